From an optimization exercise on the open Yosys and OpenROAD flow, aimed at small area and a short achievable clock period; shortcuts taken in it are not production practice.
At most, simulation tests tie the RTL to the original design; equivalence was not proved.
Runs are listed by start time; runs that overlapped did not see each other's results, and the first one shown may already differ from the original design.
Some runs may be left out. An edit can pass the tests and still lose a function that they never use.
No functional check of the RTL was part of runs 2 to 6, 9 to 12, 18, 19, 30, 31 and 33.
Power and IR drop assume default switching activity.

## flow/run.sh

```bash
#!/bin/bash
# synth_recipe.tcl (not shown) runs the flow's synth.tcl, then flattens the netlist and writes it again
# the make line also repeats each setting of config.mk as NAME=value (left out here)
make -C /OpenROAD-flow-scripts/flow DESIGN_CONFIG=/design/flow/config.mk WORK_HOME=/design/flow/orfs CLKGATE_MAP_FILE= SYNTH_SCRIPT=/design/flow/synth_recipe.tcl finish
```

## flow/constraint.sdc

```tcl
create_clock -name core_clock -period 22.0 [get_ports {aclk}]
set_input_delay 4.4000 -clock core_clock [delete_from_list [all_inputs] [get_ports {aclk}]]
set_output_delay 4.4000 -clock core_clock [all_outputs]
set_load 0.01 [all_outputs]
```

## flow/design.v

```verilog
module X_multiply_theta#(parameter m=20, n=3)
(
    input[16*m*n-1:0]X,
    input[16*n-1:0] theta,
    output reg [32*m-1:0] X_theta
    );
 reg signed [15:0] X_tmp;
 reg signed [15:0] theta_tmp;
 reg signed [31:0] tmp;
 integer i,j;
 always@(*)begin
 for (i=0;i<m;i=i+1)begin
    tmp=0;
    for(j=0;j<n;j=j+1)begin
    X_tmp=X[16*(m-i)*n-1-16*j -:16];
    theta_tmp=theta[16*n-1-16*j -:16];
    tmp= tmp+X_tmp*theta_tmp;
    end
    X_theta[32*m-1-32*i -:32] = tmp;
end
end
endmodule
`timescale 1ns / 1ps
module X_to_XT#(parameter m=20, n=3)
(
    input [16*m*n-1:0] X,
    output reg [16*n*m-1:0] XT
    );
integer i,j;   
always@(*)begin
for (i=0;i<m;i=i+1)begin
    for(j=0; j<n; j=j+1)begin
        XT[16*(n-j)*m-1-16*i -:16] =X[16*(m-i)*n-1-16*j -:16];
    end
end
end
endmodule
`timescale 1ns / 1ps
module Xtheta_minus_Y#(parameter m=20)
(
    input[32*m-1:0] X_theta,
    input[32*m-1:0] Y,
    output reg [32*m-1:0] Xtheta_Y
    );
reg signed [31:0]theta_tmp;
reg signed [31:0]Y_tmp;
reg signed [31:0]tmp;
integer i;
always@(*)begin
for(i=0;i<m;i=i+1)begin
    tmp=0;
    theta_tmp=X_theta[32*m-1-32*i -:32];
    Y_tmp=Y[32*m-1-32*i -:32];
    tmp=theta_tmp- Y_tmp;
    Xtheta_Y[32*m-1-32*i -:32] = tmp;
end
end
endmodule
`timescale 1ns / 1ps
module XT_multiply_Xtheta_Y#(parameter m=20, n=3)
(
    input [16*n*m-1:0] XT,
    input [32*m-1:0] Xtheta_Y,
    output reg [32*n-1:0] gradient_vector
    );
reg signed [15:0]XT_tmp;
reg signed [31:0]Xtheta_Y_tmp;
reg signed [31:0]tmp;
integer i,j;
always@(*)begin
for(j=0;j<n;j=j+1)begin
    tmp=0;
    for(i=0;i<m;i=i+1)begin
        XT_tmp=XT[16*(n-j)*m-1-16*i -:16];
        Xtheta_Y_tmp=Xtheta_Y[32*m-1-32*i -:32];
        tmp=tmp + XT_tmp * Xtheta_Y_tmp;
    end
    gradient_vector[32*n-1-32*j -:32]=tmp;
end
end     
endmodule
`timescale 1ns / 1ps
module gradient_calc #(parameter m=20, n=3)
    (
        input [16*m*n-1:0] X,
        input [32*m-1:0] Y,
        input [16*n-1:0] theta,
        output [32*n-1:0] gradient_vector
    );
    wire [32*m-1:0] X_theta;
    wire [16*n*m-1:0] XT;
    wire [32*m-1:0] Xtheta_Y;
    X_multiply_theta #(m,n) m1(X,theta,X_theta);
    X_to_XT #(m,n) m2(X,XT);
    Xtheta_minus_Y #(m) m3(X_theta,Y,Xtheta_Y);
    XT_multiply_Xtheta_Y #(m,n) m4(XT,Xtheta_Y,gradient_vector);
endmodule
`timescale 1 ns / 1 ps
	module AXIS_linear_regression_v1_0 #
		(
        parameter M = 8,     
        parameter N = 3,     
		parameter integer C_S00_AXIS_TDATA_WIDTH	= 32,
		parameter integer C_M00_AXIS_TDATA_WIDTH	= 32,
		parameter integer C_M00_AXIS_START_COUNT	= 32
	)
	(
		input wire  aclk,
		input wire  aresetn,
		output wire  s00_axis_tready,
		input wire [C_S00_AXIS_TDATA_WIDTH-1 : 0] s00_axis_tdata,
		input wire  s00_axis_tlast,
		input wire  s00_axis_tvalid,
		output wire  m00_axis_tvalid,
		output wire [C_M00_AXIS_TDATA_WIDTH-1 : 0] m00_axis_tdata,
		output wire  m00_axis_tlast,
		input wire  m00_axis_tready
	);
	integer i;  
    integer j;  
    integer t;  
    integer w;  
    integer count;  
    reg s00_axis_tready_reg;
	reg m00_axis_tvalid_reg;
	reg m00_axis_tlast_reg;
	reg [C_M00_AXIS_TDATA_WIDTH-1 : 0] m00_axis_tdata_reg;
	wire [C_M00_AXIS_TDATA_WIDTH-1 : 0] data_out;
    wire [32*N-1:0] gradient_vector;
    reg [16*M*N-1:0] X;
    reg [32*M-1:0] Y;
    reg [16*N-1:0] theta;
    reg temp1_tlast;
	reg temp2_tlast;
	reg temp3_tlast;
	reg temp1_valid;
	reg temp2_valid;
	reg temp3_valid;
	reg prepare_data_done;
    assign m00_axis_tvalid = m00_axis_tvalid_reg;
    assign m00_axis_tlast = m00_axis_tlast_reg;
    assign m00_axis_tdata = m00_axis_tdata_reg;
    assign s00_axis_tready = s00_axis_tready_reg;
    gradient_calc #(M,N) gradient (X,Y,theta,gradient_vector);
   always @(posedge aclk)begin
        if(aresetn==0)begin
            i<=0;
            j<=0;
            t<=0;
            count<=0;
            s00_axis_tready_reg <= 0;
            prepare_data_done <= 0;
        end
        else begin
            s00_axis_tready_reg <= m00_axis_tready;
            if (w == 2 && m00_axis_tready)begin
               prepare_data_done <= 0;
               i <= 0;
               j <= 0;
               t <= 0;
               count <= 0;
            end
            else if(s00_axis_tvalid & s00_axis_tready_reg) begin
                if(count==(M+1)*(N+1)-1)begin
                       prepare_data_done <= 1;
                end
                t <= t+1;
                if (j == M && t < N)begin
                       theta[16*N-1-(16*t) -:16] <= s00_axis_tdata[15:0];
                end
                if(j < M) begin  
                       if(t < N)begin    
                            X[16*M*N-1-16*t-16*N*j -:16] <= s00_axis_tdata[15:0];
                       end
                       if(t == N) begin
                       Y[32*M-1-(32*j) -:32] <= s00_axis_tdata;
                       t <= 0;
                       j <= j+1;
                       end
                end
                count <= count+1;
            end
     end
end
	always @(posedge aclk)begin
	    if (aresetn==0)begin
	        m00_axis_tvalid_reg <= 0;
            m00_axis_tlast_reg <= 0;
            m00_axis_tdata_reg <= 0;
            w <= 0;
            temp1_valid <= 0;
            temp2_valid <= 0;
            temp3_valid <= 0;
            temp1_tlast <= 0;
            temp2_tlast <= 0;
            temp3_tlast <= 0;
        end
        else begin
            temp1_valid <= s00_axis_tvalid;
            temp2_valid <= temp1_valid;
            temp3_valid <= temp2_valid;
            m00_axis_tvalid_reg <= temp3_valid;
            temp1_tlast <= s00_axis_tlast;
            temp2_tlast <= temp1_tlast;
            temp3_tlast <= temp2_tlast;
            m00_axis_tlast_reg <= temp3_tlast;
            if (m00_axis_tready & prepare_data_done== 1) begin
                m00_axis_tdata_reg <= gradient_vector[32*N-1-32*w -:32];
                w <= w+1;
                if(w == 2) begin
                   w <= 0;
                end
            end
      end
end
endmodule
```

## flow/config.mk

```make
export PLATFORM = sky130hd
export DESIGN_NAME = AXIS_linear_regression_v1_0
export DESIGN_NICKNAME = AXIS_linear_regression_v1_0
export VERILOG_FILES = /design/flow/design.v
export SDC_FILE = /design/flow/constraint.sdc
export NUM_CORES = 8
export LEC_CHECK = 0
export CAP_MARGIN = 20
export CORE_MARGIN = 2
export CORE_UTILIZATION = 40
export SLEW_MARGIN = 20
```

==> results of run 1 <==
-- worst min-delay path by stage --
stage	end	slack [ns]	depth (start not counted)
5_1_grt	temp2_tlast	0.44	1
6_report	m00_axis_tlast_reg	0.43	1
3_3_place_gp	temp2_tlast	0.41	1
2_1_floorplan	m00_axis_tlast_reg	0.41	1
3_5_place_dp	temp2_tlast	0.42	1
4_1_cts	temp2_tlast	0.44	1
-- area by class of cell --
| type | count | area share, % |
|---|---|---|
| antenna | 163 | 0.06842 |
| clock buffer | 174 | 0.6622 |
| clock inverter | 84 | 0.1671 |
| inverter | 15810 | 9.958 |
| multi-input combinational | 39120 | 79.11 |
| sequential | 858 | 4.037 |
| tap | 18880 | 3.962 |
| timing repair buffer | 1438 | 2.041 |
-- synth_stat cells, drive strengths merged, types with 18 or more instances --
cell type	count	area share, %
fa	15840	56
inv	15810	10
nand2	7828	5.2
and2	6938	7.7
clkbuf	3318	2.2
ha	3052	6.7
xnor2	1183	1.8
edfxtp	688	3.7
mux2	675	1.4
nand2b	660	0.73
nor2	589	0.39
nor2b	355	0.39
xor2	265	0.41
a21oi	243	0.22
o21ai	240	0.21
dfxtp	170	0.60
nor3	137	0.13
nand3	127	0.11
buf	119	0.10
o21a	79	0.10
and3	70	0.077
a21o	62	0.082
nand4	58	0.072
nor4	57	0.10
xnor3	55	0.22
or3	53	0.061
or2	43	0.048
a211oi	42	0.057
a31oi	42	0.046
o21bai	38	0.050
a21boi	35	0.046
o31ai	32	0.042
or4	24	0.033
o22ai	23	0.025
a22oi	18	0.024
o211ai	18	0.024
-- timing repair --
item                                    CTS  global route
endpoints found under the setup margin    0             1
resized for setup                         0             3
buffers inserted                          0             3
-- cell families (layout without fill, tap and decap cells) --
group / Yosys count / in the layout
AND/OR/NAND/NOR: 16990 / 16990
buffers and inverters: 19250 / 17510
XOR/XNOR: 1506 / 1506
flip-flops: 858 / 858
AO/OA/AOI/OAI: 1041 / 1041
other: 0 / 163
multiplexers: 692 / 692
adder cells (fa/ha/maj): 18900 / 18900
-- layer usage --
layer | track usage (%) | part of all wire [%]
met1 | 38.51 | 37
met2 | 48.73 | 45
met3 | 8.087 | 11
met4 | 16.54 | 6.7
met5 | 0 | 0.026
-- cell usage in the layout, fill, tap and decap left out, types with 30 or more instances in the layout --
master           count
a211oi_1            40
a21boi_0            31
a21o_1              62
a21oi_1            226
a31oi_1             39
and2_1            6937
and3_1              70
buf_12             105
buf_4             1277
clkbuf_16          153
clkdlybuf4s50_1     38
dfxtp_1            169
diode_2            163
edfxtp_1           688
fa_1             15830
ha_1              3022
ha_2                30
inv_1            15810
mux2_1              33
mux2_2             622
nand2_1           7826
nand2b_1           660
nand3_1            126
nand4_1             55
nor2_1             570
nor2b_1            354
nor3_1             131
nor4_1              38
o21a_1              79
o21ai_0            235
o21bai_1            38
o31ai_1             30
or2_2               43
or3_1               48
xnor2_1           1058
xnor2_2            123
xnor3_1             54
xor2_1             225
xor2_4              31
-- metrics by stage --
step                setup slack, ns  util, %  area, um^2  hold WS, ns  cells
finish                       0.5486    42.19      596200       0.4334  76530
CTS                          0.5384    42.16      595600       0.4357  76360
global placement             0.6292    41.81      590700       0.4140  76100
global route                 0.1163    42.17      595800       0.4406  76390
floorplan                     3.950        -      565900       0.4119  59230
detailed placement           0.6612    41.81      590700       0.4229  76110
==> out/metrics.yaml, run 1 <==
rrSetupSlack_ns: 0.55
synth_compound_area_share_pct: 1.219
dpl.hpwl_mm: 1837
fmax_mhz: 46.62
cpMaxStageDelayCell: "fa_1"
dr.pass1.iters: 8
cp.depth: 61
synth_adder_area_share_pct: 62.80
multiInputGateArea_um2: 471600
register_area_um2: 24060
slew_violations: 0
syn_avg_cell_area_um2: 9.554
tns_ns: 0
r2r_cells: 61
insertion_delay_ns: 1.12
r2r-start: "X[6]"
timing.rr.end: "m00_axis_tdata_reg[31]"
wl_mm: 2167
cts-htree-levels: 4
grt-ovfl-total: 0
crit_buf_inv: 9
grt_max_degree: 112
relSlewSlack_pct: 6.529
port_buffers: 71
io-pin-count: 72
start_kind: "flop"
period_share_pct: 97.51
grt_pass1_vias: 439600
ys.flop_type: "edfxtp_1"
slowest_delay_ns: 0.87
initial_core_util_pct: 40.05
synth_xor_area_share_pct: 2.473
die_y_mm: 1.193
cts.sinks: 858
end_kind: "flop"
synthMuxAreaShare_pct: 1.387
vias: 406500
drt_iter0_markers: 38570
reg_top3: "X x384, Y x256, theta x48"
crit_start: "X[6]"
path_delay_family: "adder cells"
outcome: "complete, no violations"
crit_type: "flop to flop"
post-route-min-period_ns: 21.45
crit_end: "m00_axis_tdata_reg[31]"
synthSimpleGateAreaFrac_pct: 15.08
synth_top_family_by_area: "adder cells"
ys_ff_latch: 858
synth_area_um2: 565900
worst_ep_required_time_ns: 22.93
drive_above_1_share_pct: 4.587
largest_reg_flops: 384
yosys_warnings: 5
finalHoldViolCount: 0
max-clock-path-buffers: 5
setup_viol: 0
crit_arrival_ns: 22.38
min_path_type: "flop to flop"
grt_pass1_wl_mm: 3124
synth_edf_count: 688
ys_async_sr_fraction_pct: 0
grt_usage_pct: 30.72
drc: 0
avgRoutedWirePerCell_um: 28.31
yosysSeqAreaShare_pct: 4.252
rsz0062_at_grt: "no"
n_fill_cell: 139800
dieArea_um2: 1424000
fp.dieW_mm: 1.193
largest_register: "X"
crit_fanout: 28
vias_per_cell: 5.312
tightest_slew_ns: 1.392
cap_violations: 0
ctsHoldBuffers: 0
tritoncts: "built"
nets: 76320
synth_cell_types: 102
gp_congestion: 1.028
row_count: 437
worst_path_most_repeated_cell: "fa_1"
final_antenna_net_count: 0
antenna_found_initial: 221
min_from: "temp3_tlast"
clockRootBuffer: "clkbuf_16"
clk_pin_slew_ns: 0.06
synthCells: 59230
finalClockSkew_ns: 0.1644
syn2layout_area_growth_pct: 5.352
cts_inserted_buffers: 151
core_area_um2: 1413000
Power of run 1 is left out: the tool's default activity adds up to more than one toggle a clock period on the data nets, which glitch-free logic cannot reach.
==> run 2: too many edits to list; what changed since run 1 <==
flow/design.v: 216 -> 952 lines; modules unchanged: 0
  AXIS_linear_regression_v1_0: edited, 118 -> 108 lines, not shown
  mac: new, 832 lines, shown in part
  fa: new, 4 lines
  ha: new, 4 lines
  bpp: new, 3 lines
  removed: X_multiply_theta, X_to_XT, Xtheta_minus_Y, XT_multiply_Xtheta_Y, gradient_calc
  code outside the modules changed too, not shown
==> module mac as of run 2, first 19 of 832 lines <==
module mac(input [15:0] a, input [31:0] b, input [31:0] c, input ci, output [31:0] r);
wire one0 = a[0] ^ 1'b0;
wire two0 = (a[1] & ~a[0] & ~1'b0) | (~a[1] & a[0] & 1'b0);
wire neg0 = a[1];
wire p0_0 = (one0 & b[0]) ^ neg0;
wire p0_1; bpp u_p0_1(one0, two0, neg0, b[1], b[0], p0_1);
wire p0_2; bpp u_p0_2(one0, two0, neg0, b[2], b[1], p0_2);
wire p0_3; bpp u_p0_3(one0, two0, neg0, b[3], b[2], p0_3);
wire p0_4; bpp u_p0_4(one0, two0, neg0, b[4], b[3], p0_4);
wire p0_5; bpp u_p0_5(one0, two0, neg0, b[5], b[4], p0_5);
wire p0_6; bpp u_p0_6(one0, two0, neg0, b[6], b[5], p0_6);
wire p0_7; bpp u_p0_7(one0, two0, neg0, b[7], b[6], p0_7);
wire p0_8; bpp u_p0_8(one0, two0, neg0, b[8], b[7], p0_8);
wire p0_9; bpp u_p0_9(one0, two0, neg0, b[9], b[8], p0_9);
wire p0_10; bpp u_p0_10(one0, two0, neg0, b[10], b[9], p0_10);
wire p0_11; bpp u_p0_11(one0, two0, neg0, b[11], b[10], p0_11);
wire p0_12; bpp u_p0_12(one0, two0, neg0, b[12], b[11], p0_12);
wire p0_13; bpp u_p0_13(one0, two0, neg0, b[13], b[12], p0_13);
wire p0_14; bpp u_p0_14(one0, two0, neg0, b[14], b[13], p0_14);
==> module fa as of run 2 <==
module fa(input a, input b, input c, output s, output co);
assign s = a ^ b ^ c;
assign co = (a & b) | (a & c) | (b & c);
endmodule
==> module ha as of run 2 <==
module ha(input a, input b, output s, output co);
assign s = a ^ b;
assign co = a & b;
endmodule
==> module bpp as of run 2 <==
module bpp(input one, input two, input neg, input bj, input bj1, output p);
assign p = ((one & bj) | (two & bj1)) ^ neg;
endmodule
--- a/flow/config.mk
+++ b/flow/config.mk
@@ -10,2 +10,4 @@
 export CORE_UTILIZATION = 40
 export SLEW_MARGIN = 20
+export SYNTH_HIERARCHICAL = 1
+export SYNTH_MINIMUM_KEEP_SIZE = 0
==> run 2 against run 1 <==
Synthesized area down 91%; non-clock buffer count down 1184; setup slack better by 13 ns; utilization up 3.3 points; largest cell class unchanged; global-route usage down 3.2 points; final cell count down 92%; critical path type unchanged; synthesized cell count down 93%.
==> out/metrics.yaml, run 2 <==
ir_worst_vdd_mv: 0.2285
final_antenna_net_count: 0  # unchanged
layout_setup_ws_ns: 13.39  # +12.84 ns
die_y_um: 352.8  # -70%
grt_usage_pct: 27.49  # -3.2 points
crit_start: "st1"
max-clock-path-buffers: 3  # -2
rsz0062_at_grt: "no"
syn_avg_cell_area_um2: 11.76  # +23%
cts_inserted_buffers: 46  # -70%
synth_most_common_cell: "xnor2_1"
n_fill_cell: 11110  # -92%
crit_buf_inv: 3  # -6
cts-htree-levels: 2  # -2
gp_congestion: 0.9435  # -8.2%
grt_pass1_wl_mm: 258.7  # -92%
initial_core_util_pct: 40.45  # +0.40 points
row_count: 127  # -71%
r2r_cells: 23  # -62%
leakagePower_uw: 0.01779
met1_length_mm: 71.53  # -91%
r2r-start: "st1"
yosysSeqAreaShare_pct: 24.46  # +20 points
end_kind: "flop"
crit_type: "flop to flop"
ys.flop_type: "edfxtp_1"
ys_async_sr_fraction_pct: 0  # unchanged
tns_ns: 0  # unchanged
synthMuxAreaShare_pct: 1.831  # +0.44 points
crit_end: "A22[26]"
insertion_delay_ns: 0.63  # -0.49 ns
synth_top_family_by_area: "adder cells"
cap_violations: 0  # unchanged
slowest_delay_ns: 0.68  # -0.19 ns
cts_setup_buffers: 0  # unchanged
slew_violations: 0  # unchanged
yosys_warnings: 7  # +2
power_uw: 7057
synth_cell_types: 73  # -28%
period_share_pct: 39.15  # -58 points
finalClockSkew_ns: 0.05822  # -0.1061 ns
cts.sinks: 426  # -50%
yosys.area.top_type: "fa_1"
path_delay_family: "adder cells"
synth_area_um2: 48650  # -91%
drive_above_1_share_pct: 23.54  # +19 points
fp.dieW_um: 352.8  # -70%
dpl.hpwl_mm: 129.3  # -93%
drt_iter0_markers: 3826  # -90%
min_path_type: "flop to flop"
ys_ff_latch: 426  # -50%
clockRootBuffer: "clkbuf_16"
cp.depth: 23  # -62%
syn2layout_area_growth_pct: 12.36
timing.rr.end: "A22[26]"
fmax_mhz: 116.1  # +150%
finalNonFillerCells: 5926  # -92%
synth_compound_area_share_pct: 25.60  # +24 points
final_cell_mix: "xnor2_1 (720), a22oi_2 (576), fa_1 (510), edfxtp_1 (337), nand2_1 (301)"
relSlewSlack_pct: 18.84  # +12 points
dr.pass1.iters: 5  # -3
synth_edf_count: 337  # -51%
post-route-min-period_ns: 8.614  # -12.84 ns
place_inst: 5834  # -92%
core_area_um2: 120300  # -91%
setup_viol: 0  # unchanged
worst_ep_required_time_ns: 22.33  # -0.60 ns
worst_path_most_repeated_cell: "fa_1"
vias_per_cell: 6.241  # +17%
grt-ovfl-total: 0  # unchanged
post_cts_resized: 0  # unchanged
clk_pin_slew_ns: 0.07  # about the same
p_per_area_nw_per_um2: 129.1
tightest_slew_ns: 1.215  # -0.1772 ns
finalHoldViolCount: 0  # unchanged
outcome: "complete, no violations"
dr_wl_met3_mm: 13.84  # -94%
highest_layer: "met5"
antenna_found_initial: 11  # -95%
synth_adder_area_share_pct: 26.00  # -37 points
vias: 36990  # -91%
cpMaxStageDelayCell: "or3_1"
dp_worst_setup_slack_ns: 13.54  # +12.88 ns
nets: 5012  # -93%
synth_area_leaders: "fa_1 (21%), edfxtp_1 (21%), a22oi_2 (15%), xnor2_1 (13%), ha_1 (5.0%)"
met2WireLength_mm: 80.06  # -92%
yosys.area.top_type_share_pct: 20.98  # -35 points
grt_max_degree: 80  # -29%
synthSimpleGateAreaFrac_pct: 5.709  # -9.4 points
crit_arrival_ns: 8.94  # -13.44 ns
rrSetupSlack_ns: 13.39  # +12.84 ns
tritoncts: "built"
avgRoutedWirePerCell_um: 29.29  # +3.5%
start_kind: "flop"
crit_fanout: 53  # +89%
drc: 0  # unchanged
yosys-top-cells-count: "xnor2_1 (720), a22oi_2 (576), fa_1 (510)"
wl_mm: 173.6  # -92%
dieArea_um2: 124400  # -91%
io-pin-count: 72  # unchanged
ctsHoldBuffers: 0  # unchanged
crit_path_cell_trace: "buf_4 -> or3_1 -> nor2_8 -> mux2_2 -> buf_4 -> nand2_1 -> o21ai_4 -> buf_4 -> a22oi_2 -> xnor2_1 -> ha_1 -> fa_1 -> fa_1 -> fa_1 -> fa_1 -> ha_1 -> nand4_1 -> nor2_1 -> a221o_1 -> a311oi_2 -> nor3_1 -> a31oi_1 -> a311oi_1"
grt_pass1_vias: 37500  # -91%
mostFrequentLayoutCell: "xnor2_1"
synth_xor_area_share_pct: 14.56  # +12 points
port_buffers: 71  # unchanged
synthCells: 4138  # -93%
## run 2: cell types whose count changed after synthesis, sizes merged, moves of 590 or more
| cell | before | now |
|---|---|---|
| inv | 15811 | 29 |
| fa | 15843 | 510 |
| nand2 | 7828 | 301 |
| and2 | 6938 | 23 |
| clkbuf | 3318 | 110 |
| ha | 3052 | 195 |
| nand2b | 660 | 4 |
| mux2 | 675 | 48 |
| a22oi | 18 | 608 |
## run 2: worst min path at each step
stage               cells after the start     from  endpoint
CTS                                     1  ldly[1]   ldly[2]
floorplan                               1  vdly[0]   vdly[1]
global placement                        1  vdly[0]   vdly[1]
detailed placement                      1  vdly[0]   vdly[1]
global route                            1  ldly[1]   ldly[2]
finish                                  1  ldly[1]   ldly[2]
## run 2: layout make-up
type | count | area [um^2] | share of cell area (%)
multi-input cells | 3512 | 37030 | 67.73
inverters | 30 | 112.6 | 0.2060
flip-flops and latches | 426 | 11920 | 21.80
diodes | 7 | 17.52 | 0.03204
clock inverters | 18 | 163.9 | 0.2998
well taps | 1612 | 2017 | 3.689
clock buffers | 67 | 1311 | 2.399
repair buffers | 254 | 2100 | 3.840
## run 2: kinds of logic after synthesis
group                    Yosys count
AO/OA/AOI/OAI                   1290
XOR/XNOR                         809
adder cells (fa/ha/maj)          705
AND/OR/NAND/NOR                  625
flip-flops                       426
buffers and inverters            200
multiplexers                      83
## run 2: metal layers
layer / global-route usage (%) / vias up
met4: 11.42 / 18
met1: 37.24 / 19180
met5: 0 / -
met2: 43.11 / 1712
li1: - / 15770
met3: 5.240 / 315
## run 2: Yosys stat by module, one instance, submodules excluded
module	copies in the design	flops+latches
AXIS_linear_regression_v1_0	1	426
bpp	576	0
fa	507	0
ha	96	0
mac	3	0
## run 2: report_power, final
part           leakage [uW]  switching, uW  internal, uW  total, uW
logic                0.0133           2980          1670       4650
clock network      0.000727            357           431        788
registers           0.00376           23.4          1600       1620
total                0.0178           3360          3700       7060
## run 2: stage by stage
step	hold WS [ns]	instance area, um^2	utilization (%)
6_report	0.4373	54670	45.45
5_1_grt	0.4482	54650	45.43
4_1_cts	0.4413	54650	45.43
3_5_place_dp	0.4220	53180	44.21
3_3_place_gp	0.4084	53160	44.19
2_1_floorplan	0.4057	48650	-
==> run 3, diff against run 2 <==
--- a/flow/design.v
+++ b/flow/design.v
@@ -34,13 +34,29 @@
     wire take = s00_axis_tvalid & tready_r & ~pending;
     wire xrow = ~row[3];
-    reg [31:0] d;                       
+    wire [15:0] bus16 = s00_axis_tdata[15:0];
+    wire [23:0] enc;
+    genvar g;
+    generate for (g = 0; g < 8; g = g + 1) begin : be
+        wire am1 = (g == 0) ? 1'b0 : bus16[2*g-1];
+        wire a0 = bus16[2*g], a1 = bus16[2*g+1];
+        assign enc[3*g]   = a0 ^ am1;
+        assign enc[3*g+1] = (a1 & ~a0 & ~am1) | (~a1 & a0 & am1);
+        assign enc[3*g+2] = a1;
+    end endgenerate
+    reg [23:0] E0, E1, E2;
+    wire [31:0] busx = (col == 2'd3) ? s00_axis_tdata : {{16{s00_axis_tdata[15]}}, bus16};
+    reg [31:0] Q0, Q1, Q2;
     reg sx0, sx1, sx2, sx3;             
     reg st0, st1, st2;                  
     reg first;                          
-    reg [15:0] X0, X1, X2;              
     reg [31:0] A00, A01, A02, A11, A12, A22;
     reg [31:0] B0, B1, B2;              
     always @(posedge aclk) begin
-        d <= s00_axis_tdata;
+        if (~xrow | col == 2'd0) E0 <= enc;
+        if (~xrow | col == 2'd1) E1 <= enc;
+        if (~xrow | col == 2'd2) E2 <= enc;
+        Q0 <= xrow ? busx : (col == 2'd0) ? A00 : (col == 2'd1) ? A01 : A02;
+        Q1 <= xrow ? busx : (col == 2'd0) ? A01 : (col == 2'd1) ? A11 : A12;
+        Q2 <= xrow ? busx : (col == 2'd0) ? A02 : (col == 2'd1) ? A12 : A22;
         if (!aresetn) begin
             tready_r <= 1'b0;
@@ -81,35 +97,27 @@
         if (take) first <= (row == 4'd0);
     end
-    wire st = st0 | st1 | st2;
     wire sx = sx0 | sx1 | sx2 | sx3;
-    wire [15:0] d16 = d[15:0];
-    wire [31:0] dx = sx3 ? d : {{16{d[15]}}, d16};
+    wire st = st0 | st1 | st2;
     wire clr = first & sx;
-    wire [15:0] a0 = (sx0 | st) ? d16 : X0;
-    wire [31:0] b0 = st0 ? A00 : st1 ? A01 : st2 ? A02 : dx;
     wire [31:0] c0 = clr ? 32'd0 : sx0 ? A00 : sx1 ? A01 : sx2 ? A02 : st0 ? ~B0 : B0;
     wire [31:0] r0;
-    mac u0 (a0, b0, c0, st0, r0);
-    wire [15:0] a1 = (sx1 | st) ? d16 : X1;
-    wire [31:0] b1 = st0 ? A01 : st1 ? A11 : st2 ? A12 : dx;
+    mac u0 (E0, Q0, c0, st0, r0);
     wire [31:0] c1 = clr ? 32'd0 : sx1 ? A11 : sx2 ? A12 : st0 ? ~B1 : B1;
     wire [31:0] r1;
-    mac u1 (a1, b1, c1, st0, r1);
-    wire [15:0] a2 = (sx2 | st) ? d16 : X2;
-    wire [31:0] b2 = st0 ? A02 : st1 ? A12 : st2 ? A22 : dx;
+    mac u1 (E1, Q1, c1, st0, r1);
     wire [31:0] c2 = clr ? 32'd0 : sx2 ? A22 : st0 ? ~B2 : B2;
     wire [31:0] r2;
-    mac u2 (a2, b2, c2, st0, r2);
+    mac u2 (E2, Q2, c2, st0, r2);
     always @(posedge aclk) begin
-        if (sx0) begin X0 <= d16; A00 <= r0; end
-        if (sx1) begin X1 <= d16; A01 <= r0; A11 <= r1; end
-        if (sx2) begin X2 <= d16; A02 <= r0; A12 <= r1; A22 <= r2; end
+        if (sx0) A00 <= r0;
+        if (sx1) begin A01 <= r0; A11 <= r1; end
+        if (sx2) begin A02 <= r0; A12 <= r1; A22 <= r2; end
         if (sx3 | st) begin B0 <= r0; B1 <= r1; B2 <= r2; end
     end
 endmodule
-module mac(input [15:0] a, input [31:0] b, input [31:0] c, input ci, output [31:0] r);
-wire one0 = a[0] ^ 1'b0;
-wire two0 = (a[1] & ~a[0] & ~1'b0) | (~a[1] & a[0] & 1'b0);
-wire neg0 = a[1];
+module mac(input [23:0] e, input [31:0] b, input [31:0] c, input ci, output [31:0] r);
+wire one0 = e[0];
+wire two0 = e[1];
+wire neg0 = e[2];
 wire p0_0 = (one0 & b[0]) ^ neg0;
 wire p0_1; bpp u_p0_1(one0, two0, neg0, b[1], b[0], p0_1);
@@ -144,7 +152,7 @@
 wire p0_30; bpp u_p0_30(one0, two0, neg0, b[30], b[29], p0_30);
 wire p0_31; bpp u_p0_31(one0, two0, neg0, b[31], b[30], p0_31);
-wire one1 = a[2] ^ a[1];
-wire two1 = (a[3] & ~a[2] & ~a[1]) | (~a[3] & a[2] & a[1]);
-wire neg1 = a[3];
+wire one1 = e[3];
+wire two1 = e[4];
+wire neg1 = e[5];
 wire p1_0 = (one1 & b[0]) ^ neg1;
 wire p1_1; bpp u_p1_1(one1, two1, neg1, b[1], b[0], p1_1);
@@ -177,7 +185,7 @@
 wire p1_28; bpp u_p1_28(one1, two1, neg1, b[28], b[27], p1_28);
 wire p1_29; bpp u_p1_29(one1, two1, neg1, b[29], b[28], p1_29);
-wire one2 = a[4] ^ a[3];
-wire two2 = (a[5] & ~a[4] & ~a[3]) | (~a[5] & a[4] & a[3]);
-wire neg2 = a[5];
+wire one2 = e[6];
+wire two2 = e[7];
+wire neg2 = e[8];
 wire p2_0 = (one2 & b[0]) ^ neg2;
 wire p2_1; bpp u_p2_1(one2, two2, neg2, b[1], b[0], p2_1);
@@ -208,7 +216,7 @@
 wire p2_26; bpp u_p2_26(one2, two2, neg2, b[26], b[25], p2_26);
 wire p2_27; bpp u_p2_27(one2, two2, neg2, b[27], b[26], p2_27);
-wire one3 = a[6] ^ a[5];
-wire two3 = (a[7] & ~a[6] & ~a[5]) | (~a[7] & a[6] & a[5]);
-wire neg3 = a[7];
+wire one3 = e[9];
+wire two3 = e[10];
+wire neg3 = e[11];
 wire p3_0 = (one3 & b[0]) ^ neg3;
 wire p3_1; bpp u_p3_1(one3, two3, neg3, b[1], b[0], p3_1);
@@ -237,7 +245,7 @@
 wire p3_24; bpp u_p3_24(one3, two3, neg3, b[24], b[23], p3_24);
 wire p3_25; bpp u_p3_25(one3, two3, neg3, b[25], b[24], p3_25);
-wire one4 = a[8] ^ a[7];
-wire two4 = (a[9] & ~a[8] & ~a[7]) | (~a[9] & a[8] & a[7]);
-wire neg4 = a[9];
+wire one4 = e[12];
+wire two4 = e[13];
+wire neg4 = e[14];
 wire p4_0 = (one4 & b[0]) ^ neg4;
 wire p4_1; bpp u_p4_1(one4, two4, neg4, b[1], b[0], p4_1);
@@ -264,7 +272,7 @@
 wire p4_22; bpp u_p4_22(one4, two4, neg4, b[22], b[21], p4_22);
 wire p4_23; bpp u_p4_23(one4, two4, neg4, b[23], b[22], p4_23);
-wire one5 = a[10] ^ a[9];
-wire two5 = (a[11] & ~a[10] & ~a[9]) | (~a[11] & a[10] & a[9]);
-wire neg5 = a[11];
+wire one5 = e[15];
+wire two5 = e[16];
+wire neg5 = e[17];
 wire p5_0 = (one5 & b[0]) ^ neg5;
 wire p5_1; bpp u_p5_1(one5, two5, neg5, b[1], b[0], p5_1);
@@ -289,7 +297,7 @@
 wire p5_20; bpp u_p5_20(one5, two5, neg5, b[20], b[19], p5_20);
 wire p5_21; bpp u_p5_21(one5, two5, neg5, b[21], b[20], p5_21);
-wire one6 = a[12] ^ a[11];
-wire two6 = (a[13] & ~a[12] & ~a[11]) | (~a[13] & a[12] & a[11]);
-wire neg6 = a[13];
+wire one6 = e[18];
+wire two6 = e[19];
+wire neg6 = e[20];
 wire p6_0 = (one6 & b[0]) ^ neg6;
 wire p6_1; bpp u_p6_1(one6, two6, neg6, b[1], b[0], p6_1);
@@ -312,7 +320,7 @@
 wire p6_18; bpp u_p6_18(one6, two6, neg6, b[18], b[17], p6_18);
 wire p6_19; bpp u_p6_19(one6, two6, neg6, b[19], b[18], p6_19);
-wire one7 = a[14] ^ a[13];
-wire two7 = (a[15] & ~a[14] & ~a[13]) | (~a[15] & a[14] & a[13]);
-wire neg7 = a[15];
+wire one7 = e[21];
+wire two7 = e[22];
+wire neg7 = e[23];
 wire p7_0 = (one7 & b[0]) ^ neg7;
 wire p7_1; bpp u_p7_1(one7, two7, neg7, b[1], b[0], p7_1);
==> run 3 against run 2 <==
Still clean on timing, DRC and antenna; synthesized cell count up 1.6%; final cell count up 1.7%; hold slack worse by 0.0088 ns; critical path depth down 7; final area up 1.6%; clock skew down 0.0084 ns; largest cell class unchanged.
==> out/metrics.yaml, run 3 <==
crit_path_cell_trace: "buf_4 -> buf_4 -> xor2_1 -> mux2i_1 -> nor2_1 -> fa_1 -> fa_1 -> fa_1 -> fa_1 -> ha_1 -> nand4_1 -> nor4_2 -> nand2_1 -> o21bai_1 -> or2_1 -> xor2_1"
n_fill_cell: 11700  # +5.3%
final_antenna_net_count: 0  # unchanged
multiInputGateArea_um2: 35730  # -3.5%
antenna_found_initial: 7  # -4
drt_iter0_markers: 3980  # +4.0%
synth_area_um2: 50390  # +3.6%
grt_max_degree: 104  # +30%
dr.pass1.iters: 6  # +1
rsz0062_at_grt: "no"
start_kind: "flop"
tritoncts: "built"
syn2layout_area_growth_pct: 10.17
insertion_delay_ns: 0.69  # +0.06 ns
grt_usage_pct: 26.72  # -0.77 points
cpMaxStageDelayCell: "buf_4"
clk_pin_slew_ns: 0.06  # about the same
synth_cell_types: 66  # -9.6%
cts.sinks: 514  # +21%
cts_inserted_buffers: 59  # +28%
mostFrequentLayoutCell: "xnor2_1"
cts-htree-levels: 2  # unchanged
max-clock-path-buffers: 3  # unchanged
yosys.area.top_type: "edfxtp_1"
crit_fanout: 43  # -19%
yosys-top-cells-count: "xnor2_1 (711), a22oi_2 (576), fa_1 (510)"
finalClockSkew_ns: 0.04983  # -0.008391 ns
tns_ns: 0  # unchanged
crit_type: "flop to flop"
synthCells: 4206  # +1.6%
ys_ff_latch: 514  # +21%
drive_above_1_share_pct: 19.87  # -3.7 points
drc: 0  # unchanged
post-route-cell-area_um2: 55520  # +1.6%
yosys.area.top_type_share_pct: 21.51  # +0.53 points
vias_per_cell: 6.179  # -0.99%
outcome: "complete, no violations"
worst_path_most_repeated_cell: "fa_1"
dpl-instance-area_um2: 53590  # +0.77%
syn_avg_cell_area_um2: 11.98  # +1.9%
yosys_warnings: 7  # unchanged
final_cell_mix: "xnor2_1 (711), a22oi_2 (576), fa_1 (510), edfxtp_1 (361), nand2_1 (240)"
die_y_um: 358.9  # +1.8%
cts_setup_buffers: 0  # unchanged
cap_violations: 0  # unchanged
gp_congestion: 0.9863  # +4.5%
dpl.hpwl_mm: 127.4  # -1.4%
avgRoutedWirePerCell_um: 28.99  # -1.0%
fmax_mhz: 138.8  # +20%
port_buffers: 71  # unchanged
grt_pass1_vias: 37980  # +1.3%
hold_depth: 1  # unchanged
grt-ovfl-total: 0  # unchanged
initial_core_util_pct: 40.24  # -0.21 points
clockRootBuffer: "clkbuf_16"
row_count: 130  # +2.4%
grt_pass1_wl_mm: 260.3  # +0.63%
dieArea_um2: 128800  # +3.5%
min_path_type: "flop to flop"
core_area_um2: 125200  # +4.1%
vias: 37230  # +0.64%
post-route-min-period_ns: 7.204  # -1.410 ns
slew_violations: 0  # unchanged
ys.flop_type: "edfxtp_1"
r2r_cells: 16  # -30%
fp.dieW_um: 358.9  # +1.8%
setup_viol: 0  # unchanged
worst_ep_required_time_ns: 22.44  # +0.11 ns
register_area_um2: 13920  # +17%
period_share_pct: 32.74  # -6.4 points
synth_edf_count: 361  # +7.1%
yosysSeqAreaShare_pct: 27.59  # +3.1 points
io-pin-count: 72  # unchanged
finalHoldViolCount: 0  # unchanged
ys_async_sr_fraction_pct: 0  # unchanged
nets: 5065  # +1.1%
synth_area_leaders: "edfxtp_1 (22%), fa_1 (20%), a22oi_2 (14%), xnor2_1 (12%), dfxtp_1 (6.1%)"
crit_arrival_ns: 7.65  # -1.29 ns
relSlewSlack_pct: 21.84  # +3.0 points
wl_mm: 174.6  # +0.61%
tightest_slew_ns: 1.171  # -0.04412 ns
end_kind: "flop"
slowest_delay_ns: 0.80  # +0.12 ns
ctsHoldBuffers: 0  # unchanged
post_cts_resized: 0  # unchanged
synth_most_common_cell: "xnor2_1"
## run 3: metal layers
layer  up-vias  global-route usage [%]  part of all wire, %
met3       244                   5.250                  8.8
met1     19320                   38.41                   44
li1      15870                       -                    -
met4         6                   7.396                  2.7
met2      1788                   40.88                   44
met5         -                       0                0.023
## run 3: critical path, delay by kind of cell, from the launching register on
kind | cells | cell delay, ns
adders and majority gates | 5 | 2.28
and+or+nand+nor | 5 | 1.50
buffers and inverters | 2 | 1.38
AOI/OAI and AO/OA | 1 | 0.55
xor gates and xnor gates | 2 | 0.48
DFF | 1 | 0.33
muxes | 1 | 0.33
## run 3: worst paths after layout
kind / slack [ns] / to / startpoint
max: 14.80 / A22[27] / st0
min: 0.43 / tlast_r / ldly[2]
max reg2reg: 14.80 / A22[27] / st0
min reg2reg: 0.43 / tlast_r / ldly[2]
## run 3: modules after synthesis, one instance, submodules excluded
module | cell area [um^2] | times used | flops+latches
ha | 12.51 | 96 | 0
fa | 20.02 | 507 | 0
AXIS_linear_regression_v1_0 | 21240 | 1 | 514
mac | 1849 | 3 | 0
bpp | 21.27 | 576 | 0
## run 3: layout make-up
type / instances / area share, %
tap: 1650 / 3.719
clock inverter: 27 / 0.4598
multi-input combinational: 3512 / 64.36
inverter: 25 / 0.1690
antenna: 1 / 0.004507
clock buffer: 84 / 3.011
sequential: 514 / 25.08
timing repair buffer: 211 / 3.196
## run 3: kinds of logic after synthesis
family / count (synthesis) / share of synthesized area [%]
AOI/OAI and AO/OA: 1310 / 24.15
xor gates and xnor gates: 789 / 13.71
adders and majority gates: 705 / 25.10
buffers and inverters: 180 / 1.601
DFF: 514 / 27.59
muxes: 115 / 2.284
and+or+nand+nor: 593 / 5.559
## run 3: metrics by stage
step	hold slack [ns]	std cells	setup slack [ns]	utilization (%)
detailed placement	0.4231	5912	14.89	42.78
floorplan	0.4057	4206	14.97	-
finish	0.4285	6024	14.80	44.33
CTS	0.4366	6023	14.84	44.32
global placement	0.4136	5912	14.87	42.78
global route	0.4413	6024	14.58	44.33
Power of run 3 is not shown: the default activity estimate is doubtful for this run.
--- run 4: outline of the changes from run 3 ---
flow/design.v: 960 -> 861 lines; modules unchanged: 3
  mac: edited, 832 -> 732 lines, shown in part
  bpp2: new, 4 lines
  removed: bpp
==> module mac as of run 4, first 37 of 732 lines <==
module mac(input [23:0] e, input [31:0] b, input [31:0] c, input ci, output [31:0] r);
wire one0 = e[0];
wire two0 = e[1];
wire neg0 = e[2];
wire one1 = e[3];
wire two1 = e[4];
wire neg1 = e[5];
wire one2 = e[6];
wire two2 = e[7];
wire neg2 = e[8];
wire one3 = e[9];
wire two3 = e[10];
wire neg3 = e[11];
wire one4 = e[12];
wire two4 = e[13];
wire neg4 = e[14];
wire one5 = e[15];
wire two5 = e[16];
wire neg5 = e[17];
wire one6 = e[18];
wire two6 = e[19];
wire neg6 = e[20];
wire one7 = e[21];
wire two7 = e[22];
wire neg7 = e[23];
wire p0_0, p0_1; bpp2 u_p0_0(one0, two0, neg0, 1'b0, b[0], b[1], p0_0, p0_1);
wire p0_2, p0_3; bpp2 u_p0_2(one0, two0, neg0, b[1], b[2], b[3], p0_2, p0_3);
wire p0_4, p0_5; bpp2 u_p0_4(one0, two0, neg0, b[3], b[4], b[5], p0_4, p0_5);
wire p0_6, p0_7; bpp2 u_p0_6(one0, two0, neg0, b[5], b[6], b[7], p0_6, p0_7);
wire p0_8, p0_9; bpp2 u_p0_8(one0, two0, neg0, b[7], b[8], b[9], p0_8, p0_9);
wire p0_10, p0_11; bpp2 u_p0_10(one0, two0, neg0, b[9], b[10], b[11], p0_10, p0_11);
wire p0_12, p0_13; bpp2 u_p0_12(one0, two0, neg0, b[11], b[12], b[13], p0_12, p0_13);
wire p0_14, p0_15; bpp2 u_p0_14(one0, two0, neg0, b[13], b[14], b[15], p0_14, p0_15);
wire p0_16, p0_17; bpp2 u_p0_16(one0, two0, neg0, b[15], b[16], b[17], p0_16, p0_17);
wire p0_18, p0_19; bpp2 u_p0_18(one0, two0, neg0, b[17], b[18], b[19], p0_18, p0_19);
wire p0_20, p0_21; bpp2 u_p0_20(one0, two0, neg0, b[19], b[20], b[21], p0_20, p0_21);
wire p0_22, p0_23; bpp2 u_p0_22(one0, two0, neg0, b[21], b[22], b[23], p0_22, p0_23);
==> module bpp2 as of run 4 <==
module bpp2(input one, input two, input neg, input bm1, input b0, input b1, output p0, output p1);
assign p0 = ((one & b0) | (two & bm1)) ^ neg;
assign p1 = ((one & b1) | (two & b0)) ^ neg;
endmodule
==> run 4 against run 3 <==
Global-route usage down 0.74 points; synthesized cell count unchanged; routed wire length down 8.2%; synthesized area down 5.5%; final area down 5.7%; hold slack better by 0.0018 ns; critical endpoint unchanged; first-iteration DRC count up 9.0%; critical path depth unchanged; die area down 5.5%; still clean on timing, DRC and antenna; register-to-register slack worse by 0.80 ns.
==> out/metrics.yaml, run 4 <==
core_area_um2: 118100  # -5.7%
yosys.area.top_type_share_pct: 22.77  # +1.3 points
yosys-top-cells-count: "xnor2_1 (711), a22oi_1 (600), fa_1 (510)"
cts_setup_buffers: 0  # unchanged
synth_area_um2: 47600  # -5.5%
ctsHoldBuffers: 0  # unchanged
cts_inserted_buffers: 59  # unchanged
gp_congestion: 0.9832  # -0.31%
grt_usage_pct: 25.98  # -0.74 points
min_path_type: "flop to flop"
drc: 0  # unchanged
rsz0062_at_grt: "no"
nets: 5031  # -0.67%
finalHoldViolCount: 0  # unchanged
antenna_found_initial: 11  # +4
worst_ep_required_time_ns: 22.47  # +0.03 ns
post-route-min-period_ns: 8.000  # +0.7968 ns
drive_above_1_share_pct: 5.580  # -14 points
synth_area_leaders: "edfxtp_1 (23%), fa_1 (21%), xnor2_1 (13%), a22oi_1 (9.5%), dfxtp_1 (6.4%)"
vias: 36270  # -2.6%
ys_async_sr_fraction_pct: 0  # unchanged
ys_ff_latch: 514  # unchanged
synth_edf_count: 361  # unchanged
dr.pass1.iters: 6  # unchanged
cap_violations: 0  # unchanged
end_kind: "flop"
tritoncts: "built"
drt_iter0_markers: 4339  # +9.0%
grt-ovfl-total: 0  # unchanged
tightest_slew_ns: 1.092  # -0.07869 ns
avgRoutedWirePerCell_um: 27.28  # -5.9%
crit_type: "flop to flop"
start_kind: "flop"
clk_pin_slew_ns: 0.06  # about the same
fp.dieW_um: 349.0  # -2.8%
tns_ns: 0  # unchanged
grt_pass1_vias: 36290  # -4.5%
yosys.area.top_type: "edfxtp_1"
initial_core_util_pct: 40.31  # +0.076 points
fmax_mhz: 125.0  # -10%
insertion_delay_ns: 0.69  # about the same
n_fill_cell: 10980  # -6.1%
synth_cell_types: 67  # +1.5%
crit_fanout: 41  # -4.7%
post_cts_resized: 0  # unchanged
dieArea_um2: 121800  # -5.5%
cts.sinks: 514  # unchanged
final_cell_mix: "xnor2_1 (711), a22oi_1 (600), fa_1 (510), edfxtp_1 (361), nand2_1 (216)"
setup_viol: 0  # unchanged
io-pin-count: 72  # unchanged
cts-htree-levels: 2  # unchanged
grt_pass1_wl_mm: 240.7  # -7.5%
yosysSeqAreaShare_pct: 29.21  # +1.6 points
mostFrequentLayoutCell: "xnor2_1"
synthCells: 4206  # unchanged
syn_avg_cell_area_um2: 11.32  # -5.5%
synth_most_common_cell: "xnor2_1"
yosys_warnings: 7  # unchanged
grt_max_degree: 102  # -1.9%
outcome: "complete, no violations"
slew_violations: 0  # unchanged
clockRootBuffer: "clkbuf_16"
layout_setup_ws_ns: 14.00  # -0.7968 ns
hold_slack_ns: 0.4302  # +0.001765 ns
syn2layout_area_growth_pct: 9.944
dp_worst_setup_slack_ns: 14.23  # -0.6590 ns
period_share_pct: 36.36  # +3.6 points
finalClockSkew_ns: 0.04302  # -0.006812 ns
die_y_um: 349.0  # -2.8%
relSlewSlack_pct: 27.20  # +5.4 points
dpl.hpwl_mm: 121.9  # -4.3%
port_buffers: 71  # unchanged
row_count: 126  # -3.1%
max-clock-path-buffers: 3  # unchanged
final_antenna_net_count: 0  # unchanged
wl_mm: 160.3  # -8.2%
crit_arrival_ns: 8.47  # +0.82 ns
vias_per_cell: 6.174  # about the same
ys.flop_type: "edfxtp_1"
## run 4: cell types whose count changed in the layout (fill, tap and decap cells not counted), moves of 3 or more
cell and delta:
conb_1 +24, a22oi_2 -576, clkinv_2 +3, clkinv_1 -5, nand2_1 -24, clkbuf_8 +3, buf_4 -59, clkbuf_1 -6
bufinv_16 +3, a22oi_1 +600
## run 4: critical path, cell delays in order (launching register included)
cell and delay [ns]:
dfxtp_4 0.70, buf_4 0.61, o41a_2 0.61, buf_4 0.59
buf_4 0.55, nor2_1 0.20, fa_1 0.42, fa_1 0.41
fa_1 0.47, fa_1 0.46, ha_1 0.42, nand4_1 0.25
nor4_2 0.74, nand2_1 0.10, o21bai_1 0.59, or2_1 0.21
xor2_1 0.25
## run 4: logic make-up (layout without fill, tap and decap cells)
logic type | after synthesis | in the layout | share of synthesized area [%]
flip-flops | 514 | 514 | 29.21
other | 3 | 26 | 0.02366
adder cells (fa/ha/maj) | 705 | 705 | 26.57
AND/OR/NAND/NOR | 569 | 569 | 5.696
multiplexers | 115 | 115 | 2.418
AO/OA/AOI/OAI | 1334 | 1334 | 19.89
XOR/XNOR | 789 | 789 | 14.52
buffers and inverters | 177 | 287 | 1.672
## run 4: area by class of cell
cell class	instances	area, um^2	area share (%)
sequential	514	13920	26.60
tap	1536	1922	3.672
inverter	25	93.84	0.1793
clock buffer	81	1690	3.230
antenna	2	5.005	0.009563
multi-input combinational	3536	33030	63.11
clock inverter	28	331.6	0.6336
timing repair buffer	153	1341	2.563
## run 4: path summary, 6_finish.rpt
| kind | from | to | slack [ns] | depth (start not counted) |
|---|---|---|---|---|
| max | sx1 | A22[27] | 14.00 | 16 |
| max reg2reg | sx1 | A22[27] | 14.00 | 16 |
| min | vdly[1] | vdly[2] | 0.43 | 1 |
| min reg2reg | vdly[1] | vdly[2] | 0.43 | 1 |
## run 4: modules after synthesis (local to each module, per instance)
| module | times used | area [um^2] |
|---|---|---|
| AXIS_linear_regression_v1_0 | 1 | 21240 |
| bpp2 | 300 | 32.53 |
| fa | 507 | 20.02 |
| ha | 96 | 12.51 |
| mac | 3 | 1749 |
## run 4: metrics by stage
stage | utilization, % | std cells | cell area (um^2)
2_1_floorplan | - | 4227 | 47680
3_3_place_gp | 42.58 | 5762 | 50280
3_5_place_dp | 42.58 | 5762 | 50280
4_1_cts | 44.29 | 5871 | 52300
5_1_grt | 44.32 | 5873 | 52330
6_report | 44.32 | 5875 | 52330
## run 4: routing by layer
metal	track usage (%)	part of all wire (%)	wire length [um]	vias up
met5	0	0.034	55	-
met4	5.120	1.9	3121	8
met3	4.865	8.6	13790	209
met2	41.18	45	72620	1738
met1	37.13	44	70710	18490
li1	-	-	-	15830
Power of run 4 is not shown: default switching activity piles up to over one toggle a cycle in this logic, so the estimate is an artifact.
--- run 5: outline of the changes from run 4 ---
flow/design.v: 861 -> 1149 lines; modules unchanged: 3
  AXIS_linear_regression_v1_0: edited, 116 -> 123 lines, not shown
  mac: edited, 732 -> 729 lines, shown in part
  add32: new, 270 lines, not shown
  pgc: new, 4 lines
  dot: new, 4 lines
  gray: new, 3 lines
  xr: new, 3 lines
==> module mac, changes in run 5, first 44 of 296 lines <==
@@ -1,27 +1,27 @@
-module mac(input [23:0] e, input [31:0] b, input [31:0] c, input ci, output [31:0] r);
+module mac(input [23:0] e, input [31:0] b, input [31:0] c, input sub, output [31:0] r);
 wire one0 = e[0];
 wire two0 = e[1];
-wire neg0 = e[2];
+wire neg0 = e[2] ^ sub;
 wire one1 = e[3];
 wire two1 = e[4];
-wire neg1 = e[5];
+wire neg1 = e[5] ^ sub;
 wire one2 = e[6];
 wire two2 = e[7];
-wire neg2 = e[8];
+wire neg2 = e[8] ^ sub;
 wire one3 = e[9];
 wire two3 = e[10];
-wire neg3 = e[11];
+wire neg3 = e[11] ^ sub;
 wire one4 = e[12];
 wire two4 = e[13];
-wire neg4 = e[14];
+wire neg4 = e[14] ^ sub;
 wire one5 = e[15];
 wire two5 = e[16];
-wire neg5 = e[17];
+wire neg5 = e[17] ^ sub;
 wire one6 = e[18];
 wire two6 = e[19];
-wire neg6 = e[20];
+wire neg6 = e[20] ^ sub;
 wire one7 = e[21];
 wire two7 = e[22];
-wire neg7 = e[23];
+wire neg7 = e[23] ^ sub;
 wire p0_0, p0_1; bpp2 u_p0_0(one0, two0, neg0, 1'b0, b[0], b[1], p0_0, p0_1);
 wire p0_2, p0_3; bpp2 u_p0_2(one0, two0, neg0, b[1], b[2], b[3], p0_2, p0_3);
@@ -540,193 +540,190 @@
 wire n277;
 wire n278;
-ha un278 (p0_0, neg0, n277, n278);
+ha un278 (p0_2, p1_0, n277, n278);
 wire n279;
 wire n280;
==> module pgc as of run 5 <==
module pgc(input a, input b, output g, output p);
assign g = a & b;
assign p = a ^ b;
endmodule
==> module dot as of run 5 <==
module dot(input g1, input p1, input g0, input p0, output g, output p);
assign g = g1 | (p1 & g0);
assign p = p1 & p0;
endmodule
==> module gray as of run 5 <==
module gray(input g1, input p1, input g0, output g);
assign g = g1 | (p1 & g0);
endmodule
==> module xr as of run 5 <==
module xr(input a, input b, output y);
assign y = a ^ b;
endmodule
==> run 5 against run 4 <==
Sequential cell count increased by 3; final cell count decreased by 8.5%; first-iteration DRC count decreased by 9.5%; non-clock buffer count decreased by 5; still clean; clock skew decreased by 0.027 ns; count of clock-buffer cells in the layout decreased by 11; setup slack improved by 1.1 ns; via count decreased by 9.7%; global-route usage decreased by 0.69 points.
==> out/metrics.yaml, run 5 <==
outcome: "complete, no violations"
antenna_found_initial: 2  # -9
place_inst: 5273  # -8.5%
slew_violations: 0  # unchanged
dpl.hpwl_mm: 107.4  # -12%
mostFrequentLayoutCell: "a22oi_1"
max-clock-path-buffers: 3  # unchanged
cts.sinks: 517  # +0.58%
yosys.area.top_type: "edfxtp_1"
syn_avg_cell_area_um2: 11.98  # +5.8%
wl_mm: 147.3  # -8.1%
grt_max_degree: 81  # -21%
cts_inserted_buffers: 52  # -12%
cts-htree-levels: 2  # unchanged
tightest_slew_ns: 1.206  # +0.1135 ns
setup_viol: 0  # unchanged
dr.pass1.iters: 6  # unchanged
yosys.area.top_type_share_pct: 24.14  # +1.4 points
relSlewSlack_pct: 19.63  # -7.6 points
grt_usage_pct: 25.30  # -0.69 points
end_kind: "flop"
cts_setup_buffers: 0  # unchanged
cap_violations: 0  # unchanged
period_share_pct: 31.59  # -4.8 points
fmax_mhz: 143.9  # +15%
ctsHoldBuffers: 0  # unchanged
clk_pin_slew_ns: 0.07  # about the same
yosys-top-cells-count: "a22oi_1 (696), xnor2_1 (602), fa_1 (504)"
clockRootBuffer: "clkbuf_16"
synth_area_leaders: "edfxtp_1 (24%), fa_1 (23%), xnor2_1 (12%), a22oi_1 (12%), dfxtp_1 (7.0%)"
finalHoldViolCount: 0  # unchanged
yosys_warnings: 7  # unchanged
insertion_delay_ns: 0.64  # -0.05 ns
crit_fanout: 33  # -20%
tns_ns: 0  # unchanged
io-pin-count: 72  # unchanged
drc: 0  # unchanged
fp.dieW_um: 338.6  # -3.0%
ys_async_sr_fraction_pct: 0  # unchanged
yosysSeqAreaShare_pct: 31.16  # +1.9 points
ys_ff_latch: 517  # +0.58%
port_buffers: 71  # unchanged
synth_edf_count: 360  # -0.28%
crit_arrival_ns: 7.32  # -1.15 ns
hold_slack_ns: 0.4299  # -0.0003650 ns
crit_type: "flop to flop"
nets: 4579  # -9.0%
die_y_um: 338.6  # -3.0%
synthCells: 3739  # -11%
final_antenna_net_count: 0  # unchanged
grt-ovfl-total: 0  # unchanged
syn2layout_area_growth_pct: 10.94
synth_cell_types: 43  # -36%
drt_iter0_markers: 3927  # -9.5%
grt_pass1_wl_mm: 221.1  # -8.1%
grt_pass1_vias: 32550  # -10%
drive_above_1_share_pct: 5.458  # -0.12 points
dieArea_um2: 114700  # -5.8%
final_cell_mix: "a22oi_1 (696), xnor2_1 (602), fa_1 (504), edfxtp_1 (360), ha_1 (196)"
synth_area_um2: 44790  # -5.9%
finalNonFillerCells: 5373  # -8.5%
rsz0062_at_grt: "no"
tritoncts: "built"
worst_ep_required_time_ns: 22.37  # -0.10 ns
gp_congestion: 0.9325  # -5.2%
ys.flop_type: "edfxtp_1"
avgRoutedWirePerCell_um: 27.41  # +0.48%
finalClockSkew_ns: 0.01595  # -0.02707 ns
start_kind: "flop"
min_path_type: "flop to flop"
post-route-min-period_ns: 6.950  # -1.051 ns
vias: 32740  # -9.7%
post_cts_resized: 0  # unchanged
synth_most_common_cell: "a22oi_1"
row_count: 122  # -3.2%
initial_core_util_pct: 40.41  # +0.10 points
vias_per_cell: 6.093  # -1.3%
final_util_pct: 44.83  # +0.51 points
core_area_um2: 110800  # -6.1%
## run 5: changes by cell type after synthesis, sizes merged, moves of 46 or more
cell   previous run  this run
mux2i           115         4
a21o             81       156
xnor2           711       602
a21oi           124        18
nand2           217        96
and2             14        83
a22oi           600       696
nor2            104        18
xor2             78       124
nand3            48         1
## run 5: cell type report
class                   instances  area (um^2)
inverters                      39        147.6
multi-input cells            3082        30570
diodes                          1        2.502
clock inverters                28        325.3
repair buffers                148         1304
clock buffers                  70         1495
flip-flops and latches        517        13980
fillers                     10300        61130
well taps                    1488         1862
## run 5: worst max-delay path: stages (launching register included)
cell	delay, ns
dfxtp_4	0.62
buf_4	0.72
xor2_4	0.18
buf_4	0.56
xnor2_1	0.16
ha_1	0.34
fa_1	0.46
fa_1	0.57
fa_1	0.44
fa_1	0.47
ha_1	0.32
and2_1	0.18
and2_1	0.16
and2_1	0.15
a21o_1	0.26
a21o_1	0.29
a21o_1	0.24
a21o_1	0.20
a21o_1	0.17
xor2_1	0.18
## run 5: Yosys stat by module, one instance, submodules excluded, a selection
module                       cells inside  cell area [um^2]  flops+latches  times used
dot                                     2             13.76              0          66
fa                                      1             20.02              0         504
mac                                    10             85.08              0           3
ha                                      1             12.51              0          96
AXIS_linear_regression_v1_0          1495             19860            517           1
add32                                   1             7.507              0           3
pgc                                     1             12.51              0          96
xr                                      1             8.758              0          93
gray                                    1             7.507              0          90
## run 5: worst paths after layout
path                            cells past startpoint  slack (ns)     from      end
worst max-delay path                               19       15.05      sx3   B1[31]
worst min register to register                      1        0.43  vdly[0]  vdly[1]
worst min-delay path                                1        0.43  vdly[0]  vdly[1]
worst max register to register                     19       15.05      sx3   B1[31]
## run 5: metal layers
layer  vias to the layer above  global-route usage, %  share of wire, %
li1                      14120                      -                 -
met1                     16790                  36.74                44
met2                      1652                  37.94                44
met3                       172                  6.561                11
met4                         2                  5.287               1.9
met5                         -                      0            0.0068
## run 5: logic make-up after synthesis
| kind of cell | count (synthesis) | synth area share (%) |
|---|---|---|
| adder cells (fa/ha/maj) | 702 | 28.06 |
| other | 3 | 0.02514 |
| multiplexers | 4 | 0.08940 |
| buffers and inverters | 161 | 1.682 |
| XOR/XNOR | 726 | 14.20 |
| flip-flops | 517 | 31.16 |
| AO/OA/AOI/OAI | 1297 | 20.79 |
| AND/OR/NAND/NOR | 329 | 4.001 |
## run 5: metrics by stage
step	worst slack, ns	cell area [um^2]
after floorplan	14.65	44860
after global routing	14.78	49680
final	15.05	49690
after CTS	15.03	49660
after detailed placement	15.05	47840
after global placement	15.10	47840
Power of run 5 is not shown: the default activity estimate is doubtful for this run.
==> run 6, diff against run 5 <==
--- a/flow/design.v
+++ b/flow/design.v
@@ -35,14 +35,20 @@
     wire xrow = ~row[3];
     wire [15:0] bus16 = s00_axis_tdata[15:0];
-    wire [23:0] enc;
+    wire [15:0] enc;
+    wire [7:0] encn;
     genvar g;
     generate for (g = 0; g < 8; g = g + 1) begin : be
         wire am1 = (g == 0) ? 1'b0 : bus16[2*g-1];
         wire a0 = bus16[2*g], a1 = bus16[2*g+1];
-        assign enc[3*g]   = a0 ^ am1;
-        assign enc[3*g+1] = (a1 & ~a0 & ~am1) | (~a1 & a0 & am1);
-        assign enc[3*g+2] = a1;
+        assign enc[2*g]   = a0 ^ am1;
+        assign enc[2*g+1] = (a1 & ~a0 & ~am1) | (~a1 & a0 & am1);
+        assign encn[g]    = a1;
     end endgenerate
-    reg [23:0] E0, E1, E2;
+    reg [15:0] E0, E1, E2;
+    reg [7:0] N0, N1, N2;
+    wire ld0 = ~xrow | (col == 2'd0);
+    wire ld1 = ~xrow | (col == 2'd1);
+    wire ld2 = ~xrow | (col == 2'd2);
+    wire flip = take & xrow & (col == 2'd3);
     wire [31:0] busx = (col == 2'd3) ? s00_axis_tdata : {{16{s00_axis_tdata[15]}}, bus16};
     reg [31:0] Q0, Q1, Q2;
@@ -53,7 +59,10 @@
     reg [31:0] B0, B1, B2;              
     always @(posedge aclk) begin
-        if (~xrow | col == 2'd0) E0 <= enc;
-        if (~xrow | col == 2'd1) E1 <= enc;
-        if (~xrow | col == 2'd2) E2 <= enc;
+        if (ld0) E0 <= enc;
+        if (ld1) E1 <= enc;
+        if (ld2) E2 <= enc;
+        if (ld0 | flip) N0 <= ld0 ? encn : ~N0;
+        if (ld1 | flip) N1 <= ld1 ? encn : ~N1;
+        if (ld2 | flip) N2 <= ld2 ? encn : ~N2;
         Q0 <= xrow ? busx : (col == 2'd0) ? A00 : (col == 2'd1) ? A01 : A02;
         Q1 <= xrow ? busx : (col == 2'd0) ? A01 : (col == 2'd1) ? A11 : A12;
@@ -65,5 +74,4 @@
             col <= 2'd0; row <= 4'd0;
             pending <= 1'b0; w <= 2'd0;
-            tdata_r <= 32'd0;
             {sx0, sx1, sx2, sx3, st0, st1, st2} <= 7'b0;
             {cA00, cA01, cA02, cB0, cA11, cA12, cB1, cA22, cB2} <= 9'b0;
@@ -96,5 +104,4 @@
             end
             if (pending & m00_axis_tready) begin
-                tdata_r <= (w == 2'd0) ? B0 : (w == 2'd1) ? B1 : B2;
                 w <= (w == 2'd2) ? 2'd0 : w + 2'd1;
                 if (w == 2'd2) begin
@@ -109,11 +116,15 @@
     wire [31:0] c0 = ({32{cA00}} & A00) | ({32{cA01}} & A01) | ({32{cA02}} & A02) | ({32{cB0}} & B0);
     wire [31:0] r0;
-    mac u0 (E0, Q0, c0, sx3, r0);
+    mac u0 (E0, N0, Q0, c0, r0);
     wire [31:0] c1 = ({32{cA11}} & A11) | ({32{cA12}} & A12) | ({32{cB1}} & B1);
     wire [31:0] r1;
-    mac u1 (E1, Q1, c1, sx3, r1);
+    mac u1 (E1, N1, Q1, c1, r1);
     wire [31:0] c2 = ({32{cA22}} & A22) | ({32{cB2}} & B2);
     wire [31:0] r2;
-    mac u2 (E2, Q2, c2, sx3, r2);
+    mac u2 (E2, N2, Q2, c2, r2);
+    wire tload = ~aresetn | (pending & m00_axis_tready);
+    wire [31:0] gw = (w == 2'd0) ? B0 : (w == 2'd1) ? B1 : B2;
+    always @(posedge aclk)
+        if (tload) tdata_r <= gw & {32{aresetn}};
     always @(posedge aclk) begin
         if (sx0) A00 <= r0;
@@ -123,29 +134,29 @@
     end
 endmodule
-module mac(input [23:0] e, input [31:0] b, input [31:0] c, input sub, output [31:0] r);
+module mac(input [15:0] e, input [7:0] n, input [31:0] b, input [31:0] c, output [31:0] r);
 wire one0 = e[0];
 wire two0 = e[1];
-wire neg0 = e[2] ^ sub;
-wire one1 = e[3];
-wire two1 = e[4];
-wire neg1 = e[5] ^ sub;
-wire one2 = e[6];
-wire two2 = e[7];
-wire neg2 = e[8] ^ sub;
-wire one3 = e[9];
-wire two3 = e[10];
-wire neg3 = e[11] ^ sub;
-wire one4 = e[12];
-wire two4 = e[13];
-wire neg4 = e[14] ^ sub;
-wire one5 = e[15];
-wire two5 = e[16];
-wire neg5 = e[17] ^ sub;
-wire one6 = e[18];
-wire two6 = e[19];
-wire neg6 = e[20] ^ sub;
-wire one7 = e[21];
-wire two7 = e[22];
-wire neg7 = e[23] ^ sub;
+wire neg0 = n[0];
+wire one1 = e[2];
+wire two1 = e[3];
+wire neg1 = n[1];
+wire one2 = e[4];
+wire two2 = e[5];
+wire neg2 = n[2];
+wire one3 = e[6];
+wire two3 = e[7];
+wire neg3 = n[3];
+wire one4 = e[8];
+wire two4 = e[9];
+wire neg4 = n[4];
+wire one5 = e[10];
+wire two5 = e[11];
+wire neg5 = n[5];
+wire one6 = e[12];
+wire two6 = e[13];
+wire neg6 = n[6];
+wire one7 = e[14];
+wire two7 = e[15];
+wire neg7 = n[7];
 wire p0_0, p0_1; bpp2 u_p0_0(one0, two0, neg0, 1'b0, b[0], b[1], p0_0, p0_1);
 wire p0_2, p0_3; bpp2 u_p0_2(one0, two0, neg0, b[1], b[2], b[3], p0_2, p0_3);
==> run 6 against run 5 <==
Die area rose by 1.8%; synthesized area rose by 1.8%; non-clock buffer count did not move; still clean on timing, DRC and antenna; critical path depth fell by 1.
==> out/metrics.yaml, run 6 <==
fp.dieW_um: 341.6  # +0.88%
tns_ns: 0  # unchanged
final_antenna_net_count: 0  # unchanged
insertion_delay_ns: 0.66  # +0.02 ns
min_from: "ldly[1]"
synth_area_leaders: "edfxtp_1 (26%), fa_1 (22%), xnor2_1 (12%), a22oi_1 (11%), dfxtp_1 (5.5%)"
yosys-top-cells-count: "a22oi_1 (664), xnor2_1 (602), fa_1 (504)"
clockRootBuffer: "clkbuf_16"
cts_inserted_buffers: 56  # +7.7%
wl_mm: 144.3  # -2.0%
grt_max_degree: 78  # -3.7%
multiInputGateArea_um2: 30600  # about the same
ys_ff_latch: 517  # unchanged
initial_core_util_pct: 40.41  # about the same
grt_pass1_wl_mm: 216.9  # -1.9%
cpMaxStageDelayCell: "buf_4"
final_cell_mix: "a22oi_1 (664), xnor2_1 (602), fa_1 (504), edfxtp_1 (392), ha_1 (196)"
n_fill_cell: 10410  # +1.1%
yosys_warnings: 7  # unchanged
drc: 0  # unchanged
grt-ovfl-total: 0  # unchanged
register_area_um2: 14300  # +2.3%
crit_fanout: 44  # +33%
ys_async_sr_fraction_pct: 0  # unchanged
synth_most_common_cell: "a22oi_1"
crit_path_cell_trace: "buf_4 -> buf_4 -> a222oi_1 -> inv_1 -> fa_1 -> fa_1 -> fa_1 -> fa_1 -> ha_1 -> and2_1 -> and2_1 -> and2_1 -> a21o_1 -> a21o_1 -> a21o_1 -> a21o_1 -> a21o_1 -> xor2_1"
grt_usage_pct: 24.38  # -0.91 points
syn2layout_area_growth_pct: 10.26
finalHoldViolCount: 0  # unchanged
tritoncts: "built"
syn_avg_cell_area_um2: 12.21  # +1.9%
synth_area_um2: 45580  # +1.8%
outcome: "complete, no violations"
cts.sinks: 517  # unchanged
crit_type: "flop to flop"
max-clock-path-buffers: 3  # unchanged
die_y_um: 341.6  # +0.88%
vias_per_cell: 6.059  # -0.56%
worst_ep_required_time_ns: 22.45  # +0.08 ns
antenna_found_initial: 7  # +5
ys.flop_type: "edfxtp_1"
avgRoutedWirePerCell_um: 26.79  # -2.3%
rrSetupSlack_ns: 15.62  # +0.57 ns
io-pin-count: 72  # unchanged
port_buffers: 71  # unchanged
dpl.hpwl_mm: 105.8  # -1.5%
cts_setup_buffers: 0  # unchanged
min_path_type: "flop to flop"
crit_buf_inv: 3  # +1
yosys.area.top_type: "edfxtp_1"
r2r_cells: 18  # -1
highest_layer: "met5"
worst_path_most_repeated_cell: "a21o_1"
dr.pass1.iters: 6  # unchanged
dpl-instance-area_um2: 48190  # +0.74%
final_util_pct: 44.55  # -0.28 points
relSlewSlack_pct: 22.03  # +2.4 points
fmax_mhz: 156.6  # +8.9%
synth_edf_count: 392  # +8.9%
start_kind: "flop"
drt_iter0_markers: 3755  # -4.4%
mostFrequentLayoutCell: "a22oi_1"
post-route-min-period_ns: 6.384  # -0.5654 ns
end_kind: "flop"
yosysSeqAreaShare_pct: 31.31  # +0.16 points
synthCells: 3734  # -0.13%
clk_pin_slew_ns: 0.06  # about the same
cts-htree-levels: 2  # unchanged
finalClockSkew_ns: 0.03271  # +0.01676 ns
ctsHoldBuffers: 0  # unchanged
cp.depth: 18  # -1
grt_pass1_vias: 32880  # +1.0%
synth_cell_types: 48  # +12%
core_area_um2: 112800  # +1.8%
dieArea_um2: 116700  # +1.8%
holdPathEnd: "ldly[2]"
slew_violations: 0  # unchanged
drive_above_1_share_pct: 7.306  # +1.8 points
hold_depth: 1  # unchanged
path_delay_family: "adder cells"
post-route-cell-area_um2: 50260  # +1.2%
cap_violations: 0  # unchanged
slowest_delay_ns: 0.65  # -0.07 ns
row_count: 123  # +0.82%
timing.rr.end: "A11[31]"
met1_length_mm: 65.98  # +2.4%
gp_congestion: 0.9345  # +0.21%
rsz0062_at_grt: "no"
dr_wl_met3_mm: 13.02  # -17%
r2r-start: "cB0"
period_share_pct: 29.02  # -2.6 points
met2WireLength_mm: 62.49  # -2.9%
nets: 4579  # unchanged
yosys.area.top_type_share_pct: 25.82  # +1.7 points
tightest_slew_ns: 1.170  # -0.03600 ns
crit_arrival_ns: 6.83  # -0.49 ns
post_cts_resized: 0  # unchanged
vias: 32650  # -0.27%
setup_viol: 0  # unchanged
[run 6: routing by layer]
layer / track usage [%] / up-vias
met1: 36.64 / 16810
met5: 0 / -
met2: 36.35 / 1574
met4: 5.672 / 6
met3: 4.422 / 167
li1: - / 14100
[run 6: modules after synthesis (local to each module, per instance)]
module	cells inside	flops+latches	times used
dot	2	0	66
add32	1	0	3
gray	1	0	90
fa	1	0	504
pgc	1	0	96
AXIS_linear_regression_v1_0	1517	517	1
ha	1	0	96
mac	1	0	3
bpp2	4	0	300
xr	1	0	93
[run 6: cells by family (layout without fill, tap and decap cells)]
kind of cell | after synthesis | after routing | share of synthesized area (%)
xor+xnor | 702 | 702 | 13.49
compound gates | 1227 | 1227 | 20.05
flops | 517 | 517 | 31.31
buf+inv | 160 | 292 | 1.792
fa+ha+maj | 702 | 702 | 27.57
mux | 67 | 67 | 1.559
other cells | 3 | 26 | 0.02470
simple gates | 356 | 356 | 4.202
[run 6: final cells by class]
| cell class | count | area share [%] |
|---|---|---|
| multi-input cells | 3078 | 60.89 |
| clock inverters | 35 | 0.8763 |
| inverters | 39 | 0.2913 |
| flip-flops and latches | 517 | 28.44 |
| diodes | 2 | 0.009958 |
| repair buffers | 148 | 2.659 |
| well taps | 1500 | 3.734 |
| clock buffers | 70 | 3.097 |
[run 6: worst max-delay path by stage]
| stage | slack, ns | endpoint | from |
|---|---|---|---|
| after floorplan | 16.18 | A00[31] | N0[0] |
| after CTS | 15.58 | s00_axis_tready | tready_r |
| final | 15.62 | A11[31] | cB0 |
| after detailed placement | 15.63 | tdata_r[2] | aresetn |
| after global routing | 15.42 | A11[31] | cB0 |
| after global placement | 15.63 | tdata_r[2] | aresetn |
[run 6: stage by stage]
step / instances / hold WS, ns / worst slack (ns)
after global placement: 5279 / 0.4178 / 15.63
after global routing: 5387 / 0.4581 / 15.42
final: 5389 / 0.4317 / 15.62
after detailed placement: 5279 / 0.4169 / 15.63
after floorplan: 3755 / 0.4119 / 16.18
after CTS: 5384 / 0.4316 / 15.58
Power of run 6 is not shown: the default activity estimate is doubtful for this run.
==> run 7, diff against run 6 <==
--- a/flow/design.v
+++ b/flow/design.v
@@ -1023,125 +1023,194 @@
 wire q97;
 wire q98;
-dot u_d98(q70, q71, q68, q69, q97, q98);
+dot u_d98(q68, q69, q66, q67, q97, q98);
 wire q99;
 wire q100;
-dot u_d100(q74, q75, q72, q73, q99, q100);
+dot u_d100(q70, q71, q68, q69, q99, q100);
 wire q101;
 wire q102;
-dot u_d102(q78, q79, q76, q77, q101, q102);
+dot u_d102(q72, q73, q70, q71, q101, q102);
 wire q103;
 wire q104;
-dot u_d104(q82, q83, q80, q81, q103, q104);
+dot u_d104(q74, q75, q72, q73, q103, q104);
 wire q105;
 wire q106;
-dot u_d106(q86, q87, q84, q85, q105, q106);
+dot u_d106(q76, q77, q74, q75, q105, q106);
 wire q107;
 wire q108;
-dot u_d108(q90, q91, q88, q89, q107, q108);
+dot u_d108(q78, q79, q76, q77, q107, q108);
 wire q109;
 wire q110;
-dot u_d110(q94, q95, q92, q93, q109, q110);
+dot u_d110(q80, q81, q78, q79, q109, q110);
 wire q111;
-gray u_g111(q97, q98, q96, q111);
 wire q112;
+dot u_d112(q82, q83, q80, q81, q111, q112);
 wire q113;
-dot u_d113(q101, q102, q99, q100, q112, q113);
 wire q114;
+dot u_d114(q84, q85, q82, q83, q113, q114);
 wire q115;
-dot u_d115(q105, q106, q103, q104, q114, q115);
 wire q116;
+dot u_d116(q86, q87, q84, q85, q115, q116);
 wire q117;
-dot u_d117(q109, q110, q107, q108, q116, q117);
 wire q118;
-gray u_g118(q112, q113, q111, q118);
+dot u_d118(q88, q89, q86, q87, q117, q118);
 wire q119;
 wire q120;
-dot u_d120(q116, q117, q114, q115, q119, q120);
+dot u_d120(q90, q91, q88, q89, q119, q120);
 wire q121;
-gray u_g121(q119, q120, q118, q121);
 wire q122;
-gray u_g122(q114, q115, q118, q122);
+dot u_d122(q92, q93, q90, q91, q121, q122);
 wire q123;
-gray u_g123(q99, q100, q111, q123);
 wire q124;
-gray u_g124(q103, q104, q118, q124);
+dot u_d124(q94, q95, q92, q93, q123, q124);
 wire q125;
-gray u_g125(q107, q108, q122, q125);
+gray u_g125(q97, q98, q65, q125);
 wire q126;
-gray u_g126(q68, q69, q96, q126);
+gray u_g126(q99, q100, q96, q126);
 wire q127;
-gray u_g127(q72, q73, q111, q127);
 wire q128;
-gray u_g128(q76, q77, q123, q128);
+dot u_d128(q101, q102, q97, q98, q127, q128);
 wire q129;
-gray u_g129(q80, q81, q118, q129);
 wire q130;
-gray u_g130(q84, q85, q124, q130);
+dot u_d130(q103, q104, q99, q100, q129, q130);
 wire q131;
-gray u_g131(q88, q89, q122, q131);
 wire q132;
-gray u_g132(q92, q93, q125, q132);
+dot u_d132(q105, q106, q101, q102, q131, q132);
 wire q133;
-gray u_g133(q5, q6, q65, q133);
 wire q134;
-gray u_g134(q9, q10, q96, q134);
+dot u_d134(q107, q108, q103, q104, q133, q134);
 wire q135;
-gray u_g135(q13, q14, q126, q135);
 wire q136;
-gray u_g136(q17, q18, q111, q136);
+dot u_d136(q109, q110, q105, q106, q135, q136);
 wire q137;
-gray u_g137(q21, q22, q127, q137);
 wire q138;
-gray u_g138(q25, q26, q123, q138);
+dot u_d138(q111, q112, q107, q108, q137, q138);
 wire q139;
-gray u_g139(q29, q30, q128, q139);
 wire q140;
-gray u_g140(q33, q34, q118, q140);
+dot u_d140(q113, q114, q109, q110, q139, q140);
 wire q141;
-gray u_g141(q37, q38, q129, q141);
 wire q142;
-gray u_g142(q41, q42, q124, q142);
+dot u_d142(q115, q116, q111, q112, q141, q142);
 wire q143;
-gray u_g143(q45, q46, q130, q143);
 wire q144;
-gray u_g144(q49, q50, q122, q144);
+dot u_d144(q117, q118, q113, q114, q143, q144);
 wire q145;
-gray u_g145(q53, q54, q131, q145);
 wire q146;
-gray u_g146(q57, q58, q125, q146);
+dot u_d146(q119, q120, q115, q116, q145, q146);
 wire q147;
-gray u_g147(q61, q62, q132, q147);
+wire q148;
+dot u_d148(q121, q122, q117, q118, q147, q148);
+wire q149;
+wire q150;
+dot u_d150(q123, q124, q119, q120, q149, q150);
+wire q151;
+gray u_g151(q127, q128, q65, q151);
+wire q152;
+gray u_g152(q129, q130, q96, q152);
+wire q153;
+gray u_g153(q131, q132, q125, q153);
+wire q154;
+gray u_g154(q133, q134, q126, q154);
+wire q155;
+wire q156;
+dot u_d156(q135, q136, q127, q128, q155, q156);
+wire q157;
+wire q158;
+dot u_d158(q137, q138, q129, q130, q157, q158);
+wire q159;
+wire q160;
+dot u_d160(q139, q140, q131, q132, q159, q160);
+wire q161;
+wire q162;
+dot u_d162(q141, q142, q133, q134, q161, q162);
+wire q163;
+wire q164;
+dot u_d164(q143, q144, q135, q136, q163, q164);
+wire q165;
+wire q166;
+dot u_d166(q145, q146, q137, q138, q165, q166);
+wire q167;
+wire q168;
+dot u_d168(q147, q148, q139, q140, q167, q168);
+wire q169;
+wire q170;
+dot u_d170(q149, q150, q141, q142, q169, q170);
+wire q171;
+gray u_g171(q155, q156, q65, q171);
+wire q172;
+gray u_g172(q157, q158, q96, q172);
+wire q173;
+gray u_g173(q159, q160, q125, q173);
+wire q174;
+gray u_g174(q161, q162, q126, q174);
+wire q175;
+gray u_g175(q163, q164, q151, q175);
+wire q176;
+gray u_g176(q165, q166, q152, q176);
+wire q177;
+gray u_g177(q167, q168, q153, q177);
+wire q178;
+gray u_g178(q169, q170, q154, q178);
+wire q179;
+gray u_g179(q5, q6, q65, q179);
+wire q180;
+gray u_g180(q9, q10, q96, q180);
+wire q181;
+gray u_g181(q13, q14, q125, q181);
+wire q182;
+gray u_g182(q17, q18, q126, q182);
+wire q183;
+gray u_g183(q21, q22, q151, q183);
+wire q184;
+gray u_g184(q25, q26, q152, q184);
+wire q185;
+gray u_g185(q29, q30, q153, q185);
+wire q186;
+gray u_g186(q33, q34, q154, q186);
+wire q187;
+gray u_g187(q37, q38, q171, q187);
+wire q188;
+gray u_g188(q41, q42, q172, q188);
+wire q189;
+gray u_g189(q45, q46, q173, q189);
+wire q190;
+gray u_g190(q49, q50, q174, q190);
+wire q191;
+gray u_g191(q53, q54, q175, q191);
+wire q192;
+gray u_g192(q57, q58, q176, q192);
+wire q193;
+gray u_g193(q61, q62, q177, q193);
 assign s[0] = q2;
 xr u_x1(q4, q1, s[1]);
 xr u_x2(q6, q65, s[2]);
-xr u_x3(q8, q133, s[3]);
+xr u_x3(q8, q179, s[3]);
 xr u_x4(q10, q96, s[4]);
-xr u_x5(q12, q134, s[5]);
-xr u_x6(q14, q126, s[6]);
-xr u_x7(q16, q135, s[7]);
-xr u_x8(q18, q111, s[8]);
-xr u_x9(q20, q136, s[9]);
-xr u_x10(q22, q127, s[10]);
-xr u_x11(q24, q137, s[11]);
-xr u_x12(q26, q123, s[12]);
-xr u_x13(q28, q138, s[13]);
-xr u_x14(q30, q128, s[14]);
-xr u_x15(q32, q139, s[15]);
-xr u_x16(q34, q118, s[16]);
-xr u_x17(q36, q140, s[17]);
-xr u_x18(q38, q129, s[18]);
-xr u_x19(q40, q141, s[19]);
-xr u_x20(q42, q124, s[20]);
-xr u_x21(q44, q142, s[21]);
-xr u_x22(q46, q130, s[22]);
-xr u_x23(q48, q143, s[23]);
-xr u_x24(q50, q122, s[24]);
-xr u_x25(q52, q144, s[25]);
-xr u_x26(q54, q131, s[26]);
-xr u_x27(q56, q145, s[27]);
-xr u_x28(q58, q125, s[28]);
-xr u_x29(q60, q146, s[29]);
-xr u_x30(q62, q132, s[30]);
-xr u_x31(q64, q147, s[31]);
+xr u_x5(q12, q180, s[5]);
+xr u_x6(q14, q125, s[6]);
+xr u_x7(q16, q181, s[7]);
+xr u_x8(q18, q126, s[8]);
+xr u_x9(q20, q182, s[9]);
+xr u_x10(q22, q151, s[10]);
+xr u_x11(q24, q183, s[11]);
+xr u_x12(q26, q152, s[12]);
+xr u_x13(q28, q184, s[13]);
+xr u_x14(q30, q153, s[14]);
+xr u_x15(q32, q185, s[15]);
+xr u_x16(q34, q154, s[16]);
+xr u_x17(q36, q186, s[17]);
+xr u_x18(q38, q171, s[18]);
+xr u_x19(q40, q187, s[19]);
+xr u_x20(q42, q172, s[20]);
+xr u_x21(q44, q188, s[21]);
+xr u_x22(q46, q173, s[22]);
+xr u_x23(q48, q189, s[23]);
+xr u_x24(q50, q174, s[24]);
+xr u_x25(q52, q190, s[25]);
+xr u_x26(q54, q175, s[26]);
+xr u_x27(q56, q191, s[27]);
+xr u_x28(q58, q176, s[28]);
+xr u_x29(q60, q192, s[29]);
+xr u_x30(q62, q177, s[30]);
+xr u_x31(q64, q193, s[31]);
 endmodule
 module pgc(input a, input b, output g, output p);
==> run 7 against run 6 <==
Largest cell class unchanged; utilization decreased by 0.44 points; synthesized area increased by 2.1%; count of clock-buffer cells in the layout unchanged; sequential cell count unchanged; clock skew increased by 0.027 ns; non-clock buffer count decreased by 2; final area increased by 1.6%; maximum frequency increased by 3.6%.
==> out/metrics.yaml, run 7 <==
grt_pass1_wl_mm: 232.2  # +7.1%
grt_usage_pct: 25.70  # +1.3 points
relSlewSlack_pct: 15.71  # -6.3 points
hold_slack_ns: 0.4364  # +0.004691 ns
n_fill_cell: 10770  # +3.5%
max-clock-path-buffers: 3  # unchanged
outcome: "complete, no violations"
yosys_warnings: 7  # unchanged
wl_mm: 156.9  # +8.7%
tns_ns: 0  # unchanged
core_area_um2: 115700  # +2.6%
tritoncts: "built"
finalNonFillerCells: 5550  # +3.0%
drc: 0  # unchanged
synth_edf_count: 392  # unchanged
drive_above_1_share_pct: 6.809  # -0.50 points
start_kind: "flop"
grt_max_degree: 144  # +85%
yosysSeqAreaShare_pct: 30.67  # -0.64 points
setup_viol: 0  # unchanged
cap_violations: 0  # unchanged
insertion_delay_ns: 0.67  # about the same
post_cts_resized: 0  # unchanged
fmax_mhz: 162.2  # +3.6%
antenna_found_initial: 8  # +1
cts.sinks: 517  # unchanged
crit_type: "flop to primary output"
syn2layout_area_growth_pct: 9.720
synth_xor_area_share_pct: 13.21  # -0.28 points
row_count: 125  # +1.6%
grt-ovfl-total: 0  # unchanged
crit_buf_inv: 1  # -2
path_delay_family: "buffers and inverters"
synth_compound_area_share_pct: 20.75  # +0.70 points
crit_arrival_ns: 1.76  # -5.07 ns
cpMaxStageDelayCell: "clkdlybuf4s50_1"
drt_iter0_markers: 4104  # +9.3%
end_kind: "primary output"
place_inst: 5441  # +3.1%
final_cell_mix: "a22oi_1 (664), xnor2_1 (602), fa_1 (504), edfxtp_1 (392), a21o_1 (225)"
synthSimpleGateAreaFrac_pct: 5.044  # +0.84 points
nets: 4715  # +3.0%
vias_per_cell: 6.159  # +1.6%
dr.pass1.iters: 6  # unchanged
cts_setup_buffers: 0  # unchanged
yosys.area.top_type: "edfxtp_1"
synth_cell_types: 48  # unchanged
synthCells: 3872  # +3.7%
dpl.hpwl_mm: 114.7  # +8.5%
port_buffers: 71  # unchanged
crit_fanout: 4  # -91%
register_area_um2: 14300  # about the same
synth_area_um2: 46530  # +2.1%
finalHoldViolCount: 0  # unchanged
fp.dieW_um: 345.1  # +1.0%
finalClockSkew_ns: 0.05994  # +0.02723 ns
mostFrequentLayoutCell: "a22oi_1"
initial_core_util_pct: 40.21  # -0.20 points
io-pin-count: 72  # unchanged
avgRoutedWirePerCell_um: 28.26  # +5.5%
post-route-min-period_ns: 6.165  # -0.2198 ns
gp_congestion: 0.9611  # +2.8%
yosys.area.top_type_share_pct: 25.30  # -0.53 points
ys_ff_latch: 517  # unchanged
tightest_slew_ns: 1.264  # +0.09480 ns
synthMuxAreaShare_pct: 1.527  # -0.032 points
synth_top_family_by_area: "adder cells"
period_share_pct: 28.02  # -1.0 points
multiInputGateArea_um2: 31560  # +3.1%
ys.flop_type: "edfxtp_1"
clk_pin_slew_ns: 0.06  # about the same
slowest_delay_ns: 0.61  # -0.04 ns
ctsHoldBuffers: 0  # unchanged
vias: 34180  # +4.7%
dieArea_um2: 119100  # +2.1%
synth_most_common_cell: "a22oi_1"
yosys-top-cells-count: "a22oi_1 (664), xnor2_1 (602), fa_1 (504)"
worst_ep_required_time_ns: 17.60  # -4.85 ns
die_y_um: 345.1  # +1.0%
rsz0062_at_grt: "no"
min_path_type: "flop to flop"
cts_inserted_buffers: 56  # unchanged
synth_adder_area_share_pct: 27.01  # -0.56 points
cts-htree-levels: 2  # unchanged
grt_pass1_vias: 34340  # +4.4%
synth_area_leaders: "edfxtp_1 (25%), fa_1 (22%), xnor2_1 (11%), a22oi_1 (11%), dfxtp_1 (5.4%)"
ys_async_sr_fraction_pct: 0  # unchanged
final_antenna_net_count: 0  # unchanged
slew_violations: 0  # unchanged
syn_avg_cell_area_um2: 12.02  # -1.6%
clockRootBuffer: "clkbuf_16"
crit_path_cell_trace: "clkdlybuf4s50_1"
[run 7: routing by layer]
metal  up-vias  routed length, um  global-route usage, %  part of all wire [%]
li1      14590                  -                      -                     -
met1     17560              67810                  36.71                    43
met2      1798              68690                  39.20                    44
met3       218              16910                  6.360                    11
met4        10               3292                  5.908                   2.1
met5         -                157                 0.6403                  0.10
[run 7: cell families after synthesis]
| logic type | count (synthesis) |
|---|---|
| adders and majority gates | 702 |
| buffers and inverters | 160 |
| muxes | 67 |
| AOI/OAI and AO/OA | 1296 |
| xor gates and xnor gates | 702 |
| and+or+nand+nor | 425 |
| DFF | 517 |
| other | 3 |
[run 7: cell type report]
class / count / share of cell area [%]
antenna: 2 / 0.009803
clock buffer: 70 / 2.985
clock inverter: 36 / 0.6372
inverter: 39 / 0.2867
multi-input combinational: 3216 / 61.81
sequential: 517 / 28.00
tap: 1524 / 3.735
timing repair buffer: 146 / 2.534
[run 7: modules after synthesis (local to each module, per instance)]
module / cell area (um^2) / cells inside / copies in the design / flops+latches
bpp2: 32.53 / 4 / 300 / 0
ha: 12.51 / 1 / 96 / 0
xr: 8.758 / 1 / 93 / 0
gray: 7.507 / 1 / 90 / 0
AXIS_linear_regression_v1_0: 20900 / 1517 / 1 / 517
fa: 20.02 / 1 / 504 / 0
pgc: 12.51 / 1 / 96 / 0
dot: 13.76 / 2 / 135 / 0
mac: 3.754 / 1 / 3 / 0
add32: 7.507 / 1 / 3 / 0
[run 7: per-stage QoR]
step / area (um^2) / setup WS [ns] / utilization, %
3_3_place_gp: 49180 / 15.45 / 42.49
5_1_grt: 51050 / 15.77 / 44.11
4_1_cts: 51030 / 15.82 / 44.09
6_report: 51060 / 15.84 / 44.11
3_5_place_dp: 49180 / 15.41 / 42.49
2_1_floorplan: 46610 / 16.36 / -
[run 7: path summary, 6_finish.rpt]
check / start / endpoint / slack [ns] / cells past startpoint
max: tready_r / s00_axis_tready / 15.84 / 1
min: vdly[0] / vdly[1] / 0.44 / 1
max reg2reg: Q2[13] / B2[27] / 16.02 / 15
min reg2reg: vdly[0] / vdly[1] / 0.44 / 1
Power of run 7 is left out: the tool's default activity adds up to more than one toggle a clock period on the data nets, which glitch-free logic cannot reach.
==> run 8, diff against run 7 <==
==> flow/flow/run.sh (new file) <==
#!/bin/bash
# The standard layout, with the port buffers made from buf_4 instead of the default cell
set -euo pipefail
bash standard.sh finish 'BUFFER_PORTS_ARGS=-buffer_cell sky130_fd_sc_hd__buf_4' > standard.log 2>&1
==> flow/standard.sh (new file) <==
#!/bin/bash
# synth_recipe.tcl (not shown) runs the flow's synth.tcl, then flattens the netlist and writes it again
# the make line also repeats each setting of config.mk as NAME=value (left out here)
make -C /OpenROAD-flow-scripts/flow DESIGN_CONFIG=/design/flow/config.mk WORK_HOME=/design/flow/orfs CLKGATE_MAP_FILE= SYNTH_SCRIPT=/design/flow/synth_recipe.tcl "${@:-finish}"
removed: flow/run.sh
==> run 8 against run 7 <==
Still clean; sequential cell count is the same; via count is essentially flat; setup slack gained 0.34 ns; sequential share of layout area is essentially flat; register-to-register slack gained 0.16 ns; first-iteration DRC count shrank 3.0%; non-clock buffer count grew 3; global-route usage shrank 0.24 points; routed wire length shrank 1.1%; clock skew shrank 0.013 ns; critical path type is now flop to flop; largest cell class unchanged.
==> out/metrics.yaml, run 8 <==
outcome: "complete, no violations"
ys.flop_type: "edfxtp_1"
relSlewSlack_pct: 22.05  # +6.3 points
core_area_um2: 115700  # unchanged
port_buffers: 71  # unchanged
ys_async_sr_fraction_pct: 0  # unchanged
cap_violations: 0  # unchanged
crit_arrival_ns: 6.21  # +4.45 ns
dieArea_um2: 119100  # unchanged
syn_avg_cell_area_um2: 12.02  # unchanged
synth_area_um2: 46530  # unchanged
antenna_found_initial: 6  # -2
grtUsageMet3_pct: 5.671  # -0.69 points
row_count: 125  # unchanged
finalHoldViolCount: 0  # unchanged
yosysSeqAreaShare_pct: 30.67  # unchanged
vias: 34150  # -0.082%
dp_worst_setup_slack_ns: 16.08  # +0.6723 ns
end_kind: "flop"
final_util_pct: 44.09  # about the same
cts_inserted_buffers: 59  # +5.4%
place_inst: 5442  # +0.018%
cts-htree-levels: 2  # unchanged
worst_ep_required_time_ns: 22.39  # +4.79 ns
grt_usage_pct: 25.47  # -0.24 points
tritoncts: "built"
dr.pass1.iters: 9  # +3
synth_most_common_cell: "a22oi_1"
vias_per_cell: 6.146  # -0.21%
setup_viol: 0  # unchanged
ctsHoldBuffers: 0  # unchanged
crit_fanout: 60  # +56
grt-ovfl-total: 0  # unchanged
synth_edf_count: 392  # unchanged
cts_setup_buffers: 0  # unchanged
tightest_slew_ns: 1.169  # -0.09511 ns
wl_mm: 155.1  # -1.1%
synthCells: 3872  # unchanged
post_cts_resized: 0  # unchanged
grt_max_degree: 99  # -31%
die_y_um: 345.1  # unchanged
initial_core_util_pct: 40.21  # unchanged
n_antenna_cell: 0  # -2
yosys-top-cells-count: "a22oi_1 (664), xnor2_1 (602), fa_1 (504)"
crit_type: "flop to flop"
dpl.hpwl_mm: 115.5  # +0.72%
final_antenna_net_count: 0  # unchanged
met1_usage_pct: 36.87  # +0.16 points
syn2layout_area_growth_pct: 9.653  # about the same
synth_area_leaders: "edfxtp_1 (25%), fa_1 (22%), xnor2_1 (11%), a22oi_1 (11%), dfxtp_1 (5.4%)"
clockRootBuffer: "clkbuf_16"
max-clock-path-buffers: 3  # unchanged
layout_setup_ws_ns: 16.18  # +0.3422 ns
fp.dieW_um: 345.1  # unchanged
cts.sinks: 517  # unchanged
period_share_pct: 26.46  # -1.6 points
slew_violations: 0  # unchanged
start_kind: "flop"
finalNonFillerCells: 5557  # +0.13%
io-pin-count: 72  # unchanged
drt_iter0_markers: 3981  # -3.0%
drc: 0  # unchanged
grt_util_met2_pct: 38.67  # -0.53 points
grt_pass1_wl_mm: 230.5  # -0.72%
yosys.area.top_type: "edfxtp_1"
min_path_type: "flop to flop"
rsz0062_at_grt: "no"
fmax_mhz: 171.8  # +5.9%
clk_pin_slew_ns: 0.07  # about the same
nets: 4721  # +0.13%
grt_pass1_vias: 33960  # -1.1%
busiest_layer: "met2"
drive_above_1_share_pct: 8.926  # +2.1 points
finalClockSkew_ns: 0.04690  # -0.01304 ns
final_cell_mix: "a22oi_1 (664), xnor2_1 (602), fa_1 (504), edfxtp_1 (392), a21o_1 (225)"
yosys_warnings: 7  # unchanged
insertion_delay_ns: 0.69  # +0.02 ns
tns_ns: 0  # unchanged
synth_cell_types: 48  # unchanged
avgRoutedWirePerCell_um: 27.91  # -1.3%
yosys.area.top_type_share_pct: 25.30  # unchanged
ys_ff_latch: 517  # unchanged
mostFrequentLayoutCell: "a22oi_1"
post-route-min-period_ns: 5.822  # -0.3422 ns
gp_congestion: 0.9377  # -2.4%
run 8: cell types whose count changed in the layout (fill, tap and decap cells not counted), moves of 3 or more:
| cell | delta |
|---|---|
| buf_4 | +73 |
| clkbuf_16 | +3 |
| clkdlybuf4s50_1 | -71 |
| clkinv_1 | -8 |
| clkinv_2 | +6 |
run 8: critical path, cell delays in order, from the launching register on:
cell	delay, ns
dfxtp_4	0.69
buf_4	0.76
a222oi_1	0.26
inv_1	0.18
fa_1	0.45
fa_1	0.41
fa_1	0.54
fa_1	0.44
ha_1	0.33
and2_1	0.21
and2_1	0.19
and2_1	0.18
and2_1	0.15
a21o_1	0.26
a21o_1	0.19
xor2_1	0.17
run 8: cell families (layout without fill, tap and decap cells):
group,after synthesis,count (layout),share of synthesized area [%]
AO/OA/AOI/OAI,1296,1296,20.75
buffers and inverters,160,300,1.756
AND/OR/NAND/NOR,425,425,5.044
flip-flops,517,517,30.67
adder cells (fa/ha/maj),702,702,27.01
XOR/XNOR,702,702,13.21
other,3,24,0.02420
multiplexers,67,67,1.527
run 8: modules after synthesis (local to each module, per instance):
module	times used	flip-flops and latches	cells	cell area (um^2)
xr	93	0	1	8.758
add32	3	0	1	7.507
dot	135	0	2	13.76
gray	90	0	1	7.507
fa	504	0	1	20.02
pgc	96	0	1	12.51
AXIS_linear_regression_v1_0	1	517	1517	20900
mac	3	0	1	3.754
ha	96	0	1	12.51
bpp2	300	0	4	32.53
run 8: final timing paths:
path	startpoint	endpoint	slack (ns)	depth (start not counted)
worst max-delay path	cB0	A11[29]	16.18	15
worst min-delay path	vdly[1]	vdly[2]	0.44	1
worst max register to register	cB0	A11[29]	16.18	15
worst min register to register	vdly[1]	vdly[2]	0.44	1
run 8: per-layer routing:
layer	wire [um]	up-vias
met5	36	-
met4	3750	6
met3	15270	200
met2	67850	1839
met1	68180	17520
li1	-	14590
run 8: metrics by stage:
stage          area, um^2  hold slack (ns)
2_1_floorplan       46610           0.4119
3_3_place_gp        49000           0.4163
3_5_place_dp        49000           0.4233
4_1_cts             50970           0.4391
5_1_grt             51020           0.4472
6_report            51020           0.4387
run 8: area by class of cell:
cell class,count,area (um^2)
clock buffer,77,1634
sequential,517,14300
timing repair buffer,149,1141
tap,1524,1907
multi-input combinational,3216,31560
fill,10860,64710
inverter,39,146.4
clock inverter,35,341.6
Power of run 8 is left out for the same reason.
==> run 9, diff against run 8 <==
--- a/flow/design.v
+++ b/flow/design.v
@@ -34,4 +34,5 @@
     wire take = s00_axis_tvalid & tready_r & ~pending;
     wire xrow = ~row[3];
+    wire nz = row != 4'd0;              
     wire [15:0] bus16 = s00_axis_tdata[15:0];
     wire [15:0] enc;
@@ -51,11 +52,15 @@
     wire ld2 = ~xrow | (col == 2'd2);
     wire flip = take & xrow & (col == 2'd3);
+    reg [31:0] R0a, R0b, R0c;           
+    reg [31:0] R1a, R1b;                
+    reg [31:0] A22;
+    reg [31:0] B0, B1, B2;              
     wire [31:0] busx = (col == 2'd3) ? s00_axis_tdata : {{16{s00_axis_tdata[15]}}, bus16};
     reg [31:0] Q0, Q1, Q2;
     reg sx0, sx1, sx2, sx3;             
-    reg st0, st1, st2;                  
-    reg cA00, cA01, cA02, cB0, cA11, cA12, cB1, cA22, cB2;
-    reg [31:0] A00, A01, A02, A11, A12, A22;
-    reg [31:0] B0, B1, B2;              
+    reg st;                             
+    reg cR0, cB0, cR1, cB1, cR2, cB2;
+    wire rot0 = take & ~xrow & (col != 2'd3);
+    wire rot1 = take & ~xrow & (col == 2'd1 || col == 2'd2);
     always @(posedge aclk) begin
         if (ld0) E0 <= enc;
@@ -65,7 +70,7 @@
         if (ld1 | flip) N1 <= ld1 ? encn : ~N1;
         if (ld2 | flip) N2 <= ld2 ? encn : ~N2;
-        Q0 <= xrow ? busx : (col == 2'd0) ? A00 : (col == 2'd1) ? A01 : A02;
-        Q1 <= xrow ? busx : (col == 2'd0) ? A01 : (col == 2'd1) ? A11 : A12;
-        Q2 <= xrow ? busx : (col == 2'd0) ? A02 : (col == 2'd1) ? A12 : A22;
+        Q0 <= xrow ? busx : R0a;
+        Q1 <= xrow ? busx : (col == 2'd0) ? R0b : R1a;
+        Q2 <= xrow ? busx : (col == 2'd0) ? R0c : (col == 2'd1) ? R1b : A22;
         if (!aresetn) begin
             tready_r <= 1'b0;
@@ -74,6 +79,6 @@
             col <= 2'd0; row <= 4'd0;
             pending <= 1'b0; w <= 2'd0;
-            {sx0, sx1, sx2, sx3, st0, st1, st2} <= 7'b0;
-            {cA00, cA01, cA02, cB0, cA11, cA12, cB1, cA22, cB2} <= 9'b0;
+            {sx0, sx1, sx2, sx3, st} <= 5'b0;
+            {cR0, cB0, cR1, cB1, cR2, cB2} <= 6'b0;
         end else begin
             tready_r <= m00_axis_tready;
@@ -86,16 +91,11 @@
             sx2 <= take & xrow & (col == 2'd2);
             sx3 <= take & xrow & (col == 2'd3);
-            st0 <= take & ~xrow & (col == 2'd0);
-            st1 <= take & ~xrow & (col == 2'd1);
-            st2 <= take & ~xrow & (col == 2'd2);
-            cA00 <= take & xrow & (row != 4'd0) & (col == 2'd0);
-            cA01 <= take & xrow & (row != 4'd0) & (col == 2'd1);
-            cA02 <= take & xrow & (row != 4'd0) & (col == 2'd2);
-            cA11 <= take & xrow & (row != 4'd0) & (col == 2'd1);
-            cA12 <= take & xrow & (row != 4'd0) & (col == 2'd2);
-            cA22 <= take & xrow & (row != 4'd0) & (col == 2'd2);
-            cB0  <= take & (xrow ? (row != 4'd0) & (col == 2'd3) : (col != 2'd3));
-            cB1  <= take & (xrow ? (row != 4'd0) & (col == 2'd3) : (col != 2'd3));
-            cB2  <= take & (xrow ? (row != 4'd0) & (col == 2'd3) : (col != 2'd3));
+            st  <= rot0;
+            cR0 <= take & xrow & nz & (col != 2'd3);
+            cB0 <= take & (xrow ? nz & (col == 2'd3) : (col != 2'd3));
+            cR1 <= take & xrow & nz & (col == 2'd1 || col == 2'd2);
+            cB1 <= take & (xrow ? nz & (col == 2'd3) : 1'b1);
+            cR2 <= take & xrow & nz & (col == 2'd2);
+            cB2 <= take & (xrow ? nz & col[0] : 1'b1);
             if (take) begin
                 col <= col + 2'd1;
@@ -113,22 +113,30 @@
         end
     end
-    wire st = st0 | st1 | st2;
-    wire [31:0] c0 = ({32{cA00}} & A00) | ({32{cA01}} & A01) | ({32{cA02}} & A02) | ({32{cB0}} & B0);
+    wire tload = ~aresetn | (pending & m00_axis_tready);
+    wire [31:0] gw = (w == 2'd0) ? B0 : (w == 2'd1) ? B1 : B2;
+    always @(posedge aclk)
+        if (tload) tdata_r <= gw & {32{aresetn}};
+    wire [31:0] c0 = ({32{cR0}} & R0a) | ({32{cB0}} & B0);
     wire [31:0] r0;
     mac u0 (E0, N0, Q0, c0, r0);
-    wire [31:0] c1 = ({32{cA11}} & A11) | ({32{cA12}} & A12) | ({32{cB1}} & B1);
+    wire [31:0] c1 = ({32{cR1}} & R1a) | ({32{cB1}} & B1);
     wire [31:0] r1;
     mac u1 (E1, N1, Q1, c1, r1);
-    wire [31:0] c2 = ({32{cA22}} & A22) | ({32{cB2}} & B2);
+    wire [31:0] c2 = ({32{cR2}} & A22) | ({32{cB2}} & B2);
     wire [31:0] r2;
     mac u2 (E2, N2, Q2, c2, r2);
-    wire tload = ~aresetn | (pending & m00_axis_tready);
-    wire [31:0] gw = (w == 2'd0) ? B0 : (w == 2'd1) ? B1 : B2;
-    always @(posedge aclk)
-        if (tload) tdata_r <= gw & {32{aresetn}};
+    wire wa0 = sx0 | sx1 | sx2;
+    wire wa1 = sx1 | sx2;
     always @(posedge aclk) begin
-        if (sx0) A00 <= r0;
-        if (sx1) begin A01 <= r0; A11 <= r1; end
-        if (sx2) begin A02 <= r0; A12 <= r1; A22 <= r2; end
+        if (wa0 | rot0) begin
+            R0a <= R0b;
+            R0b <= R0c;
+            R0c <= wa0 ? r0 : R0a;
+        end
+        if (wa1 | rot1) begin
+            R1a <= R1b;
+            R1b <= wa1 ? r1 : R1a;
+        end
+        if (sx2) A22 <= r2;
         if (sx3 | st) begin B0 <= r0; B1 <= r1; B2 <= r2; end
     end
==> flow/run.sh (new file) <==
#!/bin/bash
# synth_recipe.tcl (not shown) runs the flow's synth.tcl, then flattens the netlist and writes it again
# the make line also repeats each setting of config.mk as NAME=value (left out here)
make -C /OpenROAD-flow-scripts/flow DESIGN_CONFIG=/design/flow/config.mk WORK_HOME=/design/flow/orfs CLKGATE_MAP_FILE= SYNTH_SCRIPT=/design/flow/synth_recipe.tcl finish
removed: flow/flow/run.sh
removed: flow/standard.sh
==> run 9 against run 8 <==
Still clean on timing, DRC and antenna; sequential share of layout area is 0.35 points higher; global-route usage is 1.6 points higher; critical path depth is 11 lower; setup slack worse by 1.1 ns; synthesized cell count is 3.8% lower; via count is 1.9% lower; non-clock buffer count is 16 higher; die area is 2.3% lower; final cell count is 2.3% lower; routed wire length is 2.1% higher; count of clock-buffer cells in the layout stayed put; largest cell class unchanged.
==> out/metrics.yaml, run 9 <==
crit_type: "input port to flop"
slew_violations: 0  # unchanged
register_area_um2: 14280  # about the same
synth_cell_types: 42  # -13%
grt_max_degree: 72  # -27%
synth_edf_count: 392  # unchanged
avgRoutedWirePerCell_um: 29.18  # +4.5%
insertion_delay_ns: 0.65  # -0.04 ns
drc: 0  # unchanged
yosys.area.top_type_share_pct: 25.91  # +0.61 points
grt-ovfl-total: 0  # unchanged
dr.pass1.iters: 6  # -3
synthCells: 3726  # -3.8%
final_antenna_net_count: 0  # unchanged
synth_area_leaders: "edfxtp_1 (26%), fa_1 (22%), xnor2_1 (12%), a22oi_1 (9.9%), dfxtp_1 (5.5%)"
clockRootBuffer: "clkbuf_16"
wl_mm: 158.4  # +2.1%
ctsHoldBuffers: 0  # unchanged
tns_ns: 0  # unchanged
crit_fanout: 71  # +18%
relSlewSlack_pct: 23.41  # +1.4 points
rsz0062_at_grt: "no"
dieArea_um2: 116300  # -2.3%
ys_async_sr_fraction_pct: 0  # unchanged
grt_pass1_wl_mm: 234.5  # +1.7%
gp_congestion: 0.9457  # +0.85%
crit_path_cell_trace: "clkdlybuf4s50_1 -> nand3b_1 -> o21ai_4 -> buf_4"
path_delay_family: "buffers and inverters"
vias_per_cell: 6.173  # +0.43%
max-clock-path-buffers: 3  # unchanged
synth_most_common_cell: "xnor2_1"
multiInputGateArea_um2: 30730  # -2.6%
drive_above_1_share_pct: 7.037  # -1.9 points
outcome: "complete, no violations"
cts_setup_buffers: 0  # unchanged
grt_usage_pct: 27.11  # +1.6 points
drt_iter0_markers: 3988  # +0.18%
die_y_um: 341.0  # -1.2%
r2r_cells: 15  # unchanged
yosys-top-cells-count: "xnor2_1 (602), a22oi_1 (600), fa_1 (504)"
initial_core_util_pct: 40.33  # +0.13 points
post-route-min-period_ns: 6.891  # +1.069 ns
period_share_pct: 31.32  # +4.9 points
cpMaxStageDelayCell: "buf_4"
finalClockSkew_ns: 0.03804  # -0.008863 ns
vias: 33510  # -1.9%
io-pin-count: 72  # unchanged
post_cts_resized: 0  # unchanged
ys.flop_type: "edfxtp_1"
cap_violations: 0  # unchanged
clk_pin_slew_ns: 0.06  # about the same
cts.sinks: 517  # unchanged
finalHoldViolCount: 0  # unchanged
syn2layout_area_growth_pct: 10.79
mostFrequentLayoutCell: "xnor2_1"
hold_depth: 1  # unchanged
tritoncts: "built"
final_cell_mix: "xnor2_1 (602), a22oi_1 (600), fa_1 (504), edfxtp_1 (392), a21o_1 (225)"
cp.depth: 4  # -11
slowest_delay_ns: 0.81  # +0.05 ns
fmax_mhz: 145.1  # -16%
tightest_slew_ns: 1.149  # -0.02029 ns
min_path_type: "flop to flop"
yosys.area.top_type: "edfxtp_1"
port_buffers: 71  # unchanged
yosysSeqAreaShare_pct: 31.41  # +0.74 points
cts_inserted_buffers: 57  # -3.4%
syn_avg_cell_area_um2: 12.20  # +1.5%
worst_ep_required_time_ns: 22.25  # -0.14 ns
start_kind: "input port"
cts-htree-levels: 2  # unchanged
grt_pass1_vias: 33550  # -1.2%
antenna_found_initial: 12  # +6
setup_viol: 0  # unchanged
crit_arrival_ns: 7.14  # +0.93 ns
nets: 4612  # -2.3%
fp.dieW_um: 341.0  # -1.2%
dpl.hpwl_mm: 116.8  # +1.1%
synth_area_um2: 45440  # -2.4%
yosys_warnings: 7  # unchanged
end_kind: "flop"
core_area_um2: 112700  # -2.7%
ys_ff_latch: 517  # unchanged
row_count: 123  # -1.6%
n_fill_cell: 10550  # -2.9%
crit_buf_inv: 2  # unchanged
==> run 9: changes by cell type after synthesis, sizes merged, moves of 34 or more <==
cell | before | now
nor2b | 98 | 35
a21oi | 19 | 53
o21bai | 48 | 0
o21ai | 178 | 132
a22o | 32 | 96
a22oi | 664 | 600
a211oi | 97 | 48
==> run 9: layout make-up <==
class                      count  share of cell area (%)
multi-input combinational   3109                   61.04
sequential                   517                   28.37
tap                         1500                   3.728
clock buffer                  77                   3.363
timing repair buffer         165                   2.873
clock inverter                31                  0.4151
inverter                      23                  0.1715
antenna                        6                 0.02983
==> run 9: cell families (layout without fill, tap and decap cells) <==
logic type	after synthesis	in the layout	synth area share (%)
buffers and inverters	121	296	1.242
and+or+nand+nor	378	378	4.502
AOI/OAI and AO/OA	1172	1172	18.57
adders and majority gates	702	702	27.66
muxes	131	131	3.062
DFF	517	517	31.41
xor gates and xnor gates	702	702	13.53
other	3	30	0.02478
==> run 9: worst reg2reg max path: cells and delay by family, from the launching register on <==
kind                       cells  cell delay, ns
xor gates and xnor gates       2            0.65
and+or+nand+nor                4            0.73
adders and majority gates      6            2.65
buffers and inverters          1            0.47
AOI/OAI and AO/OA              2            0.43
DFF                            1            0.87
==> run 9: through the flow <==
stage | cells | area [um^2] | utilization (%) | hold slack, ns | setup slack (ns)
3_3_place_gp | 5311 | 48370 | 42.93 | 0.4138 | 14.53
4_1_cts | 5422 | 50320 | 44.67 | 0.4390 | 15.14
6_report | 5428 | 50340 | 44.69 | 0.4379 | 15.11
3_5_place_dp | 5314 | 48420 | 42.98 | 0.4211 | 14.46
5_1_grt | 5423 | 50330 | 44.67 | 0.4529 | 14.90
2_1_floorplan | 3747 | 45520 | - | 0.4119 | 9.941
==> run 9: layer usage <==
layer  global-route usage [%]  up-vias  routed length (um)
li1                         -    14090                   -
met1                    37.86    17140               66010
met2                    39.41     1936               67910
met3                    7.854      325               17290
met4                    10.97       12                7102
met5                        0        -                  76
==> run 9: worst paths after layout <==
kind	startpoint	endpoint	slack, ns
setup reg to reg	N2[0]	A22[25]	15.88
hold / removal	ldly[0]	ldly[1]	0.44
hold reg to reg	ldly[0]	ldly[1]	0.44
setup / recovery	s00_axis_tvalid	R0a[29]	15.11
==> run 9: per-module statistics from Yosys (local to each module, per instance), excerpt <==
module | cells | area (um^2)
AXIS_linear_regression_v1_0 | 1371 | 19810
bpp2 | 4 | 32.53
dot | 2 | 13.76
gray | 1 | 7.507
ha | 1 | 12.51
mac | 1 | 3.754
pgc | 1 | 12.51
xr | 1 | 8.758
Power of run 9 is not shown: the default activity estimate is doubtful for this run.
==> run 10, diff against run 9 <==
==> flow/flow/run.sh (new file) <==
#!/bin/bash
# The standard layout, with the port buffers made from buf_4 instead of the default cell,
# and the resizer's timing repair aiming at 16.5 ns of setup slack
set -euo pipefail
bash standard.sh finish 'BUFFER_PORTS_ARGS=-buffer_cell sky130_fd_sc_hd__buf_4' SETUP_SLACK_MARGIN=16.5 > standard.log 2>&1
==> flow/standard.sh (new file) <==
#!/bin/bash
# synth_recipe.tcl (not shown) runs the flow's synth.tcl, then flattens the netlist and writes it again
# the make line also repeats each setting of config.mk as NAME=value (left out here)
make -C /OpenROAD-flow-scripts/flow DESIGN_CONFIG=/design/flow/config.mk WORK_HOME=/design/flow/orfs CLKGATE_MAP_FILE= SYNTH_SCRIPT=/design/flow/synth_recipe.tcl "${@:-finish}"
removed: flow/run.sh
==> run 10 against run 9 <==
Still clean; via count rose by 3.1%; global-route usage rose by 1.5 points; die area unchanged; sequential cell count unchanged; critical path type is now flop to primary output; critical endpoint is now m00_axis_tdata[15]; highest routed layer unchanged.
==> out/metrics.yaml, run 10 <==
final_cell_mix: "xnor2_1 (602), a22oi_1 (549), fa_1 (419), edfxtp_1 (392), a21o_1 (223)"
cts_inserted_buffers: 51  # -11%
avgRoutedWirePerCell_um: 30.90  # +5.9%
crit_type: "flop to primary output"
grtUsageMet3_pct: 6.367  # -1.5 points
synthMuxAreaShare_pct: 3.062  # unchanged
rrSetupSlack_ns: 16.45  # +0.57 ns
max-clock-path-buffers: 3  # unchanged
yosys.area.top_type_share_pct: 25.91  # unchanged
gp_congestion: 0.9561  # +1.1%
crit_fanout: 1  # -99%
crit_arrival_ns: 1.19  # -5.95 ns
dpl.hpwl_mm: 118.4  # +1.3%
cpMaxStageDelayCell: "edfxtp_1"
dr.pass1.iters: 6  # unchanged
ctsHoldBuffers: 0  # unchanged
end_kind: "primary output"
grt_max_degree: 69  # -4.2%
crit_path_cell_trace: "buf_6"
insertion_delay_ns: 0.64  # about the same
yosys.area.top_type: "edfxtp_1"
synth_xor_area_share_pct: 13.53  # unchanged
syn_avg_cell_area_um2: 12.20  # unchanged
grt_pass1_wl_mm: 246.5  # +5.1%
syn2layout_area_growth_pct: 15.49
tns_ns: 0  # unchanged
r2r_cells: 15  # unchanged
initial_core_util_pct: 40.33  # unchanged
dieArea_um2: 116300  # unchanged
cp.depth: 1  # -3
drive_above_1_share_pct: 16.29  # +9.3 points
yosysSeqAreaShare_pct: 31.41  # unchanged
synthCells: 3726  # unchanged
grt_usage_pct: 28.65  # +1.5 points
synth_adder_area_share_pct: 27.66  # unchanged
clockRootBuffer: "clkbuf_16"
met1_usage_pct: 38.87  # +1.0 points
r2r-start: "cB1"
setup_viol: 0  # unchanged
finalHoldViolCount: 0  # unchanged
synth_cell_types: 42  # unchanged
clk_pin_slew_ns: 0.06  # about the same
synth_edf_count: 392  # unchanged
drt_iter0_markers: 4208  # +5.5%
final_util_pct: 46.58  # +1.9 points
tightest_slew_ns: 1.076  # -0.07303 ns
yosys_warnings: 7  # unchanged
cap_violations: 0  # unchanged
start_kind: "flop"
ys_async_sr_fraction_pct: 0  # unchanged
synth_area_leaders: "edfxtp_1 (26%), fa_1 (22%), xnor2_1 (12%), a22oi_1 (9.9%), dfxtp_1 (5.5%)"
period_share_pct: 25.41  # -5.9 points
crit_buf_inv: 1  # -1
synthSimpleGateAreaFrac_pct: 4.502  # unchanged
crit_start: "tdata_r[15]"
synth_most_common_cell: "xnor2_1"
path_delay_family: "flip-flops"
grt_util_met2_pct: 44.48  # +5.1 points
nets: 4679  # +1.5%
synth_area_um2: 45440  # unchanged
worst_ep_required_time_ns: 17.60  # -4.65 ns
outcome: "complete, no violations"
port_buffers: 71  # unchanged
final_antenna_net_count: 0  # unchanged
yosys-top-cells-count: "xnor2_1 (602), a22oi_1 (600), fa_1 (504)"
mostFrequentLayoutCell: "xnor2_1"
cts-htree-levels: 2  # unchanged
min_path_type: "flop to flop"
busiest_layer: "met2"
hold_slack_ns: 0.4313  # -0.006574 ns
post-route-min-period_ns: 5.590  # -1.301 ns
core_area_um2: 112700  # unchanged
slowest_delay_ns: 0.42  # -0.39 ns
place_inst: 5317  # +0.056%
tritoncts: "built"
timing.rr.end: "R1b[31]"
fmax_mhz: 178.9  # +23%
grt_pass1_vias: 35020  # +4.4%
finalNonFillerCells: 5487  # +1.1%
row_count: 123  # unchanged
crit_end: "m00_axis_tdata[15]"
vias: 34530  # +3.1%
ys.flop_type: "edfxtp_1"
wl_mm: 169.5  # +7.0%
relSlewSlack_pct: 27.52  # +4.1 points
rsz0062_at_grt: "yes"
slew_violations: 0  # unchanged
io-pin-count: 72  # unchanged
cts.sinks: 517  # unchanged
vias_per_cell: 6.293  # +2.0%
synth_top_family_by_area: "adder cells"
grt-ovfl-total: 0  # unchanged
finalClockSkew_ns: 0.03103  # -0.007011 ns
drc: 0  # unchanged
antenna_found_initial: 10  # -2
fp.dieW_um: 341.0  # unchanged
ys_ff_latch: 517  # unchanged
die_y_um: 341.0  # unchanged
synth_compound_area_share_pct: 18.57  # unchanged
-- run 10: cell counts after synthesis --
No cell type changed its count.
-- run 10: worst reg2reg max path, delay by kind of cell (launching register included) --
kind            cells  cell delay [ns]
compound gates      6             1.68
xor+xnor            1             0.20
fa+ha+maj           5             2.18
buf+inv             1             0.47
flops               1             0.30
mux                 1             0.28
simple gates        1             0.18
-- run 10: how the worst min path moves through the flow --
stage / start / end / slack [ns] / cells past startpoint
6_report: ldly[0] / ldly[1] / 0.43 / 1
5_1_grt: R0c[27] / R0b[27] / 0.44 / 0
4_1_cts: vdly[1] / vdly[2] / 0.44 / 1
3_5_place_dp: ldly[0] / ldly[1] / 0.42 / 1
3_3_place_gp: ldly[0] / ldly[1] / 0.41 / 1
2_1_floorplan: ldly[0] / ldly[1] / 0.41 / 1
-- run 10: kinds of logic (layout without fill, tap and decap cells) --
logic type	after synthesis	count (layout)
AND/OR/NAND/NOR	378	378
XOR/XNOR	702	702
multiplexers	131	131
other	3	28
AO/OA/AOI/OAI	1172	1172
buffers and inverters	121	357
adder cells (fa/ha/maj)	702	702
flip-flops	517	517
-- run 10: modules after synthesis (local to each module, per instance) --
module / flip-flops and latches / cell area (um^2) / cells / copies in the design
dot: 0 / 13.76 / 2 / 135
fa: 0 / 20.02 / 1 / 504
mac: 0 / 3.754 / 1 / 3
add32: 0 / 7.507 / 1 / 3
bpp2: 0 / 32.53 / 4 / 300
xr: 0 / 8.758 / 1 / 93
pgc: 0 / 12.51 / 1 / 96
AXIS_linear_regression_v1_0: 517 / 19810 / 1371 / 1
ha: 0 / 12.51 / 1 / 96
gray: 0 / 7.507 / 1 / 90
-- run 10: routing by layer --
layer | up-vias | share of wire (%) | wire, um
met5 | - | 0.021 | 36
met4 | 6 | 4.7 | 7995
met3 | 362 | 10 | 17630
met2 | 2092 | 45 | 76210
met1 | 17860 | 40 | 67670
li1 | 14210 | - | -
-- run 10: layout make-up --
cell class,count,area (um^2)
fillers,10290,60180
multi-input cells,3109,31910
flip-flops and latches,517,14350
repair buffers,238,2506
well taps,1500,1877
clock buffers,65,1441
clock inverters,31,292.8
inverters,23,86.33
diodes,4,10.01
-- run 10: repair_timing --
action / 4_1_cts / 5_1_grt
pin swaps: 1 / 101
gates cloned: 1 / 4
endpoints found under the setup margin: 256 / 99
resized for setup: 93 / 167
buffers inserted: 20 / 45
-- run 10: stage by stage --
step	setup slack, ns	area [um^2]
3_5_place_dp	15.21	48710
6_report	16.41	52480
4_1_cts	16.37	50990
3_3_place_gp	15.22	48710
2_1_floorplan	15.25	46010
5_1_grt	16.37	52470
Power of run 10 is not shown: default switching activity piles up to over one toggle a cycle in this logic, so the estimate is an artifact.
==> run 11, diff against run 10 <==
--- a/flow/design.v
+++ b/flow/design.v
@@ -59,8 +59,7 @@
     reg [31:0] Q0, Q1, Q2;
     reg sx0, sx1, sx2, sx3;             
-    reg st;                             
+    reg st0, st1, st2;                  
     reg cR0, cB0, cR1, cB1, cR2, cB2;
-    wire rot0 = take & ~xrow & (col != 2'd3);
-    wire rot1 = take & ~xrow & (col == 2'd1 || col == 2'd2);
+    wire st = st0 | st1 | st2;
     always @(posedge aclk) begin
         if (ld0) E0 <= enc;
@@ -70,6 +69,6 @@
         if (ld1 | flip) N1 <= ld1 ? encn : ~N1;
         if (ld2 | flip) N2 <= ld2 ? encn : ~N2;
-        Q0 <= xrow ? busx : R0a;
-        Q1 <= xrow ? busx : (col == 2'd0) ? R0b : R1a;
+        Q0 <= xrow ? busx : st ? R0b : R0a;
+        Q1 <= xrow ? busx : (col == 2'd0) ? R0b : st1 ? R1b : R1a;
         Q2 <= xrow ? busx : (col == 2'd0) ? R0c : (col == 2'd1) ? R1b : A22;
         if (!aresetn) begin
@@ -79,5 +78,5 @@
             col <= 2'd0; row <= 4'd0;
             pending <= 1'b0; w <= 2'd0;
-            {sx0, sx1, sx2, sx3, st} <= 5'b0;
+            {sx0, sx1, sx2, sx3, st0, st1, st2} <= 7'b0;
             {cR0, cB0, cR1, cB1, cR2, cB2} <= 6'b0;
         end else begin
@@ -91,5 +90,7 @@
             sx2 <= take & xrow & (col == 2'd2);
             sx3 <= take & xrow & (col == 2'd3);
-            st  <= rot0;
+            st0 <= take & ~xrow & (col == 2'd0);
+            st1 <= take & ~xrow & (col == 2'd1);
+            st2 <= take & ~xrow & (col == 2'd2);
             cR0 <= take & xrow & nz & (col != 2'd3);
             cB0 <= take & (xrow ? nz & (col == 2'd3) : (col != 2'd3));
@@ -128,4 +129,6 @@
     wire wa0 = sx0 | sx1 | sx2;
     wire wa1 = sx1 | sx2;
+    wire rot0 = st;
+    wire rot1 = st1 | st2;
     always @(posedge aclk) begin
         if (wa0 | rot0) begin
==> flow/run.sh (new file) <==
#!/bin/bash
# synth_recipe.tcl (not shown) runs the flow's synth.tcl, then flattens the netlist and writes it again
# the make line also repeats each setting of config.mk as NAME=value (left out here)
make -C /OpenROAD-flow-scripts/flow DESIGN_CONFIG=/design/flow/config.mk WORK_HOME=/design/flow/orfs CLKGATE_MAP_FILE= SYNTH_SCRIPT=/design/flow/synth_recipe.tcl finish
removed: flow/flow/run.sh
removed: flow/standard.sh
==> run 11 against run 10 <==
Maximum frequency decreased by 12%; via count decreased by 0.45%; setup slack got worse by 0.77 ns; sequential cell count increased by 2; critical endpoint is now R1b[21]; synthesized area increased by 1.4%; still clean; highest routed layer unchanged; clock skew increased by 0.0024 ns; utilization decreased by 2.0 points.
==> out/metrics.yaml, run 11 <==
yosys.area.top_type: "edfxtp_1"
synth_area_um2: 46080  # +1.4%
min_path_type: "flop to flop"
grt_pass1_vias: 34900  # -0.33%
grt-ovfl-total: 0  # unchanged
synthCells: 3809  # +2.2%
worst_ep_required_time_ns: 22.51  # +4.91 ns
fmax_mhz: 157.2  # -12%
die_y_um: 343.4  # +0.69%
period_share_pct: 28.91  # +3.5 points
clk_pin_slew_ns: 0.06  # about the same
grt_usage_pct: 27.46  # -1.2 points
outcome: "complete, no violations"
io-pin-count: 72  # unchanged
insertion_delay_ns: 0.65  # about the same
setup_viol: 0  # unchanged
yosys-top-cells-count: "xnor2_1 (602), a22oi_1 (600), fa_1 (504)"
tightest_slew_ns: 1.190  # +0.1144 ns
synth_area_leaders: "edfxtp_1 (26%), fa_1 (22%), xnor2_1 (11%), a22oi_1 (9.8%), dfxtp_1 (5.5%)"
slew_violations: 0  # unchanged
crit_fanout: 19  # +18
r2r_cells: 16  # +1
syn2layout_area_growth_pct: 10.65
cts_setup_buffers: 0  # -100%
cts_inserted_buffers: 56  # +9.8%
tns_ns: 0  # unchanged
synth_edf_count: 392  # unchanged
crit_start: "E1[1]"
grt_max_degree: 159  # +130%
layout_setup_ws_ns: 15.64  # -0.7691 ns
ctsHoldBuffers: 0  # unchanged
crit_type: "flop to flop"
drt_iter0_markers: 3766  # -11%
final_util_pct: 44.59  # -2.0 points
core_area_um2: 114300  # +1.5%
syn_avg_cell_area_um2: 12.10  # -0.80%
fp.dieW_um: 343.4  # +0.69%
port_buffers: 71  # unchanged
gp_congestion: 0.9500  # -0.64%
antenna_found_initial: 2  # -8
synth_cell_types: 42  # unchanged
cts-htree-levels: 2  # unchanged
hold_depth: 1  # unchanged
r2r-start: "E1[1]"
final_antenna_net_count: 0  # unchanged
min_from: "ldly[1]"
rsz0062_at_grt: "no"
cap_violations: 0  # unchanged
ys.flop_type: "edfxtp_1"
yosys_warnings: 7  # unchanged
relSlewSlack_pct: 20.64  # -6.9 points
yosysSeqAreaShare_pct: 31.06  # -0.35 points
vias: 34380  # -0.45%
ys_async_sr_fraction_pct: 0  # unchanged
initial_core_util_pct: 40.30  # about the same
post-route-min-period_ns: 6.359  # +0.7691 ns
vias_per_cell: 6.250  # -0.68%
nets: 4678  # -0.021%
crit_end: "R1b[21]"
crit_arrival_ns: 6.87  # +5.68 ns
yosys.area.top_type_share_pct: 25.55  # -0.36 points
grt_pass1_wl_mm: 239.1  # -3.0%
cts.sinks: 519  # +0.39%
finalHoldViolCount: 0  # unchanged
start_kind: "flop"
timing.rr.end: "R1b[21]"
wl_mm: 162.5  # -4.2%
drive_above_1_share_pct: 7.577  # -8.7 points
row_count: 124  # +0.81%
post_cts_resized: 0  # -100%
rrSetupSlack_ns: 15.64  # -0.81 ns
finalClockSkew_ns: 0.03346  # +0.002430 ns
dpl.hpwl_mm: 117.9  # -0.36%
mostFrequentLayoutCell: "xnor2_1"
dp_worst_setup_slack_ns: 15.56  # +0.3485 ns
end_kind: "flop"
dieArea_um2: 117900  # +1.4%
tritoncts: "built"
ys_ff_latch: 519  # +0.39%
final_cell_mix: "xnor2_1 (602), a22oi_1 (600), fa_1 (504), edfxtp_1 (392), a21o_1 (256)"
synth_most_common_cell: "xnor2_1"
dr.pass1.iters: 6  # unchanged
clockRootBuffer: "clkbuf_16"
max-clock-path-buffers: 3  # unchanged
avgRoutedWirePerCell_um: 29.54  # -4.4%
drc: 0  # unchanged
[run 11: changes by cell type in the layout (fill, tap and decap cells not counted), sizes merged, moves of 14 or more]
cell           delta
and3             +18
a211oi           -14
a31oi            +16
o22ai            +16
buf             -142
a311o            +15
and2             -31
o21ai            -32
mux2             +32
nor2             +49
clkdlybuf4s50    +71
a21o             +31
a21oi            -32
[run 11: final cells by class]
| class | instances | area, um^2 |
|---|---|---|
| fillers | 10480 | 63360 |
| multi-input cells | 3178 | 31340 |
| flip-flops and latches | 519 | 14330 |
| well taps | 1512 | 1892 |
| clock buffers | 76 | 1577 |
| repair buffers | 161 | 1406 |
| clock inverters | 29 | 351.6 |
| inverters | 23 | 86.33 |
| diodes | 2 | 5.005 |
[run 11: worst min-delay path by stage]
stage | end | slack (ns)
3_3_place_gp | ldly[2] | 0.41
5_1_grt | R0b[3] | 0.45
3_5_place_dp | ldly[2] | 0.43
6_report | ldly[2] | 0.44
4_1_cts | ldly[2] | 0.45
2_1_floorplan | ldly[1] | 0.41
[run 11: modules after synthesis (local to each module, per instance), a selection]
module                       times used  area (um^2)  flip-flops and latches
fa                                  504        20.02                       0
bpp2                                300        32.53                       0
add32                                 3        7.507                       0
ha                                   96        12.51                       0
mac                                   3        3.754                       0
AXIS_linear_regression_v1_0           1        20440                     519
xr                                   93        8.758                       0
[run 11: per-stage QoR]
step / hold WS, ns / instances / cell area [um^2]
floorplan: 0.4119 / 3830 / 46160
global placement: 0.4148 / 5392 / 49040
detailed placement: 0.4308 / 5392 / 49040
CTS: 0.4470 / 5497 / 50970
global route: 0.4534 / 5499 / 50980
finish: 0.4428 / 5500 / 50990
[run 11: layer usage]
layer	up-vias	wire (um)	global-route usage, %
li1	14400	-	-
met1	17850	65580	37.42
met2	1824	74910	43.11
met3	293	14170	4.636
met4	2	7810	12.06
met5	-	11	0
[run 11: cell families after synthesis]
| family | synth area share [%] |
|---|---|
| AO/OA/AOI/OAI | 18.64 |
| XOR/XNOR | 13.34 |
| adder cells (fa/ha/maj) | 27.27 |
| buffers and inverters | 1.211 |
| flip-flops | 31.06 |
| multiplexers | 3.758 |
| other | 0.02444 |
| AND/OR/NAND/NOR | 4.689 |
[run 11: critical path, stage by stage (launching register included)]
cell,delay (ns)
edfxtp_1,1.03
a22oi_1,0.24
xnor2_1,0.18
ha_1,0.35
fa_1,0.52
fa_1,0.46
fa_1,0.57
fa_1,0.45
ha_1,0.33
and2_1,0.19
and2_1,0.18
and2_1,0.17
and2_1,0.16
a21o_1,0.21
a21o_1,0.17
xor2_1,0.68
mux2_2,0.29
Power of run 11 is left out for the same reason.
==> run 12, diff against run 11 <==
==> flow/flow/run.sh (new file) <==
#!/bin/bash
# The standard layout, with the port buffers made from buf_4 instead of the default cell,
# and the resizer's timing repair aiming at 16.5 ns of setup slack
set -euo pipefail
bash standard.sh finish 'BUFFER_PORTS_ARGS=-buffer_cell sky130_fd_sc_hd__buf_4' SETUP_SLACK_MARGIN=16.5 > standard.log 2>&1
==> flow/standard.sh (new file) <==
#!/bin/bash
# synth_recipe.tcl (not shown) runs the flow's synth.tcl, then flattens the netlist and writes it again
# the make line also repeats each setting of config.mk as NAME=value (left out here)
make -C /OpenROAD-flow-scripts/flow DESIGN_CONFIG=/design/flow/config.mk WORK_HOME=/design/flow/orfs CLKGATE_MAP_FILE= SYNTH_SCRIPT=/design/flow/synth_recipe.tcl "${@:-finish}"
removed: flow/run.sh
==> run 12 against run 11 <==
First-iteration DRC count rose by 12%; critical path depth fell by 15; routed wire length rose by 5.4%; non-clock buffer count rose by 68; count of clock-buffer cells in the layout rose by 4; maximum frequency rose by 13%; critical endpoint is now m00_axis_tdata[27].
==> out/metrics.yaml, run 12 <==
grt_max_degree: 81  # -49%
slowest_delay_ns: 0.46  # -0.57 ns
ys_async_sr_fraction_pct: 0  # unchanged
synth_most_common_cell: "xnor2_1"
synth_compound_area_share_pct: 18.64  # unchanged
final_util_pct: 46.38  # +1.8 points
tightest_slew_ns: 1.020  # -0.1708 ns
yosys.area.top_type_share_pct: 25.55  # unchanged
syn2layout_area_growth_pct: 15.10
crit_buf_inv: 1  # +1
syn_avg_cell_area_um2: 12.10  # unchanged
drt_iter0_markers: 4225  # +12%
io-pin-count: 72  # unchanged
clockRootBuffer: "clkbuf_16"
yosys-top-cells-count: "xnor2_1 (602), a22oi_1 (600), fa_1 (504)"
dpl.hpwl_mm: 122.1  # +3.5%
antenna_found_initial: 2  # unchanged
ys_ff_latch: 519  # unchanged
rsz0062_at_grt: "yes"
yosys_warnings: 7  # unchanged
port_buffers: 71  # unchanged
cap_violations: 0  # unchanged
cts-htree-levels: 2  # unchanged
multiInputGateArea_um2: 32350  # +3.2%
grt-ovfl-total: 0  # unchanged
synth_top_family_by_area: "adder cells"
vias_per_cell: 6.267  # +0.27%
drc: 0  # unchanged
fmax_mhz: 177.3  # +13%
ctsHoldBuffers: 0  # unchanged
vias: 34900  # +1.5%
nets: 4746  # +1.5%
initial_core_util_pct: 40.30  # unchanged
cts.sinks: 519  # unchanged
ys.flop_type: "edfxtp_1"
relSlewSlack_pct: 31.31  # +11 points
gp_congestion: 1.011  # +6.4%
crit_type: "flop to primary output"
register_area_um2: 14400  # +0.48%
post-route-min-period_ns: 5.639  # -0.7201 ns
end_kind: "primary output"
die_y_um: 343.4  # unchanged
finalHoldViolCount: 0  # unchanged
grt_pass1_vias: 35210  # +0.90%
period_share_pct: 25.63  # -3.3 points
path_delay_family: "flip-flops"
fp.dieW_um: 343.4  # unchanged
setup_viol: 0  # unchanged
dr.pass1.iters: 6  # unchanged
crit_fanout: 1  # -18
cpMaxStageDelayCell: "edfxtp_1"
tns_ns: 0  # unchanged
busiest_layer: "met2"
grt_util_met2_pct: 43.55  # +0.45 points
grt_usage_pct: 28.42  # +0.96 points
synth_edf_count: 392  # unchanged
crit_path_cell_trace: "buf_6"
wl_mm: 171.3  # +5.4%
cts_inserted_buffers: 56  # unchanged
tritoncts: "built"
dpl-instance-area_um2: 49280  # +0.51%
insertion_delay_ns: 0.65  # about the same
post-route-cell-area_um2: 53040  # +4.0%
crit_arrival_ns: 1.24  # -5.63 ns
slew_violations: 0  # unchanged
mostFrequentLayoutCell: "xnor2_1"
synth_xor_area_share_pct: 13.34  # unchanged
met1_usage_pct: 38.93  # +1.5 points
synth_cell_types: 42  # unchanged
final_antenna_net_count: 0  # unchanged
synth_area_um2: 46080  # unchanged
synth_adder_area_share_pct: 27.27  # unchanged
dieArea_um2: 117900  # unchanged
clk_pin_slew_ns: 0.06  # about the same
outcome: "complete, no violations"
yosysSeqAreaShare_pct: 31.06  # unchanged
max-clock-path-buffers: 3  # unchanged
grtUsageMet3_pct: 5.714  # +1.1 points
grt_pass1_wl_mm: 247.2  # +3.4%
synthSimpleGateAreaFrac_pct: 4.689  # unchanged
drive_above_1_share_pct: 16.93  # +9.3 points
finalClockSkew_ns: 0.04455  # +0.01110 ns
n_fill_cell: 10360  # -1.2%
avgRoutedWirePerCell_um: 30.77  # +4.2%
final_cell_mix: "xnor2_1 (596), a22oi_1 (548), fa_1 (423), edfxtp_1 (392), a21o_1 (255)"
worst_ep_required_time_ns: 17.60  # -4.91 ns
yosys.area.top_type: "edfxtp_1"
min_path_type: "flop to flop"
start_kind: "flop"
synthMuxAreaShare_pct: 3.758  # unchanged
row_count: 124  # unchanged
synth_area_leaders: "edfxtp_1 (26%), fa_1 (22%), xnor2_1 (11%), a22oi_1 (9.8%), dfxtp_1 (5.5%)"
synthCells: 3809  # unchanged
core_area_um2: 114300  # unchanged
## run 12: cell count changes in the layout (fill, tap and decap cells not counted), moves of 51 or more
cell | previous run | this run
a22oi_1 | 600 | 548
a22oi_2 | 0 | 52
buf_6 | 0 | 56
clkdlybuf4s50_1 | 71 | 0
dfxtp_1 | 116 | 65
fa_1 | 504 | 423
fa_2 | 0 | 81
## run 12: final cells by class
cell class / count / share of cell area [%]
multi-input cells: 3178 / 61.00
flip-flops and latches: 519 / 27.15
repair buffers: 229 / 4.586
well taps: 1512 / 3.567
clock buffers: 80 / 3.161
clock inverters: 24 / 0.3586
inverters: 23 / 0.1628
diodes: 3 / 0.01415
## run 12: stage by stage
stage	setup slack [ns]	hold WS, ns	cells
2_1_floorplan	16.43	0.4119	3830
3_3_place_gp	15.96	0.4140	5389
3_5_place_dp	15.95	0.4181	5390
4_1_cts	16.32	0.4351	5521
5_1_grt	16.33	0.4440	5566
6_report	16.36	0.4329	5568
## run 12: logic make-up (layout without fill, tap and decap cells)
| group | count (synthesis) | count (layout) |
|---|---|---|
| adders and majority gates | 702 | 702 |
| and+or+nand+nor | 418 | 418 |
| other | 3 | 27 |
| DFF | 519 | 519 |
| muxes | 161 | 161 |
| buffers and inverters | 133 | 356 |
| xor gates and xnor gates | 702 | 702 |
| AOI/OAI and AO/OA | 1171 | 1171 |
## run 12: repair_timing
| item | in CTS | in global routing |
|---|---|---|
| gates resized for setup | 69 | 171 |
| pin swaps | 0 | 76 |
| cloned | 0 | 7 |
| endpoints found under the setup margin | 118 | 94 |
| buffers inserted | 27 | 36 |
## run 12: metal layers
metal	vias to the layer above	wire, um
met3	373	16710
met4	0	9548
li1	14500	-
met1	18010	68710
met5	-	0
met2	2015	76340
## run 12: worst paths after layout
kind                                           end        start  slack (ns)  depth (start not counted)
worst min-delay path                       vdly[2]      vdly[1]        0.43                          1
worst max register to register             R0c[29]        E0[1]       16.45                         19
worst max-delay path            m00_axis_tdata[27]  tdata_r[27]       16.36                          1
worst min register to register             vdly[2]      vdly[1]        0.43                          1
## run 12: modules after synthesis (local to each module, per instance), excerpt
module	cells	cell area, um^2	times used	flops+latches
ha	1	12.51	96	0
gray	1	7.507	90	0
bpp2	4	32.53	300	0
mac	1	3.754	3	0
fa	1	20.02	504	0
dot	2	13.76	135	0
add32	1	7.507	3	0
xr	1	8.758	93	0
AXIS_linear_regression_v1_0	1454	20440	1	519
Power of run 12 is not shown: the default activity estimate is doubtful for this run.
==> run 13, diff against run 12 <==
==> flow/design.v: back to that of run 7 <==
==> run 13 against run 12 <==
Critical path type unchanged; sequential share of layout area up 0.39 points; setup slack better by 0.019 ns; maximum frequency up 0.34%; synthesized area up 0.99%; final area down 1.8%; utilization down 1.4 points; first-iteration DRC count up 11%; count of clock-buffer cells in the layout unchanged; synthesized cell count up 1.7%; non-clock buffer count down 39; register-to-register slack better by 0.11 ns; via count up 0.23%.
==> out/metrics.yaml, run 13 <==
finalClockSkew_ns: 0.06879  # +0.02423 ns
port_buffers: 71  # unchanged
grt-ovfl-total: 0  # unchanged
core_area_um2: 115700  # +1.2%
clockRootBuffer: "clkbuf_16"
fp.dieW_um: 345.1  # +0.48%
dieArea_um2: 119100  # +0.97%
synth_adder_area_share_pct: 27.01  # -0.27 points
nets: 4761  # +0.32%
grt_max_degree: 104  # +28%
grt_pass1_vias: 35330  # +0.34%
row_count: 125  # +0.81%
synthSimpleGateAreaFrac_pct: 5.044  # +0.35 points
rsz0062_at_grt: "yes"
layout_setup_ws_ns: 16.38  # +0.01920 ns
dr.pass1.iters: 9  # +3
crit_buf_inv: 1  # unchanged
ctsHoldBuffers: 0  # unchanged
synth_compound_area_share_pct: 20.75  # +2.1 points
ys.flop_type: "edfxtp_1"
cts.sinks: 517  # -0.39%
yosys_warnings: 7  # unchanged
dpl.hpwl_mm: 119.0  # -2.5%
synth_top_family_by_area: "adder cells"
tns_ns: 0  # unchanged
n_fill_cell: 10730  # +3.6%
syn_avg_cell_area_um2: 12.02  # -0.66%
vias_per_cell: 6.249  # -0.29%
final_util_pct: 45.02  # -1.4 points
slowest_delay_ns: 0.44  # -0.02 ns
crit_type: "flop to primary output"
post-route-min-period_ns: 5.620  # -0.01920 ns
crit_fanout: 1  # unchanged
synth_area_leaders: "edfxtp_1 (25%), fa_1 (22%), xnor2_1 (11%), a22oi_1 (11%), dfxtp_1 (5.4%)"
synthMuxAreaShare_pct: 1.527  # -2.2 points
synthCells: 3872  # +1.7%
relSlewSlack_pct: 27.21  # -4.1 points
dp_worst_setup_slack_ns: 16.11  # +0.1609 ns
outcome: "complete, no violations"
min_path_type: "flop to flop"
io-pin-count: 72  # unchanged
yosys-top-cells-count: "a22oi_1 (664), xnor2_1 (602), fa_1 (504)"
cap_violations: 0  # unchanged
tritoncts: "built"
grt_pass1_wl_mm: 243.9  # -1.3%
drt_iter0_markers: 4698  # +11%
antenna_found_initial: 7  # +5
mostFrequentLayoutCell: "a22oi_1"
insertion_delay_ns: 0.70  # +0.05 ns
cpMaxStageDelayCell: "edfxtp_1"
slew_violations: 0  # unchanged
period_share_pct: 25.55  # -0.087 points
crit_arrival_ns: 1.22  # -0.02 ns
cts-htree-levels: 2  # unchanged
avgRoutedWirePerCell_um: 30.04  # -2.4%
synth_cell_types: 48  # +14%
vias: 34980  # +0.23%
finalHoldViolCount: 0  # unchanged
clk_pin_slew_ns: 0.07  # about the same
gp_congestion: 0.9751  # -3.5%
yosys.area.top_type: "edfxtp_1"
setup_viol: 0  # unchanged
final_cell_mix: "a22oi_1 (650), xnor2_1 (602), fa_1 (503), edfxtp_1 (392), a21o_1 (222)"
drive_above_1_share_pct: 11.59  # -5.3 points
final_antenna_net_count: 0  # unchanged
wl_mm: 168.1  # -1.9%
crit_path_cell_trace: "buf_6"
path_delay_family: "flip-flops"
fmax_mhz: 177.9  # +0.34%
grt_usage_pct: 27.33  # -1.1 points
tightest_slew_ns: 1.092  # +0.07229 ns
end_kind: "primary output"
hold_slack_ns: 0.4294  # -0.003536 ns
yosys.area.top_type_share_pct: 25.30  # -0.25 points
synth_edf_count: 392  # unchanged
synth_area_um2: 46530  # +0.99%
synth_most_common_cell: "a22oi_1"
start_kind: "flop"
initial_core_util_pct: 40.21  # -0.092 points
worst_ep_required_time_ns: 17.60  # about the same
max-clock-path-buffers: 3  # unchanged
die_y_um: 345.1  # +0.48%
synth_xor_area_share_pct: 13.21  # -0.13 points
cts_inserted_buffers: 58  # +3.6%
syn2layout_area_growth_pct: 11.98
ys_async_sr_fraction_pct: 0  # unchanged
ys_ff_latch: 517  # -0.39%
drc: 0  # unchanged
yosysSeqAreaShare_pct: 30.67  # -0.39 points
==> run 13: path summary, 6_finish.rpt <==
kind | startpoint | end | slack (ns) | cells past startpoint
worst min-delay path | vdly[1] | vdly[2] | 0.43 | 1
worst min register to register | vdly[1] | vdly[2] | 0.43 | 1
worst max-delay path | tdata_r[5] | m00_axis_tdata[5] | 16.38 | 1
worst max register to register | Q0[20] | A00[23] | 16.56 | 15
==> run 13: per-module statistics from Yosys, one instance, submodules excluded, a selection <==
module                       copies in the design  cells  flops+latches
dot                                           135      2              0
xr                                             93      1              0
mac                                             3      1              0
gray                                           90      1              0
AXIS_linear_regression_v1_0                     1   1517            517
add32                                           3      1              0
bpp2                                          300      4              0
==> run 13: final cells by class <==
cell class	instances	area, um^2	area share [%]
multi-input combinational	3216	31780	60.99
sequential	517	14350	27.54
timing repair buffer	190	1921	3.686
tap	1524	1907	3.659
clock buffer	80	1625	3.119
clock inverter	30	377.9	0.7251
inverter	39	146.4	0.2809
antenna	1	2.502	0.004802
==> run 13: repair_timing <==
action / 4_1_cts / 5_1_grt
cloned: 1 / 0
gates resized for setup: 49 / 104
setup endpoints to repair: 164 / 134
pin swaps: 1 / 3
buffers inserted: 11 / 24
==> run 13: stage by stage <==
stage,instance area [um^2],cells
4_1_cts,51370,5572
2_1_floorplan,46610,3893
6_report,52110,5597
5_1_grt,52110,5596
3_5_place_dp,49060,5450
3_3_place_gp,49060,5450
==> run 13: metal layers <==
layer  GRT usage [%]  share of wire (%)  wire [um]  vias up
met1           38.65                 42      70090    17880
met2           41.26                 44      73540     2105
li1                -                  -          -    14670
met5          0.8003               0.11        187        -
met4           8.494                3.2       5430       10
met3           6.576                 11      18870      313
==> run 13: logic make-up (layout without fill, tap and decap cells) <==
group,Yosys count,in the layout
muxes,67,67
other,3,25
and+or+nand+nor,425,425
xor gates and xnor gates,702,702
adders and majority gates,702,702
DFF,517,517
AOI/OAI and AO/OA,1296,1296
buffers and inverters,160,339
Power of run 13 is not shown: default switching activity piles up to over one toggle a cycle in this logic, so the estimate is an artifact.
==> run 14, diff against run 13 <==
--- a/flow/config.mk
+++ b/flow/config.mk
@@ -8,5 +8,6 @@
 export CAP_MARGIN = 20
 export CORE_MARGIN = 2
-export CORE_UTILIZATION = 40
+export CORE_UTILIZATION = 65
+export PLACE_DENSITY = 0.75
 export SLEW_MARGIN = 20
 export SYNTH_HIERARCHICAL = 1
==> run 14 against run 13 <==
Maximum frequency increased by 0.33%; die area decreased by 38%; register-to-register slack got worse by 0.04 ns; via count decreased by 0.46%; utilization increased by 26 points; routed wire length decreased by 11%; sequential cell count unchanged; still clean on timing, DRC and antenna; non-clock buffer count decreased by 27; synthesized area unchanged; critical path type unchanged; clock skew decreased by 0.038 ns; final cell count decreased by 11%; synthesized cell count unchanged.
==> out/metrics.yaml, run 14 <==
rsz0062_at_grt: "yes"
cts-htree-levels: 2  # unchanged
crit_type: "flop to primary output"
drt_iter0_markers: 4451  # -5.3%
tns_ns: 0  # unchanged
initial_core_util_pct: 65.32  # +25 points
vias_per_cell: 6.966  # +11%
grt_pass1_vias: 34450  # -2.5%
rrSetupSlack_ns: 16.52  # -0.04 ns
insertion_delay_ns: 0.65  # -0.05 ns
synth_edf_count: 392  # unchanged
r2r_cells: 14  # -1
synth_area_um2: 46530  # unchanged
mostFrequentLayoutCell: "a22oi_1"
timing.rr.end: "A11[31]"
finalClockSkew_ns: 0.03029  # -0.03849 ns
dieArea_um2: 73740  # -38%
io-pin-count: 72  # unchanged
dr.pass1.iters: 6  # -3
hold_depth: 1  # unchanged
ctsHoldBuffers: 0  # unchanged
crit_path_cell_trace: "buf_6"
drive_above_1_share_pct: 10.24  # -1.3 points
min_path_type: "flop to flop"
antenna_found_initial: 7  # unchanged
port_buffers: 71  # unchanged
cpMaxStageDelayCell: "edfxtp_1"
slowest_delay_ns: 0.42  # -0.02 ns
path_delay_family: "flip-flops"
r2r-start: "Q1[5]"
grt_pass1_wl_mm: 221.3  # -9.3%
yosys_warnings: 7  # unchanged
wl_mm: 149.8  # -11%
clk_pin_slew_ns: 0.06  # about the same
cts.sinks: 517  # unchanged
n_fill_cell: 5188  # -52%
synth_cell_types: 48  # unchanged
period_share_pct: 25.46  # -0.084 points
dpl.hpwl_mm: 108.6  # -8.8%
crit_arrival_ns: 1.20  # -0.02 ns
holdPathEnd: "ldly[1]"
drc: 0  # unchanged
gp_congestion: 0.9734  # -0.17%
fmax_mhz: 178.5  # +0.33%
yosys.area.top_type: "edfxtp_1"
start_kind: "flop"
finalNonFillerCells: 4998  # -11%
cts_inserted_buffers: 56  # -3.4%
syn2layout_area_growth_pct: 9.153
min_from: "ldly[0]"
synthCells: 3872  # unchanged
vias: 34820  # -0.46%
ys.flop_type: "edfxtp_1"
outcome: "complete, no violations"
crit_buf_inv: 1  # unchanged
fp.dieW_um: 271.6  # -21%
tritoncts: "built"
final_cell_mix: "a22oi_1 (663), xnor2_1 (602), fa_1 (504), edfxtp_1 (392), a21o_1 (225)"
tightest_slew_ns: 1.159  # +0.06722 ns
ys_ff_latch: 517  # unchanged
yosys.area.top_type_share_pct: 25.30  # unchanged
nets: 4732  # -0.61%
grt-ovfl-total: 0  # unchanged
avgRoutedWirePerCell_um: 29.98  # -0.18%
place_inst: 4860  # -11%
end_kind: "primary output"
clockRootBuffer: "clkbuf_16"
syn_avg_cell_area_um2: 12.02  # unchanged
ys_async_sr_fraction_pct: 0  # unchanged
cap_violations: 0  # unchanged
max-clock-path-buffers: 3  # unchanged
worst_ep_required_time_ns: 17.60  # about the same
grt_max_degree: 89  # -14%
final_antenna_net_count: 0  # unchanged
finalHoldViolCount: 0  # unchanged
slew_violations: 0  # unchanged
relSlewSlack_pct: 22.73  # -4.5 points
yosys-top-cells-count: "a22oi_1 (664), xnor2_1 (602), fa_1 (504)"
post-route-min-period_ns: 5.602  # -0.01840 ns
yosysSeqAreaShare_pct: 30.67  # unchanged
core_area_um2: 71240  # -38%
die_y_um: 271.6  # -21%
synth_most_common_cell: "a22oi_1"
grt_usage_pct: 39.73  # +12 points
synth_area_leaders: "edfxtp_1 (25%), fa_1 (22%), xnor2_1 (11%), a22oi_1 (11%), dfxtp_1 (5.4%)"
crit_fanout: 1  # unchanged
row_count: 98  # -22%
setup_viol: 0  # unchanged
[run 14: cell counts after synthesis]
Identical to the previous run, type by type.
[run 14: final cells by class]
class	count	area [um^2]	area share (%)
sequential	517	14360	28.27
antenna	7	17.52	0.03449
inverter	39	146.4	0.2882
tap	950	1189	2.340
clock buffer	69	1470	2.895
clock inverter	37	474.2	0.9336
timing repair buffer	163	1559	3.069
multi-input combinational	3216	31580	62.17
[run 14: cell families (layout without fill, tap and decap cells)]
| group | count (synthesis) | after routing | share of synthesized area (%) |
|---|---|---|---|
| compound gates | 1296 | 1296 | 20.75 |
| fa+ha+maj | 702 | 702 | 27.01 |
| xor+xnor | 702 | 702 | 13.21 |
| flops | 517 | 517 | 30.67 |
| simple gates | 425 | 425 | 5.044 |
| buf+inv | 160 | 308 | 1.756 |
| mux | 67 | 67 | 1.527 |
| other cells | 3 | 31 | 0.02420 |
[run 14: worst max-delay path by stage]
stage                               start            endpoint  slack (ns)  cells past startpoint
after global routing          tdata_r[25]  m00_axis_tdata[25]       16.38                      1
after floorplan                     N0[0]             A00[31]       16.57                     14
after detailed placement  s00_axis_tvalid               N1[2]       16.30                      3
final                         tdata_r[25]  m00_axis_tdata[25]       16.40                      1
after CTS                     tdata_r[22]  m00_axis_tdata[22]       16.37                      1
after global placement    m00_axis_tready          tdata_r[4]       16.33                      3
[run 14: per-module statistics from Yosys, one instance, submodules excluded]
module	flip-flops and latches	cells	copies in the design
AXIS_linear_regression_v1_0	517	1517	1
add32	0	1	3
bpp2	0	4	300
dot	0	2	135
fa	0	1	504
gray	0	1	90
ha	0	1	96
mac	0	1	3
pgc	0	1	96
xr	0	1	93
[run 14: metrics by stage]
step / hold WS [ns] / cell area (um^2) / setup slack [ns] / utilization (%)
after global placement: 0.4139 / 48220 / 16.33 / 67.69
after detailed placement: 0.4212 / 48220 / 16.30 / 67.69
after floorplan: 0.4119 / 46610 / 16.57 / -
after CTS: 0.4352 / 50300 / 16.37 / 70.61
final: 0.4323 / 50790 / 16.40 / 71.30
after global routing: 0.4504 / 50780 / 16.38 / 71.28
[run 14: routing by layer]
metal	part of all wire, %	GRT usage [%]
met1	39	54.34
met2	44	60.92
met3	13	12.60
met4	4.1	12.09
met5	0.016	0
[run 14: timing repair]
action | in CTS | in global routing
setup buffers | 3 | 22
cloned | 0 | 0
setup endpoints to repair | 99 | 146
gates resized for setup | 30 | 71
Power of run 14 is not shown: the default activity estimate is doubtful for this run.
==> run 15, diff against run 14 <==
--- a/flow/design.v
+++ b/flow/design.v
@@ -34,4 +34,5 @@
     wire take = s00_axis_tvalid & tready_r & ~pending;
     wire xrow = ~row[3];
+    wire nz = row != 4'd0;              
     wire [15:0] bus16 = s00_axis_tdata[15:0];
     wire [15:0] enc;
@@ -51,11 +52,13 @@
     wire ld2 = ~xrow | (col == 2'd2);
     wire flip = take & xrow & (col == 2'd3);
+    reg [31:0] R0a, R0b, R0c;           
+    reg [31:0] R1a, R1b;                
+    reg [31:0] A22;
+    reg [31:0] B0, B1, B2;              
     wire [31:0] busx = (col == 2'd3) ? s00_axis_tdata : {{16{s00_axis_tdata[15]}}, bus16};
     reg [31:0] Q0, Q1, Q2;
     reg sx0, sx1, sx2, sx3;             
-    reg st0, st1, st2;                  
-    reg cA00, cA01, cA02, cB0, cA11, cA12, cB1, cA22, cB2;
-    reg [31:0] A00, A01, A02, A11, A12, A22;
-    reg [31:0] B0, B1, B2;              
+    reg st;                             
+    reg cR0, cB0, cR1, cB1, cR2, cB2;
     always @(posedge aclk) begin
         if (ld0) E0 <= enc;
@@ -65,7 +68,7 @@
         if (ld1 | flip) N1 <= ld1 ? encn : ~N1;
         if (ld2 | flip) N2 <= ld2 ? encn : ~N2;
-        Q0 <= xrow ? busx : (col == 2'd0) ? A00 : (col == 2'd1) ? A01 : A02;
-        Q1 <= xrow ? busx : (col == 2'd0) ? A01 : (col == 2'd1) ? A11 : A12;
-        Q2 <= xrow ? busx : (col == 2'd0) ? A02 : (col == 2'd1) ? A12 : A22;
+        Q0 <= xrow ? busx : (col == 2'd0) ? R0a : (col == 2'd1) ? R0b : R0c;
+        Q1 <= xrow ? busx : (col == 2'd0) ? R0b : (col == 2'd1) ? R1a : R1b;
+        Q2 <= xrow ? busx : (col == 2'd0) ? R0c : (col == 2'd1) ? R1b : A22;
         if (!aresetn) begin
             tready_r <= 1'b0;
@@ -74,6 +77,6 @@
             col <= 2'd0; row <= 4'd0;
             pending <= 1'b0; w <= 2'd0;
-            {sx0, sx1, sx2, sx3, st0, st1, st2} <= 7'b0;
-            {cA00, cA01, cA02, cB0, cA11, cA12, cB1, cA22, cB2} <= 9'b0;
+            {sx0, sx1, sx2, sx3, st} <= 5'b0;
+            {cR0, cB0, cR1, cB1, cR2, cB2} <= 6'b0;
         end else begin
             tready_r <= m00_axis_tready;
@@ -86,16 +89,11 @@
             sx2 <= take & xrow & (col == 2'd2);
             sx3 <= take & xrow & (col == 2'd3);
-            st0 <= take & ~xrow & (col == 2'd0);
-            st1 <= take & ~xrow & (col == 2'd1);
-            st2 <= take & ~xrow & (col == 2'd2);
-            cA00 <= take & xrow & (row != 4'd0) & (col == 2'd0);
-            cA01 <= take & xrow & (row != 4'd0) & (col == 2'd1);
-            cA02 <= take & xrow & (row != 4'd0) & (col == 2'd2);
-            cA11 <= take & xrow & (row != 4'd0) & (col == 2'd1);
-            cA12 <= take & xrow & (row != 4'd0) & (col == 2'd2);
-            cA22 <= take & xrow & (row != 4'd0) & (col == 2'd2);
-            cB0  <= take & (xrow ? (row != 4'd0) & (col == 2'd3) : (col != 2'd3));
-            cB1  <= take & (xrow ? (row != 4'd0) & (col == 2'd3) : (col != 2'd3));
-            cB2  <= take & (xrow ? (row != 4'd0) & (col == 2'd3) : (col != 2'd3));
+            st  <= take & ~xrow & (col != 2'd3);
+            cR0 <= take & xrow & nz & (col != 2'd3);
+            cB0 <= take & (xrow ? nz & (col == 2'd3) : (col != 2'd3));
+            cR1 <= take & xrow & nz & (col == 2'd1 || col == 2'd2);
+            cB1 <= take & (xrow ? nz & (col == 2'd3) : 1'b1);
+            cR2 <= take & xrow & nz & (col == 2'd2);
+            cB2 <= take & (xrow ? nz & col[0] : 1'b1);
             if (take) begin
                 col <= col + 2'd1;
@@ -113,22 +111,30 @@
         end
     end
-    wire st = st0 | st1 | st2;
-    wire [31:0] c0 = ({32{cA00}} & A00) | ({32{cA01}} & A01) | ({32{cA02}} & A02) | ({32{cB0}} & B0);
+    wire tload = pending & m00_axis_tready;
+    wire [31:0] gw = (w == 2'd0) ? B0 : (w == 2'd1) ? B1 : B2;
+    always @(posedge aclk)
+        tdata_r <= ({32{tload & aresetn}} & gw) | ({32{~tload & aresetn}} & tdata_r);
+    wire [31:0] c0 = ({32{cR0}} & R0a) | ({32{cB0}} & B0);
     wire [31:0] r0;
     mac u0 (E0, N0, Q0, c0, r0);
-    wire [31:0] c1 = ({32{cA11}} & A11) | ({32{cA12}} & A12) | ({32{cB1}} & B1);
+    wire [31:0] c1 = ({32{cR1}} & R1a) | ({32{cB1}} & B1);
     wire [31:0] r1;
     mac u1 (E1, N1, Q1, c1, r1);
-    wire [31:0] c2 = ({32{cA22}} & A22) | ({32{cB2}} & B2);
+    wire [31:0] c2 = ({32{cR2}} & A22) | ({32{cB2}} & B2);
     wire [31:0] r2;
     mac u2 (E2, N2, Q2, c2, r2);
-    wire tload = ~aresetn | (pending & m00_axis_tready);
-    wire [31:0] gw = (w == 2'd0) ? B0 : (w == 2'd1) ? B1 : B2;
-    always @(posedge aclk)
-        if (tload) tdata_r <= gw & {32{aresetn}};
+    wire wa0 = sx0 | sx1 | sx2;
+    wire wa1 = sx1 | sx2;
     always @(posedge aclk) begin
-        if (sx0) A00 <= r0;
-        if (sx1) begin A01 <= r0; A11 <= r1; end
-        if (sx2) begin A02 <= r0; A12 <= r1; A22 <= r2; end
+        if (wa0) begin
+            R0a <= R0b;
+            R0b <= R0c;
+            R0c <= r0;
+        end
+        if (wa1) begin
+            R1a <= R1b;
+            R1b <= r1;
+        end
+        if (sx2) A22 <= r2;
         if (sx3 | st) begin B0 <= r0; B1 <= r1; B2 <= r2; end
     end
==> flow/flow/run.sh (replaced) <==
#!/bin/bash
# The standard layout, with the port buffers made from buf_2 instead of the default cell,
# and the resizer's timing repair aiming at 16.5 ns of setup slack
set -euo pipefail
bash standard.sh finish 'BUFFER_PORTS_ARGS=-buffer_cell sky130_fd_sc_hd__buf_2' SETUP_SLACK_MARGIN=16.5 > standard.log 2>&1
==> run 15 against run 14 <==
Register-to-register slack got worse by 0.03 ns; via count increased by 6.0%; die area decreased by 2.4%; synthesized cell count decreased by 2.6%; highest routed layer unchanged.
==> out/metrics.yaml, run 15 <==
grt_max_degree: 107  # +20%
insertion_delay_ns: 0.62  # -0.03 ns
ys.flop_type: "edfxtp_1"
grt-ovfl-total: 0  # unchanged
synth_most_common_cell: "xnor2_1"
crit_type: "input port to flop"
drt_iter0_markers: 6052  # +36%
synth_area_leaders: "edfxtp_1 (24%), fa_1 (22%), xnor2_1 (12%), a22oi_1 (9.9%), dfxtp_1 (6.9%)"
cts.sinks: 517  # unchanged
vias: 36920  # +6.0%
gp_congestion: 1.025  # +5.3%
grt_pass1_wl_mm: 245.9  # +11%
grt_usage_pct: 47.17  # +7.4 points
ctsHoldBuffers: 0  # unchanged
cts-htree-levels: 2  # unchanged
yosys_warnings: 7  # unchanged
rsz0062_at_grt: "yes"
crit_buf_inv: 1  # unchanged
cap_violations: 0  # unchanged
wl_mm: 171.2  # +14%
yosys.area.top_type: "edfxtp_1"
clk_pin_slew_ns: 0.06  # about the same
crit_arrival_ns: 6.10  # +4.90 ns
syn2layout_area_growth_pct: 11.33
dieArea_um2: 71940  # -2.4%
dpl.hpwl_mm: 119.4  # +9.9%
clockRootBuffer: "clkbuf_16"
fp.dieW_um: 268.2  # -1.2%
worst_ep_required_time_ns: 22.46  # +4.86 ns
busiest_layer: "met2"
finalHoldViolCount: 0  # unchanged
drc: 0  # unchanged
met1_usage_pct: 63.71  # +9.4 points
final_cell_mix: "xnor2_1 (600), a22oi_1 (590), fa_1 (488), edfxtp_1 (360), a21o_1 (263)"
row_count: 96  # -2.0%
ys_ff_latch: 517  # unchanged
slew_violations: 0  # unchanged
cpMaxStageDelayCell: "a221oi_1"
yosys-top-cells-count: "xnor2_1 (602), a22oi_1 (600), fa_1 (504)"
io-pin-count: 72  # unchanged
crit_fanout: 36  # +35
tritoncts: "built"
avgRoutedWirePerCell_um: 34.77  # +16%
synth_edf_count: 360  # -8.2%
min_path_type: "flop to flop"
vias_per_cell: 7.498  # +7.6%
ys_async_sr_fraction_pct: 0  # unchanged
final_antenna_net_count: 0  # unchanged
relSlewSlack_pct: 23.47  # +0.74 points
max-clock-path-buffers: 3  # unchanged
path_delay_family: "compound AO/OA/AOI/OAI gates"
outcome: "complete, no violations"
synth_area_um2: 45380  # -2.5%
yosysSeqAreaShare_pct: 30.75  # +0.074 points
synthCells: 3771  # -2.6%
antenna_found_initial: 8  # +1
post-route-min-period_ns: 5.636  # +0.03440 ns
grt_pass1_vias: 36580  # +6.2%
tightest_slew_ns: 1.148  # -0.01106 ns
port_buffers: 71  # unchanged
grt_util_met2_pct: 65.20  # +4.3 points
syn_avg_cell_area_um2: 12.03  # +0.13%
die_y_um: 268.2  # -1.2%
core_area_um2: 68830  # -3.4%
synth_cell_types: 50  # +4.2%
initial_core_util_pct: 65.93  # +0.62 points
setup_viol: 0  # unchanged
start_kind: "input port"
fmax_mhz: 177.4  # -0.61%
grtUsageMet3_pct: 19.19  # +6.6 points
crit_path_cell_trace: "buf_2 -> nand2_2 -> a221oi_1 -> o2bb2ai_1"
dr.pass1.iters: 10  # +4
mostFrequentLayoutCell: "xnor2_1"
cts_inserted_buffers: 53  # -5.4%
end_kind: "flop"
nets: 4683  # -1.0%
period_share_pct: 25.62  # +0.16 points
slowest_delay_ns: 0.86  # +0.44 ns
finalClockSkew_ns: 0.02132  # -0.008975 ns
yosys.area.top_type_share_pct: 23.82  # -1.5 points
tns_ns: 0  # unchanged
drive_above_1_share_pct: 11.46  # +1.2 points
## run 15: cell types whose count changed after synthesis, sizes merged, moves of 48 or more
| cell | previous run | this run |
|---|---|---|
| a22o | 32 | 96 |
| a22oi | 664 | 600 |
| a211oi | 97 | 48 |
| nor2b | 98 | 49 |
| a21o | 225 | 273 |
| o21bai | 48 | 0 |
## run 15: logic make-up (layout without fill, tap and decap cells)
family	Yosys count	count (layout)	share of synthesized area [%]
compound gates	1313	1313	21.14
xor+xnor	702	702	13.55
mux	51	51	1.125
flops	517	517	30.75
other cells	3	28	0.02481
fa+ha+maj	702	702	27.69
buf+inv	119	316	1.304
simple gates	364	364	4.412
## run 15: area by class of cell
cell class	count	area (um^2)
diodes	4	10.01
clock inverters	29	385.4
multi-input cells	3156	31320
well taps	931	1165
flip-flops and latches	517	14110
repair buffers	209	1992
fillers	4680	18310
clock buffers	71	1516
inverters	7	26.28
## run 15: per-layer routing
layer,part of all wire [%],wire (um),vias up
li1,-,-,14380
met1,35,60690,18280
met2,41,70460,3566
met3,17,28750,696
met4,6.6,11310,4
met5,0.016,28,-
## run 15: path summary, 6_finish.rpt
| check | startpoint | to | slack (ns) | depth (start not counted) |
|---|---|---|---|---|
| max | m00_axis_tready | tdata_r[28] | 16.36 | 4 |
| min | ldly[0] | ldly[1] | 0.43 | 1 |
| max reg2reg | E2[12] | B2[29] | 16.49 | 15 |
| min reg2reg | ldly[0] | ldly[1] | 0.43 | 1 |
## run 15: Yosys stat by module (local to each module, per instance)
module                       times used  cells inside  flops+latches  cell area [um^2]
AXIS_linear_regression_v1_0           1          1416            517             19750
bpp2                                300             4              0             32.53
fa                                  504             1              0             20.02
dot                                 135             2              0             13.76
ha                                   96             1              0             12.51
pgc                                  96             1              0             12.51
xr                                   93             1              0             8.758
add32                                 3             1              0             7.507
gray                                 90             1              0             7.507
mac                                   3             1              0             3.754
## run 15: what timing repair did
item / 4_1_cts / 5_1_grt
setup buffers: 20 / 36
pin swaps: 1 / 24
cloned: 0 / 1
resized for setup: 113 / 114
endpoints found under the setup margin: 97 / 127
## run 15: per-stage QoR
stage	setup slack (ns)	hold slack, ns	util (%)	instances	instance area [um^2]
floorplan	16.59	0.4119	-	3792	45460
global placement	15.98	0.4243	68.35	4761	47040
detailed placement	15.89	0.4200	68.37	4762	47060
CTS	16.47	0.4361	71.94	4882	49510
global route	16.40	0.4684	73.40	4923	50520
finish	16.36	0.4323	73.40	4924	50520
Power of run 15 is left out: the tool's default activity adds up to more than one toggle a clock period on the data nets, which glitch-free logic cannot reach.
==> run 16, diff against run 15 <==
==> flow/flow/run.sh (replaced) <==
#!/bin/bash
# The standard layout, with the port buffers made from buf_4 instead of the default cell,
# and the resizer's timing repair aiming at 16.5 ns of setup slack
set -euo pipefail
bash standard.sh finish 'BUFFER_PORTS_ARGS=-buffer_cell sky130_fd_sc_hd__buf_4' SETUP_SLACK_MARGIN=16.5 > standard.log 2>&1
--- a/flow/config.mk
+++ b/flow/config.mk
@@ -8,6 +8,5 @@
 export CAP_MARGIN = 20
 export CORE_MARGIN = 2
-export CORE_UTILIZATION = 65
-export PLACE_DENSITY = 0.75
+export CORE_UTILIZATION = 40
 export SLEW_MARGIN = 20
 export SYNTH_HIERARCHICAL = 1
==> run 16 against run 15 <==
Still clean; utilization fell by 29 points; synthesized cell count unchanged; final cell count is 11% higher; synthesized area unchanged; maximum frequency up 1.5%; non-clock buffer count down 27; critical path type is now flop to primary output; critical endpoint is now m00_axis_tdata[5].
==> out/metrics.yaml, run 16 <==
die_y_um: 340.8  # +27%
final_cell_mix: "xnor2_1 (602), a22oi_1 (592), fa_1 (504), edfxtp_1 (360), a21o_1 (273)"
ctsHoldBuffers: 0  # unchanged
finalHoldViolCount: 0  # unchanged
grt_usage_pct: 28.03  # -19 points
core_area_um2: 112500  # +63%
cpMaxStageDelayCell: "dfxtp_4"
cap_violations: 0  # unchanged
highest_layer: "met5"
crit_buf_inv: 1  # unchanged
cts-htree-levels: 2  # unchanged
synth_area_um2: 45380  # unchanged
insertion_delay_ns: 0.64  # +0.02 ns
period_share_pct: 25.25  # -0.37 points
crit_arrival_ns: 1.16  # -4.94 ns
synth_most_common_cell: "xnor2_1"
tightest_slew_ns: 1.160  # +0.01198 ns
grt_pass1_wl_mm: 241.1  # -2.0%
yosys-top-cells-count: "xnor2_1 (602), a22oi_1 (600), fa_1 (504)"
end_kind: "primary output"
max-clock-path-buffers: 3  # unchanged
io-pin-count: 72  # unchanged
ys_ff_latch: 517  # unchanged
initial_core_util_pct: 40.34  # -26 points
syn2layout_area_growth_pct: 11.27  # about the same
rsz0062_at_grt: "yes"
tritoncts: "built"
yosys_warnings: 7  # unchanged
antenna_found_initial: 7  # -1
mostFrequentLayoutCell: "xnor2_1"
dieArea_um2: 116200  # +61%
clk_pin_slew_ns: 0.06  # about the same
n_fill_cell: 10410  # +120%
synth_edf_count: 360  # unchanged
outcome: "complete, no violations"
drt_iter0_markers: 4109  # -32%
fp.dieW_um: 340.8  # +27%
relSlewSlack_pct: 21.85  # -1.6 points
dr.pass1.iters: 6  # -4
yosysSeqAreaShare_pct: 30.75  # unchanged
nets: 4657  # -0.56%
post-route-min-period_ns: 5.555  # -0.08090 ns
yosys.area.top_type: "edfxtp_1"
vias_per_cell: 6.259  # -17%
min_path_type: "flop to flop"
hold_slack_ns: 0.4334  # +0.001112 ns
ys.flop_type: "edfxtp_1"
dr_wl_met3_mm: 16.56  # -42%
worst_ep_required_time_ns: 17.60  # -4.86 ns
synthCells: 3771  # unchanged
grt_max_degree: 110  # +2.8%
crit_fanout: 2  # -94%
cts_inserted_buffers: 54  # +1.9%
setup_viol: 0  # unchanged
clockRootBuffer: "clkbuf_16"
vias: 34210  # -7.3%
finalClockSkew_ns: 0.04029  # +0.01897 ns
dpl-instance-area_um2: 48090  # +2.2%
grt-ovfl-total: 0  # unchanged
synth_cell_types: 50  # unchanged
crit_type: "flop to primary output"
syn_avg_cell_area_um2: 12.03  # unchanged
synth_area_leaders: "edfxtp_1 (24%), fa_1 (22%), xnor2_1 (12%), a22oi_1 (9.9%), dfxtp_1 (6.9%)"
yosys.area.top_type_share_pct: 23.82  # unchanged
crit_path_cell_trace: "buf_6"
dpl.hpwl_mm: 122.1  # +2.2%
port_buffers: 71  # unchanged
ys_async_sr_fraction_pct: 0  # unchanged
cts.sinks: 517  # unchanged
slowest_delay_ns: 0.39  # -0.47 ns
final_antenna_net_count: 0  # unchanged
avgRoutedWirePerCell_um: 30.13  # -13%
post-route-cell-area_um2: 50490  # about the same
gp_congestion: 0.9697  # -5.4%
wl_mm: 164.7  # -3.8%
path_delay_family: "flip-flops"
met1_length_mm: 67.83  # +12%
tns_ns: 0  # unchanged
fmax_mhz: 180.0  # +1.5%
met2WireLength_mm: 72.06  # +2.3%
start_kind: "flop"
grt_pass1_vias: 34240  # -6.4%
slew_violations: 0  # unchanged
drive_above_1_share_pct: 9.286  # -2.2 points
row_count: 123  # +28%
drc: 0  # unchanged
## run 16: cell types whose count changed in the layout (fill, tap and decap cells not counted), moves of 10 or more
cell	change
ha_1	+10
buf_12	-14
dfxtp_1	+16
dfxtp_2	-24
buf_4	+32
fa_2	-16
ha_4	-11
fa_1	+16
a21o_1	+10
buf_2	-37
## run 16: what timing repair did
| item | 4_1_cts | 5_1_grt |
|---|---|---|
| buffers inserted | 6 | 6 |
| endpoints found under the setup margin | 97 | 112 |
| resized for setup | 104 | 61 |
## run 16: area by class of cell
| class | instances | area [um^2] | area share (%) |
|---|---|---|---|
| tap | 1500 | 1877 | 3.717 |
| clock buffer | 76 | 1516 | 3.003 |
| clock inverter | 25 | 267.8 | 0.5303 |
| timing repair buffer | 182 | 1637 | 3.241 |
| multi-input combinational | 3156 | 31060 | 61.51 |
| sequential | 517 | 14110 | 27.94 |
| antenna | 2 | 5.005 | 0.009912 |
| inverter | 7 | 26.28 | 0.05204 |
## run 16: cell families (layout without fill, tap and decap cells)
family	Yosys count	after routing	synth area share [%]
simple gates	364	364	4.412
fa+ha+maj	702	702	27.69
compound gates	1313	1313	21.14
other cells	3	26	0.02481
flops	517	517	30.75
mux	51	51	1.125
xor+xnor	702	702	13.55
buf+inv	119	290	1.304
## run 16: worst paths after layout
| kind | to | cells after the start | slack, ns | startpoint |
|---|---|---|---|---|
| worst min-delay path | ldly[1] | 1 | 0.43 | ldly[0] |
| worst max-delay path | m00_axis_tdata[5] | 1 | 16.44 | tdata_r[5] |
| worst min register to register | ldly[1] | 1 | 0.43 | ldly[0] |
| worst max register to register | R0c[18] | 15 | 16.58 | E0[1] |
## run 16: layer usage
layer,vias up,track usage [%]
met3,306,5.565
met5,-,0
met4,2,12.66
li1,14320,-
met2,1880,41.68
met1,17700,39.51
## run 16: Yosys stat by module, one instance, submodules excluded, a selection
| module | flip-flops and latches | cells | copies in the design |
|---|---|---|---|
| fa | 0 | 1 | 504 |
| gray | 0 | 1 | 90 |
| bpp2 | 0 | 4 | 300 |
| mac | 0 | 1 | 3 |
| AXIS_linear_regression_v1_0 | 517 | 1416 | 1 |
| ha | 0 | 1 | 96 |
| add32 | 0 | 1 | 3 |
| xr | 0 | 1 | 93 |
| dot | 0 | 2 | 135 |
## run 16: through the flow
step	setup slack, ns	instances	util (%)
finish	16.44	5465	44.88
global route	16.43	5463	44.88
CTS	16.42	5457	44.63
detailed placement	16.00	5350	42.75
global placement	15.72	5349	42.73
floorplan	16.59	3792	-
Power of run 16 is left out for the same reason.
==> run 17, diff against run 16 <==
==> flow/flow/run.sh (replaced) <==
#!/bin/bash
# The standard layout, with the port buffers made from buf_4 instead of the default cell,
# and the resizer's timing repair aiming at 17 ns of setup slack
set -euo pipefail
bash standard.sh finish 'BUFFER_PORTS_ARGS=-buffer_cell sky130_fd_sc_hd__buf_4' SETUP_SLACK_MARGIN=17 > standard.log 2>&1
==> run 17 against run 16 <==
Still clean on timing, DRC and antenna; register-to-register slack better by 0.14 ns; via count up 2.2%; maximum frequency down 0.33%; global-route usage up 0.63 points; sequential share of layout area down 1.8 points; sequential cell count unchanged; final area up 7.4%; final cell count up 1.7%; utilization up 3.3 points; critical path type unchanged; critical endpoint is now m00_axis_tdata[1]; largest cell class unchanged.
==> out/metrics.yaml, run 17 <==
outcome: "complete, no violations"
busiest_layer: "met2"
drc: 0  # unchanged
grtUsageMet3_pct: 7.047  # +1.5 points
synth_area_um2: 45380  # unchanged
n_fill_cell: 9941  # -4.5%
core_area_um2: 112500  # unchanged
yosys-top-cells-count: "xnor2_1 (602), a22oi_1 (600), fa_1 (504)"
yosys.area.top_type_share_pct: 23.82  # unchanged
grt_util_met2_pct: 42.91  # +1.2 points
clk_pin_slew_ns: 0.06  # about the same
yosysSeqAreaShare_pct: 30.75  # unchanged
end_kind: "primary output"
crit_arrival_ns: 1.17  # about the same
cts-htree-levels: 2  # unchanged
met1_usage_pct: 40.59  # +1.1 points
tritoncts: "built"
vias: 34970  # +2.2%
grt-ovfl-total: 0  # unchanged
dr.pass1.iters: 8  # +2
cpMaxStageDelayCell: "dfxtp_4"
crit_path_cell_trace: "buf_6"
grt_pass1_wl_mm: 247.1  # +2.5%
avgRoutedWirePerCell_um: 30.25  # +0.37%
port_buffers: 71  # unchanged
ys.flop_type: "edfxtp_1"
crit_buf_inv: 1  # unchanged
grt_pass1_vias: 35040  # +2.3%
period_share_pct: 25.33  # +0.083 points
vias_per_cell: 6.291  # +0.51%
syn_avg_cell_area_um2: 12.03  # unchanged
tns_ns: 0  # unchanged
ys_async_sr_fraction_pct: 0  # unchanged
relSlewSlack_pct: 28.38  # +6.5 points
synth_area_leaders: "edfxtp_1 (24%), fa_1 (22%), xnor2_1 (12%), a22oi_1 (9.9%), dfxtp_1 (6.9%)"
fmax_mhz: 179.4  # -0.33%
final_antenna_net_count: 0  # unchanged
finalClockSkew_ns: 0.06754  # +0.02725 ns
clockRootBuffer: "clkbuf_16"
multiInputGateArea_um2: 33160  # +6.8%
insertion_delay_ns: 0.67  # +0.03 ns
synth_edf_count: 360  # unchanged
cts.sinks: 517  # unchanged
wl_mm: 168.1  # +2.1%
finalHoldViolCount: 0  # unchanged
gp_congestion: 0.9277  # -4.3%
yosys_warnings: 7  # unchanged
crit_type: "flop to primary output"
grt_max_degree: 100  # -9.1%
cts_inserted_buffers: 53  # -1.9%
dpl.hpwl_mm: 118.5  # -2.9%
start_kind: "flop"
io-pin-count: 72  # unchanged
max-clock-path-buffers: 3  # unchanged
path_delay_family: "flip-flops"
grt_usage_pct: 28.67  # +0.63 points
tightest_slew_ns: 1.074  # -0.08558 ns
drt_iter0_markers: 4700  # +14%
layout_setup_ws_ns: 16.43  # -0.01830 ns
synth_most_common_cell: "xnor2_1"
slowest_delay_ns: 0.38  # about the same
post-route-min-period_ns: 5.573  # +0.01830 ns
ys_ff_latch: 517  # unchanged
row_count: 123  # unchanged
synth_cell_types: 50  # unchanged
nets: 4754  # +2.1%
initial_core_util_pct: 40.34  # unchanged
yosys.area.top_type: "edfxtp_1"
syn2layout_area_growth_pct: 19.53
worst_ep_required_time_ns: 17.60  # about the same
crit_fanout: 2  # unchanged
drive_above_1_share_pct: 21.56  # +12 points
cap_violations: 0  # unchanged
rsz0062_at_grt: "yes"
dieArea_um2: 116200  # unchanged
die_y_um: 340.8  # unchanged
antenna_found_initial: 3  # -4
fp.dieW_um: 340.8  # unchanged
dp_worst_setup_slack_ns: 15.92  # -0.08420 ns
n_antenna_cell: 0  # -2
slew_violations: 0  # unchanged
final_cell_mix: "xnor2_1 (599), a22oi_1 (513), edfxtp_1 (360), fa_1 (349), a21o_1 (268)"
register_area_um2: 14160  # +0.41%
setup_viol: 0  # unchanged
synthCells: 3771  # unchanged
min_path_type: "flop to flop"
mostFrequentLayoutCell: "xnor2_1"
-- run 17: Yosys stat by module (local to each module, per instance) --
module | cells | times used | flip-flops and latches
AXIS_linear_regression_v1_0 | 1416 | 1 | 517
add32 | 1 | 3 | 0
bpp2 | 4 | 300 | 0
dot | 2 | 135 | 0
fa | 1 | 504 | 0
gray | 1 | 90 | 0
ha | 1 | 96 | 0
mac | 1 | 3 | 0
pgc | 1 | 96 | 0
xr | 1 | 93 | 0
-- run 17: cells by family after synthesis --
family / share of synthesized area [%]
AOI/OAI and AO/OA: 21.14
xor gates and xnor gates: 13.55
adders and majority gates: 27.69
buffers and inverters: 1.304
DFF: 30.75
muxes: 1.125
other: 0.02481
and+or+nand+nor: 4.412
-- run 17: final timing paths --
check / end / startpoint / cells after the start / slack [ns]
setup / recovery: m00_axis_tdata[1] / tdata_r[1] / 1 / 16.43
hold reg to reg: ldly[1] / ldly[0] / 1 / 0.44
setup reg to reg: B1[21] / E1[2] / 17 / 16.72
hold / removal: ldly[1] / ldly[0] / 1 / 0.44
-- run 17: cell type report --
cell class	instances	share of cell area (%)
multi-input cells	3157	61.13
flip-flops and latches	517	26.11
repair buffers	279	5.908
well taps	1500	3.460
clock buffers	74	2.777
clock inverters	25	0.5652
inverters	7	0.04844
-- run 17: routing by layer --
| metal | vias to the layer above | wire length, um |
|---|---|---|
| met4 | 6 | 6611 |
| met5 | - | 41 |
| met3 | 289 | 19270 |
| li1 | 14500 | - |
| met1 | 18040 | 68800 |
| met2 | 2132 | 73420 |
-- run 17: through the flow --
| stage | instances | util (%) | area [um^2] | hold slack (ns) |
|---|---|---|---|---|
| 6_report | 5559 | 48.21 | 54240 | 0.4385 |
| 3_3_place_gp | 5336 | 43.46 | 48890 | 0.4226 |
| 4_1_cts | 5533 | 47.54 | 53490 | 0.4455 |
| 2_1_floorplan | 3792 | - | 46450 | 0.4119 |
| 3_5_place_dp | 5337 | 43.47 | 48900 | 0.4283 |
| 5_1_grt | 5559 | 48.21 | 54240 | 0.4565 |
-- run 17: repair_timing --
action	CTS	global route
pin swaps	217	171
setup endpoints to repair	186	171
hold endpoints to repair	0	0
gates cloned	14	0
hold buffers	0	0
setup buffers	83	26
resized for setup	396	107
-- run 17: worst register-to-register path, stage by stage, from the launching register on --
cell,delay (ns)
edfxtp_1,0.40
buf_8,0.17
buf_12,0.16
a22oi_2,0.22
xnor2_1,0.10
ha_1,0.36
fa_2,0.38
fa_2,0.60
fa_2,0.45
fa_2,0.59
ha_4,0.23
and2_4,0.16
and2_1,0.18
and2_1,0.18
and2_1,0.16
a21o_4,0.22
a21o_1,0.19
xor2_2,0.27
Power of run 17 is left out for the same reason.
==> run 18, diff against run 17 <==
--- a/flow/design.v
+++ b/flow/design.v
@@ -165,5 +165,5 @@
 wire two7 = e[15];
 wire neg7 = n[7];
-wire p0_0, p0_1; bpp2 u_p0_0(one0, two0, neg0, 1'b0, b[0], b[1], p0_0, p0_1);
+wire p0_0, p0_1; bpp2z u_p0_0(one0, two0, neg0, b[0], b[1], p0_0, p0_1);
 wire p0_2, p0_3; bpp2 u_p0_2(one0, two0, neg0, b[1], b[2], b[3], p0_2, p0_3);
 wire p0_4, p0_5; bpp2 u_p0_4(one0, two0, neg0, b[3], b[4], b[5], p0_4, p0_5);
@@ -181,5 +181,5 @@
 wire p0_28, p0_29; bpp2 u_p0_28(one0, two0, neg0, b[27], b[28], b[29], p0_28, p0_29);
 wire p0_30, p0_31; bpp2 u_p0_30(one0, two0, neg0, b[29], b[30], b[31], p0_30, p0_31);
-wire p1_0, p1_1; bpp2 u_p1_0(one1, two1, neg1, 1'b0, b[0], b[1], p1_0, p1_1);
+wire p1_0, p1_1; bpp2z u_p1_0(one1, two1, neg1, b[0], b[1], p1_0, p1_1);
 wire p1_2, p1_3; bpp2 u_p1_2(one1, two1, neg1, b[1], b[2], b[3], p1_2, p1_3);
 wire p1_4, p1_5; bpp2 u_p1_4(one1, two1, neg1, b[3], b[4], b[5], p1_4, p1_5);
@@ -196,5 +196,5 @@
 wire p1_26, p1_27; bpp2 u_p1_26(one1, two1, neg1, b[25], b[26], b[27], p1_26, p1_27);
 wire p1_28, p1_29; bpp2 u_p1_28(one1, two1, neg1, b[27], b[28], b[29], p1_28, p1_29);
-wire p2_0, p2_1; bpp2 u_p2_0(one2, two2, neg2, 1'b0, b[0], b[1], p2_0, p2_1);
+wire p2_0, p2_1; bpp2z u_p2_0(one2, two2, neg2, b[0], b[1], p2_0, p2_1);
 wire p2_2, p2_3; bpp2 u_p2_2(one2, two2, neg2, b[1], b[2], b[3], p2_2, p2_3);
 wire p2_4, p2_5; bpp2 u_p2_4(one2, two2, neg2, b[3], b[4], b[5], p2_4, p2_5);
@@ -210,5 +210,5 @@
 wire p2_24, p2_25; bpp2 u_p2_24(one2, two2, neg2, b[23], b[24], b[25], p2_24, p2_25);
 wire p2_26, p2_27; bpp2 u_p2_26(one2, two2, neg2, b[25], b[26], b[27], p2_26, p2_27);
-wire p3_0, p3_1; bpp2 u_p3_0(one3, two3, neg3, 1'b0, b[0], b[1], p3_0, p3_1);
+wire p3_0, p3_1; bpp2z u_p3_0(one3, two3, neg3, b[0], b[1], p3_0, p3_1);
 wire p3_2, p3_3; bpp2 u_p3_2(one3, two3, neg3, b[1], b[2], b[3], p3_2, p3_3);
 wire p3_4, p3_5; bpp2 u_p3_4(one3, two3, neg3, b[3], b[4], b[5], p3_4, p3_5);
@@ -223,5 +223,5 @@
 wire p3_22, p3_23; bpp2 u_p3_22(one3, two3, neg3, b[21], b[22], b[23], p3_22, p3_23);
 wire p3_24, p3_25; bpp2 u_p3_24(one3, two3, neg3, b[23], b[24], b[25], p3_24, p3_25);
-wire p4_0, p4_1; bpp2 u_p4_0(one4, two4, neg4, 1'b0, b[0], b[1], p4_0, p4_1);
+wire p4_0, p4_1; bpp2z u_p4_0(one4, two4, neg4, b[0], b[1], p4_0, p4_1);
 wire p4_2, p4_3; bpp2 u_p4_2(one4, two4, neg4, b[1], b[2], b[3], p4_2, p4_3);
 wire p4_4, p4_5; bpp2 u_p4_4(one4, two4, neg4, b[3], b[4], b[5], p4_4, p4_5);
@@ -235,5 +235,5 @@
 wire p4_20, p4_21; bpp2 u_p4_20(one4, two4, neg4, b[19], b[20], b[21], p4_20, p4_21);
 wire p4_22, p4_23; bpp2 u_p4_22(one4, two4, neg4, b[21], b[22], b[23], p4_22, p4_23);
-wire p5_0, p5_1; bpp2 u_p5_0(one5, two5, neg5, 1'b0, b[0], b[1], p5_0, p5_1);
+wire p5_0, p5_1; bpp2z u_p5_0(one5, two5, neg5, b[0], b[1], p5_0, p5_1);
 wire p5_2, p5_3; bpp2 u_p5_2(one5, two5, neg5, b[1], b[2], b[3], p5_2, p5_3);
 wire p5_4, p5_5; bpp2 u_p5_4(one5, two5, neg5, b[3], b[4], b[5], p5_4, p5_5);
@@ -246,5 +246,5 @@
 wire p5_18, p5_19; bpp2 u_p5_18(one5, two5, neg5, b[17], b[18], b[19], p5_18, p5_19);
 wire p5_20, p5_21; bpp2 u_p5_20(one5, two5, neg5, b[19], b[20], b[21], p5_20, p5_21);
-wire p6_0, p6_1; bpp2 u_p6_0(one6, two6, neg6, 1'b0, b[0], b[1], p6_0, p6_1);
+wire p6_0, p6_1; bpp2z u_p6_0(one6, two6, neg6, b[0], b[1], p6_0, p6_1);
 wire p6_2, p6_3; bpp2 u_p6_2(one6, two6, neg6, b[1], b[2], b[3], p6_2, p6_3);
 wire p6_4, p6_5; bpp2 u_p6_4(one6, two6, neg6, b[3], b[4], b[5], p6_4, p6_5);
@@ -256,5 +256,5 @@
 wire p6_16, p6_17; bpp2 u_p6_16(one6, two6, neg6, b[15], b[16], b[17], p6_16, p6_17);
 wire p6_18, p6_19; bpp2 u_p6_18(one6, two6, neg6, b[17], b[18], b[19], p6_18, p6_19);
-wire p7_0, p7_1; bpp2 u_p7_0(one7, two7, neg7, 1'b0, b[0], b[1], p7_0, p7_1);
+wire p7_0, p7_1; bpp2z u_p7_0(one7, two7, neg7, b[0], b[1], p7_0, p7_1);
 wire p7_2, p7_3; bpp2 u_p7_2(one7, two7, neg7, b[1], b[2], b[3], p7_2, p7_3);
 wire p7_4, p7_5; bpp2 u_p7_4(one7, two7, neg7, b[3], b[4], b[5], p7_4, p7_5);
@@ -881,4 +881,8 @@
 assign p1 = ((one & b1) | (two & b0)) ^ neg;
 endmodule
+module bpp2z(input one, input two, input neg, input b0, input b1, output p0, output p1);
+assign p0 = (one & b0) ^ neg;
+assign p1 = ((one & b1) | (two & b0)) ^ neg;
+endmodule
 module add32(input [31:0] a, input [31:0] b, output [31:0] s);
 wire q1;
==> flow/flow/run.sh (replaced) <==
#!/bin/bash
# The standard layout, with the port buffers made from buf_4 instead of the default cell,
# and the resizer's timing repair aiming at 16.5 ns of setup slack
set -euo pipefail
bash standard.sh finish 'BUFFER_PORTS_ARGS=-buffer_cell sky130_fd_sc_hd__buf_4' SETUP_SLACK_MARGIN=16.5 > standard.log 2>&1
==> run 18 against run 17 <==
Via count decreased by 1.9%; register-to-register slack got worse by 0.09 ns; global-route usage decreased by 0.62 points; first-iteration DRC count barely moved; setup slack gained 0.0017 ns; routed wire length decreased by 1.3%; final area is 6.8% lower; maximum frequency about the same; hold slack got worse by 0.0050 ns; synthesized cell count about the same; critical path type unchanged; critical endpoint is now m00_axis_tdata[2].
==> out/metrics.yaml, run 18 <==
insertion_delay_ns: 0.66  # about the same
yosys-top-cells-count: "xnor2_1 (602), a22oi_1 (552), fa_1 (504)"
avgRoutedWirePerCell_um: 30.41  # +0.53%
r2r_cells: 14  # -3
max-clock-path-buffers: 3  # unchanged
synth_edf_count: 360  # unchanged
grt_usage_pct: 28.05  # -0.62 points
min_from: "ldly[0]"
cp.depth: 1  # unchanged
layout_setup_ws_ns: 16.43  # +0.001700 ns
cap_violations: 0  # unchanged
end_kind: "primary output"
dieArea_um2: 116200  # about the same
synth_area_um2: 45400  # about the same
dpl.hpwl_mm: 119.9  # +1.2%
crit_path_cell_trace: "buf_6"
vias: 34310  # -1.9%
synth_area_leaders: "edfxtp_1 (24%), fa_1 (22%), xnor2_1 (12%), a22oi_1 (9.1%), dfxtp_1 (6.9%)"
timing.rr.end: "R1b[31]"
crit_arrival_ns: 1.17  # about the same
final_cell_mix: "xnor2_1 (602), a22oi_1 (552), fa_1 (504), edfxtp_1 (360), a21o_1 (273)"
fmax_mhz: 179.5  # about the same
row_count: 123  # unchanged
outcome: "complete, no violations"
tns_ns: 0  # unchanged
crit_buf_inv: 1  # unchanged
nets: 4648  # -2.2%
antenna_found_initial: 5  # +2
grt_max_degree: 89  # -11%
tritoncts: "built"
cts-htree-levels: 2  # unchanged
final_antenna_net_count: 0  # unchanged
crit_type: "flop to primary output"
crit_start: "tdata_r[2]"
crit_fanout: 2  # unchanged
grt_pass1_vias: 34340  # -2.0%
yosys.area.top_type: "edfxtp_1"
rsz0062_at_grt: "yes"
relSlewSlack_pct: 28.85  # +0.47 points
synth_top_family_by_area: "adder cells"
clk_pin_slew_ns: 0.07  # about the same
r2r-start: "Q1[7]"
worst_ep_required_time_ns: 17.60  # about the same
rrSetupSlack_ns: 16.63  # -0.09 ns
mostFrequentLayoutCell: "xnor2_1"
setup_viol: 0  # unchanged
synth_most_common_cell: "xnor2_1"
yosys_warnings: 7  # unchanged
finalClockSkew_ns: 0.05021  # -0.01732 ns
period_share_pct: 25.33  # about the same
ys_ff_latch: 517  # unchanged
wl_mm: 165.9  # -1.3%
vias_per_cell: 6.289  # about the same
cts.sinks: 517  # unchanged
synthMuxAreaShare_pct: 1.124  # about the same
start_kind: "flop"
post-route-min-period_ns: 5.572  # -0.001700 ns
syn2layout_area_growth_pct: 11.36
synthSimpleGateAreaFrac_pct: 4.608  # +0.20 points
grt_pass1_wl_mm: 242.2  # -2.0%
clockRootBuffer: "clkbuf_16"
synth_adder_area_share_pct: 27.68  # about the same
initial_core_util_pct: 40.35  # about the same
synthCells: 3768  # -0.080%
cts_inserted_buffers: 54  # +1.9%
ys_async_sr_fraction_pct: 0  # unchanged
dp_worst_setup_slack_ns: 16.11  # +0.1925 ns
grt-ovfl-total: 0  # unchanged
core_area_um2: 112500  # unchanged
yosys.area.top_type_share_pct: 23.81  # about the same
io-pin-count: 72  # unchanged
cpMaxStageDelayCell: "dfxtp_4"
crit_end: "m00_axis_tdata[2]"
path_delay_family: "flip-flops"
syn_avg_cell_area_um2: 12.05  # +0.12%
yosysSeqAreaShare_pct: 30.74  # about the same
drt_iter0_markers: 4696  # -0.085%
slowest_delay_ns: 0.40  # +0.02 ns
finalHoldViolCount: 0  # unchanged
tightest_slew_ns: 1.067  # -0.007079 ns
min_path_type: "flop to flop"
drc: 0  # unchanged
die_y_um: 340.9  # about the same
drive_above_1_share_pct: 9.861  # -12 points
synth_xor_area_share_pct: 13.54  # about the same
synth_cell_types: 50  # unchanged
slew_violations: 0  # unchanged
ys.flop_type: "edfxtp_1"
fp.dieW_um: 340.9  # about the same
dr.pass1.iters: 6  # -2
synth_compound_area_share_pct: 21.00  # -0.14 points
port_buffers: 71  # unchanged
gp_congestion: 0.9677  # +4.3%
-- run 18: kinds of logic after synthesis --
family / after synthesis
flip-flops: 517
AO/OA/AOI/OAI: 1289
adder cells (fa/ha/maj): 702
XOR/XNOR: 702
buffers and inverters: 119
AND/OR/NAND/NOR: 388
multiplexers: 51
-- run 18: timing repair --
action / 4_1_cts / 5_1_grt
resized for setup: 98 / 32
hold buffers: 0 / 0
setup endpoints to repair: 71 / 101
buffers inserted: 4 / 12
-- run 18: stage by stage --
step | cells | hold WS, ns | util (%) | instance area (um^2)
after global placement | 5335 | 0.4155 | 42.75 | 48090
after floorplan | 3768 | 0.4119 | - | 45400
final | 5456 | 0.4335 | 44.94 | 50560
after detailed placement | 5337 | 0.4241 | 42.77 | 48120
after global routing | 5455 | 0.4510 | 44.94 | 50550
after CTS | 5443 | 0.4382 | 44.72 | 50310
-- run 18: layout make-up --
class / instances / area [um^2]
Antenna cell: 1 / 2.502
Clock buffer: 78 / 1574
Clock inverter: 24 / 336.6
Fill cell: 10310 / 61940
Inverter: 7 / 26.28
Multi-Input combinational cell: 3132 / 30890
Sequential cell: 517 / 14100
Tap cell: 1500 / 1877
Timing Repair Buffer: 197 / 1750
-- run 18: how the worst min path moves through the flow --
stage / endpoint / cells after the start / slack, ns
2_1_floorplan: ldly[1] / 1 / 0.41
3_3_place_gp: ldly[1] / 1 / 0.42
3_5_place_dp: ldly[1] / 1 / 0.42
4_1_cts: ldly[1] / 1 / 0.44
5_1_grt: ldly[1] / 1 / 0.45
6_report: ldly[1] / 1 / 0.43
-- run 18: modules after synthesis (local to each module, per instance), excerpt --
module,cell area [um^2],flip-flops and latches,times used,cells inside
ha,12.51,0,96,1
xr,8.758,0,93,1
add32,7.507,0,3,1
pgc,12.51,0,96,1
bpp2,32.53,0,276,4
dot,13.76,0,135,2
fa,20.02,0,504,1
gray,7.507,0,90,1
bpp2z,33.78,0,24,4
AXIS_linear_regression_v1_0,19750,517,1,1416
-- run 18: worst reg2reg max path, cell delays in order (launching register included) --
cell	delay, ns
dfxtp_1	0.83
a22oi_1	0.24
xnor2_1	0.26
fa_1	0.49
fa_1	0.42
fa_1	0.58
fa_1	0.45
ha_1	0.34
and2_1	0.24
and2_1	0.21
and2_1	0.19
a21o_1	0.25
a21o_1	0.24
a21o_1	0.18
xor2_1	0.18
-- run 18: per-layer routing --
metal | track usage (%) | vias up | share of wire [%]
met5 | 0 | - | 0.040
met4 | 10.85 | 8 | 4.5
met3 | 6.785 | 286 | 11
met2 | 41.88 | 2092 | 44
met1 | 39.30 | 17650 | 41
li1 | - | 14270 | -
Power of run 18 is not shown: the default activity estimate is doubtful for this run.
==> run 19, diff against run 18 <==
==> flow/flow/run.sh (replaced) <==
#!/bin/bash
# The standard layout, with the port buffers made from buf_4 instead of the default cell,
# and the resizer's timing repair aiming at 16.3 ns of setup slack
set -euo pipefail
bash standard.sh finish 'BUFFER_PORTS_ARGS=-buffer_cell sky130_fd_sc_hd__buf_4' SETUP_SLACK_MARGIN=16.3 > standard.log 2>&1
==> run 19 against run 18 <==
Maximum frequency decreased by 2.1%; synthesized area unchanged; utilization is 0.37 points lower; via count down 0.43%; non-clock buffer count is 8 lower; clock skew down 0.0013 ns; critical endpoint is now m00_axis_tdata[22]; highest routed layer unchanged.
==> out/metrics.yaml, run 19 <==
slowest_delay_ns: 0.48  # +0.08 ns
vias: 34160  # -0.43%
gp_congestion: 0.9677  # unchanged
slew_violations: 0  # unchanged
fp.dieW_um: 340.9  # unchanged
syn2layout_area_growth_pct: 10.44
fmax_mhz: 175.7  # -2.1%
synth_area_um2: 45400  # unchanged
r2r-start: "Q0[12]"
yosysSeqAreaShare_pct: 30.74  # unchanged
period_share_pct: 25.87  # +0.55 points
finalClockSkew_ns: 0.04894  # -0.001279 ns
mostFrequentLayoutCell: "xnor2_1"
crit_path_cell_trace: "buf_4"
clk_pin_slew_ns: 0.06  # about the same
synth_area_leaders: "edfxtp_1 (24%), fa_1 (22%), xnor2_1 (12%), a22oi_1 (9.1%), dfxtp_1 (6.9%)"
port_buffers: 71  # unchanged
initial_core_util_pct: 40.35  # unchanged
ys.flop_type: "edfxtp_1"
tritoncts: "built"
yosys_warnings: 7  # unchanged
path_delay_family: "flip-flops"
finalHoldViolCount: 0  # unchanged
cpMaxStageDelayCell: "dfxtp_1"
synthCells: 3768  # unchanged
wl_mm: 164.7  # -0.75%
final_antenna_net_count: 0  # unchanged
cts.sinks: 517  # unchanged
ctsHoldBuffers: 0  # unchanged
synth_most_common_cell: "xnor2_1"
outcome: "complete, no violations"
synth_cell_types: 50  # unchanged
crit_type: "flop to primary output"
drc: 0  # unchanged
grt-ovfl-total: 0  # unchanged
antenna_found_initial: 3  # -2
grt_max_degree: 89  # unchanged
vias_per_cell: 6.271  # -0.29%
crit_start: "tdata_r[22]"
tightest_slew_ns: 1.168  # +0.1004 ns
drt_iter0_markers: 5130  # +9.2%
crit_arrival_ns: 1.29  # +0.12 ns
dr.pass1.iters: 8  # +2
clockRootBuffer: "clkbuf_16"
end_kind: "primary output"
cap_violations: 0  # unchanged
setup_viol: 0  # unchanged
yosys-top-cells-count: "xnor2_1 (602), a22oi_1 (552), fa_1 (504)"
grt_pass1_vias: 34220  # -0.34%
die_y_um: 340.9  # unchanged
dpl.hpwl_mm: 119.9  # unchanged
nets: 4640  # -0.17%
cp.depth: 1  # unchanged
post-route-min-period_ns: 5.692  # +0.1206 ns
tns_ns: 0  # unchanged
crit_fanout: 2  # unchanged
rrSetupSlack_ns: 16.43  # -0.20 ns
hold_slack_ns: 0.4336  # +0.00001100 ns
cts-htree-levels: 2  # unchanged
cts_inserted_buffers: 54  # unchanged
row_count: 123  # unchanged
crit_end: "m00_axis_tdata[22]"
ys_async_sr_fraction_pct: 0  # unchanged
core_area_um2: 112500  # unchanged
io-pin-count: 72  # unchanged
start_kind: "flop"
crit_buf_inv: 1  # unchanged
drive_above_1_share_pct: 8.563  # -1.3 points
final_cell_mix: "xnor2_1 (602), a22oi_1 (552), fa_1 (504), edfxtp_1 (360), a21o_1 (273)"
yosys.area.top_type_share_pct: 23.81  # unchanged
relSlewSlack_pct: 22.15  # -6.7 points
avgRoutedWirePerCell_um: 30.22  # -0.60%
ys_ff_latch: 517  # unchanged
syn_avg_cell_area_um2: 12.05  # unchanged
timing.rr.end: "B0[25]"
r2r_cells: 15  # +1
insertion_delay_ns: 0.66  # about the same
worst_ep_required_time_ns: 17.60  # about the same
yosys.area.top_type: "edfxtp_1"
synth_edf_count: 360  # unchanged
max-clock-path-buffers: 3  # unchanged
dieArea_um2: 116200  # unchanged
rsz0062_at_grt: "no"
grt_usage_pct: 27.95  # -0.10 points
grt_pass1_wl_mm: 241.4  # -0.33%
min_path_type: "flop to flop"
run 19: cell counts after synthesis:
Identical to the previous run, type by type.
run 19: area by class of cell:
type	count	area, um^2
Fill cell	10360	62360
Multi-Input combinational cell	3132	30880
Tap cell	1500	1877
Antenna cell	1	2.502
Timing Repair Buffer	189	1460
Inverter	7	26.28
Clock inverter	24	336.6
Sequential cell	517	13980
Clock buffer	78	1574
run 19: worst register-to-register path: cells and delay by family, from the launching register on:
family	cells	cell delay, ns
and+or+nand+nor	2	0.38
xor gates and xnor gates	2	0.54
adders and majority gates	6	2.61
AOI/OAI and AO/OA	5	0.90
DFF	1	0.88
run 19: Yosys stat by module (local to each module, per instance), excerpt:
module                       cell area (um^2)  flops+latches  cells  times used
AXIS_linear_regression_v1_0             19750            517   1416           1
bpp2z                                   33.78              0      4          24
bpp2                                    32.53              0      4         276
fa                                      20.02              0      1         504
dot                                     13.76              0      2         135
ha                                      12.51              0      1          96
pgc                                     12.51              0      1          96
xr                                      8.758              0      1          93
add32                                   7.507              0      1           3
gray                                    7.507              0      1          90
run 19: how the worst min path moves through the flow:
stage	from	to	slack (ns)	cells after the start
after floorplan	ldly[0]	ldly[1]	0.41	1
after global placement	ldly[0]	ldly[1]	0.42	1
after detailed placement	ldly[0]	ldly[1]	0.42	1
after CTS	ldly[0]	ldly[1]	0.44	1
after global routing	ldly[0]	ldly[1]	0.45	1
final	ldly[0]	ldly[1]	0.43	1
run 19: kinds of logic (layout without fill, tap and decap cells):
kind of cell	count (synthesis)	in the layout	share of synthesized area (%)
other	0	1	0
xor gates and xnor gates	702	702	13.54
and+or+nand+nor	388	388	4.608
AOI/OAI and AO/OA	1289	1289	21.00
muxes	51	51	1.124
buffers and inverters	119	298	1.304
DFF	517	517	30.74
adders and majority gates	702	702	27.68
run 19: routing by layer:
metal | track usage (%) | vias to the layer above | routed length, um
li1 | - | 14260 | -
met3 | 6.662 | 296 | 18320
met4 | 10.91 | 4 | 7522
met1 | 39.28 | 17510 | 67390
met5 | 0 | - | 29
met2 | 41.62 | 2093 | 71390
run 19: stage by stage:
stage / utilization [%] / std cells / area (um^2) / setup slack (ns)
floorplan: - / 3768 / 45400 / 16.59
global placement: 42.75 / 5335 / 48090 / 16.11
detailed placement: 42.77 / 5337 / 48120 / 16.11
CTS: 44.48 / 5439 / 50040 / 16.30
global route: 44.56 / 5447 / 50130 / 16.30
finish: 44.57 / 5448 / 50140 / 16.31
run 19: repair_timing:
| action | 4_1_cts | 5_1_grt |
|---|---|---|
| gates resized for setup | 7 | 9 |
| setup buffers | 0 | 7 |
| endpoints found under the setup margin | 7 | 36 |
Power of run 19 is not shown: the default activity estimate is doubtful for this run.
==> run 20, diff against run 19 <==
==> flow/design.v: back to that of run 15 <==
==> flow/flow/run.sh (replaced) <==
#!/bin/bash
# The standard layout, with the port buffers made from buf_4 instead of the default cell,
# and the resizer's timing repair aiming at 16.5 ns of setup slack
set -euo pipefail
bash standard.sh finish 'BUFFER_PORTS_ARGS=-buffer_cell sky130_fd_sc_hd__buf_4' SETUP_SLACK_MARGIN=16.5 > standard.log 2>&1
--- a/flow/config.mk
+++ b/flow/config.mk
@@ -9,4 +9,6 @@
 export CORE_MARGIN = 2
 export CORE_UTILIZATION = 40
+export CTS_CLUSTER_DIAMETER = 60
+export CTS_CLUSTER_SIZE = 30
 export SLEW_MARGIN = 20
 export SYNTH_HIERARCHICAL = 1
==> run 20 against run 19 <==
Still clean; final cell count is 0.33% lower; critical path depth stayed put; sequential cell count stayed put; die area about the same; clock skew fell by 0.00066 ns; routed wire length is 0.70% lower; final area down 0.20%; hold slack better by 0.0051 ns; global-route usage is 0.066 points lower.
==> out/metrics.yaml, run 20 <==
clockRootBuffer: "clkbuf_16"
dpl-instance-area_um2: 48090  # about the same
yosys.area.top_type: "edfxtp_1"
drive_above_1_share_pct: 8.605  # +0.041 points
ys.flop_type: "edfxtp_1"
n_fill_cell: 10440  # +0.76%
crit_fanout: 2  # unchanged
grt_max_degree: 110  # +24%
drc: 0  # unchanged
rrSetupSlack_ns: 16.54  # +0.11 ns
r2r_cells: 15  # unchanged
dr.pass1.iters: 6  # -2
cts.sinks: 517  # unchanged
cap_violations: 0  # unchanged
path_delay_family: "flip-flops"
hold_depth: 1  # unchanged
insertion_delay_ns: 0.62  # -0.04 ns
fp.dieW_um: 340.8  # about the same
antenna_found_initial: 10  # +7
post-route-min-period_ns: 5.543  # -0.1491 ns
fmax_mhz: 180.4  # +2.7%
synth_cell_types: 50  # unchanged
clk_pin_slew_ns: 0.11  # +0.05 ns
nets: 4638  # -0.043%
slew_violations: 0  # unchanged
cpMaxStageDelayCell: "dfxtp_4"
finalClockSkew_ns: 0.04827  # -0.0006621 ns
grt_pass1_wl_mm: 239.9  # -0.62%
cts_inserted_buffers: 37  # -31%
crit_buf_inv: 1  # unchanged
setup_viol: 0  # unchanged
rsz0062_at_grt: "yes"
die_y_um: 340.8  # about the same
synthCells: 3771  # +0.080%
syn_avg_cell_area_um2: 12.03  # -0.12%
yosys-top-cells-count: "xnor2_1 (602), a22oi_1 (600), fa_1 (504)"
io-pin-count: 72  # unchanged
ys_async_sr_fraction_pct: 0  # unchanged
yosys.area.top_type_share_pct: 23.82  # about the same
max-clock-path-buffers: 3  # unchanged
synth_most_common_cell: "xnor2_1"
yosysSeqAreaShare_pct: 30.75  # about the same
vias_per_cell: 6.292  # +0.33%
grt_usage_pct: 27.89  # -0.066 points
mostFrequentLayoutCell: "xnor2_1"
core_area_um2: 112500  # unchanged
worst_ep_required_time_ns: 17.60  # about the same
r2r-start: "Q0[18]"
crit_type: "flop to primary output"
grt_pass1_vias: 34030  # -0.58%
synth_area_leaders: "edfxtp_1 (24%), fa_1 (22%), xnor2_1 (12%), a22oi_1 (9.9%), dfxtp_1 (6.9%)"
grt-ovfl-total: 0  # unchanged
final_cell_mix: "xnor2_1 (602), a22oi_1 (600), fa_1 (504), edfxtp_1 (360), a21o_1 (273)"
post-route-cell-area_um2: 50040  # -0.20%
vias: 34160  # -0.0029%
finalHoldViolCount: 0  # unchanged
syn2layout_area_growth_pct: 10.27
synth_area_um2: 45380  # about the same
outcome: "complete, no violations"
end_kind: "primary output"
yosys_warnings: 7  # unchanged
min_path_type: "flop to flop"
dpl.hpwl_mm: 122.1  # +1.8%
tritoncts: "built"
ctsHoldBuffers: 0  # unchanged
relSlewSlack_pct: 21.37  # -0.78 points
holdPathEnd: "ldly[1]"
tightest_slew_ns: 1.167  # -0.0005608 ns
gp_congestion: 0.9697  # +0.21%
slowest_delay_ns: 0.42  # -0.06 ns
dieArea_um2: 116200  # about the same
cp.depth: 1  # unchanged
start_kind: "flop"
cts-htree-levels: 2  # unchanged
crit_path_cell_trace: "buf_6"
ys_ff_latch: 517  # unchanged
synth_edf_count: 360  # unchanged
final_antenna_net_count: 0  # unchanged
period_share_pct: 25.20  # -0.68 points
tns_ns: 0  # unchanged
crit_arrival_ns: 1.14  # -0.15 ns
port_buffers: 71  # unchanged
row_count: 123  # unchanged
min_from: "ldly[0]"
wl_mm: 163.5  # -0.70%
avgRoutedWirePerCell_um: 30.11  # -0.37%
timing.rr.end: "R0c[30]"
initial_core_util_pct: 40.34  # about the same
drt_iter0_markers: 4149  # -19%
run 20: cell count changes after synthesis:
cell / previous run / this run
a22oi_2: 24 / 0
a22oi_1: 552 / 600
nand2_1: 129 / 105
conb_1: 0 / 3
run 20: worst max path at each step:
stage,startpoint,end
5_1_grt,tdata_r[12],m00_axis_tdata[12]
6_report,tdata_r[12],m00_axis_tdata[12]
4_1_cts,tdata_r[4],m00_axis_tdata[4]
3_3_place_gp,s00_axis_tdata[15],Q2[31]
3_5_place_dp,m00_axis_tready,col[1]
2_1_floorplan,N0[0],B0[31]
run 20: modules after synthesis (local to each module, per instance):
module / times used / area (um^2) / cells inside / flops+latches
dot: 135 / 13.76 / 2 / 0
xr: 93 / 8.758 / 1 / 0
bpp2: 300 / 32.53 / 4 / 0
add32: 3 / 7.507 / 1 / 0
AXIS_linear_regression_v1_0: 1 / 19750 / 1416 / 517
fa: 504 / 20.02 / 1 / 0
gray: 90 / 7.507 / 1 / 0
pgc: 96 / 12.51 / 1 / 0
mac: 3 / 3.754 / 1 / 0
ha: 96 / 12.51 / 1 / 0
run 20: metrics by stage:
| step | utilization (%) | setup slack (ns) | hold WS (ns) | cells |
|---|---|---|---|---|
| 3_3_place_gp | 42.73 | 15.72 | 0.4138 | 5349 |
| 4_1_cts | 44.32 | 16.44 | 0.4442 | 5424 |
| 3_5_place_dp | 42.75 | 16.00 | 0.4188 | 5350 |
| 5_1_grt | 44.47 | 16.43 | 0.4512 | 5428 |
| 2_1_floorplan | - | 16.59 | 0.4119 | 3792 |
| 6_report | 44.48 | 16.46 | 0.4387 | 5430 |
run 20: kinds of logic after synthesis:
family,Yosys count,share of synthesized area [%]
adders and majority gates,702,27.69
DFF,517,30.75
AOI/OAI and AO/OA,1313,21.14
other,3,0.02481
muxes,51,1.125
and+or+nand+nor,364,4.412
buffers and inverters,119,1.304
xor gates and xnor gates,702,13.55
run 20: repair_timing:
item / CTS / global route
endpoints found under the setup margin: 95 / 105
pin swaps: 0 / 2
setup buffers: 6 / 4
gates resized for setup: 109 / 39
run 20: final cells by class:
cell class | count | area [um^2] | share of cell area (%)
clock inverter | 30 | 474.2 | 0.9477
inverter | 7 | 26.28 | 0.05251
multi-input combinational | 3156 | 31040 | 62.04
tap | 1500 | 1877 | 3.751
sequential | 517 | 14100 | 28.18
timing repair buffer | 180 | 1578 | 3.153
clock buffer | 38 | 929.6 | 1.858
antenna | 2 | 5.005 | 0.01000
run 20: layer usage:
metal	vias to the layer above	GRT usage [%]	wire length [um]
li1	14260	-	-
met1	17690	39.34	67670
met2	1923	42.03	71990
met3	288	5.264	16130
met4	6	11.72	7679
met5	-	0	37
Power of run 20 is left out: the tool's default activity adds up to more than one toggle a clock period on the data nets, which glitch-free logic cannot reach.
==> run 21, diff against run 20 <==
--- a/flow/config.mk
+++ b/flow/config.mk
@@ -9,6 +9,6 @@
 export CORE_MARGIN = 2
 export CORE_UTILIZATION = 40
-export CTS_CLUSTER_DIAMETER = 60
-export CTS_CLUSTER_SIZE = 30
+export CTS_CLUSTER_DIAMETER = 50
+export CTS_CLUSTER_SIZE = 24
 export SLEW_MARGIN = 20
 export SYNTH_HIERARCHICAL = 1
==> run 21 against run 20 <==
Final area grew 0.49%; sequential cell count is the same; die area is the same; global-route usage about the same; critical path depth stayed put; still clean on timing, DRC and antenna; register-to-register slack better by 0.03 ns; setup slack worse by 0.014 ns; maximum frequency is 0.24% lower; routed wire length is essentially flat; synthesized area unchanged; synthesized cell count is the same.
==> out/metrics.yaml, run 21 <==
initial_core_util_pct: 40.34  # unchanged
crit_path_cell_trace: "buf_6"
start_kind: "flop"
yosys_warnings: 7  # unchanged
grt-ovfl-total: 0  # unchanged
drc: 0  # unchanged
ys.flop_type: "edfxtp_1"
grt_pass1_vias: 34090  # +0.18%
syn_avg_cell_area_um2: 12.03  # unchanged
max-clock-path-buffers: 3  # unchanged
nets: 4650  # +0.26%
rrSetupSlack_ns: 16.57  # +0.03 ns
fmax_mhz: 180.0  # -0.24%
crit_arrival_ns: 1.16  # +0.02 ns
yosysSeqAreaShare_pct: 30.75  # unchanged
min_from: "ldly[0]"
synth_cell_types: 50  # unchanged
yosys-top-cells-count: "xnor2_1 (602), a22oi_1 (600), fa_1 (504)"
n_fill_cell: 10410  # -0.26%
post-route-min-period_ns: 5.557  # +0.01350 ns
io-pin-count: 72  # unchanged
cts_inserted_buffers: 48  # +30%
clk_pin_slew_ns: 0.08  # -0.03 ns
outcome: "complete, no violations"
grt_max_degree: 110  # unchanged
ys_async_sr_fraction_pct: 0  # unchanged
synthCells: 3771  # unchanged
die_y_um: 340.8  # unchanged
synth_edf_count: 360  # unchanged
finalHoldViolCount: 0  # unchanged
syn2layout_area_growth_pct: 10.80
mostFrequentLayoutCell: "xnor2_1"
final_cell_mix: "xnor2_1 (602), a22oi_1 (600), fa_1 (504), edfxtp_1 (360), a21o_1 (273)"
setup_viol: 0  # unchanged
gp_congestion: 0.9697  # unchanged
min_path_type: "flop to flop"
crit_buf_inv: 1  # unchanged
synth_area_leaders: "edfxtp_1 (24%), fa_1 (22%), xnor2_1 (12%), a22oi_1 (9.9%), dfxtp_1 (6.9%)"
wl_mm: 163.5  # about the same
holdPathEnd: "ldly[1]"
tns_ns: 0  # unchanged
layout_setup_ws_ns: 16.44  # -0.01350 ns
dpl.hpwl_mm: 122.1  # unchanged
r2r_cells: 16  # +1
avgRoutedWirePerCell_um: 30.00  # -0.38%
tightest_slew_ns: 1.150  # -0.01684 ns
crit_fanout: 2  # unchanged
row_count: 123  # unchanged
rsz0062_at_grt: "yes"
vias_per_cell: 6.258  # -0.54%
vias: 34120  # -0.14%
synth_most_common_cell: "xnor2_1"
r2r-start: "E0[1]"
place_inst: 5350  # unchanged
finalNonFillerCells: 5452  # +0.41%
dieArea_um2: 116200  # unchanged
grt_usage_pct: 27.93  # +0.044 points
cts.sinks: 517  # unchanged
dp_worst_setup_slack_ns: 16.00  # unchanged
fp.dieW_um: 340.8  # unchanged
ys_ff_latch: 517  # unchanged
tritoncts: "built"
drt_iter0_markers: 4141  # -0.19%
ctsHoldBuffers: 0  # unchanged
worst_ep_required_time_ns: 17.60  # about the same
clockRootBuffer: "clkbuf_16"
drive_above_1_share_pct: 8.911  # +0.31 points
end_kind: "primary output"
dr.pass1.iters: 6  # unchanged
antenna_found_initial: 5  # -5
period_share_pct: 25.26  # +0.061 points
cpMaxStageDelayCell: "dfxtp_4"
insertion_delay_ns: 0.64  # +0.02 ns
cap_violations: 0  # unchanged
grt_pass1_wl_mm: 240.4  # +0.19%
path_delay_family: "flip-flops"
cts-htree-levels: 2  # unchanged
crit_type: "flop to primary output"
final_antenna_net_count: 0  # unchanged
core_area_um2: 112500  # unchanged
slew_violations: 0  # unchanged
finalClockSkew_ns: 0.04779  # -0.0004800 ns
synth_area_um2: 45380  # unchanged
yosys.area.top_type_share_pct: 23.82  # unchanged
hold_depth: 1  # unchanged
relSlewSlack_pct: 22.50  # +1.1 points
slowest_delay_ns: 0.41  # about the same
port_buffers: 71  # unchanged
timing.rr.end: "B0[21]"
yosys.area.top_type: "edfxtp_1"
[run 21: cell counts after synthesis]
No cell type changed its count.
[run 21: worst max-delay path by stage]
stage / startpoint / to / depth (start not counted)
final: tdata_r[31] / m00_axis_tdata[31] / 1
after floorplan: N0[0] / B0[31] / 14
after global routing: tdata_r[12] / m00_axis_tdata[12] / 1
after detailed placement: m00_axis_tready / col[1] / 4
after CTS: tdata_r[4] / m00_axis_tdata[4] / 1
after global placement: s00_axis_tdata[15] / Q2[31] / 5
[run 21: cell type report]
class                      count  area (um^2)  area share, %
clock buffer                  52         1216          2.419
tap                         1500         1877          3.733
inverter                       7        26.28        0.05226
timing repair buffer         181         1592          3.165
sequential                   517        14100          28.04
clock inverter                37        429.2         0.8536
antenna                        2        5.005       0.009954
multi-input combinational   3156        31040          61.73
[run 21: per-stage QoR]
step	hold WS [ns]	util (%)	cell area, um^2
after global placement	0.4138	42.73	48070
final	0.4356	44.69	50280
after global routing	0.4464	44.69	50270
after CTS	0.4406	44.54	50110
after detailed placement	0.4188	42.75	48090
after floorplan	0.4119	-	45460
[run 21: worst reg2reg max path, cell delays in order (launching register included)]
cell      delay [ns]
edfxtp_1        0.39
clkbuf_8        0.24
a22oi_1         0.33
xnor2_1         0.10
ha_1            0.34
fa_1            0.54
fa_1            0.47
fa_1            0.55
fa_1            0.43
ha_1            0.33
and2_1          0.19
a21o_1          0.18
a21o_1          0.21
a21o_1          0.15
a21o_1          0.20
a21o_1          0.21
xor2_2          0.36
[run 21: timing repair]
action / 4_1_cts / 5_1_grt
gates resized for setup: 110 / 36
pin swaps: 0 / 2
cloned: 0 / 0
endpoints found under the setup margin: 97 / 103
buffers inserted: 6 / 5
[run 21: per-module statistics from Yosys, one instance, submodules excluded, a selection]
module	cells inside	area [um^2]	times used	flops+latches
AXIS_linear_regression_v1_0	1416	19750	1	517
bpp2	4	32.53	300	0
dot	2	13.76	135	0
fa	1	20.02	504	0
mac	1	3.754	3	0
pgc	1	12.51	96	0
xr	1	8.758	93	0
[run 21: logic make-up (layout without fill, tap and decap cells)]
kind of cell	after synthesis	count (layout)	share of synthesized area [%]
compound gates	1313	1313	21.14
fa+ha+maj	702	702	27.69
simple gates	364	364	4.412
flops	517	517	30.75
mux	51	51	1.125
other cells	3	26	0.02481
xor+xnor	702	702	13.55
buf+inv	119	277	1.304
[run 21: per-layer routing]
| metal | vias to the layer above | GRT usage [%] | routed length, um |
|---|---|---|---|
| li1 | 14310 | - | - |
| met1 | 17620 | 39.29 | 67560 |
| met4 | 2 | 11.67 | 7788 |
| met5 | - | 0 | 9 |
| met2 | 1889 | 42.17 | 72100 |
| met3 | 304 | 5.381 | 16090 |
Power of run 21 is left out for the same reason.
==> run 22, diff against run 21 <==
--- a/flow/design.v
+++ b/flow/design.v
@@ -68,6 +68,6 @@
         if (ld1 | flip) N1 <= ld1 ? encn : ~N1;
         if (ld2 | flip) N2 <= ld2 ? encn : ~N2;
-        Q0 <= xrow ? busx : (col == 2'd0) ? R0a : (col == 2'd1) ? R0b : R0c;
-        Q1 <= xrow ? busx : (col == 2'd0) ? R0b : (col == 2'd1) ? R1a : R1b;
+        Q0 <= xrow ? busx : R0a;
+        Q1 <= xrow ? busx : (col == 2'd0) ? R0b : R1a;
         Q2 <= xrow ? busx : (col == 2'd0) ? R0c : (col == 2'd1) ? R1b : A22;
         if (!aresetn) begin
@@ -124,6 +124,6 @@
     wire [31:0] r2;
     mac u2 (E2, N2, Q2, c2, r2);
-    wire wa0 = sx0 | sx1 | sx2;
-    wire wa1 = sx1 | sx2;
+    wire wa0 = sx0 | sx1 | sx2 | (take & ~xrow & (col != 2'd3));
+    wire wa1 = sx1 | sx2 | (take & ~xrow & (col == 2'd1));
     always @(posedge aclk) begin
         if (wa0) begin
@@ -165,5 +165,5 @@
 wire two7 = e[15];
 wire neg7 = n[7];
-wire p0_0, p0_1; bpp2 u_p0_0(one0, two0, neg0, 1'b0, b[0], b[1], p0_0, p0_1);
+wire p0_0, p0_1; bpp2z u_p0_0(one0, two0, neg0, b[0], b[1], p0_0, p0_1);
 wire p0_2, p0_3; bpp2 u_p0_2(one0, two0, neg0, b[1], b[2], b[3], p0_2, p0_3);
 wire p0_4, p0_5; bpp2 u_p0_4(one0, two0, neg0, b[3], b[4], b[5], p0_4, p0_5);
@@ -181,5 +181,5 @@
 wire p0_28, p0_29; bpp2 u_p0_28(one0, two0, neg0, b[27], b[28], b[29], p0_28, p0_29);
 wire p0_30, p0_31; bpp2 u_p0_30(one0, two0, neg0, b[29], b[30], b[31], p0_30, p0_31);
-wire p1_0, p1_1; bpp2 u_p1_0(one1, two1, neg1, 1'b0, b[0], b[1], p1_0, p1_1);
+wire p1_0, p1_1; bpp2z u_p1_0(one1, two1, neg1, b[0], b[1], p1_0, p1_1);
 wire p1_2, p1_3; bpp2 u_p1_2(one1, two1, neg1, b[1], b[2], b[3], p1_2, p1_3);
 wire p1_4, p1_5; bpp2 u_p1_4(one1, two1, neg1, b[3], b[4], b[5], p1_4, p1_5);
@@ -196,5 +196,5 @@
 wire p1_26, p1_27; bpp2 u_p1_26(one1, two1, neg1, b[25], b[26], b[27], p1_26, p1_27);
 wire p1_28, p1_29; bpp2 u_p1_28(one1, two1, neg1, b[27], b[28], b[29], p1_28, p1_29);
-wire p2_0, p2_1; bpp2 u_p2_0(one2, two2, neg2, 1'b0, b[0], b[1], p2_0, p2_1);
+wire p2_0, p2_1; bpp2z u_p2_0(one2, two2, neg2, b[0], b[1], p2_0, p2_1);
 wire p2_2, p2_3; bpp2 u_p2_2(one2, two2, neg2, b[1], b[2], b[3], p2_2, p2_3);
 wire p2_4, p2_5; bpp2 u_p2_4(one2, two2, neg2, b[3], b[4], b[5], p2_4, p2_5);
@@ -210,5 +210,5 @@
 wire p2_24, p2_25; bpp2 u_p2_24(one2, two2, neg2, b[23], b[24], b[25], p2_24, p2_25);
 wire p2_26, p2_27; bpp2 u_p2_26(one2, two2, neg2, b[25], b[26], b[27], p2_26, p2_27);
-wire p3_0, p3_1; bpp2 u_p3_0(one3, two3, neg3, 1'b0, b[0], b[1], p3_0, p3_1);
+wire p3_0, p3_1; bpp2z u_p3_0(one3, two3, neg3, b[0], b[1], p3_0, p3_1);
 wire p3_2, p3_3; bpp2 u_p3_2(one3, two3, neg3, b[1], b[2], b[3], p3_2, p3_3);
 wire p3_4, p3_5; bpp2 u_p3_4(one3, two3, neg3, b[3], b[4], b[5], p3_4, p3_5);
@@ -223,5 +223,5 @@
 wire p3_22, p3_23; bpp2 u_p3_22(one3, two3, neg3, b[21], b[22], b[23], p3_22, p3_23);
 wire p3_24, p3_25; bpp2 u_p3_24(one3, two3, neg3, b[23], b[24], b[25], p3_24, p3_25);
-wire p4_0, p4_1; bpp2 u_p4_0(one4, two4, neg4, 1'b0, b[0], b[1], p4_0, p4_1);
+wire p4_0, p4_1; bpp2z u_p4_0(one4, two4, neg4, b[0], b[1], p4_0, p4_1);
 wire p4_2, p4_3; bpp2 u_p4_2(one4, two4, neg4, b[1], b[2], b[3], p4_2, p4_3);
 wire p4_4, p4_5; bpp2 u_p4_4(one4, two4, neg4, b[3], b[4], b[5], p4_4, p4_5);
@@ -235,5 +235,5 @@
 wire p4_20, p4_21; bpp2 u_p4_20(one4, two4, neg4, b[19], b[20], b[21], p4_20, p4_21);
 wire p4_22, p4_23; bpp2 u_p4_22(one4, two4, neg4, b[21], b[22], b[23], p4_22, p4_23);
-wire p5_0, p5_1; bpp2 u_p5_0(one5, two5, neg5, 1'b0, b[0], b[1], p5_0, p5_1);
+wire p5_0, p5_1; bpp2z u_p5_0(one5, two5, neg5, b[0], b[1], p5_0, p5_1);
 wire p5_2, p5_3; bpp2 u_p5_2(one5, two5, neg5, b[1], b[2], b[3], p5_2, p5_3);
 wire p5_4, p5_5; bpp2 u_p5_4(one5, two5, neg5, b[3], b[4], b[5], p5_4, p5_5);
@@ -246,5 +246,5 @@
 wire p5_18, p5_19; bpp2 u_p5_18(one5, two5, neg5, b[17], b[18], b[19], p5_18, p5_19);
 wire p5_20, p5_21; bpp2 u_p5_20(one5, two5, neg5, b[19], b[20], b[21], p5_20, p5_21);
-wire p6_0, p6_1; bpp2 u_p6_0(one6, two6, neg6, 1'b0, b[0], b[1], p6_0, p6_1);
+wire p6_0, p6_1; bpp2z u_p6_0(one6, two6, neg6, b[0], b[1], p6_0, p6_1);
 wire p6_2, p6_3; bpp2 u_p6_2(one6, two6, neg6, b[1], b[2], b[3], p6_2, p6_3);
 wire p6_4, p6_5; bpp2 u_p6_4(one6, two6, neg6, b[3], b[4], b[5], p6_4, p6_5);
@@ -256,5 +256,5 @@
 wire p6_16, p6_17; bpp2 u_p6_16(one6, two6, neg6, b[15], b[16], b[17], p6_16, p6_17);
 wire p6_18, p6_19; bpp2 u_p6_18(one6, two6, neg6, b[17], b[18], b[19], p6_18, p6_19);
-wire p7_0, p7_1; bpp2 u_p7_0(one7, two7, neg7, 1'b0, b[0], b[1], p7_0, p7_1);
+wire p7_0, p7_1; bpp2z u_p7_0(one7, two7, neg7, b[0], b[1], p7_0, p7_1);
 wire p7_2, p7_3; bpp2 u_p7_2(one7, two7, neg7, b[1], b[2], b[3], p7_2, p7_3);
 wire p7_4, p7_5; bpp2 u_p7_4(one7, two7, neg7, b[3], b[4], b[5], p7_4, p7_5);
@@ -881,4 +881,8 @@
 assign p1 = ((one & b1) | (two & b0)) ^ neg;
 endmodule
+module bpp2z(input one, input two, input neg, input b0, input b1, output p0, output p1);
+assign p0 = (one & b0) ^ neg;
+assign p1 = ((one & b1) | (two & b0)) ^ neg;
+endmodule
 module add32(input [31:0] a, input [31:0] b, output [31:0] s);
 wire q1;
--- a/flow/config.mk
+++ b/flow/config.mk
@@ -9,6 +9,4 @@
 export CORE_MARGIN = 2
 export CORE_UTILIZATION = 40
-export CTS_CLUSTER_DIAMETER = 50
-export CTS_CLUSTER_SIZE = 24
 export SLEW_MARGIN = 20
 export SYNTH_HIERARCHICAL = 1
==> run 22 against run 21 <==
Final cell count fell by 3.7%; synthesized cell count is 5.2% lower; first-iteration DRC count increased by 6.0%; final area fell by 1.1%; routed wire length fell by 3.5%; maximum frequency fell by 0.48%; sequential cell count is the same; register-to-register slack gained 0.03 ns; critical path type unchanged; critical endpoint is now m00_axis_tdata[1]; largest cell class unchanged.
==> out/metrics.yaml, run 22 <==
outcome: "complete, no violations"
synth_edf_count: 360  # unchanged
mostFrequentLayoutCell: "xnor2_1"
dpl-instance-area_um2: 47160  # -1.9%
tns_ns: 0  # unchanged
row_count: 122  # -0.81%
drc: 0  # unchanged
slowest_delay_ns: 0.40  # about the same
final_util_pct: 44.99  # +0.30 points
drt_iter0_markers: 4389  # +6.0%
worst_ep_required_time_ns: 17.60  # about the same
n_antenna_cell: 0  # -2
grt-ovfl-total: 0  # unchanged
crit_path_cell_trace: "buf_6"
yosys.area.top_type_share_pct: 24.26  # +0.43 points
rsz0062_at_grt: "yes"
final_cell_mix: "xnor2_1 (602), a22oi_1 (546), fa_1 (504), edfxtp_1 (360), a21o_1 (225)"
syn2layout_area_growth_pct: 11.57
dpl.hpwl_mm: 113.4  # -7.1%
ctsHoldBuffers: 0  # unchanged
dr.pass1.iters: 8  # +2
port_buffers: 71  # unchanged
cts.sinks: 517  # unchanged
clk_pin_slew_ns: 0.07  # about the same
dieArea_um2: 114100  # -1.8%
yosys_warnings: 7  # unchanged
synth_area_leaders: "edfxtp_1 (24%), fa_1 (23%), xnor2_1 (12%), a22oi_1 (9.3%), dfxtp_1 (7.1%)"
gp_congestion: 0.9540  # -1.6%
wl_mm: 157.9  # -3.5%
path_delay_family: "flip-flops"
io-pin-count: 72  # unchanged
core_area_um2: 110500  # -1.8%
synth_most_common_cell: "xnor2_1"
grt_max_degree: 66  # -40%
crit_arrival_ns: 1.18  # +0.02 ns
synth_area_um2: 44570  # -1.8%
min_path_type: "flop to flop"
grt_pass1_vias: 32400  # -5.0%
finalHoldViolCount: 0  # unchanged
setup_viol: 0  # unchanged
end_kind: "primary output"
grt_pass1_wl_mm: 229.2  # -4.6%
period_share_pct: 25.38  # +0.12 points
crit_fanout: 2  # unchanged
vias_per_cell: 6.225  # -0.52%
antenna_found_initial: 2  # -3
clockRootBuffer: "clkbuf_16"
hold_slack_ns: 0.4353  # -0.0003030 ns
fmax_mhz: 179.1  # -0.48%
post-route-min-period_ns: 5.583  # +0.02650 ns
crit_type: "flop to primary output"
finalClockSkew_ns: 0.08725  # +0.03946 ns
crit_buf_inv: 1  # unchanged
yosysSeqAreaShare_pct: 31.31  # +0.56 points
nets: 4457  # -4.2%
relSlewSlack_pct: 25.55  # +3.0 points
tritoncts: "built"
yosys.area.top_type: "edfxtp_1"
ys_async_sr_fraction_pct: 0  # unchanged
slew_violations: 0  # unchanged
cpMaxStageDelayCell: "dfxtp_4"
initial_core_util_pct: 40.33  # about the same
ys_ff_latch: 517  # unchanged
ys.flop_type: "edfxtp_1"
cts-htree-levels: 2  # unchanged
synthCells: 3576  # -5.2%
insertion_delay_ns: 0.66  # +0.02 ns
fp.dieW_um: 337.8  # -0.89%
synth_cell_types: 53  # +6.0%
grt_usage_pct: 27.28  # -0.65 points
yosys-top-cells-count: "xnor2_1 (602), a22oi_1 (552), fa_1 (504)"
post-route-cell-area_um2: 49730  # -1.1%
cts_inserted_buffers: 54  # +13%
drive_above_1_share_pct: 11.61  # +2.7 points
start_kind: "flop"
cap_violations: 0  # unchanged
tightest_slew_ns: 1.117  # -0.03356 ns
avgRoutedWirePerCell_um: 30.06  # +0.20%
final_antenna_net_count: 0  # unchanged
max-clock-path-buffers: 3  # unchanged
vias: 32690  # -4.2%
syn_avg_cell_area_um2: 12.46  # +3.6%
die_y_um: 337.8  # -0.89%
==> run 22: cell count changes after synthesis, sizes merged, moves of 15 or more <==
cell / previous run / this run
a211oi: 48 / 31
a21o: 273 / 225
a21oi: 22 / 56
a22oi: 600 / 576
clkbuf: 57 / 41
inv: 7 / 22
mux2: 0 / 32
nand2: 106 / 87
nor2: 18 / 48
nor2b: 49 / 4
o21ai: 209 / 82
==> run 22: per-layer routing <==
metal / wire length, um / GRT usage, %
met1: 67640 / 40.05
met2: 67770 / 39.88
met3: 16530 / 5.995
met4: 5908 / 8.709
met5: 13 / 0
==> run 22: cells by family after synthesis <==
group | Yosys count | share of synthesized area, %
fa+ha+maj | 702 | 28.20
buf+inv | 112 | 1.235
flops | 517 | 31.31
mux | 97 | 2.268
compound gates | 1133 | 19.48
xor+xnor | 702 | 13.80
simple gates | 313 | 3.717
==> run 22: per-stage QoR <==
step                setup slack, ns  instances
global route                  16.40       5252
global placement              15.21       5128
floorplan                     15.43       3576
detailed placement            15.19       5128
finish                        16.42       5252
CTS                           16.40       5236
==> run 22: area by class of cell <==
class | instances | area (um^2)
Sequential cell | 517 | 14120
Timing Repair Buffer | 175 | 1634
Clock inverter | 24 | 276.5
Multi-Input combinational cell | 2948 | 30210
Inverter | 22 | 82.58
Clock buffer | 78 | 1543
Fill cell | 10250 | 60790
Tap cell | 1488 | 1862
==> run 22: final timing paths <==
kind	startpoint	endpoint	slack, ns	cells past startpoint
max	tdata_r[1]	m00_axis_tdata[1]	16.42	1
min	ldly[1]	ldly[2]	0.44	1
max reg2reg	Q2[10]	B2[28]	16.60	13
min reg2reg	ldly[1]	ldly[2]	0.44	1
==> run 22: worst register-to-register path: stages, from the launching register on <==
cell and delay, ns:
dfxtp_1 0.90, a22oi_1 0.21, xnor2_1 0.20, fa_1 0.59
fa_1 0.45, fa_1 0.54, fa_1 0.43, ha_1 0.32
and2_1 0.18, and2_1 0.18, a21o_1 0.18, a21o_1 0.22
a21o_1 0.24, xor2_2 0.46
==> run 22: per-module statistics from Yosys (local to each module, per instance), a selection <==
module                       flops+latches  cells  cell area (um^2)
AXIS_linear_regression_v1_0            517   1224             18920
add32                                    0      1             7.507
bpp2                                     0      4             32.53
fa                                       0      1             20.02
gray                                     0      1             7.507
pgc                                      0      1             12.51
xr                                       0      1             8.758
==> run 22: timing repair <==
item | 4_1_cts | 5_1_grt
buffers inserted | 5 | 15
cloned | 1 | 0
setup endpoints to repair | 149 | 101
gates resized for setup | 116 | 50
pin swaps | 1 | 0
Power of run 22 is not shown: the default activity estimate is doubtful for this run.
==> run 23, diff against run 22 <==
--- a/flow/config.mk
+++ b/flow/config.mk
@@ -9,4 +9,6 @@
 export CORE_MARGIN = 2
 export CORE_UTILIZATION = 40
+export CTS_CLUSTER_DIAMETER = 50
+export CTS_CLUSTER_SIZE = 24
 export SLEW_MARGIN = 20
 export SYNTH_HIERARCHICAL = 1
==> run 23 against run 22 <==
Global-route usage decreased by 0.079 points; die area unchanged; routed wire length down 0.42%; register-to-register slack lost 0.02 ns; still clean; synthesized cell count did not move; largest cell class unchanged.
==> out/metrics.yaml, run 23 <==
tritoncts: "built"
core_area_um2: 110500  # unchanged
post-route-cell-area_um2: 49630  # -0.20%
r2r_cells: 16  # +3
vias_per_cell: 6.216  # -0.14%
fp.dieW_um: 337.8  # unchanged
hold_slack_ns: 0.4405  # +0.005235 ns
grt_pass1_wl_mm: 228.6  # -0.25%
mostFrequentLayoutCell: "xnor2_1"
avgRoutedWirePerCell_um: 30.03  # -0.10%
max-clock-path-buffers: 3  # unchanged
finalHoldViolCount: 0  # unchanged
final_cell_mix: "xnor2_1 (602), a22oi_1 (544), fa_1 (504), edfxtp_1 (360), a21o_1 (223)"
outcome: "complete, no violations"
holdPathEnd: "ldly[2]"
antenna_found_initial: 2  # unchanged
slowest_delay_ns: 0.41  # about the same
clk_pin_slew_ns: 0.09  # +0.02 ns
cts_inserted_buffers: 46  # -15%
tns_ns: 0  # unchanged
dpl-instance-area_um2: 47160  # unchanged
dpl.hpwl_mm: 113.4  # unchanged
rrSetupSlack_ns: 16.58  # -0.02 ns
end_kind: "primary output"
finalClockSkew_ns: 0.04367  # -0.04358 ns
dieArea_um2: 114100  # unchanged
yosysSeqAreaShare_pct: 31.31  # unchanged
finalNonFillerCells: 5235  # -0.32%
cp.depth: 1  # unchanged
synth_area_leaders: "edfxtp_1 (24%), fa_1 (23%), xnor2_1 (12%), a22oi_1 (9.3%), dfxtp_1 (7.1%)"
fmax_mhz: 180.4  # +0.70%
relSlewSlack_pct: 25.46  # -0.089 points
insertion_delay_ns: 0.61  # -0.05 ns
drc: 0  # unchanged
synth_cell_types: 53  # unchanged
synthCells: 3576  # unchanged
nets: 4449  # -0.18%
crit_fanout: 2  # unchanged
r2r-start: "E1[3]"
worst_ep_required_time_ns: 17.60  # about the same
register_area_um2: 14120  # about the same
drive_above_1_share_pct: 11.88  # +0.27 points
path_delay_family: "flip-flops"
crit_buf_inv: 1  # unchanged
initial_core_util_pct: 40.33  # unchanged
clockRootBuffer: "clkbuf_16"
multiInputGateArea_um2: 30270  # +0.19%
slew_violations: 0  # unchanged
final_util_pct: 44.90  # -0.092 points
period_share_pct: 25.20  # -0.18 points
ys_async_sr_fraction_pct: 0  # unchanged
rsz0062_at_grt: "yes"
gp_congestion: 0.9540  # unchanged
row_count: 122  # unchanged
syn2layout_area_growth_pct: 11.35
grt_max_degree: 66  # unchanged
cts-htree-levels: 2  # unchanged
crit_path_cell_trace: "buf_6"
io-pin-count: 72  # unchanged
grt_pass1_vias: 32270  # -0.41%
synth_edf_count: 360  # unchanged
crit_type: "flop to primary output"
vias: 32540  # -0.46%
tightest_slew_ns: 1.118  # +0.001334 ns
dr.pass1.iters: 7  # -1
hold_depth: 1  # unchanged
port_buffers: 71  # unchanged
synth_most_common_cell: "xnor2_1"
ctsHoldBuffers: 0  # unchanged
dp_worst_setup_slack_ns: 15.19  # unchanged
die_y_um: 337.8  # unchanged
yosys.area.top_type_share_pct: 24.26  # unchanged
place_inst: 5128  # unchanged
cpMaxStageDelayCell: "dfxtp_4"
yosys-top-cells-count: "xnor2_1 (602), a22oi_1 (552), fa_1 (504)"
yosys.area.top_type: "edfxtp_1"
syn_avg_cell_area_um2: 12.46  # unchanged
layout_setup_ws_ns: 16.46  # +0.03890 ns
synth_area_um2: 44570  # unchanged
cap_violations: 0  # unchanged
wl_mm: 157.2  # -0.42%
final_antenna_net_count: 0  # unchanged
ys.flop_type: "edfxtp_1"
grt-ovfl-total: 0  # unchanged
cts.sinks: 517  # unchanged
start_kind: "flop"
timing.rr.end: "R1b[21]"
post-route-min-period_ns: 5.544  # -0.03890 ns
yosys_warnings: 7  # unchanged
n_fill_cell: 10240  # -0.088%
grt_usage_pct: 27.20  # -0.079 points
min_from: "ldly[1]"
min_path_type: "flop to flop"
ys_ff_latch: 517  # unchanged
setup_viol: 0  # unchanged
drt_iter0_markers: 4127  # -6.0%
crit_arrival_ns: 1.14  # -0.04 ns
==> run 23: cell counts after synthesis <==
Identical to the previous run, type by type.
==> run 23: cell families (layout without fill, tap and decap cells) <==
logic type	Yosys count	count (layout)	synth area share, %
AO/OA/AOI/OAI	1133	1134	19.48
other	0	1	0
buffers and inverters	112	281	1.235
adder cells (fa/ha/maj)	702	702	28.20
XOR/XNOR	702	702	13.80
flip-flops	517	517	31.31
multiplexers	97	97	2.268
AND/OR/NAND/NOR	313	313	3.717
==> run 23: worst max-delay path by stage <==
stage | slack, ns | from | endpoint
detailed placement | 15.19 | s00_axis_tvalid | R0b[2]
global placement | 15.21 | s00_axis_tvalid | R0b[5]
CTS | 16.44 | tdata_r[22] | m00_axis_tdata[22]
floorplan | 15.43 | s00_axis_tvalid | R0a[0]
finish | 16.46 | tdata_r[21] | m00_axis_tdata[21]
global route | 16.42 | tdata_r[31] | m00_axis_tdata[31]
==> run 23: routing by layer <==
| metal | vias to the layer above | track usage (%) | part of all wire, % |
|---|---|---|---|
| met4 | 2 | 9.532 | 4.1 |
| met2 | 1852 | 39.56 | 43 |
| met5 | - | 0 | 0.040 |
| met1 | 16880 | 39.97 | 43 |
| met3 | 235 | 5.669 | 10 |
| li1 | 13580 | - | - |
==> run 23: cell type report <==
type | instances | share of cell area [%]
Antenna cell | 1 | 0.005043
Clock buffer | 47 | 2.327
Clock inverter | 37 | 0.9757
Inverter | 22 | 0.1664
Multi-Input combinational cell | 2948 | 60.99
Sequential cell | 517 | 28.45
Tap cell | 1488 | 3.752
Timing Repair Buffer | 175 | 3.331
==> run 23: modules after synthesis, one instance, submodules excluded, excerpt <==
module / cell area, um^2 / times used
AXIS_linear_regression_v1_0: 18920 / 1
bpp2: 32.53 / 276
bpp2z: 33.78 / 24
fa: 20.02 / 504
gray: 7.507 / 90
ha: 12.51 / 96
pgc: 12.51 / 96
xr: 8.758 / 93
==> run 23: what timing repair did <==
item                       4_1_cts  5_1_grt
setup buffers                    5       15
resized for setup              116       65
setup endpoints to repair      179       97
gates cloned                     1        0
pin swaps                        1        0
==> run 23: worst register-to-register path: stages, from the launching register on <==
cell      delay (ns)
edfxtp_1        0.49
buf_12          0.22
a22oi_1         0.29
xnor2_1         0.15
ha_1            0.28
fa_1            0.50
fa_1            0.46
fa_1            0.56
fa_1            0.44
ha_1            0.33
and2_1          0.22
and2_1          0.18
and2_1          0.19
and2_1          0.16
a21o_1          0.22
a21o_1          0.20
xor2_2          0.34
Power of run 23 is not shown: the default activity estimate is doubtful for this run.
==> run 24, diff against run 23 <==
==> flow/flow/run.sh (replaced) <==
#!/bin/bash
# The standard layout, with the port buffers made from buf_4 instead of the default cell,
# the resizer's timing repair aiming at 16.5 ns of setup slack, and the clock tree built
# with one level of sink clustering
set -euo pipefail
bash standard.sh finish 'BUFFER_PORTS_ARGS=-buffer_cell sky130_fd_sc_hd__buf_4' SETUP_SLACK_MARGIN=16.5 \
  'CTS_ARGS=-sink_clustering_enable -repair_clock_nets -sink_clustering_size 24 -sink_clustering_max_diameter 50 -sink_clustering_levels 1' > standard.log 2>&1
==> run 24 against run 23 <==
Synthesized area stayed put; critical path type unchanged; die area is the same; final cell count did not move; first-iteration DRC count unchanged; critical endpoint unchanged; sequential share of layout area stayed put; maximum frequency unchanged; final area is the same; setup slack unchanged; via count stayed put.
==> out/metrics.yaml, run 24 <==
outcome: "complete, no violations"
vias: 32540  # unchanged
fmax_mhz: 180.4  # unchanged
slowest_delay_ns: 0.41  # about the same
period_share_pct: 25.20  # unchanged
die_y_um: 337.8  # unchanged
dieArea_um2: 114100  # unchanged
cts.sinks: 517  # unchanged
fp.dieW_um: 337.8  # unchanged
grt_pass1_vias: 32270  # unchanged
max-clock-path-buffers: 3  # unchanged
end_kind: "primary output"
row_count: 122  # unchanged
avgRoutedWirePerCell_um: 30.03  # unchanged
synth_most_common_cell: "xnor2_1"
nets: 4449  # unchanged
relSlewSlack_pct: 25.46  # unchanged
met2WireLength_mm: 67.43  # unchanged
crit_type: "flop to primary output"
min_path_type: "flop to flop"
tns_ns: 0  # unchanged
mostFrequentLayoutCell: "xnor2_1"
finalHoldViolCount: 0  # unchanged
grt_pass1_wl_mm: 228.6  # unchanged
antenna_found_initial: 2  # unchanged
cap_violations: 0  # unchanged
grt_max_degree: 66  # unchanged
tritoncts: "built"
ys.flop_type: "edfxtp_1"
cts-htree-levels: 2  # unchanged
crit_arrival_ns: 1.14  # about the same
grt-ovfl-total: 0  # unchanged
finalClockSkew_ns: 0.04367  # unchanged
wl_mm: 157.2  # unchanged
path_delay_family: "flip-flops"
gp_congestion: 0.9540  # unchanged
setup_viol: 0  # unchanged
dr_wl_met3_mm: 16.27  # unchanged
syn_avg_cell_area_um2: 12.46  # unchanged
crit_buf_inv: 1  # unchanged
final_antenna_net_count: 0  # unchanged
vias_per_cell: 6.216  # unchanged
met1_length_mm: 67.06  # unchanged
synthCells: 3576  # unchanged
worst_ep_required_time_ns: 17.60  # about the same
tightest_slew_ns: 1.118  # unchanged
ys_ff_latch: 517  # unchanged
drive_above_1_share_pct: 11.88  # unchanged
drt_iter0_markers: 4127  # unchanged
syn2layout_area_growth_pct: 11.35  # unchanged
final_util_pct: 44.90  # unchanged
cp.depth: 1  # unchanged
dpl.hpwl_mm: 113.4  # unchanged
insertion_delay_ns: 0.61  # about the same
clk_pin_slew_ns: 0.09  # about the same
crit_path_cell_trace: "buf_6"
crit_fanout: 2  # unchanged
yosys.area.top_type: "edfxtp_1"
yosys-top-cells-count: "xnor2_1 (602), a22oi_1 (552), fa_1 (504)"
post-route-min-period_ns: 5.544  # unchanged
rsz0062_at_grt: "yes"
synth_area_um2: 44570  # unchanged
yosys.area.top_type_share_pct: 24.26  # unchanged
cpMaxStageDelayCell: "dfxtp_4"
synth_edf_count: 360  # unchanged
n_fill_cell: 10240  # unchanged
start_kind: "flop"
slew_violations: 0  # unchanged
dr.pass1.iters: 7  # unchanged
port_buffers: 71  # unchanged
clockRootBuffer: "clkbuf_16"
hold_depth: 1  # unchanged
io-pin-count: 72  # unchanged
initial_core_util_pct: 40.33  # unchanged
final_cell_mix: "xnor2_1 (602), a22oi_1 (544), fa_1 (504), edfxtp_1 (360), a21o_1 (223)"
drc: 0  # unchanged
r2r_cells: 16  # unchanged
ys_async_sr_fraction_pct: 0  # unchanged
core_area_um2: 110500  # unchanged
synth_cell_types: 53  # unchanged
yosys_warnings: 7  # unchanged
highest_layer: "met5"
cts_inserted_buffers: 46  # unchanged
yosysSeqAreaShare_pct: 31.31  # unchanged
grt_usage_pct: 27.20  # unchanged
synth_area_leaders: "edfxtp_1 (24%), fa_1 (23%), xnor2_1 (12%), a22oi_1 (9.3%), dfxtp_1 (7.1%)"
-- run 24: cell counts after synthesis --
Identical to the previous run, type by type.
-- run 24: logic make-up after synthesis --
kind of cell / after synthesis / synth area share, %
fa+ha+maj: 702 / 28.20
xor+xnor: 702 / 13.80
flops: 517 / 31.31
buf+inv: 112 / 1.235
simple gates: 313 / 3.717
mux: 97 / 2.268
compound gates: 1133 / 19.48
-- run 24: Yosys stat by module, one instance, submodules excluded, a selection --
module	copies in the design	area, um^2	cells inside
pgc	96	12.51	1
fa	504	20.02	1
bpp2z	24	33.78	4
bpp2	276	32.53	4
ha	96	12.51	1
AXIS_linear_regression_v1_0	1	18920	1224
-- run 24: worst paths after layout --
kind | start | to | slack [ns]
min reg2reg | ldly[1] | ldly[2] | 0.44
max | tdata_r[21] | m00_axis_tdata[21] | 16.46
max reg2reg | E1[3] | R1b[21] | 16.58
min | ldly[1] | ldly[2] | 0.44
-- run 24: cell type report --
type                       count  area (um^2)  share of cell area [%]
sequential                   517        14120                   28.45
multi-input combinational   2948        30270                   60.99
clock inverter                37        484.2                  0.9757
inverter                      22        82.58                  0.1664
tap                         1488         1862                   3.752
timing repair buffer         175         1653                   3.331
antenna                        1        2.502                0.005043
clock buffer                  47         1155                   2.327
-- run 24: routing by layer --
layer	up-vias	track usage [%]
met5	-	0
met3	235	5.669
met4	2	9.532
li1	13580	-
met1	16880	39.97
met2	1852	39.56
-- run 24: stage by stage --
| step | hold WS [ns] | instance area, um^2 | worst slack [ns] | instances |
|---|---|---|---|---|
| after CTS | 0.4423 | 49160 | 16.44 | 5218 |
| after floorplan | 0.4119 | 44590 | 15.43 | 3576 |
| after global routing | 0.4657 | 49620 | 16.42 | 5234 |
| after global placement | 0.4150 | 47160 | 15.21 | 5128 |
| final | 0.4405 | 49630 | 16.46 | 5235 |
| after detailed placement | 0.4210 | 47160 | 15.19 | 5128 |
-- run 24: timing repair --
| action | in CTS | in global routing |
|---|---|---|
| setup endpoints to repair | 179 | 97 |
| buffers inserted | 5 | 15 |
| gates resized for setup | 116 | 65 |
| pin swaps | 1 | 0 |
| gates cloned | 1 | 0 |
| hold buffers | 0 | 0 |
Power of run 24 is not shown: the default activity estimate is doubtful for this run.
==> run 25, diff against run 24 <==
==> flow/flow/run.sh (replaced) <==
#!/bin/bash
# The standard layout, with the port buffers made from buf_4 instead of the default cell,
# the resizer's timing repair aiming at 16.5 ns of setup slack, and the clock tree built
# with two levels of sink clustering
set -euo pipefail
bash standard.sh finish 'BUFFER_PORTS_ARGS=-buffer_cell sky130_fd_sc_hd__buf_4' SETUP_SLACK_MARGIN=16.5 \
  'CTS_ARGS=-sink_clustering_enable -repair_clock_nets -sink_clustering_size 24 -sink_clustering_max_diameter 50 -sink_clustering_levels 2' > standard.log 2>&1
==> run 25 against run 24 <==
Synthesized cell count unchanged; final area unchanged; sequential cell count unchanged; first-iteration DRC count unchanged; final cell count unchanged; maximum frequency unchanged; routed wire length unchanged; utilization unchanged; register-to-register slack about the same; critical path type unchanged; critical endpoint unchanged; highest routed layer unchanged.
==> out/metrics.yaml, run 25 <==
slowest_delay_ns: 0.41  # about the same
syn2layout_area_growth_pct: 11.35  # unchanged
fp.dieW_um: 337.8  # unchanged
outcome: "complete, no violations"
cts-htree-levels: 2  # unchanged
cpMaxStageDelayCell: "dfxtp_4"
yosys_warnings: 7  # unchanged
grt_pass1_wl_mm: 228.6  # unchanged
ys.flop_type: "edfxtp_1"
crit_path_cell_trace: "buf_6"
crit_buf_inv: 1  # unchanged
tightest_slew_ns: 1.118  # unchanged
dpl.hpwl_mm: 113.4  # unchanged
row_count: 122  # unchanged
syn_avg_cell_area_um2: 12.46  # unchanged
io-pin-count: 72  # unchanged
grt_pass1_vias: 32270  # unchanged
cap_violations: 0  # unchanged
cts.sinks: 517  # unchanged
end_kind: "primary output"
max-clock-path-buffers: 3  # unchanged
slew_violations: 0  # unchanged
crit_fanout: 2  # unchanged
yosysSeqAreaShare_pct: 31.31  # unchanged
tritoncts: "built"
min_path_type: "flop to flop"
grt_usage_pct: 27.20  # unchanged
post-route-min-period_ns: 5.544  # unchanged
final_cell_mix: "xnor2_1 (602), a22oi_1 (544), fa_1 (504), edfxtp_1 (360), a21o_1 (223)"
fmax_mhz: 180.4  # unchanged
synthCells: 3576  # unchanged
dr.pass1.iters: 7  # unchanged
period_share_pct: 25.20  # unchanged
nets: 4449  # unchanged
drive_above_1_share_pct: 11.88  # unchanged
crit_arrival_ns: 1.14  # about the same
path_delay_family: "flip-flops"
grt_max_degree: 66  # unchanged
synth_cell_types: 53  # unchanged
start_kind: "flop"
yosys-top-cells-count: "xnor2_1 (602), a22oi_1 (552), fa_1 (504)"
rsz0062_at_grt: "yes"
ys_ff_latch: 517  # unchanged
ys_async_sr_fraction_pct: 0  # unchanged
final_antenna_net_count: 0  # unchanged
relSlewSlack_pct: 25.46  # unchanged
synth_area_um2: 44570  # unchanged
clockRootBuffer: "clkbuf_16"
core_area_um2: 110500  # unchanged
drc: 0  # unchanged
worst_ep_required_time_ns: 17.60  # about the same
avgRoutedWirePerCell_um: 30.03  # unchanged
tns_ns: 0  # unchanged
crit_type: "flop to primary output"
gp_congestion: 0.9540  # unchanged
vias_per_cell: 6.216  # unchanged
synth_edf_count: 360  # unchanged
port_buffers: 71  # unchanged
clk_pin_slew_ns: 0.09  # about the same
antenna_found_initial: 2  # unchanged
wl_mm: 157.2  # unchanged
yosys.area.top_type: "edfxtp_1"
mostFrequentLayoutCell: "xnor2_1"
n_fill_cell: 10240  # unchanged
finalHoldViolCount: 0  # unchanged
drt_iter0_markers: 4127  # unchanged
yosys.area.top_type_share_pct: 24.26  # unchanged
setup_viol: 0  # unchanged
finalClockSkew_ns: 0.04367  # unchanged
ctsHoldBuffers: 0  # unchanged
vias: 32540  # unchanged
cts_inserted_buffers: 46  # unchanged
initial_core_util_pct: 40.33  # unchanged
die_y_um: 337.8  # unchanged
synth_most_common_cell: "xnor2_1"
dieArea_um2: 114100  # unchanged
insertion_delay_ns: 0.61  # about the same
synth_area_leaders: "edfxtp_1 (24%), fa_1 (23%), xnor2_1 (12%), a22oi_1 (9.3%), dfxtp_1 (7.1%)"
grt-ovfl-total: 0  # unchanged
## run 25: worst paths after layout
check / start / endpoint / slack, ns / cells after the start
worst min register to register: ldly[1] / ldly[2] / 0.44 / 1
worst max-delay path: tdata_r[21] / m00_axis_tdata[21] / 16.46 / 1
worst max register to register: E1[3] / R1b[21] / 16.58 / 16
worst min-delay path: ldly[1] / ldly[2] / 0.44 / 1
## run 25: metal layers
layer / vias to the layer above / share of wire (%) / track usage, %
met1: 16880 / 43 / 39.97
li1: 13580 / - / -
met2: 1852 / 43 / 39.56
met4: 2 / 4.1 / 9.532
met5: - / 0.040 / 0
met3: 235 / 10 / 5.669
## run 25: layout make-up
class	instances	area, um^2	share of cell area (%)
Clock buffer	47	1155	2.327
Antenna cell	1	2.502	0.005043
Sequential cell	517	14120	28.45
Timing Repair Buffer	175	1653	3.331
Tap cell	1488	1862	3.752
Clock inverter	37	484.2	0.9757
Multi-Input combinational cell	2948	30270	60.99
Inverter	22	82.58	0.1664
## run 25: kinds of logic after synthesis
logic type | Yosys count | synth area share (%)
AOI/OAI and AO/OA | 1133 | 19.48
xor gates and xnor gates | 702 | 13.80
adders and majority gates | 702 | 28.20
DFF | 517 | 31.31
and+or+nand+nor | 313 | 3.717
buffers and inverters | 112 | 1.235
muxes | 97 | 2.268
## run 25: through the flow
step | area (um^2) | setup slack [ns] | cells | util, % | hold slack (ns)
CTS | 49160 | 16.44 | 5218 | 44.49 | 0.4423
floorplan | 44590 | 15.43 | 3576 | - | 0.4119
global placement | 47160 | 15.21 | 5128 | 42.68 | 0.4150
detailed placement | 47160 | 15.19 | 5128 | 42.68 | 0.4210
global route | 49620 | 16.42 | 5234 | 44.90 | 0.4657
finish | 49630 | 16.46 | 5235 | 44.90 | 0.4405
## run 25: per-module statistics from Yosys, one instance, submodules excluded, a selection
module / times used / cells / cell area [um^2]
gray: 90 / 1 / 7.507
pgc: 96 / 1 / 12.51
fa: 504 / 1 / 20.02
xr: 93 / 1 / 8.758
dot: 135 / 2 / 13.76
AXIS_linear_regression_v1_0: 1 / 1224 / 18920
ha: 96 / 1 / 12.51
add32: 3 / 1 / 7.507
bpp2: 276 / 4 / 32.53
bpp2z: 24 / 4 / 33.78
## run 25: timing repair
item	in CTS	in global routing
endpoints found under the setup margin	179	97
buffers inserted	5	15
cloned	1	0
gates resized for setup	116	65
pin swaps	1	0
Power of run 25 is not shown: the default activity estimate is doubtful for this run.
==> run 26, diff against run 25 <==
==> flow/flow/run.sh (replaced) <==
#!/bin/bash
# The standard layout, with the port buffers made from buf_4 instead of the default cell,
# and the resizer's timing repair aiming at 16.5 ns of setup slack
set -euo pipefail
bash standard.sh finish 'BUFFER_PORTS_ARGS=-buffer_cell sky130_fd_sc_hd__buf_4' SETUP_SLACK_MARGIN=16.5 > standard.log 2>&1
--- a/flow/config.mk
+++ b/flow/config.mk
@@ -11,4 +11,5 @@
 export CTS_CLUSTER_DIAMETER = 50
 export CTS_CLUSTER_SIZE = 24
+export PLACE_DENSITY = 0.7
 export SLEW_MARGIN = 20
 export SYNTH_HIERARCHICAL = 1
==> run 26 against run 25 <==
Critical endpoint is now m00_axis_tdata[10]; hold slack got worse by 0.0026 ns; sequential share of layout area about the same; global-route usage shrank 0.98 points; count of clock-buffer cells in the layout grew 1; sequential cell count unchanged; die area unchanged.
==> out/metrics.yaml, run 26 <==
drc: 0  # unchanged
synth_cell_types: 53  # unchanged
syn2layout_area_growth_pct: 11.36  # about the same
grt_pass1_wl_mm: 223.5  # -2.2%
clk_pin_slew_ns: 0.08  # about the same
synth_area_um2: 44570  # unchanged
crit_type: "flop to primary output"
synthCells: 3576  # unchanged
cts_inserted_buffers: 46  # unchanged
end_kind: "primary output"
mostFrequentLayoutCell: "xnor2_1"
drive_above_1_share_pct: 11.18  # -0.70 points
tns_ns: 0  # unchanged
hold_slack_ns: 0.4379  # -0.002605 ns
drt_iter0_markers: 4504  # +9.1%
min_from: "R1b[13]"
finalClockSkew_ns: 0.04517  # +0.001498 ns
rrSetupSlack_ns: 16.64  # +0.06 ns
crit_arrival_ns: 1.17  # +0.03 ns
grt-ovfl-total: 0  # unchanged
syn_avg_cell_area_um2: 12.46  # unchanged
r2r_cells: 15  # -1
grt_pass1_vias: 32950  # +2.1%
core_area_um2: 110500  # unchanged
ys_async_sr_fraction_pct: 0  # unchanged
yosys.area.top_type_share_pct: 24.26  # unchanged
row_count: 122  # unchanged
timing.rr.end: "R1b[31]"
rsz0062_at_grt: "yes"
crit_path_cell_trace: "buf_6"
crit_buf_inv: 1  # unchanged
holdPathEnd: "R1a[13]"
die_y_um: 337.8  # unchanged
final_cell_mix: "xnor2_1 (602), a22oi_1 (552), fa_1 (504), edfxtp_1 (360), a21o_1 (225)"
cpMaxStageDelayCell: "dfxtp_4"
max-clock-path-buffers: 3  # unchanged
clockRootBuffer: "clkbuf_16"
dpl.hpwl_mm: 111.5  # -1.7%
final_antenna_net_count: 0  # unchanged
period_share_pct: 25.33  # +0.12 points
yosys.area.top_type: "edfxtp_1"
tritoncts: "built"
r2r-start: "E1[9]"
synth_edf_count: 360  # unchanged
io-pin-count: 72  # unchanged
n_fill_cell: 9962  # -2.8%
path_delay_family: "flip-flops"
cts.sinks: 517  # unchanged
slowest_delay_ns: 0.42  # about the same
vias_per_cell: 6.290  # +1.2%
yosys-top-cells-count: "xnor2_1 (602), a22oi_1 (552), fa_1 (504)"
gp_congestion: 1.001  # +4.9%
ys.flop_type: "edfxtp_1"
initial_core_util_pct: 40.33  # unchanged
port_buffers: 71  # unchanged
min_path_type: "flop to flop"
grt_usage_pct: 26.22  # -0.98 points
finalHoldViolCount: 0  # unchanged
crit_fanout: 2  # unchanged
fmax_mhz: 179.5  # -0.49%
post-route-min-period_ns: 5.572  # +0.02740 ns
worst_ep_required_time_ns: 17.60  # about the same
cts-htree-levels: 2  # unchanged
nets: 4459  # +0.22%
start_kind: "flop"
setup_viol: 0  # unchanged
hold_depth: 0  # -1
relSlewSlack_pct: 26.52  # +1.1 points
synth_most_common_cell: "xnor2_1"
grt_max_degree: 76  # +15%
tightest_slew_ns: 1.102  # -0.01594 ns
insertion_delay_ns: 0.63  # +0.02 ns
dr.pass1.iters: 8  # +1
outcome: "complete, no violations"
yosysSeqAreaShare_pct: 31.31  # unchanged
synth_area_leaders: "edfxtp_1 (24%), fa_1 (23%), xnor2_1 (12%), a22oi_1 (9.3%), dfxtp_1 (7.1%)"
fp.dieW_um: 337.8  # unchanged
ys_ff_latch: 517  # unchanged
vias: 33010  # +1.4%
wl_mm: 152.5  # -3.0%
cap_violations: 0  # unchanged
yosys_warnings: 7  # unchanged
slew_violations: 0  # unchanged
dieArea_um2: 114100  # unchanged
ctsHoldBuffers: 0  # unchanged
antenna_found_initial: 5  # +3
avgRoutedWirePerCell_um: 29.06  # -3.2%
==> run 26: how the worst max path moves through the flow <==
stage                                from            endpoint  slack (ns)  depth (start not counted)
after global routing           tdata_r[9]   m00_axis_tdata[9]       16.42                          1
after floorplan           s00_axis_tvalid              R0a[0]       15.43                          2
after CTS                      tdata_r[9]   m00_axis_tdata[9]       16.42                          1
final                         tdata_r[10]  m00_axis_tdata[10]       16.43                          1
after detailed placement  s00_axis_tvalid             R0b[25]       15.43                          4
after global placement    s00_axis_tvalid             R0a[25]       15.48                          4
==> run 26: modules after synthesis (local to each module, per instance), a selection <==
module	flip-flops and latches	cells inside
gray	0	1
AXIS_linear_regression_v1_0	517	1224
ha	0	1
pgc	0	1
fa	0	1
bpp2	0	4
add32	0	1
xr	0	1
dot	0	2
bpp2z	0	4
==> run 26: cell families after synthesis <==
| family | share of synthesized area (%) |
|---|---|
| AOI/OAI and AO/OA | 19.48 |
| xor gates and xnor gates | 13.80 |
| adders and majority gates | 28.20 |
| DFF | 31.31 |
| and+or+nand+nor | 3.717 |
| buffers and inverters | 1.235 |
| muxes | 2.268 |
==> run 26: through the flow <==
| stage | cell area, um^2 | utilization, % | setup slack (ns) | std cells |
|---|---|---|---|---|
| after global routing | 49630 | 44.91 | 16.42 | 5246 |
| after global placement | 47200 | 42.71 | 15.48 | 5134 |
| after detailed placement | 47220 | 42.72 | 15.43 | 5135 |
| after CTS | 49230 | 44.55 | 16.42 | 5226 |
| after floorplan | 44590 | - | 15.43 | 3576 |
| final | 49630 | 44.91 | 16.43 | 5247 |
==> run 26: what timing repair did <==
action | in CTS | in global routing
pin swaps | 1 | 0
buffers inserted | 4 | 19
gates resized for setup | 112 | 28
endpoints found under the setup margin | 177 | 167
cloned | 1 | 0
==> run 26: routing by layer <==
metal	wire (um)	part of all wire [%]	track usage [%]
met1	61620	40	37.39
met2	66560	44	39.17
met3	17510	11	5.177
met4	6775	4.4	10.35
met5	9	0.0059	0
==> run 26: final cells by class <==
cell class / instances / area [um^2] / area share, %
multi-input combinational: 2948 / 30130 / 60.70
sequential: 517 / 14100 / 28.42
tap: 1488 / 1862 / 3.751
timing repair buffer: 185 / 1769 / 3.565
clock buffer: 48 / 1159 / 2.334
clock inverter: 38 / 525.5 / 1.059
inverter: 22 / 82.58 / 0.1664
antenna: 1 / 2.502 / 0.005042
Power of run 26 is not shown: the default activity estimate is doubtful for this run.
==> run 27, diff against run 26 <==
--- a/flow/config.mk
+++ b/flow/config.mk
@@ -8,8 +8,7 @@
 export CAP_MARGIN = 20
 export CORE_MARGIN = 2
-export CORE_UTILIZATION = 40
+export CORE_UTILIZATION = 50
 export CTS_CLUSTER_DIAMETER = 50
 export CTS_CLUSTER_SIZE = 24
-export PLACE_DENSITY = 0.7
 export SLEW_MARGIN = 20
 export SYNTH_HIERARCHICAL = 1
==> run 27 against run 26 <==
Still clean on timing, DRC and antenna; count of clock-buffer cells in the layout grew 17; critical path depth unchanged; utilization grew 12 points; final cell count down 5.1%; sequential share of layout area down 0.34 points; synthesized cell count unchanged; die area decreased by 20%; non-clock buffer count up 28; largest cell class unchanged.
==> out/metrics.yaml, run 27 <==
yosysSeqAreaShare_pct: 31.31  # unchanged
crit_fanout: 2  # unchanged
drt_iter0_markers: 4610  # +2.4%
yosys.area.top_type: "edfxtp_1"
core_area_um2: 88370  # -20%
drive_above_1_share_pct: 13.67  # +2.5 points
syn2layout_area_growth_pct: 12.63
final_cell_mix: "xnor2_1 (602), a22oi_1 (541), fa_1 (501), edfxtp_1 (360), a21o_1 (225)"
nets: 4500  # +0.92%
post-route-cell-area_um2: 50200  # +1.1%
crit_type: "flop to primary output"
yosys.area.top_type_share_pct: 24.26  # unchanged
setup_viol: 0  # unchanged
synthCells: 3576  # unchanged
dieArea_um2: 91540  # -20%
synth_area_um2: 44570  # unchanged
crit_buf_inv: 1  # unchanged
tns_ns: 0  # unchanged
outcome: "complete, no violations"
drc: 0  # unchanged
fmax_mhz: 180.5  # +0.59%
period_share_pct: 25.18  # -0.15 points
n_fill_cell: 7350  # -26%
grt_pass1_wl_mm: 237.3  # +6.2%
slew_violations: 0  # unchanged
dpl-instance-area_um2: 46850  # -0.78%
avgRoutedWirePerCell_um: 32.74  # +13%
die_y_um: 302.6  # -10%
clockRootBuffer: "clkbuf_16"
row_count: 109  # -11%
path_delay_family: "flip-flops"
min_path_type: "flop to flop"
mostFrequentLayoutCell: "xnor2_1"
rrSetupSlack_ns: 16.53  # -0.11 ns
synth_area_leaders: "edfxtp_1 (24%), fa_1 (23%), xnor2_1 (12%), a22oi_1 (9.3%), dfxtp_1 (7.1%)"
cts_inserted_buffers: 60  # +30%
synth_most_common_cell: "xnor2_1"
cap_violations: 0  # unchanged
antenna_found_initial: 2  # -3
cts-htree-levels: 2  # unchanged
start_kind: "flop"
ctsHoldBuffers: 0  # unchanged
cts.sinks: 517  # unchanged
grt_usage_pct: 35.44  # +9.2 points
grt-ovfl-total: 0  # unchanged
final_antenna_net_count: 0  # unchanged
vias: 33550  # +1.7%
relSlewSlack_pct: 31.78  # +5.3 points
clk_pin_slew_ns: 0.07  # about the same
synth_cell_types: 53  # unchanged
worst_ep_required_time_ns: 17.60  # about the same
syn_avg_cell_area_um2: 12.46  # unchanged
finalClockSkew_ns: 0.02520  # -0.01997 ns
ys_async_sr_fraction_pct: 0  # unchanged
synth_edf_count: 360  # unchanged
rsz0062_at_grt: "yes"
initial_core_util_pct: 50.43  # +10 points
end_kind: "primary output"
grt_pass1_vias: 33750  # +2.4%
dr.pass1.iters: 7  # -1
cpMaxStageDelayCell: "dfxtp_4"
port_buffers: 71  # unchanged
crit_arrival_ns: 1.14  # -0.03 ns
yosys-top-cells-count: "xnor2_1 (602), a22oi_1 (552), fa_1 (504)"
ys.flop_type: "edfxtp_1"
insertion_delay_ns: 0.63  # about the same
crit_path_cell_trace: "buf_6"
gp_congestion: 0.9645  # -3.7%
io-pin-count: 72  # unchanged
grt_max_degree: 82  # +7.9%
max-clock-path-buffers: 3  # unchanged
dpl.hpwl_mm: 116.6  # +4.6%
finalHoldViolCount: 0  # unchanged
yosys_warnings: 7  # unchanged
tightest_slew_ns: 1.021  # -0.08122 ns
wl_mm: 163.0  # +6.9%
ys_ff_latch: 517  # unchanged
tritoncts: "built"
vias_per_cell: 6.741  # +7.2%
post-route-min-period_ns: 5.539  # -0.03250 ns
fp.dieW_um: 302.6  # -10%
slowest_delay_ns: 0.40  # -0.02 ns
[run 27: cell counts after synthesis]
Identical to the previous run, type by type.
[run 27: stage by stage]
step	hold WS [ns]	setup WS (ns)	instances	utilization (%)
floorplan	0.4119	15.43	3576	-
finish	0.4359	16.46	4977	56.80
detailed placement	0.4246	15.41	4811	53.01
global route	0.4569	16.44	4976	56.80
CTS	0.4353	16.45	4935	55.89
global placement	0.4198	15.50	4806	52.91
[run 27: cell type report]
| class | instances | area, um^2 | share of cell area (%) |
|---|---|---|---|
| Antenna cell | 1 | 2.502 | 0.004985 |
| Clock buffer | 65 | 1551 | 3.091 |
| Multi-Input combinational cell | 2947 | 30300 | 60.37 |
| Tap cell | 1165 | 1458 | 2.904 |
| Sequential cell | 517 | 14100 | 28.08 |
| Inverter | 22 | 82.58 | 0.1645 |
| Timing Repair Buffer | 213 | 2162 | 4.307 |
| Clock inverter | 47 | 543.0 | 1.082 |
[run 27: worst paths after layout]
path | startpoint | endpoint | depth (start not counted)
worst max-delay path | tdata_r[21] | m00_axis_tdata[21] | 1
worst min-delay path | vdly[2] | tvalid_r | 1
worst max register to register | E1[0] | B1[19] | 16
worst min register to register | vdly[2] | tvalid_r | 1
[run 27: cells by family (layout without fill, tap and decap cells)]
family                   Yosys count  after routing  synth area share (%)
AO/OA/AOI/OAI                   1133           1133                 19.48
adder cells (fa/ha/maj)          702            702                 28.20
XOR/XNOR                         702            702                 13.80
flip-flops                       517            517                 31.31
AND/OR/NAND/NOR                  313            313                 3.717
buffers and inverters            112            347                 1.235
multiplexers                      97             97                 2.268
other                              0              1                     0
[run 27: repair_timing]
item | in CTS | in global routing
pin swaps | 0 | 4
hold endpoints to repair | 0 | 0
resized for setup | 112 | 76
setup endpoints to repair | 225 | 179
setup buffers | 12 | 39
cloned | 0 | 1
[run 27: per-layer routing]
layer | GRT usage [%] | routed length (um)
met1 | 51.64 | 66760
met2 | 53.25 | 71800
met3 | 6.932 | 18060
met4 | 11.62 | 6346
met5 | 0 | 0
[run 27: per-module statistics from Yosys (local to each module, per instance), a selection]
| module | cells | copies in the design | area [um^2] |
|---|---|---|---|
| dot | 2 | 135 | 13.76 |
| fa | 1 | 504 | 20.02 |
| gray | 1 | 90 | 7.507 |
| xr | 1 | 93 | 8.758 |
| pgc | 1 | 96 | 12.51 |
| AXIS_linear_regression_v1_0 | 1224 | 1 | 18920 |
| ha | 1 | 96 | 12.51 |
| bpp2 | 4 | 276 | 32.53 |
| add32 | 1 | 3 | 7.507 |
| bpp2z | 4 | 24 | 33.78 |
Power of run 27 is not shown: the default activity estimate is doubtful for this run.
==> run 28, diff against run 27 <==
==> flow/flow/run.sh (replaced) <==
#!/bin/bash
# The standard layout, with the port buffers made from buf_4 instead of the default cell,
# and the resizer's timing repair aiming at 16.45 ns of setup slack
set -euo pipefail
bash standard.sh finish 'BUFFER_PORTS_ARGS=-buffer_cell sky130_fd_sc_hd__buf_4' SETUP_SLACK_MARGIN=16.45 > standard.log 2>&1
--- a/flow/config.mk
+++ b/flow/config.mk
@@ -8,5 +8,5 @@
 export CAP_MARGIN = 20
 export CORE_MARGIN = 2
-export CORE_UTILIZATION = 50
+export CORE_UTILIZATION = 40
 export CTS_CLUSTER_DIAMETER = 50
 export CTS_CLUSTER_SIZE = 24
==> run 28 against run 27 <==
Final cell count rose by 5.1%; routed wire length fell by 3.8%; synthesized area did not move; final area fell by 1.6%; hold slack improved by 0.0041 ns; still clean on timing, DRC and antenna.
==> out/metrics.yaml, run 28 <==
clk_pin_slew_ns: 0.09  # +0.02 ns
worst_ep_required_time_ns: 17.60  # about the same
crit_type: "flop to primary output"
min_from: "ldly[1]"
grt_max_degree: 66  # -20%
avgRoutedWirePerCell_um: 29.95  # -8.5%
setup_viol: 0  # unchanged
holdPathEnd: "ldly[2]"
relSlewSlack_pct: 25.86  # -5.9 points
yosys.area.top_type_share_pct: 24.26  # unchanged
synth_edf_count: 360  # unchanged
tritoncts: "built"
ys_async_sr_fraction_pct: 0  # unchanged
dpl.hpwl_mm: 113.4  # -2.8%
synth_compound_area_share_pct: 19.48  # unchanged
hold_depth: 1  # unchanged
syn2layout_area_growth_pct: 10.86
cpMaxStageDelayCell: "dfxtp_4"
mostFrequentLayoutCell: "xnor2_1"
max-clock-path-buffers: 3  # unchanged
dr.pass1.iters: 6  # -1
cts.sinks: 517  # unchanged
rsz0062_at_grt: "yes"
min_path_type: "flop to flop"
yosys_warnings: 7  # unchanged
synth_cell_types: 53  # unchanged
yosys.area.top_type: "edfxtp_1"
grt_pass1_wl_mm: 228.0  # -3.9%
slew_violations: 0  # unchanged
synthMuxAreaShare_pct: 2.268  # unchanged
clockRootBuffer: "clkbuf_16"
die_y_um: 337.8  # +12%
synthSimpleGateAreaFrac_pct: 3.717  # unchanged
start_kind: "flop"
drc: 0  # unchanged
tns_ns: 0  # unchanged
timing.rr.end: "R1b[29]"
fmax_mhz: 180.0  # -0.27%
crit_buf_inv: 1  # unchanged
synthCells: 3576  # unchanged
cts_inserted_buffers: 46  # -23%
tightest_slew_ns: 1.112  # +0.09120 ns
cap_violations: 0  # unchanged
n_antenna_cell: 0  # -1
yosysSeqAreaShare_pct: 31.31  # unchanged
ctsHoldBuffers: 0  # unchanged
synth_area_leaders: "edfxtp_1 (24%), fa_1 (23%), xnor2_1 (12%), a22oi_1 (9.3%), dfxtp_1 (7.1%)"
syn_avg_cell_area_um2: 12.46  # unchanged
crit_path_cell_trace: "buf_6"
ys.flop_type: "edfxtp_1"
dieArea_um2: 114100  # +25%
vias: 32560  # -3.0%
post-route-min-period_ns: 5.554  # +0.01500 ns
ys_ff_latch: 517  # unchanged
antenna_found_initial: 2  # unchanged
grt_usage_pct: 27.11  # -8.3 points
finalClockSkew_ns: 0.04742  # +0.02222 ns
finalHoldViolCount: 0  # unchanged
path_delay_family: "flip-flops"
insertion_delay_ns: 0.62  # about the same
grt-ovfl-total: 0  # unchanged
n_fill_cell: 10260  # +40%
cts-htree-levels: 2  # unchanged
cp.depth: 1  # unchanged
nets: 4447  # -1.2%
crit_fanout: 2  # unchanged
wl_mm: 156.7  # -3.8%
fp.dieW_um: 337.8  # +12%
gp_congestion: 0.9540  # -1.1%
crit_arrival_ns: 1.15  # about the same
synth_area_um2: 44570  # unchanged
row_count: 122  # +12%
synth_most_common_cell: "xnor2_1"
core_area_um2: 110500  # +25%
initial_core_util_pct: 40.33  # -10 points
slowest_delay_ns: 0.41  # about the same
synth_top_family_by_area: "adder cells"
r2r-start: "Q1[9]"
period_share_pct: 25.25  # +0.068 points
rrSetupSlack_ns: 16.57  # +0.04 ns
drt_iter0_markers: 4351  # -5.6%
drive_above_1_share_pct: 11.22  # -2.5 points
r2r_cells: 14  # -2
grt_pass1_vias: 32180  # -4.7%
yosys-top-cells-count: "xnor2_1 (602), a22oi_1 (552), fa_1 (504)"
synth_xor_area_share_pct: 13.80  # unchanged
outcome: "complete, no violations"
final_antenna_net_count: 0  # unchanged
end_kind: "primary output"
port_buffers: 71  # unchanged
io-pin-count: 72  # unchanged
synth_adder_area_share_pct: 28.20  # unchanged
vias_per_cell: 6.223  # -7.7%
final_cell_mix: "xnor2_1 (602), a22oi_1 (552), fa_1 (504), edfxtp_1 (360), a21o_1 (224)"
==> run 28: cell type report <==
class	count	area [um^2]	area share, %
clock buffer	47	1155	2.337
clock inverter	37	484.2	0.9800
inverter	22	82.58	0.1671
multi-input combinational	2948	30190	61.10
sequential	517	14090	28.52
tap	1488	1862	3.768
timing repair buffer	173	1548	3.133
==> run 28: logic make-up (layout without fill, tap and decap cells) <==
kind of cell,Yosys count,count (layout)
buf+inv,112,279
mux,97,97
compound gates,1133,1134
simple gates,313,313
xor+xnor,702,702
fa+ha+maj,702,702
flops,517,517
==> run 28: worst reg2reg max path, cell delays in order (launching register included) <==
cell	delay, ns
dfxtp_1	0.90
a22oi_1	0.25
xnor2_1	0.27
fa_1	0.49
fa_1	0.54
fa_1	0.44
fa_1	0.49
ha_1	0.32
and2_1	0.20
and2_1	0.19
and2_1	0.17
a21o_1	0.24
a21o_1	0.27
a21o_1	0.23
xor2_2	0.20
==> run 28: worst max path at each step <==
stage / startpoint / to
after global routing: tdata_r[31] / m00_axis_tdata[31]
after floorplan: s00_axis_tvalid / R0a[0]
after global placement: s00_axis_tvalid / R0b[5]
after detailed placement: s00_axis_tvalid / R0b[2]
after CTS: tdata_r[22] / m00_axis_tdata[22]
final: tdata_r[21] / m00_axis_tdata[21]
==> run 28: per-layer routing <==
metal / vias to the layer above / GRT usage [%] / part of all wire [%]
met5: - / 0 / 0
met4: 0 / 9.645 / 4.1
met3: 228 / 5.549 / 11
met2: 1905 / 39.29 / 43
met1: 16860 / 39.97 / 43
li1: 13570 / - / -
==> run 28: modules after synthesis (local to each module, per instance), excerpt <==
module	times used	cells	cell area (um^2)
AXIS_linear_regression_v1_0	1	1224	18920
bpp2z	24	4	33.78
bpp2	276	4	32.53
fa	504	1	20.02
dot	135	2	13.76
ha	96	1	12.51
pgc	96	1	12.51
xr	93	1	8.758
add32	3	1	7.507
gray	90	1	7.507
==> run 28: repair_timing <==
item | in CTS | in global routing
endpoints found under the setup margin | 121 | 152
pin swaps | 1 | 0
gates resized for setup | 88 | 39
gates cloned | 1 | 0
endpoints found under the hold margin | 0 | 0
buffers inserted | 3 | 15
==> run 28: through the flow <==
stage | utilization (%) | setup slack [ns] | std cells | hold WS [ns] | area (um^2)
final | 44.71 | 16.45 | 5232 | 0.4399 | 49410
after global routing | 44.71 | 16.42 | 5232 | 0.4657 | 49410
after CTS | 44.38 | 16.44 | 5216 | 0.4423 | 49050
after detailed placement | 42.68 | 15.19 | 5128 | 0.4210 | 47160
after global placement | 42.68 | 15.21 | 5128 | 0.4150 | 47160
after floorplan | - | 15.43 | 3576 | 0.4119 | 44590
Power of run 28 is not shown: the default activity estimate is doubtful for this run.
==> run 29, diff against run 28 <==
==> flow/flow/run.sh (replaced) <==
#!/bin/bash
# The standard layout, with the port buffers made from buf_4 instead of the default cell,
# and the resizer's timing repair aiming at 16.5 ns of setup slack
set -euo pipefail
bash standard.sh finish 'BUFFER_PORTS_ARGS=-buffer_cell sky130_fd_sc_hd__buf_4' SETUP_SLACK_MARGIN=16.5 > standard.log 2>&1
--- a/flow/config.mk
+++ b/flow/config.mk
@@ -11,4 +11,5 @@
 export CTS_CLUSTER_DIAMETER = 50
 export CTS_CLUSTER_SIZE = 24
+export GPL_TIMING_DRIVEN = 1
 export SLEW_MARGIN = 20
 export SYNTH_HIERARCHICAL = 1
==> run 29 against run 28 <==
Sequential cell count stayed put; critical path type unchanged; register-to-register slack hardly changed; highest routed layer is now met5; first-iteration DRC count is 5.1% lower; still clean; hold slack better by 0.00059 ns; final area is 0.44% higher; critical endpoint unchanged; via count hardly changed; sequential share of layout area is 0.066 points lower; die area stayed put.
==> out/metrics.yaml, run 29 <==
outcome: "complete, no violations"
port_buffers: 71  # unchanged
crit_type: "flop to primary output"
yosys-top-cells-count: "xnor2_1 (602), a22oi_1 (552), fa_1 (504)"
crit_fanout: 2  # unchanged
tritoncts: "built"
grt_pass1_wl_mm: 228.6  # +0.29%
core_area_um2: 110500  # unchanged
drc: 0  # unchanged
slowest_delay_ns: 0.41  # about the same
clk_pin_slew_ns: 0.09  # about the same
drt_iter0_markers: 4127  # -5.1%
ys_ff_latch: 517  # unchanged
crit_arrival_ns: 1.14  # about the same
period_share_pct: 25.20  # -0.045 points
initial_core_util_pct: 40.33  # unchanged
min_path_type: "flop to flop"
yosys.area.top_type: "edfxtp_1"
grt_usage_pct: 27.20  # +0.087 points
wl_mm: 157.2  # +0.30%
row_count: 122  # unchanged
die_y_um: 337.8  # unchanged
avgRoutedWirePerCell_um: 30.03  # +0.24%
synthCells: 3576  # unchanged
synth_cell_types: 53  # unchanged
synth_area_um2: 44570  # unchanged
vias_per_cell: 6.216  # -0.11%
gp_congestion: 0.9540  # unchanged
setup_viol: 0  # unchanged
io-pin-count: 72  # unchanged
cap_violations: 0  # unchanged
mostFrequentLayoutCell: "xnor2_1"
max-clock-path-buffers: 3  # unchanged
grt_max_degree: 66  # unchanged
yosys_warnings: 7  # unchanged
vias: 32540  # -0.049%
fmax_mhz: 180.4  # +0.18%
tns_ns: 0  # unchanged
yosys.area.top_type_share_pct: 24.26  # unchanged
dpl.hpwl_mm: 113.4  # unchanged
finalHoldViolCount: 0  # unchanged
ctsHoldBuffers: 0  # unchanged
cts-htree-levels: 2  # unchanged
post-route-min-period_ns: 5.544  # -0.009900 ns
nets: 4449  # +0.045%
insertion_delay_ns: 0.61  # about the same
dieArea_um2: 114100  # unchanged
hold_depth: 1  # unchanged
syn2layout_area_growth_pct: 11.35
holdPathEnd: "ldly[2]"
rsz0062_at_grt: "yes"
synth_edf_count: 360  # unchanged
ys_async_sr_fraction_pct: 0  # unchanged
min_from: "ldly[1]"
cts.sinks: 517  # unchanged
syn_avg_cell_area_um2: 12.46  # unchanged
crit_buf_inv: 1  # unchanged
path_delay_family: "flip-flops"
drive_above_1_share_pct: 11.88  # +0.66 points
synth_area_leaders: "edfxtp_1 (24%), fa_1 (23%), xnor2_1 (12%), a22oi_1 (9.3%), dfxtp_1 (7.1%)"
ys.flop_type: "edfxtp_1"
r2r_cells: 16  # +2
grt-ovfl-total: 0  # unchanged
dr.pass1.iters: 7  # +1
grt_pass1_vias: 32270  # +0.27%
relSlewSlack_pct: 25.46  # -0.40 points
tightest_slew_ns: 1.118  # +0.005958 ns
timing.rr.end: "R1b[21]"
synth_most_common_cell: "xnor2_1"
r2r-start: "E1[3]"
yosysSeqAreaShare_pct: 31.31  # unchanged
end_kind: "primary output"
slew_violations: 0  # unchanged
crit_path_cell_trace: "buf_6"
final_cell_mix: "xnor2_1 (602), a22oi_1 (544), fa_1 (504), edfxtp_1 (360), a21o_1 (223)"
cts_inserted_buffers: 46  # unchanged
cpMaxStageDelayCell: "dfxtp_4"
rrSetupSlack_ns: 16.58  # about the same
antenna_found_initial: 2  # unchanged
fp.dieW_um: 337.8  # unchanged
start_kind: "flop"
finalClockSkew_ns: 0.04367  # -0.003750 ns
worst_ep_required_time_ns: 17.60  # about the same
final_antenna_net_count: 0  # unchanged
clockRootBuffer: "clkbuf_16"
## run 29: cell counts after synthesis
No cell type changed its count.
## run 29: per-stage QoR
stage	setup slack [ns]	cell area (um^2)	hold slack [ns]	util [%]	instances
2_1_floorplan	15.43	44590	0.4119	-	3576
3_3_place_gp	15.21	47160	0.4150	42.68	5128
3_5_place_dp	15.19	47160	0.4210	42.68	5128
4_1_cts	16.44	49160	0.4423	44.49	5218
5_1_grt	16.42	49620	0.4657	44.90	5234
6_report	16.46	49630	0.4405	44.90	5235
## run 29: layout make-up
class | count | area, um^2
Multi-Input combinational cell | 2948 | 30270
Tap cell | 1488 | 1862
Fill cell | 10240 | 60890
Clock inverter | 37 | 484.2
Sequential cell | 517 | 14120
Inverter | 22 | 82.58
Clock buffer | 47 | 1155
Timing Repair Buffer | 175 | 1653
Antenna cell | 1 | 2.502
## run 29: cells by family after synthesis
kind of cell | synth area share, %
adders and majority gates | 28.20
buffers and inverters | 1.235
AOI/OAI and AO/OA | 19.48
and+or+nand+nor | 3.717
DFF | 31.31
muxes | 2.268
xor gates and xnor gates | 13.80
## run 29: routing by layer
layer  up-vias  part of all wire (%)  GRT usage [%]
li1      13580                     -              -
met1     16880                    43          39.97
met2      1852                    43          39.56
met3       235                    10          5.669
met4         2                   4.1          9.532
met5         -                 0.040              0
## run 29: what timing repair did
| item | 4_1_cts | 5_1_grt |
|---|---|---|
| cloned | 1 | 0 |
| endpoints found under the setup margin | 179 | 97 |
| pin swaps | 1 | 0 |
| resized for setup | 116 | 65 |
| setup buffers | 5 | 15 |
## run 29: how the worst max path moves through the flow
stage	start	endpoint	slack, ns	cells after the start
2_1_floorplan	s00_axis_tvalid	R0a[0]	15.43	2
3_3_place_gp	s00_axis_tvalid	R0b[5]	15.21	4
3_5_place_dp	s00_axis_tvalid	R0b[2]	15.19	4
4_1_cts	tdata_r[22]	m00_axis_tdata[22]	16.44	1
5_1_grt	tdata_r[31]	m00_axis_tdata[31]	16.42	1
6_report	tdata_r[21]	m00_axis_tdata[21]	16.46	1
## run 29: modules after synthesis (local to each module, per instance), a selection
module / times used / flops+latches / cell area (um^2)
AXIS_linear_regression_v1_0: 1 / 517 / 18920
add32: 3 / 0 / 7.507
bpp2: 276 / 0 / 32.53
bpp2z: 24 / 0 / 33.78
dot: 135 / 0 / 13.76
fa: 504 / 0 / 20.02
gray: 90 / 0 / 7.507
pgc: 96 / 0 / 12.51
xr: 93 / 0 / 8.758
Power of run 29 is not shown: the default activity estimate is doubtful for this run.
--- run 30: outline of the changes from run 29 ---
flow/design.v: 1239 -> 1170 lines; modules unchanged: 10
  add32: edited, 339 -> 270 lines, shown in part
==> module add32, changes in run 30, first 54 of 262 lines <==
@@ -147,193 +147,124 @@
 wire q97;
 wire q98;
-dot u_d98(q68, q69, q66, q67, q97, q98);
+dot u_d98(q70, q71, q68, q69, q97, q98);
 wire q99;
 wire q100;
-dot u_d100(q70, q71, q68, q69, q99, q100);
+dot u_d100(q74, q75, q72, q73, q99, q100);
 wire q101;
 wire q102;
-dot u_d102(q72, q73, q70, q71, q101, q102);
+dot u_d102(q78, q79, q76, q77, q101, q102);
 wire q103;
 wire q104;
-dot u_d104(q74, q75, q72, q73, q103, q104);
+dot u_d104(q82, q83, q80, q81, q103, q104);
 wire q105;
 wire q106;
-dot u_d106(q76, q77, q74, q75, q105, q106);
+dot u_d106(q86, q87, q84, q85, q105, q106);
 wire q107;
 wire q108;
-dot u_d108(q78, q79, q76, q77, q107, q108);
+dot u_d108(q90, q91, q88, q89, q107, q108);
 wire q109;
 wire q110;
-dot u_d110(q80, q81, q78, q79, q109, q110);
+dot u_d110(q94, q95, q92, q93, q109, q110);
 wire q111;
+gray u_g111(q97, q98, q96, q111);
 wire q112;
-dot u_d112(q82, q83, q80, q81, q111, q112);
 wire q113;
+dot u_d113(q101, q102, q99, q100, q112, q113);
 wire q114;
-dot u_d114(q84, q85, q82, q83, q113, q114);
 wire q115;
+dot u_d115(q105, q106, q103, q104, q114, q115);
 wire q116;
-dot u_d116(q86, q87, q84, q85, q115, q116);
 wire q117;
+dot u_d117(q109, q110, q107, q108, q116, q117);
 wire q118;
-dot u_d118(q88, q89, q86, q87, q117, q118);
+gray u_g118(q112, q113, q111, q118);
 wire q119;
 wire q120;
-dot u_d120(q90, q91, q88, q89, q119, q120);
+dot u_d120(q116, q117, q114, q115, q119, q120);
 wire q121;
+gray u_g121(q119, q120, q118, q121);
 wire q122;
-dot u_d122(q92, q93, q90, q91, q121, q122);
--- a/flow/config.mk
+++ b/flow/config.mk
@@ -11,5 +11,4 @@
 export CTS_CLUSTER_DIAMETER = 50
 export CTS_CLUSTER_SIZE = 24
-export GPL_TIMING_DRIVEN = 1
 export SLEW_MARGIN = 20
 export SYNTH_HIERARCHICAL = 1
==> run 30 against run 29 <==
Final area grew 0.97%; maximum frequency down 1.0%; sequential cell count unchanged; synthesized cell count decreased by 3.9%; count of clock-buffer cells in the layout up 12; routed wire length shrank 8.1%; final cell count decreased by 2.5%; utilization up 1.3 points; via count shrank 4.4%; hold slack lost 0.034 ns; register-to-register slack got worse by 0.09 ns; die area decreased by 2.1%.
==> out/metrics.yaml, run 30 <==
outcome: "complete, no violations"
ys_async_sr_fraction_pct: 0  # unchanged
period_share_pct: 25.46  # +0.25 points
tightest_slew_ns: 1.115  # -0.003351 ns
setup_viol: 0  # unchanged
crit_path_cell_trace: "buf_6"
grt_max_degree: 85  # +29%
slew_violations: 0  # unchanged
worst_ep_required_time_ns: 17.60  # about the same
die_y_um: 334.2  # -1.1%
port_buffers: 71  # unchanged
grt_usage_pct: 25.57  # -1.6 points
mostFrequentLayoutCell: "xnor2_1"
cap_violations: 0  # unchanged
yosys_warnings: 7  # unchanged
drive_above_1_share_pct: 17.58  # +5.7 points
synth_most_common_cell: "xnor2_1"
synth_edf_count: 360  # unchanged
core_area_um2: 108600  # -1.8%
yosys.area.top_type: "edfxtp_1"
final_cell_mix: "xnor2_1 (602), a22oi_1 (497), fa_1 (461), edfxtp_1 (360), ha_1 (185)"
cts-htree-levels: 2  # unchanged
synth_area_um2: 43620  # -2.1%
hold_depth: 1  # unchanged
crit_buf_inv: 1  # unchanged
gp_congestion: 0.8962  # -6.1%
wl_mm: 144.4  # -8.1%
max-clock-path-buffers: 3  # unchanged
tritoncts: "built"
multiInputGateArea_um2: 29740  # -1.7%
min_path_type: "flop to flop"
yosys.area.top_type_share_pct: 24.78  # +0.53 points
clk_pin_slew_ns: 0.08  # about the same
post-route-min-period_ns: 5.600  # +0.05600 ns
io-pin-count: 72  # unchanged
n_fill_cell: 9737  # -4.9%
row_count: 121  # -0.82%
grt-ovfl-total: 0  # unchanged
timing.rr.end: "R1b[31]"
vias: 31110  # -4.4%
clockRootBuffer: "clkbuf_16"
initial_core_util_pct: 40.18  # -0.14 points
crit_type: "flop to primary output"
avgRoutedWirePerCell_um: 28.30  # -5.8%
drt_iter0_markers: 3154  # -24%
nets: 4378  # -1.6%
rrSetupSlack_ns: 16.49  # -0.09 ns
yosys-top-cells-count: "xnor2_1 (602), a22oi_1 (552), fa_1 (504)"
synth_area_leaders: "edfxtp_1 (25%), fa_1 (23%), xnor2_1 (12%), a22oi_1 (9.5%), dfxtp_1 (7.2%)"
insertion_delay_ns: 0.69  # +0.08 ns
synthCells: 3438  # -3.9%
tns_ns: 0  # unchanged
slowest_delay_ns: 0.38  # -0.03 ns
rsz0062_at_grt: "yes"
dpl.hpwl_mm: 101.8  # -10%
end_kind: "primary output"
yosysSeqAreaShare_pct: 31.99  # +0.68 points
crit_fanout: 2  # unchanged
dr.pass1.iters: 7  # unchanged
vias_per_cell: 6.096  # -1.9%
register_area_um2: 14150  # +0.19%
dieArea_um2: 111700  # -2.1%
synth_cell_types: 53  # unchanged
finalClockSkew_ns: 0.08144  # +0.03777 ns
cts.sinks: 517  # unchanged
grt_pass1_vias: 31380  # -2.7%
start_kind: "flop"
grt_pass1_wl_mm: 215.1  # -5.9%
path_delay_family: "flip-flops"
fp.dieW_um: 334.2  # -1.1%
cts_inserted_buffers: 54  # +17%
syn2layout_area_growth_pct: 14.87
r2r-start: "E1[3]"
ys_ff_latch: 517  # unchanged
finalHoldViolCount: 0  # unchanged
r2r_cells: 19  # +3
fmax_mhz: 178.6  # -1.0%
antenna_found_initial: 5  # +3
ys.flop_type: "edfxtp_1"
syn_avg_cell_area_um2: 12.69  # +1.8%
cpMaxStageDelayCell: "dfxtp_4"
crit_arrival_ns: 1.20  # +0.06 ns
holdPathEnd: "tdata_r[16]"
min_from: "B1[16]"
relSlewSlack_pct: 25.69  # +0.22 points
final_antenna_net_count: 0  # unchanged
drc: 0  # unchanged
run 30: changes by cell type in the layout (fill, tap and decap cells not counted), moves of 33 or more:
cell | before | now
a21o_1 | 223 | 148
and2_1 | 147 | 72
a22oi_1 | 544 | 497
a22oi_2 | 32 | 79
fa_1 | 504 | 461
fa_2 | 0 | 43
buf_4 | 106 | 139
run 30: logic make-up after synthesis:
group                      Yosys count  synth area share, %
xor gates and xnor gates           702                14.10
DFF                                517                31.99
and+or+nand+nor                    244                2.808
buffers and inverters              112                1.262
AOI/OAI and AO/OA                 1064                18.71
muxes                               97                2.318
adders and majority gates          702                28.81
run 30: what timing repair did:
action / 4_1_cts / 5_1_grt
setup endpoints to repair: 133 / 49
cloned: 1 / 5
hold buffers: 0 / 0
buffers inserted: 46 / 30
endpoints found under the hold margin: 0 / 0
pin swaps: 2 / 50
resized for setup: 172 / 154
run 30: per-module statistics from Yosys, one instance, submodules excluded, excerpt:
module	flip-flops and latches	cell area, um^2	cells	copies in the design
add32	0	7.507	1	3
ha	0	12.51	1	96
gray	0	7.507	1	90
bpp2z	0	33.78	4	24
dot	0	13.76	2	66
xr	0	8.758	1	93
fa	0	20.02	1	504
pgc	0	12.51	1	96
bpp2	0	32.53	4	276
AXIS_linear_regression_v1_0	517	18920	1224	1
run 30: how the worst max path moves through the flow:
stage	slack (ns)	end	from	cells past startpoint
6_report	16.40	m00_axis_tdata[2]	tdata_r[2]	1
5_1_grt	16.37	m00_axis_tdata[0]	tdata_r[0]	1
4_1_cts	16.37	m00_axis_tdata[0]	tdata_r[0]	1
3_5_place_dp	15.68	R1a[30]	s00_axis_tvalid	4
3_3_place_gp	15.73	R1a[0]	s00_axis_tvalid	4
2_1_floorplan	15.43	R0a[0]	s00_axis_tvalid	2
run 30: metal layers:
metal | GRT usage [%] | wire [um] | part of all wire [%]
met4 | 4.572 | 2893 | 2.0
met2 | 38.67 | 63680 | 44
met1 | 36.86 | 63110 | 44
met5 | 0 | 28 | 0.019
met3 | 7.161 | 14720 | 10
run 30: area by class of cell:
class                   instances  area share (%)
multi-input cells            2809           59.36
flip-flops and latches        517           28.24
clock buffers                  59           2.754
repair buffers                235           4.840
inverters                      22          0.1648
well taps                    1414           3.531
diodes                          5         0.02497
clock inverters                43           1.091
run 30: per-stage QoR:
step / instances / setup WS, ns / util (%) / hold slack (ns) / instance area, um^2
after floorplan: 3438 / 15.43 / - / 0.4119 / 43690
after global placement: 4915 / 15.73 / 42.54 / 0.4138 / 46180
after detailed placement: 4915 / 15.68 / 42.54 / 0.4196 / 46180
after CTS: 5064 / 16.37 / 45.18 / 0.4136 / 49050
after global routing: 5101 / 16.37 / 46.15 / 0.4319 / 50100
final: 5104 / 16.40 / 46.16 / 0.4061 / 50100
Power of run 30 is not shown: the default activity estimate is doubtful for this run.
--- run 31: outline of the changes from run 30 ---
flow/design.v: 1170 -> 1239 lines; modules unchanged: 9
  AXIS_linear_regression_v1_0: edited, 140 -> 140 lines
  add32: edited, 270 -> 339 lines, shown in part
==> module AXIS_linear_regression_v1_0, changes in run 31 <==
@@ -61,10 +61,10 @@
     reg cR0, cB0, cR1, cB1, cR2, cB2;
     always @(posedge aclk) begin
-        if (ld0) E0 <= enc;
-        if (ld1) E1 <= enc;
-        if (ld2) E2 <= enc;
-        if (ld0 | flip) N0 <= ld0 ? encn : ~N0;
-        if (ld1 | flip) N1 <= ld1 ? encn : ~N1;
-        if (ld2 | flip) N2 <= ld2 ? encn : ~N2;
+        E0 <= ({16{ld0}} & enc) | ({16{~ld0}} & E0);
+        E1 <= ({16{ld1}} & enc) | ({16{~ld1}} & E1);
+        E2 <= ({16{ld2}} & enc) | ({16{~ld2}} & E2);
+        N0 <= ({8{ld0}} & encn) | ({8{~ld0}} & (N0 ^ {8{flip}}));
+        N1 <= ({8{ld1}} & encn) | ({8{~ld1}} & (N1 ^ {8{flip}}));
+        N2 <= ({8{ld2}} & encn) | ({8{~ld2}} & (N2 ^ {8{flip}}));
         Q0 <= xrow ? busx : R0a;
         Q1 <= xrow ? busx : (col == 2'd0) ? R0b : R1a;
==> module add32, changes in run 31, first 33 of 262 lines <==
@@ -147,124 +147,193 @@
 wire q97;
 wire q98;
-dot u_d98(q70, q71, q68, q69, q97, q98);
+dot u_d98(q68, q69, q66, q67, q97, q98);
 wire q99;
 wire q100;
-dot u_d100(q74, q75, q72, q73, q99, q100);
+dot u_d100(q70, q71, q68, q69, q99, q100);
 wire q101;
 wire q102;
-dot u_d102(q78, q79, q76, q77, q101, q102);
+dot u_d102(q72, q73, q70, q71, q101, q102);
 wire q103;
 wire q104;
-dot u_d104(q82, q83, q80, q81, q103, q104);
+dot u_d104(q74, q75, q72, q73, q103, q104);
 wire q105;
 wire q106;
-dot u_d106(q86, q87, q84, q85, q105, q106);
+dot u_d106(q76, q77, q74, q75, q105, q106);
 wire q107;
 wire q108;
-dot u_d108(q90, q91, q88, q89, q107, q108);
+dot u_d108(q78, q79, q76, q77, q107, q108);
 wire q109;
 wire q110;
-dot u_d110(q94, q95, q92, q93, q109, q110);
+dot u_d110(q80, q81, q78, q79, q109, q110);
 wire q111;
-gray u_g111(q97, q98, q96, q111);
 wire q112;
+dot u_d112(q82, q83, q80, q81, q111, q112);
==> run 31 against run 30 <==
Non-clock buffer count down 48; final area down 1.1%; still clean on timing, DRC and antenna; via count up 5.8%; synthesized area up 1.7%; hold slack better by 0.029 ns; sequential cell count unchanged; count of clock-buffer cells in the layout down 3; maximum frequency up 0.56%; register-to-register slack better by 0.15 ns; sequential share of layout area down 0.28 points; final cell count up 4.8%.
==> out/metrics.yaml, run 31 <==
yosys.area.top_type: "fa_1"
yosysSeqAreaShare_pct: 30.91  # -1.1 points
cts.sinks: 517  # unchanged
yosys_warnings: 7  # unchanged
ys_async_sr_fraction_pct: 0  # unchanged
relSlewSlack_pct: 24.18  # -1.5 points
start_kind: "flop"
slowest_delay_ns: 0.42  # +0.04 ns
nets: 4560  # +4.2%
synth_edf_count: 336  # -6.7%
avgRoutedWirePerCell_um: 28.99  # +2.4%
min_path_type: "flop to flop"
dieArea_um2: 113600  # +1.7%
rsz0062_at_grt: "yes"
finalClockSkew_ns: 0.04176  # -0.03968 ns
max-clock-path-buffers: 3  # unchanged
clockRootBuffer: "clkbuf_16"
synth_area_um2: 44360  # +1.7%
cpMaxStageDelayCell: "dfxtp_4"
antenna_found_initial: 5  # unchanged
vias_per_cell: 6.152  # +0.93%
crit_path_cell_trace: "buf_6"
fp.dieW_um: 337.0  # +0.84%
mostFrequentLayoutCell: "xnor2_1"
drt_iter0_markers: 3911  # +24%
fmax_mhz: 179.6  # +0.56%
period_share_pct: 25.31  # -0.14 points
finalHoldViolCount: 0  # unchanged
io-pin-count: 72  # unchanged
dr.pass1.iters: 6  # -1
grt_pass1_vias: 32940  # +5.0%
worst_ep_required_time_ns: 17.60  # about the same
wl_mm: 155.0  # +7.4%
crit_start: "tdata_r[0]"
grt_usage_pct: 26.97  # +1.4 points
min_from: "ldly[2]"
gp_congestion: 0.9646  # +7.6%
end_kind: "primary output"
finalNonFillerCells: 5349  # +4.8%
row_count: 122  # +0.83%
synth_area_leaders: "fa_1 (23%), edfxtp_1 (23%), xnor2_1 (12%), a22oi_1 (9.3%), dfxtp_1 (8.2%)"
die_y_um: 337.0  # +0.84%
dpl.hpwl_mm: 114.7  # +13%
vias: 32910  # +5.8%
drive_above_1_share_pct: 9.790  # -7.8 points
ys.flop_type: "edfxtp_1"
crit_type: "flop to primary output"
syn_avg_cell_area_um2: 12.03  # -5.2%
tritoncts: "built"
drc: 0  # unchanged
yosys-top-cells-count: "xnor2_1 (602), a22oi_1 (552), fa_1 (504)"
crit_fanout: 2  # unchanged
post-route-min-period_ns: 5.569  # -0.03140 ns
initial_core_util_pct: 40.20  # about the same
outcome: "complete, no violations"
synthCells: 3687  # +7.2%
core_area_um2: 110400  # +1.7%
place_inst: 5243  # +6.7%
final_antenna_net_count: 0  # unchanged
synth_cell_types: 45  # -15%
path_delay_family: "flip-flops"
synth_most_common_cell: "xnor2_1"
r2r_cells: 15  # -4
cts-htree-levels: 2  # unchanged
setup_viol: 0  # unchanged
grt-ovfl-total: 0  # unchanged
holdPathEnd: "tlast_r"
n_antenna_cell: 0  # -5
yosys.area.top_type_share_pct: 22.74  # -2.0 points
tns_ns: 0  # unchanged
crit_arrival_ns: 1.17  # -0.03 ns
crit_buf_inv: 1  # unchanged
hold_depth: 1  # unchanged
cts_inserted_buffers: 48  # -11%
port_buffers: 71  # unchanged
grt_pass1_wl_mm: 227.8  # +5.9%
clk_pin_slew_ns: 0.08  # about the same
insertion_delay_ns: 0.63  # -0.06 ns
timing.rr.end: "R0c[19]"
slew_violations: 0  # unchanged
grt_max_degree: 68  # -20%
syn2layout_area_growth_pct: 11.72
rrSetupSlack_ns: 16.64  # +0.15 ns
ys_ff_latch: 517  # unchanged
final_cell_mix: "xnor2_1 (602), a22oi_1 (546), fa_1 (503), edfxtp_1 (336), a21o_1 (225)"
cap_violations: 0  # unchanged
tightest_slew_ns: 1.137  # +0.02258 ns
run 31: changes by cell type after synthesis, moves of 31 or more:
cell	previous run	this run
nor3b_1	0	31
a21oi_1	50	109
o21ai_0	57	104
nor2b_1	3	34
a221oi_1	32	0
o2bb2ai_1	31	0
a32oi_1	0	31
mux2_2	32	1
and2_1	78	146
mux2i_1	65	34
a21o_1	156	225
a211oi_1	11	48
run 31: cell type report:
cell class                      instances  area (um^2)
Clock buffer                           56         1284
Inverter                               26        97.59
Fill cell                           10210        60800
Sequential cell                       517        13850
Tap cell                             1488         1862
Clock inverter                         34        524.3
Multi-Input combinational cell       3041        30240
Timing Repair Buffer                  187         1699
run 31: worst max path at each step:
stage                     cells past startpoint  slack, ns                 to
after floorplan                               2      15.38             R0a[0]
after global placement                        5      15.40            R0c[24]
after detailed placement                      5      15.36            R0c[24]
after CTS                                     1      16.43  m00_axis_tdata[0]
after global routing                          1      16.42  m00_axis_tdata[0]
final                                         1      16.43  m00_axis_tdata[0]
run 31: what timing repair did:
| item | CTS | global route |
|---|---|---|
| gates cloned | 0 | 0 |
| gates resized for setup | 92 | 44 |
| hold buffers | 0 | 0 |
| setup endpoints to repair | 131 | 183 |
| setup buffers | 8 | 8 |
run 31: cell families after synthesis:
logic type | after synthesis | share of synthesized area (%)
adders and majority gates | 702 | 28.33
DFF | 517 | 30.91
AOI/OAI and AO/OA | 1212 | 19.89
xor gates and xnor gates | 726 | 14.33
muxes | 35 | 0.7925
and+or+nand+nor | 366 | 4.535
buffers and inverters | 129 | 1.216
run 31: per-layer routing:
metal / routed length [um] / track usage (%) / up-vias
met5: 35 / 0 / -
li1: - / - / 13920
met2: 72630 / 43.77 / 1697
met1: 62520 / 36.51 / 17040
met4: 5172 / 8.007 / 6
met3: 14690 / 5.217 / 244
run 31: through the flow:
| stage | instance area (um^2) | setup slack, ns | hold slack (ns) | utilization (%) |
|---|---|---|---|---|
| 4_1_cts | 49270 | 16.43 | 0.4382 | 44.64 |
| 2_1_floorplan | 44380 | 15.38 | 0.4119 | - |
| 6_report | 49560 | 16.43 | 0.4347 | 44.91 |
| 5_1_grt | 49560 | 16.42 | 0.4458 | 44.91 |
| 3_5_place_dp | 47150 | 15.36 | 0.4209 | 42.72 |
| 3_3_place_gp | 47120 | 15.40 | 0.4145 | 42.70 |
run 31: modules after synthesis (local to each module, per instance), a selection:
module	area (um^2)	copies in the design	cells	flip-flops and latches
AXIS_linear_regression_v1_0	18710	1	1335	517
add32	7.507	3	1	0
bpp2	32.53	276	4	0
dot	13.76	135	2	0
fa	20.02	504	1	0
ha	12.51	96	1	0
pgc	12.51	96	1	0
xr	8.758	93	1	0
Power of run 31 is not shown: default switching activity piles up to over one toggle a cycle in this logic, so the estimate is an artifact.
==> run 32, diff against run 31 <==
--- a/flow/design.v
+++ b/flow/design.v
@@ -62,10 +62,10 @@
     reg cR0, cB0, cR1, cB1, cR2, cB2;
     always @(posedge aclk) begin
-        E0 <= ({16{ld0}} & enc) | ({16{~ld0}} & E0);
-        E1 <= ({16{ld1}} & enc) | ({16{~ld1}} & E1);
-        E2 <= ({16{ld2}} & enc) | ({16{~ld2}} & E2);
-        N0 <= ({8{ld0}} & encn) | ({8{~ld0}} & (N0 ^ {8{flip}}));
-        N1 <= ({8{ld1}} & encn) | ({8{~ld1}} & (N1 ^ {8{flip}}));
-        N2 <= ({8{ld2}} & encn) | ({8{~ld2}} & (N2 ^ {8{flip}}));
+        if (ld0) E0 <= enc;
+        if (ld1) E1 <= enc;
+        if (ld2) E2 <= enc;
+        if (ld0 | flip) N0 <= ld0 ? encn : ~N0;
+        if (ld1 | flip) N1 <= ld1 ? encn : ~N1;
+        if (ld2 | flip) N2 <= ld2 ? encn : ~N2;
         Q0 <= xrow ? busx : R0a;
         Q1 <= xrow ? busx : (col == 2'd0) ? R0b : R1a;
==> flow/flow/run.sh (replaced) <==
#!/bin/bash
# The standard layout, with the port buffers made from buf_4 instead of the default cell,
# and the resizer's timing repair aiming at 16.45 ns of setup slack
set -euo pipefail
bash standard.sh finish 'BUFFER_PORTS_ARGS=-buffer_cell sky130_fd_sc_hd__buf_4' SETUP_SLACK_MARGIN=16.45 > standard.log 2>&1
--- a/flow/config.mk
+++ b/flow/config.mk
@@ -9,6 +9,6 @@
 export CORE_MARGIN = 2
 export CORE_UTILIZATION = 40
-export CTS_CLUSTER_DIAMETER = 50
-export CTS_CLUSTER_SIZE = 24
+export CTS_CLUSTER_DIAMETER = 40
+export CTS_CLUSTER_SIZE = 20
 export SLEW_MARGIN = 20
 export SYNTH_HIERARCHICAL = 1
==> run 32 against run 31 <==
Largest cell class unchanged; global-route usage grew 0.30 points; critical endpoint is now m00_axis_tdata[22]; setup slack better by 0.020 ns; via count is 0.57% lower; clock skew fell by 0.0058 ns; synthesized cell count shrank 3.0%; die area is 0.45% higher; sequential cell count did not move; final area rose by 1.0%; routed wire length up 1.7%; utilization up 0.40 points; sequential share of layout area rose by 0.19 points; hold slack about the same.
==> out/metrics.yaml, run 32 <==
wl_mm: 157.7  # +1.7%
synth_edf_count: 360  # +7.1%
fp.dieW_um: 337.8  # +0.23%
finalClockSkew_ns: 0.03596  # -0.005799 ns
cts_inserted_buffers: 69  # +44%
crit_path_cell_trace: "buf_6"
gp_congestion: 0.9540  # -1.1%
path_delay_family: "flip-flops"
antenna_found_initial: 2  # -3
initial_core_util_pct: 40.33  # +0.13 points
tns_ns: 0  # unchanged
vias: 32720  # -0.57%
multiInputGateArea_um2: 30190  # -0.17%
max-clock-path-buffers: 3  # unchanged
crit_fanout: 2  # unchanged
grt_pass1_wl_mm: 229.1  # +0.54%
worst_ep_required_time_ns: 17.60  # about the same
cts.sinks: 517  # unchanged
synth_top_family_by_area: "adder cells"
synth_area_um2: 44570  # +0.46%
mostFrequentLayoutCell: "xnor2_1"
finalHoldViolCount: 0  # unchanged
synthMuxAreaShare_pct: 2.268  # +1.5 points
outcome: "complete, no violations"
synth_cell_types: 53  # +18%
drive_above_1_share_pct: 12.08  # +2.3 points
core_area_um2: 110500  # +0.14%
post-route-min-period_ns: 5.549  # -0.01990 ns
ys_async_sr_fraction_pct: 0  # unchanged
grt_pass1_vias: 32300  # -1.9%
synthSimpleGateAreaFrac_pct: 3.717  # -0.82 points
dr.pass1.iters: 6  # unchanged
fmax_mhz: 180.2  # +0.36%
dieArea_um2: 114100  # +0.45%
grt-ovfl-total: 0  # unchanged
cap_violations: 0  # unchanged
register_area_um2: 14090  # +1.7%
synth_area_leaders: "edfxtp_1 (24%), fa_1 (23%), xnor2_1 (12%), a22oi_1 (9.3%), dfxtp_1 (7.1%)"
yosys_warnings: 7  # unchanged
nets: 4468  # -2.0%
clockRootBuffer: "clkbuf_16"
ys.flop_type: "edfxtp_1"
final_cell_mix: "xnor2_1 (602), a22oi_1 (551), fa_1 (504), edfxtp_1 (360), a21o_1 (224)"
start_kind: "flop"
dpl.hpwl_mm: 113.4  # -1.1%
final_antenna_net_count: 0  # unchanged
crit_buf_inv: 1  # unchanged
relSlewSlack_pct: 26.74  # +2.6 points
grt_usage_pct: 27.27  # +0.30 points
tightest_slew_ns: 1.099  # -0.03836 ns
die_y_um: 337.8  # +0.23%
rsz0062_at_grt: "yes"
row_count: 122  # unchanged
port_buffers: 71  # unchanged
ctsHoldBuffers: 0  # unchanged
yosys.area.top_type: "edfxtp_1"
synth_adder_area_share_pct: 28.20  # -0.13 points
yosysSeqAreaShare_pct: 31.31  # +0.40 points
crit_arrival_ns: 1.15  # -0.02 ns
ys_ff_latch: 517  # unchanged
setup_viol: 0  # unchanged
syn2layout_area_growth_pct: 12.35
synth_xor_area_share_pct: 13.80  # -0.54 points
synthCells: 3576  # -3.0%
vias_per_cell: 6.205  # +0.86%
min_path_type: "flop to flop"
end_kind: "primary output"
clk_pin_slew_ns: 0.06  # -0.02 ns
cts-htree-levels: 3  # +1
tritoncts: "built"
yosys-top-cells-count: "xnor2_1 (602), a22oi_1 (552), fa_1 (504)"
io-pin-count: 72  # unchanged
insertion_delay_ns: 0.63  # about the same
avgRoutedWirePerCell_um: 29.90  # +3.2%
drc: 0  # unchanged
slowest_delay_ns: 0.41  # about the same
drt_iter0_markers: 4206  # +7.5%
crit_type: "flop to primary output"
cpMaxStageDelayCell: "dfxtp_4"
synth_compound_area_share_pct: 19.48  # -0.41 points
synth_most_common_cell: "xnor2_1"
syn_avg_cell_area_um2: 12.46  # +3.6%
grt_max_degree: 66  # -2.9%
slew_violations: 0  # unchanged
period_share_pct: 25.22  # -0.090 points
n_fill_cell: 10220  # +0.020%
yosys.area.top_type_share_pct: 24.26  # +1.5 points
[run 32: cell types whose count changed after synthesis, sizes merged, moves of 24 or more]
cell,previous run,this run
a21oi,109,56
a221oi,0,32
a32oi,31,0
dfxtp,181,157
edfxtp,336,360
mux2,1,32
mux2i,34,65
nor2b,34,4
nor3b,31,0
o21ai,106,82
o2bb2ai,0,31
xor2,124,100
[run 32: per-layer routing]
metal / vias up / GRT usage (%) / part of all wire [%]
met5: - / 0 / 0
met1: 16960 / 40.23 / 43
li1: 13630 / - / -
met2: 1899 / 39.60 / 43
met3: 225 / 5.566 / 10
met4: 0 / 9.466 / 4.0
[run 32: final timing paths]
path	from	to	slack (ns)	cells after the start
max	tdata_r[22]	m00_axis_tdata[22]	16.45	1
min	ldly[1]	ldly[2]	0.44	1
max reg2reg	E2[11]	B2[28]	16.52	14
min reg2reg	ldly[1]	ldly[2]	0.44	1
[run 32: cell families (layout without fill, tap and decap cells)]
family                   count (synthesis)  in the layout
AND/OR/NAND/NOR                        313            313
multiplexers                            97             97
flip-flops                             517            517
XOR/XNOR                               702            702
buffers and inverters                  112            319
adder cells (fa/ha/maj)                702            702
other                                    0              1
AO/OA/AOI/OAI                         1133           1134
[run 32: area by class of cell]
class                   instances  area share [%]
well taps                    1488           3.718
repair buffers                171           3.004
clock inverters                47           1.007
clock buffers                  79           3.668
inverters                      22          0.1649
multi-input cells            2948           60.30
flip-flops and latches        517           28.14
diodes                          1        0.004998
[run 32: repair_timing]
item,in CTS,in global routing
pin swaps,1,0
gates cloned,1,0
setup endpoints to repair,125,154
resized for setup,83,40
setup buffers,3,13
hold endpoints to repair,0,0
[run 32: through the flow]
stage	area, um^2	setup WS (ns)	cells	util (%)	hold slack [ns]
2_1_floorplan	44590	15.43	3576	-	0.4119
3_3_place_gp	47160	15.21	5128	42.68	0.4150
3_5_place_dp	47160	15.19	5128	42.68	0.4210
4_1_cts	49730	16.44	5258	45.00	0.4352
5_1_grt	50070	16.42	5272	45.31	0.4546
6_report	50070	16.45	5273	45.31	0.4351
[run 32: Yosys stat by module (local to each module, per instance), excerpt]
module	copies in the design	cells inside	flip-flops and latches	cell area, um^2
AXIS_linear_regression_v1_0	1	1224	517	18920
bpp2z	24	4	0	33.78
bpp2	276	4	0	32.53
dot	135	2	0	13.76
ha	96	1	0	12.51
gray	90	1	0	7.507
add32	3	1	0	7.507
Power of run 32 is not shown: the default activity estimate is doubtful for this run.
==> run 33, diff against run 32 <==
--- a/flow/design.v
+++ b/flow/design.v
@@ -57,7 +57,7 @@
     reg [31:0] B0, B1, B2;              
     wire [31:0] busx = (col == 2'd3) ? s00_axis_tdata : {{16{s00_axis_tdata[15]}}, bus16};
-    reg [31:0] Q0, Q1, Q2;
+    reg [31:0] D;
     reg sx0, sx1, sx2, sx3;             
-    reg st;                             
+    reg st0, st1, st2;                  
     reg cR0, cB0, cR1, cB1, cR2, cB2;
     always @(posedge aclk) begin
@@ -68,7 +68,5 @@
         if (ld1 | flip) N1 <= ld1 ? encn : ~N1;
         if (ld2 | flip) N2 <= ld2 ? encn : ~N2;
-        Q0 <= xrow ? busx : R0a;
-        Q1 <= xrow ? busx : (col == 2'd0) ? R0b : R1a;
-        Q2 <= xrow ? busx : (col == 2'd0) ? R0c : (col == 2'd1) ? R1b : A22;
+        D <= busx;
         if (!aresetn) begin
             tready_r <= 1'b0;
@@ -77,5 +75,5 @@
             col <= 2'd0; row <= 4'd0;
             pending <= 1'b0; w <= 2'd0;
-            {sx0, sx1, sx2, sx3, st} <= 5'b0;
+            {sx0, sx1, sx2, sx3, st0, st1, st2} <= 7'b0;
             {cR0, cB0, cR1, cB1, cR2, cB2} <= 6'b0;
         end else begin
@@ -89,5 +87,7 @@
             sx2 <= take & xrow & (col == 2'd2);
             sx3 <= take & xrow & (col == 2'd3);
-            st  <= take & ~xrow & (col != 2'd3);
+            st0 <= take & ~xrow & (col == 2'd0);
+            st1 <= take & ~xrow & (col == 2'd1);
+            st2 <= take & ~xrow & (col == 2'd2);
             cR0 <= take & xrow & nz & (col != 2'd3);
             cB0 <= take & (xrow ? nz & (col == 2'd3) : (col != 2'd3));
@@ -115,4 +115,8 @@
     always @(posedge aclk)
         tdata_r <= ({32{tload & aresetn}} & gw) | ({32{~tload & aresetn}} & tdata_r);
+    wire st = st0 | st1 | st2;
+    wire [31:0] Q0 = st ? R0a : D;
+    wire [31:0] Q1 = st0 ? R0b : (st1 | st2) ? R1a : D;
+    wire [31:0] Q2 = st0 ? R0c : st1 ? R1b : st2 ? A22 : D;
     wire [31:0] c0 = ({32{cR0}} & R0a) | ({32{cB0}} & B0);
     wire [31:0] r0;
@@ -124,6 +128,6 @@
     wire [31:0] r2;
     mac u2 (E2, N2, Q2, c2, r2);
-    wire wa0 = sx0 | sx1 | sx2 | (take & ~xrow & (col != 2'd3));
-    wire wa1 = sx1 | sx2 | (take & ~xrow & (col == 2'd1));
+    wire wa0 = sx0 | sx1 | sx2 | st0 | st1;
+    wire wa1 = sx1 | sx2 | st1;
     always @(posedge aclk) begin
         if (wa0) begin
--- a/flow/config.mk
+++ b/flow/config.mk
@@ -9,6 +9,6 @@
 export CORE_MARGIN = 2
 export CORE_UTILIZATION = 40
-export CTS_CLUSTER_DIAMETER = 40
-export CTS_CLUSTER_SIZE = 20
+export CTS_CLUSTER_DIAMETER = 50
+export CTS_CLUSTER_SIZE = 24
 export SLEW_MARGIN = 20
 export SYNTH_HIERARCHICAL = 1
==> run 33 against run 32 <==
Maximum frequency shrank 7.2%; clock skew rose by 0.0025 ns; global-route usage is 2.8 points higher; die area is 2.7% lower; setup slack worse by 0.43 ns.
==> out/metrics.yaml, run 33 <==
r2r_cells: 22  # +8
row_count: 120  # -1.6%
synth_area_leaders: "edfxtp_1 (25%), fa_1 (23%), xnor2_1 (12%), a22oi_1 (9.6%), ha_1 (5.7%)"
tns_ns: 0  # unchanged
final_cell_mix: "xnor2_1 (578), a22oi_1 (387), edfxtp_1 (360), fa_1 (307), buf_4 (278)"
end_kind: "flop"
min_from: "ldly[0]"
cts.sinks: 455  # -12%
fp.dieW_um: 333.1  # -1.4%
synth_most_common_cell: "xnor2_1"
fmax_mhz: 167.2  # -7.2%
min_path_type: "flop to flop"
rrSetupSlack_ns: 16.02  # -0.50 ns
syn_avg_cell_area_um2: 12.02  # -3.5%
rsz0062_at_grt: "yes"
ys.flop_type: "edfxtp_1"
holdPathEnd: "ldly[1]"
cts-htree-levels: 2  # -1
mostFrequentLayoutCell: "xnor2_1"
post-route-min-period_ns: 5.982  # +0.4329 ns
initial_core_util_pct: 40.42  # +0.096 points
crit_type: "flop to flop"
synth_area_um2: 43330  # -2.8%
ys_ff_latch: 455  # -12%
io-pin-count: 72  # unchanged
vias: 34630  # +5.8%
synth_edf_count: 360  # unchanged
drive_above_1_share_pct: 32.87  # +21 points
tritoncts: "built"
crit_fanout: 8  # +6
vias_per_cell: 6.366  # +2.6%
avgRoutedWirePerCell_um: 31.38  # +4.9%
yosys-top-cells-count: "xnor2_1 (602), a22oi_1 (552), fa_1 (504)"
dr.pass1.iters: 6  # unchanged
yosys_warnings: 7  # unchanged
grt_max_degree: 65  # -1.5%
cpMaxStageDelayCell: "fa_2"
grt_pass1_vias: 34350  # +6.3%
worst_ep_required_time_ns: 22.36  # +4.76 ns
nets: 4735  # +6.0%
core_area_um2: 107200  # -3.0%
dieArea_um2: 111000  # -2.7%
path_delay_family: "adder cells"
period_share_pct: 27.19  # +2.0 points
yosys.area.top_type_share_pct: 24.95  # +0.69 points
n_fill_cell: 9163  # -10%
cts_inserted_buffers: 46  # -33%
yosys.area.top_type: "edfxtp_1"
finalClockSkew_ns: 0.03846  # +0.002498 ns
slew_violations: 0  # unchanged
antenna_found_initial: 5  # +3
dpl-instance-area_um2: 46180  # -2.1%
r2r-start: "st2"
outcome: "complete, no violations"
grt_pass1_wl_mm: 247.1  # +7.9%
grt_usage_pct: 30.06  # +2.8 points
timing.rr.end: "B2[23]"
final_antenna_net_count: 0  # unchanged
max-clock-path-buffers: 3  # unchanged
hold_depth: 1  # unchanged
yosysSeqAreaShare_pct: 29.34  # -2.0 points
clockRootBuffer: "clkbuf_16"
ctsHoldBuffers: 0  # unchanged
dpl.hpwl_mm: 115.9  # +2.2%
drc: 0  # unchanged
drt_iter0_markers: 4808  # +14%
gp_congestion: 0.9757  # +2.3%
tightest_slew_ns: 1.267  # +0.1681 ns
insertion_delay_ns: 0.63  # about the same
syn2layout_area_growth_pct: 27.78
cts_setup_buffers: 189  # +186
crit_arrival_ns: 6.34  # +5.19 ns
grt-ovfl-total: 0  # unchanged
crit_path_cell_trace: "buf_4 -> buf_6 -> buf_16 -> buf_12 -> mux2_4 -> mux2i_4 -> o21ai_4 -> buf_12 -> a22oi_2 -> xnor2_2 -> fa_2 -> fa_2 -> fa_2 -> fa_2 -> ha_4 -> a21o_1 -> a21o_1 -> a21o_1 -> a21o_1 -> a21o_1 -> a21o_1 -> xor2_2"
wl_mm: 170.7  # +8.2%
synthCells: 3604  # +0.78%
slowest_delay_ns: 0.61  # +0.20 ns
relSlewSlack_pct: 14.64  # -12 points
synth_cell_types: 43  # -19%
worst_path_most_repeated_cell: "a21o_1"
setup_viol: 0  # unchanged
post-route-cell-area_um2: 55370  # +11%
post_cts_resized: 779  # +840%
crit_buf_inv: 5  # +4
clk_pin_slew_ns: 0.08  # +0.02 ns
port_buffers: 71  # unchanged
ys_async_sr_fraction_pct: 0  # unchanged
die_y_um: 333.1  # -1.4%
start_kind: "flop"
cap_violations: 0  # unchanged
finalHoldViolCount: 0  # unchanged
run 33: how the worst max path moves through the flow:
stage | to | cells after the start | startpoint | slack, ns
after floorplan | B1[31] | 20 | st2 | 16.45
after global placement | B1[25] | 19 | st0 | 15.07
after detailed placement | B1[25] | 19 | st2 | 14.98
after CTS | B1[25] | 22 | st2 | 16.06
after global routing | B1[25] | 24 | st2 | 15.92
final | B2[23] | 22 | st2 | 16.02
run 33: final cells by class:
type | instances | area [um^2] | area share, %
multi-input cells | 3056 | 34590 | 62.47
flip-flops and latches | 455 | 12800 | 23.12
repair buffers | 431 | 4563 | 8.241
well taps | 1403 | 1755 | 3.170
clock buffers | 49 | 1182 | 2.135
clock inverters | 37 | 454.2 | 0.8202
inverters | 6 | 22.52 | 0.04067
diodes | 2 | 5.005 | 0.009039
run 33: kinds of logic (layout without fill, tap and decap cells):
kind of cell / after synthesis / in the layout / share of synthesized area (%)
AND/OR/NAND/NOR: 455 / 460 / 5.154
buffers and inverters: 98 / 523 / 1.112
adder cells (fa/ha/maj): 702 / 702 / 29.00
multiplexers: 88 / 88 / 2.111
flip-flops: 455 / 455 / 29.34
AO/OA/AOI/OAI: 1104 / 1104 / 19.10
other: 0 / 2 / 0
XOR/XNOR: 702 / 702 / 14.19
run 33: metal layers:
| metal | global-route usage, % | routed length (um) |
|---|---|---|
| met1 | 42.48 | 68660 |
| met2 | 43.84 | 73800 |
| met3 | 7.657 | 19940 |
| met4 | 12.21 | 8260 |
| met5 | 0 | 11 |
run 33: per-stage QoR:
stage	setup WS [ns]	util [%]	cells	hold slack, ns
floorplan	16.45	-	3604	0.4119
global placement	15.07	43.08	5092	0.4135
detailed placement	14.98	43.08	5092	0.4185
CTS	16.06	50.12	5386	0.4271
global route	15.92	51.65	5438	0.4421
finish	16.02	51.65	5439	0.4223
run 33: Yosys stat by module (local to each module, per instance), a selection:
module	flops+latches	area, um^2
AXIS_linear_regression_v1_0	455	17680
add32	0	7.507
bpp2	0	32.53
bpp2z	0	33.78
dot	0	13.76
fa	0	20.02
gray	0	7.507
ha	0	12.51
pgc	0	12.51
xr	0	8.758
run 33: worst register-to-register path, stage by stage (launching register included):
cell and delay (ns):
dfxtp_4 0.36, buf_4 0.14, buf_6 0.12, buf_16 0.14, buf_12 0.13, mux2_4 0.30, mux2i_4 0.24, o21ai_4 0.15
buf_12 0.18, a22oi_2 0.21, xnor2_2 0.11, fa_2 0.61, fa_2 0.44, fa_2 0.55, fa_2 0.46, ha_4 0.17
a21o_1 0.19, a21o_1 0.20, a21o_1 0.18, a21o_1 0.18, a21o_1 0.21, a21o_1 0.21, xor2_2 0.20
Power of run 33 is not shown: default switching activity piles up to over one toggle a cycle in this logic, so the estimate is an artifact.
==> run 34, diff against run 33 <==
--- a/flow/design.v
+++ b/flow/design.v
@@ -57,7 +57,7 @@
     reg [31:0] B0, B1, B2;              
     wire [31:0] busx = (col == 2'd3) ? s00_axis_tdata : {{16{s00_axis_tdata[15]}}, bus16};
-    reg [31:0] D;
+    reg [31:0] Q0, Q1, Q2;
     reg sx0, sx1, sx2, sx3;             
-    reg st0, st1, st2;                  
+    reg st;                             
     reg cR0, cB0, cR1, cB1, cR2, cB2;
     always @(posedge aclk) begin
@@ -68,5 +68,7 @@
         if (ld1 | flip) N1 <= ld1 ? encn : ~N1;
         if (ld2 | flip) N2 <= ld2 ? encn : ~N2;
-        D <= busx;
+        Q0 <= xrow ? busx : R0a;
+        Q1 <= xrow ? busx : (col == 2'd0) ? R0b : R1a;
+        Q2 <= xrow ? busx : (col == 2'd0) ? R0c : (col == 2'd1) ? R1b : A22;
         if (!aresetn) begin
             tready_r <= 1'b0;
@@ -75,5 +77,5 @@
             col <= 2'd0; row <= 4'd0;
             pending <= 1'b0; w <= 2'd0;
-            {sx0, sx1, sx2, sx3, st0, st1, st2} <= 7'b0;
+            {sx0, sx1, sx2, sx3, st} <= 5'b0;
             {cR0, cB0, cR1, cB1, cR2, cB2} <= 6'b0;
         end else begin
@@ -87,7 +89,5 @@
             sx2 <= take & xrow & (col == 2'd2);
             sx3 <= take & xrow & (col == 2'd3);
-            st0 <= take & ~xrow & (col == 2'd0);
-            st1 <= take & ~xrow & (col == 2'd1);
-            st2 <= take & ~xrow & (col == 2'd2);
+            st  <= take & ~xrow & (col != 2'd3);
             cR0 <= take & xrow & nz & (col != 2'd3);
             cB0 <= take & (xrow ? nz & (col == 2'd3) : (col != 2'd3));
@@ -115,8 +115,4 @@
     always @(posedge aclk)
         tdata_r <= ({32{tload & aresetn}} & gw) | ({32{~tload & aresetn}} & tdata_r);
-    wire st = st0 | st1 | st2;
-    wire [31:0] Q0 = st ? R0a : D;
-    wire [31:0] Q1 = st0 ? R0b : (st1 | st2) ? R1a : D;
-    wire [31:0] Q2 = st0 ? R0c : st1 ? R1b : st2 ? A22 : D;
     wire [31:0] c0 = ({32{cR0}} & R0a) | ({32{cB0}} & B0);
     wire [31:0] r0;
@@ -128,6 +124,6 @@
     wire [31:0] r2;
     mac u2 (E2, N2, Q2, c2, r2);
-    wire wa0 = sx0 | sx1 | sx2 | st0 | st1;
-    wire wa1 = sx1 | sx2 | st1;
+    wire wa0 = sx0 | sx1 | sx2 | (take & ~xrow & (col != 2'd3));
+    wire wa1 = sx1 | sx2 | (take & ~xrow & (col == 2'd1));
     always @(posedge aclk) begin
         if (wa0) begin
--- a/flow/config.mk
+++ b/flow/config.mk
@@ -9,6 +9,6 @@
 export CORE_MARGIN = 2
 export CORE_UTILIZATION = 40
-export CTS_CLUSTER_DIAMETER = 50
-export CTS_CLUSTER_SIZE = 24
+export CTS_CLUSTER_DIAMETER = 55
+export CTS_CLUSTER_SIZE = 28
 export SLEW_MARGIN = 20
 export SYNTH_HIERARCHICAL = 1
==> run 34 against run 33 <==
Non-clock buffer count is 258 lower; synthesized area increased by 2.8%; clock skew rose by 0.0064 ns; first-iteration DRC count decreased by 10%; global-route usage down 3.0 points; critical path type is now flop to primary output; critical endpoint is now m00_axis_tdata[18].
==> out/metrics.yaml, run 34 <==
crit_arrival_ns: 1.15  # -5.19 ns
cp.depth: 1  # -95%
fp.dieW_um: 337.8  # +1.4%
slew_violations: 0  # unchanged
drt_iter0_markers: 4313  # -10%
clockRootBuffer: "clkbuf_16"
synth_edf_count: 360  # unchanged
finalClockSkew_ns: 0.04484  # +0.006379 ns
port_buffers: 71  # unchanged
yosys.area.top_type_share_pct: 24.26  # -0.69 points
tightest_slew_ns: 1.099  # -0.1680 ns
io-pin-count: 72  # unchanged
end_kind: "primary output"
final_antenna_net_count: 0  # unchanged
finalHoldViolCount: 0  # unchanged
synth_area_leaders: "edfxtp_1 (24%), fa_1 (23%), xnor2_1 (12%), a22oi_1 (9.3%), dfxtp_1 (7.1%)"
cts.sinks: 517  # +14%
initial_core_util_pct: 40.33  # -0.096 points
synth_area_um2: 44570  # +2.8%
ys.flop_type: "edfxtp_1"
grt_max_degree: 66  # +1.5%
gp_congestion: 0.9540  # -2.2%
slowest_delay_ns: 0.42  # -0.19 ns
crit_buf_inv: 1  # -4
ctsHoldBuffers: 0  # unchanged
crit_fanout: 2  # -6
tns_ns: 0  # unchanged
drive_above_1_share_pct: 11.02  # -22 points
rrSetupSlack_ns: 16.53  # +0.51 ns
cap_violations: 0  # unchanged
syn2layout_area_growth_pct: 10.49
fmax_mhz: 180.2  # +7.8%
antenna_found_initial: 2  # -3
tritoncts: "built"
crit_type: "flop to primary output"
vias_per_cell: 6.208  # -2.5%
post-route-min-period_ns: 5.550  # -0.4315 ns
vias: 32440  # -6.3%
path_delay_family: "flip-flops"
worst_ep_required_time_ns: 17.60  # -4.76 ns
drc: 0  # unchanged
yosysSeqAreaShare_pct: 31.31  # +2.0 points
place_inst: 5128  # +0.71%
yosys.area.top_type: "edfxtp_1"
r2r_cells: 16  # -27%
grt_usage_pct: 27.09  # -3.0 points
dieArea_um2: 114100  # +2.8%
synth_most_common_cell: "xnor2_1"
grt-ovfl-total: 0  # unchanged
dpl.hpwl_mm: 113.4  # -2.1%
outcome: "complete, no violations"
grt_pass1_vias: 32220  # -6.2%
yosys_warnings: 7  # unchanged
insertion_delay_ns: 0.61  # -0.02 ns
rsz0062_at_grt: "yes"
max-clock-path-buffers: 3  # unchanged
cpMaxStageDelayCell: "dfxtp_4"
period_share_pct: 25.23  # -2.0 points
syn_avg_cell_area_um2: 12.46  # +3.7%
min_path_type: "flop to flop"
n_antenna_cell: 0  # -2
die_y_um: 337.8  # +1.4%
ys_async_sr_fraction_pct: 0  # unchanged
hold_depth: 1  # unchanged
yosys-top-cells-count: "xnor2_1 (602), a22oi_1 (552), fa_1 (504)"
finalNonFillerCells: 5225  # -3.9%
clk_pin_slew_ns: 0.09  # about the same
start_kind: "flop"
final_cell_mix: "xnor2_1 (602), a22oi_1 (550), fa_1 (504), edfxtp_1 (360), a21o_1 (225)"
avgRoutedWirePerCell_um: 29.98  # -4.5%
relSlewSlack_pct: 26.73  # +12 points
cts_inserted_buffers: 42  # -8.7%
synthCells: 3576  # -0.78%
n_fill_cell: 10290  # +12%
synth_cell_types: 53  # +23%
grt_pass1_wl_mm: 227.7  # -7.8%
core_area_um2: 110500  # +3.1%
nets: 4443  # -6.2%
dr.pass1.iters: 5  # -1
wl_mm: 156.6  # -8.2%
setup_viol: 0  # unchanged
cts-htree-levels: 2  # unchanged
row_count: 122  # +1.7%
ys_ff_latch: 517  # +14%
crit_path_cell_trace: "buf_6"
mostFrequentLayoutCell: "xnor2_1"
[run 34: worst paths after layout]
path | start | end
max | tdata_r[18] | m00_axis_tdata[18]
min reg2reg | ldly[0] | ldly[1]
max reg2reg | E1[3] | R1b[31]
min | ldly[0] | ldly[1]
[run 34: per-module statistics from Yosys, one instance, submodules excluded, a selection]
module  area, um^2  flops+latches  copies in the design
add32        7.507              0                     3
bpp2         32.53              0                   276
dot          13.76              0                   135
gray         7.507              0                    90
ha           12.51              0                    96
pgc          12.51              0                    96
xr           8.758              0                    93
[run 34: area by class of cell]
cell class                 instances  area [um^2]  share of cell area [%]
tap                             1488         1862                   3.781
sequential                       517        14080                   28.60
clock inverter                    31        402.9                  0.8182
multi-input combinational       2948        30190                   61.30
timing repair buffer             173         1526                   3.100
clock buffer                      46         1097                   2.228
inverter                          22        82.58                  0.1677
[run 34: cell families after synthesis]
kind of cell	synth area share, %
AOI/OAI and AO/OA	19.48
xor gates and xnor gates	13.80
adders and majority gates	28.20
DFF	31.31
and+or+nand+nor	3.717
buffers and inverters	1.235
muxes	2.268
[run 34: layer usage]
layer  vias up  global-route usage (%)  share of wire [%]
li1      13540                       -                  -
met1     16830                   39.82                 43
met2      1848                   39.33                 43
met3       213                   5.720                 10
met4         2                   9.494                4.0
met5         -                       0             0.0083
[run 34: metrics by stage]
| step | util (%) | setup WS [ns] | area [um^2] | hold WS (ns) |
|---|---|---|---|---|
| 3_3_place_gp | 42.68 | 15.21 | 47160 | 0.4150 |
| 5_1_grt | 44.56 | 16.41 | 49240 | 0.4552 |
| 4_1_cts | 44.25 | 16.44 | 48900 | 0.4360 |
| 6_report | 44.56 | 16.45 | 49240 | 0.4296 |
| 3_5_place_dp | 42.68 | 15.19 | 47160 | 0.4210 |
| 2_1_floorplan | - | 15.43 | 44590 | 0.4119 |
[run 34: what timing repair did]
action / in CTS / in global routing
hold endpoints to repair: 0 / 0
setup buffers: 3 / 15
gates cloned: 1 / 0
resized for setup: 84 / 34
pin swaps: 1 / 0
setup endpoints to repair: 141 / 91
Power of run 34 is not shown: the default activity estimate is doubtful for this run.
==> run 35, diff against run 34 <==
==> flow/flow/run.sh (replaced) <==
#!/bin/bash
# The standard layout, with the port buffers made from buf_4 instead of the default cell,
# the resizer's timing repair aiming at 16.45 ns of setup slack, and no dummy loads in the
# clock tree
set -euo pipefail
bash standard.sh finish 'BUFFER_PORTS_ARGS=-buffer_cell sky130_fd_sc_hd__buf_4' SETUP_SLACK_MARGIN=16.45 \
  'CTS_ARGS=-sink_clustering_enable -repair_clock_nets -sink_clustering_size 28 -sink_clustering_max_diameter 55 -dont_use_dummy_load' > standard.log 2>&1
==> run 35 against run 34 <==
Final area is 0.94% lower; sequential cell count stayed put; die area stayed put; synthesized area stayed put; critical endpoint is now m00_axis_tdata[31]; global-route usage hardly changed; largest cell class unchanged; non-clock buffer count is 1 higher; utilization is 0.42 points lower; register-to-register slack hardly changed; clock skew is 0.059 ns higher; via count hardly changed; count of clock-buffer cells in the layout is 4 lower.
==> out/metrics.yaml, run 35 <==
outcome: "complete, no violations"
cts.sinks: 517  # unchanged
finalClockSkew_ns: 0.1038  # +0.05895 ns
place_inst: 5128  # unchanged
clk_pin_slew_ns: 0.09  # about the same
insertion_delay_ns: 0.62  # about the same
wl_mm: 157.0  # +0.21%
slowest_delay_ns: 0.42  # about the same
met2WireLength_mm: 67.64  # +0.94%
port_buffers: 71  # unchanged
avgRoutedWirePerCell_um: 30.23  # +0.84%
ys_ff_latch: 517  # unchanged
cap_violations: 0  # unchanged
yosys_warnings: 7  # unchanged
crit_path_cell_trace: "buf_6"
slew_violations: 0  # unchanged
gp_congestion: 0.9540  # unchanged
synthCells: 3576  # unchanged
synth_cell_types: 53  # unchanged
yosys.area.top_type_share_pct: 24.26  # unchanged
highest_layer: "met5"
antenna_found_initial: 2  # unchanged
tightest_slew_ns: 1.117  # +0.01816 ns
io-pin-count: 72  # unchanged
dieArea_um2: 114100  # unchanged
crit_buf_inv: 1  # unchanged
grt_usage_pct: 27.07  # about the same
clockRootBuffer: "clkbuf_16"
dpl.hpwl_mm: 113.4  # unchanged
tns_ns: 0  # unchanged
crit_fanout: 2  # unchanged
syn_avg_cell_area_um2: 12.46  # unchanged
syn2layout_area_growth_pct: 9.455
vias_per_cell: 6.242  # +0.54%
grt_pass1_wl_mm: 227.5  # about the same
finalNonFillerCells: 5192  # -0.63%
ys_async_sr_fraction_pct: 0  # unchanged
relSlewSlack_pct: 25.52  # -1.2 points
final_antenna_net_count: 0  # unchanged
cts_inserted_buffers: 42  # unchanged
row_count: 122  # unchanged
drive_above_1_share_pct: 10.18  # -0.84 points
synth_area_um2: 44570  # unchanged
crit_arrival_ns: 1.15  # about the same
ys.flop_type: "edfxtp_1"
core_area_um2: 110500  # unchanged
cpMaxStageDelayCell: "dfxtp_4"
yosys.area.top_type: "edfxtp_1"
worst_ep_required_time_ns: 17.60  # about the same
fmax_mhz: 180.3  # about the same
mostFrequentLayoutCell: "xnor2_1"
max-clock-path-buffers: 3  # unchanged
dr_wl_met3_mm: 15.99  # -1.4%
met1_length_mm: 67.49  # +0.45%
grt-ovfl-total: 0  # unchanged
path_delay_family: "flip-flops"
fp.dieW_um: 337.8  # unchanged
initial_core_util_pct: 40.33  # unchanged
dr.pass1.iters: 5  # unchanged
grt_pass1_vias: 32150  # -0.22%
crit_type: "flop to primary output"
finalHoldViolCount: 0  # unchanged
min_path_type: "flop to flop"
ctsHoldBuffers: 0  # unchanged
post-route-min-period_ns: 5.546  # -0.004100 ns
start_kind: "flop"
synth_most_common_cell: "xnor2_1"
drc: 0  # unchanged
drt_iter0_markers: 4137  # -4.1%
nets: 4444  # +0.023%
yosysSeqAreaShare_pct: 31.31  # unchanged
synth_area_leaders: "edfxtp_1 (24%), fa_1 (23%), xnor2_1 (12%), a22oi_1 (9.3%), dfxtp_1 (7.1%)"
rsz0062_at_grt: "yes"
vias: 32410  # -0.096%
tritoncts: "built"
period_share_pct: 25.21  # about the same
cts-htree-levels: 2  # unchanged
grt_max_degree: 66  # unchanged
end_kind: "primary output"
n_fill_cell: 10310  # +0.17%
yosys-top-cells-count: "xnor2_1 (602), a22oi_1 (552), fa_1 (504)"
die_y_um: 337.8  # unchanged
synth_edf_count: 360  # unchanged
final_cell_mix: "xnor2_1 (602), a22oi_1 (551), fa_1 (504), edfxtp_1 (360), a21o_1 (224)"
setup_viol: 0  # unchanged
-- run 35: cell counts after synthesis --
No cell type changed its count.
-- run 35: final timing paths --
check	from	endpoint	slack, ns	cells after the start
worst max register to register	Q2[10]	B2[28]	16.54	13
worst max-delay path	tdata_r[31]	m00_axis_tdata[31]	16.45	1
worst min-delay path	ldly[0]	ldly[1]	0.43	1
worst min register to register	ldly[0]	ldly[1]	0.43	1
-- run 35: cell families after synthesis --
logic type / count (synthesis) / synth area share (%)
compound gates: 1133 / 19.48
xor+xnor: 702 / 13.80
fa+ha+maj: 702 / 28.20
buf+inv: 112 / 1.235
flops: 517 / 31.31
mux: 97 / 2.268
simple gates: 313 / 3.717
-- run 35: repair_timing --
| item | CTS | global route |
|---|---|---|
| cloned | 1 | 0 |
| endpoints found under the setup margin | 145 | 82 |
| endpoints found under the hold margin | 0 | 0 |
| gates resized for setup | 75 | 39 |
| setup buffers | 3 | 16 |
| pin swaps | 1 | 0 |
-- run 35: worst reg2reg max path, delay by kind of cell, from the launching register on --
| kind | cells | cell delay, ns |
|---|---|---|
| adders and majority gates | 5 | 2.33 |
| DFF | 1 | 0.91 |
| xor gates and xnor gates | 2 | 0.68 |
| AOI/OAI and AO/OA | 3 | 0.67 |
| and+or+nand+nor | 3 | 0.55 |
-- run 35: through the flow --
stage | hold slack [ns] | area (um^2) | setup WS [ns] | util [%]
4_1_cts | 0.4205 | 48420 | 16.44 | 43.81
5_1_grt | 0.4398 | 48780 | 16.42 | 44.14
3_3_place_gp | 0.4150 | 47160 | 15.21 | 42.68
2_1_floorplan | 0.4119 | 44590 | 15.43 | -
3_5_place_dp | 0.4210 | 47160 | 15.19 | 42.68
6_report | 0.4279 | 48780 | 16.45 | 44.14
-- run 35: cell type report --
| type | instances | area (um^2) | share of cell area [%] |
|---|---|---|---|
| multi-input combinational | 2948 | 30170 | 61.84 |
| inverter | 22 | 82.58 | 0.1693 |
| sequential | 517 | 14080 | 28.86 |
| tap | 1488 | 1862 | 3.817 |
| clock buffer | 42 | 1051 | 2.155 |
| antenna | 1 | 2.502 | 0.005130 |
| timing repair buffer | 174 | 1539 | 3.155 |
-- run 35: routing by layer --
layer	vias to the layer above	GRT usage [%]
met3	209	5.806
met4	2	8.965
met1	16940	39.71
met5	-	0
met2	1753	39.58
li1	13500	-
-- run 35: modules after synthesis, one instance, submodules excluded, a selection --
module / copies in the design / cells / flops+latches
bpp2z: 24 / 4 / 0
bpp2: 276 / 4 / 0
ha: 96 / 1 / 0
fa: 504 / 1 / 0
dot: 135 / 2 / 0
add32: 3 / 1 / 0
xr: 93 / 1 / 0
AXIS_linear_regression_v1_0: 1 / 1224 / 517
gray: 90 / 1 / 0
pgc: 96 / 1 / 0
Power of run 35 is not shown: the default activity estimate is doubtful for this run.
==> run 36, diff against run 35 <==
==> flow/flow/run.sh (replaced) <==
#!/bin/bash
# The standard layout, with the port buffers made from buf_2 instead of the default cell,
# the resizer's timing repair aiming at 16.45 ns of setup slack, and no dummy loads in the
# clock tree
set -euo pipefail
bash standard.sh finish 'BUFFER_PORTS_ARGS=-buffer_cell sky130_fd_sc_hd__buf_2' SETUP_SLACK_MARGIN=16.45 \
  'CTS_ARGS=-sink_clustering_enable -repair_clock_nets -sink_clustering_size 28 -sink_clustering_max_diameter 55 -dont_use_dummy_load' > standard.log 2>&1
==> run 36 against run 35 <==
Maximum frequency fell by 0.20%; sequential cell count did not move; setup slack got worse by 0.011 ns; global-route usage rose by 0.52 points; synthesized cell count did not move.
==> out/metrics.yaml, run 36 <==
syn_avg_cell_area_um2: 12.46  # unchanged
port_buffers: 71  # unchanged
cp.depth: 1  # unchanged
grt_usage_pct: 27.59  # +0.52 points
crit_buf_inv: 1  # unchanged
cts-htree-levels: 2  # unchanged
period_share_pct: 25.26  # +0.049 points
synth_area_um2: 44570  # unchanged
slowest_delay_ns: 0.40  # -0.02 ns
crit_start: "tdata_r[12]"
insertion_delay_ns: 0.65  # +0.03 ns
ys.flop_type: "edfxtp_1"
grt-ovfl-total: 0  # unchanged
final_cell_mix: "xnor2_1 (602), a22oi_1 (543), fa_1 (504), edfxtp_1 (360), a21o_1 (224)"
final_util_pct: 44.48  # +0.34 points
crit_path_cell_trace: "buf_6"
initial_core_util_pct: 40.33  # unchanged
dr.pass1.iters: 6  # +1
worst_ep_required_time_ns: 17.60  # about the same
synth_area_leaders: "edfxtp_1 (24%), fa_1 (23%), xnor2_1 (12%), a22oi_1 (9.3%), dfxtp_1 (7.1%)"
yosys-top-cells-count: "xnor2_1 (602), a22oi_1 (552), fa_1 (504)"
r2r_cells: 15  # +2
cts.sinks: 517  # unchanged
rrSetupSlack_ns: 16.49  # -0.05 ns
hold_slack_ns: 0.4080  # -0.01988 ns
crit_fanout: 2  # unchanged
yosys_warnings: 7  # unchanged
min_path_type: "flop to flop"
antenna_found_initial: 9  # +7
crit_arrival_ns: 1.16  # about the same
fp.dieW_um: 337.8  # unchanged
synth_most_common_cell: "xnor2_1"
setup_viol: 0  # unchanged
max-clock-path-buffers: 3  # unchanged
finalHoldViolCount: 0  # unchanged
clockRootBuffer: "clkbuf_16"
tightest_slew_ns: 0.9747  # -0.1425 ns
grt_pass1_wl_mm: 231.6  # +1.8%
ys_ff_latch: 517  # unchanged
row_count: 122  # unchanged
start_kind: "flop"
gp_congestion: 0.9476  # -0.67%
tns_ns: 0  # unchanged
finalClockSkew_ns: 0.1148  # +0.01098 ns
r2r-start: "E2[2]"
synth_edf_count: 360  # unchanged
syn2layout_area_growth_pct: 10.29
io-pin-count: 72  # unchanged
timing.rr.end: "A22[30]"
grt_max_degree: 68  # +3.0%
nets: 4474  # +0.68%
dpl.hpwl_mm: 113.8  # +0.37%
synth_cell_types: 53  # unchanged
end_kind: "primary output"
vias_per_cell: 6.214  # -0.44%
ys_async_sr_fraction_pct: 0  # unchanged
slew_violations: 0  # unchanged
fmax_mhz: 179.9  # -0.20%
cts_inserted_buffers: 47  # +12%
drt_iter0_markers: 4193  # +1.4%
crit_type: "flop to primary output"
core_area_um2: 110500  # unchanged
n_fill_cell: 10170  # -1.3%
synthCells: 3576  # unchanged
post-route-min-period_ns: 5.557  # +0.01080 ns
crit_end: "m00_axis_tdata[12]"
yosys.area.top_type_share_pct: 24.26  # unchanged
wl_mm: 157.6  # +0.43%
outcome: "complete, no violations"
dieArea_um2: 114100  # unchanged
cpMaxStageDelayCell: "dfxtp_4"
rsz0062_at_grt: "yes"
final_antenna_net_count: 0  # unchanged
grt_pass1_vias: 32700  # +1.7%
yosys.area.top_type: "edfxtp_1"
drive_above_1_share_pct: 11.33  # +1.2 points
tritoncts: "built"
yosysSeqAreaShare_pct: 31.31  # unchanged
drc: 0  # unchanged
die_y_um: 337.8  # unchanged
mostFrequentLayoutCell: "xnor2_1"
vias: 32460  # +0.15%
path_delay_family: "flip-flops"
avgRoutedWirePerCell_um: 30.18  # -0.16%
clk_pin_slew_ns: 0.08  # about the same
cap_violations: 0  # unchanged
relSlewSlack_pct: 35.02  # +9.5 points
run 36: cell types whose count changed in the layout (fill, tap and decap cells not counted), moves of 4 or more:
cell / delta
a22oi_2: +8
dfxtp_2: +5
dfxtp_1: -6
a22oi_1: -8
buf_6: +4
buf_12: +9
buf_2: +51
buf_4: -39
clkbuf_16: +5
run 36: logic make-up after synthesis:
kind of cell | Yosys count | synth area share (%)
DFF | 517 | 31.31
adders and majority gates | 702 | 28.20
and+or+nand+nor | 313 | 3.717
muxes | 97 | 2.268
xor gates and xnor gates | 702 | 13.80
AOI/OAI and AO/OA | 1133 | 19.48
buffers and inverters | 112 | 1.235
run 36: metal layers:
metal	global-route usage (%)	part of all wire (%)
met4	8.965	3.7
met3	6.802	11
met5	0	0.0089
met2	40.50	43
met1	39.81	42
run 36: modules after synthesis, one instance, submodules excluded, a selection:
module	cells	flip-flops and latches
add32	1	0
bpp2	4	0
pgc	1	0
fa	1	0
AXIS_linear_regression_v1_0	1224	517
bpp2z	4	0
ha	1	0
xr	1	0
gray	1	0
dot	2	0
run 36: metrics by stage:
step	setup WS, ns	instances	cell area (um^2)
after global routing	16.41	5221	49150
after detailed placement	15.13	5136	47040
after CTS	16.42	5195	48540
final	16.44	5223	49150
after floorplan	15.43	3576	44590
after global placement	15.19	5136	47040
run 36: worst min path at each step:
stage,start,cells past startpoint,endpoint,slack (ns)
3_5_place_dp,ldly[1],1,ldly[2],0.42
3_3_place_gp,ldly[1],1,ldly[2],0.42
6_report,R0c[9],0,R0b[9],0.41
2_1_floorplan,ldly[0],1,ldly[1],0.41
5_1_grt,R0c[9],0,R0b[9],0.42
4_1_cts,R0c[9],0,R0b[9],0.41
run 36: area by class of cell:
class | count | area [um^2] | area share (%)
multi-input combinational | 2948 | 30220 | 61.47
sequential | 517 | 14090 | 28.66
tap | 1488 | 1862 | 3.788
timing repair buffer | 199 | 1728 | 3.515
clock buffer | 47 | 1176 | 2.393
inverter | 22 | 82.58 | 0.1680
antenna | 2 | 5.005 | 0.01018
run 36: what timing repair did:
action | CTS | global route
buffers inserted | 11 | 24
gates resized for setup | 75 | 67
gates cloned | 1 | 0
hold buffers | 0 | 0
pin swaps | 1 | 0
endpoints found under the setup margin | 170 | 76
Power of run 36 is not shown: the default activity estimate is doubtful for this run.
==> run 37, diff against run 36 <==
==> flow/flow/run.sh (replaced) <==
#!/bin/bash
# The standard layout, with the port buffers made from buf_4 instead of the default cell,
# the resizer's timing repair aiming at 16.45 ns of setup slack, and no dummy loads in the
# clock tree
set -euo pipefail
bash standard.sh finish 'BUFFER_PORTS_ARGS=-buffer_cell sky130_fd_sc_hd__buf_4' SETUP_SLACK_MARGIN=16.45 \
  'CTS_ARGS=-sink_clustering_enable -repair_clock_nets -sink_clustering_size 24 -sink_clustering_max_diameter 50 -dont_use_dummy_load' > standard.log 2>&1
==> run 37 against run 36 <==
Still clean; register-to-register slack gained 0.07 ns; sequential cell count is the same; synthesized cell count is the same; critical path type unchanged; largest cell class unchanged; highest routed layer is now met4.
==> out/metrics.yaml, run 37 <==
yosys.area.top_type_share_pct: 24.26  # unchanged
crit_path_cell_trace: "buf_6"
cts_inserted_buffers: 46  # -2.1%
dr.pass1.iters: 6  # unchanged
crit_arrival_ns: 1.15  # about the same
worst_ep_required_time_ns: 17.60  # about the same
drive_above_1_share_pct: 10.31  # -1.0 points
synthSimpleGateAreaFrac_pct: 3.717  # unchanged
synth_adder_area_share_pct: 28.20  # unchanged
r2r-start: "Q1[9]"
die_y_um: 337.8  # unchanged
clk_pin_slew_ns: 0.08  # about the same
dpl.hpwl_mm: 113.4  # -0.36%
outcome: "complete, no violations"
port_buffers: 71  # unchanged
final_antenna_net_count: 0  # unchanged
mostFrequentLayoutCell: "xnor2_1"
cts-htree-levels: 2  # unchanged
avgRoutedWirePerCell_um: 30.09  # -0.32%
ys.flop_type: "edfxtp_1"
synth_most_common_cell: "xnor2_1"
crit_fanout: 2  # unchanged
insertion_delay_ns: 0.61  # -0.04 ns
slowest_delay_ns: 0.41  # about the same
synthCells: 3576  # unchanged
cp.depth: 1  # unchanged
syn2layout_area_growth_pct: 9.613
crit_type: "flop to primary output"
synth_compound_area_share_pct: 19.48  # unchanged
end_kind: "primary output"
tritoncts: "built"
synth_area_um2: 44570  # unchanged
synthMuxAreaShare_pct: 2.268  # unchanged
initial_core_util_pct: 40.33  # unchanged
antenna_found_initial: 2  # -7
yosys.area.top_type: "edfxtp_1"
setup_viol: 0  # unchanged
clockRootBuffer: "clkbuf_16"
ys_async_sr_fraction_pct: 0  # unchanged
post-route-min-period_ns: 5.551  # -0.006600 ns
max-clock-path-buffers: 3  # unchanged
drc: 0  # unchanged
grt-ovfl-total: 0  # unchanged
row_count: 122  # unchanged
synth_top_family_by_area: "adder cells"
fmax_mhz: 180.2  # +0.12%
grt_pass1_wl_mm: 227.6  # -1.7%
synth_edf_count: 360  # unchanged
grt_max_degree: 66  # -2.9%
nets: 4445  # -0.65%
vias_per_cell: 6.219  # about the same
core_area_um2: 110500  # unchanged
n_antenna_cell: 0  # -2
crit_end: "m00_axis_tdata[14]"
synth_area_leaders: "edfxtp_1 (24%), fa_1 (23%), xnor2_1 (12%), a22oi_1 (9.3%), dfxtp_1 (7.1%)"
syn_avg_cell_area_um2: 12.46  # unchanged
min_path_type: "flop to flop"
dieArea_um2: 114100  # unchanged
finalHoldViolCount: 0  # unchanged
vias: 32290  # -0.51%
path_delay_family: "flip-flops"
yosys_warnings: 7  # unchanged
yosysSeqAreaShare_pct: 31.31  # unchanged
rsz0062_at_grt: "yes"
start_kind: "flop"
period_share_pct: 25.23  # -0.030 points
gp_congestion: 0.9540  # +0.68%
crit_start: "tdata_r[14]"
ys_ff_latch: 517  # unchanged
crit_buf_inv: 1  # unchanged
grt_usage_pct: 27.09  # -0.50 points
synth_cell_types: 53  # unchanged
relSlewSlack_pct: 25.82  # -9.2 points
slew_violations: 0  # unchanged
finalClockSkew_ns: 0.08733  # -0.02743 ns
cap_violations: 0  # unchanged
ctsHoldBuffers: 0  # unchanged
cts.sinks: 517  # unchanged
r2r_cells: 14  # -1
cpMaxStageDelayCell: "dfxtp_4"
synth_xor_area_share_pct: 13.80  # unchanged
fp.dieW_um: 337.8  # unchanged
wl_mm: 156.2  # -0.91%
final_cell_mix: "xnor2_1 (602), a22oi_1 (551), fa_1 (504), edfxtp_1 (360), a21o_1 (224)"
yosys-top-cells-count: "xnor2_1 (602), a22oi_1 (552), fa_1 (504)"
timing.rr.end: "R1b[29]"
drt_iter0_markers: 4141  # -1.2%
rrSetupSlack_ns: 16.56  # +0.07 ns
io-pin-count: 72  # unchanged
tightest_slew_ns: 1.113  # +0.1380 ns
tns_ns: 0  # unchanged
grt_pass1_vias: 32140  # -1.7%
-- run 37: changes by cell type in the layout (fill, tap and decap cells not counted), moves of 3 or more --
cell / before / now
buf_2: 51 / 0
buf_6: 37 / 30
buf_4: 90 / 129
dfxtp_1: 95 / 98
a22oi_2: 33 / 25
a22oi_1: 543 / 551
buf_12: 13 / 3
-- run 37: area by class of cell --
type,instances,area [um^2]
clock buffers,46,1151
fillers,10310,61660
inverters,22,82.58
multi-input cells,2948,30180
flip-flops and latches,517,14080
well taps,1488,1862
repair buffers,171,1500
-- run 37: worst min-delay path by stage --
stage,from,cells past startpoint,to,slack (ns)
floorplan,ldly[0],1,ldly[1],0.41
global placement,ldly[1],1,ldly[2],0.42
detailed placement,ldly[1],1,ldly[2],0.42
CTS,R1b[16],0,R1a[16],0.44
global route,R1b[18],0,R1a[18],0.45
finish,R1b[16],0,R1a[16],0.44
-- run 37: repair_timing --
item / CTS / global route
gates resized for setup: 77 / 39
pin swaps: 1 / 0
gates cloned: 1 / 0
setup endpoints to repair: 131 / 86
hold endpoints to repair: 0 / 0
setup buffers: 3 / 13
-- run 37: through the flow --
step	hold slack, ns	worst slack [ns]	cell area [um^2]	cells	utilization [%]
floorplan	0.4119	15.43	44590	3576	-
global placement	0.4150	15.21	47160	5128	42.68
detailed placement	0.4210	15.19	47160	5128	42.68
CTS	0.4357	16.45	48520	5178	43.91
global route	0.4517	16.44	48850	5192	44.20
finish	0.4372	16.45	48850	5192	44.20
-- run 37: cells by family (layout without fill, tap and decap cells) --
family | Yosys count | after routing
compound gates | 1133 | 1134
mux | 97 | 97
flops | 517 | 517
simple gates | 313 | 313
fa+ha+maj | 702 | 702
xor+xnor | 702 | 702
buf+inv | 112 | 239
-- run 37: Yosys stat by module (local to each module, per instance), excerpt --
module                       flops+latches  copies in the design  cell area (um^2)
AXIS_linear_regression_v1_0            517                     1             18920
add32                                    0                     3             7.507
bpp2                                     0                   276             32.53
bpp2z                                    0                    24             33.78
dot                                      0                   135             13.76
fa                                       0                   504             20.02
gray                                     0                    90             7.507
ha                                       0                    96             12.51
pgc                                      0                    96             12.51
xr                                       0                    93             8.758
-- run 37: metal layers --
metal / track usage, % / wire length [um] / vias to the layer above
met5: 0 / 0 / -
met4: 9.381 / 6167 / 0
met3: 5.669 / 15940 / 220
met2: 39.52 / 67190 / 1818
met1: 39.75 / 66920 / 16740
li1: - / - / 13510
Power of run 37 is not shown: the default activity estimate is doubtful for this run.
==> run 38, diff against run 37 <==
==> flow/flow/run.sh (replaced) <==
#!/bin/bash
# The standard layout, with the port buffers made from buf_4 instead of the default cell,
# the resizer's timing repair aiming at 16.45 ns of setup slack, and no dummy loads in the
# clock tree
set -euo pipefail
bash standard.sh finish 'BUFFER_PORTS_ARGS=-buffer_cell sky130_fd_sc_hd__buf_4' SETUP_SLACK_MARGIN=16.45 RECOVER_POWER=50 \
  'CTS_ARGS=-sink_clustering_enable -repair_clock_nets -sink_clustering_size 28 -sink_clustering_max_diameter 55 -dont_use_dummy_load' > standard.log 2>&1
==> run 38 against run 37 <==
The layout now fails its checks (capacitance limit, slew limit); die area unchanged; first-iteration DRC count increased by 0.56%; utilization decreased by 0.18 points; final cell count about the same; critical path type is now flop to flop; highest routed layer is now met5.
==> out/metrics.yaml, run 38 <==
outcome: "complete, but fails checks"
violations: "capacitance limit, slew limit"
crit_path_cell_trace: "clkbuf_1 -> clkbuf_1 -> or2_1 -> clkbuf_1 -> nand2b_1"
synth_edf_count: 360  # unchanged
drt_iter0_markers: 4164  # +0.56%
grt_usage_pct: 27.07  # about the same
synth_area_um2: 44570  # unchanged
worst_ep_required_time_ns: 22.19  # +4.59 ns
fp.dieW_um: 337.8  # unchanged
final_cell_mix: "xnor2_1 (602), a22oi_1 (552), fa_1 (504), edfxtp_1 (360), a21o_1 (224)"
dpl.hpwl_mm: 113.4  # unchanged
fmax_mhz: 118.5  # -34%
yosys_warnings: 7  # unchanged
row_count: 122  # unchanged
r2r-start: "row[3]"
multiInputGateArea_um2: 30150  # about the same
synth_cell_types: 53  # unchanged
tns_ns: 0  # unchanged
yosys-top-cells-count: "xnor2_1 (602), a22oi_1 (552), fa_1 (504)"
ys_async_sr_fraction_pct: 0  # unchanged
tritoncts: "built"
cts_inserted_buffers: 42  # -8.7%
finalHoldViolCount: 0  # unchanged
n_antenna_cell: 0  # unchanged
gp_congestion: 0.9540  # unchanged
core_area_um2: 110500  # unchanged
grt-ovfl-total: 0  # unchanged
ys.flop_type: "edfxtp_1"
syn2layout_area_growth_pct: 9.155
cap_violations: 12  # +12
max-clock-path-buffers: 3  # unchanged
final_util_pct: 44.02  # -0.18 points
synth_most_common_cell: "xnor2_1"
rsz0062_at_grt: "yes"
yosys.area.top_type: "edfxtp_1"
cts-htree-levels: 2  # unchanged
vias_per_cell: 6.247  # +0.44%
yosys.area.top_type_share_pct: 24.26  # unchanged
crit_arrival_ns: 8.63  # +7.48 ns
port_buffers: 71  # unchanged
finalNonFillerCells: 5191  # -0.019%
antenna_found_initial: 2  # unchanged
yosysSeqAreaShare_pct: 31.31  # unchanged
register_area_um2: 14070  # about the same
ys_ff_latch: 517  # unchanged
synthCells: 3576  # unchanged
insertion_delay_ns: 0.62  # about the same
post-route-min-period_ns: 8.437  # +2.886 ns
cpMaxStageDelayCell: "clkbuf_1"
clockRootBuffer: "clkbuf_16"
initial_core_util_pct: 40.33  # unchanged
min_from: "ldly[0]"
clk_pin_slew_ns: 0.09  # about the same
finalClockSkew_ns: 0.1040  # +0.01665 ns
dieArea_um2: 114100  # unchanged
relSlewSlack_pct: -216.4  # -240 points
mostFrequentLayoutCell: "xnor2_1"
slowest_delay_ns: 2.78  # +2.37 ns
place_inst: 5128  # unchanged
period_share_pct: 38.35  # +13 points
hold_slack_ns: 0.4358  # -0.001375 ns
vias: 32430  # +0.42%
min_path_type: "flop to flop"
start_kind: "flop"
tightest_slew_ns: 4.746  # +3.633 ns
drive_above_1_share_pct: 9.290  # -1.0 points
grt_pass1_vias: 32150  # +0.016%
final_antenna_net_count: 0  # unchanged
crit_type: "flop to flop"
setup_viol: 0  # unchanged
io-pin-count: 72  # unchanged
nets: 4444  # -0.022%
synth_area_leaders: "edfxtp_1 (24%), fa_1 (23%), xnor2_1 (12%), a22oi_1 (9.3%), dfxtp_1 (7.1%)"
ctsHoldBuffers: 0  # unchanged
die_y_um: 337.8  # unchanged
n_fill_cell: 10330  # +0.26%
grt_pass1_wl_mm: 227.5  # about the same
dr.pass1.iters: 6  # unchanged
slew_violations: 534  # +534
crit_start: "row[3]"
grt_max_degree: 66  # unchanged
syn_avg_cell_area_um2: 12.46  # unchanged
cts.sinks: 517  # unchanged
wl_mm: 157.0  # +0.48%
crit_fanout: 62  # +60
drc: 0  # unchanged
avgRoutedWirePerCell_um: 30.24  # +0.50%
end_kind: "flop"
worst_path_most_repeated_cell: "clkbuf_1"
run 38: cell counts after synthesis:
No cell type changed its count.
run 38: cells by family after synthesis:
group           count (synthesis)  share of synthesized area (%)
mux                            97                          2.268
buf+inv                       112                          1.235
flops                         517                          31.31
fa+ha+maj                     702                          28.20
compound gates               1133                          19.48
simple gates                  313                          3.717
xor+xnor                      702                          13.80
run 38: worst paths after layout:
| kind | to | slack (ns) | depth (start not counted) |
|---|---|---|---|
| min | ldly[1] | 0.44 | 1 |
| max reg2reg | N2[7] | 13.56 | 5 |
| max | N2[7] | 13.56 | 5 |
| min reg2reg | ldly[1] | 0.44 | 1 |
run 38: per-stage QoR:
step	setup WS, ns	instance area, um^2
floorplan	15.43	44590
global placement	15.21	47160
detailed placement	15.19	47160
CTS	16.44	48420
finish	13.56	48650
global route	13.28	48650
run 38: modules after synthesis, one instance, submodules excluded, a selection:
module | area [um^2] | copies in the design | cells | flops+latches
AXIS_linear_regression_v1_0 | 18920 | 1 | 1224 | 517
add32 | 7.507 | 3 | 1 | 0
bpp2z | 33.78 | 24 | 4 | 0
dot | 13.76 | 135 | 2 | 0
fa | 20.02 | 504 | 1 | 0
gray | 7.507 | 90 | 1 | 0
ha | 12.51 | 96 | 1 | 0
pgc | 12.51 | 96 | 1 | 0
xr | 8.758 | 93 | 1 | 0
run 38: area by class of cell:
cell class / instances / share of cell area, %
tap: 1488 / 3.827
clock buffer: 42 / 2.160
inverter: 22 / 0.1697
multi-input combinational: 2948 / 61.97
sequential: 517 / 28.93
timing repair buffer: 174 / 2.947
run 38: timing repair:
item                                    4_1_cts  5_1_grt
pin swaps                                     1        0
endpoints found under the setup margin      145       82
resized for setup                            75       39
endpoints found under the hold margin         0        0
buffers inserted                              3       16
cloned                                        1        0
run 38: layer usage:
metal / up-vias / routed length [um] / global-route usage [%]
met5: - / 12 / 0
met2: 1812 / 67650 / 39.58
met4: 2 / 5791 / 8.965
li1: 13510 / - / -
met1: 16890 / 67120 / 39.71
met3: 205 / 16390 / 5.806
run 38: worst max-delay path: cells and delay by family, from the launching register on:
family	cells	cell delay (ns)
simple gates	2	0.99
buf+inv	3	6.51
flops	1	0.46
Power of run 38 is not shown: the default activity estimate is doubtful for this run.
==> run 39, diff against run 38 <==
==> flow/flow/run.sh (replaced) <==
#!/bin/bash
# The standard layout, with the port buffers made from buf_4 instead of the default cell,
# the resizer's timing repair aiming at 16.55 ns of setup slack, and no dummy loads in the
# clock tree
set -euo pipefail
bash standard.sh finish 'BUFFER_PORTS_ARGS=-buffer_cell sky130_fd_sc_hd__buf_4' SETUP_SLACK_MARGIN=16.55 \
  'CTS_ARGS=-sink_clustering_enable -repair_clock_nets -sink_clustering_size 28 -sink_clustering_max_diameter 55 -dont_use_dummy_load' > standard.log 2>&1
==> run 39 against run 38 <==
The run now finishes clean; final area grew 1.8%; routed wire length grew 0.76%; largest cell class unchanged; global-route usage up 0.16 points; register-to-register slack improved by 3.1 ns; setup slack improved by 2.9 ns; critical endpoint is now m00_axis_tdata[22]; via count rose by 0.64%; synthesized cell count stayed put; sequential cell count is the same; utilization is 0.77 points higher; critical path depth is 4 lower; synthesized area stayed put.
==> out/metrics.yaml, run 39 <==
dpl.hpwl_mm: 113.4  # unchanged
grt_usage_pct: 27.23  # +0.16 points
max-clock-path-buffers: 3  # unchanged
yosys_warnings: 7  # unchanged
min_path_type: "flop to flop"
cap_violations: 0  # -12
outcome: "complete, no violations"
slowest_delay_ns: 0.41  # -2.37 ns
gp_congestion: 0.9540  # unchanged
nets: 4469  # +0.56%
dieArea_um2: 114100  # unchanged
finalHoldViolCount: 0  # unchanged
clockRootBuffer: "clkbuf_16"
grt-ovfl-total: 0  # unchanged
crit_path_cell_trace: "buf_6"
cts_inserted_buffers: 42  # unchanged
grt_max_degree: 66  # unchanged
n_fill_cell: 10240  # -0.87%
final_antenna_net_count: 0  # unchanged
place_inst: 5128  # unchanged
synth_most_common_cell: "xnor2_1"
io-pin-count: 72  # unchanged
synth_cell_types: 53  # unchanged
vias_per_cell: 6.257  # +0.16%
tns_ns: 0  # unchanged
slew_violations: 0  # -100%
ys.flop_type: "edfxtp_1"
start_kind: "flop"
synth_edf_count: 360  # unchanged
die_y_um: 337.8  # unchanged
fmax_mhz: 180.3  # +52%
ys_ff_latch: 517  # unchanged
layout_setup_ws_ns: 16.45  # +2.891 ns
syn2layout_area_growth_pct: 11.08
antenna_found_initial: 3  # +1
wl_mm: 158.2  # +0.76%
dr.pass1.iters: 6  # unchanged
relSlewSlack_pct: 26.89  # +240 points
yosysSeqAreaShare_pct: 31.31  # unchanged
core_area_um2: 110500  # unchanged
synth_area_um2: 44570  # unchanged
grt_pass1_vias: 32330  # +0.59%
yosys.area.top_type: "edfxtp_1"
mostFrequentLayoutCell: "xnor2_1"
worst_ep_required_time_ns: 17.60  # -4.59 ns
tritoncts: "built"
crit_type: "flop to primary output"
drc: 0  # unchanged
cts.sinks: 517  # unchanged
finalNonFillerCells: 5216  # +0.48%
finalClockSkew_ns: 0.1047  # +0.0007070 ns
clk_pin_slew_ns: 0.09  # about the same
ys_async_sr_fraction_pct: 0  # unchanged
drt_iter0_markers: 4215  # +1.2%
crit_buf_inv: 1  # -2
synth_area_leaders: "edfxtp_1 (24%), fa_1 (23%), xnor2_1 (12%), a22oi_1 (9.3%), dfxtp_1 (7.1%)"
yosys.area.top_type_share_pct: 24.26  # unchanged
fp.dieW_um: 337.8  # unchanged
avgRoutedWirePerCell_um: 30.32  # +0.28%
crit_fanout: 2  # -97%
path_delay_family: "flip-flops"
period_share_pct: 25.21  # -13 points
cts-htree-levels: 2  # unchanged
setup_viol: 0  # unchanged
rsz0062_at_grt: "yes"
synthCells: 3576  # unchanged
initial_core_util_pct: 40.33  # unchanged
insertion_delay_ns: 0.62  # about the same
drive_above_1_share_pct: 12.12  # +2.8 points
vias: 32630  # +0.64%
syn_avg_cell_area_um2: 12.46  # unchanged
n_antenna_cell: 0  # unchanged
post-route-min-period_ns: 5.546  # -2.891 ns
row_count: 122  # unchanged
cpMaxStageDelayCell: "dfxtp_4"
dp_worst_setup_slack_ns: 15.19  # unchanged
final_cell_mix: "xnor2_1 (602), a22oi_1 (534), fa_1 (504), edfxtp_1 (360), a21o_1 (222)"
tightest_slew_ns: 1.097  # -3.650 ns
end_kind: "primary output"
yosys-top-cells-count: "xnor2_1 (602), a22oi_1 (552), fa_1 (504)"
grt_pass1_wl_mm: 228.5  # +0.44%
crit_arrival_ns: 1.15  # -7.48 ns
port_buffers: 71  # unchanged
==> run 39: cell counts after synthesis <==
No cell type changed its count.
==> run 39: path summary, 6_finish.rpt <==
| kind | startpoint | to | slack (ns) | cells past startpoint |
|---|---|---|---|---|
| worst max-delay path | tdata_r[22] | m00_axis_tdata[22] | 16.45 | 1 |
| worst min-delay path | ldly[0] | ldly[1] | 0.43 | 1 |
| worst max register to register | E1[3] | B1[19] | 16.63 | 16 |
| worst min register to register | ldly[0] | ldly[1] | 0.43 | 1 |
==> run 39: Yosys stat by module, one instance, submodules excluded, a selection <==
module	times used	flops+latches	cell area, um^2
AXIS_linear_regression_v1_0	1	517	18920
bpp2z	24	0	33.78
bpp2	276	0	32.53
fa	504	0	20.02
dot	135	0	13.76
ha	96	0	12.51
pgc	96	0	12.51
xr	93	0	8.758
add32	3	0	7.507
gray	90	0	7.507
==> run 39: final cells by class <==
cell class / count / area (um^2) / share of cell area (%)
clock buffers: 42 / 1051 / 2.123
inverters: 22 / 82.58 / 0.1668
multi-input cells: 2948 / 30360 / 61.32
flip-flops and latches: 517 / 14140 / 28.56
well taps: 1488 / 1862 / 3.761
repair buffers: 199 / 2012 / 4.064
==> run 39: cell families (layout without fill, tap and decap cells) <==
family	after synthesis	in the layout	synth area share (%)
AOI/OAI and AO/OA	1133	1134	19.48
adders and majority gates	702	702	28.20
xor gates and xnor gates	702	702	13.80
DFF	517	517	31.31
and+or+nand+nor	313	313	3.717
buffers and inverters	112	263	1.235
muxes	97	97	2.268
==> run 39: routing by layer <==
metal	vias up	track usage, %	part of all wire [%]
li1	13550	-	-
met1	16980	39.77	42
met2	1871	39.48	43
met3	235	6.132	11
met4	2	9.721	4.1
met5	-	0	0.0076
==> run 39: through the flow <==
| stage | instance area, um^2 | util [%] | hold slack [ns] |
|---|---|---|---|
| floorplan | 44590 | - | 0.4119 |
| global placement | 47160 | 42.68 | 0.4150 |
| detailed placement | 47160 | 42.68 | 0.4210 |
| CTS | 48610 | 43.98 | 0.4205 |
| global route | 49500 | 44.79 | 0.4399 |
| finish | 49500 | 44.79 | 0.4271 |
==> run 39: worst reg2reg max path: stages, from the launching register on <==
cell and delay [ns]:
edfxtp_1 0.51, buf_12 0.23, a22oi_1 0.23, xnor2_1 0.15
ha_1 0.28, fa_1 0.50, fa_1 0.46, fa_1 0.56
fa_1 0.44, ha_1 0.33, and2_1 0.22, and2_1 0.19
and2_1 0.18, and2_1 0.16, a21o_1 0.22, a21o_1 0.18
xor2_1 0.34
==> run 39: timing repair <==
action                                  4_1_cts  5_1_grt
buffers inserted                              6       37
gates cloned                                  1        1
endpoints found under the setup margin      224      143
pin swaps                                     1        2
hold buffers                                  0        0
resized for setup                           120       98
Power of run 39 is not shown: the default activity estimate is doubtful for this run.
==> run 40, diff against run 39 <==
==> flow/flow/run.sh (replaced) <==
#!/bin/bash
# The standard layout, with the port buffers made from buf_4 instead of the default cell,
# the resizer's timing repair aiming at 16.45 ns of setup slack, and no dummy loads in the
# clock tree
set -euo pipefail
bash standard.sh finish 'BUFFER_PORTS_ARGS=-buffer_cell sky130_fd_sc_hd__buf_4' SETUP_SLACK_MARGIN=16.45 \
  'CTS_ARGS=-sink_clustering_enable -repair_clock_nets -sink_clustering_size 32 -sink_clustering_max_diameter 60 -dont_use_dummy_load' > standard.log 2>&1
==> run 40 against run 39 <==
Still clean; utilization fell by 0.77 points; sequential cell count did not move; maximum frequency rose by 0.12%; global-route usage fell by 0.19 points; first-iteration DRC count fell by 6.2%; routed wire length fell by 0.66%; non-clock buffer count fell by 26; synthesized area did not move; critical path type unchanged.
==> out/metrics.yaml, run 40 <==
outcome: "complete, no violations"
r2r-start: "Q2[10]"
drive_above_1_share_pct: 10.34  # -1.8 points
period_share_pct: 25.18  # -0.029 points
n_fill_cell: 10350  # +1.0%
port_buffers: 71  # unchanged
avgRoutedWirePerCell_um: 30.31  # about the same
cap_violations: 0  # unchanged
tritoncts: "built"
yosys_warnings: 7  # unchanged
ys.flop_type: "edfxtp_1"
relSlewSlack_pct: 26.64  # -0.25 points
ctsHoldBuffers: 0  # unchanged
multiInputGateArea_um2: 30210  # -0.50%
final_cell_mix: "xnor2_1 (602), a22oi_1 (544), fa_1 (504), edfxtp_1 (360), a21o_1 (223)"
crit_buf_inv: 1  # unchanged
start_kind: "flop"
min_path_type: "flop to flop"
hold_slack_ns: 0.4139  # -0.01318 ns
holdPathEnd: "R1a[16]"
mostFrequentLayoutCell: "xnor2_1"
synth_edf_count: 360  # unchanged
die_y_um: 337.8  # unchanged
ys_ff_latch: 517  # unchanged
grt_pass1_vias: 32110  # -0.70%
synth_area_leaders: "edfxtp_1 (24%), fa_1 (23%), xnor2_1 (12%), a22oi_1 (9.3%), dfxtp_1 (7.1%)"
yosys.area.top_type: "edfxtp_1"
crit_arrival_ns: 1.14  # about the same
finalNonFillerCells: 5184  # -0.61%
r2r_cells: 13  # -3
cpMaxStageDelayCell: "dfxtp_4"
insertion_delay_ns: 0.61  # about the same
wl_mm: 157.1  # -0.66%
dieArea_um2: 114100  # unchanged
grt-ovfl-total: 0  # unchanged
tightest_slew_ns: 1.100  # +0.003781 ns
path_delay_family: "flip-flops"
rsz0062_at_grt: "yes"
worst_ep_required_time_ns: 17.60  # about the same
vias: 32420  # -0.66%
place_inst: 5128  # unchanged
slowest_delay_ns: 0.41  # about the same
dr.pass1.iters: 6  # unchanged
drc: 0  # unchanged
row_count: 122  # unchanged
final_antenna_net_count: 0  # unchanged
nets: 4437  # -0.72%
clk_pin_slew_ns: 0.11  # +0.02 ns
min_from: "R1b[16]"
synth_area_um2: 44570  # unchanged
synth_most_common_cell: "xnor2_1"
end_kind: "primary output"
drt_iter0_markers: 3952  # -6.2%
cts-htree-levels: 2  # unchanged
dpl.hpwl_mm: 113.4  # unchanged
yosysSeqAreaShare_pct: 31.31  # unchanged
fmax_mhz: 180.5  # +0.12%
yosys-top-cells-count: "xnor2_1 (602), a22oi_1 (552), fa_1 (504)"
timing.rr.end: "B2[28]"
clockRootBuffer: "clkbuf_16"
grt_usage_pct: 27.04  # -0.19 points
gp_congestion: 0.9540  # unchanged
synthCells: 3576  # unchanged
antenna_found_initial: 2  # -1
crit_type: "flop to primary output"
register_area_um2: 14080  # -0.41%
finalHoldViolCount: 0  # unchanged
grt_pass1_wl_mm: 227.0  # -0.63%
crit_fanout: 2  # unchanged
cts_inserted_buffers: 36  # -14%
fp.dieW_um: 337.8  # unchanged
ys_async_sr_fraction_pct: 0  # unchanged
tns_ns: 0  # unchanged
finalClockSkew_ns: 0.09322  # -0.01147 ns
vias_per_cell: 6.254  # about the same
io-pin-count: 72  # unchanged
rrSetupSlack_ns: 16.53  # -0.10 ns
core_area_um2: 110500  # unchanged
n_antenna_cell: 0  # unchanged
hold_depth: 0  # -1
syn2layout_area_growth_pct: 9.177
slew_violations: 0  # unchanged
synth_cell_types: 53  # unchanged
grt_max_degree: 66  # unchanged
initial_core_util_pct: 40.33  # unchanged
yosys.area.top_type_share_pct: 24.26  # unchanged
setup_viol: 0  # unchanged
crit_path_cell_trace: "buf_6"
cts.sinks: 517  # unchanged
post-route-min-period_ns: 5.540  # -0.006300 ns
max-clock-path-buffers: 3  # unchanged
syn_avg_cell_area_um2: 12.46  # unchanged
[run 40: cell counts after synthesis]
No cell type changed its count.
[run 40: cell families after synthesis]
family	after synthesis	share of synthesized area, %
flip-flops	517	31.31
AO/OA/AOI/OAI	1133	19.48
buffers and inverters	112	1.235
XOR/XNOR	702	13.80
multiplexers	97	2.268
adder cells (fa/ha/maj)	702	28.20
AND/OR/NAND/NOR	313	3.717
[run 40: per-layer routing]
layer  track usage, %  vias to the layer above  share of wire (%)
met5                0                        -                  0
met4            9.485                        0                4.1
met3            5.818                      227                 11
met2            39.43                     1910                 43
met1            39.54                    16790                 42
li1                 -                    13490                  -
[run 40: area by class of cell]
type	count	area share (%)
Multi-Input combinational cell	2948	62.08
Sequential cell	517	28.94
Tap cell	1488	3.826
Timing Repair Buffer	173	3.137
Clock buffer	36	1.851
Inverter	22	0.1697
[run 40: worst max path at each step]
stage	startpoint	endpoint	slack, ns	cells after the start
4_1_cts	tdata_r[10]	m00_axis_tdata[10]	16.43	1
2_1_floorplan	s00_axis_tvalid	R0a[0]	15.43	2
6_report	tdata_r[10]	m00_axis_tdata[10]	16.46	1
5_1_grt	E1[3]	R1b[29]	16.41	16
3_5_place_dp	s00_axis_tvalid	R0b[2]	15.19	4
3_3_place_gp	s00_axis_tvalid	R0b[5]	15.21	4
[run 40: per-stage QoR]
| stage | setup slack [ns] | utilization [%] | area (um^2) |
|---|---|---|---|
| 6_report | 16.46 | 44.03 | 48660 |
| 5_1_grt | 16.41 | 44.03 | 48660 |
| 4_1_cts | 16.43 | 43.68 | 48270 |
| 3_5_place_dp | 15.19 | 42.68 | 47160 |
| 3_3_place_gp | 15.21 | 42.68 | 47160 |
| 2_1_floorplan | 15.43 | - | 44590 |
[run 40: Yosys stat by module (local to each module, per instance), excerpt]
module	flops+latches	times used	cells	area, um^2
AXIS_linear_regression_v1_0	517	1	1224	18920
add32	0	3	1	7.507
bpp2	0	276	4	32.53
bpp2z	0	24	4	33.78
dot	0	135	2	13.76
fa	0	504	1	20.02
gray	0	90	1	7.507
ha	0	96	1	12.51
pgc	0	96	1	12.51
xr	0	93	1	8.758
[run 40: what timing repair did]
action	CTS	global route
endpoints found under the hold margin	0	0
endpoints found under the setup margin	141	70
setup buffers	3	14
pin swaps	1	0
cloned	1	1
gates resized for setup	74	53
Power of run 40 is not shown: the default activity estimate is doubtful for this run.
==> run 41, diff against run 40 <==
==> flow/flow/run.sh (replaced) <==
#!/bin/bash
# The standard layout, with the port buffers made from buf_4 instead of the default cell,
# the resizer's timing repair aiming at 16.45 ns of setup slack, and no dummy loads in the
# clock tree
set -euo pipefail
bash standard.sh finish 'BUFFER_PORTS_ARGS=-buffer_cell sky130_fd_sc_hd__buf_4' SETUP_SLACK_MARGIN=16.45 SKIP_GATE_CLONING=1 \
  'CTS_ARGS=-sink_clustering_enable -repair_clock_nets -sink_clustering_size 28 -sink_clustering_max_diameter 55 -dont_use_dummy_load' > standard.log 2>&1
==> run 41 against run 40 <==
Utilization up 0.13 points; setup slack worse by 0.016 ns; final area up 0.30%; routed wire length down 0.11%; critical path depth unchanged; critical path type unchanged; first-iteration DRC count up 5.9%; still clean on timing, DRC and antenna; clock skew up 0.012 ns; non-clock buffer count up 3; sequential share of layout area down 0.098 points; hold slack better by 0.011 ns; die area unchanged; sequential cell count unchanged.
==> out/metrics.yaml, run 41 <==
ys_async_sr_fraction_pct: 0  # unchanged
dp_worst_setup_slack_ns: 15.19  # unchanged
tightest_slew_ns: 1.115  # +0.01430 ns
period_share_pct: 25.25  # +0.071 points
die_y_um: 337.8  # unchanged
layout_setup_ws_ns: 16.44  # -0.01560 ns
mostFrequentLayoutCell: "xnor2_1"
synth_adder_area_share_pct: 28.20  # unchanged
core_area_um2: 110500  # unchanged
finalNonFillerCells: 5192  # +0.15%
port_buffers: 71  # unchanged
syn_avg_cell_area_um2: 12.46  # unchanged
drc: 0  # unchanged
yosys-top-cells-count: "xnor2_1 (602), a22oi_1 (552), fa_1 (504)"
slew_violations: 0  # unchanged
io-pin-count: 72  # unchanged
max-clock-path-buffers: 3  # unchanged
drt_iter0_markers: 4184  # +5.9%
grt_usage_pct: 27.07  # about the same
fp.dieW_um: 337.8  # unchanged
synthSimpleGateAreaFrac_pct: 3.717  # unchanged
final_cell_mix: "xnor2_1 (602), a22oi_1 (551), fa_1 (504), edfxtp_1 (360), a21o_1 (224)"
crit_buf_inv: 1  # unchanged
cts_inserted_buffers: 42  # +17%
crit_type: "flop to primary output"
cts.sinks: 517  # unchanged
cts-htree-levels: 2  # unchanged
n_antenna_cell: 0  # unchanged
initial_core_util_pct: 40.33  # unchanged
place_inst: 5128  # unchanged
synth_area_um2: 44570  # unchanged
cap_violations: 0  # unchanged
synth_area_leaders: "edfxtp_1 (24%), fa_1 (23%), xnor2_1 (12%), a22oi_1 (9.3%), dfxtp_1 (7.1%)"
yosys_warnings: 7  # unchanged
dieArea_um2: 114100  # unchanged
clk_pin_slew_ns: 0.09  # -0.02 ns
min_path_type: "flop to flop"
vias: 32380  # -0.14%
drive_above_1_share_pct: 10.21  # -0.13 points
grt_util_met2_pct: 39.46  # about the same
crit_path_cell_trace: "buf_6"
avgRoutedWirePerCell_um: 30.23  # -0.26%
clockRootBuffer: "clkbuf_16"
yosys.area.top_type: "edfxtp_1"
met1_usage_pct: 39.73  # +0.19 points
busiest_layer: "met1"
synth_most_common_cell: "xnor2_1"
finalClockSkew_ns: 0.1057  # +0.01243 ns
end_kind: "primary output"
multiInputGateArea_um2: 30160  # -0.15%
crit_arrival_ns: 1.16  # +0.02 ns
tns_ns: 0  # unchanged
wl_mm: 156.9  # -0.11%
synthMuxAreaShare_pct: 2.268  # unchanged
outcome: "complete, no violations"
syn2layout_area_growth_pct: 9.509
start_kind: "flop"
ys_ff_latch: 517  # unchanged
crit_fanout: 2  # unchanged
dpl-instance-area_um2: 47160  # unchanged
post-route-min-period_ns: 5.555  # +0.01560 ns
post-route-cell-area_um2: 48810  # +0.30%
n_fill_cell: 10300  # -0.41%
synthCells: 3576  # unchanged
finalHoldViolCount: 0  # unchanged
yosysSeqAreaShare_pct: 31.31  # unchanged
synth_edf_count: 360  # unchanged
rsz0062_at_grt: "yes"
dr.pass1.iters: 6  # unchanged
grt_pass1_wl_mm: 227.4  # +0.16%
gp_congestion: 0.9540  # unchanged
fmax_mhz: 180.0  # -0.28%
grt-ovfl-total: 0  # unchanged
grt_max_degree: 66  # unchanged
final_antenna_net_count: 0  # unchanged
grt_pass1_vias: 32150  # +0.12%
setup_viol: 0  # unchanged
slowest_delay_ns: 0.42  # about the same
row_count: 122  # unchanged
synth_compound_area_share_pct: 19.48  # unchanged
worst_ep_required_time_ns: 17.60  # about the same
grtUsageMet3_pct: 5.835  # +0.017 points
register_area_um2: 14080  # about the same
cpMaxStageDelayCell: "dfxtp_4"
vias_per_cell: 6.236  # -0.29%
synth_xor_area_share_pct: 13.80  # unchanged
ys.flop_type: "edfxtp_1"
dpl.hpwl_mm: 113.4  # unchanged
relSlewSlack_pct: 25.69  # -0.95 points
tritoncts: "built"
antenna_found_initial: 2  # unchanged
synth_cell_types: 53  # unchanged
yosys.area.top_type_share_pct: 24.26  # unchanged
nets: 4445  # +0.18%
synth_top_family_by_area: "adder cells"
insertion_delay_ns: 0.63  # +0.02 ns
path_delay_family: "flip-flops"
## run 41: changes by cell type in the layout (fill, tap and decap cells not counted), moves of 2 or more
| cell | delta |
|---|---|
| a22oi_2 | -7 |
| buf_4 | -3 |
| dfxtp_2 | -4 |
| buf_12 | +2 |
| clkbuf_16 | +5 |
| a22oi_1 | +7 |
| dfxtp_1 | +4 |
| buf_6 | +5 |
## run 41: kinds of logic after synthesis
| group | after synthesis |
|---|---|
| fa+ha+maj | 702 |
| buf+inv | 112 |
| compound gates | 1133 |
| flops | 517 |
| xor+xnor | 702 |
| simple gates | 313 |
| mux | 97 |
## run 41: through the flow
stage / hold slack [ns] / utilization [%]
2_1_floorplan: 0.4119 / -
3_3_place_gp: 0.4150 / 42.68
3_5_place_dp: 0.4210 / 42.68
4_1_cts: 0.4205 / 43.83
5_1_grt: 0.4398 / 44.16
6_report: 0.4252 / 44.16
## run 41: per-module statistics from Yosys (local to each module, per instance), a selection
module                       flops+latches  cells
AXIS_linear_regression_v1_0            517   1224
add32                                    0      1
bpp2                                     0      4
bpp2z                                    0      4
dot                                      0      2
fa                                       0      1
gray                                     0      1
ha                                       0      1
pgc                                      0      1
xr                                       0      1
## run 41: final timing paths
kind                from                  to  slack, ns  cells after the start
min reg2reg      ldly[0]             ldly[1]       0.43                      1
min              ldly[0]             ldly[1]       0.43                      1
max reg2reg       E1[11]              B1[19]      16.53                     15
max          tdata_r[31]  m00_axis_tdata[31]      16.44                      1
## run 41: what timing repair did
item	in CTS	in global routing
setup endpoints to repair	145	82
pin swaps	1	0
resized for setup	75	39
buffers inserted	5	16
hold buffers	0	0
## run 41: layer usage
metal / part of all wire, % / vias up
met1: 43 / 16830
li1: - / 13510
met2: 43 / 1822
met4: 3.8 / 2
met3: 10 / 213
met5: 0.0083 / -
## run 41: worst register-to-register path, cell delays in order, from the launching register on
cell and delay [ns]:
edfxtp_1 0.86, buf_8 0.28, a22oi_1 0.10, xnor2_1 0.23
fa_1 0.47, fa_1 0.45, fa_1 0.55, fa_1 0.45
ha_1 0.34, and2_1 0.20, and2_1 0.19, and2_1 0.19
and2_1 0.16, a21o_1 0.22, a21o_1 0.18, xor2_1 0.36
## run 41: final cells by class
class	count	share of cell area, %
well taps	1488	3.815
flip-flops and latches	517	28.84
inverters	22	0.1692
clock buffers	42	2.153
repair buffers	176	3.225
multi-input cells	2947	61.80
Power of run 41 is not shown: the default activity estimate is doubtful for this run.
==> run 42, diff against run 41 <==
==> flow/flow/run.sh (replaced) <==
#!/bin/bash
# The standard layout, with the port buffers made from buf_4 instead of the default cell,
# the resizer's timing repair aiming at 16.45 ns of setup slack, and no dummy loads in the
# clock tree
set -euo pipefail
bash standard.sh finish 'BUFFER_PORTS_ARGS=-buffer_cell sky130_fd_sc_hd__buf_4' SETUP_SLACK_MARGIN=16.45 \
  'CTS_ARGS=-sink_clustering_enable -repair_clock_nets -sink_clustering_size 28 -sink_clustering_max_diameter 55 -dont_use_dummy_load' > standard.log 2>&1
--- a/flow/config.mk
+++ b/flow/config.mk
@@ -11,4 +11,5 @@
 export CTS_CLUSTER_DIAMETER = 55
 export CTS_CLUSTER_SIZE = 28
+export PLACE_DENSITY = 0.5
 export SLEW_MARGIN = 20
 export SYNTH_HIERARCHICAL = 1
==> run 42 against run 41 <==
Sequential share of layout area is 0.30 points lower; first-iteration DRC count is 17% lower; final area is 1.3% higher; setup slack worse by 0.023 ns; still clean on timing, DRC and antenna.
==> out/metrics.yaml, run 42 <==
synth_most_common_cell: "xnor2_1"
period_share_pct: 25.35  # +0.10 points
cts.sinks: 517  # unchanged
crit_fanout: 2  # unchanged
r2r_cells: 15  # unchanged
yosys.area.top_type: "edfxtp_1"
crit_start: "tdata_r[20]"
synth_area_leaders: "edfxtp_1 (24%), fa_1 (23%), xnor2_1 (12%), a22oi_1 (9.3%), dfxtp_1 (7.1%)"
nets: 4479  # +0.76%
drc: 0  # unchanged
dpl.hpwl_mm: 120.9  # +6.6%
syn2layout_area_growth_pct: 10.90
insertion_delay_ns: 0.66  # +0.03 ns
vias_per_cell: 6.151  # -1.4%
drive_above_1_share_pct: 11.69  # +1.5 points
final_util_pct: 44.72  # +0.56 points
r2r-start: "E1[3]"
vias: 32140  # -0.72%
n_antenna_cell: 0  # unchanged
rrSetupSlack_ns: 16.51  # -0.02 ns
final_antenna_net_count: 0  # unchanged
core_area_um2: 110500  # unchanged
tns_ns: 0  # unchanged
start_kind: "flop"
path_delay_family: "flip-flops"
crit_type: "flop to primary output"
worst_ep_required_time_ns: 17.60  # about the same
avgRoutedWirePerCell_um: 32.01  # +5.9%
cap_violations: 0  # unchanged
gp_congestion: 0.9276  # -2.8%
crit_path_cell_trace: "buf_6"
tightest_slew_ns: 1.107  # -0.007532 ns
mostFrequentLayoutCell: "xnor2_1"
dr.pass1.iters: 6  # unchanged
finalClockSkew_ns: 0.1043  # -0.001346 ns
finalHoldViolCount: 0  # unchanged
synthCells: 3576  # unchanged
cpMaxStageDelayCell: "dfxtp_4"
grt_pass1_wl_mm: 240.6  # +5.8%
io-pin-count: 72  # unchanged
dieArea_um2: 114100  # unchanged
clockRootBuffer: "clkbuf_16"
ys_ff_latch: 517  # unchanged
antenna_found_initial: 4  # +2
clk_pin_slew_ns: 0.09  # about the same
end_kind: "primary output"
post-route-min-period_ns: 5.578  # +0.02290 ns
max-clock-path-buffers: 3  # unchanged
grt_max_degree: 65  # -1.5%
yosys-top-cells-count: "xnor2_1 (602), a22oi_1 (552), fa_1 (504)"
cp.depth: 1  # unchanged
grt_usage_pct: 29.14  # +2.1 points
cts-htree-levels: 2  # unchanged
timing.rr.end: "B1[20]"
outcome: "complete, no violations"
relSlewSlack_pct: 25.41  # -0.28 points
crit_end: "m00_axis_tdata[20]"
syn_avg_cell_area_um2: 12.46  # unchanged
yosysSeqAreaShare_pct: 31.31  # unchanged
fmax_mhz: 179.3  # -0.41%
yosys_warnings: 7  # unchanged
ctsHoldBuffers: 0  # unchanged
crit_arrival_ns: 1.18  # +0.02 ns
ys.flop_type: "edfxtp_1"
fp.dieW_um: 337.8  # unchanged
final_cell_mix: "xnor2_1 (602), a22oi_1 (549), fa_1 (504), edfxtp_1 (360), a21o_1 (225)"
cts_inserted_buffers: 54  # +29%
initial_core_util_pct: 40.33  # unchanged
slowest_delay_ns: 0.41  # about the same
synth_edf_count: 360  # unchanged
synth_cell_types: 53  # unchanged
setup_viol: 0  # unchanged
ys_async_sr_fraction_pct: 0  # unchanged
wl_mm: 167.3  # +6.6%
grt-ovfl-total: 0  # unchanged
grt_pass1_vias: 32010  # -0.41%
crit_buf_inv: 1  # unchanged
die_y_um: 337.8  # unchanged
tritoncts: "built"
rsz0062_at_grt: "yes"
slew_violations: 0  # unchanged
synth_area_um2: 44570  # unchanged
min_path_type: "flop to flop"
row_count: 122  # unchanged
drt_iter0_markers: 3490  # -17%
port_buffers: 71  # unchanged
yosys.area.top_type_share_pct: 24.26  # unchanged
run 42: cell counts after synthesis:
Identical to the previous run, type by type.
run 42: how the worst min path moves through the flow:
| stage | startpoint | slack (ns) | to | cells after the start |
|---|---|---|---|---|
| 6_report | R0c[9] | 0.40 | R0b[9] | 0 |
| 5_1_grt | R0c[9] | 0.43 | R0b[9] | 0 |
| 4_1_cts | R0c[9] | 0.41 | R0b[9] | 0 |
| 3_5_place_dp | ldly[0] | 0.42 | ldly[1] | 1 |
| 3_3_place_gp | ldly[0] | 0.42 | ldly[1] | 1 |
| 2_1_floorplan | ldly[0] | 0.41 | ldly[1] | 1 |
run 42: routing by layer:
layer	share of wire [%]	global-route usage [%]
met3	8.1	4.862
met1	46	44.27
met2	44	42.98
met5	0	0
met4	2.6	7.206
run 42: modules after synthesis (local to each module, per instance), excerpt:
module  flip-flops and latches  times used  area, um^2
xr                           0          93       8.758
gray                         0          90       7.507
pgc                          0          96       12.51
bpp2z                        0          24       33.78
ha                           0          96       12.51
add32                        0           3       7.507
fa                           0         504       20.02
dot                          0         135       13.76
bpp2                         0         276       32.53
run 42: metrics by stage:
step / worst slack (ns) / area [um^2] / cells / hold slack, ns
floorplan: 15.43 / 44590 / 3576 / 0.4119
global placement: 15.15 / 47270 / 5142 / 0.4156
detailed placement: 15.13 / 47270 / 5142 / 0.4185
CTS: 16.40 / 48960 / 5203 / 0.4136
global route: 16.39 / 49420 / 5226 / 0.4321
finish: 16.42 / 49420 / 5226 / 0.4044
run 42: timing repair:
item / CTS / global route
hold endpoints to repair: 0 / 0
gates resized for setup: 103 / 51
pin swaps: 1 / 0
setup endpoints to repair: 152 / 72
gates cloned: 1 / 0
setup buffers: 6 / 23
run 42: final cells by class:
type	count	area, um^2
clock buffers	54	1351
fillers	10410	61090
inverters	22	82.58
multi-input cells	2948	30220
flip-flops and latches	517	14100
well taps	1488	1862
repair buffers	197	1807
run 42: cell families (layout without fill, tap and decap cells):
| logic type | count (synthesis) | count (layout) | share of synthesized area, % |
|---|---|---|---|
| flip-flops | 517 | 517 | 31.31 |
| AO/OA/AOI/OAI | 1133 | 1134 | 19.48 |
| buffers and inverters | 112 | 273 | 1.235 |
| multiplexers | 97 | 97 | 2.268 |
| XOR/XNOR | 702 | 702 | 13.80 |
| adder cells (fa/ha/maj) | 702 | 702 | 28.20 |
| AND/OR/NAND/NOR | 313 | 313 | 3.717 |
Power of run 42 is not shown: the default activity estimate is doubtful for this run.
==> run 43, diff against run 42 <==
==> flow/flow/run.sh (replaced) <==
#!/bin/bash
# The standard layout, with the port buffers made from buf_4 instead of the default cell,
# the resizer's timing repair aiming at 16.45 ns of setup slack, and no dummy loads in the
# clock tree
set -euo pipefail
bash standard.sh finish 'BUFFER_PORTS_ARGS=-buffer_cell sky130_fd_sc_hd__buf_4' SETUP_SLACK_MARGIN=16.45 \
  'CTS_ARGS=-sink_clustering_enable -repair_clock_nets -sink_clustering_size 28 -sink_clustering_max_diameter 55 -buf_list {sky130_fd_sc_hd__clkbuf_8 sky130_fd_sc_hd__clkbuf_16} -dont_use_dummy_load' > standard.log 2>&1
--- a/flow/config.mk
+++ b/flow/config.mk
@@ -11,5 +11,4 @@
 export CTS_CLUSTER_DIAMETER = 55
 export CTS_CLUSTER_SIZE = 28
-export PLACE_DENSITY = 0.5
 export SLEW_MARGIN = 20
 export SYNTH_HIERARCHICAL = 1
==> run 43 against run 42 <==
Via count increased by 0.82%; die area unchanged; clock skew is 0.00052 ns lower; critical path depth stayed put; routed wire length down 6.2%; register-to-register slack improved by 0.03 ns; maximum frequency grew 0.57%; final cell count down 0.65%; synthesized area did not move; non-clock buffer count down 23.
==> out/metrics.yaml, run 43 <==
outcome: "complete, no violations"
layout_setup_ws_ns: 16.45  # +0.03160 ns
synthCells: 3576  # unchanged
n_fill_cell: 10310  # -1.0%
fmax_mhz: 180.3  # +0.57%
syn2layout_area_growth_pct: 9.455
clk_pin_slew_ns: 0.09  # about the same
yosys-top-cells-count: "xnor2_1 (602), a22oi_1 (552), fa_1 (504)"
crit_path_cell_trace: "buf_6"
yosys_warnings: 7  # unchanged
path_delay_family: "flip-flops"
grt_pass1_wl_mm: 227.5  # -5.4%
end_kind: "primary output"
tritoncts: "built"
dieArea_um2: 114100  # unchanged
cap_violations: 0  # unchanged
mostFrequentLayoutCell: "xnor2_1"
worst_ep_required_time_ns: 17.60  # about the same
ys_async_sr_fraction_pct: 0  # unchanged
crit_buf_inv: 1  # unchanged
slew_violations: 0  # unchanged
grt_usage_pct: 27.07  # -2.1 points
core_area_um2: 110500  # unchanged
ys_ff_latch: 517  # unchanged
drt_iter0_markers: 4137  # +19%
vias_per_cell: 6.242  # +1.5%
final_util_pct: 44.14  # -0.58 points
io-pin-count: 72  # unchanged
grt_pass1_vias: 32150  # +0.41%
yosysSeqAreaShare_pct: 31.31  # unchanged
tightest_slew_ns: 1.117  # +0.01011 ns
cpMaxStageDelayCell: "dfxtp_4"
synth_area_um2: 44570  # unchanged
crit_type: "flop to primary output"
dpl.hpwl_mm: 113.4  # -6.2%
cts-htree-levels: 2  # unchanged
tns_ns: 0  # unchanged
nets: 4444  # -0.78%
setup_viol: 0  # unchanged
grt-ovfl-total: 0  # unchanged
fp.dieW_um: 337.8  # unchanged
vias: 32410  # +0.82%
max-clock-path-buffers: 3  # unchanged
rsz0062_at_grt: "yes"
initial_core_util_pct: 40.33  # unchanged
yosys.area.top_type: "edfxtp_1"
hold_slack_ns: 0.4279  # +0.02355 ns
synth_area_leaders: "edfxtp_1 (24%), fa_1 (23%), xnor2_1 (12%), a22oi_1 (9.3%), dfxtp_1 (7.1%)"
port_buffers: 71  # unchanged
drc: 0  # unchanged
start_kind: "flop"
met2WireLength_mm: 67.64  # -7.1%
finalClockSkew_ns: 0.1038  # -0.0005190 ns
yosys.area.top_type_share_pct: 24.26  # unchanged
finalHoldViolCount: 0  # unchanged
synth_cell_types: 53  # unchanged
ys.flop_type: "edfxtp_1"
dr.pass1.iters: 5  # -1
crit_fanout: 2  # unchanged
period_share_pct: 25.21  # -0.14 points
dr_wl_met3_mm: 15.99  # +18%
synth_most_common_cell: "xnor2_1"
min_path_type: "flop to flop"
post-route-min-period_ns: 5.546  # -0.03160 ns
dp_worst_setup_slack_ns: 15.19  # +0.06890 ns
final_cell_mix: "xnor2_1 (602), a22oi_1 (551), fa_1 (504), edfxtp_1 (360), a21o_1 (224)"
gp_congestion: 0.9540  # +2.8%
die_y_um: 337.8  # unchanged
relSlewSlack_pct: 25.52  # +0.11 points
slowest_delay_ns: 0.42  # about the same
wl_mm: 157.0  # -6.2%
final_antenna_net_count: 0  # unchanged
insertion_delay_ns: 0.62  # -0.04 ns
grt_max_degree: 66  # +1.5%
ctsHoldBuffers: 0  # unchanged
highest_layer: "met5"
synth_edf_count: 360  # unchanged
clockRootBuffer: "clkbuf_16"
antenna_found_initial: 2  # -2
crit_arrival_ns: 1.15  # -0.03 ns
row_count: 122  # unchanged
met1_length_mm: 67.49  # -12%
cts.sinks: 517  # unchanged
avgRoutedWirePerCell_um: 30.23  # -5.6%
drive_above_1_share_pct: 10.18  # -1.5 points
syn_avg_cell_area_um2: 12.46  # unchanged
cts_inserted_buffers: 42  # -22%
[run 43: path summary, 6_finish.rpt]
path              depth (start not counted)  slack (ns)                  to        start
setup / recovery                          1       16.45  m00_axis_tdata[31]  tdata_r[31]
hold / removal                            1        0.43             ldly[1]      ldly[0]
setup reg to reg                         13       16.54              B2[28]       Q2[10]
hold reg to reg                           1        0.43             ldly[1]      ldly[0]
[run 43: layer usage]
metal  up-vias  GRT usage (%)
met5         -              0
met1     16940          39.71
met4         2          8.965
met3       209          5.806
li1      13500              -
met2      1753          39.58
[run 43: kinds of logic (layout without fill, tap and decap cells)]
kind of cell,count (synthesis),after routing,synth area share (%)
buf+inv,112,238,1.235
compound gates,1133,1134,19.48
other cells,0,1,0
simple gates,313,313,3.717
fa+ha+maj,702,702,28.20
flops,517,517,31.31
mux,97,97,2.268
xor+xnor,702,702,13.80
[run 43: what timing repair did]
item | 4_1_cts | 5_1_grt
gates resized for setup | 75 | 39
hold endpoints to repair | 0 | 0
setup endpoints to repair | 145 | 82
gates cloned | 1 | 0
pin swaps | 1 | 0
setup buffers | 3 | 16
[run 43: cell type report]
| cell class | count | area (um^2) | area share, % |
|---|---|---|---|
| Timing Repair Buffer | 174 | 1539 | 3.155 |
| Clock buffer | 42 | 1051 | 2.155 |
| Inverter | 22 | 82.58 | 0.1693 |
| Antenna cell | 1 | 2.502 | 0.005130 |
| Tap cell | 1488 | 1862 | 3.817 |
| Multi-Input combinational cell | 2948 | 30170 | 61.84 |
| Sequential cell | 517 | 14080 | 28.86 |
[run 43: stage by stage]
step	cell area [um^2]	cells
final	48780	5192
after global routing	48780	5191
after CTS	48420	5174
after detailed placement	47160	5128
after global placement	47160	5128
after floorplan	44590	3576
[run 43: per-module statistics from Yosys, one instance, submodules excluded, excerpt]
module                       cell area, um^2  flip-flops and latches  times used
xr                                     8.758                       0          93
gray                                   7.507                       0          90
bpp2z                                  33.78                       0          24
add32                                  7.507                       0           3
ha                                     12.51                       0          96
bpp2                                   32.53                       0         276
fa                                     20.02                       0         504
dot                                    13.76                       0         135
AXIS_linear_regression_v1_0            18920                     517           1
pgc                                    12.51                       0          96
Power of run 43 is not shown: the default activity estimate is doubtful for this run.
==> run 44, diff against run 43 <==
==> flow/flow/run.sh (replaced) <==
#!/bin/bash
# The standard layout, with the port buffers made from buf_4 instead of the default cell,
# the resizer's timing repair aiming at 16.45 ns of setup slack, and no dummy loads in the
# clock tree
set -euo pipefail
bash standard.sh finish 'BUFFER_PORTS_ARGS=-buffer_cell sky130_fd_sc_hd__buf_4' SETUP_SLACK_MARGIN=16.45 \
  'CTS_ARGS=-sink_clustering_enable -repair_clock_nets -sink_clustering_size 26 -sink_clustering_max_diameter 52 -dont_use_dummy_load' > standard.log 2>&1
==> run 44 against run 43 <==
Synthesized cell count is the same; sequential cell count is the same; sequential share of layout area is essentially flat; utilization grew 0.051 points; critical endpoint is now m00_axis_tdata[13].
==> out/metrics.yaml, run 44 <==
outcome: "complete, no violations"
yosys.area.top_type_share_pct: 24.26  # unchanged
ctsHoldBuffers: 0  # unchanged
drc: 0  # unchanged
ys.flop_type: "edfxtp_1"
drive_above_1_share_pct: 10.42  # +0.24 points
avgRoutedWirePerCell_um: 30.06  # -0.58%
cts_inserted_buffers: 46  # +9.5%
syn2layout_area_growth_pct: 9.582
hold_slack_ns: 0.4200  # -0.007879 ns
core_area_um2: 110500  # unchanged
slew_violations: 0  # unchanged
max-clock-path-buffers: 3  # unchanged
tightest_slew_ns: 1.110  # -0.007452 ns
port_buffers: 71  # unchanged
die_y_um: 337.8  # unchanged
grt_max_degree: 66  # unchanged
dpl.hpwl_mm: 113.4  # unchanged
final_antenna_net_count: 0  # unchanged
nets: 4444  # unchanged
cts-htree-levels: 2  # unchanged
tritoncts: "built"
synth_edf_count: 360  # unchanged
gp_congestion: 0.9540  # unchanged
relSlewSlack_pct: 26.01  # +0.50 points
vias: 32390  # -0.046%
synth_area_leaders: "edfxtp_1 (24%), fa_1 (23%), xnor2_1 (12%), a22oi_1 (9.3%), dfxtp_1 (7.1%)"
io-pin-count: 72  # unchanged
cpMaxStageDelayCell: "dfxtp_2"
end_kind: "primary output"
clockRootBuffer: "clkbuf_16"
path_delay_family: "flip-flops"
min_path_type: "flop to flop"
clk_pin_slew_ns: 0.08  # about the same
vias_per_cell: 6.240  # about the same
fp.dieW_um: 337.8  # unchanged
yosysSeqAreaShare_pct: 31.31  # unchanged
finalNonFillerCells: 5191  # -0.019%
rsz0062_at_grt: "yes"
wl_mm: 156.0  # -0.60%
yosys.area.top_type: "edfxtp_1"
slowest_delay_ns: 0.40  # -0.02 ns
synth_area_um2: 44570  # unchanged
crit_fanout: 2  # unchanged
mostFrequentLayoutCell: "xnor2_1"
tns_ns: 0  # unchanged
final_cell_mix: "xnor2_1 (602), a22oi_1 (546), fa_1 (504), edfxtp_1 (360), a21o_1 (223)"
finalClockSkew_ns: 0.09381  # -0.009979 ns
syn_avg_cell_area_um2: 12.46  # unchanged
grt-ovfl-total: 0  # unchanged
grt_usage_pct: 27.05  # about the same
initial_core_util_pct: 40.33  # unchanged
insertion_delay_ns: 0.63  # about the same
row_count: 122  # unchanged
synth_most_common_cell: "xnor2_1"
ys_async_sr_fraction_pct: 0  # unchanged
yosys_warnings: 7  # unchanged
place_inst: 5128  # unchanged
dieArea_um2: 114100  # unchanged
crit_arrival_ns: 1.14  # about the same
grt_pass1_wl_mm: 227.4  # about the same
crit_path_cell_trace: "buf_4"
dr.pass1.iters: 8  # +3
n_antenna_cell: 0  # -1
synth_cell_types: 53  # unchanged
cts.sinks: 517  # unchanged
n_fill_cell: 10300  # -0.068%
fmax_mhz: 180.5  # +0.13%
cap_violations: 0  # unchanged
start_kind: "flop"
worst_ep_required_time_ns: 17.60  # about the same
setup_viol: 0  # unchanged
grt_pass1_vias: 32100  # -0.13%
post-route-min-period_ns: 5.539  # -0.007300 ns
finalHoldViolCount: 0  # unchanged
crit_buf_inv: 1  # unchanged
period_share_pct: 25.18  # -0.033 points
antenna_found_initial: 3  # +1
synthCells: 3576  # unchanged
yosys-top-cells-count: "xnor2_1 (602), a22oi_1 (552), fa_1 (504)"
drt_iter0_markers: 4052  # -2.1%
ys_ff_latch: 517  # unchanged
crit_type: "flop to primary output"
## run 44: cell counts after synthesis
Identical to the previous run, type by type.
## run 44: timing repair
item	CTS	global route
buffers inserted	3	12
pin swaps	1	0
resized for setup	67	44
setup endpoints to repair	144	78
gates cloned	1	0
## run 44: cells by family (layout without fill, tap and decap cells)
logic type                 after synthesis  count (layout)  share of synthesized area (%)
AOI/OAI and AO/OA                     1133            1134                          19.48
xor gates and xnor gates               702             702                          13.80
adders and majority gates              702             702                          28.20
buffers and inverters                  112             238                          1.235
DFF                                    517             517                          31.31
muxes                                   97              97                          2.268
and+or+nand+nor                        313             313                          3.717
## run 44: per-stage QoR
step / setup WS (ns) / cell area (um^2) / util [%]
floorplan: 15.43 / 44590 / -
global placement: 15.21 / 47160 / 42.68
detailed placement: 15.19 / 47160 / 42.68
CTS: 16.45 / 48500 / 43.88
global route: 16.43 / 48840 / 44.19
finish: 16.46 / 48840 / 44.19
## run 44: worst paths after layout
kind / startpoint / end / slack (ns) / cells past startpoint
hold reg to reg: R1b[31] / R1a[31] / 0.42 / 0
setup reg to reg: E1[3] / R1b[21] / 16.56 / 16
hold / removal: R1b[31] / R1a[31] / 0.42 / 0
setup / recovery: tdata_r[13] / m00_axis_tdata[13] / 16.46 / 1
## run 44: worst reg2reg max path, stage by stage (launching register included)
cell and delay (ns):
edfxtp_1 0.45, buf_8 0.29, a22oi_1 0.22, xnor2_1 0.16, ha_1 0.32, fa_1 0.50, fa_1 0.47, fa_1 0.57
fa_1 0.44, ha_1 0.33, and2_1 0.22, and2_1 0.18, and2_1 0.19, and2_1 0.16, a21o_1 0.22, a21o_1 0.20
xor2_2 0.33
## run 44: per-layer routing
layer	GRT usage, %	part of all wire (%)
met5	0	0
met4	9.664	3.9
met3	5.600	11
met2	39.39	43
met1	39.66	43
## run 44: cell type report
| type | instances | area [um^2] | area share [%] |
|---|---|---|---|
| clock buffers | 46 | 1151 | 2.357 |
| inverters | 22 | 82.58 | 0.1691 |
| multi-input cells | 2948 | 30210 | 61.86 |
| flip-flops and latches | 517 | 14070 | 28.81 |
| well taps | 1488 | 1862 | 3.812 |
| repair buffers | 170 | 1463 | 2.995 |
## run 44: Yosys stat by module (local to each module, per instance), a selection
module	times used	cells	flops+latches	area [um^2]
bpp2	276	4	0	32.53
dot	135	2	0	13.76
AXIS_linear_regression_v1_0	1	1224	517	18920
ha	96	1	0	12.51
gray	90	1	0	7.507
pgc	96	1	0	12.51
xr	93	1	0	8.758
add32	3	1	0	7.507
bpp2z	24	4	0	33.78
fa	504	1	0	20.02
Power of run 44 is not shown: the default activity estimate is doubtful for this run.
==> run 45, diff against run 44 <==
==> flow/flow/run.sh (replaced) <==
#!/bin/bash
# The standard layout, with the port buffers made from buf_4 instead of the default cell,
# the resizer's timing repair aiming at 16.45 ns of setup slack, and no dummy loads in the
# clock tree
set -euo pipefail
bash standard.sh finish 'BUFFER_PORTS_ARGS=-buffer_cell sky130_fd_sc_hd__buf_4' SETUP_SLACK_MARGIN=16.45 TNS_END_PERCENT=0 \
  'CTS_ARGS=-sink_clustering_enable -repair_clock_nets -sink_clustering_size 28 -sink_clustering_max_diameter 55 -dont_use_dummy_load' > standard.log 2>&1
==> run 45 against run 44 <==
Die area unchanged; critical endpoint is now m00_axis_tdata[5]; non-clock buffer count increased by 5; register-to-register slack got worse by 0.09 ns; still clean; largest cell class unchanged; critical path type unchanged; via count decreased by 0.13%.
==> out/metrics.yaml, run 45 <==
setup_viol: 0  # unchanged
grt_pass1_wl_mm: 229.6  # +0.96%
tns_ns: 0  # unchanged
yosys_warnings: 7  # unchanged
rsz0062_at_grt: "yes"
vias_per_cell: 6.228  # -0.18%
outcome: "complete, no violations"
post-route-min-period_ns: 5.611  # +0.07170 ns
place_inst: 5137  # +0.18%
synth_cell_types: 53  # unchanged
final_antenna_net_count: 0  # unchanged
tightest_slew_ns: 1.026  # -0.08402 ns
drc: 0  # unchanged
crit_arrival_ns: 1.21  # +0.07 ns
crit_path_cell_trace: "buf_4"
hold_slack_ns: 0.4138  # -0.006191 ns
finalHoldViolCount: 0  # unchanged
antenna_found_initial: 2  # -1
dr.pass1.iters: 6  # -2
ctsHoldBuffers: 0  # unchanged
crit_buf_inv: 1  # unchanged
cpMaxStageDelayCell: "dfxtp_1"
initial_core_util_pct: 40.33  # unchanged
synth_area_um2: 44570  # unchanged
slowest_delay_ns: 0.45  # +0.05 ns
rrSetupSlack_ns: 16.47  # -0.09 ns
drive_above_1_share_pct: 9.606  # -0.82 points
clockRootBuffer: "clkbuf_16"
cts_inserted_buffers: 45  # -2.2%
grt_max_degree: 65  # -1.5%
synth_area_leaders: "edfxtp_1 (24%), fa_1 (23%), xnor2_1 (12%), a22oi_1 (9.3%), dfxtp_1 (7.1%)"
io-pin-count: 72  # unchanged
cts-htree-levels: 2  # unchanged
synthCells: 3576  # unchanged
vias: 32350  # -0.13%
yosys.area.top_type: "edfxtp_1"
grt-ovfl-total: 0  # unchanged
finalClockSkew_ns: 0.09881  # +0.005001 ns
start_kind: "flop"
wl_mm: 155.6  # -0.29%
ys_ff_latch: 517  # unchanged
row_count: 122  # unchanged
final_cell_mix: "xnor2_1 (602), a22oi_1 (552), fa_1 (504), edfxtp_1 (360), a21o_1 (225)"
fmax_mhz: 178.2  # -1.3%
dpl.hpwl_mm: 114.0  # +0.53%
period_share_pct: 25.50  # +0.33 points
core_area_um2: 110500  # unchanged
mostFrequentLayoutCell: "xnor2_1"
die_y_um: 337.8  # unchanged
tritoncts: "built"
nets: 4447  # +0.068%
syn2layout_area_growth_pct: 9.138
cap_violations: 0  # unchanged
clk_pin_slew_ns: 0.10  # +0.02 ns
final_util_pct: 44.01  # -0.18 points
dieArea_um2: 114100  # unchanged
synth_most_common_cell: "xnor2_1"
end_kind: "primary output"
min_path_type: "flop to flop"
port_buffers: 71  # unchanged
gp_congestion: 0.9502  # -0.40%
yosysSeqAreaShare_pct: 31.31  # unchanged
slew_violations: 0  # unchanged
ys_async_sr_fraction_pct: 0  # unchanged
fp.dieW_um: 337.8  # unchanged
insertion_delay_ns: 0.63  # about the same
syn_avg_cell_area_um2: 12.46  # unchanged
path_delay_family: "flip-flops"
synth_edf_count: 360  # unchanged
grt_usage_pct: 27.31  # +0.26 points
drt_iter0_markers: 3820  # -5.7%
yosys.area.top_type_share_pct: 24.26  # unchanged
yosys-top-cells-count: "xnor2_1 (602), a22oi_1 (552), fa_1 (504)"
avgRoutedWirePerCell_um: 29.95  # -0.35%
relSlewSlack_pct: 31.62  # +5.6 points
grt_pass1_vias: 32440  # +1.0%
worst_ep_required_time_ns: 17.60  # about the same
finalNonFillerCells: 5194  # +0.058%
crit_type: "flop to primary output"
max-clock-path-buffers: 3  # unchanged
n_antenna_cell: 0  # unchanged
ys.flop_type: "edfxtp_1"
crit_fanout: 2  # unchanged
cts.sinks: 517  # unchanged
[run 45: cell counts after synthesis]
No cell type changed its count.
[run 45: cell type report]
| cell class | instances | area [um^2] |
|---|---|---|
| fill | 10240 | 61880 |
| inverter | 22 | 82.58 |
| multi-input combinational | 2947 | 30110 |
| clock buffer | 45 | 1126 |
| sequential | 517 | 14010 |
| timing repair buffer | 175 | 1450 |
| tap | 1488 | 1862 |
[run 45: metrics by stage]
| step | setup slack [ns] | instance area, um^2 |
|---|---|---|
| 2_1_floorplan | 15.43 | 44580 |
| 3_3_place_gp | 15.58 | 47230 |
| 3_5_place_dp | 15.53 | 47230 |
| 4_1_cts | 16.36 | 48400 |
| 5_1_grt | 16.36 | 48640 |
| 6_report | 16.39 | 48640 |
[run 45: worst paths after layout]
check,start,end,cells past startpoint
max,tdata_r[5],m00_axis_tdata[5],1
min,R0c[10],R0b[10],0
max reg2reg,E1[1],B1[27],16
min reg2reg,R0c[10],R0b[10],0
[run 45: modules after synthesis, one instance, submodules excluded, excerpt]
module | cell area [um^2] | cells inside | times used | flops+latches
add32 | 7.507 | 1 | 3 | 0
dot | 13.76 | 2 | 135 | 0
xr | 8.758 | 1 | 93 | 0
ha | 12.51 | 1 | 96 | 0
fa | 20.02 | 1 | 504 | 0
bpp2 | 32.53 | 4 | 276 | 0
[run 45: metal layers]
layer / wire length, um / part of all wire (%) / vias to the layer above / GRT usage [%]
met1: 66050 / 42 / 16720 / 39.99
li1: - / - / 13520 / -
met4: 6053 / 3.9 / 0 / 9.636
met5: 0 / 0 / - / 0
met2: 67100 / 43 / 1883 / 39.92
met3: 16360 / 11 / 229 / 5.600
[run 45: cells by family after synthesis]
logic type	synth area share [%]
buf+inv	1.235
compound gates	19.48
simple gates	3.717
flops	31.31
fa+ha+maj	28.20
mux	2.268
xor+xnor	13.80
[run 45: what timing repair did]
item	in CTS	in global routing
setup buffers	1	7
setup endpoints to repair	123	229
pin swaps	0	0
gates resized for setup	22	28
Power of run 45 is not shown: the default activity estimate is doubtful for this run.
==> run 46, diff against run 45 <==
--- a/flow/flow/run.sh
+++ b/flow/flow/run.sh
@@ -4,4 +4,4 @@
 # clock tree
 set -euo pipefail
-bash standard.sh finish 'BUFFER_PORTS_ARGS=-buffer_cell sky130_fd_sc_hd__buf_4' SETUP_SLACK_MARGIN=16.45 TNS_END_PERCENT=0 \
+bash standard.sh finish 'BUFFER_PORTS_ARGS=-buffer_cell sky130_fd_sc_hd__buf_4' SETUP_SLACK_MARGIN=16.45 TNS_END_PERCENT=20 \
   'CTS_ARGS=-sink_clustering_enable -repair_clock_nets -sink_clustering_size 28 -sink_clustering_max_diameter 55 -dont_use_dummy_load' > standard.log 2>&1
==> run 46 against run 45 <==
Still clean on timing, DRC and antenna; final area is 0.34% higher; synthesized cell count did not move; die area is the same; routed wire length grew 0.51%; critical endpoint is now m00_axis_tdata[21].
==> out/metrics.yaml, run 46 <==
initial_core_util_pct: 40.33  # unchanged
nets: 4452  # +0.11%
synth_top_family_by_area: "adder cells"
highest_layer: "met4"
synth_cell_types: 53  # unchanged
start_kind: "flop"
clockRootBuffer: "clkbuf_16"
cts_inserted_buffers: 45  # unchanged
hold_depth: 0  # unchanged
port_buffers: 71  # unchanged
dr_wl_met3_mm: 16.68  # +1.9%
dr.pass1.iters: 8  # +2
yosys.area.top_type_share_pct: 24.26  # unchanged
clk_pin_slew_ns: 0.09  # about the same
grt_pass1_vias: 32420  # -0.040%
layout_setup_ws_ns: 16.40  # +0.01230 ns
finalHoldViolCount: 0  # unchanged
gp_congestion: 0.9502  # unchanged
grt-ovfl-total: 0  # unchanged
syn_avg_cell_area_um2: 12.46  # unchanged
wl_mm: 156.4  # +0.51%
final_cell_mix: "xnor2_1 (602), a22oi_1 (549), fa_1 (504), edfxtp_1 (360), a21o_1 (225)"
min_from: "R0c[10]"
synth_area_leaders: "edfxtp_1 (24%), fa_1 (23%), xnor2_1 (12%), a22oi_1 (9.3%), dfxtp_1 (7.1%)"
tightest_slew_ns: 1.021  # -0.004523 ns
hold_slack_ns: 0.4119  # -0.001926 ns
path_delay_family: "flip-flops"
setup_viol: 0  # unchanged
fp.dieW_um: 337.8  # unchanged
rrSetupSlack_ns: 16.52  # +0.05 ns
ys_async_sr_fraction_pct: 0  # unchanged
worst_ep_required_time_ns: 17.60  # about the same
mostFrequentLayoutCell: "xnor2_1"
min_path_type: "flop to flop"
cts-htree-levels: 2  # unchanged
slowest_delay_ns: 0.42  # -0.03 ns
grt_max_degree: 65  # unchanged
synthMuxAreaShare_pct: 2.268  # unchanged
synth_edf_count: 360  # unchanged
post-route-min-period_ns: 5.599  # -0.01230 ns
met2WireLength_mm: 67.35  # +0.37%
dp_worst_setup_slack_ns: 15.53  # unchanged
grt_pass1_wl_mm: 229.6  # about the same
ctsHoldBuffers: 0  # unchanged
yosys-top-cells-count: "xnor2_1 (602), a22oi_1 (552), fa_1 (504)"
cts.sinks: 517  # unchanged
crit_buf_inv: 1  # unchanged
row_count: 122  # unchanged
relSlewSlack_pct: 31.92  # +0.30 points
n_antenna_cell: 0  # unchanged
core_area_um2: 110500  # unchanged
syn2layout_area_growth_pct: 9.509
crit_fanout: 2  # unchanged
r2r-start: "Q2[10]"
n_fill_cell: 10230  # -0.18%
dpl.hpwl_mm: 114.0  # unchanged
tritoncts: "built"
outcome: "complete, no violations"
yosysSeqAreaShare_pct: 31.31  # unchanged
dpl-instance-area_um2: 47230  # unchanged
io-pin-count: 72  # unchanged
drive_above_1_share_pct: 10.16  # +0.55 points
synth_xor_area_share_pct: 13.80  # unchanged
fmax_mhz: 178.6  # +0.22%
drt_iter0_markers: 3952  # +3.5%
avgRoutedWirePerCell_um: 30.08  # +0.41%
insertion_delay_ns: 0.63  # about the same
dieArea_um2: 114100  # unchanged
crit_arrival_ns: 1.20  # about the same
period_share_pct: 25.45  # -0.056 points
cpMaxStageDelayCell: "dfxtp_2"
ys.flop_type: "edfxtp_1"
synth_most_common_cell: "xnor2_1"
die_y_um: 337.8  # unchanged
synthCells: 3576  # unchanged
post-route-cell-area_um2: 48810  # +0.34%
tns_ns: 0  # unchanged
rsz0062_at_grt: "yes"
met1_length_mm: 65.98  # -0.11%
antenna_found_initial: 2  # unchanged
end_kind: "primary output"
holdPathEnd: "R0b[10]"
yosys_warnings: 7  # unchanged
finalClockSkew_ns: 0.1010  # +0.002212 ns
synth_compound_area_share_pct: 19.48  # unchanged
crit_type: "flop to primary output"
synth_adder_area_share_pct: 28.20  # unchanged
grt_usage_pct: 27.30  # about the same
ys_ff_latch: 517  # unchanged
timing.rr.end: "B2[30]"
yosys.area.top_type: "edfxtp_1"
crit_path_cell_trace: "buf_4"
drc: 0  # unchanged
max-clock-path-buffers: 3  # unchanged
vias: 32350  # -0.015%
final_antenna_net_count: 0  # unchanged
r2r_cells: 13  # -3
synth_area_um2: 44570  # unchanged
slew_violations: 0  # unchanged
cap_violations: 0  # unchanged
synthSimpleGateAreaFrac_pct: 3.717  # unchanged
vias_per_cell: 6.221  # -0.11%
[run 46: cell type report]
type | count | area [um^2] | area share, %
inverters | 22 | 82.58 | 0.1692
repair buffers | 180 | 1538 | 3.151
flip-flops and latches | 517 | 14020 | 28.73
well taps | 1488 | 1862 | 3.815
multi-input cells | 2947 | 30180 | 61.83
clock buffers | 45 | 1126 | 2.307
[run 46: worst max-delay path by stage]
stage / startpoint / endpoint / slack [ns] / cells after the start
after global routing: tdata_r[5] / m00_axis_tdata[5] / 16.38 / 1
final: tdata_r[21] / m00_axis_tdata[21] / 16.40 / 1
after CTS: tdata_r[5] / m00_axis_tdata[5] / 16.36 / 1
after floorplan: s00_axis_tvalid / R0a[0] / 15.43 / 2
after detailed placement: s00_axis_tvalid / R0b[4] / 15.53 / 5
after global placement: s00_axis_tvalid / R0c[5] / 15.58 / 5
[run 46: per-module statistics from Yosys, one instance, submodules excluded, excerpt]
module / flops+latches / copies in the design / cells
AXIS_linear_regression_v1_0: 517 / 1 / 1224
add32: 0 / 3 / 1
bpp2: 0 / 276 / 4
bpp2z: 0 / 24 / 4
dot: 0 / 135 / 2
fa: 0 / 504 / 1
gray: 0 / 90 / 1
ha: 0 / 96 / 1
pgc: 0 / 96 / 1
xr: 0 / 93 / 1
[run 46: repair_timing]
item,4_1_cts,5_1_grt
setup buffers,1,12
pin swaps,0,0
gates resized for setup,24,51
endpoints found under the setup margin,123,194
[run 46: per-layer routing]
layer | vias to the layer above | track usage [%]
li1 | 13520 | -
met1 | 16720 | 39.97
met2 | 1864 | 39.92
met3 | 240 | 5.595
met4 | 0 | 9.636
met5 | - | 0
[run 46: kinds of logic after synthesis]
family | Yosys count
adders and majority gates | 702
AOI/OAI and AO/OA | 1133
muxes | 97
DFF | 517
and+or+nand+nor | 313
xor gates and xnor gates | 702
buffers and inverters | 112
[run 46: metrics by stage]
stage	utilization, %	std cells
detailed placement	42.74	5137
floorplan	-	3576
finish	44.16	5199
global route	44.16	5199
global placement	42.74	5137
CTS	43.80	5183
Power of run 46 is not shown: the default activity estimate is doubtful for this run.
==> run 47, diff against run 46 <==
==> flow/flow/run.sh (replaced) <==
#!/bin/bash
# The standard layout, with the port buffers made from buf_4 instead of the default cell,
# the resizer's timing repair aiming at 16.45 ns of setup slack, and no dummy loads in the
# clock tree
set -euo pipefail
bash standard.sh finish 'BUFFER_PORTS_ARGS=-buffer_cell sky130_fd_sc_hd__buf_4' SETUP_SLACK_MARGIN=16.45 \
  'CTS_ARGS=-sink_clustering_enable -repair_clock_nets -sink_clustering_size 28 -sink_clustering_max_diameter 55 -dont_use_dummy_load' > standard.log 2>&1
--- a/flow/config.mk
+++ b/flow/config.mk
@@ -11,4 +11,5 @@
 export CTS_CLUSTER_DIAMETER = 55
 export CTS_CLUSTER_SIZE = 28
+export GPL_ROUTABILITY_DRIVEN = 0
 export SLEW_MARGIN = 20
 export SYNTH_HIERARCHICAL = 1
==> run 47 against run 46 <==
Final area about the same; maximum frequency increased by 0.94%; via count increased by 0.19%; sequential share of layout area increased by 0.13 points; synthesized area unchanged; clock skew increased by 0.0028 ns; utilization about the same; count of clock-buffer cells in the layout decreased by 3; non-clock buffer count decreased by 6; critical path type unchanged; synthesized cell count unchanged.
==> out/metrics.yaml, run 47 <==
outcome: "complete, no violations"
yosys.area.top_type: "edfxtp_1"
fmax_mhz: 180.3  # +0.94%
wl_mm: 157.0  # +0.39%
yosys.area.top_type_share_pct: 24.26  # unchanged
grt_max_degree: 66  # +1.5%
crit_path_cell_trace: "buf_6"
cts.sinks: 517  # unchanged
dpl-instance-area_um2: 47160  # -0.14%
crit_type: "flop to primary output"
port_buffers: 71  # unchanged
tritoncts: "built"
cts_inserted_buffers: 42  # -6.7%
initial_core_util_pct: 40.33  # unchanged
yosysSeqAreaShare_pct: 31.31  # unchanged
path_delay_family: "flip-flops"
relSlewSlack_pct: 25.52  # -6.4 points
max-clock-path-buffers: 3  # unchanged
drt_iter0_markers: 4137  # +4.7%
dpl.hpwl_mm: 113.4  # -0.53%
min_path_type: "flop to flop"
start_kind: "flop"
worst_ep_required_time_ns: 17.60  # about the same
die_y_um: 337.8  # unchanged
tightest_slew_ns: 1.117  # +0.09599 ns
finalNonFillerCells: 5192  # -0.13%
period_share_pct: 25.21  # -0.24 points
rsz0062_at_grt: "yes"
drc: 0  # unchanged
synth_edf_count: 360  # unchanged
vias_per_cell: 6.242  # +0.32%
core_area_um2: 110500  # unchanged
synth_area_um2: 44570  # unchanged
avgRoutedWirePerCell_um: 30.23  # +0.52%
final_cell_mix: "xnor2_1 (602), a22oi_1 (551), fa_1 (504), edfxtp_1 (360), a21o_1 (224)"
slew_violations: 0  # unchanged
syn_avg_cell_area_um2: 12.46  # unchanged
cts-htree-levels: 2  # unchanged
nets: 4444  # -0.18%
dieArea_um2: 114100  # unchanged
synthCells: 3576  # unchanged
place_inst: 5128  # -0.18%
ys.flop_type: "edfxtp_1"
setup_viol: 0  # unchanged
antenna_found_initial: 2  # unchanged
clk_pin_slew_ns: 0.09  # about the same
vias: 32410  # +0.19%
grt_usage_pct: 27.07  # -0.23 points
post-route-cell-area_um2: 48780  # about the same
ys_ff_latch: 517  # unchanged
io-pin-count: 72  # unchanged
cpMaxStageDelayCell: "dfxtp_4"
ys_async_sr_fraction_pct: 0  # unchanged
drive_above_1_share_pct: 10.18  # +0.022 points
crit_fanout: 2  # unchanged
n_fill_cell: 10310  # +0.77%
yosys_warnings: 7  # unchanged
crit_arrival_ns: 1.15  # -0.05 ns
slowest_delay_ns: 0.42  # about the same
post-route-min-period_ns: 5.546  # -0.05210 ns
dp_worst_setup_slack_ns: 15.19  # -0.3328 ns
grt_pass1_wl_mm: 227.5  # -0.90%
yosys-top-cells-count: "xnor2_1 (602), a22oi_1 (552), fa_1 (504)"
synth_cell_types: 53  # unchanged
tns_ns: 0  # unchanged
finalClockSkew_ns: 0.1038  # +0.002767 ns
synth_most_common_cell: "xnor2_1"
syn2layout_area_growth_pct: 9.455  # about the same
dr.pass1.iters: 5  # -3
clockRootBuffer: "clkbuf_16"
end_kind: "primary output"
row_count: 122  # unchanged
layout_setup_ws_ns: 16.45  # +0.05210 ns
cap_violations: 0  # unchanged
crit_buf_inv: 1  # unchanged
synth_area_leaders: "edfxtp_1 (24%), fa_1 (23%), xnor2_1 (12%), a22oi_1 (9.3%), dfxtp_1 (7.1%)"
final_antenna_net_count: 0  # unchanged
fp.dieW_um: 337.8  # unchanged
grt-ovfl-total: 0  # unchanged
mostFrequentLayoutCell: "xnor2_1"
insertion_delay_ns: 0.62  # about the same
grt_pass1_vias: 32150  # -0.86%
finalHoldViolCount: 0  # unchanged
-- run 47: layout make-up --
cell class / count / area [um^2] / share of cell area [%]
multi-input combinational: 2948 / 30170 / 61.84
sequential: 517 / 14080 / 28.86
tap: 1488 / 1862 / 3.817
timing repair buffer: 174 / 1539 / 3.155
clock buffer: 42 / 1051 / 2.155
inverter: 22 / 82.58 / 0.1693
antenna: 1 / 2.502 / 0.005130
-- run 47: metrics by stage --
step | hold WS [ns] | utilization (%)
floorplan | 0.4119 | -
global placement | 0.4150 | 42.68
detailed placement | 0.4210 | 42.68
CTS | 0.4205 | 43.81
global route | 0.4398 | 44.14
finish | 0.4279 | 44.14
-- run 47: path summary, 6_finish.rpt --
| path | from | endpoint | slack (ns) | cells past startpoint |
|---|---|---|---|---|
| worst max register to register | Q2[10] | B2[28] | 16.54 | 13 |
| worst min-delay path | ldly[0] | ldly[1] | 0.43 | 1 |
| worst max-delay path | tdata_r[31] | m00_axis_tdata[31] | 16.45 | 1 |
| worst min register to register | ldly[0] | ldly[1] | 0.43 | 1 |
-- run 47: logic make-up after synthesis --
group / after synthesis / synth area share (%)
XOR/XNOR: 702 / 13.80
AO/OA/AOI/OAI: 1133 / 19.48
flip-flops: 517 / 31.31
adder cells (fa/ha/maj): 702 / 28.20
AND/OR/NAND/NOR: 313 / 3.717
buffers and inverters: 112 / 1.235
multiplexers: 97 / 2.268
-- run 47: Yosys stat by module (local to each module, per instance), a selection --
module                       cells  cell area [um^2]  flops+latches
AXIS_linear_regression_v1_0   1224             18920            517
bpp2z                            4             33.78              0
bpp2                             4             32.53              0
fa                               1             20.02              0
dot                              2             13.76              0
ha                               1             12.51              0
pgc                              1             12.51              0
xr                               1             8.758              0
add32                            1             7.507              0
gray                             1             7.507              0
-- run 47: routing by layer --
layer,routed length [um],global-route usage (%),vias up
met4,5843,8.965,2
met5,12,0,-
li1,-,-,13500
met2,67640,39.58,1753
met1,67490,39.71,16940
met3,15990,5.806,209
-- run 47: repair_timing --
item / CTS / global route
setup endpoints to repair: 145 / 82
hold buffers: 0 / 0
gates resized for setup: 75 / 39
buffers inserted: 3 / 16
cloned: 1 / 0
pin swaps: 1 / 0
Power of run 47 is not shown: the default activity estimate is doubtful for this run.
==> run 48, diff against run 47 <==
--- a/flow/config.mk
+++ b/flow/config.mk
@@ -11,5 +11,5 @@
 export CTS_CLUSTER_DIAMETER = 55
 export CTS_CLUSTER_SIZE = 28
-export GPL_ROUTABILITY_DRIVEN = 0
+export GPL_TIMING_DRIVEN = 0
 export SLEW_MARGIN = 20
 export SYNTH_HIERARCHICAL = 1
==> run 48 against run 47 <==
Still clean; utilization rose by 1.5 points; final cell count rose by 2.4%; non-clock buffer count rose by 123; first-iteration DRC count rose by 0.31%; register-to-register slack barely moved; sequential cell count did not move; clock skew fell by 0.011 ns; hold slack improved by 0.0033 ns; routed wire length rose by 2.8%; critical path depth rose by 2; sequential share of layout area fell by 0.99 points; critical endpoint is now E0[5].
==> out/metrics.yaml, run 48 <==
outcome: "complete, no violations"
grt_pass1_wl_mm: 233.9  # +2.8%
synth_most_common_cell: "xnor2_1"
yosys.area.top_type: "edfxtp_1"
grt_max_degree: 44  # -33%
dpl.hpwl_mm: 123.1  # +8.5%
fmax_mhz: 179.8  # -0.30%
finalHoldViolCount: 0  # unchanged
slew_violations: 0  # unchanged
yosys-top-cells-count: "xnor2_1 (602), a22oi_1 (552), fa_1 (504)"
cap_violations: 0  # unchanged
tritoncts: "built"
yosys.area.top_type_share_pct: 24.26  # unchanged
vias_per_cell: 6.201  # -0.64%
start_kind: "input port"
synthCells: 3576  # unchanged
min_from: "ldly[2]"
core_area_um2: 110500  # unchanged
holdPathEnd: "tlast_r"
end_kind: "flop"
final_antenna_net_count: 0  # unchanged
ys_ff_latch: 517  # unchanged
rsz0062_at_grt: "yes"
synth_area_um2: 44570  # unchanged
nets: 4566  # +2.7%
vias: 32970  # +1.7%
dr.pass1.iters: 6  # +1
wl_mm: 161.4  # +2.8%
ctsHoldBuffers: 0  # unchanged
tns_ns: 0  # unchanged
grt_pass1_vias: 32750  # +1.9%
min_path_type: "flop to flop"
rrSetupSlack_ns: 16.54  # about the same
r2r_cells: 17  # +4
final_cell_mix: "xnor2_1 (601), a22oi_1 (547), fa_1 (495), edfxtp_1 (360), a21o_1 (223)"
hold_slack_ns: 0.4312  # +0.003328 ns
ys.flop_type: "edfxtp_1"
die_y_um: 337.8  # unchanged
yosysSeqAreaShare_pct: 31.31  # unchanged
grt_usage_pct: 28.09  # +1.0 points
gp_congestion: 0.9672
fp.dieW_um: 337.8  # unchanged
max-clock-path-buffers: 3  # unchanged
drt_iter0_markers: 4150  # +0.31%
syn_avg_cell_area_um2: 12.46  # unchanged
cts.sinks: 517  # unchanged
synth_cell_types: 53  # unchanged
finalClockSkew_ns: 0.09292  # -0.01087 ns
cts-htree-levels: 2  # unchanged
relSlewSlack_pct: 25.84  # +0.33 points
row_count: 122  # unchanged
initial_core_util_pct: 40.33  # unchanged
crit_fanout: 10  # +8
io-pin-count: 72  # unchanged
syn2layout_area_growth_pct: 13.25
antenna_found_initial: 4  # +2
tightest_slew_ns: 1.112  # -0.004875 ns
grt-ovfl-total: 0  # unchanged
insertion_delay_ns: 0.63  # about the same
timing.rr.end: "R1b[23]"
post-route-min-period_ns: 5.563  # +0.01690 ns
crit_type: "input port to flop"
crit_arrival_ns: 5.70  # +4.55 ns
r2r-start: "N1[1]"
synth_area_leaders: "edfxtp_1 (24%), fa_1 (23%), xnor2_1 (12%), a22oi_1 (9.3%), dfxtp_1 (7.1%)"
period_share_pct: 25.29  # +0.077 points
clk_pin_slew_ns: 0.06  # -0.03 ns
ys_async_sr_fraction_pct: 0  # unchanged
cts_inserted_buffers: 41  # -2.4%
avgRoutedWirePerCell_um: 30.35  # +0.38%
yosys_warnings: 7  # unchanged
worst_ep_required_time_ns: 22.14  # +4.54 ns
drc: 0  # unchanged
drive_above_1_share_pct: 12.89  # +2.7 points
synth_edf_count: 360  # unchanged
dieArea_um2: 114100  # unchanged
setup_viol: 0  # unchanged
hold_depth: 1  # unchanged
port_buffers: 68  # -4.2%
clockRootBuffer: "clkbuf_16"
mostFrequentLayoutCell: "xnor2_1"
## run 48: metal layers
metal / routed length (um) / global-route usage (%) / vias up / share of wire (%)
met5: 25 / 0 / - / 0.015
met4: 6149 / 9.144 / 4 / 3.8
met3: 17730 / 6.115 / 231 / 11
met2: 70220 / 41.62 / 1882 / 44
met1: 67240 / 40.72 / 17100 / 42
li1: - / - / 13750 / -
## run 48: how the worst max path moves through the flow
stage | startpoint | endpoint
2_1_floorplan | s00_axis_tvalid | R0a[0]
3_3_place_gp | s00_axis_tvalid | R0a[29]
3_5_place_dp | s00_axis_tdata[15] | Q2[18]
4_1_cts | tdata_r[11] | m00_axis_tdata[11]
5_1_grt | E1[13] | R1b[25]
6_report | s00_axis_tdata[5] | E0[5]
## run 48: per-module statistics from Yosys (local to each module, per instance), a selection
module / cells inside / copies in the design / flip-flops and latches / area [um^2]
AXIS_linear_regression_v1_0: 1224 / 1 / 517 / 18920
bpp2z: 4 / 24 / 0 / 33.78
bpp2: 4 / 276 / 0 / 32.53
fa: 1 / 504 / 0 / 20.02
dot: 2 / 135 / 0 / 13.76
ha: 1 / 96 / 0 / 12.51
pgc: 1 / 96 / 0 / 12.51
xr: 1 / 93 / 0 / 8.758
add32: 1 / 3 / 0 / 7.507
gray: 1 / 90 / 0 / 7.507
## run 48: kinds of logic (layout without fill, tap and decap cells)
family          after synthesis  after routing  synth area share, %
simple gates                313            313                3.717
mux                          97             97                2.268
flops                       517            517                31.31
compound gates             1133           1134                19.48
xor+xnor                    702            702                13.80
buf+inv                     112            360                1.235
fa+ha+maj                   702            702                28.20
other cells                   0              4                    0
## run 48: worst max-delay path, cell delays in order
cell and delay (ns):
buf_4 0.09, clkbuf_1 0.68, o21ai_1 0.54
## run 48: final cells by class
cell class / instances / area (um^2)
Multi-Input combinational cell: 2948 / 30400
Fill cell: 10160 / 60050
Timing Repair Buffer: 207 / 2544
Buffer: 90 / 483.0
Tap cell: 1488 / 1862
Sequential cell: 517 / 14060
Antenna cell: 4 / 10.01
Inverter: 22 / 82.58
Clock buffer: 41 / 1026
## run 48: metrics by stage
step	setup WS (ns)	cells	util [%]	cell area, um^2
2_1_floorplan	15.43	3576	-	44590
3_3_place_gp	14.48	5132	42.49	46960
3_5_place_dp	15.63	5213	43.75	48350
4_1_cts	16.45	5289	45.15	49900
5_1_grt	16.43	5313	45.66	50460
6_report	16.44	5317	45.67	50470
## run 48: timing repair
action / CTS / global route
endpoints found under the setup margin: 98 / 87
setup buffers: 35 / 20
gates cloned: 0 / 1
endpoints found under the hold margin: 0 / 0
resized for setup: 73 / 61
pin swaps: 0 / 10
Power of run 48 is not shown: the default activity estimate is doubtful for this run.

## what the ideal ports hide
No port has a modelled driver above. Below, the same layouts with a new extraction and two added sets of constraints. Step 1 assumes that a clkbuf_16 drives the clock port and a buf_2 every other input. Step 2, shift: input delay + t, output delay - t, t = (earliest + latest rising clock arrival at the registers) / 2. This alone moves slack from input paths to output paths. Three values: no drivers, after step 1, after step 2; two values: the first two.
run	t (ns)	setup WS [ns]	hold WS [ns]	worst setup path at the end	cell pins on the clock port's net
run 1	1.205	0.549 / 0.549 / 0.549	0.433 / 0.433 / 0.433	register to register	1
run 2	0.667	13.386 / 13.386 / 13.386	0.437 / 0.437 / 0.437	register to register	1
run 3	0.730	14.796 / 14.796 / 14.796	0.428 / 0.428 / 0.428	register to register	1
run 4	0.733	14.000 / 14.000 / 14.000	0.430 / 0.430 / 0.430	register to register	1
run 5	0.696	15.050 / 15.050 / 15.050	0.430 / 0.430 / 0.430	register to register	1
run 6	0.709	15.616 / 15.563 / 15.453	0.432 / 0.432 / 0.432	input to register	1
run 7	0.708	15.835 / 15.767 / 15.459	0.436 / 0.436 / 0.436	input to register	1
run 8	0.741	16.178 / 16.134 / 16.054	0.439 / 0.439 / 0.439	input to register	1
run 9	0.708	15.109 / 15.158 / 14.450	0.438 / 0.438 / 0.438	input to register	1
run 10	0.715	16.410 / 16.323 / 15.919	0.431 / 0.431 / 0.431	input to register	1
run 11	0.716	15.641 / 15.641 / 15.468	0.443 / 0.443 / 0.443	input to register	1
run 12	0.705	16.361 / 16.285 / 15.967	0.433 / 0.433 / 0.433	input to register	1
run 13	0.732	16.380 / 16.310 / 16.111	0.429 / 0.429 / 0.429	input to register	1
run 14	0.706	16.398 / 16.327 / 16.218	0.432 / 0.432 / 0.432	input to register	1
run 15	0.678	16.364 / 16.404 / 15.725	0.432 / 0.432 / 0.432	input to register	1
run 16	0.696	16.445 / 16.373 / 15.982	0.433 / 0.433 / 0.433	input to register	1
run 17	0.705	16.427 / 16.360 / 16.282	0.439 / 0.439 / 0.439	input to register	1
run 18	0.708	16.428 / 16.357 / 16.057	0.434 / 0.434 / 0.434	input to register	1
run 19	0.712	16.308 / 16.236 / 16.092	0.434 / 0.434 / 0.434	input to register	1
run 20	0.665	16.457 / 16.388 / 16.023	0.439 / 0.439 / 0.439	input to register	1
run 21	0.682	16.443 / 16.373 / 16.035	0.436 / 0.436 / 0.436	input to register	1
run 22	0.698	16.417 / 16.342 / 15.939	0.435 / 0.435 / 0.435	input to register	1
run 23	0.664	16.456 / 16.388 / 15.956	0.441 / 0.441 / 0.441	input to register	1
run 24	0.664	16.456 / 16.388 / 15.956	0.441 / 0.441 / 0.441	input to register	1
run 25	0.664	16.456 / 16.388 / 15.956	0.441 / 0.441 / 0.441	input to register	1
run 26	0.669	16.428 / 16.373 / 15.768	0.438 / 0.438 / 0.438	input to register	1
run 27	0.682	16.461 / 16.393 / 15.940	0.436 / 0.436 / 0.436	input to register	1
run 28	0.672	16.446 / 16.377 / 15.949	0.440 / 0.440 / 0.440	input to register	1
run 29	0.664	16.456 / 16.388 / 15.956	0.441 / 0.441 / 0.441	input to register	1
run 30	0.725	16.400 / 16.324 / 15.865	0.406 / 0.406 / 0.406	input to register	1
run 31	0.674	16.431 / 16.365 / 15.980	0.435 / 0.435 / 0.435	input to register	1
run 32	0.679	16.451 / 16.384 / 15.905	0.435 / 0.435 / 0.435	input to register	1
run 33	0.674	16.018 / 16.018 / 15.911	0.422 / 0.422 / 0.422	input to register	1
run 34	0.658	16.449 / 16.385 / 15.928	0.430 / 0.430 / 0.430	input to register	1
run 35	0.634	16.454 / 16.388 / 15.921	0.428 / 0.428 / 0.428	input to register	1
run 36	0.663	16.443 / 16.372 / 15.853	0.408 / 0.408 / 0.408	input to register	1
run 37	0.643	16.449 / 16.382 / 15.949	0.437 / 0.437 / 0.437	input to register	1
run 38	0.635	13.563 / 13.563 / 13.563	0.436 / 0.436 / 0.436	register to register	1
run 39	0.637	16.454 / 16.388 / 15.952	0.427 / 0.427 / 0.427	input to register	1
run 40	0.633	16.461 / 16.394 / 15.896	0.414 / 0.414 / 0.414	input to register	1
run 41	0.638	16.445 / 16.379 / 15.913	0.425 / 0.425 / 0.425	input to register	1
run 42	0.683	16.422 / 16.348 / 15.867	0.404 / 0.404 / 0.404	input to register	1
run 43	0.634	16.454 / 16.388 / 15.921	0.428 / 0.428 / 0.428	input to register	1
run 44	0.645	16.461 / 16.395 / 15.944	0.420 / 0.420 / 0.420	input to register	1
run 45	0.639	16.389 / 16.326 / 15.805	0.414 / 0.414 / 0.414	input to register	1
run 46	0.637	16.402 / 16.339 / 15.799	0.412 / 0.412 / 0.412	input to register	1
run 47	0.634	16.454 / 16.388 / 15.921	0.428 / 0.428 / 0.428	input to register	1
run 48	0.643	16.437 / 16.386 / 15.826	0.431 / 0.431 / 0.431	input to register	1
The setup slack of run 26, which loses most, moves by -0.055 ns with the drivers and by -0.660 ns with both steps.
